Source: an optimization exercise on an open RTL-to-GDS flow (aim: small area, a short achievable clock period and few clock cycles). Production flows keep margins and buffers that such runs may drop.
RTL that was checked went through simulation tests only; none was proved equivalent to the original.
The runs stand in the order in which they began. Some may have run side by side, so a run need not build on the results above it, and the first need not be the original design.
Some runs may be left out. An edit can pass the tests and still lose a function that they never use.
The RTL of runs 1 to 5, 9, 13, 15 to 20, 26 and 28 was laid out without a check of its function.

<file path="design.v">
`timescale 1ns / 1ps
module mmult#(parameter MATRIX_SIZE = 3,
              parameter INPUT_UNIT_LEN = 8,
              parameter OUTPUT_UNIT_LEN = INPUT_UNIT_LEN*2+1)
             (input clk,                                       
              input reset_n,                                   
              input enable,                                    
              input [0:9*INPUT_UNIT_LEN-1] A_mat,              
              input [0:9*INPUT_UNIT_LEN-1] B_mat,              
              output valid,                                    
              output wire [0:9*OUTPUT_UNIT_LEN-1] C_mat);      
    reg valid_store;
    reg [0:9*INPUT_UNIT_LEN-1] A_store,B_store;
    reg [0:9*OUTPUT_UNIT_LEN-1] C_store;
    reg[1:0] idx;
    reg[1:0] current_state,next_state;
    localparam S_IDLE = 0, S_ADD = 1, S_OUT = 2;
    integer i;
    always @(posedge clk) begin
        if (!reset_n)current_state                <= S_IDLE;
        else if (reset_n && enable) current_state <= next_state;
        else current_state                        <= S_IDLE;
    end
    wire add_done;
    assign add_done = (idx == 0);
    always @(*) begin
        case(current_state)
            S_IDLE: next_state = (enable)? S_ADD : S_IDLE;
            S_ADD: next_state  = (add_done)? S_OUT:S_ADD;
            S_OUT: next_state  = S_IDLE;
            default:next_state = S_IDLE;
        endcase
    end
    always @(posedge clk) begin
        if (!reset_n)idx <= 0;
        else if (enable && current_state == S_IDLE) idx <= MATRIX_SIZE-1;
        else if (enable && current_state == S_ADD) idx <= idx-1;
        else idx <= idx;
    end
    always @(posedge clk) begin
        if (!reset_n)A_store <= 0;
        else if (enable && current_state == S_IDLE) A_store<= A_mat;
        else A_store <= A_store;
    end
    always @(posedge clk) begin
        if (!reset_n)B_store <= 0;
        else if (enable && current_state == S_IDLE) B_store <= B_mat;
        else B_store <= B_store;
    end
    integer  k;
    always @(posedge clk) begin
        if (!reset_n)C_store <= 0;
        else if (enable && current_state == S_ADD) begin
        for (k = 0; k<3; k = k+1) begin
            if ((2-k) == idx)begin
                for(i = 0;i<MATRIX_SIZE;i = i+1)begin
                    C_store[OUTPUT_UNIT_LEN*(3*k+i)+:OUTPUT_UNIT_LEN] <= add_sum(
                    A_store[(3*k+0)*INPUT_UNIT_LEN+:INPUT_UNIT_LEN],
                    A_store[(3*k+1)*INPUT_UNIT_LEN+:INPUT_UNIT_LEN],
                    A_store[(3*k+2)*INPUT_UNIT_LEN+:INPUT_UNIT_LEN],
                    B_store[INPUT_UNIT_LEN*(0+i)+:INPUT_UNIT_LEN],
                    B_store[INPUT_UNIT_LEN*(3+i)+:INPUT_UNIT_LEN],
                    B_store[INPUT_UNIT_LEN*(6+i)+:INPUT_UNIT_LEN]
                    );
                end
            end
        end
    end
    else C_store <= C_store;
    end
    function [OUTPUT_UNIT_LEN-1:0] add_sum;
        input [INPUT_UNIT_LEN-1:0] a1 ,a2 ,a3, b1, b2, b3;
        reg [OUTPUT_UNIT_LEN-2:0] temp1, temp2, temp3;
        begin
            temp1   = a1*b1;
            temp2   = a2*b2;
            temp3   = a3*b3;
            add_sum = temp1+temp2+temp3;
        end
    endfunction
    always @(posedge clk) begin
        if (!reset_n)valid_store <= 0;
        else if (enable && current_state == S_OUT) valid_store <= 1;
        else valid_store <= 0;
    end
    assign C_mat = C_store;
    assign valid = valid_store;
endmodule
</file>
<file path="run.sh">
#!/bin/bash
# synth_recipe.tcl (not shown) runs the flow's synth.tcl, then flattens the netlist and writes it again
# the make line also repeats each setting of config.mk as NAME=value (left out here)
make -C /OpenROAD-flow-scripts/flow DESIGN_CONFIG=/design/flow/config.mk WORK_HOME=/design/flow/orfs CLKGATE_MAP_FILE= SYNTH_SCRIPT=/design/flow/synth_recipe.tcl finish
</file>
<file path="config.mk">
export PLATFORM = sky130hd
export DESIGN_NAME = mmult
export DESIGN_NICKNAME = mmult
export VERILOG_FILES = /design/flow/design.v
export SDC_FILE = /design/flow/constraint.sdc
export NUM_CORES = 4
export LEC_CHECK = 0
export CAP_MARGIN = 30
export CORE_MARGIN = 2
export CORE_UTILIZATION = 40
export SLEW_MARGIN = 45
</file>
<file path="constraint.sdc">
create_clock -name core_clock -period 8.0 [get_ports {clk}]
set_input_delay 1.6000 -clock core_clock [delete_from_list [all_inputs] [get_ports {clk}]]
set_output_delay 1.6000 -clock core_clock [all_outputs]
set_load 0.01 [all_outputs]
</file>
==> summary.txt, run 1 <==
Yosys
  – Distinct cells, synth: 55
  – Area leader, netlist: fa_1
  – Area share of the largest cell type after synthesis: 0.402
  – Post-synth EDFFs: 0
  – Syn_nets: 10700
  – Synthesized area: 71700 um^2
  – Sequential area share after synthesis: 0.0843
  – Avg Inst Size Synth: 8.76 um^2
  – Synth Flop Type: dfxtp_1
  – Yosys reg bits: 302
  – Yosys Warn Count: 1
  – Fraction of registers with async set/reset: 0
  – Largest cells by area after synthesis: fa_1 (40%), ha_1 (15%), inv_1 (11%)
  – Mapped Cells: 8189

Setup path
  – CP arrival: 7430 ps
  – Crit Path Category: reg -> reg
  – Nature of the critical path endpoint: register
  – Worst Setup Start Kind: register
  – Worst Setup EP: C_store[52]
  – Buffer and inverter count on the worst path: 4
  – Worst Path Required: 8550 ps
  – CP Max Fanout: 16
  – Worst path slowest cell: dfxtp_1
  – Reg2reg setup slack: 1120 ps
  – Critical-path cell list: buf_4 > nand2_1 > fa_1 > fa_1 > inv_1 > fa_1 > fa_1 > fa_1 > fa_1 > inv_1 > fa_1 > inv_1 > ha_1 > o21a_1 > o31a_1 > o2111ai_1 > a21oi_1 > o211ai_1 > a2111oi_0 > a311o_1
  – Most frequent CP cell: fa_1
  – CP Depth: 20
  – Reg2reg start: B_store[54]
  – Worst reg2reg endpoint: C_store[52]
  – Crit path launch: B_store[54]
  – Critical Path Max Stage Delay: 770 ps
  – Delay-heaviest family, CP: adder cells
  – Worst r2r path cells: 20

Die
  – Core box area: 178000 um^2
  – Initial Util: 0.402
  – Die Area: 183000 um^2
  – Die width: 427 um
  – I/O pin total: 301
  – Die H: 427 um
  – # rows: 155

Global route
  – GRT Overall Usage: 0.246
  – Gr ovfl total: 0
  – Met3 usage in global routing: 0.0270
  – Met1 Use GR: 0.317
  – Gr busiest metal: met2
  – Largest net degree at the start of global routing: 82
  – First-pass GRT wire length: 342000 um
  – Met2 usage: 0.410
  – Number of global-route vias before repair: 57800
  – Initial antenna violation count: 7

Run status
  – Status: timing/DRC/antenna clean

Place
  – IO Port Bufs: 300
  – DP HPWL: 180000 um
  – Placed cell count: 10700
  – GPL Wtd Cong: 0.921

Timing
  – Min Clock Period, post-route: 6880 ps
  – Max frequency: 145 MHz
  – Slew @ Worst Pin: 830 ps
  – Final setup fails: 0
  – Fin. Hold Viols: 0
  – Setup TNS: 0 ps
  – Rel. slew slack: 0.446
  – Clk_skew: 46.1 ps
  – Slew Viols, Final: 0
  – Final period util: 0.860
  – Unrepaired setup endpoints after global routing: false

Clock tree
  – Root buf cell: clkbuf_16
  – TritonCTS clock tree: yes
  – # resized after CTS: 0
  – # hold bufs at CTS: 0
  – Clock sinks: 302
  – CTS Buf Count: 44
  – Clock slew at reported path FFs: 60 ps
  – Bufs on Longest Clock Path: 3
  – Worst-Skew Late Latency: 650 ps
  – Post-CTS setup buffer count: 0
  – H-tree level count: 2

Route
  – # DRC: 0
  – DR pass1 iterations: 6
  – Total Wirelength: 219000 um
  – DR vias: 53300
  – WL/cell: 20.4 um
  – Routed Antenna Nets: 0
  – Iter 0 DRT Violations: 3063
  – Vias per inst: 4.96

Worst hold path
  – Hold depth: 2
  – Worst hold path class: reg -> reg

Run
  – Number of max-cap violations: 0

Layout
  – Nets: 10800
  – Area delta synth->final: 10.8%
  – Share of layout cells above drive strength 1: 0.0408
  – Post-route insts no fill: 10700
==> final cells by class <==
class | count | area, um^2
clock buffer | 54 | 1180
timing repair buffer | 508 | 4640
clock inverter | 25 | 294
antenna | 7 | 17.5
fill | 17500 | 98800
inverter | 2045 | 7680
multi-input combinational | 5451 | 56600
tap | 2355 | 2950
sequential | 302 | 6100
==> flip-flops by register name, summed over array words and instances (netlist names) <==
signal and flops:
current_state 2, C_store 153, A_store 72, B_store 72, idx 2, valid_store 1
==> worst reg2reg max path: cells and delay by family (launching register included) <==
kind | cells | cell delay (ps)
adders and majority gates | 8 | 3880
AOI/OAI and AO/OA | 7 | 1480
DFF | 1 | 770
and+or+nand+nor | 1 | 120
buffers and inverters | 4 | 520
==> placed cells by master (no fill, tap or decap), drive strengths merged, types with 5 or more instances in the layout <==
| master | synthesis | routed |
|---|---|---|
| inv | 2045 | 2052 |
| fa | 1440 | 1440 |
| and2 | 1140 | 1140 |
| nand2 | 1065 | 1065 |
| ha | 876 | 876 |
| a21oi | 306 | 306 |
| dfxtp | 302 | 302 |
| clkdlybuf4s50 | 0 | 299 |
| buf | 15 | 209 |
| xnor2 | 73 | 73 |
| nor2 | 73 | 73 |
| o21ai | 72 | 72 |
| nand3 | 56 | 56 |
| clkbuf | 376 | 54 |
| nor3 | 45 | 45 |
| a21o | 41 | 41 |
| o21a | 26 | 26 |
| nor2b | 25 | 25 |
| a211oi | 23 | 23 |
| and3 | 23 | 23 |
| xor2 | 18 | 18 |
| or3 | 16 | 16 |
| o211ai | 15 | 15 |
| o21bai | 15 | 15 |
| nand3b | 12 | 12 |
| a31oi | 12 | 12 |
| nand4 | 9 | 9 |
| clkinv | 0 | 9 |
| diode | 0 | 7 |
| a21boi | 7 | 7 |
| a311o | 7 | 7 |
| clkinvlp | 0 | 5 |
==> cell families (layout without fill, tap and decap cells) <==
family | Yosys count | in the layout | share of synthesized area
mux | 2 | 2 | 0.000279
compound gates | 558 | 558 | 0.0462
xor+xnor | 91 | 91 | 0.0111
flops | 302 | 302 | 0.0843
simple gates | 2484 | 2484 | 0.176
other cells | 0 | 7 | 0
buf+inv | 2436 | 2632 | 0.128
fa+ha+maj | 2316 | 2316 | 0.555
==> per-stage QoR <==
stage / instance area, um^2 / hold slack (ps) / util / setup slack (ps)
global route: 79400 / 464 / 0.446 / 707
finish: 79400 / 447 / 0.446 / 1120
detailed placement: 77900 / 444 / 0.437 / 1210
global placement: 77800 / 441 / 0.436 / 1120
CTS: 79400 / 452 / 0.445 / 1150
floorplan: 71700 / 429 / - / 1870
==> layer usage <==
layer | share of wire | vias up
met2 | 0.47 | 1461
met5 | 0 | -
met4 | 0.060 | 0
met1 | 0.41 | 27200
met3 | 0.052 | 354
li1 | - | 24300
==> how the worst min path moves through the flow <==
stage                     start      endpoint
4_1_cts             C_store[76]   C_store[76]
6_report            C_store[56]   C_store[56]
3_5_place_dp        C_store[76]   C_store[76]
3_3_place_gp       C_store[127]  C_store[127]
5_1_grt             C_store[88]   C_store[88]
2_1_floorplan  current_state[1]   valid_store
==> cell usage after synthesis, drive strengths merged (2+ instances only) <==
| master | instances |
|---|---|
| ha | 876 |
| or2 | 4 |
| buf | 15 |
| o211a | 2 |
| and3 | 23 |
| a211o | 3 |
| o41ai | 3 |
| a21boi | 7 |
| fa | 1440 |
| nand3b | 12 |
| mux2i | 2 |
| a2111oi | 2 |
| o31ai | 4 |
| o21a | 26 |
| inv | 2045 |
| and2 | 1140 |
| nand2 | 1065 |
| xnor2 | 73 |
| o21bai | 15 |
| nand4b | 3 |
| or3 | 16 |
| a311o | 7 |
| a311oi | 3 |
| o21ai | 72 |
| nand4 | 9 |
| a21oi | 306 |
| o31a | 4 |
| or4 | 4 |
| o211ai | 15 |
| a221oi | 2 |
| dfxtp | 302 |
| xor2 | 18 |
| nor2 | 73 |
| nor3b | 3 |
| a21o | 41 |
| clkbuf | 376 |
| a211oi | 23 |
| a31oi | 12 |
| o2111ai | 4 |
| nor3 | 45 |
| nor2b | 25 |
| nand2b | 4 |
| nand3 | 56 |
Power of run 1 is not shown: the default activity estimate is doubtful for this run.
==> run 2, diff against run 1 <==
==> design.v (replaced) <==
`timescale 1ns / 1ps
module mmult#(parameter MATRIX_SIZE = 3,
              parameter INPUT_UNIT_LEN = 8,
              parameter OUTPUT_UNIT_LEN = INPUT_UNIT_LEN*2+1)
             (input clk,
              input reset_n,
              input enable,
              input [0:9*INPUT_UNIT_LEN-1] A_mat,
              input [0:9*INPUT_UNIT_LEN-1] B_mat,
              output valid,
              output wire [0:9*OUTPUT_UNIT_LEN-1] C_mat);
    reg valid_store;
    reg [0:9*OUTPUT_UNIT_LEN-1] C_store;
    integer r, c;
    always @(posedge clk) begin
        for (r = 0; r < 3; r = r + 1)
            for (c = 0; c < 3; c = c + 1)
                C_store[OUTPUT_UNIT_LEN*(3*r+c)+:OUTPUT_UNIT_LEN] <=
                    A_mat[(3*r+0)*8+:8] * B_mat[(0+c)*8+:8] +
                    A_mat[(3*r+1)*8+:8] * B_mat[(3+c)*8+:8] +
                    A_mat[(3*r+2)*8+:8] * B_mat[(6+c)*8+:8];
    end
    always @(posedge clk) begin
        if (!reset_n) valid_store <= 1'b0;
        else          valid_store <= enable;
    end
    assign C_mat = C_store;
    assign valid = valid_store;
endmodule
==> summary.txt, run 2 <==
Run status
  – Status: timing/DRC/antenna clean

Yosys
  – Yosys Warn Count: 1 (unchanged)
  – Synthesized area: 65100 um^2 (-9.2%)
  – Area share of the largest cell type after synthesis: 0.443 (+0.0409)
  – Yosys reg bits: 154 (-49%)
  – Synth top cells by count: inv_1 (2068), fa_1 (1440), and2_1 (1121), ha_1 (873), nand2_1 (637)
  – Distinct cells, synth: 56 (+1.8%)
  – Largest cells by area after synthesis: fa_1 (44%), ha_1 (17%), inv_1 (12%)
  – Fraction of registers with async set/reset: 0 (unchanged)
  – Avg Inst Size Synth: 9.06 um^2 (+3.4%)
  – Count leader, synth: inv_1
  – Synth Flop Type: dfxtp_1
  – Sequential area share after synthesis: 0.0474 (-0.0369)
  – Area leader, netlist: fa_1
  – Syn_nets: 9646 (-9.4%)
  – Mapped Cells: 7186 (-12%)
  – Post-synth EDFFs: 0 (unchanged)

Die
  – Die width: 407 um (-4.7%)
  – Initial Util: 0.401 (-0.00114)
  – Die H: 407 um (-4.7%)
  – I/O pin total: 301 (unchanged)
  – # rows: 148 (-4.5%)
  – Core box area: 162000 um^2 (-9.0%)
  – Die Area: 166000 um^2 (-9.2%)

Setup path
  – Worst Path Required: 8460 ps (-90 ps)
  – Crit Path Category: in -> reg
  – Nature of the critical path endpoint: register
  – CP Max Fanout: 17 (+1)
  – Worst Setup Start Kind: input port
  – Crit path launch: B_mat[12]
  – CP arrival: 8040 ps (+610 ps)

Layout
  – Area delta synth->final: 14.4%
  – Post-route insts no fill: 9720 (-9.6%)
  – Register area: 3080 um^2 (-49%)
  – Post-route cell area: 74500 um^2 (-6.2%)
  – Fin util: 0.459 (+0.0135)
  – Largest register FFs: 153 (unchanged)
  – Area of the multi-input gates: 53100 um^2 (-6.1%)
  – Biggest regs: C_store x153, valid_store x1
  – Commonest non-fill, non-tap cells in the layout: inv_1 (2068), fa_1 (1440), and2_1 (1121)
  – Biggest register: C_store
  – Share of layout cells above drive strength 1: 0.0477 (+0.00696)
  – # fillers: 15700 (-11%)
  – Most common cell after layout, fill and taps aside: inv_1
  – Nets: 9988 (-7.6%)

Clock tree
  – Bufs on Longest Clock Path: 2 (-1)
  – # resized after CTS: 0 (unchanged)
  – Clock sinks: 154 (-49%)
  – Root buf cell: clkbuf_16
  – H-tree level count: 4 (+2)
  – Clock slew at reported path FFs: 70 ps (about the same)
  – CTS Buf Count: 17 (-61%)
  – TritonCTS clock tree: yes
  – Post-CTS setup buffer count: 0 (unchanged)
  – # hold bufs at CTS: 0 (unchanged)

Global route
  – Number of global-route vias before repair: 51900 (-10%)
  – GRT Overall Usage: 0.231 (-0.0145)
  – Gr ovfl total: 0 (unchanged)
  – Largest net degree at the start of global routing: 25 (-70%)
  – First-pass GRT wire length: 295000 um (-14%)
  – Initial antenna violation count: 14 (+7)

Timing
  – Max frequency: 132 MHz (-9.3%)
  – Final period util: 0.947 (+0.0878)
  – Rel. slew slack: 0.488 (+0.0416)
  – Slew Viols, Final: 0 (unchanged)
  – Slew @ Worst Pin: 763 ps (-66.7 ps)
  – Unrepaired setup endpoints after global routing: false
  – Final setup fails: 0 (unchanged)
  – Min Clock Period, post-route: 7580 ps (+703 ps)
  – Fin. Hold Viols: 0 (unchanged)

Place
  – IO Port Bufs: 300 (unchanged)
  – Placed cell count: 9684 (-9.2%)
  – DP HPWL: 154000 um (-15%)
  – GPL Wtd Cong: 0.887 (-3.6%)
  – Cell Area, Placed: 73800 um^2 (-5.2%)

Route
  – DR pass1 iterations: 6 (unchanged)
  – Total Wirelength: 184000 um (-16%)
  – Iter 0 DRT Violations: 2335 (-24%)
  – DR vias: 47100 (-12%)
  – Routed Antenna Nets: 0 (unchanged)
  – # DRC: 0 (unchanged)
  – WL/cell: 18.9 um (-7.1%)
  – Vias per inst: 4.84 (-2.4%)

Worst hold path
  – Min-delay src: enable
  – Worst hold path class: in -> reg

Run
  – Number of max-cap violations: 0 (unchanged)
[run 2: cell types whose count changed in the layout (fill, tap and decap cells not counted), sizes merged, moves of 14 or more]
cell,before,now
nand3,56,17
clkbuf,54,20
inv,2052,2069
xnor2,73,96
and2,1140,1121
dfxtp,302,154
nor3,45,20
nand2,1065,637
a21o,41,21
buf,209,321
and3,23,9
a21oi,306,73
[run 2: stage by stage]
step	hold WS (ps)	setup slack, ps	TNS, ps
final	1590	420	0
after global routing	1560	209	0
after CTS	1510	483	0
after detailed placement	2170	-169	-405
after global placement	2170	-79.2	-128
after floorplan	1720	859	0
[run 2: critical path, stage by stage]
cell	delay, ps
clkdlybuf4s50_1	500
buf_12	170
buf_4	180
nand2_1	80
fa_1	540
inv_1	50
fa_1	480
inv_1	60
fa_1	510
fa_1	530
inv_1	60
fa_1	440
fa_1	510
inv_1	50
fa_1	490
inv_1	50
ha_1	320
a2111oi_0	610
a221oi_1	240
o31ai_1	330
nand4b_1	130
o311ai_0	110
[run 2: layer usage]
layer	global-route usage	share of wire
met3	0.0343	0.060
met5	0	0.000071
met2	0.395	0.49
met1	0.302	0.42
met4	0.0741	0.033
[run 2: cell type report]
| type | instances | share of cell area |
|---|---|---|
| flip-flops and latches | 154 | 0.0414 |
| clock buffers | 20 | 0.00600 |
| repair buffers | 621 | 0.0962 |
| inverters | 2068 | 0.104 |
| clock inverters | 11 | 0.00228 |
| diodes | 5 | 0.000168 |
| well taps | 2175 | 0.0365 |
| multi-input cells | 4666 | 0.713 |
[run 2: worst paths after layout]
check / depth (start not counted) / slack, ps / to
max: 22 / 420 / C_store[121]
min: 2 / 1590 / valid_store
[run 2: kinds of logic after synthesis]
kind of cell | share of synthesized area
fa+ha+maj | 0.611
xor+xnor | 0.0149
simple gates | 0.160
mux | 0.000461
compound gates | 0.0304
flops | 0.0474
buf+inv | 0.136
Power of run 2 is not shown: default switching activity piles up to over one toggle a cycle in this logic, so the estimate is an artifact.
## Run 3: large edit since run 2, in outline
design.v: 29 -> 4827 lines; modules unchanged: 0
  mmult: edited, 28 -> 4814 lines, shown in part
  mmult_fa: new, 4 lines
  mmult_ha: new, 4 lines
  mmult_ho: new, 4 lines
==> module mmult, changes in run 3, first 47 of 4818 lines <==
@@ -9,20 +9,4806 @@
               output valid,
               output wire [0:9*OUTPUT_UNIT_LEN-1] C_mat);
     reg valid_store;
-    reg [0:9*OUTPUT_UNIT_LEN-1] C_store;
-    integer r, c;
-    always @(posedge clk) begin
-        for (r = 0; r < 3; r = r + 1)
-            for (c = 0; c < 3; c = c + 1)
-                C_store[OUTPUT_UNIT_LEN*(3*r+c)+:OUTPUT_UNIT_LEN] <=
-                    A_mat[(3*r+0)*8+:8] * B_mat[(0+c)*8+:8] +
-                    A_mat[(3*r+1)*8+:8] * B_mat[(3+c)*8+:8] +
-                    A_mat[(3*r+2)*8+:8] * B_mat[(6+c)*8+:8];
-    end
     always @(posedge clk) begin
         if (!reset_n) valid_store <= 1'b0;
         else          valid_store <= enable;
     end
-    assign C_mat = C_store;
     assign valid = valid_store;
+    wire [7:0] a0 = A_mat[0 +: 8];
+    wire [7:0] a1 = A_mat[8 +: 8];
+    wire [7:0] a2 = A_mat[16 +: 8];
+    wire [7:0] a3 = A_mat[24 +: 8];
+    wire [7:0] a4 = A_mat[32 +: 8];
+    wire [7:0] a5 = A_mat[40 +: 8];
+    wire [7:0] a6 = A_mat[48 +: 8];
+    wire [7:0] a7 = A_mat[56 +: 8];
+    wire [7:0] a8 = A_mat[64 +: 8];
+    wire [7:0] b0 = B_mat[0 +: 8];
+    wire [7:0] b1 = B_mat[8 +: 8];
+    wire [7:0] b2 = B_mat[16 +: 8];
+    wire [7:0] b3 = B_mat[24 +: 8];
+    wire [7:0] b4 = B_mat[32 +: 8];
+    wire [7:0] b5 = B_mat[40 +: 8];
+    wire [7:0] b6 = B_mat[48 +: 8];
+    wire [7:0] b7 = B_mat[56 +: 8];
+    wire [7:0] b8 = B_mat[64 +: 8];
+    wire e00_p0_0_0 = ~(a0[0] & b0[0]);
+    wire e00_p0_0_1 = ~(a0[0] & b0[1]);
+    wire e00_p0_0_2 = ~(a0[0] & b0[2]);
+    wire e00_p0_0_3 = ~(a0[0] & b0[3]);
+    wire e00_p0_0_4 = ~(a0[0] & b0[4]);
+    wire e00_p0_0_5 = ~(a0[0] & b0[5]);
+    wire e00_p0_0_6 = ~(a0[0] & b0[6]);
+    wire e00_p0_0_7 = ~(a0[0] & b0[7]);
+    wire e00_p0_1_0 = ~(a0[1] & b0[0]);
==> module mmult_fa as of run 3 <==
module mmult_fa(input a, input b, input c, output s, output co);
    assign s  = a ^ b ^ c;
    assign co = (a & b) | (a & c) | (b & c);
endmodule
==> module mmult_ha as of run 3 <==
module mmult_ha(input a, input b, output s, output co);
    assign s  = a ^ b;
    assign co = a & b;
endmodule
==> module mmult_ho as of run 3 <==
module mmult_ho(input a, input b, output s, output co);
    assign s  = a ^ b;
    assign co = a | b;
endmodule
--- a/config.mk
+++ b/config.mk
@@ -9,3 +9,4 @@
 export CORE_MARGIN = 2
 export CORE_UTILIZATION = 40
 export SLEW_MARGIN = 45
+export SYNTH_HIERARCHICAL = 1
==> summary.txt, run 3 <==
Run status
  – Status: timing/DRC/antenna clean

Setup path
  – Critical-path cell list: fa_1 > fa_1 > inv_1 > ha_1 > and4b_1 > a221oi_1 > nand3b_1 > a21oi_1 > xor2_1 > clkdlybuf4s50_1
  – Most frequent CP cell: fa_1
  – Nature of the critical path endpoint: primary output
  – CP Max Fanout: 5 (-12)
  – Critical Path Max Stage Delay: 660 ps (+50 ps)
  – Worst Path Required: 6400 ps (-2060 ps)
  – Crit Path Category: reg -> out
  – Worst Setup Start Kind: register
  – Worst path slowest cell: clkdlybuf4s50_1
  – Buffer and inverter count on the worst path: 2 (-6)
  – CP Depth: 10 (-55%)
  – CP arrival: 4570 ps (-3470 ps)
  – Delay-heaviest family, CP: adder cells

Timing
  – Unrepaired setup endpoints after global routing: false
  – Final setup fails: 0 (unchanged)
  – Rel. slew slack: 0.419 (-0.0691)
  – Min Clock Period, post-route: 6170 ps (-1410 ps)
  – Fin. Hold Viols: 0 (unchanged)
  – Final period util: 0.771 (-0.177)
  – Max frequency: 162 MHz (+23%)
  – Slew @ Worst Pin: 872 ps (+109 ps)
  – Setup TNS: 0 ps (unchanged)
  – Slew Viols, Final: 0 (unchanged)
  – Worst setup margin: 1830 ps (+1410 ps)

Yosys
  – Largest cells by area after synthesis: fa_1 (59%), dfxtp_1 (14%), nand2_1 (13%)
  – Mapped Cells: 4752 (-34%)
  – Avg Inst Size Synth: 10.6 um^2 (+17%)
  – Area leader, netlist: fa_1
  – Yosys reg bits: 352 (+130%)
  – Synth top cells by count: nand2_1 (1762), fa_1 (1485), dfxtp_1 (352), clkbuf_1 (293), inv_1 (284)
  – Sequential area share after synthesis: 0.140 (+0.0928)
  – Synthesized area: 50300 um^2 (-23%)
  – Synth Flop Type: dfxtp_1
  – Area share of the largest cell type after synthesis: 0.591 (+0.148)
  – Fraction of registers with async set/reset: 0 (unchanged)
  – Post-synth EDFFs: 0 (unchanged)
  – Yosys Warn Count: 7 (+6)
  – Distinct cells, synth: 62 (+11%)
  – Syn_nets: 6510 (-33%)
  – Count leader, synth: nand2_1

Layout
  – Share of layout cells above drive strength 1: 0.0544 (+0.00667)
  – Nets: 6645 (-33%)
  – Area delta synth->final: 12.0%
  – Area of the multi-input gates: 41100 um^2 (-23%)
  – Most common cell after layout, fill and taps aside: nand2_1
  – # fillers: 11600 (-26%)
  – Commonest non-fill, non-tap cells in the layout: nand2_1 (1762), fa_1 (1485), dfxtp_1 (352)
  – Register area: 7050 um^2 (+130%)
  – Post-route cell area: 56300 um^2 (-24%)

Route
  – Routed Antenna Nets: 0 (unchanged)
  – Vias per inst: 5.64 (+16%)
  – DR vias: 37100 (-21%)
  – WL met1: 64300 um (-16%)
  – # DRC: 0 (unchanged)
  – DR pass1 iterations: 8 (+2)
  – Total Wirelength: 172000 um (-6.4%)
  – DR WL met2: 79400 um (-12%)
  – WL/cell: 26.2 um (+38%)
  – Iter 0 DRT Violations: 3398 (+46%)
  – Highest Signal Layer: met5
  – Met3 routed WL: 18900 um (+73%)

Global route
  – GRT Overall Usage: 0.279 (+0.0477)
  – Number of global-route vias before repair: 42000 (-19%)
  – Initial antenna violation count: 10 (-4)
  – First-pass GRT wire length: 264000 um (-10%)
  – Largest net degree at the start of global routing: 25 (unchanged)
  – Gr ovfl total: 0 (unchanged)

Place
  – Cell Area, Placed: 54600 um^2 (-26%)
  – IO Port Bufs: 300 (unchanged)
  – GPL Wtd Cong: 0.880 (-0.83%)
  – DP HPWL: 124000 um (-19%)
  – Pre-CTS setup slack: 2440 ps (+2610 ps)

Clock tree
  – Clock slew at reported path FFs: 60 ps (about the same)
  – Bufs on Longest Clock Path: 3 (+1)
  – Clock sinks: 352 (+130%)
  – Root buf cell: clkbuf_16
  – TritonCTS clock tree: yes
  – # resized after CTS: 0 (unchanged)
  – CTS Buf Count: 48 (+31)
  – # hold bufs at CTS: 0 (unchanged)
  – H-tree level count: 2 (-2)
  – Post-CTS setup buffer count: 0 (unchanged)

Die
  – # rows: 130 (-12%)
  – Die width: 358 um (-12%)
  – Initial Util: 0.402 (+0.000677)
  – Core box area: 125000 um^2 (-23%)
  – Die Area: 129000 um^2 (-23%)
  – I/O pin total: 301 (unchanged)
  – Die H: 358 um (-12%)

Run
  – Number of max-cap violations: 0 (unchanged)

Worst hold path
  – Hold depth: 2 (unchanged)
  – Worst hold path class: in -> reg
run 3: cell types whose count changed in the layout (fill, tap and decap cells not counted), moves of 91 or more:
cell / previous run / this run
and2_1: 1121 / 3
buf_12: 140 / 0
clkdlybuf4s50_1: 300 / 209
dfxtp_1: 154 / 352
ha_1: 873 / 126
inv_1: 2068 / 284
nand2_1: 637 / 1762
run 3: modules after synthesis, one instance, submodules excluded:
module    copies in the design  flip-flops and latches  area (um^2)
mmult_fa                  1485                       0         20.0
mmult_ho                    27                       0         23.8
mmult                        1                     352        19900
run 3: worst paths after layout:
path / start / end / slack [ps]
max: e11_q[25] / C_mat[68] / 1830
min: enable / valid_store / 1540
run 3: metrics by stage:
stage          std cells  hold WS (ps)  utilization
2_1_floorplan       4752          1720            -
4_1_cts             6572          1490        0.449
6_report            6583          1540        0.450
5_1_grt             6582          1520        0.450
3_3_place_gp        6476          2170        0.435
3_5_place_dp        6484          2170        0.436
run 3: cell families after synthesis:
group | count (synthesis) | share of synthesized area
buf+inv | 577 | 0.0431
mux | 1 | 0.000199
simple gates | 1899 | 0.148
fa+ha+maj | 1611 | 0.623
xor+xnor | 111 | 0.0193
flops | 352 | 0.140
compound gates | 201 | 0.0269
run 3: per-layer routing:
layer / vias to the layer above / track usage
met3: 651 / 0.0671
li1: 14600 / -
met5: - / 0
met4: 4 / 0.129
met2: 2525 / 0.444
met1: 19400 / 0.363
run 3: final cells by class:
class | instances | share of cell area
Inverter | 284 | 0.0189
Clock buffer | 60 | 0.0239
Sequential cell | 352 | 0.125
Tap cell | 1650 | 0.0367
Antenna cell | 8 | 0.000355
Timing Repair Buffer | 378 | 0.0612
Clock inverter | 28 | 0.00478
Multi-Input combinational cell | 3823 | 0.729
Power of run 3 is not shown: the default activity estimate is doubtful for this run.
==> run 4, diff against run 3 <==
--- a/config.mk
+++ b/config.mk
@@ -8,5 +8,6 @@
 export CAP_MARGIN = 30
 export CORE_MARGIN = 2
 export CORE_UTILIZATION = 40
+export SETUP_SLACK_MARGIN = 3.5
 export SLEW_MARGIN = 45
 export SYNTH_HIERARCHICAL = 1
==> summary.txt, run 4 <==
Setup path
  – Worst path slowest cell: fa_1
  – Worst Setup Start Kind: register
  – CP arrival: 3710 ps (-860 ps)
  – CP Max Fanout: 3 (-2)
  – Critical-path cell list: fa_1 > fa_1 > inv_2 > ha_4 > and4b_1 > a221oi_2 > nand3b_1 > a21oi_2 > xor2_2 > buf_2
  – Nature of the critical path endpoint: primary output
  – Worst Path Required: 6400 ps (about the same)
  – Critical Path Max Stage Delay: 530 ps (-130 ps)
  – Most frequent CP cell: fa_1
  – Crit Path Category: reg -> out

Die
  – # rows: 130 (unchanged)
  – Core box area: 125000 um^2 (unchanged)
  – Die Area: 129000 um^2 (unchanged)
  – I/O pin total: 301 (unchanged)
  – Die width: 358 um (unchanged)
  – Initial Util: 0.402 (unchanged)
  – Die H: 358 um (unchanged)

Yosys
  – Syn_nets: 6510 (unchanged)
  – Post-synth EDFFs: 0 (unchanged)
  – Synthesized area: 50300 um^2 (unchanged)
  – Area share of the largest cell type after synthesis: 0.591 (unchanged)
  – Avg Inst Size Synth: 10.6 um^2 (unchanged)
  – Yosys reg bits: 352 (unchanged)
  – Synth top cells by count: nand2_1 (1762), fa_1 (1485), dfxtp_1 (352), clkbuf_1 (293), inv_1 (284)
  – Count leader, synth: nand2_1
  – Yosys Warn Count: 7 (unchanged)
  – Area leader, netlist: fa_1
  – Largest cells by area after synthesis: fa_1 (59%), dfxtp_1 (14%), nand2_1 (13%)
  – Distinct cells, synth: 62 (unchanged)
  – Fraction of registers with async set/reset: 0 (unchanged)
  – Mapped Cells: 4752 (unchanged)
  – Synth Flop Type: dfxtp_1
  – Sequential area share after synthesis: 0.140 (unchanged)

Layout
  – Nets: 6713 (+1.0%)
  – Post-route cell area: 58700 um^2 (+4.3%)
  – Most common cell after layout, fill and taps aside: nand2_1
  – Share of layout cells above drive strength 1: 0.132 (+0.0778)
  – # fillers: 11400 (-1.9%)
  – Post-route insts no fill: 6652 (+1.0%)
  – Commonest non-fill, non-tap cells in the layout: nand2_1 (1756), fa_1 (1473), dfxtp_1 (331)
  – Area delta synth->final: 16.8%

Route
  – WL/cell: 26.2 um (+0.29%)
  – DR vias: 37500 (+1.1%)
  – Vias per inst: 5.64 (about the same)
  – Iter 0 DRT Violations: 3330 (-2.0%)
  – DR pass1 iterations: 5 (-3)
  – Routed Antenna Nets: 0 (unchanged)
  – # DRC: 0 (unchanged)
  – Total Wirelength: 175000 um (+1.3%)

Run
  – Number of max-cap violations: 0 (unchanged)

Timing
  – Min Hold Slack: 1540 ps (+0.760 ps)
  – Rel. slew slack: 0.422 (+0.00310)
  – Setup TNS: 0 ps (unchanged)
  – Min Clock Period, post-route: 5310 ps (-860 ps)
  – Final period util: 0.663 (-0.107)
  – Slew @ Worst Pin: 867 ps (-4.64 ps)
  – Unrepaired setup endpoints after global routing: true
  – Final setup fails: 0 (unchanged)
  – Fin. Hold Viols: 0 (unchanged)
  – Max frequency: 188 MHz (+16%)
  – Slew Viols, Final: 0 (unchanged)

Clock tree
  – Clock sinks: 352 (unchanged)
  – Bufs on Longest Clock Path: 3 (unchanged)
  – H-tree level count: 2 (unchanged)
  – # hold bufs at CTS: 0 (unchanged)
  – Clock slew at reported path FFs: 60 ps (about the same)
  – CTS Buf Count: 48 (unchanged)
  – TritonCTS clock tree: yes
  – Root buf cell: clkbuf_16

Global route
  – Number of global-route vias before repair: 42600 (+1.4%)
  – Largest net degree at the start of global routing: 25 (unchanged)
  – First-pass GRT wire length: 268000 um (+1.2%)
  – Initial antenna violation count: 8 (-2)
  – GRT Overall Usage: 0.282 (+0.00296)
  – Gr ovfl total: 0 (unchanged)

Place
  – IO Port Bufs: 300 (unchanged)
  – DP HPWL: 124000 um (unchanged)
  – Placed cell count: 6484 (unchanged)
  – GPL Wtd Cong: 0.880 (unchanged)
  – Cell Area, Placed: 54600 um^2 (unchanged)

Run status
  – Status: timing/DRC/antenna clean

Worst hold path
  – Worst hold path class: in -> reg
run 4: cell counts after synthesis:
Identical to the previous run, type by type.
run 4: worst max-delay path: cells and delay by family (launching register included):
| kind | cells | cell delay [ps] |
|---|---|---|
| xor+xnor | 1 | 350 |
| flops | 1 | 320 |
| compound gates | 2 | 520 |
| buf+inv | 2 | 260 |
| simple gates | 2 | 380 |
| fa+ha+maj | 3 | 1240 |
run 4: routing by layer:
metal	wire (um)	track usage	vias up
met5	9	0	-
met4	10300	0.132	2
met3	18400	0.0669	680
met2	80900	0.450	2492
met1	65000	0.365	19600
li1	-	-	14700
run 4: kinds of logic (layout without fill, tap and decap cells):
kind of cell | after synthesis | after routing | share of synthesized area
AOI/OAI and AO/OA | 201 | 201 | 0.0269
xor gates and xnor gates | 111 | 111 | 0.0193
adders and majority gates | 1611 | 1611 | 0.623
buffers and inverters | 577 | 818 | 0.0431
DFF | 352 | 352 | 0.140
muxes | 1 | 1 | 0.000199
other | 0 | 9 | 0
and+or+nand+nor | 1899 | 1899 | 0.148
run 4: what timing repair did:
| action | 4_1_cts | 5_1_grt |
|---|---|---|
| resized for setup | 571 | 213 |
| endpoints found under the setup margin | 214 | 175 |
| pin swaps | 117 | 108 |
| buffers inserted | 43 | 25 |
run 4: final cells by class:
class / count / area, um^2 / share of cell area
clock inverters: 28 / 269 / 0.00458
multi-input cells: 3823 / 42800 / 0.729
inverters: 284 / 1070 / 0.0182
repair buffers: 446 / 4090 / 0.0696
diodes: 9 / 22.5 / 0.000384
clock buffers: 60 / 1350 / 0.0229
well taps: 1650 / 2060 / 0.0352
flip-flops and latches: 352 / 7070 / 0.120
run 4: modules after synthesis, one instance, submodules excluded:
module | copies in the design | area (um^2) | flops+latches | cells
mmult_fa | 1485 | 20.0 | 0 | 1
mmult | 1 | 19900 | 352 | 3159
mmult_ho | 27 | 23.8 | 0 | 4
run 4: worst paths after layout:
| check | from | end | slack [ps] | cells past startpoint |
|---|---|---|---|---|
| max | e11_q[25] | C_mat[68] | 2690 | 10 |
| min | enable | valid_store | 1540 | 2 |
run 4: stage by stage:
stage	setup WS, ps	utilization
2_1_floorplan	3550	-
3_3_place_gp	2080	0.435
3_5_place_dp	2440	0.436
4_1_cts	2650	0.460
5_1_grt	2540	0.469
6_report	2690	0.469
Power of run 4 is not shown: the default activity estimate is doubtful for this run.
==> run 5, diff against run 4 <==
--- a/config.mk
+++ b/config.mk
@@ -8,6 +8,6 @@
 export CAP_MARGIN = 30
 export CORE_MARGIN = 2
 export CORE_UTILIZATION = 40
-export SETUP_SLACK_MARGIN = 3.5
+export SETUP_SLACK_MARGIN = 3.0
 export SLEW_MARGIN = 45
 export SYNTH_HIERARCHICAL = 1
==> summary.txt, run 5 <==
Yosys
  – Sequential area share after synthesis: 0.140 (unchanged)
  – Largest cells by area after synthesis: fa_1 (59%), dfxtp_1 (14%), nand2_1 (13%)
  – Distinct cells, synth: 62 (unchanged)
  – Synth top cells by count: nand2_1 (1762), fa_1 (1485), dfxtp_1 (352), clkbuf_1 (293), inv_1 (284)
  – Post-synthesis simple-gate area fraction: 0.148 (unchanged)
  – Synth Flop Type: dfxtp_1
  – Fraction of registers with async set/reset: 0 (unchanged)
  – Adder-cell area share of the yosys netlist: 0.623 (unchanged)
  – Post-synth EDFFs: 0 (unchanged)
  – Mapped Cells: 4752 (unchanged)
  – Multiplexer area fraction after synthesis: 0.000199 (unchanged)
  – Yosys Warn Count: 7 (unchanged)
  – Area leader, netlist: fa_1
  – Avg Inst Size Synth: 10.6 um^2 (unchanged)
  – Count leader, synth: nand2_1
  – Largest family of logic cells by synthesized area: adder cells
  – Post-synthesis share of cell area spent on xor and xnor gates: 0.0193 (unchanged)
  – Compound-cell area share of the yosys netlist: 0.0269 (unchanged)
  – Synthesized area: 50300 um^2 (unchanged)
  – Area share of the largest cell type after synthesis: 0.591 (unchanged)
  – Yosys reg bits: 352 (unchanged)
  – Syn_nets: 6510 (unchanged)

Clock tree
  – CTS Buf Count: 48 (unchanged)
  – TritonCTS clock tree: yes
  – Bufs on Longest Clock Path: 3 (unchanged)
  – Root buf cell: clkbuf_16
  – Clock slew at reported path FFs: 60 ps (about the same)
  – H-tree level count: 2 (unchanged)
  – Clock sinks: 352 (unchanged)

Setup path
  – Most frequent CP cell: fa_1
  – Nature of the critical path endpoint: primary output
  – CP Max Fanout: 4 (+1)
  – Worst Path Required: 6400 ps (about the same)
  – CP arrival: 3710 ps (about the same)
  – Critical-path cell list: fa_1 > fa_1 > inv_2 > ha_4 > and4b_2 > a221oi_4 > nand3b_1 > a21oi_2 > xor2_2 > buf_2
  – Worst path slowest cell: fa_1
  – Worst Setup Start Kind: register
  – Critical Path Max Stage Delay: 550 ps (+20 ps)
  – Crit Path Category: reg -> out

Timing
  – Min Clock Period, post-route: 5310 ps (-0.140 ps)
  – Final period util: 0.663 (about the same)
  – Fin. Hold Viols: 0 (unchanged)
  – Slew @ Worst Pin: 877 ps (+9.41 ps)
  – Setup TNS: 0 ps (unchanged)
  – Unrepaired setup endpoints after global routing: true
  – Rel. slew slack: 0.415 (-0.00627)
  – Max frequency: 188 MHz (about the same)
  – Slew Viols, Final: 0 (unchanged)
  – Final setup fails: 0 (unchanged)

Place
  – GPL Wtd Cong: 0.880 (unchanged)
  – DP HPWL: 124000 um (unchanged)
  – IO Port Bufs: 300 (unchanged)

Global route
  – First-pass GRT wire length: 266000 um (-0.51%)
  – Number of global-route vias before repair: 42300 (-0.65%)
  – GRT Overall Usage: 0.281 (-0.00124)
  – Largest net degree at the start of global routing: 25 (unchanged)
  – Gr ovfl total: 0 (unchanged)
  – Initial antenna violation count: 9 (+1)

Route
  – # DRC: 0 (unchanged)
  – DR pass1 iterations: 6 (+1)
  – DR WL met2: 80000 um (-1.1%)
  – Total Wirelength: 173000 um (-0.84%)
  – Vias per inst: 5.64 (about the same)
  – Met3 routed WL: 18600 um (+1.5%)
  – Highest Signal Layer: met5
  – DR vias: 37300 (-0.49%)
  – Routed Antenna Nets: 0 (unchanged)
  – WL met1: 64500 um (-0.87%)
  – WL/cell: 26.1 um (-0.41%)
  – Iter 0 DRT Violations: 3332 (+0.060%)

Layout
  – Area delta synth->final: 14.3%
  – Nets: 6684 (-0.43%)
  – Share of layout cells above drive strength 1: 0.102 (-0.0307)
  – Most common cell after layout, fill and taps aside: nand2_1
  – Commonest non-fill, non-tap cells in the layout: nand2_1 (1760), fa_1 (1480), dfxtp_1 (344)

Run status
  – Status: timing/DRC/antenna clean

Run
  – Number of max-cap violations: 0 (unchanged)

Die
  – Core box area: 125000 um^2 (unchanged)
  – I/O pin total: 301 (unchanged)
  – Die width: 358 um (unchanged)
  – # rows: 130 (unchanged)
  – Die H: 358 um (unchanged)
  – Initial Util: 0.402 (unchanged)
  – Die Area: 129000 um^2 (unchanged)

Worst hold path
  – Worst hold path class: in -> reg
run 5: cell types whose count changed in the layout (fill, tap and decap cells not counted), sizes merged:
cell / change
clkdlybuf4s50: +24
dlygate4sd2: -3
clkdlybuf4s15: -3
dlymetal6s2s: +4
clkbuf: +11
buf: -62
run 5: per-module statistics from Yosys (local to each module, per instance):
module	cells inside	times used	area (um^2)	flip-flops and latches
mmult_ho	4	27	23.8	0
mmult	3159	1	19900	352
mmult_fa	1	1485	20.0	0
run 5: layout make-up:
cell class	instances	area (um^2)
diodes	9	22.5
clock buffers	60	1350
clock inverters	28	269
fillers	11500	67600
inverters	284	1070
multi-input cells	3823	42100
flip-flops and latches	352	7060
well taps	1650	2060
repair buffers	417	3560
run 5: kinds of logic (layout without fill, tap and decap cells):
group,after synthesis,after routing
AO/OA/AOI/OAI,201,201
XOR/XNOR,111,111
adder cells (fa/ha/maj),1611,1611
AND/OR/NAND/NOR,1899,1899
multiplexers,1,1
buffers and inverters,577,789
other,0,9
flip-flops,352,352
run 5: through the flow:
step                      hold WS (ps)  instance area, um^2  utilization  cells  setup WS (ps)
final                             1540                57500        0.459   6623           2690
after global placement            2170                54400        0.435   6476           2080
after detailed placement          2170                54600        0.436   6484           2440
after global routing              1520                57500        0.459   6621           2500
after CTS                         1490                56900        0.455   6589           2650
after floorplan                   1720                50300            -   4752           3550
run 5: critical path: cells and delay by family (launching register included):
kind	cells	cell delay [ps]
adder cells (fa/ha/maj)	3	1270
flip-flops	1	320
AND/OR/NAND/NOR	2	390
AO/OA/AOI/OAI	2	480
buffers and inverters	2	260
XOR/XNOR	1	350
run 5: path summary, 6_finish.rpt:
path	slack, ps	start	cells past startpoint	to
hold / removal	1540	enable	2	valid_store
setup / recovery	2690	e11_q[27]	10	C_mat[68]
run 5: layer usage:
layer	up-vias	GRT usage
li1	14600	-
met1	19500	0.364
met2	2497	0.447
met3	673	0.0676
met4	2	0.130
met5	-	0
run 5: repair_timing:
action	CTS	global route
gates resized for setup	303	111
pin swaps	70	69
setup endpoints to repair	67	56
hold buffers	0	0
setup buffers	17	22
hold endpoints to repair	0	0
Power of run 5 is not shown: the default activity estimate is doubtful for this run.
## Run 6: large edit since run 5, in outline
design.v: 4827 -> 4827 lines; modules unchanged: 3
  mmult: edited, 4814 -> 4814 lines, shown in part
==> module mmult, changes in run 6, first 25 of 3535 lines <==
@@ -307,262 +307,262 @@
     wire e00_s40, e00_c40;
     mmult_fa e00_fa40 (.a(e00_s37), .b(e00_s38), .c(e00_c26), .s(e00_s40), .co(e00_c40));
     wire e00_s41, e00_c41;
-    mmult_fa e00_fa41 (.a(e00_p0_0_6), .b(e00_p0_1_5), .c(e00_p0_2_4), .s(e00_s41), .co(e00_c41));
+    mmult_fa e00_fa41 (.a(e00_s39), .b(e00_s40), .c(e00_c27), .s(e00_s41), .co(e00_c41));
     wire e00_s42, e00_c42;
-    mmult_fa e00_fa42 (.a(e00_p0_3_3), .b(e00_p0_4_2), .c(e00_p0_5_1), .s(e00_s42), .co(e00_c42));
+    mmult_fa e00_fa42 (.a(e00_p0_0_6), .b(e00_p0_1_5), .c(e00_p0_2_4), .s(e00_s42), .co(e00_c42));
     wire e00_s43, e00_c43;
-    mmult_fa e00_fa43 (.a(e00_p0_6_0), .b(e00_p1_0_6), .c(e00_p1_1_5), .s(e00_s43), .co(e00_c43));
+    mmult_fa e00_fa43 (.a(e00_p0_3_3), .b(e00_p0_4_2), .c(e00_p0_5_1), .s(e00_s43), .co(e00_c43));
     wire e00_s44, e00_c44;
-    mmult_fa e00_fa44 (.a(e00_p1_2_4), .b(e00_p1_3_3), .c(e00_p1_4_2), .s(e00_s44), .co(e00_c44));
+    mmult_fa e00_fa44 (.a(e00_p0_6_0), .b(e00_p1_0_6), .c(e00_p1_1_5), .s(e00_s44), .co(e00_c44));
     wire e00_s45, e00_c45;
-    mmult_fa e00_fa45 (.a(e00_p1_5_1), .b(e00_p1_6_0), .c(e00_p2_0_6), .s(e00_s45), .co(e00_c45));
+    mmult_fa e00_fa45 (.a(e00_p1_2_4), .b(e00_p1_3_3), .c(e00_p1_4_2), .s(e00_s45), .co(e00_c45));
     wire e00_s46, e00_c46;
-    mmult_fa e00_fa46 (.a(e00_p2_1_5), .b(e00_p2_2_4), .c(e00_p2_3_3), .s(e00_s46), .co(e00_c46));
+    mmult_fa e00_fa46 (.a(e00_p1_5_1), .b(e00_p1_6_0), .c(e00_p2_0_6), .s(e00_s46), .co(e00_c46));
     wire e00_s47, e00_c47;
-    mmult_fa e00_fa47 (.a(e00_p2_4_2), .b(e00_p2_5_1), .c(e00_p2_6_0), .s(e00_s47), .co(e00_c47));
+    mmult_fa e00_fa47 (.a(e00_p2_1_5), .b(e00_p2_2_4), .c(e00_p2_3_3), .s(e00_s47), .co(e00_c47));
     wire e00_s48, e00_c48;
--- a/config.mk
+++ b/config.mk
@@ -8,6 +8,6 @@
 export CAP_MARGIN = 30
 export CORE_MARGIN = 2
 export CORE_UTILIZATION = 40
-export SETUP_SLACK_MARGIN = 3.0
+export SETUP_SLACK_MARGIN = 4.0
 export SLEW_MARGIN = 45
 export SYNTH_HIERARCHICAL = 1
==> summary.txt, run 6 <==
Route
  – Vias per inst: 5.94 (+5.4%)
  – Routed Antenna Nets: 0 (unchanged)
  – DR pass1 iterations: 6 (unchanged)
  – WL/cell: 32.4 um (+24%)
  – Total Wirelength: 226000 um (+30%)
  – DR vias: 41400 (+11%)
  – # DRC: 0 (unchanged)
  – Iter 0 DRT Violations: 4146 (+24%)

Die
  – Die H: 353 um (-1.5%)
  – # rows: 128 (-1.5%)
  – Initial Util: 0.402 (about the same)
  – Die width: 353 um (-1.5%)
  – Die Area: 125000 um^2 (-3.0%)
  – Core box area: 121000 um^2 (-2.9%)
  – I/O pin total: 301 (unchanged)

Place
  – GPL Wtd Cong: 0.863 (-1.9%)
  – DP HPWL: 121000 um (-2.5%)
  – IO Port Bufs: 300 (unchanged)

Yosys
  – Post-synth EDFFs: 0 (unchanged)
  – Fraction of registers with async set/reset: 0 (unchanged)
  – Syn_nets: 6425 (-1.3%)
  – Synthesized area: 48700 um^2 (-3.0%)
  – Largest cells by area after synthesis: fa_1 (61%), nand2_1 (14%), dfxtp_1 (12%)
  – Sequential area share after synthesis: 0.115 (-0.0252)
  – Yosys reg bits: 280 (-20%)
  – Avg Inst Size Synth: 10.4 um^2 (-1.3%)
  – Area share of the largest cell type after synthesis: 0.610 (+0.0185)
  – Synth top cells by count: nand2_1 (1778), fa_1 (1485), clkbuf_1 (289), dfxtp_1 (280), inv_1 (274)
  – Count leader, synth: nand2_1
  – Distinct cells, synth: 61 (-1.6%)
  – Mapped Cells: 4667 (-1.8%)
  – Yosys Warn Count: 7 (unchanged)
  – Area leader, netlist: fa_1
  – Synth Flop Type: dfxtp_1

Clock tree
  – H-tree level count: 2 (unchanged)
  – # hold bufs at CTS: 0 (unchanged)
  – Bufs on Longest Clock Path: 3 (unchanged)
  – Root buf cell: clkbuf_16
  – CTS Buf Count: 39 (-19%)
  – Clock slew at reported path FFs: 60 ps (about the same)
  – TritonCTS clock tree: yes
  – Clock sinks: 280 (-20%)

Setup path
  – Worst path slowest cell: fa_1
  – CP arrival: 3170 ps (-540 ps)
  – Worst Path Required: 6400 ps (about the same)
  – CP Max Fanout: 4 (unchanged)
  – Critical Path Max Stage Delay: 560 ps (about the same)
  – Delay-heaviest family, CP: adder cells
  – Buffer and inverter count on the worst path: 3 (+1)
  – Nature of the critical path endpoint: primary output
  – Worst Setup Start Kind: register
  – Critical-path cell list: fa_1 > inv_2 > ha_4 > nand4_1 > a21oi_2 > buf_4 > o41ai_2 > xnor2_2 > buf_2
  – Crit Path Category: reg -> out

Layout
  – Area delta synth->final: 46.1%
  – Most common cell after layout, fill and taps aside: nand2_1
  – Nets: 7073 (+5.8%)
  – Commonest non-fill, non-tap cells in the layout: nand2_1 (1353), fa_2 (899), fa_1 (586)
  – Share of layout cells above drive strength 1: 0.476 (+0.375)
  – # fillers: 9451 (-18%)

Global route
  – Largest net degree at the start of global routing: 25 (unchanged)
  – GRT Overall Usage: 0.352 (+0.0709)
  – Number of global-route vias before repair: 45300 (+7.2%)
  – First-pass GRT wire length: 314000 um (+18%)
  – Gr ovfl total: 0 (unchanged)
  – Initial antenna violation count: 5 (-4)

Timing
  – Setup TNS: 0 ps (unchanged)
  – Final period util: 0.597 (-0.0666)
  – Max frequency: 209 MHz (+11%)
  – Slew Viols, Final: 0 (unchanged)
  – Slew @ Worst Pin: 454 ps (-423 ps)
  – Rel. slew slack: 0.696 (+0.280)
  – Fin. Hold Viols: 0 (unchanged)
  – Final setup fails: 0 (unchanged)
  – Unrepaired setup endpoints after global routing: true
  – Min Clock Period, post-route: 4770 ps (-533 ps)

Run
  – Number of max-cap violations: 0 (unchanged)

Worst hold path
  – Worst hold path class: in -> reg

Run status
  – Status: timing/DRC/antenna clean
## run 6: changes by cell type after synthesis, moves of 6 or more
cell	before	now
a21oi_1	48	61
dfxtp_1	352	280
inv_1	284	274
o21a_1	8	2
and2_1	3	12
a21boi_0	0	7
nand3_1	12	5
nand2b_1	9	15
o21bai_1	9	1
o21ai_1	11	3
nand2_1	1762	1778
nor2_1	48	41
## run 6: what timing repair did
item	CTS	global route
gates cloned	116	15
setup endpoints to repair	338	229
pin swaps	524	403
hold endpoints to repair	0	0
setup buffers	250	126
resized for setup	1973	450
## run 6: modules after synthesis (local to each module, per instance)
module / flip-flops and latches / area [um^2]
mmult_fa: 0 / 20.0
mmult_ho: 0 / 23.8
mmult: 280 / 18400
## run 6: per-layer routing
layer / global-route usage / wire length, um / up-vias
met1: 0.421 / 74000 / 21300
met2: 0.517 / 95100 / 3476
met3: 0.143 / 33800 / 1233
met4: 0.248 / 22500 / 12
li1: - / - / 15400
met5: 0 / 150 / -
## run 6: per-stage QoR
| stage | utilization | worst slack (ps) | cells | hold slack [ps] | instance area [um^2] |
|---|---|---|---|---|---|
| final | 0.587 | 3230 | 6970 | 1430 | 71200 |
| after global routing | 0.587 | 3170 | 6967 | 1440 | 71200 |
| after CTS | 0.559 | 3320 | 6826 | 1400 | 67800 |
| after detailed placement | 0.462 | 1980 | 6392 | 2170 | 56100 |
| after global placement | 0.461 | 1830 | 6388 | 2170 | 56000 |
| after floorplan | - | 3400 | 4667 | 1720 | 56000 |
## run 6: cell type report
type,count,area [um^2],area share
Multi-Input combinational cell,3824,47300,0.665
Timing Repair Buffer,896,13800,0.194
Sequential cell,280,5660,0.0795
Inverter,274,1030,0.0144
Antenna cell,3,7.51,0.000105
Tap cell,1625,2030,0.0286
Clock inverter,21,238,0.00334
Clock buffer,47,1080,0.0151
## run 6: logic make-up (layout without fill, tap and decap cells)
group / after synthesis / after routing / share of synthesized area
flip-flops: 280 / 280 / 0.115
buffers and inverters: 563 / 1238 / 0.0434
multiplexers: 1 / 1 / 0.000205
adder cells (fa/ha/maj): 1611 / 1611 / 0.642
XOR/XNOR: 109 / 109 / 0.0196
AND/OR/NAND/NOR: 1913 / 1913 / 0.154
AO/OA/AOI/OAI: 190 / 190 / 0.0259
other: 0 / 3 / 0
## run 6: final timing paths
kind | endpoint | start | slack, ps | cells past startpoint
max | C_mat[70] | e11_q[14] | 3230 | 9
min | e22_q[0] | A_mat[71] | 1430 | 3
Testbench counts for the RTL of run 6, summed over its fixed seeds: cycles 320.
Power of run 6 is not shown: the default activity estimate is doubtful for this run.
==> run 7, diff against run 6 <==
--- a/config.mk
+++ b/config.mk
@@ -8,6 +8,6 @@
 export CAP_MARGIN = 30
 export CORE_MARGIN = 2
 export CORE_UTILIZATION = 40
-export SETUP_SLACK_MARGIN = 4.0
+export SETUP_SLACK_MARGIN = 3.5
 export SLEW_MARGIN = 45
 export SYNTH_HIERARCHICAL = 1
==> summary.txt, run 7 <==
Run status
  – Status: timing/DRC/antenna clean

Timing
  – Final period util: 0.604 (+0.00688)
  – Slew @ Worst Pin: 559 ps (+105 ps)
  – Fin. Hold Viols: 0 (unchanged)
  – Min Clock Period, post-route: 4830 ps (+55.0 ps)
  – Rel. slew slack: 0.627 (-0.0685)
  – Unrepaired setup endpoints after global routing: true
  – Max frequency: 207 MHz (-1.1%)
  – Setup TNS: 0 ps (unchanged)
  – Slew Viols, Final: 0 (unchanged)
  – Final setup fails: 0 (unchanged)

Global route
  – Met1 Use GR: 0.386 (-0.0346)
  – Gr ovfl total: 0 (unchanged)
  – Met2 usage: 0.454 (-0.0628)
  – Number of global-route vias before repair: 42300 (-6.6%)
  – Initial antenna violation count: 13 (+8)
  – Gr busiest metal: met2
  – Largest net degree at the start of global routing: 25 (unchanged)
  – Met3 usage in global routing: 0.0967 (-0.0459)
  – GRT Overall Usage: 0.299 (-0.0528)
  – First-pass GRT wire length: 274000 um (-13%)

Layout
  – Fin util: 0.488 (-0.0985)
  – Nets: 6644 (-6.1%)
  – Area delta synth->final: 21.6%
  – Commonest non-fill, non-tap cells in the layout: nand2_1 (1702), fa_1 (1012), fa_2 (473)
  – Share of layout cells above drive strength 1: 0.239 (-0.237)
  – Post-route insts no fill: 6544 (-6.1%)
  – Post-route cell area: 59300 um^2 (-17%)
  – Most common cell after layout, fill and taps aside: nand2_1

Clock tree
  – Root buf cell: clkbuf_16
  – CTS Buf Count: 42 (+7.7%)
  – H-tree level count: 2 (unchanged)
  – Clock sinks: 280 (unchanged)
  – Clock slew at reported path FFs: 60 ps (about the same)
  – Bufs on Longest Clock Path: 3 (unchanged)
  – # hold bufs at CTS: 0 (unchanged)
  – TritonCTS clock tree: yes

Yosys
  – Yosys reg bits: 280 (unchanged)
  – Area share of the largest cell type after synthesis: 0.610 (unchanged)
  – Post-synth EDFFs: 0 (unchanged)
  – Synthesized area: 48700 um^2 (unchanged)
  – Fraction of registers with async set/reset: 0 (unchanged)
  – Synth top cells by count: nand2_1 (1778), fa_1 (1485), clkbuf_1 (289), dfxtp_1 (280), inv_1 (274)
  – Yosys Warn Count: 7 (unchanged)
  – Synth Flop Type: dfxtp_1
  – Post-synthesis share of cell area spent on xor and xnor gates: 0.0196 (unchanged)
  – Largest cells by area after synthesis: fa_1 (61%), nand2_1 (14%), dfxtp_1 (12%)
  – Syn_nets: 6425 (unchanged)
  – Adder-cell area share of the yosys netlist: 0.642 (unchanged)
  – Compound-cell area share of the yosys netlist: 0.0259 (unchanged)
  – Mapped Cells: 4667 (unchanged)
  – Distinct cells, synth: 61 (unchanged)
  – Sequential area share after synthesis: 0.115 (unchanged)
  – Largest family of logic cells by synthesized area: adder cells
  – Multiplexer area fraction after synthesis: 0.000205 (unchanged)
  – Area leader, netlist: fa_1
  – Post-synthesis simple-gate area fraction: 0.154 (unchanged)
  – Count leader, synth: nand2_1
  – Avg Inst Size Synth: 10.4 um^2 (unchanged)

Setup path
  – Worst Setup Start Kind: register
  – Worst Path Required: 6400 ps (about the same)
  – CP Max Fanout: 3 (-1)
  – Crit Path Category: reg -> out
  – Nature of the critical path endpoint: primary output
  – Crit path launch: e00_q[14]
  – CP arrival: 3230 ps (+60 ps)

Route
  – Iter 0 DRT Violations: 3600 (-13%)
  – Vias per inst: 5.71 (-3.9%)
  – Total Wirelength: 183000 um (-19%)
  – DR vias: 37400 (-9.8%)
  – DR pass1 iterations: 8 (+2)
  – # DRC: 0 (unchanged)
  – Routed Antenna Nets: 0 (unchanged)
  – WL/cell: 27.9 um (-14%)

Run
  – Number of max-cap violations: 0 (unchanged)

Place
  – DP HPWL: 120000 um (-1.3%)
  – IO Port Bufs: 300 (unchanged)
  – GPL Wtd Cong: 0.861 (-0.24%)
  – Placed cell count: 6370 (-0.34%)
  – Cell Area, Placed: 54200 um^2 (-3.4%)

Worst hold path
  – Min-delay src: A_mat[23]
  – Worst hold path class: in -> reg

Die
  – # rows: 128 (unchanged)
  – Die Area: 125000 um^2 (unchanged)
  – Core box area: 121000 um^2 (unchanged)
  – Die H: 353 um (unchanged)
  – Die width: 353 um (unchanged)
  – I/O pin total: 301 (unchanged)
  – Initial Util: 0.402 (unchanged)
==> run 7: cell counts after synthesis <==
No cell type changed its count.
==> run 7: critical path: stages (launching register included) <==
cell	delay [ps]
dfxtp_2	320
fa_1	580
inv_2	60
ha_4	270
and4_1	190
a221oi_2	60
buf_4	170
nand3b_1	260
buf_6	190
o21ai_4	180
xnor2_4	170
buf_2	180
==> run 7: cells by family after synthesis <==
family | Yosys count
DFF | 280
and+or+nand+nor | 1913
AOI/OAI and AO/OA | 190
buffers and inverters | 563
xor gates and xnor gates | 109
adders and majority gates | 1611
muxes | 1
==> run 7: path summary, 6_finish.rpt <==
check,depth (start not counted),slack [ps],end
setup / recovery,11,3170,C_mat[0]
hold / removal,3,1490,e01_q[0]
==> run 7: layout make-up <==
class	count	area (um^2)
multi-input cells	3824	43900
flip-flops and latches	280	5620
clock buffers	55	1210
inverters	274	1030
repair buffers	464	5190
fillers	11100	62100
diodes	2	5.00
well taps	1625	2030
clock inverters	20	246
==> run 7: routing by layer <==
| layer | up-vias | wire length (um) |
|---|---|---|
| li1 | 14500 | - |
| met1 | 19600 | 66700 |
| met2 | 2609 | 80800 |
| met3 | 676 | 23700 |
| met4 | 19 | 11500 |
| met5 | - | 164 |
==> run 7: through the flow <==
step,setup WS (ps),hold WS [ps]
floorplan,3410,1720
global placement,1900,2170
detailed placement,2100,2170
CTS,3140,1490
global route,3070,1500
finish,3170,1490
==> run 7: Yosys stat by module (local to each module, per instance) <==
| module | area, um^2 | cells |
|---|---|---|
| mmult | 18400 | 3074 |
| mmult_fa | 20.0 | 1 |
| mmult_ho | 23.8 | 4 |
==> run 7: timing repair <==
item / CTS / global route
setup endpoints to repair: 263 / 132
pin swaps: 87 / 79
gates cloned: 36 / 2
buffers inserted: 35 / 24
resized for setup: 645 / 228
Power of run 7 is not shown: the default activity estimate is doubtful for this run.
==> run 8, diff against run 7 <==
--- a/config.mk
+++ b/config.mk
@@ -11,3 +11,4 @@
 export SETUP_SLACK_MARGIN = 3.5
 export SLEW_MARGIN = 45
 export SYNTH_HIERARCHICAL = 1
+export TNS_END_PERCENT = 5
==> summary.txt, run 8 <==
Run status
  – Status: timing/DRC/antenna clean

Worst hold path
  – Hold Path Sink: e22_q[0]
  – Hold depth: 3 (unchanged)
  – Min-delay src: A_mat[55]
  – Worst hold path class: in -> reg

Die
  – Die width: 353 um (unchanged)
  – # rows: 128 (unchanged)
  – Core box area: 121000 um^2 (unchanged)
  – Initial Util: 0.402 (unchanged)
  – I/O pin total: 301 (unchanged)
  – Die Area: 125000 um^2 (unchanged)
  – Die H: 353 um (unchanged)

Clock tree
  – TritonCTS clock tree: yes
  – CTS Buf Count: 39 (-7.1%)
  – Bufs on Longest Clock Path: 3 (unchanged)
  – Root buf cell: clkbuf_16
  – Clock sinks: 280 (unchanged)
  – # hold bufs at CTS: 0 (unchanged)
  – Clock slew at reported path FFs: 60 ps (about the same)
  – H-tree level count: 2 (unchanged)

Global route
  – Gr ovfl total: 0 (unchanged)
  – Initial antenna violation count: 11 (-2)
  – Number of global-route vias before repair: 41900 (-1.1%)
  – First-pass GRT wire length: 259000 um (-5.6%)
  – GRT Overall Usage: 0.279 (-0.0201)
  – Largest net degree at the start of global routing: 25 (unchanged)

Timing
  – Max frequency: 208 MHz (+0.47%)
  – Slew Viols, Final: 0 (unchanged)
  – Min Clock Period, post-route: 4810 ps (-22.5 ps)
  – Worst setup margin: 3190 ps (+22.5 ps)
  – Unrepaired setup endpoints after global routing: true
  – Final period util: 0.601 (-0.00281)
  – Slew @ Worst Pin: 794 ps (+235 ps)
  – Fin. Hold Viols: 0 (unchanged)
  – Rel. slew slack: 0.470 (-0.157)
  – Final setup fails: 0 (unchanged)
  – Setup TNS: 0 ps (unchanged)

Layout
  – Area delta synth->final: 18.0%
  – Fin util: 0.474 (-0.0144)
  – Share of layout cells above drive strength 1: 0.159 (-0.0799)
  – Most common cell after layout, fill and taps aside: nand2_1
  – Commonest non-fill, non-tap cells in the layout: nand2_1 (1755), fa_1 (1173), fa_2 (312)
  – Nets: 6615 (-0.44%)

Place
  – DP HPWL: 121000 um (+1.6%)
  – Pre-CTS setup slack: 2160 ps (+58.3 ps)
  – GPL Wtd Cong: 0.860 (-0.10%)
  – IO Port Bufs: 300 (unchanged)

Yosys
  – Avg Inst Size Synth: 10.4 um^2 (unchanged)
  – Mapped Cells: 4667 (unchanged)
  – Sequential area share after synthesis: 0.115 (unchanged)
  – Synthesized area: 48700 um^2 (unchanged)
  – Yosys reg bits: 280 (unchanged)
  – Distinct cells, synth: 61 (unchanged)
  – Synth top cells by count: nand2_1 (1778), fa_1 (1485), clkbuf_1 (289), dfxtp_1 (280), inv_1 (274)
  – Area share of the largest cell type after synthesis: 0.610 (unchanged)
  – Area leader, netlist: fa_1
  – Post-synth EDFFs: 0 (unchanged)
  – Syn_nets: 6425 (unchanged)
  – Yosys Warn Count: 7 (unchanged)
  – Synth Flop Type: dfxtp_1
  – Fraction of registers with async set/reset: 0 (unchanged)
  – Count leader, synth: nand2_1
  – Largest cells by area after synthesis: fa_1 (61%), nand2_1 (14%), dfxtp_1 (12%)

Setup path
  – Worst Setup Start Kind: register
  – Crit Path Category: reg -> out
  – Worst Path Required: 6400 ps (about the same)
  – Most frequent CP cell: buf_4
  – Delay-heaviest family, CP: adder cells
  – Buffer and inverter count on the worst path: 4 (unchanged)
  – Nature of the critical path endpoint: primary output
  – CP Max Fanout: 4 (+1)
  – Critical Path Max Stage Delay: 610 ps (+30 ps)
  – CP arrival: 3210 ps (-20 ps)
  – Critical-path cell list: fa_2 > inv_2 > ha_4 > o211ai_1 > buf_4 > buf_4 > o21ai_4 > o21ai_2 > or4b_4 > o311ai_2 > buf_2
  – Worst path slowest cell: fa_2

Route
  – Routed Antenna Nets: 0 (unchanged)
  – DR vias: 37500 (+0.34%)
  – Total Wirelength: 186000 um (+1.5%)
  – Iter 0 DRT Violations: 3554 (-1.3%)
  – Vias per inst: 5.76 (+0.79%)
  – DR pass1 iterations: 7 (-1)
  – WL/cell: 28.5 um (+2.0%)
  – # DRC: 0 (unchanged)

Run
  – Number of max-cap violations: 0 (unchanged)
## run 8: cell counts after synthesis
No cell type changed its count.
## run 8: area by class of cell
type / count / area, um^2
clock buffer: 52 / 1060
multi-input combinational: 3824 / 42500
sequential: 280 / 5610
clock inverter: 17 / 240
tap: 1625 / 2030
antenna: 5 / 12.5
timing repair buffer: 438 / 4980
inverter: 274 / 1030
fill: 11200 / 63900
## run 8: routing by layer
metal  GRT usage  wire [um]  vias up
met3      0.0696      25300      701
met1       0.356      64400    19500
met2       0.454      83100     2899
met4       0.116      12700        8
met5           0         51        -
li1            -          -    14400
## run 8: kinds of logic after synthesis
family,count (synthesis),share of synthesized area
AO/OA/AOI/OAI,190,0.0259
XOR/XNOR,109,0.0196
adder cells (fa/ha/maj),1611,0.642
buffers and inverters,563,0.0434
flip-flops,280,0.115
multiplexers,1,0.000205
AND/OR/NAND/NOR,1913,0.154
## run 8: per-module statistics from Yosys, one instance, submodules excluded
module,cells,flip-flops and latches,cell area [um^2],copies in the design
mmult_ho,4,0,23.8,27
mmult_fa,1,0,20.0,1485
mmult,3074,280,18400,1
## run 8: through the flow
step | area [um^2] | cells | hold WS [ps]
floorplan | 50800 | 4667 | 1720
global placement | 53700 | 6375 | 2170
detailed placement | 53800 | 6380 | 2180
CTS | 55900 | 6469 | 1540
global route | 57500 | 6510 | 1500
finish | 57500 | 6515 | 1490
## run 8: how the worst max path moves through the flow
stage	depth (start not counted)	start	slack [ps]	endpoint
final	11	e21_q[21]	3190	C_mat[121]
after global routing	11	e21_q[14]	3070	C_mat[121]
after CTS	11	e21_q[14]	3190	C_mat[121]
after detailed placement	9	A_mat[7]	2160	e02_q[13]
after global placement	9	A_mat[55]	1820	e20_q[18]
after floorplan	8	B_mat[60]	3400	e01_q[13]
## run 8: repair_timing
item	in CTS	in global routing
cloned	0	40
endpoints found under the hold margin	0	0
setup buffers	20	1
pin swaps	44	4
endpoints found under the setup margin	252	248
resized for setup	235	298
## run 8: tightest hold or removal path, stage by stage
cell and delay [ps]:
buf_6 170, nand2_1 120, fa_1 170
Power of run 8 is not shown: the default activity estimate is doubtful for this run.
## Run 9: large edit since run 8, in outline
design.v: 4827 -> 4827 lines; modules unchanged: 3
  mmult: edited, 4814 -> 4814 lines, shown in part
==> module mmult, changes in run 9, first 25 of 3076 lines <==
@@ -341,228 +341,228 @@
     wire e00_s57, e00_c57;
     mmult_fa e00_fa57 (.a(e00_c39), .b(e00_s55), .c(e00_s56), .s(e00_s57), .co(e00_c57));
     wire e00_s58, e00_c58;
-    mmult_fa e00_fa58 (.a(e00_p0_0_7), .b(e00_p0_1_6), .c(e00_p0_2_5), .s(e00_s58), .co(e00_c58));
+    mmult_fa e00_fa58 (.a(e00_c40), .b(e00_s57), .c(e00_c41), .s(e00_s58), .co(e00_c58));
     wire e00_s59, e00_c59;
-    mmult_fa e00_fa59 (.a(e00_p0_3_4), .b(e00_p0_4_3), .c(e00_p0_5_2), .s(e00_s59), .co(e00_c59));
+    mmult_fa e00_fa59 (.a(e00_p0_0_7), .b(e00_p0_1_6), .c(e00_p0_2_5), .s(e00_s59), .co(e00_c59));
     wire e00_s60, e00_c60;
-    mmult_fa e00_fa60 (.a(e00_p0_6_1), .b(e00_p0_7_0), .c(e00_p1_0_7), .s(e00_s60), .co(e00_c60));
+    mmult_fa e00_fa60 (.a(e00_p0_3_4), .b(e00_p0_4_3), .c(e00_p0_5_2), .s(e00_s60), .co(e00_c60));
     wire e00_s61, e00_c61;
-    mmult_fa e00_fa61 (.a(e00_p1_1_6), .b(e00_p1_2_5), .c(e00_p1_3_4), .s(e00_s61), .co(e00_c61));
+    mmult_fa e00_fa61 (.a(e00_p0_6_1), .b(e00_p0_7_0), .c(e00_p1_0_7), .s(e00_s61), .co(e00_c61));
     wire e00_s62, e00_c62;
-    mmult_fa e00_fa62 (.a(e00_p1_4_3), .b(e00_p1_5_2), .c(e00_p1_6_1), .s(e00_s62), .co(e00_c62));
+    mmult_fa e00_fa62 (.a(e00_p1_1_6), .b(e00_p1_2_5), .c(e00_p1_3_4), .s(e00_s62), .co(e00_c62));
     wire e00_s63, e00_c63;
-    mmult_fa e00_fa63 (.a(e00_p1_7_0), .b(e00_p2_0_7), .c(e00_p2_1_6), .s(e00_s63), .co(e00_c63));
+    mmult_fa e00_fa63 (.a(e00_p1_4_3), .b(e00_p1_5_2), .c(e00_p1_6_1), .s(e00_s63), .co(e00_c63));
     wire e00_s64, e00_c64;
-    mmult_fa e00_fa64 (.a(e00_p2_2_5), .b(e00_p2_3_4), .c(e00_p2_4_3), .s(e00_s64), .co(e00_c64));
+    mmult_fa e00_fa64 (.a(e00_p1_7_0), .b(e00_p2_0_7), .c(e00_p2_1_6), .s(e00_s64), .co(e00_c64));
     wire e00_s65, e00_c65;
==> summary.txt, run 9 <==
Setup path
  – Worst Path Required: 6400 ps (about the same)
  – Critical-path cell list: fa_2 > nor4_4 > buf_4 > a31oi_1 > xnor2_1 > clkdlybuf4s50_1
  – Crit path launch: e11_q[9]
  – Nature of the critical path endpoint: primary output
  – Critical Path Max Stage Delay: 700 ps (+90 ps)
  – Buffer and inverter count on the worst path: 2 (-2)
  – Delay-heaviest family, CP: buffers and inverters
  – Worst Setup Start Kind: register
  – Worst path slowest cell: clkdlybuf4s50_1
  – Crit Path Category: reg -> out
  – CP Depth: 6 (-5)
  – CP arrival: 3200 ps (about the same)
  – CP Max Fanout: 3 (-1)
  – Worst Setup EP: C_mat[75]

Route
  – Highest Signal Layer: met5
  – Routed Antenna Nets: 0 (unchanged)
  – Vias per inst: 5.93 (+3.0%)
  – DR WL met2: 82900 um (-0.30%)
  – DR vias: 38000 (+1.4%)
  – DR pass1 iterations: 5 (-2)
  – Iter 0 DRT Violations: 3979 (+12%)
  – Total Wirelength: 199000 um (+7.2%)
  – WL/cell: 31.0 um (+8.8%)
  – Met3 routed WL: 30100 um (+19%)
  – WL met1: 66300 um (+2.9%)
  – # DRC: 0 (unchanged)

Die
  – I/O pin total: 301 (unchanged)
  – Die width: 348 um (-1.5%)
  – # rows: 126 (-1.6%)
  – Core box area: 118000 um^2 (-3.1%)
  – Initial Util: 0.402 (about the same)
  – Die Area: 121000 um^2 (-3.0%)
  – Die H: 348 um (-1.5%)

Yosys
  – Post-synth EDFFs: 0 (unchanged)
  – Distinct cells, synth: 53 (-13%)
  – Avg Inst Size Synth: 10.6 um^2 (+1.2%)
  – Synthesized area: 47300 um^2 (-3.0%)
  – Yosys Warn Count: 7 (unchanged)
  – Synth top cells by count: nand2_1 (1752), fa_1 (1503), clkbuf_1 (288), dfxtp_1 (244), inv_1 (215)
  – Largest cells by area after synthesis: fa_1 (64%), nand2_1 (14%), dfxtp_1 (10%)
  – Mapped Cells: 4473 (-4.2%)
  – Yosys reg bits: 244 (-13%)
  – Area share of the largest cell type after synthesis: 0.637 (+0.0268)
  – Count leader, synth: nand2_1
  – Sequential area share after synthesis: 0.103 (-0.0116)
  – Area leader, netlist: fa_1
  – Fraction of registers with async set/reset: 0 (unchanged)
  – Syn_nets: 6213 (-3.3%)
  – Synth Flop Type: dfxtp_1

Global route
  – Number of global-route vias before repair: 43000 (+2.6%)
  – Largest net degree at the start of global routing: 25 (unchanged)
  – First-pass GRT wire length: 292000 um (+13%)
  – Gr ovfl total: 0 (unchanged)
  – GRT Overall Usage: 0.339 (+0.0600)
  – Initial antenna violation count: 13 (+2)

Timing
  – Max frequency: 208 MHz (+0.22%)
  – Setup TNS: 0 ps (unchanged)
  – Rel. slew slack: 0.517 (+0.0465)
  – Min Clock Period, post-route: 4800 ps (-10.7 ps)
  – Unrepaired setup endpoints after global routing: true
  – Slew @ Worst Pin: 720 ps (-74.9 ps)
  – Final period util: 0.600 (-0.00134)
  – Fin. Hold Viols: 0 (unchanged)
  – Slew Viols, Final: 0 (unchanged)
  – Final setup fails: 0 (unchanged)

Clock tree
  – Clock sinks: 244 (-13%)
  – TritonCTS clock tree: yes
  – # hold bufs at CTS: 0 (unchanged)
  – H-tree level count: 2 (unchanged)
  – CTS Buf Count: 36 (-7.7%)
  – Root buf cell: clkbuf_16
  – Bufs on Longest Clock Path: 3 (unchanged)
  – Clock slew at reported path FFs: 60 ps (about the same)

Place
  – GPL Wtd Cong: 0.896 (+4.1%)
  – DP HPWL: 117000 um (-3.4%)
  – IO Port Bufs: 300 (unchanged)

Worst hold path
  – Hold depth: 3 (unchanged)
  – Worst hold path class: in -> reg

Layout
  – Most common cell after layout, fill and taps aside: nand2_1
  – Commonest non-fill, non-tap cells in the layout: nand2_1 (1679), fa_1 (1142), fa_2 (361)
  – Area delta synth->final: 29.1%
  – Share of layout cells above drive strength 1: 0.212 (+0.0528)
  – Nets: 6590 (-0.38%)

Run status
  – Status: timing/DRC/antenna clean

Run
  – Number of max-cap violations: 0 (unchanged)
run 9: cell types whose count changed after synthesis, moves of 17 or more:
cell	change
nand2_1	-26
inv_1	-59
dfxtp_1	-36
fa_1	+18
o21ai_0	-17
ha_1	-36
run 9: timing repair:
action | CTS | global route
buffers inserted | 121 | 4
pin swaps | 170 | 13
endpoints found under the hold margin | 0 | 0
endpoints found under the setup margin | 244 | 157
gates resized for setup | 1186 | 48
gates cloned | 107 | 0
run 9: layer usage:
metal	up-vias	track usage
li1	14200	-
met2	3181	0.490
met4	16	0.253
met3	1145	0.147
met5	-	0
met1	19500	0.399
run 9: worst min path at each step:
| stage | start | end |
|---|---|---|
| 3_5_place_dp | enable | valid_store |
| 5_1_grt | B_mat[47] | e22_q[0] |
| 4_1_cts | B_mat[31] | e10_q[0] |
| 2_1_floorplan | enable | valid_store |
| 6_report | B_mat[47] | e22_q[0] |
| 3_3_place_gp | enable | valid_store |
run 9: final cells by class:
type                       instances  area, um^2
fill                           10100       56600
multi-input combinational       3726       42100
clock buffer                      49        1030
inverter                         215         807
sequential                       244        4890
timing repair buffer             627       10100
antenna                            5        12.5
clock inverter                    14         185
tap                             1536        1920
run 9: Yosys stat by module (local to each module, per instance):
module	cell area, um^2	flip-flops and latches	copies in the design
mmult_ho	23.8	0	9
mmult	17000	244	1
mmult_fa	20.0	0	1503
run 9: worst min-delay path: stages:
cell and delay (ps):
buf_12 130, nand2_1 80, fa_1 170
run 9: logic make-up (layout without fill, tap and decap cells):
family	count (synthesis)	in the layout	synth area share
XOR/XNOR	113	113	0.0209
other	0	5	0
flip-flops	244	244	0.103
AO/OA/AOI/OAI	147	147	0.0218
AND/OR/NAND/NOR	1873	1873	0.153
adder cells (fa/ha/maj)	1593	1593	0.661
buffers and inverters	503	905	0.0400
run 9: stage by stage:
step / std cells / area, um^2 / hold slack [ps] / worst slack (ps) / util
global placement: 6110 / 52200 / 2170 / 1530 / 0.444
CTS: 6407 / 60800 / 1400 / 3220 / 0.517
floorplan: 4473 / 49800 / 1720 / 2990 / -
finish: 6416 / 61000 / 1420 / 3200 / 0.519
global route: 6412 / 61000 / 1410 / 3130 / 0.519
detailed placement: 6116 / 52400 / 2170 / 1710 / 0.445
Power of run 9 is not shown: the default activity estimate is doubtful for this run.
==> run 10, diff against run 9 <==
==> design.v: back to that of run 6 <==
==> flow/run.sh (new file) <==
#!/bin/bash
# The standard layout (standard.sh, synthesis unchanged), except that
# the port buffers are a stronger buffer than the one buffer_ports picks on
# its own: every input and output port still gets exactly one buffer.
set -euo pipefail
export BUFFER_PORTS_ARGS="-buffer_cell sky130_fd_sc_hd__buf_4"
bash standard.sh finish > standard.log 2>&1
==> standard.sh (new file) <==
#!/bin/bash
# synth_recipe.tcl (not shown) runs the flow's synth.tcl, then flattens the netlist and writes it again
# the make line also repeats each setting of config.mk as NAME=value (left out here)
make -C /OpenROAD-flow-scripts/flow DESIGN_CONFIG=/design/flow/config.mk WORK_HOME=/design/flow/orfs CLKGATE_MAP_FILE= SYNTH_SCRIPT=/design/flow/synth_recipe.tcl "${@:-finish}"
removed: run.sh
==> summary.txt, run 10 <==
Route
  – # DRC: 0 (unchanged)
  – Vias per inst: 5.64 (-4.9%)
  – WL/cell: 26.3 um (-15%)
  – Highest Signal Layer: met5
  – DR WL met2: 79300 um (-4.3%)
  – Total Wirelength: 168000 um (-16%)
  – Routed Antenna Nets: 0 (unchanged)
  – DR vias: 36000 (-5.4%)
  – WL met1: 62300 um (-6.0%)
  – DR pass1 iterations: 6 (+1)
  – Met3 routed WL: 17900 um (-41%)
  – Iter 0 DRT Violations: 2797 (-30%)

Timing
  – Unrepaired setup endpoints after global routing: true
  – Fin. Hold Viols: 0 (unchanged)
  – Slew Viols, Final: 0 (unchanged)
  – Final period util: 0.596 (-0.00331)
  – Worst setup margin: 3230 ps (+26.4 ps)
  – Min Clock Period, post-route: 4770 ps (-26.4 ps)
  – Setup TNS: 0 ps (unchanged)
  – Min Hold Slack: 1170 ps (-248 ps)
  – Slew @ Worst Pin: 613 ps (-106 ps)
  – Final setup fails: 0 (unchanged)
  – Rel. slew slack: 0.588 (+0.0713)
  – Max frequency: 210 MHz (+0.55%)

Yosys
  – Yosys reg bits: 280 (+15%)
  – Fraction of registers with async set/reset: 0 (unchanged)
  – Distinct cells, synth: 61 (+15%)
  – Area leader, netlist: fa_1
  – Yosys Warn Count: 7 (unchanged)
  – Synth Flop Type: dfxtp_1
  – Mapped Cells: 4667 (+4.3%)
  – Sequential area share after synthesis: 0.115 (+0.0116)
  – Syn_nets: 6425 (+3.4%)
  – Post-synth EDFFs: 0 (unchanged)
  – Synth top cells by count: nand2_1 (1778), fa_1 (1485), clkbuf_1 (289), dfxtp_1 (280), inv_1 (274)
  – Avg Inst Size Synth: 10.4 um^2 (-1.1%)
  – Count leader, synth: nand2_1
  – Area share of the largest cell type after synthesis: 0.610 (-0.0268)
  – Largest cells by area after synthesis: fa_1 (61%), nand2_1 (14%), dfxtp_1 (12%)
  – Synthesized area: 48700 um^2 (+3.1%)

Die
  – Initial Util: 0.402 (about the same)
  – Die width: 353 um (+1.5%)
  – # rows: 128 (+1.6%)
  – Die H: 353 um (+1.5%)
  – Core box area: 121000 um^2 (+3.2%)
  – Die Area: 125000 um^2 (+3.1%)
  – I/O pin total: 301 (unchanged)

Clock tree
  – TritonCTS clock tree: yes
  – H-tree level count: 2 (unchanged)
  – Clock sinks: 280 (+15%)
  – CTS Buf Count: 40 (+11%)
  – Clock slew at reported path FFs: 60 ps (about the same)
  – Bufs on Longest Clock Path: 3 (unchanged)
  – Root buf cell: clkbuf_16
  – # hold bufs at CTS: 0 (unchanged)

Place
  – IO Port Bufs: 300 (unchanged)
  – Pre-CTS setup slack: 2880 ps (+1170 ps)
  – DP HPWL: 119000 um (+1.4%)
  – GPL Wtd Cong: 0.860 (-4.0%)

Setup path
  – Most frequent CP cell: o21ai_1
  – Worst Path Required: 6400 ps (about the same)
  – Worst path slowest cell: fa_2
  – CP arrival: 3170 ps (-30 ps)
  – Critical-path cell list: fa_2 > inv_2 > ha_4 > o211ai_1 > o21ai_1 > o21ai_1 > or4b_4 > o311ai_4 > buf_4
  – CP Max Fanout: 4 (+1)
  – Nature of the critical path endpoint: primary output
  – Worst Setup Start Kind: register
  – Critical Path Max Stage Delay: 600 ps (-100 ps)
  – Crit Path Category: reg -> out

Global route
  – Gr ovfl total: 0 (unchanged)
  – First-pass GRT wire length: 258000 um (-12%)
  – Largest net degree at the start of global routing: 25 (unchanged)
  – Number of global-route vias before repair: 40900 (-4.7%)
  – Initial antenna violation count: 5 (-8)
  – GRT Overall Usage: 0.280 (-0.0594)

Layout
  – Register area: 5610 um^2 (+15%)
  – Commonest non-fill, non-tap cells in the layout: nand2_1 (1756), fa_1 (1174), fa_2 (311)
  – Area delta synth->final: 11.6%
  – Nets: 6483 (-1.6%)
  – Most common cell after layout, fill and taps aside: nand2_1
  – # fillers: 11500 (+13%)
  – Share of layout cells above drive strength 1: 0.159 (-0.0529)
  – Area of the multi-input gates: 42100 um^2 (about the same)

Run
  – Number of max-cap violations: 0 (unchanged)

Worst hold path
  – Hold depth: 2 (-1)
  – Min-delay src: enable
  – Worst hold path class: in -> reg
  – Hold Path Sink: valid_store

Run status
  – Status: timing/DRC/antenna clean
==> run 10: layout make-up <==
type / instances / share of cell area
inverter: 274 / 0.0189
tap: 1625 / 0.0374
antenna: 3 / 0.000138
sequential: 280 / 0.103
clock inverter: 17 / 0.00304
clock buffer: 55 / 0.0204
timing repair buffer: 305 / 0.0422
multi-input combinational: 3824 / 0.775
==> run 10: cells by family (layout without fill, tap and decap cells) <==
group,count (synthesis),in the layout,synth area share
fa+ha+maj,1611,1611,0.642
xor+xnor,109,109,0.0196
flops,280,280,0.115
simple gates,1913,1913,0.154
mux,1,1,0.000205
other cells,0,3,0
compound gates,190,190,0.0259
buf+inv,563,651,0.0434
==> run 10: through the flow <==
stage,cells,util,area [um^2]
4_1_cts,6379,0.447,54300
2_1_floorplan,4667,-,50800
3_5_place_dp,6303,0.435,52800
5_1_grt,6381,0.448,54400
3_3_place_gp,6303,0.435,52800
6_report,6383,0.448,54400
==> run 10: repair_timing <==
action	CTS	global route
pin swaps	16	9
resized for setup	45	11
buffers inserted	4	1
setup endpoints to repair	45	72
==> run 10: worst max-delay path, delay by kind of cell (launching register included) <==
family          cells  cell delay (ps)
simple gates        1              500
buf+inv             2              210
compound gates      4              700
fa+ha+maj           2              820
flops               1              320
==> run 10: worst max-delay path by stage <==
stage	start	to	slack (ps)
after floorplan	B_mat[60]	e01_q[13]	3400
after global placement	B_mat[59]	e11_q[25]	2900
after detailed placement	B_mat[59]	e11_q[25]	2880
after CTS	e21_q[16]	C_mat[121]	3220
after global routing	e00_q[14]	C_mat[2]	3140
final	e21_q[14]	C_mat[121]	3230
==> run 10: per-module statistics from Yosys (local to each module, per instance) <==
module	flops+latches	cells	cell area (um^2)
mmult_fa	0	1	20.0
mmult_ho	0	4	23.8
mmult	280	3074	18400
==> run 10: metal layers <==
| layer | global-route usage | vias up |
|---|---|---|
| met5 | 0.00151 | - |
| met4 | 0.124 | 2 |
| met3 | 0.0666 | 489 |
| met2 | 0.452 | 2242 |
| met1 | 0.358 | 19100 |
| li1 | - | 14100 |
Testbench counts for the RTL of run 10, summed over its fixed seeds: cycles 320.
Power of run 10 is not shown: the default activity estimate is doubtful for this run.
==> run 11, diff against run 10 <==
==> run.sh (new file) <==
#!/bin/bash
# synth_recipe.tcl (not shown) runs the flow's synth.tcl, then flattens the netlist and writes it again
# the make line also repeats each setting of config.mk as NAME=value (left out here)
make -C /OpenROAD-flow-scripts/flow DESIGN_CONFIG=/design/flow/config.mk WORK_HOME=/design/flow/orfs CLKGATE_MAP_FILE= SYNTH_SCRIPT=/design/flow/synth_recipe.tcl finish
--- a/config.mk
+++ b/config.mk
@@ -7,7 +7,7 @@
 export LEC_CHECK = 0
 export CAP_MARGIN = 30
 export CORE_MARGIN = 2
-export CORE_UTILIZATION = 40
+export CORE_UTILIZATION = 55
 export SETUP_SLACK_MARGIN = 3.5
 export SLEW_MARGIN = 45
 export SYNTH_HIERARCHICAL = 1
removed: flow/run.sh
removed: standard.sh
==> summary.txt, run 11 <==
Run status
  – Status: timing/DRC/antenna clean

Die
  – Die width: 302 um (-15%)
  – Initial Util: 0.553 (+0.152)
  – # rows: 109 (-15%)
  – Core box area: 88100 um^2 (-27%)
  – Die Area: 91000 um^2 (-27%)
  – Die H: 302 um (-15%)
  – I/O pin total: 301 (unchanged)

Worst hold path
  – Min-delay src: A_mat[31]
  – Worst hold path class: in -> reg

Setup path
  – CP Max Fanout: 4 (unchanged)
  – Crit path launch: e12_q[7]
  – Crit Path Category: reg -> out
  – Worst Path Required: 6400 ps (about the same)
  – Buffer and inverter count on the worst path: 1 (-1)
  – CP Depth: 6 (-3)
  – Worst path slowest cell: clkdlybuf4s50_1
  – Critical-path cell list: fa_1 > nor3_4 > nand4_1 > nand2_1 > xor2_1 > clkdlybuf4s50_1
  – Critical Path Max Stage Delay: 630 ps (+30 ps)
  – Worst Setup EP: C_mat[91]
  – Nature of the critical path endpoint: primary output
  – CP arrival: 3240 ps (+70 ps)
  – Worst Setup Start Kind: register
  – Delay-heaviest family, CP: simple AND/OR/NAND/NOR gates

Yosys
  – Adder-cell area share of the yosys netlist: 0.642 (unchanged)
  – Count leader, synth: nand2_1
  – Compound-cell area share of the yosys netlist: 0.0259 (unchanged)
  – Yosys reg bits: 280 (unchanged)
  – Post-synth EDFFs: 0 (unchanged)
  – Area share of the largest cell type after synthesis: 0.610 (unchanged)
  – Distinct cells, synth: 61 (unchanged)
  – Post-synthesis share of cell area spent on xor and xnor gates: 0.0196 (unchanged)
  – Synth top cells by count: nand2_1 (1778), fa_1 (1485), clkbuf_1 (289), dfxtp_1 (280), inv_1 (274)
  – Multiplexer area fraction after synthesis: 0.000205 (unchanged)
  – Yosys Warn Count: 7 (unchanged)
  – Area leader, netlist: fa_1
  – Sequential area share after synthesis: 0.115 (unchanged)
  – Synthesized area: 48700 um^2 (unchanged)
  – Avg Inst Size Synth: 10.4 um^2 (unchanged)
  – Fraction of registers with async set/reset: 0 (unchanged)
  – Synth Flop Type: dfxtp_1
  – Largest cells by area after synthesis: fa_1 (61%), nand2_1 (14%), dfxtp_1 (12%)
  – Mapped Cells: 4667 (unchanged)
  – Post-synthesis simple-gate area fraction: 0.154 (unchanged)
  – Syn_nets: 6425 (unchanged)
  – Largest family of logic cells by synthesized area: adder cells

Timing
  – Setup TNS: 0 ps (unchanged)
  – Max frequency: 206 MHz (-1.5%)
  – Unrepaired setup endpoints after global routing: true
  – Worst setup margin: 3160 ps (-74.0 ps)
  – Slew Viols, Final: 0 (unchanged)
  – Final setup fails: 0 (unchanged)
  – Final period util: 0.606 (+0.00924)
  – Rel. slew slack: 0.559 (-0.0289)
  – Slew @ Worst Pin: 661 ps (+47.8 ps)
  – Min Clock Period, post-route: 4840 ps (+74.0 ps)
  – Fin. Hold Viols: 0 (unchanged)

Place
  – Placed cell count: 5922 (-6.0%)
  – IO Port Bufs: 300 (unchanged)
  – Cell Area, Placed: 53200 um^2 (+0.78%)
  – DP HPWL: 117000 um (-1.8%)
  – Pre-CTS setup slack: 2050 ps (-831 ps)
  – GPL Wtd Cong: 0.885 (+2.9%)

Route
  – Total Wirelength: 185000 um (+10%)
  – Vias per inst: 6.18 (+9.7%)
  – DR vias: 37500 (+4.2%)
  – Iter 0 DRT Violations: 4027 (+44%)
  – WL/cell: 30.4 um (+16%)
  – Routed Antenna Nets: 0 (unchanged)
  – DR pass1 iterations: 6 (unchanged)
  – # DRC: 0 (unchanged)

Layout
  – Most common cell after layout, fill and taps aside: nand2_1
  – Share of layout cells above drive strength 1: 0.163 (+0.00408)
  – Post-route insts no fill: 6066 (-5.0%)
  – Post-route cell area: 57300 um^2 (+5.4%)
  – Area delta synth->final: 17.6%
  – Area of the multi-input gates: 42500 um^2 (+0.77%)
  – # fillers: 7123 (-38%)
  – Nets: 6627 (+2.2%)
  – Register area: 5610 um^2 (unchanged)
  – Commonest non-fill, non-tap cells in the layout: nand2_1 (1756), fa_1 (1171), fa_2 (314)

Clock tree
  – Root buf cell: clkbuf_16
  – Bufs on Longest Clock Path: 3 (unchanged)
  – H-tree level count: 2 (unchanged)
  – Clock sinks: 280 (unchanged)
  – CTS Buf Count: 40 (unchanged)
  – TritonCTS clock tree: yes
  – Clock slew at reported path FFs: 60 ps (about the same)

Run
  – Number of max-cap violations: 0 (unchanged)

Global route
  – First-pass GRT wire length: 267000 um (+3.5%)
  – Number of global-route vias before repair: 41300 (+0.85%)
  – GRT Overall Usage: 0.411 (+0.131)
  – Gr ovfl total: 0 (unchanged)
  – Initial antenna violation count: 5 (unchanged)
  – Largest net degree at the start of global routing: 25 (unchanged)
-- run 11: cell counts after synthesis --
No cell type changed its count.
-- run 11: worst min path at each step --
stage                       end  slack, ps  depth (start not counted)
floorplan           valid_store       1720                          1
global placement    valid_store       2170                          2
detailed placement  valid_store       2180                          2
CTS                    e11_q[0]       1520                          3
global route           e11_q[0]       1570                          3
finish                 e11_q[0]       1550                          3
-- run 11: logic make-up after synthesis --
kind of cell / after synthesis
muxes: 1
and+or+nand+nor: 1913
xor gates and xnor gates: 109
DFF: 280
adders and majority gates: 1611
AOI/OAI and AO/OA: 190
buffers and inverters: 563
-- run 11: repair_timing --
item                                    CTS  global route
pin swaps                                29            11
endpoints found under the setup margin  261           223
buffers inserted                         14             8
resized for setup                       444           139
cloned                                   30            16
hold buffers                              0             0
-- run 11: routing by layer --
layer  track usage  share of wire  vias to the layer above
li1              -              -                    14400
met1         0.540           0.35                    19500
met2         0.635           0.44                     2887
met3         0.126           0.14                      684
met4         0.181          0.067                        6
met5             0        0.00025                        -
-- run 11: final cells by class --
cell class | count | area share
Multi-Input combinational cell | 3824 | 0.741
Sequential cell | 280 | 0.0979
Timing Repair Buffer | 449 | 0.0958
Tap cell | 1165 | 0.0254
Clock buffer | 54 | 0.0200
Inverter | 274 | 0.0179
Clock inverter | 19 | 0.00238
Antenna cell | 1 | 0.0000436
-- run 11: per-module statistics from Yosys (local to each module, per instance) --
module | cells | times used | flops+latches | cell area (um^2)
mmult | 3074 | 1 | 280 | 18400
mmult_ho | 4 | 27 | 0 | 23.8
mmult_fa | 1 | 1485 | 0 | 20.0
-- run 11: metrics by stage --
stage | hold slack [ps] | utilization
2_1_floorplan | 1720 | -
3_3_place_gp | 2170 | 0.603
3_5_place_dp | 2180 | 0.604
4_1_cts | 1520 | 0.642
5_1_grt | 1570 | 0.651
6_report | 1550 | 0.651
Power of run 11 is not shown: the default activity estimate is doubtful for this run.
==> run 12, diff against run 11 <==
==> flow/run.sh (new file) <==
#!/bin/bash
# The standard layout (standard.sh, synthesis unchanged), except that
# the port buffers are a stronger buffer than the one buffer_ports picks on
# its own: every input and output port still gets exactly one buffer.
set -euo pipefail
export BUFFER_PORTS_ARGS="-buffer_cell sky130_fd_sc_hd__buf_4"
bash standard.sh finish > standard.log 2>&1
==> standard.sh (new file) <==
#!/bin/bash
# synth_recipe.tcl (not shown) runs the flow's synth.tcl, then flattens the netlist and writes it again
# the make line also repeats each setting of config.mk as NAME=value (left out here)
make -C /OpenROAD-flow-scripts/flow DESIGN_CONFIG=/design/flow/config.mk WORK_HOME=/design/flow/orfs CLKGATE_MAP_FILE= SYNTH_SCRIPT=/design/flow/synth_recipe.tcl "${@:-finish}"
--- a/config.mk
+++ b/config.mk
@@ -7,8 +7,6 @@
 export LEC_CHECK = 0
 export CAP_MARGIN = 30
 export CORE_MARGIN = 2
-export CORE_UTILIZATION = 55
-export SETUP_SLACK_MARGIN = 3.5
+export CORE_UTILIZATION = 40
 export SLEW_MARGIN = 45
 export SYNTH_HIERARCHICAL = 1
-export TNS_END_PERCENT = 5
removed: run.sh
==> summary.txt, run 12 <==
Route
  – Total Wirelength: 167000 um (-9.5%)
  – WL/cell: 26.2 um (-14%)
  – Routed Antenna Nets: 0 (unchanged)
  – DR vias: 36200 (-3.6%)
  – Iter 0 DRT Violations: 3260 (-19%)
  – # DRC: 0 (unchanged)
  – DR pass1 iterations: 6 (unchanged)
  – Vias per inst: 5.67 (-8.2%)

Timing
  – Unrepaired setup endpoints after global routing: false
  – Max frequency: 190 MHz (-7.7%)
  – Final setup fails: 0 (unchanged)
  – Fin. Hold Viols: 0 (unchanged)
  – Rel. slew slack: 0.526 (-0.0335)
  – Slew Viols, Final: 0 (unchanged)
  – Min Clock Period, post-route: 5250 ps (+407 ps)
  – Setup TNS: 0 ps (unchanged)
  – Slew @ Worst Pin: 702 ps (+41.3 ps)
  – Final period util: 0.656 (+0.0509)

Yosys
  – Compound-cell area share of the yosys netlist: 0.0259 (unchanged)
  – Multiplexer area fraction after synthesis: 0.000205 (unchanged)
  – Adder-cell area share of the yosys netlist: 0.642 (unchanged)
  – Avg Inst Size Synth: 10.4 um^2 (unchanged)
  – Post-synth EDFFs: 0 (unchanged)
  – Synthesized area: 48700 um^2 (unchanged)
  – Largest cells by area after synthesis: fa_1 (61%), nand2_1 (14%), dfxtp_1 (12%)
  – Synth top cells by count: nand2_1 (1778), fa_1 (1485), clkbuf_1 (289), dfxtp_1 (280), inv_1 (274)
  – Mapped Cells: 4667 (unchanged)
  – Post-synthesis simple-gate area fraction: 0.154 (unchanged)
  – Yosys Warn Count: 7 (unchanged)
  – Sequential area share after synthesis: 0.115 (unchanged)
  – Largest family of logic cells by synthesized area: adder cells
  – Syn_nets: 6425 (unchanged)
  – Area share of the largest cell type after synthesis: 0.610 (unchanged)
  – Area leader, netlist: fa_1
  – Count leader, synth: nand2_1
  – Yosys reg bits: 280 (unchanged)
  – Fraction of registers with async set/reset: 0 (unchanged)
  – Synth Flop Type: dfxtp_1
  – Distinct cells, synth: 61 (unchanged)
  – Post-synthesis share of cell area spent on xor and xnor gates: 0.0196 (unchanged)

Clock tree
  – # hold bufs at CTS: 0 (unchanged)
  – TritonCTS clock tree: yes
  – H-tree level count: 2 (unchanged)
  – Clock slew at reported path FFs: 60 ps (about the same)
  – # resized after CTS: 0 (-100%)
  – Clock sinks: 280 (unchanged)
  – Root buf cell: clkbuf_16
  – CTS Buf Count: 38 (-5.0%)
  – Post-CTS setup buffer count: 0 (-14)
  – Bufs on Longest Clock Path: 3 (unchanged)

Run status
  – Status: timing/DRC/antenna clean

Global route
  – Number of global-route vias before repair: 41100 (-0.47%)
  – Initial antenna violation count: 11 (+6)
  – GRT Overall Usage: 0.278 (-0.133)
  – Largest net degree at the start of global routing: 25 (unchanged)
  – Gr ovfl total: 0 (unchanged)
  – First-pass GRT wire length: 258000 um (-3.1%)

Setup path
  – Buffer and inverter count on the worst path: 3 (+2)
  – CP Max Fanout: 4 (unchanged)
  – Delay-heaviest family, CP: compound AO/OA/AOI/OAI gates
  – CP arrival: 3650 ps (+410 ps)
  – Nature of the critical path endpoint: primary output
  – Worst Setup EP: C_mat[121]
  – Critical-path cell list: fa_1 > inv_1 > ha_1 > o211ai_1 > nor4_1 > o21ai_0 > o311ai_0 > buf_4 > buf_4
  – Worst Setup Start Kind: register
  – Critical Path Max Stage Delay: 630 ps (about the same)
  – Crit Path Category: reg -> out
  – Worst Path Required: 6400 ps (about the same)
  – Crit path launch: e21_q[19]
  – Worst path slowest cell: o311ai_0
  – CP Depth: 9 (+3)
  – Most frequent CP cell: buf_4

Layout
  – # fillers: 11600 (+63%)
  – Commonest non-fill, non-tap cells in the layout: nand2_1 (1778), fa_1 (1485), buf_4 (301)
  – Most common cell after layout, fill and taps aside: nand2_1
  – Share of layout cells above drive strength 1: 0.0807 (-0.0822)
  – Nets: 6477 (-2.3%)
  – Area delta synth->final: 9.28%

Place
  – DP HPWL: 121000 um (+3.6%)
  – IO Port Bufs: 300 (unchanged)
  – GPL Wtd Cong: 0.872 (-1.5%)

Die
  – Die Area: 125000 um^2 (+37%)
  – # rows: 128 (+17%)
  – Die H: 353 um (+17%)
  – Core box area: 121000 um^2 (+38%)
  – Die width: 353 um (+17%)
  – I/O pin total: 301 (unchanged)
  – Initial Util: 0.402 (-0.152)

Worst hold path
  – Worst hold path class: in -> reg

Run
  – Number of max-cap violations: 0 (unchanged)
## run 12: modules after synthesis, one instance, submodules excluded
module | times used | flip-flops and latches | area, um^2
mmult | 1 | 280 | 18400
mmult_ho | 27 | 0 | 23.8
mmult_fa | 1485 | 0 | 20.0
## run 12: cell families after synthesis
kind of cell | count (synthesis)
mux | 1
fa+ha+maj | 1611
flops | 280
simple gates | 1913
buf+inv | 563
xor+xnor | 109
compound gates | 190
## run 12: layout make-up
| type | instances | area [um^2] | area share |
|---|---|---|---|
| clock buffers | 47 | 1070 | 0.0200 |
| well taps | 1625 | 2030 | 0.0382 |
| inverters | 274 | 1030 | 0.0193 |
| clock inverters | 21 | 240 | 0.00451 |
| repair buffers | 301 | 2260 | 0.0424 |
| diodes | 4 | 10.0 | 0.000188 |
| multi-input cells | 3824 | 41000 | 0.770 |
| flip-flops and latches | 280 | 5610 | 0.105 |
## run 12: layer usage
metal  global-route usage  share of wire
met1                0.351           0.36
met4                0.123          0.051
met5                    0        0.00038
met2                0.450           0.47
met3               0.0732           0.11
## run 12: how the worst min path moves through the flow
stage,startpoint,depth (start not counted),end,slack [ps]
after global placement,enable,2,valid_store,1800
after CTS,enable,2,valid_store,1170
after floorplan,enable,1,valid_store,1720
final,enable,2,valid_store,1210
after global routing,enable,2,valid_store,1190
after detailed placement,enable,2,valid_store,1800
## run 12: metrics by stage
| stage | cell area (um^2) | hold slack [ps] | cells | worst slack [ps] | util |
|---|---|---|---|---|---|
| 3_3_place_gp | 51900 | 1800 | 6304 | 2830 | 0.428 |
| 2_1_floorplan | 48700 | 1720 | 4667 | 3150 | - |
| 5_1_grt | 53300 | 1190 | 6372 | 2340 | 0.439 |
| 3_5_place_dp | 51900 | 1800 | 6304 | 2810 | 0.428 |
| 6_report | 53300 | 1210 | 6376 | 2750 | 0.439 |
| 4_1_cts | 53300 | 1170 | 6372 | 2680 | 0.439 |
Power of run 12 is not shown: the default activity estimate is doubtful for this run.
## Run 13: large edit since run 12, in outline
design.v: 4827 -> 4827 lines; modules unchanged: 3
  mmult: edited, 4814 -> 4814 lines, shown in part
==> module mmult, changes in run 13, first 25 of 3076 lines <==
@@ -341,228 +341,228 @@
     wire e00_s57, e00_c57;
     mmult_fa e00_fa57 (.a(e00_c39), .b(e00_s55), .c(e00_s56), .s(e00_s57), .co(e00_c57));
     wire e00_s58, e00_c58;
-    mmult_fa e00_fa58 (.a(e00_p0_0_7), .b(e00_p0_1_6), .c(e00_p0_2_5), .s(e00_s58), .co(e00_c58));
+    mmult_fa e00_fa58 (.a(e00_c40), .b(e00_s57), .c(e00_c41), .s(e00_s58), .co(e00_c58));
     wire e00_s59, e00_c59;
-    mmult_fa e00_fa59 (.a(e00_p0_3_4), .b(e00_p0_4_3), .c(e00_p0_5_2), .s(e00_s59), .co(e00_c59));
+    mmult_fa e00_fa59 (.a(e00_p0_0_7), .b(e00_p0_1_6), .c(e00_p0_2_5), .s(e00_s59), .co(e00_c59));
     wire e00_s60, e00_c60;
-    mmult_fa e00_fa60 (.a(e00_p0_6_1), .b(e00_p0_7_0), .c(e00_p1_0_7), .s(e00_s60), .co(e00_c60));
+    mmult_fa e00_fa60 (.a(e00_p0_3_4), .b(e00_p0_4_3), .c(e00_p0_5_2), .s(e00_s60), .co(e00_c60));
     wire e00_s61, e00_c61;
-    mmult_fa e00_fa61 (.a(e00_p1_1_6), .b(e00_p1_2_5), .c(e00_p1_3_4), .s(e00_s61), .co(e00_c61));
+    mmult_fa e00_fa61 (.a(e00_p0_6_1), .b(e00_p0_7_0), .c(e00_p1_0_7), .s(e00_s61), .co(e00_c61));
     wire e00_s62, e00_c62;
-    mmult_fa e00_fa62 (.a(e00_p1_4_3), .b(e00_p1_5_2), .c(e00_p1_6_1), .s(e00_s62), .co(e00_c62));
+    mmult_fa e00_fa62 (.a(e00_p1_1_6), .b(e00_p1_2_5), .c(e00_p1_3_4), .s(e00_s62), .co(e00_c62));
     wire e00_s63, e00_c63;
-    mmult_fa e00_fa63 (.a(e00_p1_7_0), .b(e00_p2_0_7), .c(e00_p2_1_6), .s(e00_s63), .co(e00_c63));
+    mmult_fa e00_fa63 (.a(e00_p1_4_3), .b(e00_p1_5_2), .c(e00_p1_6_1), .s(e00_s63), .co(e00_c63));
     wire e00_s64, e00_c64;
-    mmult_fa e00_fa64 (.a(e00_p2_2_5), .b(e00_p2_3_4), .c(e00_p2_4_3), .s(e00_s64), .co(e00_c64));
+    mmult_fa e00_fa64 (.a(e00_p1_7_0), .b(e00_p2_0_7), .c(e00_p2_1_6), .s(e00_s64), .co(e00_c64));
     wire e00_s65, e00_c65;
--- a/config.mk
+++ b/config.mk
@@ -8,5 +8,7 @@
 export CAP_MARGIN = 30
 export CORE_MARGIN = 2
 export CORE_UTILIZATION = 40
+export SETUP_SLACK_MARGIN = 3.5
 export SLEW_MARGIN = 45
 export SYNTH_HIERARCHICAL = 1
+export TNS_END_PERCENT = 5
==> summary.txt, run 13 <==
Run status
  – Status: timing/DRC/antenna clean

Yosys
  – Fraction of registers with async set/reset: 0 (unchanged)
  – Mapped Cells: 4605 (-1.3%)
  – Synth Flop Type: dfxtp_1
  – Yosys reg bits: 262 (-6.4%)
  – Syn_nets: 6354 (-1.1%)
  – Area leader, netlist: fa_1
  – Count leader, synth: nand2_1
  – Avg Inst Size Synth: 10.5 um^2 (+0.15%)
  – Largest cells by area after synthesis: fa_1 (62%), nand2_1 (14%), dfxtp_1 (11%)
  – Sequential area share after synthesis: 0.109 (-0.00610)
  – Yosys Warn Count: 7 (unchanged)
  – Post-synth EDFFs: 0 (unchanged)
  – Synth top cells by count: nand2_1 (1765), fa_1 (1494), clkbuf_1 (291), dfxtp_1 (262), inv_1 (249)
  – Distinct cells, synth: 56 (-8.2%)
  – Area share of the largest cell type after synthesis: 0.621 (+0.0110)
  – Synthesized area: 48200 um^2 (-1.2%)

Die
  – Initial Util: 0.403 (+0.00103)
  – I/O pin total: 301 (unchanged)
  – Die width: 351 um (-0.59%)
  – # rows: 127 (-0.78%)
  – Die Area: 123000 um^2 (-1.2%)
  – Die H: 351 um (-0.59%)
  – Core box area: 120000 um^2 (-1.4%)

Global route
  – GRT Overall Usage: 0.286 (+0.00804)
  – Met1 Use GR: 0.358 (+0.00714)
  – Gr busiest metal: met2
  – Met2 usage: 0.460 (+0.0105)
  – Initial antenna violation count: 20 (+9)
  – Met3 usage in global routing: 0.0782 (+0.00498)
  – Gr ovfl total: 0 (unchanged)
  – Number of global-route vias before repair: 40700 (-1.1%)
  – First-pass GRT wire length: 257000 um (-0.48%)
  – Largest net degree at the start of global routing: 25 (unchanged)

Clock tree
  – Clock slew at reported path FFs: 70 ps (about the same)
  – Bufs on Longest Clock Path: 3 (unchanged)
  – # hold bufs at CTS: 0 (unchanged)
  – CTS Buf Count: 37 (-2.6%)
  – TritonCTS clock tree: yes
  – Root buf cell: clkbuf_16
  – H-tree level count: 2 (unchanged)
  – Clock sinks: 262 (-6.4%)

Place
  – DP HPWL: 124000 um (+2.8%)
  – IO Port Bufs: 300 (unchanged)
  – GPL Wtd Cong: 0.890 (+2.1%)

Setup path
  – Crit Path Category: reg -> out
  – Nature of the critical path endpoint: primary output
  – CP arrival: 3330 ps (-320 ps)
  – Worst Setup Start Kind: register
  – Worst Path Required: 6400 ps (about the same)
  – CP Max Fanout: 3 (-1)

Route
  – DR vias: 36000 (-0.54%)
  – # DRC: 0 (unchanged)
  – DR pass1 iterations: 5 (-1)
  – WL/cell: 26.9 um (+2.6%)
  – Total Wirelength: 170000 um (+1.5%)
  – Vias per inst: 5.70 (+0.53%)
  – Iter 0 DRT Violations: 3285 (+0.77%)
  – Routed Antenna Nets: 0 (unchanged)

Layout
  – Register area: 5250 um^2 (-6.3%)
  – Area of the multi-input gates: 41900 um^2 (+2.1%)
  – Area delta synth->final: 11.5%
  – Nets: 6417 (-0.93%)
  – Most common cell after layout, fill and taps aside: nand2_1
  – # fillers: 11200 (-3.4%)
  – Commonest non-fill, non-tap cells in the layout: nand2_1 (1732), fa_1 (1292), buf_4 (312)
  – Share of layout cells above drive strength 1: 0.144 (+0.0634)

Timing
  – Slew @ Worst Pin: 696 ps (-6.47 ps)
  – Final period util: 0.616 (-0.0401)
  – Unrepaired setup endpoints after global routing: true
  – Final setup fails: 0 (unchanged)
  – Setup TNS: 0 ps (unchanged)
  – Max frequency: 203 MHz (+6.5%)
  – Rel. slew slack: 0.535 (+0.00925)
  – Min Clock Period, post-route: 4930 ps (-321 ps)
  – Fin. Hold Viols: 0 (unchanged)
  – Slew Viols, Final: 0 (unchanged)

Worst hold path
  – Worst hold path class: in -> reg

Run
  – Number of max-cap violations: 0 (unchanged)
-- run 13: final timing paths --
path	startpoint	to	cells after the start
max	e02_q[18]	C_mat[34]	9
min	enable	valid_store	2
-- run 13: critical path, cell delays in order, from the launching register on --
cell	delay (ps)
dfxtp_2	320
fa_1	550
inv_2	50
ha_4	220
a2111o_1	400
a31oi_4	260
o41ai_4	120
a21oi_4	250
xor2_4	370
buf_6	160
-- run 13: repair_timing --
item                                    CTS  global route
cloned                                    0             0
setup buffers                             5             7
pin swaps                                11            21
resized for setup                        29            48
endpoints found under the setup margin   98           163
-- run 13: area by class of cell --
| type | instances | area share |
|---|---|---|
| Sequential cell | 262 | 0.0978 |
| Clock inverter | 20 | 0.00408 |
| Clock buffer | 42 | 0.0184 |
| Antenna cell | 5 | 0.000233 |
| Tap cell | 1612 | 0.0376 |
| Multi-Input combinational cell | 3803 | 0.780 |
| Timing Repair Buffer | 315 | 0.0443 |
| Inverter | 249 | 0.0174 |
-- run 13: cell families after synthesis --
| group | after synthesis | synth area share |
|---|---|---|
| mux | 6 | 0.00125 |
| xor+xnor | 102 | 0.0185 |
| flops | 262 | 0.109 |
| compound gates | 191 | 0.0264 |
| simple gates | 1902 | 0.154 |
| buf+inv | 540 | 0.0421 |
| fa+ha+maj | 1602 | 0.649 |
-- run 13: Yosys stat by module (local to each module, per instance) --
module,cells,flops+latches,cell area [um^2],times used
mmult_fa,1,0,20.0,1494
mmult,3039,262,17800,1
mmult_ho,4,0,23.8,18
-- run 13: through the flow --
stage	setup WS (ps)	cells	util	hold WS (ps)	instance area, um^2
floorplan	3190	4605	-	1720	50000
global placement	2740	6229	0.434	1800	52000
detailed placement	2700	6229	0.434	1810	52000
CTS	3050	6296	0.446	1140	53400
global route	2970	6306	0.449	1180	53700
finish	3070	6308	0.449	1180	53700
-- run 13: layer usage --
metal / wire (um) / vias to the layer above
li1: - / 14000
met1: 61200 / 19100
met2: 79800 / 2272
met3: 19600 / 624
met4: 8860 / 28
met5: 164 / -
Power of run 13 is not shown: the default activity estimate is doubtful for this run.
==> run 14, diff against run 13 <==
==> design.v: back to that of run 6 <==
--- a/config.mk
+++ b/config.mk
@@ -8,6 +8,7 @@
 export CAP_MARGIN = 30
 export CORE_MARGIN = 2
 export CORE_UTILIZATION = 40
+export CTS_BUF_LIST = sky130_fd_sc_hd__clkbuf_4 sky130_fd_sc_hd__clkbuf_8
 export SETUP_SLACK_MARGIN = 3.5
 export SLEW_MARGIN = 45
 export SYNTH_HIERARCHICAL = 1
==> summary.txt, run 14 <==
Yosys
  – Count leader, synth: nand2_1
  – Area share of the largest cell type after synthesis: 0.610 (-0.0110)
  – Distinct cells, synth: 61 (+8.9%)
  – Synthesized area: 48700 um^2 (+1.2%)
  – Largest cells by area after synthesis: fa_1 (61%), nand2_1 (14%), dfxtp_1 (12%)
  – Mapped Cells: 4667 (+1.3%)
  – Avg Inst Size Synth: 10.4 um^2 (-0.15%)
  – Synth Flop Type: dfxtp_1
  – Post-synth EDFFs: 0 (unchanged)
  – Yosys reg bits: 280 (+6.9%)
  – Yosys Warn Count: 7 (unchanged)
  – Syn_nets: 6425 (+1.1%)
  – Area leader, netlist: fa_1
  – Synth top cells by count: nand2_1 (1778), fa_1 (1485), clkbuf_1 (289), dfxtp_1 (280), inv_1 (274)
  – Fraction of registers with async set/reset: 0 (unchanged)
  – Sequential area share after synthesis: 0.115 (+0.00610)

Timing
  – Slew Viols, Final: 0 (unchanged)
  – Final period util: 0.616 (about the same)
  – Max frequency: 203 MHz (about the same)
  – Fin. Hold Viols: 0 (unchanged)
  – Unrepaired setup endpoints after global routing: true
  – Setup TNS: 0 ps (unchanged)
  – Min Clock Period, post-route: 4930 ps (-3.96 ps)
  – Min Hold Slack: 1060 ps (-113 ps)
  – Slew @ Worst Pin: 583 ps (-113 ps)
  – Final setup fails: 0 (unchanged)
  – Rel. slew slack: 0.609 (+0.0736)

Layout
  – Most common cell after layout, fill and taps aside: nand2_1
  – Area delta synth->final: 11.8%
  – Post-route cell area: 54500 um^2 (+1.5%)
  – Nets: 6502 (+1.3%)
  – Share of layout cells above drive strength 1: 0.168 (+0.0238)
  – Commonest non-fill, non-tap cells in the layout: nand2_1 (1756), fa_1 (1174), fa_2 (311)

Route
  – WL/cell: 26.3 um (-2.2%)
  – Total Wirelength: 169000 um (-0.52%)
  – Iter 0 DRT Violations: 2948 (-10%)
  – Vias per inst: 5.63 (-1.2%)
  – DR WL met2: 79000 um (-0.99%)
  – Highest Signal Layer: met5
  – WL met1: 61700 um (+0.81%)
  – Routed Antenna Nets: 0 (unchanged)
  – # DRC: 0 (unchanged)
  – DR vias: 36200 (+0.48%)
  – Met3 routed WL: 19500 um (-0.28%)
  – DR pass1 iterations: 7 (+2)

Global route
  – GRT Overall Usage: 0.280 (-0.00593)
  – First-pass GRT wire length: 258000 um (+0.25%)
  – Largest net degree at the start of global routing: 25 (unchanged)
  – Initial antenna violation count: 8 (-60%)
  – Number of global-route vias before repair: 41100 (+1.1%)
  – Gr ovfl total: 0 (unchanged)

Place
  – IO Port Bufs: 300 (unchanged)
  – DP HPWL: 119000 um (-4.4%)
  – Cell Area, Placed: 52800 um^2 (+1.5%)
  – GPL Wtd Cong: 0.860 (-3.3%)

Die
  – I/O pin total: 301 (unchanged)
  – Initial Util: 0.402 (-0.00103)
  – Die width: 353 um (+0.59%)
  – Die H: 353 um (+0.59%)
  – Core box area: 121000 um^2 (+1.5%)
  – Die Area: 125000 um^2 (+1.2%)
  – # rows: 128 (+0.79%)

Clock tree
  – # hold bufs at CTS: 0 (unchanged)
  – Bufs on Longest Clock Path: 3 (unchanged)
  – Clock sinks: 280 (+6.9%)
  – H-tree level count: 2 (unchanged)
  – CTS Buf Count: 58 (+57%)
  – Clock slew at reported path FFs: 60 ps (about the same)
  – TritonCTS clock tree: yes
  – Root buf cell: clkbuf_8

Setup path
  – CP Max Fanout: 4 (+1)
  – Worst Setup Start Kind: register
  – CP arrival: 3330 ps (about the same)
  – Worst Path Required: 6400 ps (about the same)
  – Crit Path Category: reg -> out
  – Nature of the critical path endpoint: primary output

Run status
  – Status: timing/DRC/antenna clean

Worst hold path
  – Hold depth: 2 (unchanged)
  – Hold Path Sink: valid_store
  – Min-delay src: enable
  – Worst hold path class: in -> reg

Run
  – Number of max-cap violations: 0 (unchanged)
==> run 14: final cells by class <==
class	count	area (um^2)
fillers	11500	66900
well taps	1625	2030
diodes	4	10.0
clock buffers	84	1070
inverters	274	1030
repair buffers	306	2300
flip-flops and latches	280	5610
clock inverters	20	270
multi-input cells	3824	42200
==> run 14: through the flow <==
step / instances / setup slack [ps] / utilization
after global placement: 6303 / 2900 / 0.435
after CTS: 6412 / 3050 / 0.448
after detailed placement: 6303 / 2880 / 0.435
after global routing: 6415 / 2960 / 0.449
final: 6417 / 3070 / 0.449
after floorplan: 4667 / 3400 / -
==> run 14: worst max path at each step <==
stage               startpoint          to  slack (ps)  cells after the start
detailed placement   B_mat[59]   e11_q[25]        2880                      8
floorplan            B_mat[60]   e01_q[13]        3400                      8
CTS                  e21_q[21]  C_mat[121]        3050                     10
finish               e21_q[14]  C_mat[121]        3070                      9
global placement     B_mat[59]   e11_q[25]        2900                      8
global route         e21_q[14]  C_mat[121]        2960                      9
==> run 14: repair_timing <==
item,4_1_cts,5_1_grt
hold endpoints to repair,0,0
setup buffers,5,1
resized for setup,42,24
gates cloned,0,0
endpoints found under the setup margin,56,60
pin swaps,17,11
==> run 14: cell families after synthesis <==
kind of cell | synth area share
XOR/XNOR | 0.0196
flip-flops | 0.115
AND/OR/NAND/NOR | 0.154
buffers and inverters | 0.0434
AO/OA/AOI/OAI | 0.0259
adder cells (fa/ha/maj) | 0.642
multiplexers | 0.000205
==> run 14: routing by layer <==
layer,track usage,vias to the layer above
met4,0.123,4
met1,0.355,19100
li1,-,14200
met3,0.0765,515
met5,0.00151,-
met2,0.449,2367
==> run 14: worst max-delay path, stage by stage (launching register included) <==
cell and delay, ps:
dfxtp_2 320, fa_2 600, inv_2 50, ha_4 220, o211ai_1 280, o21ai_1 140, o21ai_1 180, or4b_4 500
o311ai_4 100, buf_4 170
==> run 14: Yosys stat by module, one instance, submodules excluded <==
module    flops+latches  area (um^2)
mmult_fa              0         20.0
mmult_ho              0         23.8
mmult               280        18400
Testbench counts for the RTL of run 14, summed over its fixed seeds: cycles 320.
Power of run 14 is not shown: the default activity estimate is doubtful for this run.
==> run 15: too many edits to list; what changed since run 14 <==
design.v: 4827 -> 6118 lines; modules unchanged: 1
  mmult: edited, 4814 -> 6101 lines, shown in part
  mmult_xor: new, 3 lines
  mmult_xnor: new, 3 lines
  mmult_or: new, 3 lines
  mmult_nor: new, 3 lines
  removed: mmult_ha, mmult_ho
==> module mmult, changes in run 15, first 30 of 1996 lines <==
@@ -253,9 +253,9 @@
     wire e00_s13, e00_c13;
     mmult_fa e00_fa13 (.a(e00_c4), .b(e00_c5), .c(e00_c6), .s(e00_s13), .co(e00_c13));
     wire e00_s14, e00_c14;
-    mmult_fa e00_fa14 (.a(e00_s9), .b(e00_s10), .c(e00_s11), .s(e00_s14), .co(e00_c14));
+    mmult_fa e00_fa14 (.a(e00_s10), .b(e00_s11), .c(e00_s12), .s(e00_s14), .co(e00_c14));
     wire e00_s15, e00_c15;
-    mmult_fa e00_fa15 (.a(e00_s12), .b(e00_c7), .c(e00_s13), .s(e00_s15), .co(e00_c15));
+    mmult_fa e00_fa15 (.a(e00_s9), .b(e00_c7), .c(e00_s13), .s(e00_s15), .co(e00_c15));
     wire e00_s16, e00_c16;
     mmult_fa e00_fa16 (.a(e00_s14), .b(e00_c8), .c(e00_s15), .s(e00_s16), .co(e00_c16));
     wire e00_s17, e00_c17;
@@ -269,9 +269,9 @@
     wire e00_s21, e00_c21;
     mmult_fa e00_fa21 (.a(e00_p2_2_2), .b(e00_p2_3_1), .c(e00_p2_4_0), .s(e00_s21), .co(e00_c21));
     wire e00_s22, e00_c22;
-    mmult_fa e00_fa22 (.a(e00_c9), .b(e00_c10), .c(e00_c11), .s(e00_s22), .co(e00_c22));
+    mmult_fa e00_fa22 (.a(e00_c10), .b(e00_c11), .c(e00_c12), .s(e00_s22), .co(e00_c22));
     wire e00_s23, e00_c23;
-    mmult_fa e00_fa23 (.a(e00_c12), .b(e00_s17), .c(e00_s18), .s(e00_s23), .co(e00_c23));
+    mmult_fa e00_fa23 (.a(e00_c9), .b(e00_s17), .c(e00_s18), .s(e00_s23), .co(e00_c23));
     wire e00_s24, e00_c24;
     mmult_fa e00_fa24 (.a(e00_s19), .b(e00_s20), .c(e00_s21), .s(e00_s24), .co(e00_c24));
     wire e00_s25, e00_c25;
@@ -433,11 +433,11 @@
     wire e00_s103, e00_c103;
     mmult_fa e00_fa103 (.a(e00_c80), .b(e00_c81), .c(e00_c82), .s(e00_s103), .co(e00_c103));
     wire e00_s104, e00_c104;
-    mmult_fa e00_fa104 (.a(e00_c83), .b(e00_s96), .c(e00_s97), .s(e00_s104), .co(e00_c104));
+    mmult_fa e00_fa104 (.a(e00_c83), .b(e00_s100), .c(e00_s101), .s(e00_s104), .co(e00_c104));
==> module mmult_xor as of run 15 <==
module mmult_xor(input a, input b, output y);
    assign y = a ^ b;
endmodule
==> module mmult_xnor as of run 15 <==
module mmult_xnor(input a, input b, output y);
    assign y = ~(a ^ b);
endmodule
==> module mmult_or as of run 15 <==
module mmult_or(input a, input b, output y);
    assign y = a | b;
endmodule
==> module mmult_nor as of run 15 <==
module mmult_nor(input a, input b, output y);
    assign y = ~(a | b);
endmodule
--- a/config.mk
+++ b/config.mk
@@ -8,7 +8,6 @@
 export CAP_MARGIN = 30
 export CORE_MARGIN = 2
 export CORE_UTILIZATION = 40
-export CTS_BUF_LIST = sky130_fd_sc_hd__clkbuf_4 sky130_fd_sc_hd__clkbuf_8
 export SETUP_SLACK_MARGIN = 3.5
 export SLEW_MARGIN = 45
 export SYNTH_HIERARCHICAL = 1
==> summary.txt, run 15 <==
Yosys
  – Area leader, netlist: fa_1
  – Mapped Cells: 4598 (-1.5%)
  – Post-synthesis simple-gate area fraction: 0.168 (+0.0142)
  – Largest cells by area after synthesis: fa_1 (62%), nand2_1 (14%), dfxtp_1 (12%)
  – Sequential area share after synthesis: 0.116 (+0.00111)
  – Count leader, synth: nand2_1
  – Compound-cell area share of the yosys netlist: 0.0264 (+0.000458)
  – Post-synthesis share of cell area spent on xor and xnor gates: 0.0406 (+0.0211)
  – Yosys reg bits: 280 (unchanged)
  – Synth Flop Type: dfxtp_1
  – Avg Inst Size Synth: 10.5 um^2 (+0.53%)
  – Multiplexer area fraction after synthesis: 0.000415 (+0.000209)
  – Post-synth EDFFs: 0 (unchanged)
  – Yosys Warn Count: 7 (unchanged)
  – Largest family of logic cells by synthesized area: adder cells
  – Synth top cells by count: nand2_1 (1766), fa_1 (1485), clkbuf_1 (288), dfxtp_1 (280), xor2_1 (130)
  – Fraction of registers with async set/reset: 0 (unchanged)
  – Syn_nets: 6239 (-2.9%)
  – Distinct cells, synth: 56 (-8.2%)
  – Synthesized area: 48300 um^2 (-0.96%)
  – Area share of the largest cell type after synthesis: 0.616 (+0.00590)
  – Adder-cell area share of the yosys netlist: 0.618 (-0.0241)

Setup path
  – Critical Path Max Stage Delay: 570 ps (-30 ps)
  – CP Max Fanout: 5 (+1)
  – Worst Path Required: 6400 ps (about the same)
  – CP arrival: 3090 ps (-240 ps)
  – Crit Path Category: reg -> out
  – Buffer and inverter count on the worst path: 1 (-1)
  – Most frequent CP cell: and3_1
  – Critical-path cell list: fa_1 > xor2_1 > and3_1 > a21oi_2 > and3_1 > or4_1 > buf_4
  – Worst Setup Start Kind: register
  – Nature of the critical path endpoint: primary output
  – Worst path slowest cell: fa_1
  – Delay-heaviest family, CP: simple AND/OR/NAND/NOR gates

Die
  – Die Area: 123000 um^2 (-0.95%)
  – Core box area: 120000 um^2 (-1.3%)
  – I/O pin total: 301 (unchanged)
  – Initial Util: 0.403 (+0.00141)
  – Die H: 351 um (-0.47%)
  – # rows: 127 (-0.78%)
  – Die width: 351 um (-0.47%)

Route
  – Iter 0 DRT Violations: 2990 (+1.4%)
  – DR pass1 iterations: 6 (-1)
  – # DRC: 0 (unchanged)
  – DR vias: 35400 (-2.2%)
  – WL/cell: 26.4 um (+0.22%)
  – Routed Antenna Nets: 0 (unchanged)
  – Total Wirelength: 165000 um (-2.0%)
  – Vias per inst: 5.63 (about the same)

Clock tree
  – Clock sinks: 280 (unchanged)
  – TritonCTS clock tree: yes
  – CTS Buf Count: 39 (-33%)
  – # hold bufs at CTS: 0 (unchanged)
  – H-tree level count: 2 (unchanged)
  – Clock slew at reported path FFs: 60 ps (about the same)
  – Bufs on Longest Clock Path: 3 (unchanged)
  – Root buf cell: clkbuf_16

Timing
  – Slew @ Worst Pin: 769 ps (+186 ps)
  – Max frequency: 213 MHz (+5.1%)
  – Final period util: 0.586 (-0.0297)
  – Final setup fails: 0 (unchanged)
  – Slew Viols, Final: 0 (unchanged)
  – Rel. slew slack: 0.486 (-0.123)
  – Setup TNS: 0 ps (unchanged)
  – Unrepaired setup endpoints after global routing: true
  – Fin. Hold Viols: 0 (unchanged)
  – Min Clock Period, post-route: 4690 ps (-238 ps)

Global route
  – Gr ovfl total: 0 (unchanged)
  – GRT Overall Usage: 0.278 (-0.00149)
  – Number of global-route vias before repair: 40000 (-2.6%)
  – Initial antenna violation count: 5 (-3)
  – Largest net degree at the start of global routing: 25 (unchanged)
  – First-pass GRT wire length: 251000 um (-2.5%)

Worst hold path
  – Min-delay src: enable
  – Hold depth: 2 (unchanged)
  – Worst hold path class: in -> reg
  – Hold Path Sink: valid_store

Layout
  – Nets: 6274 (-3.5%)
  – Commonest non-fill, non-tap cells in the layout: nand2_1 (1744), fa_1 (1171), fa_2 (314)
  – Share of layout cells above drive strength 1: 0.168 (+0.000248)
  – Most common cell after layout, fill and taps aside: nand2_1
  – # fillers: 11300 (-1.7%)
  – Area delta synth->final: 11.5%

Place
  – GPL Wtd Cong: 0.876 (+1.9%)
  – DP HPWL: 120000 um (+1.2%)
  – IO Port Bufs: 300 (unchanged)

Run status
  – Status: timing/DRC/antenna clean

Run
  – Number of max-cap violations: 0 (unchanged)
[run 15: worst max path at each step]
stage | startpoint | endpoint | depth (start not counted)
2_1_floorplan | B_mat[60] | e01_q[13] | 8
3_3_place_gp | A_mat[8] | e01_q[18] | 8
3_5_place_dp | A_mat[8] | e01_q[18] | 8
4_1_cts | e12_q[14] | C_mat[87] | 8
5_1_grt | e12_q[14] | C_mat[87] | 8
6_report | e02_q[14] | C_mat[35] | 7
[run 15: logic make-up after synthesis]
logic type | Yosys count
simple gates | 2039
buf+inv | 365
flops | 280
xor+xnor | 224
mux | 2
fa+ha+maj | 1494
compound gates | 194
[run 15: per-stage QoR]
| stage | hold WS, ps | setup slack [ps] | instances | utilization | instance area, um^2 |
|---|---|---|---|---|---|
| after floorplan | 1720 | 3400 | 4598 | - | 50300 |
| final | 1180 | 3310 | 6277 | 0.449 | 53800 |
| after global placement | 1800 | 2890 | 6195 | 0.435 | 52100 |
| after detailed placement | 1820 | 2860 | 6195 | 0.435 | 52100 |
| after CTS | 1150 | 3300 | 6270 | 0.448 | 53700 |
| after global routing | 1190 | 3200 | 6274 | 0.449 | 53800 |
[run 15: layout make-up]
class / count / area, um^2 / share of cell area
flip-flops and latches: 280 / 5610 / 0.104
diodes: 3 / 7.51 / 0.000139
clock buffers: 51 / 1080 / 0.0201
well taps: 1612 / 2020 / 0.0375
inverters: 50 / 188 / 0.00349
multi-input cells: 3953 / 42300 / 0.786
repair buffers: 309 / 2320 / 0.0432
clock inverters: 19 / 294 / 0.00546
[run 15: what timing repair did]
| item | 4_1_cts | 5_1_grt |
|---|---|---|
| pin swaps | 5 | 9 |
| setup buffers | 5 | 4 |
| gates resized for setup | 27 | 23 |
| hold endpoints to repair | 0 | 0 |
| setup endpoints to repair | 30 | 71 |
| gates cloned | 0 | 0 |
[run 15: Yosys stat by module (local to each module, per instance)]
module / copies in the design / cells inside / area (um^2) / flip-flops and latches
mmult_xnor: 27 / 1 / 8.76 / 0
mmult_xor: 90 / 1 / 8.76 / 0
mmult: 1 / 2879 / 17000 / 280
mmult_fa: 1485 / 1 / 20.0 / 0
mmult_or: 27 / 1 / 6.26 / 0
mmult_nor: 90 / 1 / 3.75 / 0
[run 15: metal layers]
layer	routed length, um	share of wire	GRT usage
met1	63200	0.38	0.368
met2	74400	0.45	0.431
met3	19700	0.12	0.0785
met4	8190	0.049	0.118
met5	44	0.00027	0
Power of run 15 is not shown: the default activity estimate is doubtful for this run.
==> run 16, diff against run 15 <==
--- a/config.mk
+++ b/config.mk
@@ -8,7 +8,7 @@
 export CAP_MARGIN = 30
 export CORE_MARGIN = 2
 export CORE_UTILIZATION = 40
-export SETUP_SLACK_MARGIN = 3.5
+export SETUP_SLACK_MARGIN = 3.7
 export SLEW_MARGIN = 45
 export SYNTH_HIERARCHICAL = 1
 export TNS_END_PERCENT = 5
==> summary.txt, run 16 <==
Global route
  – Largest net degree at the start of global routing: 25 (unchanged)
  – Gr ovfl total: 0 (unchanged)
  – Initial antenna violation count: 9 (+4)
  – First-pass GRT wire length: 257000 um (+2.2%)
  – GRT Overall Usage: 0.283 (+0.00530)
  – Number of global-route vias before repair: 40800 (+2.0%)

Worst hold path
  – Worst hold path class: in -> reg
  – Min-delay src: enable

Yosys
  – Sequential area share after synthesis: 0.116 (unchanged)
  – Distinct cells, synth: 56 (unchanged)
  – Area share of the largest cell type after synthesis: 0.616 (unchanged)
  – Largest cells by area after synthesis: fa_1 (62%), nand2_1 (14%), dfxtp_1 (12%)
  – Post-synth EDFFs: 0 (unchanged)
  – Adder-cell area share of the yosys netlist: 0.618 (unchanged)
  – Post-synthesis simple-gate area fraction: 0.168 (unchanged)
  – Synth top cells by count: nand2_1 (1766), fa_1 (1485), clkbuf_1 (288), dfxtp_1 (280), xor2_1 (130)
  – Syn_nets: 6239 (unchanged)
  – Post-synthesis share of cell area spent on xor and xnor gates: 0.0406 (unchanged)
  – Synth Flop Type: dfxtp_1
  – Area leader, netlist: fa_1
  – Synthesized area: 48300 um^2 (unchanged)
  – Yosys reg bits: 280 (unchanged)
  – Multiplexer area fraction after synthesis: 0.000415 (unchanged)
  – Avg Inst Size Synth: 10.5 um^2 (unchanged)
  – Fraction of registers with async set/reset: 0 (unchanged)
  – Compound-cell area share of the yosys netlist: 0.0264 (unchanged)
  – Yosys Warn Count: 7 (unchanged)
  – Largest family of logic cells by synthesized area: adder cells
  – Mapped Cells: 4598 (unchanged)
  – Count leader, synth: nand2_1

Place
  – GPL Wtd Cong: 0.903 (+3.0%)
  – IO Port Bufs: 300 (unchanged)
  – Pre-CTS setup slack: 2840 ps (-18.6 ps)
  – Placed cell count: 6195 (unchanged)
  – DP HPWL: 121000 um (+0.84%)

Timing
  – Worst setup margin: 3370 ps (+60.6 ps)
  – Slew @ Worst Pin: 662 ps (-108 ps)
  – Rel. slew slack: 0.557 (+0.0720)
  – Slew Viols, Final: 0 (unchanged)
  – Max frequency: 216 MHz (+1.3%)
  – Min Clock Period, post-route: 4630 ps (-60.6 ps)
  – Final setup fails: 0 (unchanged)
  – Final period util: 0.579 (-0.00758)
  – Unrepaired setup endpoints after global routing: true
  – Fin. Hold Viols: 0 (unchanged)
  – Setup TNS: 0 ps (unchanged)

Route
  – Routed Antenna Nets: 0 (unchanged)
  – # DRC: 0 (unchanged)
  – DR vias: 35800 (+1.3%)
  – DR pass1 iterations: 6 (unchanged)
  – Total Wirelength: 168000 um (+1.8%)
  – Iter 0 DRT Violations: 3153 (+5.5%)
  – Vias per inst: 5.66 (+0.44%)
  – WL/cell: 26.6 um (+1.0%)

Clock tree
  – Clock slew at reported path FFs: 60 ps (about the same)
  – # hold bufs at CTS: 0 (unchanged)
  – CTS Buf Count: 40 (+2.6%)
  – Root buf cell: clkbuf_16
  – Bufs on Longest Clock Path: 3 (unchanged)
  – Clock sinks: 280 (unchanged)
  – H-tree level count: 2 (unchanged)
  – TritonCTS clock tree: yes

Run
  – Number of max-cap violations: 0 (unchanged)

Run status
  – Status: timing/DRC/antenna clean

Setup path
  – Nature of the critical path endpoint: primary output
  – CP arrival: 3030 ps (-60 ps)
  – Worst Setup Start Kind: register
  – Critical-path cell list: fa_2 > xor2_2 > and4_4 > a221oi_4 > nand3b_1 > a311oi_2 > xor2_1 > buf_4
  – Worst Path Required: 6400 ps (about the same)
  – Critical Path Max Stage Delay: 630 ps (+60 ps)
  – Worst path slowest cell: fa_2
  – Crit Path Category: reg -> out
  – CP Max Fanout: 2 (-3)
  – Crit path launch: e12_q[16]

Layout
  – Post-route insts no fill: 6328 (+0.81%)
  – Most common cell after layout, fill and taps aside: nand2_1
  – Area of the multi-input gates: 42800 um^2 (+1.2%)
  – Register area: 5620 um^2 (+0.25%)
  – Share of layout cells above drive strength 1: 0.197 (+0.0292)
  – Nets: 6324 (+0.80%)
  – Commonest non-fill, non-tap cells in the layout: nand2_1 (1738), fa_1 (1148), buf_4 (353)
  – # fillers: 11100 (-1.2%)
  – Area delta synth->final: 13.4%

Die
  – Die Area: 123000 um^2 (unchanged)
  – Die width: 351 um (unchanged)
  – I/O pin total: 301 (unchanged)
  – # rows: 127 (unchanged)
  – Die H: 351 um (unchanged)
  – Core box area: 120000 um^2 (unchanged)
  – Initial Util: 0.403 (unchanged)
## run 16: cell counts after synthesis
No cell type changed its count.
## run 16: path summary, 6_finish.rpt
kind,endpoint,slack (ps),depth (start not counted)
setup / recovery,C_mat[87],3370,8
hold / removal,valid_store,1190,2
## run 16: kinds of logic after synthesis
family | Yosys count
multiplexers | 2
XOR/XNOR | 224
AND/OR/NAND/NOR | 2039
buffers and inverters | 365
flip-flops | 280
adder cells (fa/ha/maj) | 1494
AO/OA/AOI/OAI | 194
## run 16: area by class of cell
type,count,area share
Clock inverter,16,0.00437
Multi-Input combinational cell,3953,0.782
Clock buffer,54,0.0209
Tap cell,1612,0.0368
Antenna cell,5,0.000229
Inverter,50,0.00343
Timing Repair Buffer,358,0.0494
Sequential cell,280,0.103
## run 16: timing repair
action / in CTS / in global routing
gates resized for setup: 79 / 68
buffers inserted: 27 / 31
endpoints found under the setup margin: 137 / 202
pin swaps: 31 / 49
## run 16: layer usage
layer  track usage  share of wire  vias to the layer above
li1              -              -                    14000
met1         0.364           0.37                    19000
met2         0.452           0.46                     2282
met3        0.0807           0.12                      485
met4         0.117          0.048                       10
met5             0        0.00053                        -
## run 16: worst max-delay path: cells and delay by family, from the launching register on
family / cells / cell delay [ps]
adders and majority gates: 1 / 630
and+or+nand+nor: 2 / 450
xor gates and xnor gates: 2 / 430
AOI/OAI and AO/OA: 2 / 380
DFF: 1 / 330
buffers and inverters: 1 / 170
## run 16: per-module statistics from Yosys (local to each module, per instance)
module	flip-flops and latches	copies in the design	cell area (um^2)	cells inside
mmult_xnor	0	27	8.76	1
mmult_fa	0	1485	20.0	1
mmult_or	0	27	6.26	1
mmult_nor	0	90	3.75	1
mmult_xor	0	90	8.76	1
mmult	280	1	17000	2879
## run 16: stage by stage
stage	util	hold WS (ps)	cell area, um^2
after floorplan	-	1720	50400
after global placement	0.435	1800	52100
after detailed placement	0.435	1810	52100
after CTS	0.452	1150	54200
after global routing	0.457	1190	54700
final	0.457	1190	54700
Power of run 16 is not shown: the default activity estimate is doubtful for this run.
==> run 17, diff against run 16 <==
--- a/config.mk
+++ b/config.mk
@@ -8,7 +8,7 @@
 export CAP_MARGIN = 30
 export CORE_MARGIN = 2
 export CORE_UTILIZATION = 40
-export SETUP_SLACK_MARGIN = 3.7
+export SETUP_SLACK_MARGIN = 3.3
 export SLEW_MARGIN = 45
 export SYNTH_HIERARCHICAL = 1
 export TNS_END_PERCENT = 5
==> summary.txt, run 17 <==
Timing
  – Slew @ Worst Pin: 623 ps (-38.1 ps)
  – Min Clock Period, post-route: 4730 ps (+103 ps)
  – Slew Viols, Final: 0 (unchanged)
  – Fin. Hold Viols: 0 (unchanged)
  – Unrepaired setup endpoints after global routing: true
  – Max frequency: 211 MHz (-2.2%)
  – Rel. slew slack: 0.583 (+0.0255)
  – Setup TNS: 0 ps (unchanged)
  – Final setup fails: 0 (unchanged)
  – Final period util: 0.591 (+0.0129)

Yosys
  – Area leader, netlist: fa_1
  – Count leader, synth: nand2_1
  – Yosys reg bits: 280 (unchanged)
  – Syn_nets: 6239 (unchanged)
  – Post-synth EDFFs: 0 (unchanged)
  – Sequential area share after synthesis: 0.116 (unchanged)
  – Largest cells by area after synthesis: fa_1 (62%), nand2_1 (14%), dfxtp_1 (12%)
  – Synth Flop Type: dfxtp_1
  – Mapped Cells: 4598 (unchanged)
  – Distinct cells, synth: 56 (unchanged)
  – Yosys Warn Count: 7 (unchanged)
  – Fraction of registers with async set/reset: 0 (unchanged)
  – Synth top cells by count: nand2_1 (1766), fa_1 (1485), clkbuf_1 (288), dfxtp_1 (280), xor2_1 (130)
  – Area share of the largest cell type after synthesis: 0.616 (unchanged)
  – Avg Inst Size Synth: 10.5 um^2 (unchanged)
  – Synthesized area: 48300 um^2 (unchanged)

Setup path
  – Worst Path Required: 6400 ps (about the same)
  – Worst Setup EP: C_mat[69]
  – CP arrival: 3130 ps (+100 ps)
  – CP Max Fanout: 4 (+2)
  – Nature of the critical path endpoint: primary output
  – Worst Setup Start Kind: register
  – Worst path slowest cell: fa_2
  – Crit path launch: e11_q[22]
  – Critical-path cell list: fa_2 > xor2_4 > a21o_1 > a21oi_2 > nor3_1 > a31o_2 > or4_4 > buf_4
  – Crit Path Category: reg -> out
  – Critical Path Max Stage Delay: 630 ps (about the same)

Layout
  – Most common cell after layout, fill and taps aside: nand2_1
  – Area delta synth->final: 9.72%
  – Post-route cell area: 53000 um^2 (-3.2%)
  – # fillers: 11300 (+1.3%)
  – Nets: 6271 (-0.84%)
  – Commonest non-fill, non-tap cells in the layout: nand2_1 (1766), fa_1 (1461), buf_4 (305)
  – Share of layout cells above drive strength 1: 0.0983 (-0.0991)

Die
  – Die Area: 123000 um^2 (unchanged)
  – I/O pin total: 301 (unchanged)
  – Core box area: 120000 um^2 (unchanged)
  – # rows: 127 (unchanged)
  – Die H: 351 um (unchanged)
  – Die width: 351 um (unchanged)
  – Initial Util: 0.403 (unchanged)

Global route
  – Initial antenna violation count: 2 (-7)
  – Gr ovfl total: 0 (unchanged)
  – Largest net degree at the start of global routing: 25 (unchanged)
  – First-pass GRT wire length: 253000 um (-1.5%)
  – Number of global-route vias before repair: 40600 (-0.50%)
  – GRT Overall Usage: 0.278 (-0.00535)

Clock tree
  – CTS Buf Count: 40 (unchanged)
  – Clock sinks: 280 (unchanged)
  – TritonCTS clock tree: yes
  – # hold bufs at CTS: 0 (unchanged)
  – H-tree level count: 2 (unchanged)
  – Root buf cell: clkbuf_16
  – Bufs on Longest Clock Path: 3 (unchanged)
  – Clock slew at reported path FFs: 60 ps (about the same)

Place
  – DP HPWL: 118000 um (-3.0%)
  – GPL Wtd Cong: 0.855 (-5.4%)
  – Cell Area, Placed: 51300 um^2 (-1.6%)
  – IO Port Bufs: 300 (unchanged)

Route
  – Iter 0 DRT Violations: 3212 (+1.9%)
  – DR vias: 35800 (-0.095%)
  – Routed Antenna Nets: 0 (unchanged)
  – # DRC: 0 (unchanged)
  – Vias per inst: 5.70 (+0.80%)
  – WL/cell: 26.3 um (-1.2%)
  – Total Wirelength: 165000 um (-2.1%)
  – DR pass1 iterations: 6 (unchanged)

Run status
  – Status: timing/DRC/antenna clean

Worst hold path
  – Worst hold path class: in -> reg

Run
  – Number of max-cap violations: 0 (unchanged)
## run 17: final cells by class
class | count | area [um^2] | area share
multi-input combinational | 3953 | 41500 | 0.783
clock inverter | 19 | 327 | 0.00617
timing repair buffer | 305 | 2290 | 0.0432
sequential | 280 | 5610 | 0.106
inverter | 50 | 188 | 0.00354
antenna | 1 | 2.50 | 0.0000472
tap | 1612 | 2020 | 0.0381
clock buffer | 52 | 1070 | 0.0201
## run 17: routing by layer
layer  vias up  track usage  wire, um
met2      2348        0.440     76100
li1      13900            -         -
met4         4        0.120      8350
met3       508       0.0715     19400
met1     19000        0.364     61000
met5         -            0        24
## run 17: cell families after synthesis
kind of cell	synth area share
xor+xnor	0.0406
compound gates	0.0264
simple gates	0.168
mux	0.000415
flops	0.116
fa+ha+maj	0.618
buf+inv	0.0305
## run 17: how the worst min path moves through the flow
| stage | cells past startpoint | slack (ps) | start | end |
|---|---|---|---|---|
| 3_3_place_gp | 2 | 1800 | enable | valid_store |
| 4_1_cts | 2 | 1150 | enable | valid_store |
| 2_1_floorplan | 1 | 1720 | enable | valid_store |
| 6_report | 2 | 1180 | enable | valid_store |
| 5_1_grt | 2 | 1160 | enable | valid_store |
| 3_5_place_dp | 2 | 1810 | enable | valid_store |
## run 17: through the flow
stage	cells	util	hold slack (ps)	worst slack [ps]
3_5_place_dp	6195	0.428	1810	2800
3_3_place_gp	6195	0.428	1800	2840
2_1_floorplan	4598	-	1720	3280
6_report	6272	0.442	1180	3270
4_1_cts	6270	0.441	1150	3220
5_1_grt	6272	0.442	1160	3170
## run 17: critical path, delay by kind of cell (launching register included)
kind	cells	cell delay (ps)
buffers and inverters	1	190
adders and majority gates	1	630
and+or+nand+nor	2	600
AOI/OAI and AO/OA	3	640
DFF	1	320
xor gates and xnor gates	1	130
## run 17: repair_timing
| item | in CTS | in global routing |
|---|---|---|
| endpoints found under the setup margin | 13 | 28 |
| pin swaps | 3 | 3 |
| resized for setup | 12 | 25 |
| endpoints found under the hold margin | 0 | 0 |
| setup buffers | 4 | 1 |
## run 17: Yosys stat by module, one instance, submodules excluded
module      flip-flops and latches  cells inside  cell area [um^2]  copies in the design
mmult_nor                        0             1              3.75                    90
mmult_xor                        0             1              8.76                    90
mmult_or                         0             1              6.26                    27
mmult_xnor                       0             1              8.76                    27
mmult_fa                         0             1              20.0                  1485
mmult                          280          2879             17000                     1
Power of run 17 is not shown: the default activity estimate is doubtful for this run.
==> run 18, diff against run 17 <==
==> flow/run.sh (replaced) <==
#!/bin/bash
# The standard layout (standard.sh, synthesis unchanged), except for
# the port buffers: every input and output port still gets exactly one
# buffer, but a buf_4 instead of the weak buffer buffer_ports picks on its
# own, and after global placement the input-port buffers, which each drive
# the 24 partial products of one operand bit, are made buf_8
# (upsize_inputs.tcl).  make's output goes to standard.log; each step's log
# stays in orfs/logs.
set -euo pipefail
export BUFFER_PORTS_ARGS="-buffer_cell sky130_fd_sc_hd__buf_4"
export POST_GLOBAL_PLACE_TCL="$PWD/flow/upsize_inputs.tcl"
bash standard.sh finish > standard.log 2>&1
==> flow/upsize_inputs.tcl (new file) <==
# Make the buffers that buffer_ports put on the A_mat and B_mat inputs buf_8.
set n 0
foreach inst [get_cells *] {
  if { [get_property $inst ref_name] != "sky130_fd_sc_hd__buf_4" } { continue }
  set pin [get_pins -of_objects $inst -filter "direction == input"]
  set net [get_property [get_nets -of_objects $pin] name]
  if { [string match "A_mat*" $net] || [string match "B_mat*" $net] } {
    replace_cell $inst sky130_fd_sc_hd__buf_8
    incr n
  }
}
puts "upsize_inputs: $n input buffers made buf_8"
==> summary.txt, run 18 <==
Clock tree
  – # hold bufs at CTS: 0 (unchanged)
  – Clock slew at reported path FFs: 60 ps (about the same)
  – TritonCTS clock tree: yes
  – Root buf cell: clkbuf_16
  – CTS Buf Count: 39 (-2.5%)
  – H-tree level count: 2 (unchanged)
  – Bufs on Longest Clock Path: 3 (unchanged)
  – Clock sinks: 280 (unchanged)

Route
  – Iter 0 DRT Violations: 3128 (-2.6%)
  – DR pass1 iterations: 6 (unchanged)
  – DR vias: 35500 (-0.65%)
  – WL/cell: 26.3 um (about the same)
  – Total Wirelength: 165000 um (about the same)
  – Routed Antenna Nets: 0 (unchanged)
  – Vias per inst: 5.67 (-0.61%)
  – # DRC: 0 (unchanged)

Setup path
  – Worst Path Required: 6400 ps (about the same)
  – CP Max Fanout: 3 (-1)
  – CP arrival: 3140 ps (about the same)
  – Nature of the critical path endpoint: primary output
  – Worst Setup Start Kind: register
  – Crit Path Category: reg -> out

Yosys
  – Distinct cells, synth: 56 (unchanged)
  – Count leader, synth: nand2_1
  – Synthesized area: 48300 um^2 (unchanged)
  – Yosys reg bits: 280 (unchanged)
  – Area share of the largest cell type after synthesis: 0.616 (unchanged)
  – Fraction of registers with async set/reset: 0 (unchanged)
  – Yosys Warn Count: 7 (unchanged)
  – Synth top cells by count: nand2_1 (1766), fa_1 (1485), clkbuf_1 (288), dfxtp_1 (280), xor2_1 (130)
  – Sequential area share after synthesis: 0.116 (unchanged)
  – Post-synth EDFFs: 0 (unchanged)
  – Avg Inst Size Synth: 10.5 um^2 (unchanged)
  – Syn_nets: 6239 (unchanged)
  – Area leader, netlist: fa_1
  – Largest cells by area after synthesis: fa_1 (62%), nand2_1 (14%), dfxtp_1 (12%)
  – Synth Flop Type: dfxtp_1
  – Mapped Cells: 4598 (unchanged)

Timing
  – Rel. slew slack: 0.567 (-0.0160)
  – Max frequency: 211 MHz (-0.14%)
  – Fin. Hold Viols: 0 (unchanged)
  – Worst setup margin: 3260 ps (-6.44 ps)
  – Min Clock Period, post-route: 4740 ps (+6.44 ps)
  – Unrepaired setup endpoints after global routing: true
  – Final setup fails: 0 (unchanged)
  – Setup TNS: 0 ps (unchanged)
  – Slew Viols, Final: 0 (unchanged)
  – Slew @ Worst Pin: 645 ps (+21.5 ps)
  – Final period util: 0.592 (+0.000805)

Place
  – DP HPWL: 118000 um (+0.17%)
  – Pre-CTS setup slack: 2980 ps (+183 ps)
  – IO Port Bufs: 300 (unchanged)

Layout
  – Share of layout cells above drive strength 1: 0.0988 (+0.000472)
  – Commonest non-fill, non-tap cells in the layout: nand2_1 (1766), fa_1 (1460), dfxtp_1 (280)
  – Most common cell after layout, fill and taps aside: nand2_1
  – # fillers: 11100 (-1.6%)
  – Nets: 6269 (-0.032%)
  – Antenna Cells: 0 (-1)
  – Area delta synth->final: 11.8%

Die
  – Initial Util: 0.403 (unchanged)
  – I/O pin total: 301 (unchanged)
  – # rows: 127 (unchanged)
  – Die Area: 123000 um^2 (unchanged)
  – Die H: 351 um (unchanged)
  – Die width: 351 um (unchanged)
  – Core box area: 120000 um^2 (unchanged)

Global route
  – Number of global-route vias before repair: 40500 (-0.19%)
  – Gr ovfl total: 0 (unchanged)
  – Initial antenna violation count: 1 (-1)
  – Largest net degree at the start of global routing: 25 (unchanged)
  – First-pass GRT wire length: 253000 um (+0.11%)
  – GRT Overall Usage: 0.278 (about the same)

Run
  – Number of max-cap violations: 0 (unchanged)

Worst hold path
  – Hold depth: 2 (unchanged)
  – Worst hold path class: in -> reg

Run status
  – Status: timing/DRC/antenna clean
[run 18: metal layers]
layer  part of all wire  global-route usage  vias up
met3               0.11              0.0626      502
met1               0.37               0.367    18800
li1                   -                   -    13900
met5           0.000067                   0        -
met2               0.46               0.441     2273
met4              0.053               0.125        2
[run 18: logic make-up after synthesis]
| family | share of synthesized area |
|---|---|
| buf+inv | 0.0305 |
| flops | 0.116 |
| fa+ha+maj | 0.618 |
| simple gates | 0.168 |
| compound gates | 0.0264 |
| xor+xnor | 0.0406 |
| mux | 0.000415 |
[run 18: final cells by class]
| cell class | count | area [um^2] | area share |
|---|---|---|---|
| multi-input combinational | 3953 | 41500 | 0.768 |
| clock inverter | 20 | 236 | 0.00438 |
| clock buffer | 50 | 1100 | 0.0203 |
| timing repair buffer | 304 | 3360 | 0.0623 |
| inverter | 50 | 188 | 0.00348 |
| sequential | 280 | 5610 | 0.104 |
| tap | 1612 | 2020 | 0.0374 |
[run 18: path summary, 6_finish.rpt]
kind / startpoint / end / slack [ps]
max: e11_q[13] / C_mat[69] / 3260
min: enable / valid_store / 1190
[run 18: through the flow]
| stage | hold slack (ps) | utilization | area, um^2 | std cells |
|---|---|---|---|---|
| after detailed placement | 1800 | 0.437 | 52400 | 6195 |
| final | 1190 | 0.451 | 54000 | 6269 |
| after CTS | 1150 | 0.449 | 53800 | 6266 |
| after floorplan | 1720 | - | 48800 | 4598 |
| after global routing | 1190 | 0.451 | 54000 | 6269 |
| after global placement | 1800 | 0.428 | 51300 | 6195 |
[run 18: worst max-delay path: stages (launching register included)]
cell and delay [ps]:
dfxtp_1 310, xnor2_1 300, xor2_1 330, nand3b_1 240
o21ai_4 270, a21oi_2 120, and3_1 160, or4_4 590
buf_4 180
[run 18: repair_timing]
item / CTS / global route
endpoints found under the setup margin: 13 / 28
gates resized for setup: 8 / 29
buffers inserted: 1 / 3
pin swaps: 3 / 5
[run 18: per-module statistics from Yosys (local to each module, per instance)]
module	flip-flops and latches	area (um^2)
mmult_or	0	6.26
mmult_xor	0	8.76
mmult_fa	0	20.0
mmult_xnor	0	8.76
mmult	280	17000
mmult_nor	0	3.75
Power of run 18 is not shown: the default activity estimate is doubtful for this run.
==> run 19: too many edits to list; what changed since run 18 <==
design.v: 6118 -> 6073 lines; modules unchanged: 5
  mmult: edited, 6101 -> 6056 lines, shown in part
==> module mmult, changes in run 19, first 25 of 3969 lines <==
@@ -341,230 +341,229 @@
     wire e00_s57, e00_c57;
     mmult_fa e00_fa57 (.a(e00_c39), .b(e00_s55), .c(e00_s56), .s(e00_s57), .co(e00_c57));
     wire e00_s58, e00_c58;
-    mmult_fa e00_fa58 (.a(e00_p0_0_7), .b(e00_p0_1_6), .c(e00_p0_2_5), .s(e00_s58), .co(e00_c58));
+    mmult_fa e00_fa58 (.a(e00_c40), .b(e00_s57), .c(e00_c41), .s(e00_s58), .co(e00_c58));
     wire e00_s59, e00_c59;
-    mmult_fa e00_fa59 (.a(e00_p0_3_4), .b(e00_p0_4_3), .c(e00_p0_5_2), .s(e00_s59), .co(e00_c59));
+    mmult_fa e00_fa59 (.a(e00_p0_0_7), .b(e00_p0_1_6), .c(e00_p0_2_5), .s(e00_s59), .co(e00_c59));
     wire e00_s60, e00_c60;
-    mmult_fa e00_fa60 (.a(e00_p0_6_1), .b(e00_p0_7_0), .c(e00_p1_0_7), .s(e00_s60), .co(e00_c60));
+    mmult_fa e00_fa60 (.a(e00_p0_3_4), .b(e00_p0_4_3), .c(e00_p0_5_2), .s(e00_s60), .co(e00_c60));
     wire e00_s61, e00_c61;
-    mmult_fa e00_fa61 (.a(e00_p1_1_6), .b(e00_p1_2_5), .c(e00_p1_3_4), .s(e00_s61), .co(e00_c61));
+    mmult_fa e00_fa61 (.a(e00_p0_6_1), .b(e00_p0_7_0), .c(e00_p1_0_7), .s(e00_s61), .co(e00_c61));
     wire e00_s62, e00_c62;
-    mmult_fa e00_fa62 (.a(e00_p1_4_3), .b(e00_p1_5_2), .c(e00_p1_6_1), .s(e00_s62), .co(e00_c62));
+    mmult_fa e00_fa62 (.a(e00_p1_1_6), .b(e00_p1_2_5), .c(e00_p1_3_4), .s(e00_s62), .co(e00_c62));
     wire e00_s63, e00_c63;
-    mmult_fa e00_fa63 (.a(e00_p1_7_0), .b(e00_p2_0_7), .c(e00_p2_1_6), .s(e00_s63), .co(e00_c63));
+    mmult_fa e00_fa63 (.a(e00_p1_4_3), .b(e00_p1_5_2), .c(e00_p1_6_1), .s(e00_s63), .co(e00_c63));
     wire e00_s64, e00_c64;
-    mmult_fa e00_fa64 (.a(e00_p2_2_5), .b(e00_p2_3_4), .c(e00_p2_4_3), .s(e00_s64), .co(e00_c64));
+    mmult_fa e00_fa64 (.a(e00_p1_7_0), .b(e00_p2_0_7), .c(e00_p2_1_6), .s(e00_s64), .co(e00_c64));
     wire e00_s65, e00_c65;
==> summary.txt, run 19 <==
Die
  – Initial Util: 0.402 (-0.000640)
  – I/O pin total: 301 (unchanged)
  – Die Area: 125000 um^2 (+1.1%)
  – Core box area: 121000 um^2 (+1.3%)
  – # rows: 128 (+0.79%)
  – Die H: 353 um (+0.57%)
  – Die width: 353 um (+0.57%)

Yosys
  – Yosys Warn Count: 7 (unchanged)
  – Distinct cells, synth: 50 (-11%)
  – Area share of the largest cell type after synthesis: 0.612 (-0.00338)
  – Syn_nets: 6296 (+0.91%)
  – Fraction of registers with async set/reset: 0 (unchanged)
  – Avg Inst Size Synth: 10.5 um^2 (+0.12%)
  – Count leader, synth: nand2_1
  – Synthesized area: 48800 um^2 (+1.2%)
  – Post-synth EDFFs: 0 (unchanged)
  – Synth top cells by count: nand2_1 (1782), fa_1 (1494), clkbuf_1 (293), dfxtp_1 (262), xor2_1 (113)
  – Area leader, netlist: fa_1
  – Yosys reg bits: 262 (-6.4%)
  – Mapped Cells: 4646 (+1.0%)
  – Synth Flop Type: dfxtp_1
  – Largest cells by area after synthesis: fa_1 (61%), nand2_1 (14%), dfxtp_1 (11%)
  – Sequential area share after synthesis: 0.107 (-0.00871)

Timing
  – Slew @ Worst Pin: 750 ps (+105 ps)
  – Fin. Hold Viols: 0 (unchanged)
  – Setup TNS: 0 ps (unchanged)
  – Unrepaired setup endpoints after global routing: true
  – Slew Viols, Final: 0 (unchanged)
  – Min Hold Slack: 1220 ps (+24.1 ps)
  – Min Clock Period, post-route: 4660 ps (-81.1 ps)
  – Final period util: 0.582 (-0.0101)
  – Final setup fails: 0 (unchanged)
  – Rel. slew slack: 0.496 (-0.0707)
  – Max frequency: 215 MHz (+1.7%)

Layout
  – # fillers: 11500 (+3.2%)
  – Most common cell after layout, fill and taps aside: nand2_1
  – Antenna Cells: 0 (unchanged)
  – Post-route cell area: 54700 um^2 (+1.3%)
  – Fin util: 0.451 (about the same)
  – Nets: 6309 (+0.64%)
  – Commonest non-fill, non-tap cells in the layout: nand2_1 (1757), fa_1 (1305), dfxtp_1 (262)
  – Area delta synth->final: 12.0%
  – Share of layout cells above drive strength 1: 0.141 (+0.0419)

Setup path
  – Worst Setup Start Kind: register
  – CP Max Fanout: 4 (+1)
  – Crit Path Category: reg -> out
  – Nature of the critical path endpoint: primary output
  – Worst Path Required: 6400 ps (about the same)
  – CP arrival: 3060 ps (-80 ps)

Clock tree
  – H-tree level count: 2 (unchanged)
  – CTS Buf Count: 35 (-10%)
  – Clock sinks: 262 (-6.4%)
  – # resized after CTS: 4 (-4)
  – Clock slew at reported path FFs: 60 ps (about the same)
  – # hold bufs at CTS: 0 (unchanged)
  – Post-CTS setup buffer count: 0 (-1)
  – TritonCTS clock tree: yes
  – Root buf cell: clkbuf_16
  – Bufs on Longest Clock Path: 3 (unchanged)

Place
  – DP HPWL: 123000 um (+4.4%)
  – IO Port Bufs: 300 (unchanged)
  – Cell Area, Placed: 53400 um^2 (+2.0%)

Route
  – Routed Antenna Nets: 0 (unchanged)
  – Iter 0 DRT Violations: 3345 (+6.9%)
  – Vias per inst: 5.76 (+1.6%)
  – DR pass1 iterations: 6 (unchanged)
  – DR vias: 36300 (+2.2%)
  – WL/cell: 26.3 um (about the same)
  – Total Wirelength: 166000 um (+0.72%)
  – # DRC: 0 (unchanged)

Run
  – Number of max-cap violations: 0 (unchanged)

Global route
  – First-pass GRT wire length: 254000 um (+0.16%)
  – Initial antenna violation count: 3 (+2)
  – GRT Overall Usage: 0.271 (-0.00699)
  – Largest net degree at the start of global routing: 25 (unchanged)
  – Gr ovfl total: 0 (unchanged)
  – Number of global-route vias before repair: 40900 (+0.88%)

Worst hold path
  – Hold depth: 2 (unchanged)
  – Worst hold path class: in -> reg

Run status
  – Status: timing/DRC/antenna clean
==> run 19: modules after synthesis (local to each module, per instance) <==
| module | cell area (um^2) | cells | times used | flops+latches |
|---|---|---|---|---|
| mmult_or | 6.26 | 1 | 18 | 0 |
| mmult_fa | 20.0 | 1 | 1494 | 0 |
| mmult | 17600 | 2954 | 1 | 262 |
| mmult_xnor | 8.76 | 1 | 18 | 0 |
| mmult_xor | 8.76 | 1 | 81 | 0 |
| mmult_nor | 3.75 | 1 | 81 | 0 |
==> run 19: cell families after synthesis <==
| kind of cell | synth area share |
|---|---|
| AOI/OAI and AO/OA | 0.0352 |
| and+or+nand+nor | 0.173 |
| muxes | 0.00576 |
| DFF | 0.107 |
| xor gates and xnor gates | 0.0323 |
| buffers and inverters | 0.0312 |
| adders and majority gates | 0.615 |
==> run 19: final timing paths <==
kind	start	slack [ps]	end
setup / recovery	e02_q[13]	3340	C_mat[37]
hold / removal	enable	1220	valid_store
==> run 19: critical path: stages, from the launching register on <==
cell and delay, ps:
dfxtp_1 310, fa_1 560, xor2_1 340, nand2_1 110, a21boi_0 460, a2111oi_2 140
a311o_1 360, buf_4 160
==> run 19: layout make-up <==
class,instances,area [um^2],area share
multi-input combinational,4006,42700,0.781
sequential,262,5250,0.0959
timing repair buffer,300,3330,0.0609
tap,1625,2030,0.0372
clock buffer,47,992,0.0181
inverter,54,203,0.00371
clock inverter,16,184,0.00336
==> run 19: per-stage QoR <==
step / worst slack [ps] / std cells
5_1_grt: 3220 / 6310
3_3_place_gp: 2730 / 6247
3_5_place_dp: 2890 / 6247
4_1_cts: 3220 / 6310
2_1_floorplan: 3190 / 4646
6_report: 3340 / 6310
==> run 19: layer usage <==
layer / global-route usage / vias to the layer above / part of all wire / wire length, um
met4: 0.107 / 6 / 0.044 / 7340
met5: 0 / - / 0.00025 / 41
li1: - / 14200 / - / -
met3: 0.0823 / 460 / 0.12 / 20400
met2: 0.433 / 2347 / 0.47 / 77400
met1: 0.347 / 19300 / 0.37 / 61000
Power of run 19 is not shown: the default activity estimate is doubtful for this run.
==> run 20, diff against run 19 <==
--- a/design.v
+++ b/design.v
@@ -600,91 +600,51 @@
     mmult_xor e00_pp15 (.a(e00_q[26]), .b(e00_q[27]), .y(e00_t15));
     mmult_nor e00_pg15 (.a(e00_q[26]), .b(e00_q[27]), .y(e00_g15));
     wire e00_t16 = ~e00_q[28];
-    wire e00_G0_2 = e00_g2 | (e00_t2 & 1'b0);
-    wire e00_P0_2 = e00_t2 & e00_t1;
     wire e00_G0_3 = 1'b0 | (e00_t3 & e00_g2);
     wire e00_P0_3 = e00_t3 & e00_t2;
-    wire e00_P0_4 = e00_t4 & e00_t3;
     wire e00_P0_5 = e00_t5 & e00_t4;
-    wire e00_P0_6 = e00_t6 & e00_t5;
     wire e00_P0_7 = e00_t7 & e00_t6;
-    wire e00_G0_8 = e00_g8 | (e00_t8 & 1'b0);
-    wire e00_P0_8 = e00_t8 & e00_t7;
     wire e00_G0_9 = e00_g9 | (e00_t9 & e00_g8);
     wire e00_P0_9 = e00_t9 & e00_t8;
-    wire e00_G0_10 = e00_g10 | (e00_t10 & e00_g9);
-    wire e00_P0_10 = e00_t10 & e00_t9;
     wire e00_G0_11 = e00_g11 | (e00_t11 & e00_g10);
     wire e00_P0_11 = e00_t11 & e00_t10;
-    wire e00_G0_12 = e00_g12 | (e00_t12 & e00_g11);
-    wire e00_P0_12 = e00_t12 & e00_t11;
     wire e00_G0_13 = e00_g13 | (e00_t13 & e00_g12);
     wire e00_P0_13 = e00_t13 & e00_t12;
-    wire e00_G0_14 = e00_g14 | (e00_t14 & e00_g13);
-    wire e00_P0_14 = e00_t14 & e00_t13;
     wire e00_G0_15 = e00_g15 | (e00_t15 & e00_g14);
     wire e00_P0_15 = e00_t15 & e00_t14;
-    wire e00_G0_16 = 1'b0 | (e00_t16 & e00_g15);
-    wire e00_P0_16 = e00_t16 & e00_t15;
-    wire e00_G1_2 = e00_G0_2 | (e00_P0_2 & 1'b0);
+    wire e00_G1_2 = e00_g2 | (e00_t2 & 1'b0);
     wire e00_G1_3 = e00_G0_3 | (e00_P0_3 & 1'b0);
-    wire e00_G1_4 = 1'b0 | (e00_P0_4 & e00_G0_2);
-    wire e00_P1_4 = e00_P0_4 & e00_P0_2;
-    wire e00_G1_5 = 1'b0 | (e00_P0_5 & e00_G0_3);
-    wire e00_P1_5 = e00_P0_5 & e00_P0_3;
-    wire e00_P1_6 = e00_P0_6 & e00_P0_4;
+    wire e00_P1_6 = e00_t6 & e00_P0_5;
     wire e00_P1_7 = e00_P0_7 & e00_P0_5;
-    wire e00_G1_8 = e00_G0_8 | (e00_P0_8 & 1'b0);
-    wire e00_P1_8 = e00_P0_8 & e00_P0_6;
-    wire e00_G1_9 = e00_G0_9 | (e00_P0_9 & 1'b0);
-    wire e00_P1_9 = e00_P0_9 & e00_P0_7;
-    wire e00_G1_10 = e00_G0_10 | (e00_P0_10 & e00_G0_8);
-    wire e00_P1_10 = e00_P0_10 & e00_P0_8;
+    wire e00_G1_10 = e00_g10 | (e00_t10 & e00_G0_9);
+    wire e00_P1_10 = e00_t10 & e00_P0_9;
     wire e00_G1_11 = e00_G0_11 | (e00_P0_11 & e00_G0_9);
     wire e00_P1_11 = e00_P0_11 & e00_P0_9;
-    wire e00_G1_12 = e00_G0_12 | (e00_P0_12 & e00_G0_10);
-    wire e00_P1_12 = e00_P0_12 & e00_P0_10;
-    wire e00_G1_13 = e00_G0_13 | (e00_P0_13 & e00_G0_11);
-    wire e00_P1_13 = e00_P0_13 & e00_P0_11;
-    wire e00_G1_14 = e00_G0_14 | (e00_P0_14 & e00_G0_12);
-    wire e00_P1_14 = e00_P0_14 & e00_P0_12;
+    wire e00_G1_14 = e00_g14 | (e00_t14 & e00_G0_13);
+    wire e00_P1_14 = e00_t14 & e00_P0_13;
     wire e00_G1_15 = e00_G0_15 | (e00_P0_15 & e00_G0_13);
     wire e00_P1_15 = e00_P0_15 & e00_P0_13;
-    wire e00_G1_16 = e00_G0_16 | (e00_P0_16 & e00_G0_14);
-    wire e00_P1_16 = e00_P0_16 & e00_P0_14;
-    wire e00_G2_4 = e00_G1_4 | (e00_P1_4 & 1'b0);
-    wire e00_G2_5 = e00_G1_5 | (e00_P1_5 & 1'b0);
-    wire e00_G2_6 = 1'b0 | (e00_P1_6 & e00_G1_2);
+    wire e00_G2_4 = 1'b0 | (e00_t4 & e00_G1_3);
+    wire e00_G2_5 = 1'b0 | (e00_P0_5 & e00_G1_3);
+    wire e00_G2_6 = 1'b0 | (e00_P1_6 & e00_G1_3);
     wire e00_G2_7 = 1'b0 | (e00_P1_7 & e00_G1_3);
-    wire e00_G2_8 = e00_G1_8 | (e00_P1_8 & e00_G1_4);
-    wire e00_P2_8 = e00_P1_8 & e00_P1_4;
-    wire e00_G2_9 = e00_G1_9 | (e00_P1_9 & e00_G1_5);
-    wire e00_P2_9 = e00_P1_9 & e00_P1_5;
-    wire e00_G2_10 = e00_G1_10 | (e00_P1_10 & 1'b0);
-    wire e00_P2_10 = e00_P1_10 & e00_P1_6;
-    wire e00_G2_11 = e00_G1_11 | (e00_P1_11 & 1'b0);
-    wire e00_P2_11 = e00_P1_11 & e00_P1_7;
-    wire e00_G2_12 = e00_G1_12 | (e00_P1_12 & e00_G1_8);
-    wire e00_P2_12 = e00_P1_12 & e00_P1_8;
-    wire e00_G2_13 = e00_G1_13 | (e00_P1_13 & e00_G1_9);
-    wire e00_P2_13 = e00_P1_13 & e00_P1_9;
-    wire e00_G2_14 = e00_G1_14 | (e00_P1_14 & e00_G1_10);
-    wire e00_P2_14 = e00_P1_14 & e00_P1_10;
+    wire e00_G2_12 = e00_g12 | (e00_t12 & e00_G1_11);
+    wire e00_P2_12 = e00_t12 & e00_P1_11;
+    wire e00_G2_13 = e00_G0_13 | (e00_P0_13 & e00_G1_11);
+    wire e00_P2_13 = e00_P0_13 & e00_P1_11;
+    wire e00_G2_14 = e00_G1_14 | (e00_P1_14 & e00_G1_11);
+    wire e00_P2_14 = e00_P1_14 & e00_P1_11;
     wire e00_G2_15 = e00_G1_15 | (e00_P1_15 & e00_G1_11);
     wire e00_P2_15 = e00_P1_15 & e00_P1_11;
-    wire e00_G2_16 = e00_G1_16 | (e00_P1_16 & e00_G1_12);
-    wire e00_P2_16 = e00_P1_16 & e00_P1_12;
-    wire e00_G3_8 = e00_G2_8 | (e00_P2_8 & 1'b0);
-    wire e00_G3_9 = e00_G2_9 | (e00_P2_9 & 1'b0);
-    wire e00_G3_10 = e00_G2_10 | (e00_P2_10 & e00_G1_2);
-    wire e00_G3_11 = e00_G2_11 | (e00_P2_11 & e00_G1_3);
-    wire e00_G3_12 = e00_G2_12 | (e00_P2_12 & e00_G2_4);
-    wire e00_G3_13 = e00_G2_13 | (e00_P2_13 & e00_G2_5);
-    wire e00_G3_14 = e00_G2_14 | (e00_P2_14 & e00_G2_6);
+    wire e00_G3_8 = e00_g8 | (e00_t8 & e00_G2_7);
+    wire e00_G3_9 = e00_G0_9 | (e00_P0_9 & e00_G2_7);
+    wire e00_G3_10 = e00_G1_10 | (e00_P1_10 & e00_G2_7);
+    wire e00_G3_11 = e00_G1_11 | (e00_P1_11 & e00_G2_7);
+    wire e00_G3_12 = e00_G2_12 | (e00_P2_12 & e00_G2_7);
+    wire e00_G3_13 = e00_G2_13 | (e00_P2_13 & e00_G2_7);
+    wire e00_G3_14 = e00_G2_14 | (e00_P2_14 & e00_G2_7);
     wire e00_G3_15 = e00_G2_15 | (e00_P2_15 & e00_G2_7);
-    wire e00_G3_16 = e00_G2_16 | (e00_P2_16 & e00_G2_8);
-    wire e00_P3_16 = e00_P2_16 & e00_P2_8;
-    wire e00_G4_16 = e00_G3_16 | (e00_P3_16 & 1'b0);
+    wire e00_G4_16 = 1'b0 | (e00_t16 & e00_G3_15);
     assign C_mat[16] = e00_t0;
     assign C_mat[15] = e00_t1 ^ 1'b0;
     assign C_mat[14] = e00_t2 ^ 1'b0;
@@ -1269,91 +1229,51 @@
     mmult_xor e01_pp15 (.a(e01_q[26]), .b(e01_q[27]), .y(e01_t15));
     mmult_nor e01_pg15 (.a(e01_q[26]), .b(e01_q[27]), .y(e01_g15));
     wire e01_t16 = ~e01_q[28];
-    wire e01_G0_2 = e01_g2 | (e01_t2 & 1'b0);
-    wire e01_P0_2 = e01_t2 & e01_t1;
     wire e01_G0_3 = 1'b0 | (e01_t3 & e01_g2);
     wire e01_P0_3 = e01_t3 & e01_t2;
-    wire e01_P0_4 = e01_t4 & e01_t3;
     wire e01_P0_5 = e01_t5 & e01_t4;
-    wire e01_P0_6 = e01_t6 & e01_t5;
     wire e01_P0_7 = e01_t7 & e01_t6;
-    wire e01_G0_8 = e01_g8 | (e01_t8 & 1'b0);
-    wire e01_P0_8 = e01_t8 & e01_t7;
     wire e01_G0_9 = e01_g9 | (e01_t9 & e01_g8);
     wire e01_P0_9 = e01_t9 & e01_t8;
-    wire e01_G0_10 = e01_g10 | (e01_t10 & e01_g9);
-    wire e01_P0_10 = e01_t10 & e01_t9;
     wire e01_G0_11 = e01_g11 | (e01_t11 & e01_g10);
     wire e01_P0_11 = e01_t11 & e01_t10;
-    wire e01_G0_12 = e01_g12 | (e01_t12 & e01_g11);
-    wire e01_P0_12 = e01_t12 & e01_t11;
     wire e01_G0_13 = e01_g13 | (e01_t13 & e01_g12);
     wire e01_P0_13 = e01_t13 & e01_t12;
-    wire e01_G0_14 = e01_g14 | (e01_t14 & e01_g13);
-    wire e01_P0_14 = e01_t14 & e01_t13;
     wire e01_G0_15 = e01_g15 | (e01_t15 & e01_g14);
     wire e01_P0_15 = e01_t15 & e01_t14;
-    wire e01_G0_16 = 1'b0 | (e01_t16 & e01_g15);
-    wire e01_P0_16 = e01_t16 & e01_t15;
-    wire e01_G1_2 = e01_G0_2 | (e01_P0_2 & 1'b0);
+    wire e01_G1_2 = e01_g2 | (e01_t2 & 1'b0);
     wire e01_G1_3 = e01_G0_3 | (e01_P0_3 & 1'b0);
-    wire e01_G1_4 = 1'b0 | (e01_P0_4 & e01_G0_2);
-    wire e01_P1_4 = e01_P0_4 & e01_P0_2;
-    wire e01_G1_5 = 1'b0 | (e01_P0_5 & e01_G0_3);
-    wire e01_P1_5 = e01_P0_5 & e01_P0_3;
-    wire e01_P1_6 = e01_P0_6 & e01_P0_4;
+    wire e01_P1_6 = e01_t6 & e01_P0_5;
     wire e01_P1_7 = e01_P0_7 & e01_P0_5;
-    wire e01_G1_8 = e01_G0_8 | (e01_P0_8 & 1'b0);
-    wire e01_P1_8 = e01_P0_8 & e01_P0_6;
-    wire e01_G1_9 = e01_G0_9 | (e01_P0_9 & 1'b0);
-    wire e01_P1_9 = e01_P0_9 & e01_P0_7;
-    wire e01_G1_10 = e01_G0_10 | (e01_P0_10 & e01_G0_8);
-    wire e01_P1_10 = e01_P0_10 & e01_P0_8;
+    wire e01_G1_10 = e01_g10 | (e01_t10 & e01_G0_9);
+    wire e01_P1_10 = e01_t10 & e01_P0_9;
     wire e01_G1_11 = e01_G0_11 | (e01_P0_11 & e01_G0_9);
     wire e01_P1_11 = e01_P0_11 & e01_P0_9;
-    wire e01_G1_12 = e01_G0_12 | (e01_P0_12 & e01_G0_10);
-    wire e01_P1_12 = e01_P0_12 & e01_P0_10;
-    wire e01_G1_13 = e01_G0_13 | (e01_P0_13 & e01_G0_11);
-    wire e01_P1_13 = e01_P0_13 & e01_P0_11;
-    wire e01_G1_14 = e01_G0_14 | (e01_P0_14 & e01_G0_12);
-    wire e01_P1_14 = e01_P0_14 & e01_P0_12;
+    wire e01_G1_14 = e01_g14 | (e01_t14 & e01_G0_13);
+    wire e01_P1_14 = e01_t14 & e01_P0_13;
     wire e01_G1_15 = e01_G0_15 | (e01_P0_15 & e01_G0_13);
     wire e01_P1_15 = e01_P0_15 & e01_P0_13;
-    wire e01_G1_16 = e01_G0_16 | (e01_P0_16 & e01_G0_14);
-    wire e01_P1_16 = e01_P0_16 & e01_P0_14;
-    wire e01_G2_4 = e01_G1_4 | (e01_P1_4 & 1'b0);
-    wire e01_G2_5 = e01_G1_5 | (e01_P1_5 & 1'b0);
-    wire e01_G2_6 = 1'b0 | (e01_P1_6 & e01_G1_2);
+    wire e01_G2_4 = 1'b0 | (e01_t4 & e01_G1_3);
+    wire e01_G2_5 = 1'b0 | (e01_P0_5 & e01_G1_3);
+    wire e01_G2_6 = 1'b0 | (e01_P1_6 & e01_G1_3);
     wire e01_G2_7 = 1'b0 | (e01_P1_7 & e01_G1_3);
-    wire e01_G2_8 = e01_G1_8 | (e01_P1_8 & e01_G1_4);
-    wire e01_P2_8 = e01_P1_8 & e01_P1_4;
-    wire e01_G2_9 = e01_G1_9 | (e01_P1_9 & e01_G1_5);
-    wire e01_P2_9 = e01_P1_9 & e01_P1_5;
-    wire e01_G2_10 = e01_G1_10 | (e01_P1_10 & 1'b0);
-    wire e01_P2_10 = e01_P1_10 & e01_P1_6;
-    wire e01_G2_11 = e01_G1_11 | (e01_P1_11 & 1'b0);
-    wire e01_P2_11 = e01_P1_11 & e01_P1_7;
-    wire e01_G2_12 = e01_G1_12 | (e01_P1_12 & e01_G1_8);
-    wire e01_P2_12 = e01_P1_12 & e01_P1_8;
-    wire e01_G2_13 = e01_G1_13 | (e01_P1_13 & e01_G1_9);
-    wire e01_P2_13 = e01_P1_13 & e01_P1_9;
-    wire e01_G2_14 = e01_G1_14 | (e01_P1_14 & e01_G1_10);
-    wire e01_P2_14 = e01_P1_14 & e01_P1_10;
+    wire e01_G2_12 = e01_g12 | (e01_t12 & e01_G1_11);
+    wire e01_P2_12 = e01_t12 & e01_P1_11;
+    wire e01_G2_13 = e01_G0_13 | (e01_P0_13 & e01_G1_11);
+    wire e01_P2_13 = e01_P0_13 & e01_P1_11;
+    wire e01_G2_14 = e01_G1_14 | (e01_P1_14 & e01_G1_11);
+    wire e01_P2_14 = e01_P1_14 & e01_P1_11;
     wire e01_G2_15 = e01_G1_15 | (e01_P1_15 & e01_G1_11);
     wire e01_P2_15 = e01_P1_15 & e01_P1_11;
-    wire e01_G2_16 = e01_G1_16 | (e01_P1_16 & e01_G1_12);
-    wire e01_P2_16 = e01_P1_16 & e01_P1_12;
-    wire e01_G3_8 = e01_G2_8 | (e01_P2_8 & 1'b0);
-    wire e01_G3_9 = e01_G2_9 | (e01_P2_9 & 1'b0);
-    wire e01_G3_10 = e01_G2_10 | (e01_P2_10 & e01_G1_2);
-    wire e01_G3_11 = e01_G2_11 | (e01_P2_11 & e01_G1_3);
-    wire e01_G3_12 = e01_G2_12 | (e01_P2_12 & e01_G2_4);
-    wire e01_G3_13 = e01_G2_13 | (e01_P2_13 & e01_G2_5);
-    wire e01_G3_14 = e01_G2_14 | (e01_P2_14 & e01_G2_6);
+    wire e01_G3_8 = e01_g8 | (e01_t8 & e01_G2_7);
+    wire e01_G3_9 = e01_G0_9 | (e01_P0_9 & e01_G2_7);
+    wire e01_G3_10 = e01_G1_10 | (e01_P1_10 & e01_G2_7);
+    wire e01_G3_11 = e01_G1_11 | (e01_P1_11 & e01_G2_7);
+    wire e01_G3_12 = e01_G2_12 | (e01_P2_12 & e01_G2_7);
+    wire e01_G3_13 = e01_G2_13 | (e01_P2_13 & e01_G2_7);
+    wire e01_G3_14 = e01_G2_14 | (e01_P2_14 & e01_G2_7);
     wire e01_G3_15 = e01_G2_15 | (e01_P2_15 & e01_G2_7);
-    wire e01_G3_16 = e01_G2_16 | (e01_P2_16 & e01_G2_8);
-    wire e01_P3_16 = e01_P2_16 & e01_P2_8;
-    wire e01_G4_16 = e01_G3_16 | (e01_P3_16 & 1'b0);
+    wire e01_G4_16 = 1'b0 | (e01_t16 & e01_G3_15);
     assign C_mat[33] = e01_t0;
     assign C_mat[32] = e01_t1 ^ 1'b0;
     assign C_mat[31] = e01_t2 ^ 1'b0;
@@ -1938,91 +1858,51 @@
     mmult_xor e02_pp15 (.a(e02_q[26]), .b(e02_q[27]), .y(e02_t15));
     mmult_nor e02_pg15 (.a(e02_q[26]), .b(e02_q[27]), .y(e02_g15));
     wire e02_t16 = ~e02_q[28];
-    wire e02_G0_2 = e02_g2 | (e02_t2 & 1'b0);
-    wire e02_P0_2 = e02_t2 & e02_t1;
     wire e02_G0_3 = 1'b0 | (e02_t3 & e02_g2);
     wire e02_P0_3 = e02_t3 & e02_t2;
-    wire e02_P0_4 = e02_t4 & e02_t3;
     wire e02_P0_5 = e02_t5 & e02_t4;
-    wire e02_P0_6 = e02_t6 & e02_t5;
     wire e02_P0_7 = e02_t7 & e02_t6;
-    wire e02_G0_8 = e02_g8 | (e02_t8 & 1'b0);
-    wire e02_P0_8 = e02_t8 & e02_t7;
     wire e02_G0_9 = e02_g9 | (e02_t9 & e02_g8);
     wire e02_P0_9 = e02_t9 & e02_t8;
-    wire e02_G0_10 = e02_g10 | (e02_t10 & e02_g9);
-    wire e02_P0_10 = e02_t10 & e02_t9;
     wire e02_G0_11 = e02_g11 | (e02_t11 & e02_g10);
     wire e02_P0_11 = e02_t11 & e02_t10;
-    wire e02_G0_12 = e02_g12 | (e02_t12 & e02_g11);
-    wire e02_P0_12 = e02_t12 & e02_t11;
     wire e02_G0_13 = e02_g13 | (e02_t13 & e02_g12);
     wire e02_P0_13 = e02_t13 & e02_t12;
-    wire e02_G0_14 = e02_g14 | (e02_t14 & e02_g13);
-    wire e02_P0_14 = e02_t14 & e02_t13;
     wire e02_G0_15 = e02_g15 | (e02_t15 & e02_g14);
     wire e02_P0_15 = e02_t15 & e02_t14;
-    wire e02_G0_16 = 1'b0 | (e02_t16 & e02_g15);
-    wire e02_P0_16 = e02_t16 & e02_t15;
-    wire e02_G1_2 = e02_G0_2 | (e02_P0_2 & 1'b0);
+    wire e02_G1_2 = e02_g2 | (e02_t2 & 1'b0);
     wire e02_G1_3 = e02_G0_3 | (e02_P0_3 & 1'b0);
-    wire e02_G1_4 = 1'b0 | (e02_P0_4 & e02_G0_2);
-    wire e02_P1_4 = e02_P0_4 & e02_P0_2;
-    wire e02_G1_5 = 1'b0 | (e02_P0_5 & e02_G0_3);
-    wire e02_P1_5 = e02_P0_5 & e02_P0_3;
-    wire e02_P1_6 = e02_P0_6 & e02_P0_4;
+    wire e02_P1_6 = e02_t6 & e02_P0_5;
     wire e02_P1_7 = e02_P0_7 & e02_P0_5;
-    wire e02_G1_8 = e02_G0_8 | (e02_P0_8 & 1'b0);
-    wire e02_P1_8 = e02_P0_8 & e02_P0_6;
-    wire e02_G1_9 = e02_G0_9 | (e02_P0_9 & 1'b0);
-    wire e02_P1_9 = e02_P0_9 & e02_P0_7;
-    wire e02_G1_10 = e02_G0_10 | (e02_P0_10 & e02_G0_8);
-    wire e02_P1_10 = e02_P0_10 & e02_P0_8;
+    wire e02_G1_10 = e02_g10 | (e02_t10 & e02_G0_9);
+    wire e02_P1_10 = e02_t10 & e02_P0_9;
     wire e02_G1_11 = e02_G0_11 | (e02_P0_11 & e02_G0_9);
     wire e02_P1_11 = e02_P0_11 & e02_P0_9;
-    wire e02_G1_12 = e02_G0_12 | (e02_P0_12 & e02_G0_10);
-    wire e02_P1_12 = e02_P0_12 & e02_P0_10;
-    wire e02_G1_13 = e02_G0_13 | (e02_P0_13 & e02_G0_11);
-    wire e02_P1_13 = e02_P0_13 & e02_P0_11;
-    wire e02_G1_14 = e02_G0_14 | (e02_P0_14 & e02_G0_12);
-    wire e02_P1_14 = e02_P0_14 & e02_P0_12;
+    wire e02_G1_14 = e02_g14 | (e02_t14 & e02_G0_13);
+    wire e02_P1_14 = e02_t14 & e02_P0_13;
     wire e02_G1_15 = e02_G0_15 | (e02_P0_15 & e02_G0_13);
     wire e02_P1_15 = e02_P0_15 & e02_P0_13;
-    wire e02_G1_16 = e02_G0_16 | (e02_P0_16 & e02_G0_14);
-    wire e02_P1_16 = e02_P0_16 & e02_P0_14;
-    wire e02_G2_4 = e02_G1_4 | (e02_P1_4 & 1'b0);
-    wire e02_G2_5 = e02_G1_5 | (e02_P1_5 & 1'b0);
-    wire e02_G2_6 = 1'b0 | (e02_P1_6 & e02_G1_2);
+    wire e02_G2_4 = 1'b0 | (e02_t4 & e02_G1_3);
+    wire e02_G2_5 = 1'b0 | (e02_P0_5 & e02_G1_3);
+    wire e02_G2_6 = 1'b0 | (e02_P1_6 & e02_G1_3);
     wire e02_G2_7 = 1'b0 | (e02_P1_7 & e02_G1_3);
-    wire e02_G2_8 = e02_G1_8 | (e02_P1_8 & e02_G1_4);
-    wire e02_P2_8 = e02_P1_8 & e02_P1_4;
-    wire e02_G2_9 = e02_G1_9 | (e02_P1_9 & e02_G1_5);
-    wire e02_P2_9 = e02_P1_9 & e02_P1_5;
-    wire e02_G2_10 = e02_G1_10 | (e02_P1_10 & 1'b0);
-    wire e02_P2_10 = e02_P1_10 & e02_P1_6;
-    wire e02_G2_11 = e02_G1_11 | (e02_P1_11 & 1'b0);
-    wire e02_P2_11 = e02_P1_11 & e02_P1_7;
-    wire e02_G2_12 = e02_G1_12 | (e02_P1_12 & e02_G1_8);
-    wire e02_P2_12 = e02_P1_12 & e02_P1_8;
-    wire e02_G2_13 = e02_G1_13 | (e02_P1_13 & e02_G1_9);
-    wire e02_P2_13 = e02_P1_13 & e02_P1_9;
-    wire e02_G2_14 = e02_G1_14 | (e02_P1_14 & e02_G1_10);
-    wire e02_P2_14 = e02_P1_14 & e02_P1_10;
+    wire e02_G2_12 = e02_g12 | (e02_t12 & e02_G1_11);
+    wire e02_P2_12 = e02_t12 & e02_P1_11;
+    wire e02_G2_13 = e02_G0_13 | (e02_P0_13 & e02_G1_11);
+    wire e02_P2_13 = e02_P0_13 & e02_P1_11;
+    wire e02_G2_14 = e02_G1_14 | (e02_P1_14 & e02_G1_11);
+    wire e02_P2_14 = e02_P1_14 & e02_P1_11;
     wire e02_G2_15 = e02_G1_15 | (e02_P1_15 & e02_G1_11);
     wire e02_P2_15 = e02_P1_15 & e02_P1_11;
-    wire e02_G2_16 = e02_G1_16 | (e02_P1_16 & e02_G1_12);
-    wire e02_P2_16 = e02_P1_16 & e02_P1_12;
-    wire e02_G3_8 = e02_G2_8 | (e02_P2_8 & 1'b0);
-    wire e02_G3_9 = e02_G2_9 | (e02_P2_9 & 1'b0);
-    wire e02_G3_10 = e02_G2_10 | (e02_P2_10 & e02_G1_2);
-    wire e02_G3_11 = e02_G2_11 | (e02_P2_11 & e02_G1_3);
-    wire e02_G3_12 = e02_G2_12 | (e02_P2_12 & e02_G2_4);
-    wire e02_G3_13 = e02_G2_13 | (e02_P2_13 & e02_G2_5);
-    wire e02_G3_14 = e02_G2_14 | (e02_P2_14 & e02_G2_6);
+    wire e02_G3_8 = e02_g8 | (e02_t8 & e02_G2_7);
+    wire e02_G3_9 = e02_G0_9 | (e02_P0_9 & e02_G2_7);
+    wire e02_G3_10 = e02_G1_10 | (e02_P1_10 & e02_G2_7);
+    wire e02_G3_11 = e02_G1_11 | (e02_P1_11 & e02_G2_7);
+    wire e02_G3_12 = e02_G2_12 | (e02_P2_12 & e02_G2_7);
+    wire e02_G3_13 = e02_G2_13 | (e02_P2_13 & e02_G2_7);
+    wire e02_G3_14 = e02_G2_14 | (e02_P2_14 & e02_G2_7);
     wire e02_G3_15 = e02_G2_15 | (e02_P2_15 & e02_G2_7);
-    wire e02_G3_16 = e02_G2_16 | (e02_P2_16 & e02_G2_8);
-    wire e02_P3_16 = e02_P2_16 & e02_P2_8;
-    wire e02_G4_16 = e02_G3_16 | (e02_P3_16 & 1'b0);
+    wire e02_G4_16 = 1'b0 | (e02_t16 & e02_G3_15);
     assign C_mat[50] = e02_t0;
     assign C_mat[49] = e02_t1 ^ 1'b0;
     assign C_mat[48] = e02_t2 ^ 1'b0;
@@ -2607,91 +2487,51 @@
     mmult_xor e10_pp15 (.a(e10_q[26]), .b(e10_q[27]), .y(e10_t15));
     mmult_nor e10_pg15 (.a(e10_q[26]), .b(e10_q[27]), .y(e10_g15));
     wire e10_t16 = ~e10_q[28];
-    wire e10_G0_2 = e10_g2 | (e10_t2 & 1'b0);
-    wire e10_P0_2 = e10_t2 & e10_t1;
     wire e10_G0_3 = 1'b0 | (e10_t3 & e10_g2);
     wire e10_P0_3 = e10_t3 & e10_t2;
-    wire e10_P0_4 = e10_t4 & e10_t3;
     wire e10_P0_5 = e10_t5 & e10_t4;
-    wire e10_P0_6 = e10_t6 & e10_t5;
     wire e10_P0_7 = e10_t7 & e10_t6;
-    wire e10_G0_8 = e10_g8 | (e10_t8 & 1'b0);
-    wire e10_P0_8 = e10_t8 & e10_t7;
     wire e10_G0_9 = e10_g9 | (e10_t9 & e10_g8);
     wire e10_P0_9 = e10_t9 & e10_t8;
-    wire e10_G0_10 = e10_g10 | (e10_t10 & e10_g9);
-    wire e10_P0_10 = e10_t10 & e10_t9;
     wire e10_G0_11 = e10_g11 | (e10_t11 & e10_g10);
     wire e10_P0_11 = e10_t11 & e10_t10;
-    wire e10_G0_12 = e10_g12 | (e10_t12 & e10_g11);
-    wire e10_P0_12 = e10_t12 & e10_t11;
     wire e10_G0_13 = e10_g13 | (e10_t13 & e10_g12);
     wire e10_P0_13 = e10_t13 & e10_t12;
-    wire e10_G0_14 = e10_g14 | (e10_t14 & e10_g13);
-    wire e10_P0_14 = e10_t14 & e10_t13;
     wire e10_G0_15 = e10_g15 | (e10_t15 & e10_g14);
     wire e10_P0_15 = e10_t15 & e10_t14;
-    wire e10_G0_16 = 1'b0 | (e10_t16 & e10_g15);
-    wire e10_P0_16 = e10_t16 & e10_t15;
-    wire e10_G1_2 = e10_G0_2 | (e10_P0_2 & 1'b0);
+    wire e10_G1_2 = e10_g2 | (e10_t2 & 1'b0);
     wire e10_G1_3 = e10_G0_3 | (e10_P0_3 & 1'b0);
-    wire e10_G1_4 = 1'b0 | (e10_P0_4 & e10_G0_2);
-    wire e10_P1_4 = e10_P0_4 & e10_P0_2;
-    wire e10_G1_5 = 1'b0 | (e10_P0_5 & e10_G0_3);
-    wire e10_P1_5 = e10_P0_5 & e10_P0_3;
-    wire e10_P1_6 = e10_P0_6 & e10_P0_4;
+    wire e10_P1_6 = e10_t6 & e10_P0_5;
     wire e10_P1_7 = e10_P0_7 & e10_P0_5;
-    wire e10_G1_8 = e10_G0_8 | (e10_P0_8 & 1'b0);
-    wire e10_P1_8 = e10_P0_8 & e10_P0_6;
-    wire e10_G1_9 = e10_G0_9 | (e10_P0_9 & 1'b0);
-    wire e10_P1_9 = e10_P0_9 & e10_P0_7;
-    wire e10_G1_10 = e10_G0_10 | (e10_P0_10 & e10_G0_8);
-    wire e10_P1_10 = e10_P0_10 & e10_P0_8;
+    wire e10_G1_10 = e10_g10 | (e10_t10 & e10_G0_9);
+    wire e10_P1_10 = e10_t10 & e10_P0_9;
     wire e10_G1_11 = e10_G0_11 | (e10_P0_11 & e10_G0_9);
     wire e10_P1_11 = e10_P0_11 & e10_P0_9;
-    wire e10_G1_12 = e10_G0_12 | (e10_P0_12 & e10_G0_10);
-    wire e10_P1_12 = e10_P0_12 & e10_P0_10;
-    wire e10_G1_13 = e10_G0_13 | (e10_P0_13 & e10_G0_11);
-    wire e10_P1_13 = e10_P0_13 & e10_P0_11;
-    wire e10_G1_14 = e10_G0_14 | (e10_P0_14 & e10_G0_12);
-    wire e10_P1_14 = e10_P0_14 & e10_P0_12;
+    wire e10_G1_14 = e10_g14 | (e10_t14 & e10_G0_13);
+    wire e10_P1_14 = e10_t14 & e10_P0_13;
     wire e10_G1_15 = e10_G0_15 | (e10_P0_15 & e10_G0_13);
     wire e10_P1_15 = e10_P0_15 & e10_P0_13;
-    wire e10_G1_16 = e10_G0_16 | (e10_P0_16 & e10_G0_14);
-    wire e10_P1_16 = e10_P0_16 & e10_P0_14;
-    wire e10_G2_4 = e10_G1_4 | (e10_P1_4 & 1'b0);
-    wire e10_G2_5 = e10_G1_5 | (e10_P1_5 & 1'b0);
-    wire e10_G2_6 = 1'b0 | (e10_P1_6 & e10_G1_2);
+    wire e10_G2_4 = 1'b0 | (e10_t4 & e10_G1_3);
+    wire e10_G2_5 = 1'b0 | (e10_P0_5 & e10_G1_3);
+    wire e10_G2_6 = 1'b0 | (e10_P1_6 & e10_G1_3);
     wire e10_G2_7 = 1'b0 | (e10_P1_7 & e10_G1_3);
-    wire e10_G2_8 = e10_G1_8 | (e10_P1_8 & e10_G1_4);
-    wire e10_P2_8 = e10_P1_8 & e10_P1_4;
-    wire e10_G2_9 = e10_G1_9 | (e10_P1_9 & e10_G1_5);
-    wire e10_P2_9 = e10_P1_9 & e10_P1_5;
-    wire e10_G2_10 = e10_G1_10 | (e10_P1_10 & 1'b0);
-    wire e10_P2_10 = e10_P1_10 & e10_P1_6;
-    wire e10_G2_11 = e10_G1_11 | (e10_P1_11 & 1'b0);
-    wire e10_P2_11 = e10_P1_11 & e10_P1_7;
-    wire e10_G2_12 = e10_G1_12 | (e10_P1_12 & e10_G1_8);
-    wire e10_P2_12 = e10_P1_12 & e10_P1_8;
-    wire e10_G2_13 = e10_G1_13 | (e10_P1_13 & e10_G1_9);
-    wire e10_P2_13 = e10_P1_13 & e10_P1_9;
-    wire e10_G2_14 = e10_G1_14 | (e10_P1_14 & e10_G1_10);
-    wire e10_P2_14 = e10_P1_14 & e10_P1_10;
+    wire e10_G2_12 = e10_g12 | (e10_t12 & e10_G1_11);
+    wire e10_P2_12 = e10_t12 & e10_P1_11;
+    wire e10_G2_13 = e10_G0_13 | (e10_P0_13 & e10_G1_11);
+    wire e10_P2_13 = e10_P0_13 & e10_P1_11;
+    wire e10_G2_14 = e10_G1_14 | (e10_P1_14 & e10_G1_11);
+    wire e10_P2_14 = e10_P1_14 & e10_P1_11;
     wire e10_G2_15 = e10_G1_15 | (e10_P1_15 & e10_G1_11);
     wire e10_P2_15 = e10_P1_15 & e10_P1_11;
-    wire e10_G2_16 = e10_G1_16 | (e10_P1_16 & e10_G1_12);
-    wire e10_P2_16 = e10_P1_16 & e10_P1_12;
-    wire e10_G3_8 = e10_G2_8 | (e10_P2_8 & 1'b0);
-    wire e10_G3_9 = e10_G2_9 | (e10_P2_9 & 1'b0);
-    wire e10_G3_10 = e10_G2_10 | (e10_P2_10 & e10_G1_2);
-    wire e10_G3_11 = e10_G2_11 | (e10_P2_11 & e10_G1_3);
-    wire e10_G3_12 = e10_G2_12 | (e10_P2_12 & e10_G2_4);
-    wire e10_G3_13 = e10_G2_13 | (e10_P2_13 & e10_G2_5);
-    wire e10_G3_14 = e10_G2_14 | (e10_P2_14 & e10_G2_6);
+    wire e10_G3_8 = e10_g8 | (e10_t8 & e10_G2_7);
+    wire e10_G3_9 = e10_G0_9 | (e10_P0_9 & e10_G2_7);
+    wire e10_G3_10 = e10_G1_10 | (e10_P1_10 & e10_G2_7);
+    wire e10_G3_11 = e10_G1_11 | (e10_P1_11 & e10_G2_7);
+    wire e10_G3_12 = e10_G2_12 | (e10_P2_12 & e10_G2_7);
+    wire e10_G3_13 = e10_G2_13 | (e10_P2_13 & e10_G2_7);
+    wire e10_G3_14 = e10_G2_14 | (e10_P2_14 & e10_G2_7);
     wire e10_G3_15 = e10_G2_15 | (e10_P2_15 & e10_G2_7);
-    wire e10_G3_16 = e10_G2_16 | (e10_P2_16 & e10_G2_8);
-    wire e10_P3_16 = e10_P2_16 & e10_P2_8;
-    wire e10_G4_16 = e10_G3_16 | (e10_P3_16 & 1'b0);
+    wire e10_G4_16 = 1'b0 | (e10_t16 & e10_G3_15);
     assign C_mat[67] = e10_t0;
     assign C_mat[66] = e10_t1 ^ 1'b0;
     assign C_mat[65] = e10_t2 ^ 1'b0;
@@ -3276,91 +3116,51 @@
     mmult_xor e11_pp15 (.a(e11_q[26]), .b(e11_q[27]), .y(e11_t15));
     mmult_nor e11_pg15 (.a(e11_q[26]), .b(e11_q[27]), .y(e11_g15));
     wire e11_t16 = ~e11_q[28];
-    wire e11_G0_2 = e11_g2 | (e11_t2 & 1'b0);
-    wire e11_P0_2 = e11_t2 & e11_t1;
     wire e11_G0_3 = 1'b0 | (e11_t3 & e11_g2);
     wire e11_P0_3 = e11_t3 & e11_t2;
-    wire e11_P0_4 = e11_t4 & e11_t3;
     wire e11_P0_5 = e11_t5 & e11_t4;
-    wire e11_P0_6 = e11_t6 & e11_t5;
     wire e11_P0_7 = e11_t7 & e11_t6;
-    wire e11_G0_8 = e11_g8 | (e11_t8 & 1'b0);
-    wire e11_P0_8 = e11_t8 & e11_t7;
     wire e11_G0_9 = e11_g9 | (e11_t9 & e11_g8);
     wire e11_P0_9 = e11_t9 & e11_t8;
-    wire e11_G0_10 = e11_g10 | (e11_t10 & e11_g9);
-    wire e11_P0_10 = e11_t10 & e11_t9;
     wire e11_G0_11 = e11_g11 | (e11_t11 & e11_g10);
     wire e11_P0_11 = e11_t11 & e11_t10;
-    wire e11_G0_12 = e11_g12 | (e11_t12 & e11_g11);
-    wire e11_P0_12 = e11_t12 & e11_t11;
     wire e11_G0_13 = e11_g13 | (e11_t13 & e11_g12);
     wire e11_P0_13 = e11_t13 & e11_t12;
-    wire e11_G0_14 = e11_g14 | (e11_t14 & e11_g13);
-    wire e11_P0_14 = e11_t14 & e11_t13;
     wire e11_G0_15 = e11_g15 | (e11_t15 & e11_g14);
     wire e11_P0_15 = e11_t15 & e11_t14;
-    wire e11_G0_16 = 1'b0 | (e11_t16 & e11_g15);
-    wire e11_P0_16 = e11_t16 & e11_t15;
-    wire e11_G1_2 = e11_G0_2 | (e11_P0_2 & 1'b0);
+    wire e11_G1_2 = e11_g2 | (e11_t2 & 1'b0);
     wire e11_G1_3 = e11_G0_3 | (e11_P0_3 & 1'b0);
-    wire e11_G1_4 = 1'b0 | (e11_P0_4 & e11_G0_2);
-    wire e11_P1_4 = e11_P0_4 & e11_P0_2;
-    wire e11_G1_5 = 1'b0 | (e11_P0_5 & e11_G0_3);
-    wire e11_P1_5 = e11_P0_5 & e11_P0_3;
-    wire e11_P1_6 = e11_P0_6 & e11_P0_4;
+    wire e11_P1_6 = e11_t6 & e11_P0_5;
     wire e11_P1_7 = e11_P0_7 & e11_P0_5;
-    wire e11_G1_8 = e11_G0_8 | (e11_P0_8 & 1'b0);
-    wire e11_P1_8 = e11_P0_8 & e11_P0_6;
-    wire e11_G1_9 = e11_G0_9 | (e11_P0_9 & 1'b0);
-    wire e11_P1_9 = e11_P0_9 & e11_P0_7;
-    wire e11_G1_10 = e11_G0_10 | (e11_P0_10 & e11_G0_8);
-    wire e11_P1_10 = e11_P0_10 & e11_P0_8;
+    wire e11_G1_10 = e11_g10 | (e11_t10 & e11_G0_9);
+    wire e11_P1_10 = e11_t10 & e11_P0_9;
     wire e11_G1_11 = e11_G0_11 | (e11_P0_11 & e11_G0_9);
     wire e11_P1_11 = e11_P0_11 & e11_P0_9;
-    wire e11_G1_12 = e11_G0_12 | (e11_P0_12 & e11_G0_10);
-    wire e11_P1_12 = e11_P0_12 & e11_P0_10;
-    wire e11_G1_13 = e11_G0_13 | (e11_P0_13 & e11_G0_11);
-    wire e11_P1_13 = e11_P0_13 & e11_P0_11;
-    wire e11_G1_14 = e11_G0_14 | (e11_P0_14 & e11_G0_12);
-    wire e11_P1_14 = e11_P0_14 & e11_P0_12;
+    wire e11_G1_14 = e11_g14 | (e11_t14 & e11_G0_13);
+    wire e11_P1_14 = e11_t14 & e11_P0_13;
     wire e11_G1_15 = e11_G0_15 | (e11_P0_15 & e11_G0_13);
     wire e11_P1_15 = e11_P0_15 & e11_P0_13;
-    wire e11_G1_16 = e11_G0_16 | (e11_P0_16 & e11_G0_14);
-    wire e11_P1_16 = e11_P0_16 & e11_P0_14;
-    wire e11_G2_4 = e11_G1_4 | (e11_P1_4 & 1'b0);
-    wire e11_G2_5 = e11_G1_5 | (e11_P1_5 & 1'b0);
-    wire e11_G2_6 = 1'b0 | (e11_P1_6 & e11_G1_2);
+    wire e11_G2_4 = 1'b0 | (e11_t4 & e11_G1_3);
+    wire e11_G2_5 = 1'b0 | (e11_P0_5 & e11_G1_3);
+    wire e11_G2_6 = 1'b0 | (e11_P1_6 & e11_G1_3);
     wire e11_G2_7 = 1'b0 | (e11_P1_7 & e11_G1_3);
-    wire e11_G2_8 = e11_G1_8 | (e11_P1_8 & e11_G1_4);
-    wire e11_P2_8 = e11_P1_8 & e11_P1_4;
-    wire e11_G2_9 = e11_G1_9 | (e11_P1_9 & e11_G1_5);
-    wire e11_P2_9 = e11_P1_9 & e11_P1_5;
-    wire e11_G2_10 = e11_G1_10 | (e11_P1_10 & 1'b0);
-    wire e11_P2_10 = e11_P1_10 & e11_P1_6;
-    wire e11_G2_11 = e11_G1_11 | (e11_P1_11 & 1'b0);
-    wire e11_P2_11 = e11_P1_11 & e11_P1_7;
-    wire e11_G2_12 = e11_G1_12 | (e11_P1_12 & e11_G1_8);
-    wire e11_P2_12 = e11_P1_12 & e11_P1_8;
-    wire e11_G2_13 = e11_G1_13 | (e11_P1_13 & e11_G1_9);
-    wire e11_P2_13 = e11_P1_13 & e11_P1_9;
-    wire e11_G2_14 = e11_G1_14 | (e11_P1_14 & e11_G1_10);
-    wire e11_P2_14 = e11_P1_14 & e11_P1_10;
+    wire e11_G2_12 = e11_g12 | (e11_t12 & e11_G1_11);
+    wire e11_P2_12 = e11_t12 & e11_P1_11;
+    wire e11_G2_13 = e11_G0_13 | (e11_P0_13 & e11_G1_11);
+    wire e11_P2_13 = e11_P0_13 & e11_P1_11;
+    wire e11_G2_14 = e11_G1_14 | (e11_P1_14 & e11_G1_11);
+    wire e11_P2_14 = e11_P1_14 & e11_P1_11;
     wire e11_G2_15 = e11_G1_15 | (e11_P1_15 & e11_G1_11);
     wire e11_P2_15 = e11_P1_15 & e11_P1_11;
-    wire e11_G2_16 = e11_G1_16 | (e11_P1_16 & e11_G1_12);
-    wire e11_P2_16 = e11_P1_16 & e11_P1_12;
-    wire e11_G3_8 = e11_G2_8 | (e11_P2_8 & 1'b0);
-    wire e11_G3_9 = e11_G2_9 | (e11_P2_9 & 1'b0);
-    wire e11_G3_10 = e11_G2_10 | (e11_P2_10 & e11_G1_2);
-    wire e11_G3_11 = e11_G2_11 | (e11_P2_11 & e11_G1_3);
-    wire e11_G3_12 = e11_G2_12 | (e11_P2_12 & e11_G2_4);
-    wire e11_G3_13 = e11_G2_13 | (e11_P2_13 & e11_G2_5);
-    wire e11_G3_14 = e11_G2_14 | (e11_P2_14 & e11_G2_6);
+    wire e11_G3_8 = e11_g8 | (e11_t8 & e11_G2_7);
+    wire e11_G3_9 = e11_G0_9 | (e11_P0_9 & e11_G2_7);
+    wire e11_G3_10 = e11_G1_10 | (e11_P1_10 & e11_G2_7);
+    wire e11_G3_11 = e11_G1_11 | (e11_P1_11 & e11_G2_7);
+    wire e11_G3_12 = e11_G2_12 | (e11_P2_12 & e11_G2_7);
+    wire e11_G3_13 = e11_G2_13 | (e11_P2_13 & e11_G2_7);
+    wire e11_G3_14 = e11_G2_14 | (e11_P2_14 & e11_G2_7);
     wire e11_G3_15 = e11_G2_15 | (e11_P2_15 & e11_G2_7);
-    wire e11_G3_16 = e11_G2_16 | (e11_P2_16 & e11_G2_8);
-    wire e11_P3_16 = e11_P2_16 & e11_P2_8;
-    wire e11_G4_16 = e11_G3_16 | (e11_P3_16 & 1'b0);
+    wire e11_G4_16 = 1'b0 | (e11_t16 & e11_G3_15);
     assign C_mat[84] = e11_t0;
     assign C_mat[83] = e11_t1 ^ 1'b0;
     assign C_mat[82] = e11_t2 ^ 1'b0;
@@ -3945,91 +3745,51 @@
     mmult_xor e12_pp15 (.a(e12_q[26]), .b(e12_q[27]), .y(e12_t15));
     mmult_nor e12_pg15 (.a(e12_q[26]), .b(e12_q[27]), .y(e12_g15));
     wire e12_t16 = ~e12_q[28];
-    wire e12_G0_2 = e12_g2 | (e12_t2 & 1'b0);
-    wire e12_P0_2 = e12_t2 & e12_t1;
     wire e12_G0_3 = 1'b0 | (e12_t3 & e12_g2);
     wire e12_P0_3 = e12_t3 & e12_t2;
-    wire e12_P0_4 = e12_t4 & e12_t3;
     wire e12_P0_5 = e12_t5 & e12_t4;
-    wire e12_P0_6 = e12_t6 & e12_t5;
     wire e12_P0_7 = e12_t7 & e12_t6;
-    wire e12_G0_8 = e12_g8 | (e12_t8 & 1'b0);
-    wire e12_P0_8 = e12_t8 & e12_t7;
     wire e12_G0_9 = e12_g9 | (e12_t9 & e12_g8);
     wire e12_P0_9 = e12_t9 & e12_t8;
-    wire e12_G0_10 = e12_g10 | (e12_t10 & e12_g9);
-    wire e12_P0_10 = e12_t10 & e12_t9;
     wire e12_G0_11 = e12_g11 | (e12_t11 & e12_g10);
     wire e12_P0_11 = e12_t11 & e12_t10;
-    wire e12_G0_12 = e12_g12 | (e12_t12 & e12_g11);
-    wire e12_P0_12 = e12_t12 & e12_t11;
     wire e12_G0_13 = e12_g13 | (e12_t13 & e12_g12);
     wire e12_P0_13 = e12_t13 & e12_t12;
-    wire e12_G0_14 = e12_g14 | (e12_t14 & e12_g13);
-    wire e12_P0_14 = e12_t14 & e12_t13;
     wire e12_G0_15 = e12_g15 | (e12_t15 & e12_g14);
     wire e12_P0_15 = e12_t15 & e12_t14;
-    wire e12_G0_16 = 1'b0 | (e12_t16 & e12_g15);
-    wire e12_P0_16 = e12_t16 & e12_t15;
-    wire e12_G1_2 = e12_G0_2 | (e12_P0_2 & 1'b0);
+    wire e12_G1_2 = e12_g2 | (e12_t2 & 1'b0);
     wire e12_G1_3 = e12_G0_3 | (e12_P0_3 & 1'b0);
-    wire e12_G1_4 = 1'b0 | (e12_P0_4 & e12_G0_2);
-    wire e12_P1_4 = e12_P0_4 & e12_P0_2;
-    wire e12_G1_5 = 1'b0 | (e12_P0_5 & e12_G0_3);
-    wire e12_P1_5 = e12_P0_5 & e12_P0_3;
-    wire e12_P1_6 = e12_P0_6 & e12_P0_4;
+    wire e12_P1_6 = e12_t6 & e12_P0_5;
     wire e12_P1_7 = e12_P0_7 & e12_P0_5;
-    wire e12_G1_8 = e12_G0_8 | (e12_P0_8 & 1'b0);
-    wire e12_P1_8 = e12_P0_8 & e12_P0_6;
-    wire e12_G1_9 = e12_G0_9 | (e12_P0_9 & 1'b0);
-    wire e12_P1_9 = e12_P0_9 & e12_P0_7;
-    wire e12_G1_10 = e12_G0_10 | (e12_P0_10 & e12_G0_8);
-    wire e12_P1_10 = e12_P0_10 & e12_P0_8;
+    wire e12_G1_10 = e12_g10 | (e12_t10 & e12_G0_9);
+    wire e12_P1_10 = e12_t10 & e12_P0_9;
     wire e12_G1_11 = e12_G0_11 | (e12_P0_11 & e12_G0_9);
     wire e12_P1_11 = e12_P0_11 & e12_P0_9;
-    wire e12_G1_12 = e12_G0_12 | (e12_P0_12 & e12_G0_10);
-    wire e12_P1_12 = e12_P0_12 & e12_P0_10;
-    wire e12_G1_13 = e12_G0_13 | (e12_P0_13 & e12_G0_11);
-    wire e12_P1_13 = e12_P0_13 & e12_P0_11;
-    wire e12_G1_14 = e12_G0_14 | (e12_P0_14 & e12_G0_12);
-    wire e12_P1_14 = e12_P0_14 & e12_P0_12;
+    wire e12_G1_14 = e12_g14 | (e12_t14 & e12_G0_13);
+    wire e12_P1_14 = e12_t14 & e12_P0_13;
     wire e12_G1_15 = e12_G0_15 | (e12_P0_15 & e12_G0_13);
     wire e12_P1_15 = e12_P0_15 & e12_P0_13;
-    wire e12_G1_16 = e12_G0_16 | (e12_P0_16 & e12_G0_14);
-    wire e12_P1_16 = e12_P0_16 & e12_P0_14;
-    wire e12_G2_4 = e12_G1_4 | (e12_P1_4 & 1'b0);
-    wire e12_G2_5 = e12_G1_5 | (e12_P1_5 & 1'b0);
-    wire e12_G2_6 = 1'b0 | (e12_P1_6 & e12_G1_2);
+    wire e12_G2_4 = 1'b0 | (e12_t4 & e12_G1_3);
+    wire e12_G2_5 = 1'b0 | (e12_P0_5 & e12_G1_3);
+    wire e12_G2_6 = 1'b0 | (e12_P1_6 & e12_G1_3);
     wire e12_G2_7 = 1'b0 | (e12_P1_7 & e12_G1_3);
-    wire e12_G2_8 = e12_G1_8 | (e12_P1_8 & e12_G1_4);
-    wire e12_P2_8 = e12_P1_8 & e12_P1_4;
-    wire e12_G2_9 = e12_G1_9 | (e12_P1_9 & e12_G1_5);
-    wire e12_P2_9 = e12_P1_9 & e12_P1_5;
-    wire e12_G2_10 = e12_G1_10 | (e12_P1_10 & 1'b0);
-    wire e12_P2_10 = e12_P1_10 & e12_P1_6;
-    wire e12_G2_11 = e12_G1_11 | (e12_P1_11 & 1'b0);
-    wire e12_P2_11 = e12_P1_11 & e12_P1_7;
-    wire e12_G2_12 = e12_G1_12 | (e12_P1_12 & e12_G1_8);
-    wire e12_P2_12 = e12_P1_12 & e12_P1_8;
-    wire e12_G2_13 = e12_G1_13 | (e12_P1_13 & e12_G1_9);
-    wire e12_P2_13 = e12_P1_13 & e12_P1_9;
-    wire e12_G2_14 = e12_G1_14 | (e12_P1_14 & e12_G1_10);
-    wire e12_P2_14 = e12_P1_14 & e12_P1_10;
+    wire e12_G2_12 = e12_g12 | (e12_t12 & e12_G1_11);
+    wire e12_P2_12 = e12_t12 & e12_P1_11;
+    wire e12_G2_13 = e12_G0_13 | (e12_P0_13 & e12_G1_11);
+    wire e12_P2_13 = e12_P0_13 & e12_P1_11;
+    wire e12_G2_14 = e12_G1_14 | (e12_P1_14 & e12_G1_11);
+    wire e12_P2_14 = e12_P1_14 & e12_P1_11;
     wire e12_G2_15 = e12_G1_15 | (e12_P1_15 & e12_G1_11);
     wire e12_P2_15 = e12_P1_15 & e12_P1_11;
-    wire e12_G2_16 = e12_G1_16 | (e12_P1_16 & e12_G1_12);
-    wire e12_P2_16 = e12_P1_16 & e12_P1_12;
-    wire e12_G3_8 = e12_G2_8 | (e12_P2_8 & 1'b0);
-    wire e12_G3_9 = e12_G2_9 | (e12_P2_9 & 1'b0);
-    wire e12_G3_10 = e12_G2_10 | (e12_P2_10 & e12_G1_2);
-    wire e12_G3_11 = e12_G2_11 | (e12_P2_11 & e12_G1_3);
-    wire e12_G3_12 = e12_G2_12 | (e12_P2_12 & e12_G2_4);
-    wire e12_G3_13 = e12_G2_13 | (e12_P2_13 & e12_G2_5);
-    wire e12_G3_14 = e12_G2_14 | (e12_P2_14 & e12_G2_6);
+    wire e12_G3_8 = e12_g8 | (e12_t8 & e12_G2_7);
+    wire e12_G3_9 = e12_G0_9 | (e12_P0_9 & e12_G2_7);
+    wire e12_G3_10 = e12_G1_10 | (e12_P1_10 & e12_G2_7);
+    wire e12_G3_11 = e12_G1_11 | (e12_P1_11 & e12_G2_7);
+    wire e12_G3_12 = e12_G2_12 | (e12_P2_12 & e12_G2_7);
+    wire e12_G3_13 = e12_G2_13 | (e12_P2_13 & e12_G2_7);
+    wire e12_G3_14 = e12_G2_14 | (e12_P2_14 & e12_G2_7);
     wire e12_G3_15 = e12_G2_15 | (e12_P2_15 & e12_G2_7);
-    wire e12_G3_16 = e12_G2_16 | (e12_P2_16 & e12_G2_8);
-    wire e12_P3_16 = e12_P2_16 & e12_P2_8;
-    wire e12_G4_16 = e12_G3_16 | (e12_P3_16 & 1'b0);
+    wire e12_G4_16 = 1'b0 | (e12_t16 & e12_G3_15);
     assign C_mat[101] = e12_t0;
     assign C_mat[100] = e12_t1 ^ 1'b0;
     assign C_mat[99] = e12_t2 ^ 1'b0;
@@ -4614,91 +4374,51 @@
     mmult_xor e20_pp15 (.a(e20_q[26]), .b(e20_q[27]), .y(e20_t15));
     mmult_nor e20_pg15 (.a(e20_q[26]), .b(e20_q[27]), .y(e20_g15));
     wire e20_t16 = ~e20_q[28];
-    wire e20_G0_2 = e20_g2 | (e20_t2 & 1'b0);
-    wire e20_P0_2 = e20_t2 & e20_t1;
     wire e20_G0_3 = 1'b0 | (e20_t3 & e20_g2);
     wire e20_P0_3 = e20_t3 & e20_t2;
-    wire e20_P0_4 = e20_t4 & e20_t3;
     wire e20_P0_5 = e20_t5 & e20_t4;
-    wire e20_P0_6 = e20_t6 & e20_t5;
     wire e20_P0_7 = e20_t7 & e20_t6;
-    wire e20_G0_8 = e20_g8 | (e20_t8 & 1'b0);
-    wire e20_P0_8 = e20_t8 & e20_t7;
     wire e20_G0_9 = e20_g9 | (e20_t9 & e20_g8);
     wire e20_P0_9 = e20_t9 & e20_t8;
-    wire e20_G0_10 = e20_g10 | (e20_t10 & e20_g9);
-    wire e20_P0_10 = e20_t10 & e20_t9;
     wire e20_G0_11 = e20_g11 | (e20_t11 & e20_g10);
     wire e20_P0_11 = e20_t11 & e20_t10;
-    wire e20_G0_12 = e20_g12 | (e20_t12 & e20_g11);
-    wire e20_P0_12 = e20_t12 & e20_t11;
     wire e20_G0_13 = e20_g13 | (e20_t13 & e20_g12);
     wire e20_P0_13 = e20_t13 & e20_t12;
-    wire e20_G0_14 = e20_g14 | (e20_t14 & e20_g13);
-    wire e20_P0_14 = e20_t14 & e20_t13;
     wire e20_G0_15 = e20_g15 | (e20_t15 & e20_g14);
     wire e20_P0_15 = e20_t15 & e20_t14;
-    wire e20_G0_16 = 1'b0 | (e20_t16 & e20_g15);
-    wire e20_P0_16 = e20_t16 & e20_t15;
-    wire e20_G1_2 = e20_G0_2 | (e20_P0_2 & 1'b0);
+    wire e20_G1_2 = e20_g2 | (e20_t2 & 1'b0);
     wire e20_G1_3 = e20_G0_3 | (e20_P0_3 & 1'b0);
-    wire e20_G1_4 = 1'b0 | (e20_P0_4 & e20_G0_2);
-    wire e20_P1_4 = e20_P0_4 & e20_P0_2;
-    wire e20_G1_5 = 1'b0 | (e20_P0_5 & e20_G0_3);
-    wire e20_P1_5 = e20_P0_5 & e20_P0_3;
-    wire e20_P1_6 = e20_P0_6 & e20_P0_4;
+    wire e20_P1_6 = e20_t6 & e20_P0_5;
     wire e20_P1_7 = e20_P0_7 & e20_P0_5;
-    wire e20_G1_8 = e20_G0_8 | (e20_P0_8 & 1'b0);
-    wire e20_P1_8 = e20_P0_8 & e20_P0_6;
-    wire e20_G1_9 = e20_G0_9 | (e20_P0_9 & 1'b0);
-    wire e20_P1_9 = e20_P0_9 & e20_P0_7;
-    wire e20_G1_10 = e20_G0_10 | (e20_P0_10 & e20_G0_8);
-    wire e20_P1_10 = e20_P0_10 & e20_P0_8;
+    wire e20_G1_10 = e20_g10 | (e20_t10 & e20_G0_9);
+    wire e20_P1_10 = e20_t10 & e20_P0_9;
     wire e20_G1_11 = e20_G0_11 | (e20_P0_11 & e20_G0_9);
     wire e20_P1_11 = e20_P0_11 & e20_P0_9;
-    wire e20_G1_12 = e20_G0_12 | (e20_P0_12 & e20_G0_10);
-    wire e20_P1_12 = e20_P0_12 & e20_P0_10;
-    wire e20_G1_13 = e20_G0_13 | (e20_P0_13 & e20_G0_11);
-    wire e20_P1_13 = e20_P0_13 & e20_P0_11;
-    wire e20_G1_14 = e20_G0_14 | (e20_P0_14 & e20_G0_12);
-    wire e20_P1_14 = e20_P0_14 & e20_P0_12;
+    wire e20_G1_14 = e20_g14 | (e20_t14 & e20_G0_13);
+    wire e20_P1_14 = e20_t14 & e20_P0_13;
     wire e20_G1_15 = e20_G0_15 | (e20_P0_15 & e20_G0_13);
     wire e20_P1_15 = e20_P0_15 & e20_P0_13;
-    wire e20_G1_16 = e20_G0_16 | (e20_P0_16 & e20_G0_14);
-    wire e20_P1_16 = e20_P0_16 & e20_P0_14;
-    wire e20_G2_4 = e20_G1_4 | (e20_P1_4 & 1'b0);
-    wire e20_G2_5 = e20_G1_5 | (e20_P1_5 & 1'b0);
-    wire e20_G2_6 = 1'b0 | (e20_P1_6 & e20_G1_2);
+    wire e20_G2_4 = 1'b0 | (e20_t4 & e20_G1_3);
+    wire e20_G2_5 = 1'b0 | (e20_P0_5 & e20_G1_3);
+    wire e20_G2_6 = 1'b0 | (e20_P1_6 & e20_G1_3);
     wire e20_G2_7 = 1'b0 | (e20_P1_7 & e20_G1_3);
-    wire e20_G2_8 = e20_G1_8 | (e20_P1_8 & e20_G1_4);
-    wire e20_P2_8 = e20_P1_8 & e20_P1_4;
-    wire e20_G2_9 = e20_G1_9 | (e20_P1_9 & e20_G1_5);
-    wire e20_P2_9 = e20_P1_9 & e20_P1_5;
-    wire e20_G2_10 = e20_G1_10 | (e20_P1_10 & 1'b0);
-    wire e20_P2_10 = e20_P1_10 & e20_P1_6;
-    wire e20_G2_11 = e20_G1_11 | (e20_P1_11 & 1'b0);
-    wire e20_P2_11 = e20_P1_11 & e20_P1_7;
-    wire e20_G2_12 = e20_G1_12 | (e20_P1_12 & e20_G1_8);
-    wire e20_P2_12 = e20_P1_12 & e20_P1_8;
-    wire e20_G2_13 = e20_G1_13 | (e20_P1_13 & e20_G1_9);
-    wire e20_P2_13 = e20_P1_13 & e20_P1_9;
-    wire e20_G2_14 = e20_G1_14 | (e20_P1_14 & e20_G1_10);
-    wire e20_P2_14 = e20_P1_14 & e20_P1_10;
+    wire e20_G2_12 = e20_g12 | (e20_t12 & e20_G1_11);
+    wire e20_P2_12 = e20_t12 & e20_P1_11;
+    wire e20_G2_13 = e20_G0_13 | (e20_P0_13 & e20_G1_11);
+    wire e20_P2_13 = e20_P0_13 & e20_P1_11;
+    wire e20_G2_14 = e20_G1_14 | (e20_P1_14 & e20_G1_11);
+    wire e20_P2_14 = e20_P1_14 & e20_P1_11;
     wire e20_G2_15 = e20_G1_15 | (e20_P1_15 & e20_G1_11);
     wire e20_P2_15 = e20_P1_15 & e20_P1_11;
-    wire e20_G2_16 = e20_G1_16 | (e20_P1_16 & e20_G1_12);
-    wire e20_P2_16 = e20_P1_16 & e20_P1_12;
-    wire e20_G3_8 = e20_G2_8 | (e20_P2_8 & 1'b0);
-    wire e20_G3_9 = e20_G2_9 | (e20_P2_9 & 1'b0);
-    wire e20_G3_10 = e20_G2_10 | (e20_P2_10 & e20_G1_2);
-    wire e20_G3_11 = e20_G2_11 | (e20_P2_11 & e20_G1_3);
-    wire e20_G3_12 = e20_G2_12 | (e20_P2_12 & e20_G2_4);
-    wire e20_G3_13 = e20_G2_13 | (e20_P2_13 & e20_G2_5);
-    wire e20_G3_14 = e20_G2_14 | (e20_P2_14 & e20_G2_6);
+    wire e20_G3_8 = e20_g8 | (e20_t8 & e20_G2_7);
+    wire e20_G3_9 = e20_G0_9 | (e20_P0_9 & e20_G2_7);
+    wire e20_G3_10 = e20_G1_10 | (e20_P1_10 & e20_G2_7);
+    wire e20_G3_11 = e20_G1_11 | (e20_P1_11 & e20_G2_7);
+    wire e20_G3_12 = e20_G2_12 | (e20_P2_12 & e20_G2_7);
+    wire e20_G3_13 = e20_G2_13 | (e20_P2_13 & e20_G2_7);
+    wire e20_G3_14 = e20_G2_14 | (e20_P2_14 & e20_G2_7);
     wire e20_G3_15 = e20_G2_15 | (e20_P2_15 & e20_G2_7);
-    wire e20_G3_16 = e20_G2_16 | (e20_P2_16 & e20_G2_8);
-    wire e20_P3_16 = e20_P2_16 & e20_P2_8;
-    wire e20_G4_16 = e20_G3_16 | (e20_P3_16 & 1'b0);
+    wire e20_G4_16 = 1'b0 | (e20_t16 & e20_G3_15);
     assign C_mat[118] = e20_t0;
     assign C_mat[117] = e20_t1 ^ 1'b0;
     assign C_mat[116] = e20_t2 ^ 1'b0;
@@ -5283,91 +5003,51 @@
     mmult_xor e21_pp15 (.a(e21_q[26]), .b(e21_q[27]), .y(e21_t15));
     mmult_nor e21_pg15 (.a(e21_q[26]), .b(e21_q[27]), .y(e21_g15));
     wire e21_t16 = ~e21_q[28];
-    wire e21_G0_2 = e21_g2 | (e21_t2 & 1'b0);
-    wire e21_P0_2 = e21_t2 & e21_t1;
     wire e21_G0_3 = 1'b0 | (e21_t3 & e21_g2);
     wire e21_P0_3 = e21_t3 & e21_t2;
-    wire e21_P0_4 = e21_t4 & e21_t3;
     wire e21_P0_5 = e21_t5 & e21_t4;
-    wire e21_P0_6 = e21_t6 & e21_t5;
     wire e21_P0_7 = e21_t7 & e21_t6;
-    wire e21_G0_8 = e21_g8 | (e21_t8 & 1'b0);
-    wire e21_P0_8 = e21_t8 & e21_t7;
     wire e21_G0_9 = e21_g9 | (e21_t9 & e21_g8);
     wire e21_P0_9 = e21_t9 & e21_t8;
-    wire e21_G0_10 = e21_g10 | (e21_t10 & e21_g9);
-    wire e21_P0_10 = e21_t10 & e21_t9;
     wire e21_G0_11 = e21_g11 | (e21_t11 & e21_g10);
     wire e21_P0_11 = e21_t11 & e21_t10;
-    wire e21_G0_12 = e21_g12 | (e21_t12 & e21_g11);
-    wire e21_P0_12 = e21_t12 & e21_t11;
     wire e21_G0_13 = e21_g13 | (e21_t13 & e21_g12);
     wire e21_P0_13 = e21_t13 & e21_t12;
-    wire e21_G0_14 = e21_g14 | (e21_t14 & e21_g13);
-    wire e21_P0_14 = e21_t14 & e21_t13;
     wire e21_G0_15 = e21_g15 | (e21_t15 & e21_g14);
     wire e21_P0_15 = e21_t15 & e21_t14;
-    wire e21_G0_16 = 1'b0 | (e21_t16 & e21_g15);
-    wire e21_P0_16 = e21_t16 & e21_t15;
-    wire e21_G1_2 = e21_G0_2 | (e21_P0_2 & 1'b0);
+    wire e21_G1_2 = e21_g2 | (e21_t2 & 1'b0);
     wire e21_G1_3 = e21_G0_3 | (e21_P0_3 & 1'b0);
-    wire e21_G1_4 = 1'b0 | (e21_P0_4 & e21_G0_2);
-    wire e21_P1_4 = e21_P0_4 & e21_P0_2;
-    wire e21_G1_5 = 1'b0 | (e21_P0_5 & e21_G0_3);
-    wire e21_P1_5 = e21_P0_5 & e21_P0_3;
-    wire e21_P1_6 = e21_P0_6 & e21_P0_4;
+    wire e21_P1_6 = e21_t6 & e21_P0_5;
     wire e21_P1_7 = e21_P0_7 & e21_P0_5;
-    wire e21_G1_8 = e21_G0_8 | (e21_P0_8 & 1'b0);
-    wire e21_P1_8 = e21_P0_8 & e21_P0_6;
-    wire e21_G1_9 = e21_G0_9 | (e21_P0_9 & 1'b0);
-    wire e21_P1_9 = e21_P0_9 & e21_P0_7;
-    wire e21_G1_10 = e21_G0_10 | (e21_P0_10 & e21_G0_8);
-    wire e21_P1_10 = e21_P0_10 & e21_P0_8;
+    wire e21_G1_10 = e21_g10 | (e21_t10 & e21_G0_9);
+    wire e21_P1_10 = e21_t10 & e21_P0_9;
     wire e21_G1_11 = e21_G0_11 | (e21_P0_11 & e21_G0_9);
     wire e21_P1_11 = e21_P0_11 & e21_P0_9;
-    wire e21_G1_12 = e21_G0_12 | (e21_P0_12 & e21_G0_10);
-    wire e21_P1_12 = e21_P0_12 & e21_P0_10;
-    wire e21_G1_13 = e21_G0_13 | (e21_P0_13 & e21_G0_11);
-    wire e21_P1_13 = e21_P0_13 & e21_P0_11;
-    wire e21_G1_14 = e21_G0_14 | (e21_P0_14 & e21_G0_12);
-    wire e21_P1_14 = e21_P0_14 & e21_P0_12;
+    wire e21_G1_14 = e21_g14 | (e21_t14 & e21_G0_13);
+    wire e21_P1_14 = e21_t14 & e21_P0_13;
     wire e21_G1_15 = e21_G0_15 | (e21_P0_15 & e21_G0_13);
     wire e21_P1_15 = e21_P0_15 & e21_P0_13;
-    wire e21_G1_16 = e21_G0_16 | (e21_P0_16 & e21_G0_14);
-    wire e21_P1_16 = e21_P0_16 & e21_P0_14;
-    wire e21_G2_4 = e21_G1_4 | (e21_P1_4 & 1'b0);
-    wire e21_G2_5 = e21_G1_5 | (e21_P1_5 & 1'b0);
-    wire e21_G2_6 = 1'b0 | (e21_P1_6 & e21_G1_2);
+    wire e21_G2_4 = 1'b0 | (e21_t4 & e21_G1_3);
+    wire e21_G2_5 = 1'b0 | (e21_P0_5 & e21_G1_3);
+    wire e21_G2_6 = 1'b0 | (e21_P1_6 & e21_G1_3);
     wire e21_G2_7 = 1'b0 | (e21_P1_7 & e21_G1_3);
-    wire e21_G2_8 = e21_G1_8 | (e21_P1_8 & e21_G1_4);
-    wire e21_P2_8 = e21_P1_8 & e21_P1_4;
-    wire e21_G2_9 = e21_G1_9 | (e21_P1_9 & e21_G1_5);
-    wire e21_P2_9 = e21_P1_9 & e21_P1_5;
-    wire e21_G2_10 = e21_G1_10 | (e21_P1_10 & 1'b0);
-    wire e21_P2_10 = e21_P1_10 & e21_P1_6;
-    wire e21_G2_11 = e21_G1_11 | (e21_P1_11 & 1'b0);
-    wire e21_P2_11 = e21_P1_11 & e21_P1_7;
-    wire e21_G2_12 = e21_G1_12 | (e21_P1_12 & e21_G1_8);
-    wire e21_P2_12 = e21_P1_12 & e21_P1_8;
-    wire e21_G2_13 = e21_G1_13 | (e21_P1_13 & e21_G1_9);
-    wire e21_P2_13 = e21_P1_13 & e21_P1_9;
-    wire e21_G2_14 = e21_G1_14 | (e21_P1_14 & e21_G1_10);
-    wire e21_P2_14 = e21_P1_14 & e21_P1_10;
+    wire e21_G2_12 = e21_g12 | (e21_t12 & e21_G1_11);
+    wire e21_P2_12 = e21_t12 & e21_P1_11;
+    wire e21_G2_13 = e21_G0_13 | (e21_P0_13 & e21_G1_11);
+    wire e21_P2_13 = e21_P0_13 & e21_P1_11;
+    wire e21_G2_14 = e21_G1_14 | (e21_P1_14 & e21_G1_11);
+    wire e21_P2_14 = e21_P1_14 & e21_P1_11;
     wire e21_G2_15 = e21_G1_15 | (e21_P1_15 & e21_G1_11);
     wire e21_P2_15 = e21_P1_15 & e21_P1_11;
-    wire e21_G2_16 = e21_G1_16 | (e21_P1_16 & e21_G1_12);
-    wire e21_P2_16 = e21_P1_16 & e21_P1_12;
-    wire e21_G3_8 = e21_G2_8 | (e21_P2_8 & 1'b0);
-    wire e21_G3_9 = e21_G2_9 | (e21_P2_9 & 1'b0);
-    wire e21_G3_10 = e21_G2_10 | (e21_P2_10 & e21_G1_2);
-    wire e21_G3_11 = e21_G2_11 | (e21_P2_11 & e21_G1_3);
-    wire e21_G3_12 = e21_G2_12 | (e21_P2_12 & e21_G2_4);
-    wire e21_G3_13 = e21_G2_13 | (e21_P2_13 & e21_G2_5);
-    wire e21_G3_14 = e21_G2_14 | (e21_P2_14 & e21_G2_6);
+    wire e21_G3_8 = e21_g8 | (e21_t8 & e21_G2_7);
+    wire e21_G3_9 = e21_G0_9 | (e21_P0_9 & e21_G2_7);
+    wire e21_G3_10 = e21_G1_10 | (e21_P1_10 & e21_G2_7);
+    wire e21_G3_11 = e21_G1_11 | (e21_P1_11 & e21_G2_7);
+    wire e21_G3_12 = e21_G2_12 | (e21_P2_12 & e21_G2_7);
+    wire e21_G3_13 = e21_G2_13 | (e21_P2_13 & e21_G2_7);
+    wire e21_G3_14 = e21_G2_14 | (e21_P2_14 & e21_G2_7);
     wire e21_G3_15 = e21_G2_15 | (e21_P2_15 & e21_G2_7);
-    wire e21_G3_16 = e21_G2_16 | (e21_P2_16 & e21_G2_8);
-    wire e21_P3_16 = e21_P2_16 & e21_P2_8;
-    wire e21_G4_16 = e21_G3_16 | (e21_P3_16 & 1'b0);
+    wire e21_G4_16 = 1'b0 | (e21_t16 & e21_G3_15);
     assign C_mat[135] = e21_t0;
     assign C_mat[134] = e21_t1 ^ 1'b0;
     assign C_mat[133] = e21_t2 ^ 1'b0;
@@ -5952,91 +5632,51 @@
     mmult_xor e22_pp15 (.a(e22_q[26]), .b(e22_q[27]), .y(e22_t15));
     mmult_nor e22_pg15 (.a(e22_q[26]), .b(e22_q[27]), .y(e22_g15));
     wire e22_t16 = ~e22_q[28];
-    wire e22_G0_2 = e22_g2 | (e22_t2 & 1'b0);
-    wire e22_P0_2 = e22_t2 & e22_t1;
     wire e22_G0_3 = 1'b0 | (e22_t3 & e22_g2);
     wire e22_P0_3 = e22_t3 & e22_t2;
-    wire e22_P0_4 = e22_t4 & e22_t3;
     wire e22_P0_5 = e22_t5 & e22_t4;
-    wire e22_P0_6 = e22_t6 & e22_t5;
     wire e22_P0_7 = e22_t7 & e22_t6;
-    wire e22_G0_8 = e22_g8 | (e22_t8 & 1'b0);
-    wire e22_P0_8 = e22_t8 & e22_t7;
     wire e22_G0_9 = e22_g9 | (e22_t9 & e22_g8);
     wire e22_P0_9 = e22_t9 & e22_t8;
-    wire e22_G0_10 = e22_g10 | (e22_t10 & e22_g9);
-    wire e22_P0_10 = e22_t10 & e22_t9;
     wire e22_G0_11 = e22_g11 | (e22_t11 & e22_g10);
     wire e22_P0_11 = e22_t11 & e22_t10;
-    wire e22_G0_12 = e22_g12 | (e22_t12 & e22_g11);
-    wire e22_P0_12 = e22_t12 & e22_t11;
     wire e22_G0_13 = e22_g13 | (e22_t13 & e22_g12);
     wire e22_P0_13 = e22_t13 & e22_t12;
-    wire e22_G0_14 = e22_g14 | (e22_t14 & e22_g13);
-    wire e22_P0_14 = e22_t14 & e22_t13;
     wire e22_G0_15 = e22_g15 | (e22_t15 & e22_g14);
     wire e22_P0_15 = e22_t15 & e22_t14;
-    wire e22_G0_16 = 1'b0 | (e22_t16 & e22_g15);
-    wire e22_P0_16 = e22_t16 & e22_t15;
-    wire e22_G1_2 = e22_G0_2 | (e22_P0_2 & 1'b0);
+    wire e22_G1_2 = e22_g2 | (e22_t2 & 1'b0);
     wire e22_G1_3 = e22_G0_3 | (e22_P0_3 & 1'b0);
-    wire e22_G1_4 = 1'b0 | (e22_P0_4 & e22_G0_2);
-    wire e22_P1_4 = e22_P0_4 & e22_P0_2;
-    wire e22_G1_5 = 1'b0 | (e22_P0_5 & e22_G0_3);
-    wire e22_P1_5 = e22_P0_5 & e22_P0_3;
-    wire e22_P1_6 = e22_P0_6 & e22_P0_4;
+    wire e22_P1_6 = e22_t6 & e22_P0_5;
     wire e22_P1_7 = e22_P0_7 & e22_P0_5;
-    wire e22_G1_8 = e22_G0_8 | (e22_P0_8 & 1'b0);
-    wire e22_P1_8 = e22_P0_8 & e22_P0_6;
-    wire e22_G1_9 = e22_G0_9 | (e22_P0_9 & 1'b0);
-    wire e22_P1_9 = e22_P0_9 & e22_P0_7;
-    wire e22_G1_10 = e22_G0_10 | (e22_P0_10 & e22_G0_8);
-    wire e22_P1_10 = e22_P0_10 & e22_P0_8;
+    wire e22_G1_10 = e22_g10 | (e22_t10 & e22_G0_9);
+    wire e22_P1_10 = e22_t10 & e22_P0_9;
     wire e22_G1_11 = e22_G0_11 | (e22_P0_11 & e22_G0_9);
     wire e22_P1_11 = e22_P0_11 & e22_P0_9;
-    wire e22_G1_12 = e22_G0_12 | (e22_P0_12 & e22_G0_10);
-    wire e22_P1_12 = e22_P0_12 & e22_P0_10;
-    wire e22_G1_13 = e22_G0_13 | (e22_P0_13 & e22_G0_11);
-    wire e22_P1_13 = e22_P0_13 & e22_P0_11;
-    wire e22_G1_14 = e22_G0_14 | (e22_P0_14 & e22_G0_12);
-    wire e22_P1_14 = e22_P0_14 & e22_P0_12;
+    wire e22_G1_14 = e22_g14 | (e22_t14 & e22_G0_13);
+    wire e22_P1_14 = e22_t14 & e22_P0_13;
     wire e22_G1_15 = e22_G0_15 | (e22_P0_15 & e22_G0_13);
     wire e22_P1_15 = e22_P0_15 & e22_P0_13;
-    wire e22_G1_16 = e22_G0_16 | (e22_P0_16 & e22_G0_14);
-    wire e22_P1_16 = e22_P0_16 & e22_P0_14;
-    wire e22_G2_4 = e22_G1_4 | (e22_P1_4 & 1'b0);
-    wire e22_G2_5 = e22_G1_5 | (e22_P1_5 & 1'b0);
-    wire e22_G2_6 = 1'b0 | (e22_P1_6 & e22_G1_2);
+    wire e22_G2_4 = 1'b0 | (e22_t4 & e22_G1_3);
+    wire e22_G2_5 = 1'b0 | (e22_P0_5 & e22_G1_3);
+    wire e22_G2_6 = 1'b0 | (e22_P1_6 & e22_G1_3);
     wire e22_G2_7 = 1'b0 | (e22_P1_7 & e22_G1_3);
-    wire e22_G2_8 = e22_G1_8 | (e22_P1_8 & e22_G1_4);
-    wire e22_P2_8 = e22_P1_8 & e22_P1_4;
-    wire e22_G2_9 = e22_G1_9 | (e22_P1_9 & e22_G1_5);
-    wire e22_P2_9 = e22_P1_9 & e22_P1_5;
-    wire e22_G2_10 = e22_G1_10 | (e22_P1_10 & 1'b0);
-    wire e22_P2_10 = e22_P1_10 & e22_P1_6;
-    wire e22_G2_11 = e22_G1_11 | (e22_P1_11 & 1'b0);
-    wire e22_P2_11 = e22_P1_11 & e22_P1_7;
-    wire e22_G2_12 = e22_G1_12 | (e22_P1_12 & e22_G1_8);
-    wire e22_P2_12 = e22_P1_12 & e22_P1_8;
-    wire e22_G2_13 = e22_G1_13 | (e22_P1_13 & e22_G1_9);
-    wire e22_P2_13 = e22_P1_13 & e22_P1_9;
-    wire e22_G2_14 = e22_G1_14 | (e22_P1_14 & e22_G1_10);
-    wire e22_P2_14 = e22_P1_14 & e22_P1_10;
+    wire e22_G2_12 = e22_g12 | (e22_t12 & e22_G1_11);
+    wire e22_P2_12 = e22_t12 & e22_P1_11;
+    wire e22_G2_13 = e22_G0_13 | (e22_P0_13 & e22_G1_11);
+    wire e22_P2_13 = e22_P0_13 & e22_P1_11;
+    wire e22_G2_14 = e22_G1_14 | (e22_P1_14 & e22_G1_11);
+    wire e22_P2_14 = e22_P1_14 & e22_P1_11;
     wire e22_G2_15 = e22_G1_15 | (e22_P1_15 & e22_G1_11);
     wire e22_P2_15 = e22_P1_15 & e22_P1_11;
-    wire e22_G2_16 = e22_G1_16 | (e22_P1_16 & e22_G1_12);
-    wire e22_P2_16 = e22_P1_16 & e22_P1_12;
-    wire e22_G3_8 = e22_G2_8 | (e22_P2_8 & 1'b0);
-    wire e22_G3_9 = e22_G2_9 | (e22_P2_9 & 1'b0);
-    wire e22_G3_10 = e22_G2_10 | (e22_P2_10 & e22_G1_2);
-    wire e22_G3_11 = e22_G2_11 | (e22_P2_11 & e22_G1_3);
-    wire e22_G3_12 = e22_G2_12 | (e22_P2_12 & e22_G2_4);
-    wire e22_G3_13 = e22_G2_13 | (e22_P2_13 & e22_G2_5);
-    wire e22_G3_14 = e22_G2_14 | (e22_P2_14 & e22_G2_6);
+    wire e22_G3_8 = e22_g8 | (e22_t8 & e22_G2_7);
+    wire e22_G3_9 = e22_G0_9 | (e22_P0_9 & e22_G2_7);
+    wire e22_G3_10 = e22_G1_10 | (e22_P1_10 & e22_G2_7);
+    wire e22_G3_11 = e22_G1_11 | (e22_P1_11 & e22_G2_7);
+    wire e22_G3_12 = e22_G2_12 | (e22_P2_12 & e22_G2_7);
+    wire e22_G3_13 = e22_G2_13 | (e22_P2_13 & e22_G2_7);
+    wire e22_G3_14 = e22_G2_14 | (e22_P2_14 & e22_G2_7);
     wire e22_G3_15 = e22_G2_15 | (e22_P2_15 & e22_G2_7);
-    wire e22_G3_16 = e22_G2_16 | (e22_P2_16 & e22_G2_8);
-    wire e22_P3_16 = e22_P2_16 & e22_P2_8;
-    wire e22_G4_16 = e22_G3_16 | (e22_P3_16 & 1'b0);
+    wire e22_G4_16 = 1'b0 | (e22_t16 & e22_G3_15);
     assign C_mat[152] = e22_t0;
     assign C_mat[151] = e22_t1 ^ 1'b0;
     assign C_mat[150] = e22_t2 ^ 1'b0;
==> flow/run.sh (replaced) <==
#!/bin/bash
# The standard layout (standard.sh, synthesis unchanged), except that
# the port buffers are a stronger buffer than the one buffer_ports picks on
# its own: every input and output port still gets exactly one buffer.
set -euo pipefail
export BUFFER_PORTS_ARGS="-buffer_cell sky130_fd_sc_hd__buf_4"
bash standard.sh finish > standard.log 2>&1
removed: flow/upsize_inputs.tcl
==> summary.txt, run 20 <==
Clock tree
  – Clock slew at reported path FFs: 60 ps (about the same)
  – Bufs on Longest Clock Path: 3 (unchanged)
  – H-tree level count: 2 (unchanged)
  – TritonCTS clock tree: yes
  – Root buf cell: clkbuf_16
  – Clock sinks: 262 (unchanged)
  – # hold bufs at CTS: 0 (unchanged)
  – CTS Buf Count: 38 (+8.6%)

Setup path
  – Worst Path Required: 8490 ps (+2090 ps)
  – Most frequent CP cell: fa_1
  – Nature of the critical path endpoint: register
  – Buffer and inverter count on the worst path: 1 (unchanged)
  – Crit Path Category: in -> reg
  – CP arrival: 5200 ps (+2140 ps)
  – Critical-path cell list: buf_4 > nand2_1 > fa_2 > fa_1 > fa_1 > fa_2 > fa_1 > fa_2 > fa_1
  – Worst path slowest cell: fa_1
  – CP Max Fanout: 24 (+20)
  – Delay-heaviest family, CP: adder cells
  – Critical Path Max Stage Delay: 500 ps (-60 ps)
  – Worst Setup Start Kind: input port

Route
  – Iter 0 DRT Violations: 3095 (-7.5%)
  – DR vias: 34900 (-4.0%)
  – DR pass1 iterations: 6 (unchanged)
  – Met3 routed WL: 19100 um (-6.7%)
  – # DRC: 0 (unchanged)
  – DR WL met2: 76800 um (-0.67%)
  – WL met1: 60100 um (-1.6%)
  – Highest Signal Layer: met5
  – Total Wirelength: 165000 um (-0.64%)
  – Vias per inst: 5.71 (-0.89%)
  – WL/cell: 27.0 um (+2.6%)
  – Routed Antenna Nets: 0 (unchanged)

Timing
  – Slew Viols, Final: 0 (unchanged)
  – Final period util: 0.589 (+0.00667)
  – Max frequency: 212 MHz (-1.1%)
  – Fin. Hold Viols: 0 (unchanged)
  – Setup TNS: 0 ps (unchanged)
  – Unrepaired setup endpoints after global routing: true
  – Min Hold Slack: 1210 ps (-9.44 ps)
  – Rel. slew slack: 0.620 (+0.123)
  – Slew @ Worst Pin: 571 ps (-180 ps)
  – Final setup fails: 0 (unchanged)
  – Min Clock Period, post-route: 4710 ps (+53.3 ps)

Yosys
  – Adder-cell area share of the yosys netlist: 0.636 (+0.0212)
  – Synth top cells by count: nand2_1 (1755), fa_1 (1494), clkbuf_1 (288), dfxtp_1 (262), nor2_1 (171)
  – Largest cells by area after synthesis: fa_1 (63%), nand2_1 (14%), dfxtp_1 (11%)
  – Syn_nets: 6179 (-1.9%)
  – Area leader, netlist: fa_1
  – Post-synthesis share of cell area spent on xor and xnor gates: 0.0298 (-0.00245)
  – Synth Flop Type: dfxtp_1
  – Largest family of logic cells by synthesized area: adder cells
  – Yosys Warn Count: 7 (unchanged)
  – Mapped Cells: 4511 (-2.9%)
  – Area share of the largest cell type after synthesis: 0.629 (+0.0165)
  – Post-synth EDFFs: 0 (unchanged)
  – Multiplexer area fraction after synthesis: 0.00189 (-0.00387)
  – Post-synthesis simple-gate area fraction: 0.171 (-0.00229)
  – Synthesized area: 47600 um^2 (-2.6%)
  – Compound-cell area share of the yosys netlist: 0.0194 (-0.0158)
  – Distinct cells, synth: 32 (-36%)
  – Avg Inst Size Synth: 10.5 um^2 (+0.30%)
  – Yosys reg bits: 262 (unchanged)
  – Fraction of registers with async set/reset: 0 (unchanged)
  – Count leader, synth: nand2_1
  – Sequential area share after synthesis: 0.110 (+0.00288)

Worst hold path
  – Min-delay src: enable
  – Hold Path Sink: valid_store
  – Hold depth: 2 (unchanged)
  – Worst hold path class: in -> reg

Die
  – I/O pin total: 301 (unchanged)
  – Core box area: 118000 um^2 (-2.9%)
  – Die Area: 122000 um^2 (-2.6%)
  – Die H: 349 um (-1.3%)
  – Initial Util: 0.403 (+0.00102)
  – Die width: 349 um (-1.3%)
  – # rows: 126 (-1.6%)

Place
  – IO Port Bufs: 300 (unchanged)
  – Placed cell count: 6023 (-3.6%)
  – GPL Wtd Cong: 0.888
  – DP HPWL: 118000 um (-4.1%)

Run status
  – Status: timing/DRC/antenna clean

Layout
  – Share of layout cells above drive strength 1: 0.147 (+0.00657)
  – Nets: 6211 (-1.6%)
  – Fin util: 0.448 (-0.00292)
  – Post-route insts no fill: 6111 (-3.2%)
  – Commonest non-fill, non-tap cells in the layout: nand2_1 (1730), fa_1 (1298), buf_4 (302)
  – Area delta synth->final: 11.0%
  – Most common cell after layout, fill and taps aside: nand2_1

Global route
  – Number of global-route vias before repair: 39300 (-3.9%)
  – Largest net degree at the start of global routing: 25 (unchanged)
  – Gr ovfl total: 0 (unchanged)
  – Initial antenna violation count: 10 (+7)
  – GRT Overall Usage: 0.280 (+0.00866)
  – First-pass GRT wire length: 251000 um (-1.2%)

Run
  – Number of max-cap violations: 0 (unchanged)
[run 20: metrics by stage]
stage | setup slack (ps) | area [um^2]
CTS | 3260 | 52400
floorplan | 3190 | 49300
global placement | 2690 | 51000
global route | 3200 | 52800
finish | 3290 | 52800
detailed placement | 2680 | 51000
[run 20: worst max-delay path by stage]
| stage | endpoint | cells after the start | from |
|---|---|---|---|
| after floorplan | e11_q[21] | 9 | B_mat[36] |
| after global placement | e11_q[7] | 8 | B_mat[15] |
| after detailed placement | e20_q[21] | 9 | A_mat[54] |
| after CTS | C_mat[120] | 8 | e21_q[18] |
| after global routing | C_mat[51] | 8 | e10_q[18] |
| final | e20_q[21] | 9 | A_mat[49] |
[run 20: cells by family after synthesis]
family / after synthesis
compound gates: 135
xor+xnor: 162
fa+ha+maj: 1521
buf+inv: 369
flops: 262
mux: 9
simple gates: 2053
[run 20: routing by layer]
metal  track usage  vias to the layer above
met5             0                        -
li1              -                    13600
met2         0.445                     2322
met3        0.0756                      556
met4         0.129                        8
met1         0.358                    18400
[run 20: what timing repair did]
action / CTS / global route
pin swaps: 0 / 14
gates cloned: 0 / 0
endpoints found under the setup margin: 9 / 46
buffers inserted: 0 / 16
resized for setup: 9 / 47
[run 20: modules after synthesis (local to each module, per instance)]
module	flops+latches	area, um^2	cells inside
mmult_fa	0	20.0	1
mmult_nor	0	3.75	1
mmult_or	0	6.26	1
mmult_xor	0	8.76	1
mmult	262	16400	2819
mmult_xnor	0	8.76	1
[run 20: final cells by class]
type / instances / area [um^2]
antenna: 4 / 10.0
tap: 1536 / 1920
fill: 11000 / 65100
multi-input combinational: 3880 / 41700
sequential: 262 / 5250
inverter: 45 / 169
clock buffer: 49 / 1070
timing repair buffer: 316 / 2420
clock inverter: 19 / 273
Power of run 20 is not shown: the default activity estimate is doubtful for this run.
--- run 21: outline of the changes from run 20 ---
design.v: 5713 -> 5758 lines; modules unchanged: 5
  mmult: edited, 5696 -> 5741 lines, shown in part
==> module mmult, changes in run 21, first 25 of 3789 lines <==
@@ -341,229 +341,230 @@
     wire e00_s57, e00_c57;
     mmult_fa e00_fa57 (.a(e00_c39), .b(e00_s55), .c(e00_s56), .s(e00_s57), .co(e00_c57));
     wire e00_s58, e00_c58;
-    mmult_fa e00_fa58 (.a(e00_c40), .b(e00_s57), .c(e00_c41), .s(e00_s58), .co(e00_c58));
+    mmult_fa e00_fa58 (.a(e00_p0_0_7), .b(e00_p0_1_6), .c(e00_p0_2_5), .s(e00_s58), .co(e00_c58));
     wire e00_s59, e00_c59;
-    mmult_fa e00_fa59 (.a(e00_p0_0_7), .b(e00_p0_1_6), .c(e00_p0_2_5), .s(e00_s59), .co(e00_c59));
+    mmult_fa e00_fa59 (.a(e00_p0_3_4), .b(e00_p0_4_3), .c(e00_p0_5_2), .s(e00_s59), .co(e00_c59));
     wire e00_s60, e00_c60;
-    mmult_fa e00_fa60 (.a(e00_p0_3_4), .b(e00_p0_4_3), .c(e00_p0_5_2), .s(e00_s60), .co(e00_c60));
+    mmult_fa e00_fa60 (.a(e00_p0_6_1), .b(e00_p0_7_0), .c(e00_p1_0_7), .s(e00_s60), .co(e00_c60));
     wire e00_s61, e00_c61;
-    mmult_fa e00_fa61 (.a(e00_p0_6_1), .b(e00_p0_7_0), .c(e00_p1_0_7), .s(e00_s61), .co(e00_c61));
+    mmult_fa e00_fa61 (.a(e00_p1_1_6), .b(e00_p1_2_5), .c(e00_p1_3_4), .s(e00_s61), .co(e00_c61));
     wire e00_s62, e00_c62;
-    mmult_fa e00_fa62 (.a(e00_p1_1_6), .b(e00_p1_2_5), .c(e00_p1_3_4), .s(e00_s62), .co(e00_c62));
+    mmult_fa e00_fa62 (.a(e00_p1_4_3), .b(e00_p1_5_2), .c(e00_p1_6_1), .s(e00_s62), .co(e00_c62));
     wire e00_s63, e00_c63;
-    mmult_fa e00_fa63 (.a(e00_p1_4_3), .b(e00_p1_5_2), .c(e00_p1_6_1), .s(e00_s63), .co(e00_c63));
+    mmult_fa e00_fa63 (.a(e00_p1_7_0), .b(e00_p2_0_7), .c(e00_p2_1_6), .s(e00_s63), .co(e00_c63));
     wire e00_s64, e00_c64;
-    mmult_fa e00_fa64 (.a(e00_p1_7_0), .b(e00_p2_0_7), .c(e00_p2_1_6), .s(e00_s64), .co(e00_c64));
+    mmult_fa e00_fa64 (.a(e00_p2_2_5), .b(e00_p2_3_4), .c(e00_p2_4_3), .s(e00_s64), .co(e00_c64));
     wire e00_s65, e00_c65;
==> summary.txt, run 21 <==
Setup path
  – Worst Path Required: 6400 ps (-2090 ps)
  – Crit Path Category: reg -> out
  – Nature of the critical path endpoint: primary output
  – Worst Setup Start Kind: register
  – CP arrival: 3150 ps (-2050 ps)
  – Worst path slowest cell: fa_2
  – Delay-heaviest family, CP: compound AO/OA/AOI/OAI gates
  – CP Max Fanout: 4 (-83%)
  – Buffer and inverter count on the worst path: 1 (unchanged)
  – Critical Path Max Stage Delay: 630 ps (+130 ps)
  – Critical-path cell list: fa_2 > xor2_4 > a2111o_1 > a21oi_2 > nand2b_4 > o21ai_4 > a211oi_4 > buf_4

Timing
  – Slew @ Worst Pin: 803 ps (+232 ps)
  – Max frequency: 210 MHz (-0.91%)
  – Final period util: 0.594 (+0.00540)
  – Slew Viols, Final: 0 (unchanged)
  – Unrepaired setup endpoints after global routing: true
  – Fin. Hold Viols: 0 (unchanged)
  – Min Clock Period, post-route: 4750 ps (+43.2 ps)
  – Setup TNS: 0 ps (unchanged)
  – Rel. slew slack: 0.461 (-0.159)
  – Final setup fails: 0 (unchanged)

Yosys
  – Synth Flop Type: dfxtp_1
  – Area share of the largest cell type after synthesis: 0.616 (-0.0125)
  – Sequential area share after synthesis: 0.116 (+0.00593)
  – Count leader, synth: nand2_1
  – Synth top cells by count: nand2_1 (1774), fa_1 (1485), clkbuf_1 (288), dfxtp_1 (280), nor2_1 (147)
  – Syn_nets: 6216 (+0.60%)
  – Avg Inst Size Synth: 10.6 um^2 (+0.39%)
  – Mapped Cells: 4557 (+1.0%)
  – Largest cells by area after synthesis: fa_1 (62%), nand2_1 (14%), dfxtp_1 (12%)
  – Distinct cells, synth: 43 (+34%)
  – Yosys reg bits: 280 (+6.9%)
  – Fraction of registers with async set/reset: 0 (unchanged)
  – Post-synth EDFFs: 0 (unchanged)
  – Synthesized area: 48200 um^2 (+1.4%)
  – Area leader, netlist: fa_1
  – Yosys Warn Count: 7 (unchanged)

Die
  – # rows: 127 (+0.79%)
  – Die width: 351 um (+0.70%)
  – Initial Util: 0.403 (-0.000731)
  – Core box area: 120000 um^2 (+1.6%)
  – Die Area: 123000 um^2 (+1.4%)
  – Die H: 351 um (+0.70%)
  – I/O pin total: 301 (unchanged)

Clock tree
  – Bufs on Longest Clock Path: 3 (unchanged)
  – H-tree level count: 2 (unchanged)
  – Clock sinks: 280 (+6.9%)
  – Clock slew at reported path FFs: 60 ps (about the same)
  – TritonCTS clock tree: yes
  – CTS Buf Count: 40 (+5.3%)
  – Root buf cell: clkbuf_16

Route
  – Total Wirelength: 168000 um (+1.6%)
  – DR vias: 35300 (+1.2%)
  – # DRC: 0 (unchanged)
  – WL/cell: 26.9 um (-0.41%)
  – Routed Antenna Nets: 0 (unchanged)
  – Iter 0 DRT Violations: 3117 (+0.71%)
  – Vias per inst: 5.66 (-0.86%)
  – DR pass1 iterations: 7 (+1)

Run
  – Number of max-cap violations: 0 (unchanged)

Place
  – DP HPWL: 121000 um (+2.5%)
  – GPL Wtd Cong: 0.863 (-2.8%)
  – Placed cell count: 6154 (+2.2%)
  – IO Port Bufs: 300 (unchanged)

Layout
  – Area delta synth->final: 9.80%
  – Nets: 6248 (+0.60%)
  – Share of layout cells above drive strength 1: 0.102 (-0.0449)
  – Post-route insts no fill: 6236 (+2.0%)
  – Most common cell after layout, fill and taps aside: nand2_1
  – Commonest non-fill, non-tap cells in the layout: nand2_1 (1774), fa_1 (1460), buf_4 (304)

Worst hold path
  – Worst hold path class: in -> reg
  – Min-delay src: enable
  – Hold Path Sink: valid_store
  – Hold depth: 2 (unchanged)

Global route
  – Initial antenna violation count: 15 (+5)
  – Number of global-route vias before repair: 39800 (+1.3%)
  – GRT Overall Usage: 0.284 (+0.00375)
  – Largest net degree at the start of global routing: 25 (unchanged)
  – First-pass GRT wire length: 254000 um (+1.5%)
  – Gr ovfl total: 0 (unchanged)

Run status
  – Status: timing/DRC/antenna clean
run 21: cell types whose count changed in the layout (fill, tap and decap cells not counted), sizes merged, moves of 16 or more:
cell / delta
nor3: -25
nor4: -18
a211oi: +16
nand2: +19
nor2: -33
inv: +17
o31a: -18
xnor2: +20
dfxtp: +18
run 21: per-layer routing:
metal | wire length (um) | track usage
met3 | 20200 | 0.0880
met1 | 59400 | 0.349
met2 | 78900 | 0.460
met5 | 179 | 0.00392
met4 | 9110 | 0.126
run 21: Yosys stat by module, one instance, submodules excluded:
module      cells  copies in the design  flops+latches  area, um^2
mmult_fa        1                  1485              0        20.0
mmult_or        1                    27              0        6.26
mmult_xor       1                    90              0        8.76
mmult_xnor      1                    27              0        8.76
mmult_nor       1                    90              0        3.75
mmult        2838                     1            280       17000
run 21: cell families after synthesis:
kind of cell    Yosys count  share of synthesized area
compound gates          174                     0.0269
fa+ha+maj              1512                      0.623
flops                   280                      0.116
buf+inv                 376                     0.0314
simple gates           2024                      0.167
xor+xnor                191                     0.0347
run 21: worst max-delay path by stage:
stage,startpoint,end,cells past startpoint
floorplan,B_mat[35],e21_q[13],8
global placement,B_mat[25],e20_q[18],8
detailed placement,B_mat[25],e20_q[18],8
CTS,e01_q[14],C_mat[17],8
global route,e20_q[16],C_mat[102],8
finish,e20_q[16],C_mat[102],8
run 21: layout make-up:
type                    count  area [um^2]
inverters                  61          229
diodes                      3         7.51
flip-flops and latches    280         5610
clock buffers              51         1120
clock inverters            23          287
well taps                1612         2020
multi-input cells        3901        41400
fillers                 11300        66900
repair buffers            305         2290
run 21: metrics by stage:
| stage | utilization | worst slack (ps) | cell area, um^2 | hold slack, ps |
|---|---|---|---|---|
| floorplan | - | 3280 | 48800 | 1720 |
| global placement | 0.428 | 2840 | 51300 | 1800 |
| detailed placement | 0.428 | 2800 | 51300 | 1810 |
| CTS | 0.440 | 3150 | 52800 | 1150 |
| global route | 0.442 | 3160 | 53000 | 1170 |
| finish | 0.442 | 3250 | 53000 | 1180 |
run 21: what timing repair did:
item	in CTS	in global routing
setup endpoints to repair	18	37
pin swaps	1	11
buffers inserted	2	3
resized for setup	10	22
hold buffers	0	0
Testbench counts for the RTL of run 21, summed over its fixed seeds: cycles 320.
Power of run 21 is not shown: the default activity estimate is doubtful for this run.
==> run 22, diff against run 21 <==
--- a/config.mk
+++ b/config.mk
@@ -8,6 +8,7 @@
 export CAP_MARGIN = 30
 export CORE_MARGIN = 2
 export CORE_UTILIZATION = 40
+export PLACE_DENSITY = 0.75
 export SETUP_SLACK_MARGIN = 3.3
 export SLEW_MARGIN = 45
 export SYNTH_HIERARCHICAL = 1
==> summary.txt, run 22 <==
Layout
  – Area of the multi-input gates: 41300 um^2 (-0.17%)
  – Share of layout cells above drive strength 1: 0.0979 (-0.00444)
  – Nets: 6247 (-0.016%)
  – Commonest non-fill, non-tap cells in the layout: nand2_1 (1774), fa_1 (1461), buf_4 (305)
  – Area delta synth->final: 9.54%
  – Post-route insts no fill: 6233 (-0.048%)
  – Register area: 5610 um^2 (unchanged)
  – Most common cell after layout, fill and taps aside: nand2_1
  – # fillers: 11000 (-2.9%)

Yosys
  – Synthesized area: 48200 um^2 (unchanged)
  – Post-synth EDFFs: 0 (unchanged)
  – Yosys reg bits: 280 (unchanged)
  – Distinct cells, synth: 43 (unchanged)
  – Sequential area share after synthesis: 0.116 (unchanged)
  – Yosys Warn Count: 7 (unchanged)
  – Avg Inst Size Synth: 10.6 um^2 (unchanged)
  – Fraction of registers with async set/reset: 0 (unchanged)
  – Area share of the largest cell type after synthesis: 0.616 (unchanged)
  – Area leader, netlist: fa_1
  – Mapped Cells: 4557 (unchanged)
  – Largest cells by area after synthesis: fa_1 (62%), nand2_1 (14%), dfxtp_1 (12%)
  – Syn_nets: 6216 (unchanged)
  – Count leader, synth: nand2_1
  – Synth Flop Type: dfxtp_1
  – Synth top cells by count: nand2_1 (1774), fa_1 (1485), clkbuf_1 (288), dfxtp_1 (280), nor2_1 (147)

Clock tree
  – Root buf cell: clkbuf_16
  – CTS Buf Count: 39 (-2.5%)
  – TritonCTS clock tree: yes
  – Clock slew at reported path FFs: 60 ps (about the same)
  – Clock sinks: 280 (unchanged)
  – H-tree level count: 2 (unchanged)
  – # hold bufs at CTS: 0 (unchanged)
  – Bufs on Longest Clock Path: 3 (unchanged)

Route
  – Total Wirelength: 163000 um (-2.7%)
  – DR vias: 36200 (+2.6%)
  – WL/cell: 26.2 um (-2.7%)
  – # DRC: 0 (unchanged)
  – Vias per inst: 5.81 (+2.7%)
  – Iter 0 DRT Violations: 3748 (+20%)
  – Routed Antenna Nets: 0 (unchanged)
  – DR pass1 iterations: 6 (-1)

Global route
  – Number of global-route vias before repair: 41500 (+4.2%)
  – Gr ovfl total: 0 (unchanged)
  – Largest net degree at the start of global routing: 25 (unchanged)
  – Initial antenna violation count: 24 (+9)
  – GRT Overall Usage: 0.273 (-0.0102)
  – First-pass GRT wire length: 249000 um (-2.1%)

Place
  – Placed cell count: 6154 (unchanged)
  – GPL Wtd Cong: 0.915 (+6.0%)
  – IO Port Bufs: 300 (unchanged)
  – DP HPWL: 121000 um (-0.41%)
  – Pre-CTS setup slack: 2830 ps (+26.3 ps)

Timing
  – Setup TNS: 0 ps (unchanged)
  – Slew Viols, Final: 0 (unchanged)
  – Unrepaired setup endpoints after global routing: true
  – Rel. slew slack: 0.479 (+0.0185)
  – Slew @ Worst Pin: 776 ps (-27.5 ps)
  – Final setup fails: 0 (unchanged)
  – Final period util: 0.604 (+0.00994)
  – Min Clock Period, post-route: 4830 ps (+79.5 ps)
  – Fin. Hold Viols: 0 (unchanged)
  – Min Hold Slack: 1180 ps (+2.70 ps)
  – Worst setup margin: 3170 ps (-79.5 ps)
  – Max frequency: 207 MHz (-1.6%)

Die
  – Die H: 351 um (unchanged)
  – # rows: 127 (unchanged)
  – Die width: 351 um (unchanged)
  – I/O pin total: 301 (unchanged)
  – Die Area: 123000 um^2 (unchanged)
  – Core box area: 120000 um^2 (unchanged)
  – Initial Util: 0.403 (unchanged)

Setup path
  – CP Max Fanout: 4 (unchanged)
  – Nature of the critical path endpoint: primary output
  – Worst Setup Start Kind: register
  – CP arrival: 3230 ps (+80 ps)
  – Worst Path Required: 6400 ps (about the same)
  – Crit Path Category: reg -> out

Run status
  – Status: timing/DRC/antenna clean

Worst hold path
  – Worst hold path class: in -> reg
  – Min-delay src: enable
  – Hold depth: 2 (unchanged)
  – Hold Path Sink: valid_store

Run
  – Number of max-cap violations: 0 (unchanged)
-- run 22: cell types whose count changed in the layout (fill, tap and decap cells not counted), moves of 3 or more --
| cell | before | now |
|---|---|---|
| clkbuf_1 | 4 | 8 |
| clkinv_4 | 6 | 2 |
| inv_6 | 5 | 2 |
| nor2_1 | 143 | 146 |
| nor2_2 | 4 | 0 |
| xor2_1 | 105 | 112 |
| xor2_2 | 9 | 3 |
-- run 22: worst max path at each step --
stage | startpoint | slack, ps | depth (start not counted) | end
3_5_place_dp | B_mat[27] | 2830 | 8 | e10_q[18]
5_1_grt | e20_q[15] | 3130 | 8 | C_mat[102]
4_1_cts | e20_q[7] | 3250 | 7 | C_mat[105]
6_report | e20_q[15] | 3170 | 8 | C_mat[102]
3_3_place_gp | A_mat[3] | 2870 | 8 | e01_q[18]
2_1_floorplan | B_mat[35] | 3280 | 8 | e21_q[13]
-- run 22: kinds of logic after synthesis --
family          Yosys count  synth area share
compound gates          174            0.0269
xor+xnor                191            0.0347
fa+ha+maj              1512             0.623
buf+inv                 376            0.0314
flops                   280             0.116
simple gates           2024             0.167
-- run 22: what timing repair did --
item | 4_1_cts | 5_1_grt
buffers inserted | 3 | 2
endpoints found under the setup margin | 11 | 32
pin swaps | 4 | 5
gates resized for setup | 8 | 10
-- run 22: layout make-up --
class                           count  share of cell area
Tap cell                         1612              0.0382
Sequential cell                   280               0.106
Clock inverter                     17             0.00504
Timing Repair Buffer              305              0.0433
Multi-Input combinational cell   3901               0.782
Inverter                           61             0.00433
Antenna cell                        5            0.000237
Clock buffer                       52              0.0206
-- run 22: per-module statistics from Yosys (local to each module, per instance) --
module	flip-flops and latches	cells inside	area [um^2]
mmult_fa	0	1	20.0
mmult_xnor	0	1	8.76
mmult_nor	0	1	3.75
mmult	280	2838	17000
mmult_xor	0	1	8.76
mmult_or	0	1	6.26
-- run 22: metrics by stage --
stage / cell area (um^2) / util
5_1_grt: 52800 / 0.441
4_1_cts: 52700 / 0.440
3_5_place_dp: 51300 / 0.428
3_3_place_gp: 51300 / 0.428
2_1_floorplan: 48800 / -
6_report: 52800 / 0.441
-- run 22: worst max-delay path: stages, from the launching register on --
cell and delay (ps):
dfxtp_2 320, fa_2 500, xor2_2 210, a2111o_1 440, a21oi_2 150, nand2b_4 190, o21ai_4 70, a211oi_4 500
buf_4 220
-- run 22: per-layer routing --
metal  global-route usage  share of wire  up-vias
li1                     -              -    13800
met1                0.318           0.32    18500
met2                0.434           0.46     2968
met3               0.0986           0.15      939
met4                0.165          0.073       32
met5               0.0102         0.0021        -
Power of run 22 is not shown: the default activity estimate is doubtful for this run.
==> run 23, diff against run 22 <==
==> flow/run.sh (replaced) <==
#!/bin/bash
# The standard layout (standard.sh, synthesis unchanged), except for
# the port buffers: every input and output port still gets exactly one
# buffer, but a buf_4 instead of the weak buffer buffer_ports picks on its
# own, and after global placement each port buffer is moved from beside its
# pin to the logic it serves (move_port_buffers.tcl); detailed placement
# then legalizes it.  make's output goes to standard.log; each step's log
# stays in orfs/logs.
set -euo pipefail
export BUFFER_PORTS_ARGS="-buffer_cell sky130_fd_sc_hd__buf_4"
export POST_GLOBAL_PLACE_TCL="$PWD/flow/move_port_buffers.tcl"
bash standard.sh finish > standard.log 2>&1
==> flow/move_port_buffers.tcl (new file) <==
# Move each port buffer from beside its pin to the logic it serves: an
# input port's buffer to the middle of the cells it drives, an output
# port's buffer next to the cell that drives it.  The port itself drives,
# or is driven by, the longer wire to the pin instead of a small logic
# cell.  Detailed placement legalizes the moved buffers afterwards.
set block [ord::get_db_block]
set moved 0
foreach bterm [$block getBTerms] {
  set net [$bterm getNet]
  if { $net == "NULL" } { continue }
  if { [$net getSigType] != "SIGNAL" } { continue }
  set iterms [$net getITerms]
  if { [llength $iterms] != 1 } { continue }
  set buf [[lindex $iterms 0] getInst]
  set master [[$buf getMaster] getName]
  if { ![string match "sky130_fd_sc_hd__buf_*" $master] } { continue }
  # the buffer's other net
  set other "NULL"
  foreach it [$buf getITerms] {
    set n [$it getNet]
    if { $n == "NULL" || $n == $net } { continue }
    if { [$n getSigType] != "SIGNAL" } { continue }
    set other $n
  }
  if { $other == "NULL" } { continue }
  set xs 0; set ys 0; set cnt 0
  foreach it [$other getITerms] {
    set i [$it getInst]
    if { $i == $buf } { continue }
    set loc [$i getLocation]
    incr xs [lindex $loc 0]; incr ys [lindex $loc 1]; incr cnt
  }
  if { $cnt == 0 } { continue }
  $buf setLocation [expr {$xs / $cnt}] [expr {$ys / $cnt}]
  $buf setPlacementStatus PLACED
  incr moved
}
puts "move_port_buffers: moved $moved port buffers"
--- a/config.mk
+++ b/config.mk
@@ -8,7 +8,6 @@
 export CAP_MARGIN = 30
 export CORE_MARGIN = 2
 export CORE_UTILIZATION = 40
-export PLACE_DENSITY = 0.75
 export SETUP_SLACK_MARGIN = 3.3
 export SLEW_MARGIN = 45
 export SYNTH_HIERARCHICAL = 1
==> summary.txt, run 23 <==
Yosys
  – Area leader, netlist: fa_1
  – Area share of the largest cell type after synthesis: 0.616 (unchanged)
  – Multiplexer area fraction after synthesis: 0 (unchanged)
  – Mapped Cells: 4557 (unchanged)
  – Distinct cells, synth: 43 (unchanged)
  – Yosys Warn Count: 7 (unchanged)
  – Yosys reg bits: 280 (unchanged)
  – Adder-cell area share of the yosys netlist: 0.623 (unchanged)
  – Largest family of logic cells by synthesized area: adder cells
  – Syn_nets: 6216 (unchanged)
  – Count leader, synth: nand2_1
  – Fraction of registers with async set/reset: 0 (unchanged)
  – Post-synthesis simple-gate area fraction: 0.167 (unchanged)
  – Synth Flop Type: dfxtp_1
  – Synthesized area: 48200 um^2 (unchanged)
  – Post-synthesis share of cell area spent on xor and xnor gates: 0.0347 (unchanged)
  – Avg Inst Size Synth: 10.6 um^2 (unchanged)
  – Post-synth EDFFs: 0 (unchanged)
  – Sequential area share after synthesis: 0.116 (unchanged)
  – Synth top cells by count: nand2_1 (1774), fa_1 (1485), clkbuf_1 (288), dfxtp_1 (280), nor2_1 (147)
  – Largest cells by area after synthesis: fa_1 (62%), nand2_1 (14%), dfxtp_1 (12%)
  – Compound-cell area share of the yosys netlist: 0.0269 (unchanged)

Route
  – Highest Signal Layer: met5
  – Routed Antenna Nets: 0 (unchanged)
  – WL/cell: 29.6 um (+13%)
  – Iter 0 DRT Violations: 3373 (-10%)
  – DR pass1 iterations: 6 (unchanged)
  – # DRC: 0 (unchanged)
  – DR vias: 36400 (+0.41%)
  – DR WL met2: 82200 um (+10%)
  – WL met1: 61100 um (+17%)
  – Total Wirelength: 187000 um (+14%)
  – Met3 routed WL: 27200 um (+12%)
  – Vias per inst: 5.77 (-0.58%)

Global route
  – GRT Overall Usage: 0.313 (+0.0394)
  – Number of global-route vias before repair: 40000 (-3.7%)
  – Largest net degree at the start of global routing: 25 (unchanged)
  – Gr ovfl total: 0 (unchanged)
  – Initial antenna violation count: 80 (+230%)
  – First-pass GRT wire length: 275000 um (+10%)

Setup path
  – Crit Path Category: reg -> out
  – CP Max Fanout: 3 (-1)
  – Worst path slowest cell: fa_1
  – CP arrival: 3100 ps (-130 ps)
  – Buffer and inverter count on the worst path: 2 (+1)
  – Worst Path Required: 6400 ps (about the same)
  – Worst Setup Start Kind: register
  – Most frequent CP cell: buf_4
  – Delay-heaviest family, CP: adder cells
  – Nature of the critical path endpoint: primary output
  – Critical-path cell list: fa_1 > nor4b_4 > buf_4 > and4_1 > o21ai_1 > o211ai_2 > xor2_1 > buf_4
  – Critical Path Max Stage Delay: 630 ps (+130 ps)

Timing
  – Slew @ Worst Pin: 643 ps (-133 ps)
  – Unrepaired setup endpoints after global routing: true
  – Min Clock Period, post-route: 4700 ps (-130 ps)
  – Slew Viols, Final: 0 (unchanged)
  – Max frequency: 213 MHz (+2.8%)
  – Final setup fails: 0 (unchanged)
  – Final period util: 0.588 (-0.0163)
  – Setup TNS: 0 ps (unchanged)
  – Rel. slew slack: 0.570 (+0.0906)
  – Fin. Hold Viols: 0 (unchanged)

Place
  – IO Port Bufs: 300 (unchanged)
  – DP HPWL: 139000 um (+15%)
  – Cell Area, Placed: 51300 um^2 (about the same)

Clock tree
  – # hold bufs at CTS: 0 (unchanged)
  – TritonCTS clock tree: yes
  – Clock sinks: 280 (unchanged)
  – Root buf cell: clkbuf_16
  – H-tree level count: 2 (unchanged)
  – Clock slew at reported path FFs: 80 ps (+20 ps)
  – CTS Buf Count: 41 (+5.1%)
  – Bufs on Longest Clock Path: 3 (unchanged)

Die
  – I/O pin total: 301 (unchanged)
  – Die H: 351 um (unchanged)
  – Initial Util: 0.403 (unchanged)
  – Die Area: 123000 um^2 (unchanged)
  – Core box area: 120000 um^2 (unchanged)
  – # rows: 127 (unchanged)
  – Die width: 351 um (unchanged)

Layout
  – Post-route cell area: 53000 um^2 (+0.34%)
  – Most common cell after layout, fill and taps aside: nand2_1
  – Fin util: 0.442 (+0.00148)
  – Share of layout cells above drive strength 1: 0.0970 (-0.000951)
  – Commonest non-fill, non-tap cells in the layout: nand2_1 (1774), fa_1 (1462), buf_4 (303)
  – Area delta synth->final: 9.90%
  – Nets: 6247 (unchanged)

Run status
  – Status: timing/DRC/antenna clean

Worst hold path
  – Worst hold path class: in -> reg

Run
  – Number of max-cap violations: 0 (unchanged)
run 23: cell counts after synthesis:
Identical to the previous run, type by type.
run 23: modules after synthesis (local to each module, per instance):
module,flip-flops and latches,area [um^2]
mmult_or,0,6.26
mmult_xnor,0,8.76
mmult_xor,0,8.76
mmult_fa,0,20.0
mmult_nor,0,3.75
mmult,280,17000
run 23: what timing repair did:
action,in CTS,in global routing
setup buffers,3,0
resized for setup,0,5
setup endpoints to repair,4,26
gates cloned,0,0
pin swaps,1,0
run 23: final cells by class:
class,count,area [um^2]
Fill cell,11300,66800
Multi-Input combinational cell,3901,41200
Sequential cell,280,5610
Timing Repair Buffer,303,2270
Tap cell,1612,2020
Clock buffer,50,1130
Clock inverter,25,384
Inverter,61,229
Antenna cell,63,158
run 23: metal layers:
layer | global-route usage | vias to the layer above
met5 | 0 | -
met4 | 0.214 | 38
met3 | 0.130 | 795
met2 | 0.474 | 2735
met1 | 0.362 | 18900
li1 | - | 13900
run 23: kinds of logic after synthesis:
logic type,after synthesis
AOI/OAI and AO/OA,174
adders and majority gates,1512
xor gates and xnor gates,191
buffers and inverters,376
and+or+nand+nor,2024
DFF,280
run 23: worst paths after layout:
path,slack (ps),cells past startpoint,startpoint,endpoint
setup / recovery,3300,8,e20_q[7],C_mat[105]
hold / removal,1180,2,enable,valid_store
run 23: through the flow:
stage                     setup WS (ps)  hold WS [ps]  std cells
after CTS                          3310          1150       6232
after floorplan                    3280          1720       4557
after global routing               3210          1180       6285
after global placement             2840          1800       6154
after detailed placement           2820          1810       6154
final                              3300          1180       6295
Power of run 23 is not shown: the default activity estimate is doubtful for this run.
==> run 24, diff against run 23 <==
--- a/config.mk
+++ b/config.mk
@@ -8,7 +8,7 @@
 export CAP_MARGIN = 30
 export CORE_MARGIN = 2
 export CORE_UTILIZATION = 40
-export SETUP_SLACK_MARGIN = 3.3
+export SETUP_SLACK_MARGIN = 3.5
 export SLEW_MARGIN = 45
 export SYNTH_HIERARCHICAL = 1
-export TNS_END_PERCENT = 5
+export TNS_END_PERCENT = 1
==> summary.txt, run 24 <==
Yosys
  – Post-synth EDFFs: 0 (unchanged)
  – Synth top cells by count: nand2_1 (1774), fa_1 (1485), clkbuf_1 (288), dfxtp_1 (280), nor2_1 (147)
  – Distinct cells, synth: 43 (unchanged)
  – Syn_nets: 6216 (unchanged)
  – Yosys reg bits: 280 (unchanged)
  – Sequential area share after synthesis: 0.116 (unchanged)
  – Multiplexer area fraction after synthesis: 0 (unchanged)
  – Yosys Warn Count: 7 (unchanged)
  – Synthesized area: 48200 um^2 (unchanged)
  – Compound-cell area share of the yosys netlist: 0.0269 (unchanged)
  – Area share of the largest cell type after synthesis: 0.616 (unchanged)
  – Fraction of registers with async set/reset: 0 (unchanged)
  – Avg Inst Size Synth: 10.6 um^2 (unchanged)
  – Adder-cell area share of the yosys netlist: 0.623 (unchanged)
  – Post-synthesis share of cell area spent on xor and xnor gates: 0.0347 (unchanged)
  – Mapped Cells: 4557 (unchanged)
  – Area leader, netlist: fa_1
  – Largest cells by area after synthesis: fa_1 (62%), nand2_1 (14%), dfxtp_1 (12%)
  – Synth Flop Type: dfxtp_1
  – Count leader, synth: nand2_1
  – Post-synthesis simple-gate area fraction: 0.167 (unchanged)
  – Largest family of logic cells by synthesized area: adder cells

Layout
  – Post-route cell area: 53700 um^2 (+1.3%)
  – Area delta synth->final: 11.4%
  – # fillers: 11300 (-0.62%)
  – Nets: 6260 (+0.21%)
  – Most common cell after layout, fill and taps aside: nand2_1
  – Commonest non-fill, non-tap cells in the layout: nand2_1 (1773), fa_1 (1216), buf_4 (316)
  – Share of layout cells above drive strength 1: 0.156 (+0.0590)

Route
  – Iter 0 DRT Violations: 3457 (+2.5%)
  – WL/cell: 29.3 um (-1.2%)
  – Vias per inst: 5.77 (about the same)
  – DR pass1 iterations: 6 (unchanged)
  – DR vias: 36400 (+0.16%)
  – # DRC: 0 (unchanged)
  – Routed Antenna Nets: 0 (unchanged)
  – Total Wirelength: 185000 um (-1.0%)

Timing
  – Final setup fails: 0 (unchanged)
  – Slew @ Worst Pin: 639 ps (-3.68 ps)
  – Min Clock Period, post-route: 4560 ps (-144 ps)
  – Unrepaired setup endpoints after global routing: true
  – Max frequency: 219 MHz (+3.2%)
  – Rel. slew slack: 0.574 (+0.00390)
  – Min Hold Slack: 1180 ps (+3.78 ps)
  – Setup TNS: 0 ps (unchanged)
  – Slew Viols, Final: 0 (unchanged)
  – Fin. Hold Viols: 0 (unchanged)
  – Final period util: 0.570 (-0.0180)

Clock tree
  – Clock slew at reported path FFs: 60 ps (-20 ps)
  – Bufs on Longest Clock Path: 3 (unchanged)
  – H-tree level count: 2 (unchanged)
  – # hold bufs at CTS: 0 (unchanged)
  – CTS Buf Count: 40 (-2.4%)
  – TritonCTS clock tree: yes
  – Root buf cell: clkbuf_16
  – Clock sinks: 280 (unchanged)

Setup path
  – CP arrival: 5050 ps (+1950 ps)
  – Worst Path Required: 8490 ps (+2090 ps)
  – Worst path slowest cell: fa_1
  – Worst Setup Start Kind: input port
  – Most frequent CP cell: fa_1
  – CP Max Fanout: 24 (+21)
  – Critical-path cell list: buf_4 > nand2_1 > fa_2 > fa_1 > fa_1 > fa_1 > fa_1 > fa_1
  – Nature of the critical path endpoint: register
  – Crit Path Category: in -> reg
  – Critical Path Max Stage Delay: 550 ps (-80 ps)

Global route
  – Met1 Use GR: 0.357 (-0.00475)
  – Met2 usage: 0.469 (-0.00551)
  – Number of global-route vias before repair: 40500 (+1.3%)
  – First-pass GRT wire length: 272000 um (-1.1%)
  – Gr ovfl total: 0 (unchanged)
  – Gr busiest metal: met2
  – GRT Overall Usage: 0.308 (-0.00507)
  – Initial antenna violation count: 83 (+3.8%)
  – Largest net degree at the start of global routing: 25 (unchanged)
  – Met3 usage in global routing: 0.125 (-0.00449)

Die
  – # rows: 127 (unchanged)
  – Die H: 351 um (unchanged)
  – Die width: 351 um (unchanged)
  – Core box area: 120000 um^2 (unchanged)
  – Initial Util: 0.403 (unchanged)
  – Die Area: 123000 um^2 (unchanged)
  – I/O pin total: 301 (unchanged)

Worst hold path
  – Worst hold path class: in -> reg

Place
  – IO Port Bufs: 300 (unchanged)
  – Cell Area, Placed: 51900 um^2 (+1.2%)
  – DP HPWL: 137000 um (-1.6%)

Run status
  – Status: timing/DRC/antenna clean

Run
  – Number of max-cap violations: 0 (unchanged)
run 24: cell counts after synthesis:
No cell type changed its count.
run 24: metrics by stage:
| stage | setup slack [ps] | cells | util |
|---|---|---|---|
| 2_1_floorplan | 3400 | 4557 | - |
| 3_3_place_gp | 2900 | 6154 | 0.433 |
| 3_5_place_dp | 2880 | 6154 | 0.433 |
| 4_1_cts | 3480 | 6237 | 0.446 |
| 5_1_grt | 3400 | 6298 | 0.448 |
| 6_report | 3440 | 6305 | 0.448 |
run 24: critical path, delay by kind of cell:
kind	cells	cell delay, ps
adder cells (fa/ha/maj)	6	2820
buffers and inverters	1	460
AND/OR/NAND/NOR	1	170
run 24: area by class of cell:
type | instances | area (um^2) | share of cell area
tap | 1612 | 2020 | 0.0376
timing repair buffer | 317 | 2380 | 0.0444
clock buffer | 53 | 1130 | 0.0211
inverter | 61 | 229 | 0.00426
clock inverter | 18 | 233 | 0.00433
antenna | 63 | 158 | 0.00294
multi-input combinational | 3901 | 42000 | 0.781
sequential | 280 | 5610 | 0.104
run 24: kinds of logic (layout without fill, tap and decap cells):
group,count (synthesis),after routing
AO/OA/AOI/OAI,174,174
XOR/XNOR,191,191
adder cells (fa/ha/maj),1512,1512
buffers and inverters,376,449
flip-flops,280,280
other,0,63
AND/OR/NAND/NOR,2024,2024
run 24: modules after synthesis, one instance, submodules excluded:
module      flops+latches  cells inside
mmult                 280          2838
mmult_fa                0             1
mmult_xnor              0             1
mmult_xor               0             1
mmult_or                0             1
mmult_nor               0             1
run 24: worst paths after layout:
kind | from | endpoint | slack [ps] | cells after the start
max | A_mat[27] | e12_q[18] | 3440 | 8
min | enable | valid_store | 1180 | 2
run 24: timing repair:
| action | 4_1_cts | 5_1_grt |
|---|---|---|
| cloned | 0 | 0 |
| hold endpoints to repair | 0 | 0 |
| gates resized for setup | 20 | 13 |
| setup buffers | 12 | 5 |
| pin swaps | 22 | 11 |
| endpoints found under the setup margin | 31 | 64 |
run 24: per-layer routing:
metal / share of wire / wire (um)
met5: 0.0013 / 241
met4: 0.077 / 14200
met3: 0.14 / 26800
met2: 0.45 / 82700
met1: 0.33 / 60800
Power of run 24 is not shown: the default activity estimate is doubtful for this run.
==> run 25, diff against run 24 <==
--- a/config.mk
+++ b/config.mk
@@ -7,8 +7,8 @@
 export LEC_CHECK = 0
 export CAP_MARGIN = 30
 export CORE_MARGIN = 2
-export CORE_UTILIZATION = 40
-export SETUP_SLACK_MARGIN = 3.5
+export CORE_UTILIZATION = 45
+export SETUP_SLACK_MARGIN = 3.3
 export SLEW_MARGIN = 45
 export SYNTH_HIERARCHICAL = 1
-export TNS_END_PERCENT = 1
+export TNS_END_PERCENT = 5
==> summary.txt, run 25 <==
Run status
  – Status: timing/DRC/antenna clean

Setup path
  – Buffer and inverter count on the worst path: 1 (unchanged)
  – Crit Path Category: reg -> out
  – Delay-heaviest family, CP: compound AO/OA/AOI/OAI gates
  – Critical-path cell list: fa_1 > xor2_2 > a2111o_1 > a21oi_1 > nand2b_4 > o221ai_1 > xor2_1 > buf_4
  – CP Max Fanout: 6 (-75%)
  – Nature of the critical path endpoint: primary output
  – CP arrival: 3010 ps (-2040 ps)
  – Worst Path Required: 6400 ps (-2090 ps)
  – Worst Setup Start Kind: register
  – Worst path slowest cell: fa_1
  – Critical Path Max Stage Delay: 540 ps (about the same)

Place
  – IO Port Bufs: 300 (unchanged)
  – DP HPWL: 133000 um (-2.4%)

Clock tree
  – Post-CTS setup buffer count: 0 (-12)
  – # hold bufs at CTS: 0 (unchanged)
  – Bufs on Longest Clock Path: 3 (unchanged)
  – TritonCTS clock tree: yes
  – CTS Buf Count: 39 (-2.5%)
  – Root buf cell: clkbuf_16
  – Clock sinks: 280 (unchanged)
  – Clock slew at reported path FFs: 60 ps (about the same)
  – # resized after CTS: 0 (-100%)
  – H-tree level count: 2 (unchanged)

Timing
  – Min Clock Period, post-route: 4610 ps (+48.1 ps)
  – Final period util: 0.576 (+0.00601)
  – Final setup fails: 0 (unchanged)
  – Fin. Hold Viols: 0 (unchanged)
  – Max frequency: 217 MHz (-1.0%)
  – Slew Viols, Final: 0 (unchanged)
  – Slew @ Worst Pin: 586 ps (-53.1 ps)
  – Setup TNS: 0 ps (unchanged)
  – Rel. slew slack: 0.608 (+0.0341)
  – Unrepaired setup endpoints after global routing: true

Layout
  – Area of the multi-input gates: 41200 um^2 (-1.8%)
  – Share of layout cells above drive strength 1: 0.0961 (-0.0599)
  – Area delta synth->final: 9.22%
  – Most common cell after layout, fill and taps aside: nand2_1
  – Register area: 5610 um^2 (unchanged)
  – Nets: 6242 (-0.29%)
  – Commonest non-fill, non-tap cells in the layout: nand2_1 (1774), fa_1 (1462), buf_4 (300)
  – # fillers: 9686 (-14%)

Global route
  – First-pass GRT wire length: 267000 um (-1.8%)
  – Largest net degree at the start of global routing: 25 (unchanged)
  – Initial antenna violation count: 83 (unchanged)
  – Gr ovfl total: 0 (unchanged)
  – GRT Overall Usage: 0.335 (+0.0273)
  – Number of global-route vias before repair: 40300 (-0.43%)

Route
  – Iter 0 DRT Violations: 3383 (-2.1%)
  – Routed Antenna Nets: 0 (unchanged)
  – Met3 routed WL: 24900 um (-6.8%)
  – Total Wirelength: 178000 um (-3.4%)
  – Highest Signal Layer: met5
  – WL met1: 59400 um (-2.3%)
  – DR WL met2: 79800 um (-3.5%)
  – # DRC: 0 (unchanged)
  – Vias per inst: 5.88 (+1.8%)
  – WL/cell: 29.3 um (about the same)
  – DR vias: 35800 (-1.7%)
  – DR pass1 iterations: 5 (-1)

Yosys
  – Area leader, netlist: fa_1
  – Count leader, synth: nand2_1
  – Sequential area share after synthesis: 0.116 (unchanged)
  – Fraction of registers with async set/reset: 0 (unchanged)
  – Yosys Warn Count: 7 (unchanged)
  – Distinct cells, synth: 43 (unchanged)
  – Synth Flop Type: dfxtp_1
  – Largest cells by area after synthesis: fa_1 (62%), nand2_1 (14%), dfxtp_1 (12%)
  – Synthesized area: 48200 um^2 (unchanged)
  – Yosys reg bits: 280 (unchanged)
  – Area share of the largest cell type after synthesis: 0.616 (unchanged)
  – Avg Inst Size Synth: 10.6 um^2 (unchanged)
  – Syn_nets: 6216 (unchanged)
  – Post-synth EDFFs: 0 (unchanged)
  – Mapped Cells: 4557 (unchanged)
  – Synth top cells by count: nand2_1 (1774), fa_1 (1485), clkbuf_1 (288), dfxtp_1 (280), nor2_1 (147)

Die
  – Die Area: 110000 um^2 (-11%)
  – Initial Util: 0.452 (+0.0492)
  – Die H: 331 um (-5.7%)
  – Die width: 331 um (-5.7%)
  – I/O pin total: 301 (unchanged)
  – Core box area: 107000 um^2 (-11%)
  – # rows: 120 (-5.5%)

Worst hold path
  – Worst hold path class: in -> reg

Run
  – Number of max-cap violations: 0 (unchanged)
## run 25: cell counts after synthesis
Identical to the previous run, type by type.
## run 25: final cells by class
cell class,instances,area share
well taps,1403,0.0333
inverters,61,0.00435
diodes,70,0.00333
clock buffers,50,0.0214
multi-input cells,3901,0.782
flip-flops and latches,280,0.106
repair buffers,300,0.0428
clock inverters,19,0.00596
## run 25: cell families (layout without fill, tap and decap cells)
logic type               after synthesis  in the layout  share of synthesized area
AO/OA/AOI/OAI                        174            174                     0.0269
XOR/XNOR                             191            191                     0.0347
adder cells (fa/ha/maj)             1512           1512                      0.623
buffers and inverters                376            430                     0.0314
flip-flops                           280            280                      0.116
other                                  0             70                          0
AND/OR/NAND/NOR                     2024           2024                      0.167
## run 25: path summary, 6_finish.rpt
check,startpoint,slack [ps],cells after the start,endpoint
setup / recovery,e22_q[14],3390,8,C_mat[137]
hold / removal,enable,1190,2,valid_store
## run 25: modules after synthesis (local to each module, per instance)
| module | cell area [um^2] | flip-flops and latches | copies in the design |
|---|---|---|---|
| mmult | 17000 | 280 | 1 |
| mmult_fa | 20.0 | 0 | 1485 |
| mmult_nor | 3.75 | 0 | 90 |
| mmult_or | 6.26 | 0 | 27 |
| mmult_xnor | 8.76 | 0 | 27 |
| mmult_xor | 8.76 | 0 | 90 |
## run 25: through the flow
stage	setup slack (ps)	util	cell area, um^2	cells	hold WS [ps]
after floorplan	3280	-	48800	4557	1720
after global placement	2830	0.478	51000	5945	1800
after detailed placement	2830	0.478	51000	5945	1810
after CTS	3320	0.491	52500	6014	1160
after global routing	3240	0.493	52700	6079	1200
final	3390	0.493	52700	6084	1190
## run 25: routing by layer
metal | GRT usage | vias up
li1 | - | 13900
met1 | 0.390 | 18700
met2 | 0.509 | 2469
met3 | 0.135 | 710
met4 | 0.228 | 30
met5 | 0 | -
Power of run 25 is not shown: the default activity estimate is doubtful for this run.
==> run 26, diff against run 25 <==
==> design.v: back to that of run 20 <==
==> flow/run.sh (replaced) <==
#!/bin/bash
# The standard layout (standard.sh, synthesis unchanged), except for
# the port buffers: every input and output port still gets exactly one
# buffer, but a buf_4 instead of the weak buffer buffer_ports picks on its
# own; after global placement the A_mat/B_mat buffers, which each drive 24
# partial products, are made buf_8 (upsize_inputs.tcl), and each port
# buffer is moved from beside its pin to the logic it serves
# (move_port_buffers.tcl); detailed placement then legalizes them.  make's
# output goes to standard.log; each step's log stays in orfs/logs.
set -euo pipefail
export BUFFER_PORTS_ARGS="-buffer_cell sky130_fd_sc_hd__buf_4"
export POST_GLOBAL_PLACE_TCL="$PWD/flow/post_gp.tcl"
bash standard.sh finish > standard.log 2>&1
==> flow/post_gp.tcl (new file) <==
# After global placement: make the input-port buffers buf_8, then move every
# port buffer to the logic it serves.
set here [file dirname [info script]]
source [file join $here upsize_inputs.tcl]
source [file join $here move_port_buffers.tcl]
==> flow/upsize_inputs.tcl (new file) <==
# Make the buffers that buffer_ports put on the A_mat and B_mat inputs buf_8.
set n 0
foreach inst [get_cells *] {
  if { [get_property $inst ref_name] != "sky130_fd_sc_hd__buf_4" } { continue }
  set pin [get_pins -of_objects $inst -filter "direction == input"]
  set net [get_property [get_nets -of_objects $pin] name]
  if { [string match "A_mat*" $net] || [string match "B_mat*" $net] } {
    replace_cell $inst sky130_fd_sc_hd__buf_8
    incr n
  }
}
puts "upsize_inputs: $n input buffers made buf_8"
--- a/config.mk
+++ b/config.mk
@@ -7,7 +7,7 @@
 export LEC_CHECK = 0
 export CAP_MARGIN = 30
 export CORE_MARGIN = 2
-export CORE_UTILIZATION = 45
+export CORE_UTILIZATION = 40
 export SETUP_SLACK_MARGIN = 3.3
 export SLEW_MARGIN = 45
 export SYNTH_HIERARCHICAL = 1
==> summary.txt, run 26 <==
Run status
  – Status: timing/DRC/antenna clean

Yosys
  – Sequential area share after synthesis: 0.110 (-0.00593)
  – Count leader, synth: nand2_1
  – Synth top cells by count: nand2_1 (1755), fa_1 (1494), clkbuf_1 (288), dfxtp_1 (262), nor2_1 (171)
  – Syn_nets: 6179 (-0.60%)
  – Largest cells by area after synthesis: fa_1 (63%), nand2_1 (14%), dfxtp_1 (11%)
  – Synthesized area: 47600 um^2 (-1.4%)
  – Distinct cells, synth: 32 (-26%)
  – Area leader, netlist: fa_1
  – Synth Flop Type: dfxtp_1
  – Yosys reg bits: 262 (-6.4%)
  – Area share of the largest cell type after synthesis: 0.629 (+0.0125)
  – Fraction of registers with async set/reset: 0 (unchanged)
  – Post-synth EDFFs: 0 (unchanged)
  – Yosys Warn Count: 7 (unchanged)
  – Mapped Cells: 4511 (-1.0%)
  – Avg Inst Size Synth: 10.5 um^2 (-0.39%)

Die
  – # rows: 126 (+5.0%)
  – Die Area: 122000 um^2 (+11%)
  – Die width: 349 um (+5.3%)
  – Core box area: 118000 um^2 (+10%)
  – I/O pin total: 301 (unchanged)
  – Initial Util: 0.403 (-0.0485)
  – Die H: 349 um (+5.3%)

Clock tree
  – Bufs on Longest Clock Path: 3 (unchanged)
  – CTS Buf Count: 39 (unchanged)
  – TritonCTS clock tree: yes
  – Clock sinks: 262 (-6.4%)
  – # hold bufs at CTS: 0 (unchanged)
  – Clock slew at reported path FFs: 50 ps (about the same)
  – Root buf cell: clkbuf_16
  – H-tree level count: 2 (unchanged)

Run
  – Number of max-cap violations: 0 (unchanged)

Global route
  – Gr busiest metal: met2
  – First-pass GRT wire length: 276000 um (+3.5%)
  – Met2 usage: 0.470 (-0.0399)
  – Met1 Use GR: 0.361 (-0.0294)
  – GRT Overall Usage: 0.317 (-0.0177)
  – Gr ovfl total: 0 (unchanged)
  – Number of global-route vias before repair: 40100 (-0.46%)
  – Initial antenna violation count: 11 (-87%)
  – Met3 usage in global routing: 0.130 (-0.00536)
  – Largest net degree at the start of global routing: 25 (unchanged)

Setup path
  – Worst Path Required: 6400 ps (about the same)
  – Worst Setup EP: C_mat[0]
  – Nature of the critical path endpoint: primary output
  – CP Max Fanout: 5 (-1)
  – CP arrival: 3020 ps (about the same)
  – Worst Setup Start Kind: register
  – Crit path launch: e00_q[18]
  – Crit Path Category: reg -> out

Timing
  – Slew Viols, Final: 0 (unchanged)
  – Fin. Hold Viols: 0 (unchanged)
  – Slew @ Worst Pin: 548 ps (-37.9 ps)
  – Min Clock Period, post-route: 4620 ps (+18.2 ps)
  – Unrepaired setup endpoints after global routing: true
  – Setup TNS: 0 ps (unchanged)
  – Max frequency: 216 MHz (-0.39%)
  – Final period util: 0.578 (+0.00228)
  – Final setup fails: 0 (unchanged)
  – Rel. slew slack: 0.634 (+0.0262)

Layout
  – Share of layout cells above drive strength 1: 0.138 (+0.0420)
  – Nets: 6199 (-0.69%)
  – Most common cell after layout, fill and taps aside: nand2_1
  – Commonest non-fill, non-tap cells in the layout: nand2_1 (1730), fa_1 (1301), dfxtp_1 (262)
  – Area delta synth->final: 12.3%

Route
  – Iter 0 DRT Violations: 3748 (+11%)
  – DR vias: 36000 (+0.71%)
  – DR pass1 iterations: 7 (+2)
  – Vias per inst: 5.91 (+0.56%)
  – Routed Antenna Nets: 0 (unchanged)
  – Total Wirelength: 187000 um (+5.1%)
  – WL/cell: 30.7 um (+4.9%)
  – # DRC: 0 (unchanged)

Place
  – IO Port Bufs: 300 (unchanged)
  – DP HPWL: 138000 um (+3.3%)

Worst hold path
  – Worst hold path class: in -> reg
-- run 26: changes by cell type after synthesis, sizes merged, moves of 19 or more --
cell,previous run,this run
nand2,1774,1755
nor2,147,180
nor3,2,27
xnor2,74,54
-- run 26: metal layers --
metal,share of wire,vias to the layer above
li1,-,13600
met4,0.11,10
met2,0.42,2860
met1,0.32,18600
met3,0.14,908
met5,0.00084,-
-- run 26: how the worst min path moves through the flow --
stage               cells past startpoint    from  slack, ps           to
floorplan                               1  enable       1720  valid_store
global placement                        2  enable       1810  valid_store
detailed placement                      2  enable       1820  valid_store
CTS                                     2  enable       1170  valid_store
global route                            2  enable       1180  valid_store
finish                                  2  enable       1190  valid_store
-- run 26: cells by family after synthesis --
group / share of synthesized area
AOI/OAI and AO/OA: 0.0194
muxes: 0.00189
adders and majority gates: 0.636
and+or+nand+nor: 0.171
xor gates and xnor gates: 0.0298
DFF: 0.110
buffers and inverters: 0.0315
-- run 26: modules after synthesis, one instance, submodules excluded --
module,times used,cells inside,cell area [um^2]
mmult_xor,81,1,8.76
mmult_or,18,1,6.26
mmult_nor,81,1,3.75
mmult_fa,1494,1,20.0
mmult,1,2819,16400
mmult_xnor,18,1,8.76
-- run 26: metrics by stage --
step | std cells | worst slack (ps) | area, um^2 | util | hold slack (ps)
6_report | 6093 | 3380 | 53400 | 0.453 | 1190
3_3_place_gp | 6023 | 2690 | 51000 | 0.432 | 1810
2_1_floorplan | 4511 | 3190 | 49300 | - | 1720
3_5_place_dp | 6023 | 2880 | 52000 | 0.441 | 1820
5_1_grt | 6093 | 3190 | 53400 | 0.453 | 1180
4_1_cts | 6087 | 3310 | 53300 | 0.452 | 1170
-- run 26: final cells by class --
cell class	instances	area (um^2)
Antenna cell	3	7.51
Clock buffer	50	1040
Clock inverter	14	189
Fill cell	10700	64500
Inverter	45	169
Multi-Input combinational cell	3880	41500
Sequential cell	262	5250
Tap cell	1536	1920
Timing Repair Buffer	303	3360
-- run 26: timing repair --
action                     CTS  global route
resized for setup            1            16
buffers inserted             0             3
setup endpoints to repair    3            25
pin swaps                    0             3
-- run 26: critical path, cell delays in order, from the launching register on --
cell	delay (ps)
dfxtp_1	310
fa_1	570
xor2_1	350
nand3_1	200
nor4_4	310
nor2_2	120
o31ai_1	280
a311oi_1	80
buf_4	170
Power of run 26 is not shown: the default activity estimate is doubtful for this run.
==> run 27, diff against run 26 <==
==> design.v: back to that of run 21 <==
==> flow/run.sh (replaced) <==
#!/bin/bash
# The standard layout (standard.sh, synthesis unchanged), except for
# the port buffers: every input and output port still gets exactly one
# buffer, but a buf_4 instead of the weak buffer buffer_ports picks on its
# own, and after global placement each port buffer is moved from beside its
# pin to the logic it serves (move_port_buffers.tcl); detailed placement
# then legalizes it.  make's output goes to standard.log; each step's log
# stays in orfs/logs.
set -euo pipefail
export BUFFER_PORTS_ARGS="-buffer_cell sky130_fd_sc_hd__buf_4"
export POST_GLOBAL_PLACE_TCL="$PWD/flow/move_port_buffers.tcl"
bash standard.sh finish > standard.log 2>&1
--- a/config.mk
+++ b/config.mk
@@ -7,8 +7,8 @@
 export LEC_CHECK = 0
 export CAP_MARGIN = 30
 export CORE_MARGIN = 2
-export CORE_UTILIZATION = 40
-export SETUP_SLACK_MARGIN = 3.3
+export CORE_UTILIZATION = 45
+export SETUP_SLACK_MARGIN = 3.5
 export SLEW_MARGIN = 45
 export SYNTH_HIERARCHICAL = 1
-export TNS_END_PERCENT = 5
+export TNS_END_PERCENT = 1
removed: flow/post_gp.tcl
removed: flow/upsize_inputs.tcl
==> summary.txt, run 27 <==
Run status
  – Status: timing/DRC/antenna clean

Route
  – Total Wirelength: 180000 um (-4.1%)
  – Vias per inst: 5.94 (+0.50%)
  – Routed Antenna Nets: 0 (unchanged)
  – # DRC: 0 (unchanged)
  – WL/cell: 29.5 um (-4.0%)
  – Iter 0 DRT Violations: 3961 (+5.7%)
  – DR pass1 iterations: 5 (-2)
  – DR vias: 36200 (+0.37%)

Yosys
  – Largest cells by area after synthesis: fa_1 (62%), nand2_1 (14%), dfxtp_1 (12%)
  – Count leader, synth: nand2_1
  – Adder-cell area share of the yosys netlist: 0.623 (-0.0126)
  – Post-synthesis simple-gate area fraction: 0.167 (-0.00361)
  – Multiplexer area fraction after synthesis: 0 (-0.00189)
  – Synth Flop Type: dfxtp_1
  – Fraction of registers with async set/reset: 0 (unchanged)
  – Syn_nets: 6216 (+0.60%)
  – Area leader, netlist: fa_1
  – Post-synth EDFFs: 0 (unchanged)
  – Yosys Warn Count: 7 (unchanged)
  – Distinct cells, synth: 43 (+34%)
  – Post-synthesis share of cell area spent on xor and xnor gates: 0.0347 (+0.00485)
  – Synthesized area: 48200 um^2 (+1.4%)
  – Compound-cell area share of the yosys netlist: 0.0269 (+0.00748)
  – Synth top cells by count: nand2_1 (1774), fa_1 (1485), clkbuf_1 (288), dfxtp_1 (280), nor2_1 (147)
  – Mapped Cells: 4557 (+1.0%)
  – Avg Inst Size Synth: 10.6 um^2 (+0.39%)
  – Sequential area share after synthesis: 0.116 (+0.00593)
  – Area share of the largest cell type after synthesis: 0.616 (-0.0125)
  – Yosys reg bits: 280 (+6.9%)
  – Largest family of logic cells by synthesized area: adder cells

Setup path
  – Nature of the critical path endpoint: register
  – Delay-heaviest family, CP: adder cells
  – Crit Path Category: in -> reg
  – Critical Path Max Stage Delay: 560 ps (about the same)
  – CP Max Fanout: 24 (+19)
  – Worst Setup Start Kind: input port
  – Most frequent CP cell: fa_1
  – Critical-path cell list: buf_4 > nand2_1 > fa_1 > fa_1 > fa_1 > fa_1 > fa_1 > fa_1
  – CP arrival: 5060 ps (+2040 ps)
  – Worst path slowest cell: fa_1
  – Worst Path Required: 8490 ps (+2090 ps)
  – Buffer and inverter count on the worst path: 1 (unchanged)

Timing
  – Unrepaired setup endpoints after global routing: true
  – Slew Viols, Final: 0 (unchanged)
  – Final setup fails: 0 (unchanged)
  – Setup TNS: 0 ps (unchanged)
  – Fin. Hold Viols: 0 (unchanged)
  – Final period util: 0.571 (-0.00697)
  – Min Clock Period, post-route: 4570 ps (-55.8 ps)
  – Rel. slew slack: 0.597 (-0.0367)
  – Max frequency: 219 MHz (+1.2%)
  – Slew @ Worst Pin: 602 ps (+53.6 ps)

Layout
  – Area delta synth->final: 10.6%
  – Commonest non-fill, non-tap cells in the layout: nand2_1 (1773), fa_1 (1216), buf_4 (314)
  – Post-route insts no fill: 6085 (-0.13%)
  – # fillers: 9560 (-11%)
  – Nets: 6257 (+0.94%)
  – Share of layout cells above drive strength 1: 0.155 (+0.0172)
  – Fin util: 0.500 (+0.0468)
  – Most common cell after layout, fill and taps aside: nand2_1

Global route
  – Largest net degree at the start of global routing: 25 (unchanged)
  – Number of global-route vias before repair: 40200 (+0.19%)
  – GRT Overall Usage: 0.334 (+0.0171)
  – Initial antenna violation count: 83 (+72)
  – First-pass GRT wire length: 267000 um (-3.4%)
  – Gr ovfl total: 0 (unchanged)

Clock tree
  – Clock slew at reported path FFs: 50 ps (about the same)
  – CTS Buf Count: 39 (unchanged)
  – Root buf cell: clkbuf_16
  – Bufs on Longest Clock Path: 3 (unchanged)
  – # hold bufs at CTS: 0 (unchanged)
  – TritonCTS clock tree: yes
  – H-tree level count: 2 (unchanged)
  – Clock sinks: 280 (+6.9%)

Place
  – Placed cell count: 5945 (-1.3%)
  – DP HPWL: 133000 um (-3.3%)
  – IO Port Bufs: 300 (unchanged)

Worst hold path
  – Hold Path Sink: valid_store
  – Min-delay src: enable
  – Hold depth: 2 (unchanged)
  – Worst hold path class: in -> reg

Die
  – # rows: 120 (-4.8%)
  – Initial Util: 0.452 (+0.0485)
  – Die Area: 110000 um^2 (-9.7%)
  – Core box area: 107000 um^2 (-9.5%)
  – Die H: 331 um (-5.0%)
  – I/O pin total: 301 (unchanged)
  – Die width: 331 um (-5.0%)

Run
  – Number of max-cap violations: 0 (unchanged)
==> run 27: Yosys stat by module, one instance, submodules excluded <==
module,cells,copies in the design
mmult,2838,1
mmult_nor,1,90
mmult_or,1,27
mmult_xnor,1,27
mmult_xor,1,90
mmult_fa,1,1485
==> run 27: worst max-delay path by stage <==
stage	end	startpoint	cells past startpoint
4_1_cts	C_mat[136]	e22_q[16]	8
3_3_place_gp	e10_q[18]	A_mat[30]	8
5_1_grt	C_mat[52]	e10_q[22]	7
2_1_floorplan	e01_q[13]	B_mat[60]	8
3_5_place_dp	e10_q[18]	A_mat[30]	8
6_report	e10_q[18]	A_mat[37]	8
==> run 27: area by class of cell <==
class	instances	area, um^2	area share
antenna	58	145	0.00272
clock buffer	54	1100	0.0207
clock inverter	13	201	0.00377
inverter	61	229	0.00429
multi-input combinational	3901	42000	0.786
sequential	280	5610	0.105
tap	1403	1760	0.0329
timing repair buffer	315	2370	0.0444
==> run 27: cells by family after synthesis <==
group,count (synthesis)
xor+xnor,191
simple gates,2024
fa+ha+maj,1512
buf+inv,376
flops,280
compound gates,174
==> run 27: per-stage QoR <==
| step | cell area [um^2] | hold WS, ps | setup slack [ps] |
|---|---|---|---|
| floorplan | 49900 | 1720 | 3400 |
| global placement | 51600 | 1810 | 2900 |
| detailed placement | 51600 | 1810 | 2880 |
| CTS | 53000 | 1160 | 3440 |
| global route | 53400 | 1190 | 3370 |
| finish | 53400 | 1190 | 3430 |
==> run 27: layer usage <==
| metal | global-route usage | up-vias | share of wire |
|---|---|---|---|
| met1 | 0.393 | 18800 | 0.33 |
| met2 | 0.505 | 2650 | 0.45 |
| met5 | 0.00564 | - | 0.0017 |
| li1 | - | 13900 | - |
| met3 | 0.141 | 733 | 0.15 |
| met4 | 0.216 | 48 | 0.073 |
==> run 27: repair_timing <==
action | CTS | global route
gates cloned | 0 | 0
setup endpoints to repair | 29 | 70
pin swaps | 5 | 26
buffers inserted | 2 | 13
gates resized for setup | 16 | 21
Testbench counts for the RTL of run 27, summed over its fixed seeds: cycles 320.
Power of run 27 is not shown: the default activity estimate is doubtful for this run.
==> run 28, diff against run 27 <==
==> design.v: back to that of run 20 <==
==> flow/run.sh (replaced) <==
#!/bin/bash
# The standard layout (standard.sh, synthesis unchanged), except for
# the port buffers: every input and output port still gets exactly one
# buffer, but a buf_4 instead of the weak buffer buffer_ports picks on its
# own; after global placement the A_mat/B_mat buffers, which each drive 24
# partial products, are made buf_8 (upsize_inputs.tcl), and each port
# buffer is moved from beside its pin to the logic it serves
# (move_port_buffers.tcl); detailed placement then legalizes them.  make's
# output goes to standard.log; each step's log stays in orfs/logs.
set -euo pipefail
export BUFFER_PORTS_ARGS="-buffer_cell sky130_fd_sc_hd__buf_4"
export POST_GLOBAL_PLACE_TCL="$PWD/flow/post_gp.tcl"
bash standard.sh finish > standard.log 2>&1
==> flow/post_gp.tcl (new file) <==
# After global placement: make the input-port buffers buf_8, then move every
# port buffer to the logic it serves.
set here [file dirname [info script]]
source [file join $here upsize_inputs.tcl]
source [file join $here move_port_buffers.tcl]
==> flow/upsize_inputs.tcl (new file) <==
# Make the buffers that buffer_ports put on the A_mat and B_mat inputs buf_8.
set n 0
foreach inst [get_cells *] {
  if { [get_property $inst ref_name] != "sky130_fd_sc_hd__buf_4" } { continue }
  set pin [get_pins -of_objects $inst -filter "direction == input"]
  set net [get_property [get_nets -of_objects $pin] name]
  if { [string match "A_mat*" $net] || [string match "B_mat*" $net] } {
    replace_cell $inst sky130_fd_sc_hd__buf_8
    incr n
  }
}
puts "upsize_inputs: $n input buffers made buf_8"
--- a/config.mk
+++ b/config.mk
@@ -8,7 +8,7 @@
 export CAP_MARGIN = 30
 export CORE_MARGIN = 2
 export CORE_UTILIZATION = 45
-export SETUP_SLACK_MARGIN = 3.5
+export SETUP_SLACK_MARGIN = 3.3
 export SLEW_MARGIN = 45
 export SYNTH_HIERARCHICAL = 1
-export TNS_END_PERCENT = 1
+export TNS_END_PERCENT = 5
==> summary.txt, run 28 <==
Route
  – Iter 0 DRT Violations: 3545 (-11%)
  – DR vias: 36100 (-0.19%)
  – DR pass1 iterations: 7 (+2)
  – Total Wirelength: 184000 um (+2.5%)
  – Vias per inst: 6.05 (+1.9%)
  – Routed Antenna Nets: 0 (unchanged)
  – WL/cell: 30.9 um (+4.6%)
  – # DRC: 0 (unchanged)

Run status
  – Status: timing/DRC/antenna clean

Clock tree
  – Clock sinks: 262 (-6.4%)
  – Root buf cell: clkbuf_16
  – TritonCTS clock tree: yes
  – Bufs on Longest Clock Path: 3 (unchanged)
  – CTS Buf Count: 40 (+2.6%)
  – H-tree level count: 2 (unchanged)
  – Clock slew at reported path FFs: 70 ps (+20 ps)

Layout
  – Post-route insts no fill: 5961 (-2.0%)
  – Post-route cell area: 53400 um^2 (+0.11%)
  – Commonest non-fill, non-tap cells in the layout: nand2_1 (1730), fa_1 (1301), dfxtp_1 (262)
  – Nets: 6201 (-0.89%)
  – Share of layout cells above drive strength 1: 0.143 (-0.0124)
  – Most common cell after layout, fill and taps aside: nand2_1
  – Area delta synth->final: 12.3%

Yosys
  – Count leader, synth: nand2_1
  – Syn_nets: 6179 (-0.60%)
  – Yosys reg bits: 262 (-6.4%)
  – Synthesized area: 47600 um^2 (-1.4%)
  – Synth top cells by count: nand2_1 (1755), fa_1 (1494), clkbuf_1 (288), dfxtp_1 (262), nor2_1 (171)
  – Yosys Warn Count: 7 (unchanged)
  – Fraction of registers with async set/reset: 0 (unchanged)
  – Area leader, netlist: fa_1
  – Mapped Cells: 4511 (-1.0%)
  – Post-synth EDFFs: 0 (unchanged)
  – Largest cells by area after synthesis: fa_1 (63%), nand2_1 (14%), dfxtp_1 (11%)
  – Sequential area share after synthesis: 0.110 (-0.00593)
  – Synth Flop Type: dfxtp_1
  – Area share of the largest cell type after synthesis: 0.629 (+0.0125)
  – Avg Inst Size Synth: 10.5 um^2 (-0.39%)
  – Distinct cells, synth: 32 (-26%)

Timing
  – Min Clock Period, post-route: 4660 ps (+94.1 ps)
  – Final setup fails: 0 (unchanged)
  – Fin. Hold Viols: 0 (unchanged)
  – Setup TNS: 0 ps (unchanged)
  – Slew Viols, Final: 0 (unchanged)
  – Max frequency: 214 MHz (-2.0%)
  – Rel. slew slack: 0.679 (+0.0819)
  – Final period util: 0.583 (+0.0118)
  – Slew @ Worst Pin: 480 ps (-122 ps)
  – Min Hold Slack: 1170 ps (-17.2 ps)
  – Unrepaired setup endpoints after global routing: true

Setup path
  – CP Max Fanout: 5 (-79%)
  – Most frequent CP cell: buf_4
  – Worst Path Required: 6400 ps (-2090 ps)
  – Nature of the critical path endpoint: primary output
  – Buffer and inverter count on the worst path: 2 (+1)
  – Critical Path Max Stage Delay: 620 ps (+60 ps)
  – Critical-path cell list: fa_1 > xor2_2 > nand3_2 > nor4_4 > buf_4 > nor2_2 > o31ai_1 > a311oi_1 > buf_4
  – CP arrival: 3060 ps (-2000 ps)
  – Delay-heaviest family, CP: adder cells
  – Worst Setup Start Kind: register
  – Crit path launch: e10_q[18]
  – Worst path slowest cell: fa_1
  – Crit Path Category: reg -> out

Global route
  – First-pass GRT wire length: 275000 um (+3.1%)
  – GRT Overall Usage: 0.355 (+0.0202)
  – Initial antenna violation count: 6 (-93%)
  – Largest net degree at the start of global routing: 25 (unchanged)
  – Number of global-route vias before repair: 40500 (+0.91%)
  – Gr ovfl total: 0 (unchanged)

Die
  – Die H: 329 um (-0.69%)
  – Initial Util: 0.452 (+0.000608)
  – # rows: 119 (-0.83%)
  – Die Area: 108000 um^2 (-1.4%)
  – I/O pin total: 301 (unchanged)
  – Core box area: 105000 um^2 (-1.5%)
  – Die width: 329 um (-0.69%)

Worst hold path
  – Min-delay src: enable
  – Worst hold path class: in -> reg

Place
  – Cell Area, Placed: 51900 um^2 (+0.48%)
  – IO Port Bufs: 300 (unchanged)
  – Placed cell count: 5878 (-1.1%)
  – DP HPWL: 137000 um (+2.8%)

Run
  – Number of max-cap violations: 0 (unchanged)
run 28: cell types whose count changed in the layout (fill, tap and decap cells not counted), sizes merged, moves of 19 or more:
cell   before   now
diode      58     7
nand2    1774  1755
nor2      147   180
xnor2      74    54
nor3        2    27
run 28: cells by family after synthesis:
logic type | Yosys count | share of synthesized area
buffers and inverters | 369 | 0.0315
adder cells (fa/ha/maj) | 1521 | 0.636
multiplexers | 9 | 0.00189
AO/OA/AOI/OAI | 135 | 0.0194
AND/OR/NAND/NOR | 2053 | 0.171
flip-flops | 262 | 0.110
XOR/XNOR | 162 | 0.0298
run 28: per-module statistics from Yosys, one instance, submodules excluded:
module	area, um^2	flip-flops and latches	cells
mmult_nor	3.75	0	1
mmult_xnor	8.76	0	1
mmult_or	6.26	0	1
mmult_xor	8.76	0	1
mmult_fa	20.0	0	1
mmult	16400	262	2819
run 28: through the flow:
step / utilization / setup slack [ps]
final: 0.508 / 3340
after global routing: 0.508 / 3220
after CTS: 0.507 / 3270
after detailed placement: 0.493 / 2900
after global placement: 0.483 / 2740
after floorplan: - / 3190
run 28: path summary, 6_finish.rpt:
check	endpoint	cells after the start
setup / recovery	C_mat[51]	9
hold / removal	valid_store	2
run 28: area by class of cell:
type | count | area [um^2]
Fill cell | 9344 | 51700
Multi-Input combinational cell | 3880 | 41500
Sequential cell | 262 | 5250
Timing Repair Buffer | 304 | 3360
Tap cell | 1391 | 1740
Clock buffer | 46 | 1060
Clock inverter | 26 | 280
Inverter | 45 | 169
Antenna cell | 7 | 17.5
run 28: layer usage:
metal  wire (um)  GRT usage
met1       59400      0.414
met2       78200      0.513
met3       28700      0.164
met4       17700      0.260
met5          61    0.00391
run 28: what timing repair did:
action	CTS	global route
hold buffers	0	0
endpoints found under the setup margin	7	28
pin swaps	1	3
setup buffers	1	3
resized for setup	4	22
Power of run 28 is not shown: the default activity estimate is doubtful for this run.
==> run 29, diff against run 28 <==
==> design.v: back to that of run 21 <==
==> flow/run.sh (replaced) <==
#!/bin/bash
# The standard layout (standard.sh, synthesis unchanged), except for
# the port buffers: every input and output port still gets exactly one
# buffer, but a buf_4 instead of the weak buffer buffer_ports picks on its
# own, and after global placement each port buffer is moved from beside its
# pin to the logic it serves (move_port_buffers.tcl); detailed placement
# then legalizes it.  make's output goes to standard.log; each step's log
# stays in orfs/logs.
set -euo pipefail
export BUFFER_PORTS_ARGS="-buffer_cell sky130_fd_sc_hd__buf_4"
export POST_GLOBAL_PLACE_TCL="$PWD/flow/move_port_buffers.tcl"
bash standard.sh finish > standard.log 2>&1
--- a/config.mk
+++ b/config.mk
@@ -7,7 +7,7 @@
 export LEC_CHECK = 0
 export CAP_MARGIN = 30
 export CORE_MARGIN = 2
-export CORE_UTILIZATION = 45
+export CORE_UTILIZATION = 50
 export SETUP_SLACK_MARGIN = 3.3
 export SLEW_MARGIN = 45
 export SYNTH_HIERARCHICAL = 1
removed: flow/post_gp.tcl
removed: flow/upsize_inputs.tcl
==> summary.txt, run 29 <==
Route
  – Total Wirelength: 173000 um (-6.2%)
  – DR WL met2: 77600 um (-0.71%)
  – WL met1: 58900 um (-0.91%)
  – Routed Antenna Nets: 0 (unchanged)
  – Highest Signal Layer: met5
  – Met3 routed WL: 24300 um (-15%)
  – WL/cell: 29.1 um (-5.8%)
  – DR vias: 35600 (-1.3%)
  – Iter 0 DRT Violations: 3429 (-3.3%)
  – Vias per inst: 6.00 (-0.88%)
  – # DRC: 0 (unchanged)
  – DR pass1 iterations: 5 (-2)

Yosys
  – Sequential area share after synthesis: 0.116 (+0.00593)
  – Mapped Cells: 4557 (+1.0%)
  – Fraction of registers with async set/reset: 0 (unchanged)
  – Synth Flop Type: dfxtp_1
  – Largest cells by area after synthesis: fa_1 (62%), nand2_1 (14%), dfxtp_1 (12%)
  – Distinct cells, synth: 43 (+34%)
  – Avg Inst Size Synth: 10.6 um^2 (+0.39%)
  – Synthesized area: 48200 um^2 (+1.4%)
  – Yosys Warn Count: 7 (unchanged)
  – Syn_nets: 6216 (+0.60%)
  – Yosys reg bits: 280 (+6.9%)
  – Post-synth EDFFs: 0 (unchanged)
  – Area share of the largest cell type after synthesis: 0.616 (-0.0125)
  – Area leader, netlist: fa_1
  – Count leader, synth: nand2_1
  – Synth top cells by count: nand2_1 (1774), fa_1 (1485), clkbuf_1 (288), dfxtp_1 (280), nor2_1 (147)

Setup path
  – Nature of the critical path endpoint: primary output
  – CP arrival: 3040 ps (-20 ps)
  – Worst Path Required: 6400 ps (about the same)
  – Crit path launch: e02_q[14]
  – CP Max Fanout: 6 (+1)
  – Crit Path Category: reg -> out
  – Worst Setup Start Kind: register

Die
  – Die Area: 99000 um^2 (-8.6%)
  – I/O pin total: 301 (unchanged)
  – # rows: 113 (-5.0%)
  – Core box area: 95300 um^2 (-9.3%)
  – Die H: 315 um (-4.4%)
  – Initial Util: 0.506 (+0.0537)
  – Die width: 315 um (-4.4%)

Layout
  – Commonest non-fill, non-tap cells in the layout: nand2_1 (1774), fa_1 (1462), buf_4 (300)
  – Fin util: 0.550 (+0.0419)
  – Share of layout cells above drive strength 1: 0.0959 (-0.0469)
  – Nets: 6244 (+0.69%)
  – Area delta synth->final: 8.69%
  – Most common cell after layout, fill and taps aside: nand2_1

Clock tree
  – TritonCTS clock tree: yes
  – Root buf cell: clkbuf_16
  – Clock sinks: 280 (+6.9%)
  – CTS Buf Count: 41 (+2.5%)
  – # hold bufs at CTS: 0 (unchanged)
  – Post-CTS setup buffer count: 0 (-1)
  – Clock slew at reported path FFs: 60 ps (about the same)
  – # resized after CTS: 1 (-3)
  – Bufs on Longest Clock Path: 3 (unchanged)
  – H-tree level count: 2 (unchanged)

Global route
  – Number of global-route vias before repair: 39400 (-2.8%)
  – Gr ovfl total: 0 (unchanged)
  – Initial antenna violation count: 79 (+73)
  – Largest net degree at the start of global routing: 25 (unchanged)
  – GRT Overall Usage: 0.364 (+0.00960)
  – First-pass GRT wire length: 260000 um (-5.5%)

Worst hold path
  – Min-delay src: enable
  – Worst hold path class: in -> reg
  – Hold depth: 2 (unchanged)

Timing
  – Final setup fails: 0 (unchanged)
  – Min Clock Period, post-route: 4640 ps (-25.4 ps)
  – Slew @ Worst Pin: 574 ps (+94.0 ps)
  – Rel. slew slack: 0.618 (-0.0616)
  – Fin. Hold Viols: 0 (unchanged)
  – Setup TNS: 0 ps (unchanged)
  – Unrepaired setup endpoints after global routing: true
  – Max frequency: 216 MHz (+0.55%)
  – Slew Viols, Final: 0 (unchanged)
  – Final period util: 0.580 (-0.00317)

Place
  – DP HPWL: 130000 um (-5.0%)
  – IO Port Bufs: 300 (unchanged)

Run
  – Number of max-cap violations: 0 (unchanged)

Run status
  – Status: timing/DRC/antenna clean
==> run 29: per-stage QoR <==
step	instance area, um^2	worst slack, ps	hold slack (ps)	cells
final	52400	3360	1150	5938
after global placement	50800	2820	1800	5807
after global routing	52400	3210	1160	5932
after floorplan	48800	3280	1720	4557
after detailed placement	50800	2820	1810	5807
after CTS	52200	3290	1130	5882
==> run 29: kinds of logic (layout without fill, tap and decap cells) <==
logic type                 Yosys count  count (layout)  synth area share
xor gates and xnor gates           191             191            0.0347
adders and majority gates         1512            1512             0.623
buffers and inverters              376             436            0.0314
AOI/OAI and AO/OA                  174             174            0.0269
other                                0              56                 0
DFF                                280             280             0.116
and+or+nand+nor                   2024            2024             0.167
==> run 29: final timing paths <==
check / slack [ps] / to
worst max-delay path: 3360 / C_mat[34]
worst min-delay path: 1150 / valid_store
==> run 29: layout make-up <==
class,count,area (um^2)
multi-input cells,3901,41200
diodes,56,140
fillers,8364,42900
inverters,61,229
well taps,1265,1580
repair buffers,300,2250
clock buffers,54,1150
clock inverters,21,254
flip-flops and latches,280,5610
==> run 29: critical path, stage by stage (launching register included) <==
cell and delay [ps]:
dfxtp_1 310, fa_1 620, xor2_2 270, a21oi_1 140, a21oi_1 370, nand2b_4 140
o211a_1 250, a211oi_2 150, buf_4 150
==> run 29: routing by layer <==
metal  GRT usage  vias up
met1       0.445    18700
met3       0.143      610
li1            -    13800
met4       0.221       46
met2       0.547     2461
met5           0        -
==> run 29: Yosys stat by module (local to each module, per instance) <==
module	cells	copies in the design
mmult_fa	1	1485
mmult_xor	1	90
mmult_nor	1	90
mmult	2838	1
mmult_xnor	1	27
mmult_or	1	27
Testbench counts for the RTL of run 29, summed over its fixed seeds: cycles 320.
Power of run 29 is not shown: the default activity estimate is doubtful for this run.
==> run 30, diff against run 29 <==
--- a/config.mk
+++ b/config.mk
@@ -8,7 +8,7 @@
 export CAP_MARGIN = 30
 export CORE_MARGIN = 2
 export CORE_UTILIZATION = 50
-export SETUP_SLACK_MARGIN = 3.3
+export SETUP_SLACK_MARGIN = 3.5
 export SLEW_MARGIN = 45
 export SYNTH_HIERARCHICAL = 1
-export TNS_END_PERCENT = 5
+export TNS_END_PERCENT = 1
==> summary.txt, run 30 <==
Place
  – Placed cell count: 5807 (unchanged)
  – IO Port Bufs: 300 (unchanged)
  – DP HPWL: 130000 um (+0.23%)

Layout
  – Commonest non-fill, non-tap cells in the layout: nand2_1 (1774), fa_1 (1215), buf_4 (312)
  – Fin util: 0.560 (+0.00961)
  – Share of layout cells above drive strength 1: 0.158 (+0.0616)
  – Post-route insts no fill: 5966 (+0.47%)
  – Nets: 6256 (+0.19%)
  – Area delta synth->final: 10.6%
  – Most common cell after layout, fill and taps aside: nand2_1

Yosys
  – Fraction of registers with async set/reset: 0 (unchanged)
  – Area leader, netlist: fa_1
  – Yosys Warn Count: 7 (unchanged)
  – Synthesized area: 48200 um^2 (unchanged)
  – Distinct cells, synth: 43 (unchanged)
  – Largest cells by area after synthesis: fa_1 (62%), nand2_1 (14%), dfxtp_1 (12%)
  – Mapped Cells: 4557 (unchanged)
  – Synth top cells by count: nand2_1 (1774), fa_1 (1485), clkbuf_1 (288), dfxtp_1 (280), nor2_1 (147)
  – Yosys reg bits: 280 (unchanged)
  – Area share of the largest cell type after synthesis: 0.616 (unchanged)
  – Synth Flop Type: dfxtp_1
  – Sequential area share after synthesis: 0.116 (unchanged)
  – Avg Inst Size Synth: 10.6 um^2 (unchanged)
  – Post-synth EDFFs: 0 (unchanged)
  – Syn_nets: 6216 (unchanged)
  – Count leader, synth: nand2_1

Route
  – DR vias: 36300 (+1.8%)
  – WL/cell: 29.9 um (+2.8%)
  – Vias per inst: 6.08 (+1.3%)
  – Iter 0 DRT Violations: 3457 (+0.82%)
  – # DRC: 0 (unchanged)
  – Total Wirelength: 178000 um (+3.3%)
  – DR pass1 iterations: 6 (+1)
  – Routed Antenna Nets: 0 (unchanged)

Die
  – Die width: 315 um (unchanged)
  – Die H: 315 um (unchanged)
  – Initial Util: 0.506 (unchanged)
  – # rows: 113 (unchanged)
  – I/O pin total: 301 (unchanged)
  – Core box area: 95300 um^2 (unchanged)
  – Die Area: 99000 um^2 (unchanged)

Clock tree
  – Clock sinks: 280 (unchanged)
  – Root buf cell: clkbuf_16
  – CTS Buf Count: 40 (-2.4%)
  – Bufs on Longest Clock Path: 3 (unchanged)
  – H-tree level count: 2 (unchanged)
  – TritonCTS clock tree: yes
  – Clock slew at reported path FFs: 60 ps (about the same)

Run
  – Number of max-cap violations: 0 (unchanged)

Timing
  – Min Clock Period, post-route: 4550 ps (-90.9 ps)
  – Slew Viols, Final: 0 (unchanged)
  – Max frequency: 220 MHz (+2.0%)
  – Unrepaired setup endpoints after global routing: true
  – Final setup fails: 0 (unchanged)
  – Fin. Hold Viols: 0 (unchanged)
  – Rel. slew slack: 0.598 (-0.0192)
  – Slew @ Worst Pin: 600 ps (+26.7 ps)
  – Min Hold Slack: 1170 ps (+17.4 ps)
  – Setup TNS: 0 ps (unchanged)
  – Final period util: 0.568 (-0.0114)

Setup path
  – CP arrival: 5050 ps (+2010 ps)
  – CP Max Fanout: 24 (+18)
  – Worst Setup Start Kind: input port
  – Crit Path Category: in -> reg
  – Worst Path Required: 8510 ps (+2110 ps)
  – Nature of the critical path endpoint: register

Global route
  – Initial antenna violation count: 99 (+25%)
  – GRT Overall Usage: 0.374 (+0.00970)
  – Gr ovfl total: 0 (unchanged)
  – First-pass GRT wire length: 265000 um (+2.0%)
  – Number of global-route vias before repair: 40300 (+2.2%)
  – Largest net degree at the start of global routing: 25 (unchanged)

Run status
  – Status: timing/DRC/antenna clean

Worst hold path
  – Worst hold path class: in -> reg
[run 30: cell counts after synthesis]
Identical to the previous run, type by type.
[run 30: worst paths after layout]
| check | endpoint | cells after the start | slack (ps) | start |
|---|---|---|---|---|
| worst min-delay path | valid_store | 2 | 1170 | enable |
| worst max-delay path | e12_q[18] | 8 | 3450 | A_mat[42] |
[run 30: logic make-up (layout without fill, tap and decap cells)]
family / count (synthesis) / count (layout) / share of synthesized area
buffers and inverters: 376 / 447 / 0.0314
DFF: 280 / 280 / 0.116
AOI/OAI and AO/OA: 174 / 174 / 0.0269
adders and majority gates: 1512 / 1512 / 0.623
xor gates and xnor gates: 191 / 191 / 0.0347
other: 0 / 73 / 0
and+or+nand+nor: 2024 / 2024 / 0.167
[run 30: layout make-up]
class / instances / area [um^2]
flip-flops and latches: 280 / 5610
clock buffers: 51 / 1120
fillers: 8261 / 42000
multi-input cells: 3901 / 42000
well taps: 1265 / 1580
inverters: 61 / 229
diodes: 73 / 183
clock inverters: 22 / 290
repair buffers: 313 / 2350
[run 30: Yosys stat by module, one instance, submodules excluded]
module,cell area (um^2),cells inside,times used
mmult,17000,2838,1
mmult_fa,20.0,1,1485
mmult_xnor,8.76,1,27
mmult_xor,8.76,1,90
mmult_or,6.26,1,27
mmult_nor,3.75,1,90
[run 30: worst max-delay path: stages]
cell     delay [ps]
buf_4           470
nand2_1         180
fa_1            510
fa_2            400
fa_2            420
fa_1            500
fa_1            540
fa_1            430
[run 30: metal layers]
metal  part of all wire  global-route usage  up-vias  wire length [um]
met3               0.14               0.145      769             25100
met2               0.44               0.551     2594             78400
met5             0.0019              0.0102        -               345
met1               0.34               0.451    19000             60000
met4              0.081               0.264       48             14500
li1                   -                   -    13900                 -
[run 30: metrics by stage]
step,area [um^2],worst slack [ps]
finish,53300,3450
global route,53300,3380
CTS,53000,3420
detailed placement,51400,2860
global placement,51400,2950
floorplan,49900,3400
[run 30: repair_timing]
action,in CTS,in global routing
pin swaps,7,22
resized for setup,21,20
endpoints found under the setup margin,34,57
hold buffers,0,0
cloned,0,0
buffers inserted,3,10
Power of run 30 is not shown: the default activity estimate is doubtful for this run.
==> run 31, diff against run 30 <==
--- a/config.mk
+++ b/config.mk
@@ -7,8 +7,9 @@
 export LEC_CHECK = 0
 export CAP_MARGIN = 30
 export CORE_MARGIN = 2
-export CORE_UTILIZATION = 50
-export SETUP_SLACK_MARGIN = 3.5
+export CORE_UTILIZATION = 60
+export CTS_BUF_LIST = sky130_fd_sc_hd__clkbuf_8
+export SETUP_SLACK_MARGIN = 3.3
 export SLEW_MARGIN = 45
 export SYNTH_HIERARCHICAL = 1
-export TNS_END_PERCENT = 1
+export TNS_END_PERCENT = 5
==> summary.txt, run 31 <==
Run status
  – Status: timing/DRC/antenna clean

Clock tree
  – H-tree level count: 2 (unchanged)
  – Bufs on Longest Clock Path: 3 (unchanged)
  – # hold bufs at CTS: 0 (unchanged)
  – Clock sinks: 280 (unchanged)
  – CTS Buf Count: 58 (+45%)
  – Root buf cell: clkbuf_8
  – Clock slew at reported path FFs: 60 ps (about the same)
  – TritonCTS clock tree: yes

Yosys
  – Fraction of registers with async set/reset: 0 (unchanged)
  – Yosys Warn Count: 7 (unchanged)
  – Syn_nets: 6216 (unchanged)
  – Synth top cells by count: nand2_1 (1774), fa_1 (1485), clkbuf_1 (288), dfxtp_1 (280), nor2_1 (147)
  – Count leader, synth: nand2_1
  – Area leader, netlist: fa_1
  – Distinct cells, synth: 43 (unchanged)
  – Avg Inst Size Synth: 10.6 um^2 (unchanged)
  – Synthesized area: 48200 um^2 (unchanged)
  – Mapped Cells: 4557 (unchanged)
  – Synth Flop Type: dfxtp_1
  – Sequential area share after synthesis: 0.116 (unchanged)
  – Yosys reg bits: 280 (unchanged)
  – Post-synth EDFFs: 0 (unchanged)
  – Area share of the largest cell type after synthesis: 0.616 (unchanged)
  – Largest cells by area after synthesis: fa_1 (62%), nand2_1 (14%), dfxtp_1 (12%)

Route
  – DR pass1 iterations: 6 (unchanged)
  – Routed Antenna Nets: 0 (unchanged)
  – DR vias: 36200 (-0.16%)
  – Total Wirelength: 171000 um (-4.3%)
  – Vias per inst: 6.29 (+3.4%)
  – # DRC: 0 (unchanged)
  – WL/cell: 29.6 um (-0.90%)
  – Iter 0 DRT Violations: 3711 (+7.3%)

Layout
  – Commonest non-fill, non-tap cells in the layout: nand2_1 (1774), fa_1 (1462), buf_4 (304)
  – Post-route cell area: 52100 um^2 (-2.3%)
  – Register area: 5610 um^2 (about the same)
  – Most common cell after layout, fill and taps aside: nand2_1
  – Share of layout cells above drive strength 1: 0.104 (-0.0535)
  – Nets: 6265 (+0.14%)
  – Area of the multi-input gates: 41300 um^2 (-1.7%)
  – # fillers: 6258 (-24%)
  – Area delta synth->final: 8.07%
  – Fin util: 0.658 (+0.0979)

Timing
  – Unrepaired setup endpoints after global routing: true
  – Slew Viols, Final: 0 (unchanged)
  – Rel. slew slack: 0.566 (-0.0327)
  – Worst setup margin: 3350 ps (-104 ps)
  – Final setup fails: 0 (unchanged)
  – Final period util: 0.581 (+0.0129)
  – Slew @ Worst Pin: 649 ps (+48.8 ps)
  – Min Clock Period, post-route: 4650 ps (+104 ps)
  – Fin. Hold Viols: 0 (unchanged)
  – Max frequency: 215 MHz (-2.2%)
  – Setup TNS: 0 ps (unchanged)

Setup path
  – Worst Setup Start Kind: register
  – Crit Path Category: reg -> out
  – Worst Path Required: 6400 ps (-2110 ps)
  – Nature of the critical path endpoint: primary output
  – CP arrival: 3050 ps (-2000 ps)
  – CP Max Fanout: 6 (-75%)

Place
  – Cell Area, Placed: 50600 um^2 (-1.7%)
  – DP HPWL: 128000 um (-2.0%)
  – IO Port Bufs: 300 (unchanged)
  – Pre-CTS setup slack: 2830 ps (-31.8 ps)

Die
  – Core box area: 79300 um^2 (-17%)
  – Initial Util: 0.609 (+0.102)
  – Die width: 288 um (-8.6%)
  – I/O pin total: 301 (unchanged)
  – # rows: 103 (-8.8%)
  – Die H: 288 um (-8.6%)
  – Die Area: 82700 um^2 (-16%)

Global route
  – First-pass GRT wire length: 257000 um (-3.3%)
  – Gr ovfl total: 0 (unchanged)
  – Number of global-route vias before repair: 40200 (-0.22%)
  – GRT Overall Usage: 0.433 (+0.0592)
  – Initial antenna violation count: 74 (-25%)
  – Largest net degree at the start of global routing: 25 (unchanged)

Worst hold path
  – Worst hold path class: in -> reg

Run
  – Number of max-cap violations: 0 (unchanged)
run 31: path summary, 6_finish.rpt:
check                 startpoint           to  slack, ps  depth (start not counted)
worst min-delay path      enable  valid_store       1090                          2
worst max-delay path   e02_q[14]    C_mat[35]       3350                          8
run 31: per-stage QoR:
stage | hold WS, ps | instances
after floorplan | 1720 | 4557
after global placement | 1800 | 5592
after detailed placement | 1810 | 5592
after CTS | 1040 | 5697
after global routing | 1090 | 5752
final | 1090 | 5759
run 31: cells by family (layout without fill, tap and decap cells):
group	count (synthesis)	in the layout	synth area share
AND/OR/NAND/NOR	2024	2024	0.167
adder cells (fa/ha/maj)	1512	1512	0.623
buffers and inverters	376	470	0.0314
flip-flops	280	280	0.116
XOR/XNOR	191	191	0.0347
AO/OA/AOI/OAI	174	174	0.0269
other	0	58	0
run 31: layout make-up:
class | instances | share of cell area
Timing Repair Buffer | 304 | 0.0438
Multi-Input combinational cell | 3901 | 0.791
Clock buffer | 76 | 0.0201
Sequential cell | 280 | 0.108
Inverter | 61 | 0.00439
Tap cell | 1050 | 0.0252
Antenna cell | 58 | 0.00278
Clock inverter | 29 | 0.00473
run 31: per-module statistics from Yosys, one instance, submodules excluded:
module	flops+latches	area, um^2	cells inside
mmult	280	17000	2838
mmult_fa	0	20.0	1
mmult_xnor	0	8.76	1
mmult_xor	0	8.76	1
mmult_or	0	6.26	1
mmult_nor	0	3.75	1
run 31: critical path: stages (launching register included):
cell,delay [ps]
dfxtp_1,310
fa_1,530
xor2_2,240
a2111o_1,450
a21oi_2,170
nand2b_4,200
o221ai_1,130
xor2_1,160
buf_4,150
run 31: per-layer routing:
metal / global-route usage / vias up / wire, um
li1: - / 13900 / -
met1: 0.530 / 18700 / 56500
met2: 0.636 / 2791 / 75100
met3: 0.188 / 750 / 26200
met4: 0.270 / 38 / 12500
met5: 0 / - / 248
run 31: timing repair:
action	in CTS	in global routing
buffers inserted	0	4
pin swaps	0	7
resized for setup	3	12
setup endpoints to repair	8	36
hold endpoints to repair	0	0
Power of run 31 is not shown: the default activity estimate is doubtful for this run.
==> run 32, diff against run 31 <==
==> flow/run.sh (replaced) <==
#!/bin/bash
# The standard layout (standard.sh, synthesis unchanged), except for
# the port buffers: every input and output port still gets exactly one
# buffer, but a buf_4 instead of the weak buffer buffer_ports picks on its
# own; after global placement the output-port buffers are made buf_2
# (downsize_outputs.tcl), and each port buffer is moved from beside its pin
# to the logic it serves (move_port_buffers.tcl); detailed placement then
# legalizes them.  make's output goes to standard.log; each step's log
# stays in orfs/logs.
set -euo pipefail
export BUFFER_PORTS_ARGS="-buffer_cell sky130_fd_sc_hd__buf_4"
export POST_GLOBAL_PLACE_TCL="$PWD/flow/post_gp.tcl"
bash standard.sh finish > standard.log 2>&1
==> flow/downsize_outputs.tcl (new file) <==
# Make the buffers that buffer_ports put on the outputs buf_2: after
# move_port_buffers.tcl each sits by the logic and drives the wire to its pin
# and the pin's 0.01 pF, for which a buf_2 is enough.
set n 0
foreach inst [get_cells *] {
  if { [get_property $inst ref_name] != "sky130_fd_sc_hd__buf_4" } { continue }
  set pin [get_pins -of_objects $inst -filter "direction == output"]
  set net [get_property [get_nets -of_objects $pin] name]
  if { [string match "C_mat*" $net] || $net == "valid" } {
    replace_cell $inst sky130_fd_sc_hd__buf_2
    incr n
  }
}
puts "downsize_outputs: $n output buffers made buf_2"
==> flow/post_gp.tcl (new file) <==
# After global placement: make the output-port buffers buf_2, then move every
# port buffer to the logic it serves.
set here [file dirname [info script]]
source [file join $here downsize_outputs.tcl]
source [file join $here move_port_buffers.tcl]
--- a/config.mk
+++ b/config.mk
@@ -8,7 +8,6 @@
 export CAP_MARGIN = 30
 export CORE_MARGIN = 2
 export CORE_UTILIZATION = 60
-export CTS_BUF_LIST = sky130_fd_sc_hd__clkbuf_8
 export SETUP_SLACK_MARGIN = 3.3
 export SLEW_MARGIN = 45
 export SYNTH_HIERARCHICAL = 1
==> summary.txt, run 32 <==
Die
  – Die Area: 82700 um^2 (unchanged)
  – # rows: 103 (unchanged)
  – Core box area: 79300 um^2 (unchanged)
  – Die H: 288 um (unchanged)
  – Die width: 288 um (unchanged)
  – Initial Util: 0.609 (unchanged)
  – I/O pin total: 301 (unchanged)

Timing
  – Slew @ Worst Pin: 636 ps (-12.8 ps)
  – Slew Viols, Final: 0 (unchanged)
  – Final period util: 0.584 (+0.00312)
  – Setup TNS: 0 ps (unchanged)
  – Max frequency: 214 MHz (-0.53%)
  – Min Clock Period, post-route: 4670 ps (+25.0 ps)
  – Unrepaired setup endpoints after global routing: true
  – Fin. Hold Viols: 0 (unchanged)
  – Rel. slew slack: 0.574 (+0.00857)
  – Final setup fails: 0 (unchanged)

Layout
  – Commonest non-fill, non-tap cells in the layout: nand2_1 (1774), fa_1 (1462), dfxtp_1 (280)
  – Most common cell after layout, fill and taps aside: nand2_1
  – Share of layout cells above drive strength 1: 0.0947 (-0.00933)
  – Area delta synth->final: 7.29%
  – Post-route insts no fill: 5727 (-0.56%)
  – Nets: 6242 (-0.37%)

Run
  – Number of max-cap violations: 0 (unchanged)

Route
  – Total Wirelength: 171000 um (+0.42%)
  – # DRC: 0 (unchanged)
  – Vias per inst: 6.33 (+0.75%)
  – WL/cell: 29.9 um (+0.98%)
  – DR vias: 36300 (+0.19%)
  – Iter 0 DRT Violations: 3821 (+3.0%)
  – Routed Antenna Nets: 0 (unchanged)
  – DR pass1 iterations: 6 (unchanged)

Setup path
  – Critical Path Max Stage Delay: 540 ps (about the same)
  – Critical-path cell list: fa_1 > xor2_2 > a2111o_1 > a21oi_1 > nand2b_4 > o21ai_2 > a211oi_2 > buf_2
  – CP arrival: 3070 ps (+20 ps)
  – Worst Setup Start Kind: register
  – CP Max Fanout: 6 (unchanged)
  – Worst path slowest cell: fa_1
  – Crit Path Category: reg -> out
  – Worst Path Required: 6400 ps (about the same)
  – Nature of the critical path endpoint: primary output

Yosys
  – Yosys reg bits: 280 (unchanged)
  – Synth Flop Type: dfxtp_1
  – Mapped Cells: 4557 (unchanged)
  – Avg Inst Size Synth: 10.6 um^2 (unchanged)
  – Count leader, synth: nand2_1
  – Area share of the largest cell type after synthesis: 0.616 (unchanged)
  – Syn_nets: 6216 (unchanged)
  – Area leader, netlist: fa_1
  – Post-synth EDFFs: 0 (unchanged)
  – Yosys Warn Count: 7 (unchanged)
  – Synth top cells by count: nand2_1 (1774), fa_1 (1485), clkbuf_1 (288), dfxtp_1 (280), nor2_1 (147)
  – Synthesized area: 48200 um^2 (unchanged)
  – Distinct cells, synth: 43 (unchanged)
  – Sequential area share after synthesis: 0.116 (unchanged)
  – Largest cells by area after synthesis: fa_1 (62%), nand2_1 (14%), dfxtp_1 (12%)
  – Fraction of registers with async set/reset: 0 (unchanged)

Clock tree
  – Clock slew at reported path FFs: 50 ps (about the same)
  – CTS Buf Count: 39 (-33%)
  – Clock sinks: 280 (unchanged)
  – H-tree level count: 2 (unchanged)
  – # hold bufs at CTS: 0 (unchanged)
  – # resized after CTS: 0 (-3)
  – Bufs on Longest Clock Path: 3 (unchanged)
  – TritonCTS clock tree: yes
  – Root buf cell: clkbuf_16
  – Post-CTS setup buffer count: 0 (unchanged)

Global route
  – Gr ovfl total: 0 (unchanged)
  – Initial antenna violation count: 78 (+5.4%)
  – GRT Overall Usage: 0.434 (+0.00110)
  – Largest net degree at the start of global routing: 25 (unchanged)
  – Number of global-route vias before repair: 40100 (-0.25%)
  – First-pass GRT wire length: 257000 um (+0.15%)

Place
  – DP HPWL: 128000 um (about the same)
  – Placed cell count: 5592 (unchanged)
  – IO Port Bufs: 300 (unchanged)

Worst hold path
  – Worst hold path class: in -> reg

Run status
  – Status: timing/DRC/antenna clean
==> run 32: cell counts after synthesis <==
Identical to the previous run, type by type.
==> run 32: logic make-up (layout without fill, tap and decap cells) <==
logic type,count (synthesis),count (layout),share of synthesized area
AOI/OAI and AO/OA,174,174,0.0269
adders and majority gates,1512,1512,0.623
DFF,280,280,0.116
buffers and inverters,376,432,0.0314
xor gates and xnor gates,191,191,0.0347
and+or+nand+nor,2024,2024,0.167
other,0,64,0
==> run 32: Yosys stat by module, one instance, submodules excluded <==
| module | cell area, um^2 | cells | times used | flip-flops and latches |
|---|---|---|---|---|
| mmult | 17000 | 2838 | 1 | 280 |
| mmult_fa | 20.0 | 1 | 1485 | 0 |
| mmult_xnor | 8.76 | 1 | 27 | 0 |
| mmult_xor | 8.76 | 1 | 90 | 0 |
| mmult_or | 6.26 | 1 | 27 | 0 |
| mmult_nor | 3.75 | 1 | 90 | 0 |
==> run 32: final timing paths <==
check                  from           to  slack [ps]  cells past startpoint
setup / recovery  e20_q[14]   C_mat[102]        3330                      8
hold / removal       enable  valid_store        1200                      2
==> run 32: final cells by class <==
cell class	count	area, um^2
repair buffers	300	1870
clock inverters	17	244
inverters	61	229
flip-flops and latches	280	5610
fillers	6365	27500
clock buffers	54	1140
diodes	64	160
multi-input cells	3901	41200
well taps	1050	1310
==> run 32: worst max-delay path, delay by kind of cell (launching register included) <==
family	cells	cell delay (ps)
buf+inv	1	240
xor+xnor	1	240
fa+ha+maj	1	540
flops	1	310
compound gates	4	950
simple gates	1	200
==> run 32: per-stage QoR <==
stage	area [um^2]	setup WS, ps	hold WS, ps	utilization
after global placement	50600	2880	1800	0.638
final	51700	3330	1200	0.653
after detailed placement	50200	2830	1800	0.633
after CTS	51600	3350	1190	0.651
after global routing	51700	3220	1210	0.653
after floorplan	48800	3280	1720	-
==> run 32: metal layers <==
| layer | global-route usage | wire length (um) | part of all wire |
|---|---|---|---|
| met3 | 0.174 | 25500 | 0.15 |
| met4 | 0.286 | 13100 | 0.076 |
| met5 | 0 | 180 | 0.0011 |
| met2 | 0.633 | 75500 | 0.44 |
| met1 | 0.539 | 57000 | 0.33 |
Power of run 32 is not shown: the default activity estimate is doubtful for this run.
==> run 33, diff against run 32 <==
==> flow/run.sh (replaced) <==
#!/bin/bash
# The standard layout (standard.sh, synthesis unchanged), except for
# the port buffers: every input and output port still gets exactly one
# buffer, but a buf_4 instead of the weak buffer buffer_ports picks on its
# own, and after global placement each port buffer is moved from beside its
# pin to the logic it serves (move_port_buffers.tcl); detailed placement
# then legalizes it.  make's output goes to standard.log; each step's log
# stays in orfs/logs.
set -euo pipefail
export BUFFER_PORTS_ARGS="-buffer_cell sky130_fd_sc_hd__buf_4"
export POST_GLOBAL_PLACE_TCL="$PWD/flow/move_port_buffers.tcl"
bash standard.sh finish > standard.log 2>&1
removed: flow/downsize_outputs.tcl
removed: flow/post_gp.tcl
==> summary.txt, run 33 <==
Die
  – Initial Util: 0.609 (unchanged)
  – Core box area: 79300 um^2 (unchanged)
  – Die Area: 82700 um^2 (unchanged)
  – I/O pin total: 301 (unchanged)
  – Die H: 288 um (unchanged)
  – # rows: 103 (unchanged)
  – Die width: 288 um (unchanged)

Worst hold path
  – Worst hold path class: in -> reg

Setup path
  – Critical Path Max Stage Delay: 570 ps (+30 ps)
  – Worst Path Required: 6400 ps (about the same)
  – Crit Path Category: reg -> out
  – CP Max Fanout: 6 (unchanged)
  – Worst Setup Start Kind: register
  – Worst path slowest cell: fa_1
  – CP arrival: 3010 ps (-60 ps)
  – Nature of the critical path endpoint: primary output
  – Most frequent CP cell: a21oi_1
  – Critical-path cell list: fa_1 > xor2_1 > a21oi_1 > a21oi_1 > nand2b_4 > o211a_1 > a211oi_2 > buf_4
  – Crit path launch: e02_q[14]
  – Worst Setup EP: C_mat[34]

Yosys
  – Avg Inst Size Synth: 10.6 um^2 (unchanged)
  – Mapped Cells: 4557 (unchanged)
  – Synth top cells by count: nand2_1 (1774), fa_1 (1485), clkbuf_1 (288), dfxtp_1 (280), nor2_1 (147)
  – Sequential area share after synthesis: 0.116 (unchanged)
  – Syn_nets: 6216 (unchanged)
  – Area leader, netlist: fa_1
  – Yosys Warn Count: 7 (unchanged)
  – Fraction of registers with async set/reset: 0 (unchanged)
  – Area share of the largest cell type after synthesis: 0.616 (unchanged)
  – Synthesized area: 48200 um^2 (unchanged)
  – Yosys reg bits: 280 (unchanged)
  – Count leader, synth: nand2_1
  – Largest cells by area after synthesis: fa_1 (62%), nand2_1 (14%), dfxtp_1 (12%)
  – Distinct cells, synth: 43 (unchanged)
  – Synth Flop Type: dfxtp_1
  – Post-synth EDFFs: 0 (unchanged)

Layout
  – Most common cell after layout, fill and taps aside: nand2_1
  – Share of layout cells above drive strength 1: 0.0941 (-0.000589)
  – Nets: 6241 (-0.016%)
  – Area delta synth->final: 7.82%
  – Commonest non-fill, non-tap cells in the layout: nand2_1 (1774), fa_1 (1462), buf_4 (300)

Route
  – Routed Antenna Nets: 0 (unchanged)
  – DR pass1 iterations: 6 (unchanged)
  – Total Wirelength: 171000 um (-0.45%)
  – WL/cell: 29.8 um (-0.28%)
  – Iter 0 DRT Violations: 3661 (-4.2%)
  – DR vias: 36200 (-0.10%)
  – # DRC: 0 (unchanged)
  – Vias per inst: 6.34 (about the same)

Global route
  – Gr ovfl total: 0 (unchanged)
  – Largest net degree at the start of global routing: 25 (unchanged)
  – Initial antenna violation count: 76 (-2.6%)
  – GRT Overall Usage: 0.433 (-0.000925)
  – First-pass GRT wire length: 257000 um (-0.15%)
  – Number of global-route vias before repair: 40200 (+0.24%)

Clock tree
  – Root buf cell: clkbuf_16
  – Clock slew at reported path FFs: 60 ps (about the same)
  – # hold bufs at CTS: 0 (unchanged)
  – CTS Buf Count: 38 (-2.6%)
  – Bufs on Longest Clock Path: 3 (unchanged)
  – H-tree level count: 2 (unchanged)
  – Post-CTS setup buffer count: 0 (unchanged)
  – Clock sinks: 280 (unchanged)
  – # resized after CTS: 0 (unchanged)
  – TritonCTS clock tree: yes

Place
  – DP HPWL: 128000 um (about the same)
  – Pre-CTS setup slack: 2830 ps (-0.440 ps)
  – IO Port Bufs: 300 (unchanged)

Timing
  – Slew Viols, Final: 0 (unchanged)
  – Max frequency: 217 MHz (+1.4%)
  – Fin. Hold Viols: 0 (unchanged)
  – Rel. slew slack: 0.558 (-0.0161)
  – Min Clock Period, post-route: 4610 ps (-64.9 ps)
  – Slew @ Worst Pin: 660 ps (+24.0 ps)
  – Final setup fails: 0 (unchanged)
  – Setup TNS: 0 ps (unchanged)
  – Worst setup margin: 3390 ps (+64.9 ps)
  – Final period util: 0.576 (-0.00812)
  – Unrepaired setup endpoints after global routing: true

Run
  – Number of max-cap violations: 0 (unchanged)

Run status
  – Status: timing/DRC/antenna clean
[run 33: cell counts after synthesis]
No cell type changed its count.
[run 33: stage by stage]
step,hold slack [ps],area (um^2),cells,util
6_report,1210,52000,5717,0.656
5_1_grt,1230,52000,5708,0.656
4_1_cts,1200,51800,5660,0.654
3_5_place_dp,1810,50600,5592,0.638
3_3_place_gp,1800,50600,5592,0.638
2_1_floorplan,1720,48800,4557,-
[run 33: worst min path at each step]
stage,start,to,slack [ps],depth (start not counted)
2_1_floorplan,enable,valid_store,1720,1
3_3_place_gp,enable,valid_store,1800,2
3_5_place_dp,enable,valid_store,1810,2
4_1_cts,enable,valid_store,1200,2
5_1_grt,enable,valid_store,1230,2
6_report,enable,valid_store,1210,2
[run 33: Yosys stat by module, one instance, submodules excluded]
module | cells inside | cell area, um^2
mmult_fa | 1 | 20.0
mmult | 2838 | 17000
mmult_xor | 1 | 8.76
mmult_xnor | 1 | 8.76
mmult_or | 1 | 6.26
mmult_nor | 1 | 3.75
[run 33: layer usage]
| metal | vias to the layer above | GRT usage | part of all wire |
|---|---|---|---|
| met5 | - | 0 | 0.0014 |
| met4 | 38 | 0.276 | 0.074 |
| met3 | 794 | 0.190 | 0.15 |
| met2 | 2754 | 0.636 | 0.44 |
| met1 | 18800 | 0.525 | 0.33 |
| li1 | 13800 | - | - |
[run 33: area by class of cell]
| class | instances | area, um^2 |
|---|---|---|
| clock buffer | 52 | 1100 |
| timing repair buffer | 300 | 2250 |
| clock inverter | 16 | 169 |
| fill | 6257 | 27300 |
| multi-input combinational | 3901 | 41200 |
| tap | 1050 | 1310 |
| antenna | 57 | 143 |
| inverter | 61 | 229 |
| sequential | 280 | 5610 |
[run 33: cells by family after synthesis]
group / Yosys count / synth area share
buffers and inverters: 376 / 0.0314
XOR/XNOR: 191 / 0.0347
adder cells (fa/ha/maj): 1512 / 0.623
flip-flops: 280 / 0.116
AND/OR/NAND/NOR: 2024 / 0.167
AO/OA/AOI/OAI: 174 / 0.0269
[run 33: worst max-delay path, delay by kind of cell (launching register included)]
| family | cells | cell delay (ps) |
|---|---|---|
| AO/OA/AOI/OAI | 4 | 860 |
| adder cells (fa/ha/maj) | 1 | 570 |
| XOR/XNOR | 1 | 390 |
| flip-flops | 1 | 310 |
| buffers and inverters | 1 | 150 |
| AND/OR/NAND/NOR | 1 | 130 |
Power of run 33 is not shown: the default activity estimate is doubtful for this run.

re-timing with driven ports:
The results above use ideal ports. As a check the final layouts listed here were re-extracted and re-timed, cells and wires unchanged.
Step 1 (the two cells are an assumption about what drives the block):
set clk [get_ports {clk}]
set_driving_cell -lib_cell sky130_fd_sc_hd__clkbuf_16 $clk
set_driving_cell -lib_cell sky130_fd_sc_hd__buf_2 [delete_from_list [all_inputs] $clk]
Step 2 times the ports against the registers' clock, not the clock port: input delays grow and output delays shrink by t, the midpoint of the rising clock arrivals with the driver on.
Slacks: ideal ports / drivers / drivers and shift; pairs: ideal ports / drivers.
| run | t (ns) | setup slack, ns | clock arrival spread, ns | pins driven straight from the clock port |
|---|---|---|---|---|
| run 1 | 0.715 | 1.123 / 1.123 / 1.123 | 0.048 / 0.048 | 1 |
| run 2 | 0.647 | 0.420 / 0.465 / -0.182 | 0.026 / 0.026 | 1 |
| run 3 | 0.704 | 1.833 / 1.758 / 2.374 | 0.017 / 0.017 | 1 |
| run 4 | 0.704 | 2.692 / 2.617 / 2.852 | 0.020 / 0.019 | 1 |
| run 5 | 0.704 | 2.692 / 2.617 / 2.360 | 0.019 / 0.018 | 1 |
| run 6 | 0.706 | 3.225 / 3.144 / 2.871 | 0.031 / 0.031 | 1 |
| run 7 | 0.702 | 3.170 / 3.092 / 2.821 | 0.031 / 0.031 | 1 |
| run 8 | 0.688 | 3.193 / 3.112 / 2.581 | 0.036 / 0.036 | 1 |
| run 9 | 0.706 | 3.203 / 3.122 / 2.478 | 0.030 / 0.031 | 1 |
| run 10 | 0.682 | 3.230 / 3.153 / 2.836 | 0.038 / 0.038 | 1 |
| run 11 | 0.650 | 3.156 / 3.086 / 2.681 | 0.042 / 0.042 | 1 |
| run 12 | 0.667 | 2.749 / 2.676 / 2.730 | 0.018 / 0.018 | 1 |
| run 13 | 0.683 | 3.070 / 2.992 / 2.524 | 0.036 / 0.037 | 1 |
| run 14 | 0.819 | 3.073 / 3.000 / 2.829 | 0.045 / 0.045 | 1 |
| run 15 | 0.676 | 3.311 / 3.239 / 2.831 | 0.053 / 0.053 | 1 |
| run 16 | 0.693 | 3.372 / 3.295 / 2.776 | 0.040 / 0.040 | 1 |
| run 17 | 0.682 | 3.269 / 3.194 / 2.710 | 0.035 / 0.035 | 1 |
| run 18 | 0.683 | 3.262 / 3.189 / 2.896 | 0.041 / 0.041 | 1 |
| run 19 | 0.665 | 3.343 / 3.272 / 2.702 | 0.035 / 0.035 | 1 |
| run 20 | 0.681 | 3.290 / 3.230 / 2.644 | 0.040 / 0.040 | 1 |
| run 21 | 0.692 | 3.247 / 3.172 / 2.682 | 0.030 / 0.029 | 1 |
| run 22 | 0.696 | 3.167 / 3.092 / 2.616 | 0.048 / 0.049 | 1 |
| run 23 | 0.708 | 3.298 / 3.217 / 2.557 | 0.047 / 0.047 | 1 |
| run 24 | 0.692 | 3.442 / 3.289 / 2.597 | 0.032 / 0.032 | 1 |
| run 25 | 0.696 | 3.394 / 3.309 / 2.614 | 0.033 / 0.033 | 1 |
| run 26 | 0.686 | 3.376 / 3.217 / 2.531 | 0.028 / 0.029 | 1 |
| run 27 | 0.680 | 3.431 / 3.282 / 2.602 | 0.030 / 0.030 | 1 |
| run 28 | 0.701 | 3.337 / 3.264 / 2.622 | 0.031 / 0.030 | 1 |
| run 29 | 0.703 | 3.363 / 3.287 / 2.609 | 0.042 / 0.041 | 1 |
| run 30 | 0.693 | 3.454 / 3.339 / 2.646 | 0.031 / 0.030 | 1 |
| run 31 | 0.780 | 3.350 / 3.280 / 2.572 | 0.041 / 0.041 | 1 |
| run 32 | 0.665 | 3.325 / 3.241 / 2.575 | 0.026 / 0.027 | 1 |
| run 33 | 0.653 | 3.390 / 3.246 / 2.593 | 0.024 / 0.023 | 1 |
Met with ideal ports but missed after step 2: setup timing in run 2.
